This design comes from an exercise in tuning for small area and a short achievable clock period on the open sky130 flow, not from production work. At most, simulation tests tie the RTL to the original design; equivalence was not proved. Order is by start time. A run may have started before the one above it ended, and the first run may already hold edits. Not every run is shown, and edits may drop behaviour that the tests do not exercise. Only the layout flow was run in runs 2 to 12, 18 to 21, 30 to 34 and 36; the RTL was not checked for function there. No activity file was given, so power comes from the tool's default toggle rates.

==> design/flow/design.v <==
module DCIM (
    input clk,
    input rst_n,
    input in_valid,
    input [127:0] in_data1,
    input [127:0] in_data2,
    input [127:0] in_data3,
    input [127:0] in_data4, 
    output reg out_valid,
    output reg [12:0] O1,
    output reg [12:0] O2,
    output reg [12:0] O3,
    output reg [12:0] O4
);
reg [127:0] in_data1_dff, in_data2_dff, in_data3_dff, in_data4_dff;
always @(posedge clk) begin
    in_data1_dff <= in_data1;
    in_data2_dff <= in_data2;
    in_data3_dff <= in_data3;
    in_data4_dff <= in_data4;
end
reg in_valid_dff, in_valid_d2, in_valid_d3, in_valid_d4, in_valid_d5, in_valid_d6, in_valid_d7, in_valid_d8;
reg [1:0] cnt;
always @(posedge clk or negedge rst_n) begin
    if (!rst_n) begin
        in_valid_dff <= 1'b0;
        in_valid_d2 <= 1'b0;
        in_valid_d3 <= 1'b0;
        in_valid_d4 <= 1'b0;
        in_valid_d5 <= 1'b0;
        in_valid_d6 <= 1'b0;
        in_valid_d7 <= 1'b0;
        in_valid_d8 <= 1'b0;
    end
    else begin
        in_valid_dff <= in_valid;
        in_valid_d2 <= in_valid_dff;
        in_valid_d3 <= in_valid_d2;
        in_valid_d4 <= in_valid_d3;
        in_valid_d5 <= in_valid_d4;
        in_valid_d6 <= in_valid_d5;
        in_valid_d7 <= in_valid_d6;
        in_valid_d8 <= in_valid_d7;
    end
end
reg [4:0] sum1_1 [0:15], sum2_1 [0:15], sum3_1 [0:15], sum4_1 [0:15];
reg [5:0] sum1_2 [0:7], sum2_2 [0:7], sum3_2 [0:7], sum4_2 [0:7];
reg [6:0] sum1_3 [0:3], sum2_3 [0:3], sum3_3 [0:3], sum4_3 [0:3];
reg [7:0] sum1_4 [0:1], sum2_4 [0:1], sum3_4 [0:1], sum4_4 [0:1];
reg [8:0] sum1_5, sum2_5, sum3_5, sum4_5;
generate
    genvar i_1;
    for (i_1 = 0; i_1 < 16; i_1 = i_1 + 1) begin
        always @(posedge clk) begin
            sum1_1[i_1] <= in_data1_dff[127-i_1*8:124-i_1*8] + in_data1_dff[123-i_1*8:120-i_1*8];
            sum2_1[i_1] <= in_data2_dff[127-i_1*8:124-i_1*8] + in_data2_dff[123-i_1*8:120-i_1*8];
            sum3_1[i_1] <= in_data3_dff[127-i_1*8:124-i_1*8] + in_data3_dff[123-i_1*8:120-i_1*8];
            sum4_1[i_1] <= in_data4_dff[127-i_1*8:124-i_1*8] + in_data4_dff[123-i_1*8:120-i_1*8];
        end
    end
endgenerate
generate
    genvar i_2;
    for (i_2 = 0; i_2 < 8; i_2 = i_2 + 1) begin
        always @(posedge clk) begin
            sum1_2[i_2] <= sum1_1[i_2*2] + sum1_1[i_2*2+1];
            sum2_2[i_2] <= sum2_1[i_2*2] + sum2_1[i_2*2+1];
            sum3_2[i_2] <= sum3_1[i_2*2] + sum3_1[i_2*2+1];
            sum4_2[i_2] <= sum4_1[i_2*2] + sum4_1[i_2*2+1];
        end
    end
endgenerate
generate
    genvar i_3;
    for (i_3 = 0; i_3 < 4; i_3 = i_3 + 1) begin
        always @(posedge clk) begin
            sum1_3[i_3] <= sum1_2[i_3*2] + sum1_2[i_3*2+1];
            sum2_3[i_3] <= sum2_2[i_3*2] + sum2_2[i_3*2+1];
            sum3_3[i_3] <= sum3_2[i_3*2] + sum3_2[i_3*2+1];
            sum4_3[i_3] <= sum4_2[i_3*2] + sum4_2[i_3*2+1];
        end
    end
endgenerate
generate
    genvar i_4;
    for (i_4 = 0; i_4 < 2; i_4 = i_4 + 1) begin
        always @(posedge clk) begin
            sum1_4[i_4] <= sum1_3[i_4*2] + sum1_3[i_4*2+1];
            sum2_4[i_4] <= sum2_3[i_4*2] + sum2_3[i_4*2+1];
            sum3_4[i_4] <= sum3_3[i_4*2] + sum3_3[i_4*2+1];
            sum4_4[i_4] <= sum4_3[i_4*2] + sum4_3[i_4*2+1];
        end
    end
endgenerate
always @(posedge clk) begin
    sum1_5 <= sum1_4[0] + sum1_4[1];
    sum2_5 <= sum2_4[0] + sum2_4[1];
    sum3_5 <= sum3_4[0] + sum3_4[1];
    sum4_5 <= sum4_4[0] + sum4_4[1];
end
always @(posedge clk or negedge rst_n) begin
    if (!rst_n) begin
        cnt <= 2'd0;
    end
    else begin
        if (in_valid_d6) begin
            cnt <= cnt + 1;
        end
    end
end
reg [12:0] sum1, sum2, sum3, sum4;
always @(posedge clk or negedge rst_n) begin
    if (!rst_n) begin
        sum1 <= 13'b0;
        sum2 <= 13'b0;
        sum3 <= 13'b0;
        sum4 <= 13'b0;
    end
    else begin
        if (in_valid_d6) begin
            if (~|cnt) begin
                sum1 <= sum1_5;
                sum2 <= sum2_5;
                sum3 <= sum3_5;
                sum4 <= sum4_5;
            end else begin
                sum1 <= {sum1[11:0], 1'b0} + sum1_5;
                sum2 <= {sum2[11:0], 1'b0} + sum2_5;
                sum3 <= {sum3[11:0], 1'b0} + sum3_5;
                sum4 <= {sum4[11:0], 1'b0} + sum4_5;
            end
        end
    end
end
always @(posedge clk or negedge rst_n) begin
    if (!rst_n) begin
        O1 <= 13'b0;
        O2 <= 13'b0;
        O3 <= 13'b0;
        O4 <= 13'b0;
    end
    else begin
        if (in_valid_d7 & ~|cnt) begin
            O1 <= sum1;
            O2 <= sum2;
            O3 <= sum3;
            O4 <= sum4;
        end 
        else begin
            O1 <= 13'b0;
            O2 <= 13'b0;
            O3 <= 13'b0;
            O4 <= 13'b0;
        end
    end
end
always @(posedge clk or negedge rst_n) begin
    if (!rst_n) begin
        out_valid <= 1'b0;
    end
    else begin
        if (in_valid_d7 & ~|cnt) begin
            out_valid <= 1'b1;
        end
        else begin
            out_valid <= 1'b0;
        end
    end
end
endmodule
==> design/flow/run.sh <==
#!/bin/bash
# synth_recipe.tcl (not shown) runs the flow's synth.tcl, then flattens the netlist and writes it again
# the make line also repeats each setting of config.mk as NAME=value (left out here)
make -C /OpenROAD-flow-scripts/flow DESIGN_CONFIG=/design/flow/config.mk WORK_HOME=/design/flow/orfs CLKGATE_MAP_FILE= SYNTH_SCRIPT=/design/flow/synth_recipe.tcl finish
==> design/flow/config.mk <==
export PLATFORM = sky130hd
export DESIGN_NAME = DCIM
export DESIGN_NICKNAME = DCIM
export VERILOG_FILES = /design/flow/design.v
export SDC_FILE = /design/flow/constraint.sdc
export NUM_CORES = 4
export LEC_CHECK = 0
export CAP_MARGIN = 20
export CORE_MARGIN = 2
export CORE_UTILIZATION = 40
export SLEW_MARGIN = 20
==> design/flow/constraint.sdc <==
create_clock -name core_clock -period 2.4 [get_ports {clk}]
set_input_delay 0.4800 -clock core_clock [delete_from_list [all_inputs] [get_ports {clk}]]
set_output_delay 0.4800 -clock core_clock [all_outputs]
set_load 0.01 [all_outputs]
==> results of run 1 <==
## power groups by stage
stage / clock, mW / combinational [mW] / sequential, mW
final: 23.0 / 25.6 / 30.8
after CTS: 23.8 / 26.3 / 30.9
after detailed placement: 0 / 26.1 / 31.4
after global placement: 0 / 25.8 / 31.3
after floorplan: 0 / 19.0 / 30.2
after global routing: 24.7 / 29.4 / 31.3
## timing repair
item | 4_1_cts | 5_1_grt
endpoints found under the hold margin | 28 | 0
hold buffers | 1 | 0
gates resized for setup | 0 | 0
## cells in the mapped netlist, types with 14 or more instances
cell type  instances
a21o_1           191
a21oi_1          250
and3_1            60
clkbuf_1          23
dfrtp_1          114
dfxtp_1         1236
fa_1             128
ha_1             633
inv_1            398
nand2_1           52
nand2b_1         115
nand3_1           17
nor2_1            53
nor2b_1          122
nor3_1            22
nor4_1            14
o21ai_0          142
o21ai_1           19
o21bai_1          24
xnor2_1          311
xor2_1            56
## per-layer routing
metal,vias up,wire length [um],global-route usage
li1,15237,-,-
met1,13484,43300,0.189
met2,546,49100,0.276
met3,203,4890,0.0377
met4,22,2680,0.0542
met5,-,147,0
## cells by family (layout without fill, tap and decap cells)
family | after synthesis | after routing
DFF | 1350 | 1350
adders and majority gates | 761 | 761
AOI/OAI and AO/OA | 717 | 717
and+or+nand+nor | 485 | 485
buffers and inverters | 427 | 1247
xor gates and xnor gates | 367 | 367
muxes | 13 | 13
other | 0 | 3
## flip-flops by register name, summed over array words and instances (netlist names), 48 cells and up
signal / flops
sum4_2: 48
sum4_1: 80
in_data1_dff: 128
in_data4_dff: 128
sum2_2: 48
sum2_1: 80
in_data3_dff: 128
sum3_2: 48
sum1_2: 48
sum1_1: 80
in_data2_dff: 128
sum3_1: 80
## worst paths after layout
check	from	to	depth (start not counted)
min reg2reg	in_valid_d2$_DFF_PN0_	in_valid_d3$_DFF_PN0_	0
min in group asynchronous	rst_n	sum2[4]$_DFFE_PN0P_	2
max in group asynchronous	rst_n	sum4[12]$_DFFE_PN0P_	3
max	sum1[0]$_DFFE_PN0P_	sum1[7]$_DFFE_PN0P_	8
max reg2reg	sum1[0]$_DFFE_PN0P_	sum1[7]$_DFFE_PN0P_	8
min	in_data1[113]	in_data1_dff[113]$_DFF_P_	1
## layout make-up
cell class | instances | share of cell area
Tap cell | 1650 | 0.0327
Sequential cell | 1350 | 0.437
Inverter | 398 | 0.0237
Antenna cell | 3 | 0.000119
Clock buffer | 210 | 0.0686
Timing Repair Buffer | 582 | 0.0925
Multi-Input combinational cell | 2343 | 0.334
Clock inverter | 57 | 0.0115
## critical path: stages, from the launching register on
cell and delay (ns):
dfrtp_1 0.36, ha_1 0.23, inv_1 0.08, fa_1 0.39, nor2b_1 0.21, o31a_1 0.21, o22ai_1 0.15, and4b_1 0.21
or3_1 0.33
## stage by stage
step                cell area (um^2)  instances  worst slack, ns  hold slack (ns)
finish                         63100       6593            0.136            0.169
global route                   63100       6591           0.0313            0.103
CTS                            63100       6590           0.0563           0.0854
detailed placement             58000       6322            0.136            0.335
global placement               58000       6322            0.203            0.332
floorplan                      50300       4120            0.348            0.184
==> impl_results.html, run 1 <==
<table>
<tr><th>Metric</th><th>Value</th></tr>
<tr><th colspan="2">Status</th></tr>
<tr><td>Run status</td><td>complete, no violations</td></tr>
<tr><th colspan="2">STA</th></tr>
<tr><td>Maximum achievable frequency</td><td>0.442 GHz</td></tr>
<tr><td>Final-report max-slew violation count</td><td>0</td></tr>
<tr><td>Final Hold Vio Count</td><td>0</td></tr>
<tr><td>Setup-failing EPs final</td><td>0</td></tr>
<tr><td>Relative slew slack</td><td>0.526</td></tr>
<tr><td>Unrepaired setup endpoints after global routing</td><td>no</td></tr>
<tr><td>Final worst path period share</td><td>0.943</td></tr>
<tr><td>Worst clock skew</td><td>0.0206 ns</td></tr>
<tr><td>Tightest Pin Transition</td><td>0.705 ns</td></tr>
<tr><td>Period minus WS final</td><td>2.26 ns</td></tr>
<tr><td>Total negative setup slack</td><td>0 ns</td></tr>
<tr><th colspan="2">Yosys</th></tr>
<tr><td>Number of synthesized register bits</td><td>1350</td></tr>
<tr><td>Mapped Nets</td><td>5396</td></tr>
<tr><td>Area fraction of the dominant cell type after synthesis</td><td>0.492</td></tr>
<tr><td>Netlist area before placement</td><td>50300 um^2</td></tr>
<tr><td>Gate Count Post-Synth</td><td>4120</td></tr>
<tr><td>Dominant cell type by area after synthesis</td><td>dfxtp_1</td></tr>
<tr><td>Area share of fa/ha/maj cells after synthesis</td><td>0.209</td></tr>
<tr><td>Netlist cell types</td><td>51</td></tr>
<tr><td>Most instantiated flip-flop cell in the synthesis netlist</td><td>dfxtp_1</td></tr>
<tr><td>Parity-gate share of the synthesized area counting xor and xnor cells</td><td>0.0640</td></tr>
<tr><td>Synth Area per Inst</td><td>12.2 um^2</td></tr>
<tr><td>YS warnings</td><td>17</td></tr>
<tr><td>Number of enable-type register cells in the synthesized netlist</td><td>0</td></tr>
<tr><td>Mux contribution to synthesized area</td><td>0.00279</td></tr>
<tr><td>Seq/Total Area, Yosys</td><td>0.549</td></tr>
<tr><td>Combinational family with the most area after synthesis</td><td>adder cells</td></tr>
<tr><td>Share of flip-flops with an asynchronous set or reset</td><td>0.0844</td></tr>
<tr><td>Post-synthesis compound-gate area fraction</td><td>0.0891</td></tr>
<tr><td>Simple-Gate Fraction of Synth Area</td><td>0.0545</td></tr>
<tr><td>Synth area leaders</td><td>dfxtp_1, ha_1, dfrtp_1</td></tr>
<tr><th colspan="2">Floorplan</th></tr>
<tr><td>Die Y</td><td>358 um</td></tr>
<tr><td>Top-level I/O count</td><td>568</td></tr>
<tr><td>DIE WIDTH</td><td>358 um</td></tr>
<tr><td>Std-Cell Core Area</td><td>125000 um^2</td></tr>
<tr><td>Area enclosed by the die boundary</td><td>128000 um^2</td></tr>
<tr><td>Row count</td><td>130</td></tr>
<tr><td>Starting utilization of the core area</td><td>0.402</td></tr>
<tr><th colspan="2">Worst setup path</th></tr>
<tr><td>Worst path arrival time</td><td>2.88 ns</td></tr>
<tr><td>Critical path startpoint category</td><td>flip-flop</td></tr>
<tr><td>Required time of the critical path</td><td>3.02 ns</td></tr>
<tr><td>Crit Path Category</td><td>flip-flop to flip-flop</td></tr>
<tr><td>Critical-path maximum fanout</td><td>4</td></tr>
<tr><td>Capturing element type of the critical path</td><td>flip-flop</td></tr>
<tr><td>Reg2Reg Setup Slack</td><td>0.14 ns</td></tr>
<tr><th colspan="2">Power and ir drop</th></tr>
<tr><td>Switching power share of the total</td><td>0.313</td></tr>
<tr><td>Maximum vdd drop</td><td>0.696 mV</td></tr>
<tr><td>Internal power</td><td>54.5 mW</td></tr>
<tr><td>Pwr/cell area</td><td>1260 nW/um^2</td></tr>
<tr><td>Clock Power Share</td><td>0.290</td></tr>
<tr><td>Gate power share</td><td>0.323</td></tr>
<tr><td>P_leak</td><td>29.2 nW</td></tr>
<tr><td>Switching pwr</td><td>24.8 mW</td></tr>
<tr><td>Final Total Pwr</td><td>79.4 mW</td></tr>
<tr><td>Sequential share of power</td><td>0.388</td></tr>
<tr><th colspan="2">Drt</th></tr>
<tr><td>Routed wire length</td><td>100000 um</td></tr>
<tr><td>Remaining DRCs</td><td>0</td></tr>
<tr><td>Length of the first detailed-routing pass in iterations</td><td>5</td></tr>
<tr><td>Number of vias in the routed layout</td><td>29.5k</td></tr>
<tr><td>DRT antenna net count</td><td>0</td></tr>
<tr><td>DR vias/cell</td><td>4.47</td></tr>
<tr><td>Iter 0 DRT Violations</td><td>1005</td></tr>
<tr><td>Post-detailed-route wirelength per cell</td><td>15.2 um</td></tr>
<tr><th colspan="2">Finish</th></tr>
<tr><td>Area delta synth-&gt;final</td><td>25.6%</td></tr>
<tr><td>Layout net count</td><td>6098</td></tr>
<tr><td>Footprint of the multi-input gates</td><td>21100 um^2</td></tr>
<tr><td>FF+latch area</td><td>27600 um^2</td></tr>
<tr><td>Utilization after layout</td><td>0.505</td></tr>
<tr><td>Fill cell instance count of the final layout</td><td>10.9k</td></tr>
<tr><td>Most frequent cells in the layout</td><td>dfxtp_1, ha_1, clkdlybuf4s50_1</td></tr>
<tr><td>Share of cells above drive strength 1</td><td>0.0581</td></tr>
<tr><td>Most common library cell in the layout ignoring fill and taps</td><td>dfxtp_1</td></tr>
<tr><th colspan="2">Clocking</th></tr>
<tr><td>Cell at the root of the clock tree</td><td>clkbuf_16</td></tr>
<tr><td>Number of buffers added by the clock tree synthesis step</td><td>147</td></tr>
<tr><td>Clock-pin transition on the worst setup and hold timing paths</td><td>0.06 ns</td></tr>
<tr><td>Worst-skew pair later-pin latency</td><td>0.75 ns</td></tr>
<tr><td>Buffer depth of the longest clock path</td><td>3</td></tr>
<tr><td>Post-CTS Setup Repair Bufs</td><td>0</td></tr>
<tr><td>Maximum level of the CTS H-tree</td><td>4</td></tr>
<tr><td>CTS tree</td><td>built</td></tr>
<tr><td>TritonCTS Sinks</td><td>1350</td></tr>
<tr><th colspan="2">Global route</th></tr>
<tr><td>First-pass GRT wire length</td><td>157000 um</td></tr>
<tr><td>Vias in the first global route</td><td>30.5k</td></tr>
<tr><td>Maximum number of pins on one net before global-route repair</td><td>62</td></tr>
<tr><td>Total congestion overflow after global routing</td><td>0</td></tr>
<tr><td>Gr usage total</td><td>0.158</td></tr>
<tr><td>Number of antenna violations at the first check in global routing</td><td>21</td></tr>
<tr><th colspan="2">Place</th></tr>
<tr><td>Final weighted congestion in routability-driven placement</td><td>0.808</td></tr>
<tr><td>Placed wire-length estimate after detailed placement</td><td>79900 um</td></tr>
<tr><td>Port Buffers</td><td>567</td></tr>
<tr><th colspan="2">Min path</th></tr>
<tr><td>Type of the tightest min-delay check</td><td>input port to flip-flop</td></tr>
<tr><th colspan="2">Flow run</th></tr>
<tr><td>Max cap viols</td><td>0</td></tr>
</table>
==> run 2: changes to the inputs <==
==> design/flow/design.v (replaced) <==
module DCIM (
    input clk,
    input rst_n,
    input in_valid,
    input [127:0] in_data1,
    input [127:0] in_data2,
    input [127:0] in_data3,
    input [127:0] in_data4,
    output reg out_valid,
    output reg [12:0] O1,
    output reg [12:0] O2,
    output reg [12:0] O3,
    output reg [12:0] O4
);
reg [12:0] acc1;
reg [12:0] acc2;
reg [12:0] acc3;
reg [12:0] acc4;
reg [6:1] v;
reg [1:0] cnt;
reg lst;
always @(posedge clk or negedge rst_n) begin
    if (!rst_n) begin
        v <= 6'd0; cnt <= 2'd0; lst <= 1'b0;
        out_valid <= 1'b0; O1 <= 13'd0; O2 <= 13'd0; O3 <= 13'd0; O4 <= 13'd0;
    end else begin
        v <= {v[5:1], in_valid};
        if (v[6]) cnt <= cnt + 2'd1;
        lst <= v[6] & (&cnt);
        out_valid <= lst;
        O1 <= lst ? acc1 : 13'd0;
        O2 <= lst ? acc2 : 13'd0;
        O3 <= lst ? acc3 : 13'd0;
        O4 <= lst ? acc4 : 13'd0;
    end
end
wire c1s1 = in_data1[0] ^ in_data1[4] ^ in_data1[8];
wire c1c2 = (in_data1[0] & in_data1[4]) | (in_data1[8] & (in_data1[0] ^ in_data1[4]));
wire c1s3 = in_data1[12] ^ in_data1[16] ^ in_data1[20];
wire c1c4 = (in_data1[12] & in_data1[16]) | (in_data1[20] & (in_data1[12] ^ in_data1[16]));
wire c1s5 = in_data1[24] ^ in_data1[28] ^ in_data1[32];
wire c1c6 = (in_data1[24] & in_data1[28]) | (in_data1[32] & (in_data1[24] ^ in_data1[28]));
wire c1s7 = in_data1[36] ^ in_data1[40] ^ in_data1[44];
wire c1c8 = (in_data1[36] & in_data1[40]) | (in_data1[44] & (in_data1[36] ^ in_data1[40]));
wire c1s9 = in_data1[48] ^ in_data1[52] ^ in_data1[56];
wire c1c10 = (in_data1[48] & in_data1[52]) | (in_data1[56] & (in_data1[48] ^ in_data1[52]));
wire c1s11 = in_data1[60] ^ in_data1[64] ^ in_data1[68];
wire c1c12 = (in_data1[60] & in_data1[64]) | (in_data1[68] & (in_data1[60] ^ in_data1[64]));
wire c1s13 = in_data1[72] ^ in_data1[76] ^ in_data1[80];
wire c1c14 = (in_data1[72] & in_data1[76]) | (in_data1[80] & (in_data1[72] ^ in_data1[76]));
wire c1s15 = in_data1[84] ^ in_data1[88] ^ in_data1[92];
wire c1c16 = (in_data1[84] & in_data1[88]) | (in_data1[92] & (in_data1[84] ^ in_data1[88]));
wire c1s17 = in_data1[96] ^ in_data1[100] ^ in_data1[104];
wire c1c18 = (in_data1[96] & in_data1[100]) | (in_data1[104] & (in_data1[96] ^ in_data1[100]));
wire c1s19 = in_data1[108] ^ in_data1[112] ^ in_data1[116];
wire c1c20 = (in_data1[108] & in_data1[112]) | (in_data1[116] & (in_data1[108] ^ in_data1[112]));
wire c1s21 = in_data1[120] ^ in_data1[124] ^ c1s1;
wire c1c22 = (in_data1[120] & in_data1[124]) | (c1s1 & (in_data1[120] ^ in_data1[124]));
wire c1s23 = c1s3 ^ c1s5 ^ c1s7;
wire c1c24 = (c1s3 & c1s5) | (c1s7 & (c1s3 ^ c1s5));
wire c1s25 = c1s9 ^ c1s11 ^ c1s13;
wire c1c26 = (c1s9 & c1s11) | (c1s13 & (c1s9 ^ c1s11));
wire c1s27 = c1s15 ^ c1s17 ^ c1s19;
wire c1c28 = (c1s15 & c1s17) | (c1s19 & (c1s15 ^ c1s17));
wire c1s29 = c1s21 ^ c1s23 ^ c1s25;
wire c1c30 = (c1s21 & c1s23) | (c1s25 & (c1s21 ^ c1s23));
wire c1s31 = in_data1[1] ^ in_data1[5] ^ in_data1[9];
wire c1c32 = (in_data1[1] & in_data1[5]) | (in_data1[9] & (in_data1[1] ^ in_data1[5]));
wire c1s33 = in_data1[13] ^ in_data1[17] ^ in_data1[21];
wire c1c34 = (in_data1[13] & in_data1[17]) | (in_data1[21] & (in_data1[13] ^ in_data1[17]));
wire c1s35 = in_data1[25] ^ in_data1[29] ^ in_data1[33];
wire c1c36 = (in_data1[25] & in_data1[29]) | (in_data1[33] & (in_data1[25] ^ in_data1[29]));
wire c1s37 = in_data1[37] ^ in_data1[41] ^ in_data1[45];
wire c1c38 = (in_data1[37] & in_data1[41]) | (in_data1[45] & (in_data1[37] ^ in_data1[41]));
wire c1s39 = in_data1[49] ^ in_data1[53] ^ in_data1[57];
wire c1c40 = (in_data1[49] & in_data1[53]) | (in_data1[57] & (in_data1[49] ^ in_data1[53]));
wire c1s41 = in_data1[61] ^ in_data1[65] ^ in_data1[69];
wire c1c42 = (in_data1[61] & in_data1[65]) | (in_data1[69] & (in_data1[61] ^ in_data1[65]));
wire c1s43 = in_data1[73] ^ in_data1[77] ^ in_data1[81];
wire c1c44 = (in_data1[73] & in_data1[77]) | (in_data1[81] & (in_data1[73] ^ in_data1[77]));
wire c1s45 = in_data1[85] ^ in_data1[89] ^ in_data1[93];
wire c1c46 = (in_data1[85] & in_data1[89]) | (in_data1[93] & (in_data1[85] ^ in_data1[89]));
wire c1s47 = in_data1[97] ^ in_data1[101] ^ in_data1[105];
wire c1c48 = (in_data1[97] & in_data1[101]) | (in_data1[105] & (in_data1[97] ^ in_data1[101]));
wire c1s49 = in_data1[109] ^ in_data1[113] ^ in_data1[117];
wire c1c50 = (in_data1[109] & in_data1[113]) | (in_data1[117] & (in_data1[109] ^ in_data1[113]));
wire c1s51 = in_data1[121] ^ in_data1[125] ^ c1c2;
wire c1c52 = (in_data1[121] & in_data1[125]) | (c1c2 & (in_data1[121] ^ in_data1[125]));
wire c1s53 = c1c4 ^ c1c6 ^ c1c8;
wire c1c54 = (c1c4 & c1c6) | (c1c8 & (c1c4 ^ c1c6));
wire c1s55 = c1c10 ^ c1c12 ^ c1c14;
wire c1c56 = (c1c10 & c1c12) | (c1c14 & (c1c10 ^ c1c12));
wire c1s57 = c1c16 ^ c1c18 ^ c1c20;
wire c1c58 = (c1c16 & c1c18) | (c1c20 & (c1c16 ^ c1c18));
wire c1s59 = c1s31 ^ c1s33 ^ c1s35;
wire c1c60 = (c1s31 & c1s33) | (c1s35 & (c1s31 ^ c1s33));
wire c1s61 = c1s37 ^ c1s39 ^ c1s41;
wire c1c62 = (c1s37 & c1s39) | (c1s41 & (c1s37 ^ c1s39));
wire c1s63 = c1s43 ^ c1s45 ^ c1s47;
wire c1c64 = (c1s43 & c1s45) | (c1s47 & (c1s43 ^ c1s45));
wire c1s65 = c1s49 ^ c1c22 ^ c1c24;
wire c1c66 = (c1s49 & c1c22) | (c1c24 & (c1s49 ^ c1c22));
wire c1s67 = c1c26 ^ c1c28 ^ c1s51;
wire c1c68 = (c1c26 & c1c28) | (c1s51 & (c1c26 ^ c1c28));
wire c1s69 = c1s53 ^ c1s55 ^ c1s57;
wire c1c70 = (c1s53 & c1s55) | (c1s57 & (c1s53 ^ c1s55));
wire c1s71 = c1s59 ^ c1s61 ^ c1s63;
wire c1c72 = (c1s59 & c1s61) | (c1s63 & (c1s59 ^ c1s61));
wire c1s73 = in_data1[2] ^ in_data1[6] ^ in_data1[10];
wire c1c74 = (in_data1[2] & in_data1[6]) | (in_data1[10] & (in_data1[2] ^ in_data1[6]));
wire c1s75 = in_data1[14] ^ in_data1[18] ^ in_data1[22];
wire c1c76 = (in_data1[14] & in_data1[18]) | (in_data1[22] & (in_data1[14] ^ in_data1[18]));
wire c1s77 = in_data1[26] ^ in_data1[30] ^ in_data1[34];
wire c1c78 = (in_data1[26] & in_data1[30]) | (in_data1[34] & (in_data1[26] ^ in_data1[30]));
wire c1s79 = in_data1[38] ^ in_data1[42] ^ in_data1[46];
wire c1c80 = (in_data1[38] & in_data1[42]) | (in_data1[46] & (in_data1[38] ^ in_data1[42]));
wire c1s81 = in_data1[50] ^ in_data1[54] ^ in_data1[58];
wire c1c82 = (in_data1[50] & in_data1[54]) | (in_data1[58] & (in_data1[50] ^ in_data1[54]));
wire c1s83 = in_data1[62] ^ in_data1[66] ^ in_data1[70];
wire c1c84 = (in_data1[62] & in_data1[66]) | (in_data1[70] & (in_data1[62] ^ in_data1[66]));
wire c1s85 = in_data1[74] ^ in_data1[78] ^ in_data1[82];
wire c1c86 = (in_data1[74] & in_data1[78]) | (in_data1[82] & (in_data1[74] ^ in_data1[78]));
wire c1s87 = in_data1[86] ^ in_data1[90] ^ in_data1[94];
wire c1c88 = (in_data1[86] & in_data1[90]) | (in_data1[94] & (in_data1[86] ^ in_data1[90]));
wire c1s89 = in_data1[98] ^ in_data1[102] ^ in_data1[106];
wire c1c90 = (in_data1[98] & in_data1[102]) | (in_data1[106] & (in_data1[98] ^ in_data1[102]));
wire c1s91 = in_data1[110] ^ in_data1[114] ^ in_data1[118];
wire c1c92 = (in_data1[110] & in_data1[114]) | (in_data1[118] & (in_data1[110] ^ in_data1[114]));
wire c1s93 = in_data1[122] ^ in_data1[126] ^ c1c32;
wire c1c94 = (in_data1[122] & in_data1[126]) | (c1c32 & (in_data1[122] ^ in_data1[126]));
wire c1s95 = c1c34 ^ c1c36 ^ c1c38;
wire c1c96 = (c1c34 & c1c36) | (c1c38 & (c1c34 ^ c1c36));
wire c1s97 = c1c40 ^ c1c42 ^ c1c44;
wire c1c98 = (c1c40 & c1c42) | (c1c44 & (c1c40 ^ c1c42));
wire c1s99 = c1c46 ^ c1c48 ^ c1c50;
wire c1c100 = (c1c46 & c1c48) | (c1c50 & (c1c46 ^ c1c48));
wire c1s101 = c1s73 ^ c1s75 ^ c1s77;
wire c1c102 = (c1s73 & c1s75) | (c1s77 & (c1s73 ^ c1s75));
wire c1s103 = c1s79 ^ c1s81 ^ c1s83;
wire c1c104 = (c1s79 & c1s81) | (c1s83 & (c1s79 ^ c1s81));
wire c1s105 = c1s85 ^ c1s87 ^ c1s89;
wire c1c106 = (c1s85 & c1s87) | (c1s89 & (c1s85 ^ c1s87));
wire c1s107 = c1s91 ^ c1c52 ^ c1c54;
wire c1c108 = (c1s91 & c1c52) | (c1c54 & (c1s91 ^ c1c52));
wire c1s109 = c1c56 ^ c1c58 ^ c1c60;
wire c1c110 = (c1c56 & c1c58) | (c1c60 & (c1c56 ^ c1c58));
wire c1s111 = c1c62 ^ c1c64 ^ c1s93;
wire c1c112 = (c1c62 & c1c64) | (c1s93 & (c1c62 ^ c1c64));
wire c1s113 = c1s95 ^ c1s97 ^ c1s99;
wire c1c114 = (c1s95 & c1s97) | (c1s99 & (c1s95 ^ c1s97));
wire c1s115 = c1s101 ^ c1s103 ^ c1s105;
wire c1c116 = (c1s101 & c1s103) | (c1s105 & (c1s101 ^ c1s103));
wire c1s117 = in_data1[3] ^ in_data1[7] ^ in_data1[11];
wire c1c118 = (in_data1[3] & in_data1[7]) | (in_data1[11] & (in_data1[3] ^ in_data1[7]));
wire c1s119 = in_data1[15] ^ in_data1[19] ^ in_data1[23];
wire c1c120 = (in_data1[15] & in_data1[19]) | (in_data1[23] & (in_data1[15] ^ in_data1[19]));
wire c1s121 = in_data1[27] ^ in_data1[31] ^ in_data1[35];
wire c1c122 = (in_data1[27] & in_data1[31]) | (in_data1[35] & (in_data1[27] ^ in_data1[31]));
wire c1s123 = in_data1[39] ^ in_data1[43] ^ in_data1[47];
wire c1c124 = (in_data1[39] & in_data1[43]) | (in_data1[47] & (in_data1[39] ^ in_data1[43]));
wire c1s125 = in_data1[51] ^ in_data1[55] ^ in_data1[59];
wire c1c126 = (in_data1[51] & in_data1[55]) | (in_data1[59] & (in_data1[51] ^ in_data1[55]));
wire c1s127 = in_data1[63] ^ in_data1[67] ^ in_data1[71];
wire c1c128 = (in_data1[63] & in_data1[67]) | (in_data1[71] & (in_data1[63] ^ in_data1[67]));
wire c1s129 = in_data1[75] ^ in_data1[79] ^ in_data1[83];
wire c1c130 = (in_data1[75] & in_data1[79]) | (in_data1[83] & (in_data1[75] ^ in_data1[79]));
wire c1s131 = in_data1[87] ^ in_data1[91] ^ in_data1[95];
wire c1c132 = (in_data1[87] & in_data1[91]) | (in_data1[95] & (in_data1[87] ^ in_data1[91]));
wire c1s133 = in_data1[99] ^ in_data1[103] ^ in_data1[107];
wire c1c134 = (in_data1[99] & in_data1[103]) | (in_data1[107] & (in_data1[99] ^ in_data1[103]));
wire c1s135 = in_data1[111] ^ in_data1[115] ^ in_data1[119];
wire c1c136 = (in_data1[111] & in_data1[115]) | (in_data1[119] & (in_data1[111] ^ in_data1[115]));
wire c1s137 = in_data1[123] ^ in_data1[127] ^ c1c74;
wire c1c138 = (in_data1[123] & in_data1[127]) | (c1c74 & (in_data1[123] ^ in_data1[127]));
wire c1s139 = c1c76 ^ c1c78 ^ c1c80;
wire c1c140 = (c1c76 & c1c78) | (c1c80 & (c1c76 ^ c1c78));
wire c1s141 = c1c82 ^ c1c84 ^ c1c86;
wire c1c142 = (c1c82 & c1c84) | (c1c86 & (c1c82 ^ c1c84));
wire c1s143 = c1c88 ^ c1c90 ^ c1c92;
wire c1c144 = (c1c88 & c1c90) | (c1c92 & (c1c88 ^ c1c90));
wire c1s145 = c1s117 ^ c1s119 ^ c1s121;
wire c1c146 = (c1s117 & c1s119) | (c1s121 & (c1s117 ^ c1s119));
wire c1s147 = c1s123 ^ c1s125 ^ c1s127;
wire c1c148 = (c1s123 & c1s125) | (c1s127 & (c1s123 ^ c1s125));
wire c1s149 = c1s129 ^ c1s131 ^ c1s133;
wire c1c150 = (c1s129 & c1s131) | (c1s133 & (c1s129 ^ c1s131));
wire c1s151 = c1s135 ^ c1c94 ^ c1c96;
wire c1c152 = (c1s135 & c1c94) | (c1c96 & (c1s135 ^ c1c94));
wire c1s153 = c1c98 ^ c1c100 ^ c1c102;
wire c1c154 = (c1c98 & c1c100) | (c1c102 & (c1c98 ^ c1c100));
wire c1s155 = c1c104 ^ c1c106 ^ c1s137;
wire c1c156 = (c1c104 & c1c106) | (c1s137 & (c1c104 ^ c1c106));
wire c1s157 = c1s139 ^ c1s141 ^ c1s143;
wire c1c158 = (c1s139 & c1s141) | (c1s143 & (c1s139 ^ c1s141));
wire c1s159 = c1s145 ^ c1s147 ^ c1s149;
wire c1c160 = (c1s145 & c1s147) | (c1s149 & (c1s145 ^ c1s147));
wire c1s161 = c1c118 ^ c1c120 ^ c1c122;
wire c1c162 = (c1c118 & c1c120) | (c1c122 & (c1c118 ^ c1c120));
wire c1s163 = c1c124 ^ c1c126 ^ c1c128;
wire c1c164 = (c1c124 & c1c126) | (c1c128 & (c1c124 ^ c1c126));
wire c1s165 = c1c130 ^ c1c132 ^ c1c134;
wire c1c166 = (c1c130 & c1c132) | (c1c134 & (c1c130 ^ c1c132));
wire c1s167 = c1c136 ^ c1c138 ^ c1c140;
wire c1c168 = (c1c136 & c1c138) | (c1c140 & (c1c136 ^ c1c138));
wire c1s169 = c1c142 ^ c1c144 ^ c1c146;
wire c1c170 = (c1c142 & c1c144) | (c1c146 & (c1c142 ^ c1c144));
wire c1s171 = c1c148 ^ c1c150 ^ c1s161;
wire c1c172 = (c1c148 & c1c150) | (c1s161 & (c1c148 ^ c1c150));
wire c1s173 = c1c162 ^ c1c164 ^ c1c166;
wire c1c174 = (c1c162 & c1c164) | (c1c166 & (c1c162 ^ c1c164));
reg [40:0] p1_r0;
always @(posedge clk) p1_r0 <= {c1c174, c1s173, c1c172, c1c170, c1c168, c1s171, c1s169, c1s167, c1c160, c1c158, c1c156, c1c154, c1c152, c1s165, c1s163, c1s159, c1s157, c1s155, c1s153, c1s151, c1c116, c1c114, c1c112, c1c110, c1c108, c1s115, c1s113, c1s111, c1s109, c1s107, c1c72, c1c70, c1c68, c1c66, c1s71, c1s69, c1s67, c1s65, c1c30, c1s29, c1s27};
wire c1s175 = p1_r0[2] ^ p1_r0[3] ^ p1_r0[4];
wire c1c176 = (p1_r0[2] & p1_r0[3]) | (p1_r0[4] & (p1_r0[2] ^ p1_r0[3]));
wire c1s177 = p1_r0[5] ^ p1_r0[6] ^ c1s175;
wire c1c178 = (p1_r0[5] & p1_r0[6]) | (c1s175 & (p1_r0[5] ^ p1_r0[6]));
wire c1s179 = p1_r0[7] ^ p1_r0[8] ^ p1_r0[9];
wire c1c180 = (p1_r0[7] & p1_r0[8]) | (p1_r0[9] & (p1_r0[7] ^ p1_r0[8]));
wire c1s181 = p1_r0[10] ^ p1_r0[11] ^ p1_r0[12];
wire c1c182 = (p1_r0[10] & p1_r0[11]) | (p1_r0[12] & (p1_r0[10] ^ p1_r0[11]));
wire c1s183 = p1_r0[13] ^ p1_r0[14] ^ p1_r0[15];
wire c1c184 = (p1_r0[13] & p1_r0[14]) | (p1_r0[15] & (p1_r0[13] ^ p1_r0[14]));
wire c1s185 = c1c176 ^ c1s179 ^ c1s181;
wire c1c186 = (c1c176 & c1s179) | (c1s181 & (c1c176 ^ c1s179));
wire c1s187 = c1s183 ^ c1c178 ^ c1s185;
wire c1c188 = (c1s183 & c1c178) | (c1s185 & (c1s183 ^ c1c178));
wire c1s189 = p1_r0[16] ^ p1_r0[17] ^ p1_r0[18];
wire c1c190 = (p1_r0[16] & p1_r0[17]) | (p1_r0[18] & (p1_r0[16] ^ p1_r0[17]));
wire c1s191 = p1_r0[19] ^ p1_r0[20] ^ p1_r0[21];
wire c1c192 = (p1_r0[19] & p1_r0[20]) | (p1_r0[21] & (p1_r0[19] ^ p1_r0[20]));
wire c1s193 = p1_r0[22] ^ p1_r0[23] ^ p1_r0[24];
wire c1c194 = (p1_r0[22] & p1_r0[23]) | (p1_r0[24] & (p1_r0[22] ^ p1_r0[23]));
wire c1s195 = p1_r0[25] ^ c1c180 ^ c1c182;
wire c1c196 = (p1_r0[25] & c1c180) | (c1c182 & (p1_r0[25] ^ c1c180));
wire c1s197 = c1c184 ^ c1s189 ^ c1s191;
wire c1c198 = (c1c184 & c1s189) | (c1s191 & (c1c184 ^ c1s189));
wire c1s199 = c1s193 ^ c1c186 ^ c1s195;
wire c1c200 = (c1s193 & c1c186) | (c1s195 & (c1s193 ^ c1c186));
wire c1s201 = p1_r0[26] ^ p1_r0[27] ^ p1_r0[28];
wire c1c202 = (p1_r0[26] & p1_r0[27]) | (p1_r0[28] & (p1_r0[26] ^ p1_r0[27]));
wire c1s203 = p1_r0[29] ^ p1_r0[30] ^ p1_r0[31];
wire c1c204 = (p1_r0[29] & p1_r0[30]) | (p1_r0[31] & (p1_r0[29] ^ p1_r0[30]));
wire c1s205 = p1_r0[32] ^ p1_r0[33] ^ p1_r0[34];
wire c1c206 = (p1_r0[32] & p1_r0[33]) | (p1_r0[34] & (p1_r0[32] ^ p1_r0[33]));
wire c1s207 = p1_r0[35] ^ c1c190 ^ c1c192;
wire c1c208 = (p1_r0[35] & c1c190) | (c1c192 & (p1_r0[35] ^ c1c190));
wire c1s209 = c1c194 ^ c1s201 ^ c1s203;
wire c1c210 = (c1c194 & c1s201) | (c1s203 & (c1c194 ^ c1s201));
wire c1s211 = c1s205 ^ c1c196 ^ c1c198;
wire c1c212 = (c1s205 & c1c196) | (c1c198 & (c1s205 ^ c1c196));
wire c1s213 = p1_r0[36] ^ p1_r0[37] ^ p1_r0[38];
wire c1c214 = (p1_r0[36] & p1_r0[37]) | (p1_r0[38] & (p1_r0[36] ^ p1_r0[37]));
wire c1s215 = p1_r0[39] ^ c1c202 ^ c1c204;
wire c1c216 = (p1_r0[39] & c1c202) | (c1c204 & (p1_r0[39] ^ c1c202));
wire c1s217 = c1c206 ^ c1s213 ^ c1c208;
wire c1c218 = (c1c206 & c1s213) | (c1c208 & (c1c206 ^ c1s213));
wire c1s219 = p1_r0[40] ^ c1c214 ^ c1c216;
wire c1c220 = (p1_r0[40] & c1c214) | (c1c216 & (p1_r0[40] ^ c1c214));
reg [17:0] p1_r1;
always @(posedge clk) p1_r1 <= {c1c220, c1s219, c1c218, c1s217, c1c212, c1s215, c1c210, c1s211, c1c200, c1s209, c1s207, c1s199, c1c188, c1s197, c1s187, c1s177, p1_r0[1], p1_r0[0]};
wire c1s221 = p1_r1[4] ^ p1_r1[5] ^ p1_r1[6];
wire c1c222 = (p1_r1[4] & p1_r1[5]) | (p1_r1[6] & (p1_r1[4] ^ p1_r1[5]));
wire c1s223 = p1_r1[7] ^ p1_r1[8] ^ p1_r1[9];
wire c1c224 = (p1_r1[7] & p1_r1[8]) | (p1_r1[9] & (p1_r1[7] ^ p1_r1[8]));
wire c1s225 = p1_r1[10] ^ c1c222 ^ c1s223;
wire c1c226 = (p1_r1[10] & c1c222) | (c1s223 & (p1_r1[10] ^ c1c222));
wire c1s227 = p1_r1[11] ^ p1_r1[12] ^ p1_r1[13];
wire c1c228 = (p1_r1[11] & p1_r1[12]) | (p1_r1[13] & (p1_r1[11] ^ p1_r1[12]));
wire c1s229 = p1_r1[14] ^ c1c224 ^ c1s227;
wire c1c230 = (p1_r1[14] & c1c224) | (c1s227 & (p1_r1[14] ^ c1c224));
wire c1s231 = p1_r1[15] ^ p1_r1[16] ^ c1c228;
wire c1c232 = (p1_r1[15] & p1_r1[16]) | (c1c228 & (p1_r1[15] ^ p1_r1[16]));
wire [8:0] S1_w = {p1_r1[17], c1c230, c1c226, c1s225, c1s221, p1_r1[3], p1_r1[2], p1_r1[0]} + {c1c232, c1s231, c1s229, 1'b0, 1'b0, 1'b0, 1'b0, p1_r1[1]};
reg [8:0] S1_r2;
always @(posedge clk) S1_r2 <= S1_w;
reg [8:0] S1_r3;
always @(posedge clk) S1_r3 <= S1_r2;
reg [8:0] S1_r4;
always @(posedge clk) S1_r4 <= S1_r3;
reg [8:0] S1_r5;
always @(posedge clk) S1_r5 <= S1_r4;
always @(posedge clk) if (v[6]) acc1 <= ((|cnt) ? {acc1[11:0], 1'b0} : 13'd0) + {4'd0, S1_r5};
wire c2s1 = in_data2[0] ^ in_data2[4] ^ in_data2[8];
wire c2c2 = (in_data2[0] & in_data2[4]) | (in_data2[8] & (in_data2[0] ^ in_data2[4]));
wire c2s3 = in_data2[12] ^ in_data2[16] ^ in_data2[20];
wire c2c4 = (in_data2[12] & in_data2[16]) | (in_data2[20] & (in_data2[12] ^ in_data2[16]));
wire c2s5 = in_data2[24] ^ in_data2[28] ^ in_data2[32];
wire c2c6 = (in_data2[24] & in_data2[28]) | (in_data2[32] & (in_data2[24] ^ in_data2[28]));
wire c2s7 = in_data2[36] ^ in_data2[40] ^ in_data2[44];
wire c2c8 = (in_data2[36] & in_data2[40]) | (in_data2[44] & (in_data2[36] ^ in_data2[40]));
wire c2s9 = in_data2[48] ^ in_data2[52] ^ in_data2[56];
wire c2c10 = (in_data2[48] & in_data2[52]) | (in_data2[56] & (in_data2[48] ^ in_data2[52]));
wire c2s11 = in_data2[60] ^ in_data2[64] ^ in_data2[68];
wire c2c12 = (in_data2[60] & in_data2[64]) | (in_data2[68] & (in_data2[60] ^ in_data2[64]));
wire c2s13 = in_data2[72] ^ in_data2[76] ^ in_data2[80];
wire c2c14 = (in_data2[72] & in_data2[76]) | (in_data2[80] & (in_data2[72] ^ in_data2[76]));
wire c2s15 = in_data2[84] ^ in_data2[88] ^ in_data2[92];
wire c2c16 = (in_data2[84] & in_data2[88]) | (in_data2[92] & (in_data2[84] ^ in_data2[88]));
wire c2s17 = in_data2[96] ^ in_data2[100] ^ in_data2[104];
wire c2c18 = (in_data2[96] & in_data2[100]) | (in_data2[104] & (in_data2[96] ^ in_data2[100]));
wire c2s19 = in_data2[108] ^ in_data2[112] ^ in_data2[116];
wire c2c20 = (in_data2[108] & in_data2[112]) | (in_data2[116] & (in_data2[108] ^ in_data2[112]));
wire c2s21 = in_data2[120] ^ in_data2[124] ^ c2s1;
wire c2c22 = (in_data2[120] & in_data2[124]) | (c2s1 & (in_data2[120] ^ in_data2[124]));
wire c2s23 = c2s3 ^ c2s5 ^ c2s7;
wire c2c24 = (c2s3 & c2s5) | (c2s7 & (c2s3 ^ c2s5));
wire c2s25 = c2s9 ^ c2s11 ^ c2s13;
wire c2c26 = (c2s9 & c2s11) | (c2s13 & (c2s9 ^ c2s11));
wire c2s27 = c2s15 ^ c2s17 ^ c2s19;
wire c2c28 = (c2s15 & c2s17) | (c2s19 & (c2s15 ^ c2s17));
wire c2s29 = c2s21 ^ c2s23 ^ c2s25;
wire c2c30 = (c2s21 & c2s23) | (c2s25 & (c2s21 ^ c2s23));
wire c2s31 = in_data2[1] ^ in_data2[5] ^ in_data2[9];
wire c2c32 = (in_data2[1] & in_data2[5]) | (in_data2[9] & (in_data2[1] ^ in_data2[5]));
wire c2s33 = in_data2[13] ^ in_data2[17] ^ in_data2[21];
wire c2c34 = (in_data2[13] & in_data2[17]) | (in_data2[21] & (in_data2[13] ^ in_data2[17]));
wire c2s35 = in_data2[25] ^ in_data2[29] ^ in_data2[33];
wire c2c36 = (in_data2[25] & in_data2[29]) | (in_data2[33] & (in_data2[25] ^ in_data2[29]));
wire c2s37 = in_data2[37] ^ in_data2[41] ^ in_data2[45];
wire c2c38 = (in_data2[37] & in_data2[41]) | (in_data2[45] & (in_data2[37] ^ in_data2[41]));
wire c2s39 = in_data2[49] ^ in_data2[53] ^ in_data2[57];
wire c2c40 = (in_data2[49] & in_data2[53]) | (in_data2[57] & (in_data2[49] ^ in_data2[53]));
wire c2s41 = in_data2[61] ^ in_data2[65] ^ in_data2[69];
wire c2c42 = (in_data2[61] & in_data2[65]) | (in_data2[69] & (in_data2[61] ^ in_data2[65]));
wire c2s43 = in_data2[73] ^ in_data2[77] ^ in_data2[81];
wire c2c44 = (in_data2[73] & in_data2[77]) | (in_data2[81] & (in_data2[73] ^ in_data2[77]));
wire c2s45 = in_data2[85] ^ in_data2[89] ^ in_data2[93];
wire c2c46 = (in_data2[85] & in_data2[89]) | (in_data2[93] & (in_data2[85] ^ in_data2[89]));
wire c2s47 = in_data2[97] ^ in_data2[101] ^ in_data2[105];
wire c2c48 = (in_data2[97] & in_data2[101]) | (in_data2[105] & (in_data2[97] ^ in_data2[101]));
wire c2s49 = in_data2[109] ^ in_data2[113] ^ in_data2[117];
wire c2c50 = (in_data2[109] & in_data2[113]) | (in_data2[117] & (in_data2[109] ^ in_data2[113]));
wire c2s51 = in_data2[121] ^ in_data2[125] ^ c2c2;
wire c2c52 = (in_data2[121] & in_data2[125]) | (c2c2 & (in_data2[121] ^ in_data2[125]));
wire c2s53 = c2c4 ^ c2c6 ^ c2c8;
wire c2c54 = (c2c4 & c2c6) | (c2c8 & (c2c4 ^ c2c6));
wire c2s55 = c2c10 ^ c2c12 ^ c2c14;
wire c2c56 = (c2c10 & c2c12) | (c2c14 & (c2c10 ^ c2c12));
wire c2s57 = c2c16 ^ c2c18 ^ c2c20;
wire c2c58 = (c2c16 & c2c18) | (c2c20 & (c2c16 ^ c2c18));
wire c2s59 = c2s31 ^ c2s33 ^ c2s35;
wire c2c60 = (c2s31 & c2s33) | (c2s35 & (c2s31 ^ c2s33));
wire c2s61 = c2s37 ^ c2s39 ^ c2s41;
wire c2c62 = (c2s37 & c2s39) | (c2s41 & (c2s37 ^ c2s39));
wire c2s63 = c2s43 ^ c2s45 ^ c2s47;
wire c2c64 = (c2s43 & c2s45) | (c2s47 & (c2s43 ^ c2s45));
wire c2s65 = c2s49 ^ c2c22 ^ c2c24;
wire c2c66 = (c2s49 & c2c22) | (c2c24 & (c2s49 ^ c2c22));
wire c2s67 = c2c26 ^ c2c28 ^ c2s51;
wire c2c68 = (c2c26 & c2c28) | (c2s51 & (c2c26 ^ c2c28));
wire c2s69 = c2s53 ^ c2s55 ^ c2s57;
wire c2c70 = (c2s53 & c2s55) | (c2s57 & (c2s53 ^ c2s55));
wire c2s71 = c2s59 ^ c2s61 ^ c2s63;
wire c2c72 = (c2s59 & c2s61) | (c2s63 & (c2s59 ^ c2s61));
wire c2s73 = in_data2[2] ^ in_data2[6] ^ in_data2[10];
wire c2c74 = (in_data2[2] & in_data2[6]) | (in_data2[10] & (in_data2[2] ^ in_data2[6]));
wire c2s75 = in_data2[14] ^ in_data2[18] ^ in_data2[22];
wire c2c76 = (in_data2[14] & in_data2[18]) | (in_data2[22] & (in_data2[14] ^ in_data2[18]));
wire c2s77 = in_data2[26] ^ in_data2[30] ^ in_data2[34];
wire c2c78 = (in_data2[26] & in_data2[30]) | (in_data2[34] & (in_data2[26] ^ in_data2[30]));
wire c2s79 = in_data2[38] ^ in_data2[42] ^ in_data2[46];
wire c2c80 = (in_data2[38] & in_data2[42]) | (in_data2[46] & (in_data2[38] ^ in_data2[42]));
wire c2s81 = in_data2[50] ^ in_data2[54] ^ in_data2[58];
wire c2c82 = (in_data2[50] & in_data2[54]) | (in_data2[58] & (in_data2[50] ^ in_data2[54]));
wire c2s83 = in_data2[62] ^ in_data2[66] ^ in_data2[70];
wire c2c84 = (in_data2[62] & in_data2[66]) | (in_data2[70] & (in_data2[62] ^ in_data2[66]));
wire c2s85 = in_data2[74] ^ in_data2[78] ^ in_data2[82];
wire c2c86 = (in_data2[74] & in_data2[78]) | (in_data2[82] & (in_data2[74] ^ in_data2[78]));
wire c2s87 = in_data2[86] ^ in_data2[90] ^ in_data2[94];
wire c2c88 = (in_data2[86] & in_data2[90]) | (in_data2[94] & (in_data2[86] ^ in_data2[90]));
wire c2s89 = in_data2[98] ^ in_data2[102] ^ in_data2[106];
wire c2c90 = (in_data2[98] & in_data2[102]) | (in_data2[106] & (in_data2[98] ^ in_data2[102]));
wire c2s91 = in_data2[110] ^ in_data2[114] ^ in_data2[118];
wire c2c92 = (in_data2[110] & in_data2[114]) | (in_data2[118] & (in_data2[110] ^ in_data2[114]));
wire c2s93 = in_data2[122] ^ in_data2[126] ^ c2c32;
wire c2c94 = (in_data2[122] & in_data2[126]) | (c2c32 & (in_data2[122] ^ in_data2[126]));
wire c2s95 = c2c34 ^ c2c36 ^ c2c38;
wire c2c96 = (c2c34 & c2c36) | (c2c38 & (c2c34 ^ c2c36));
wire c2s97 = c2c40 ^ c2c42 ^ c2c44;
wire c2c98 = (c2c40 & c2c42) | (c2c44 & (c2c40 ^ c2c42));
wire c2s99 = c2c46 ^ c2c48 ^ c2c50;
wire c2c100 = (c2c46 & c2c48) | (c2c50 & (c2c46 ^ c2c48));
wire c2s101 = c2s73 ^ c2s75 ^ c2s77;
wire c2c102 = (c2s73 & c2s75) | (c2s77 & (c2s73 ^ c2s75));
wire c2s103 = c2s79 ^ c2s81 ^ c2s83;
wire c2c104 = (c2s79 & c2s81) | (c2s83 & (c2s79 ^ c2s81));
wire c2s105 = c2s85 ^ c2s87 ^ c2s89;
wire c2c106 = (c2s85 & c2s87) | (c2s89 & (c2s85 ^ c2s87));
wire c2s107 = c2s91 ^ c2c52 ^ c2c54;
wire c2c108 = (c2s91 & c2c52) | (c2c54 & (c2s91 ^ c2c52));
wire c2s109 = c2c56 ^ c2c58 ^ c2c60;
wire c2c110 = (c2c56 & c2c58) | (c2c60 & (c2c56 ^ c2c58));
wire c2s111 = c2c62 ^ c2c64 ^ c2s93;
wire c2c112 = (c2c62 & c2c64) | (c2s93 & (c2c62 ^ c2c64));
wire c2s113 = c2s95 ^ c2s97 ^ c2s99;
wire c2c114 = (c2s95 & c2s97) | (c2s99 & (c2s95 ^ c2s97));
wire c2s115 = c2s101 ^ c2s103 ^ c2s105;
wire c2c116 = (c2s101 & c2s103) | (c2s105 & (c2s101 ^ c2s103));
wire c2s117 = in_data2[3] ^ in_data2[7] ^ in_data2[11];
wire c2c118 = (in_data2[3] & in_data2[7]) | (in_data2[11] & (in_data2[3] ^ in_data2[7]));
wire c2s119 = in_data2[15] ^ in_data2[19] ^ in_data2[23];
wire c2c120 = (in_data2[15] & in_data2[19]) | (in_data2[23] & (in_data2[15] ^ in_data2[19]));
wire c2s121 = in_data2[27] ^ in_data2[31] ^ in_data2[35];
wire c2c122 = (in_data2[27] & in_data2[31]) | (in_data2[35] & (in_data2[27] ^ in_data2[31]));
wire c2s123 = in_data2[39] ^ in_data2[43] ^ in_data2[47];
wire c2c124 = (in_data2[39] & in_data2[43]) | (in_data2[47] & (in_data2[39] ^ in_data2[43]));
wire c2s125 = in_data2[51] ^ in_data2[55] ^ in_data2[59];
wire c2c126 = (in_data2[51] & in_data2[55]) | (in_data2[59] & (in_data2[51] ^ in_data2[55]));
wire c2s127 = in_data2[63] ^ in_data2[67] ^ in_data2[71];
wire c2c128 = (in_data2[63] & in_data2[67]) | (in_data2[71] & (in_data2[63] ^ in_data2[67]));
wire c2s129 = in_data2[75] ^ in_data2[79] ^ in_data2[83];
wire c2c130 = (in_data2[75] & in_data2[79]) | (in_data2[83] & (in_data2[75] ^ in_data2[79]));
wire c2s131 = in_data2[87] ^ in_data2[91] ^ in_data2[95];
wire c2c132 = (in_data2[87] & in_data2[91]) | (in_data2[95] & (in_data2[87] ^ in_data2[91]));
wire c2s133 = in_data2[99] ^ in_data2[103] ^ in_data2[107];
wire c2c134 = (in_data2[99] & in_data2[103]) | (in_data2[107] & (in_data2[99] ^ in_data2[103]));
wire c2s135 = in_data2[111] ^ in_data2[115] ^ in_data2[119];
wire c2c136 = (in_data2[111] & in_data2[115]) | (in_data2[119] & (in_data2[111] ^ in_data2[115]));
wire c2s137 = in_data2[123] ^ in_data2[127] ^ c2c74;
wire c2c138 = (in_data2[123] & in_data2[127]) | (c2c74 & (in_data2[123] ^ in_data2[127]));
wire c2s139 = c2c76 ^ c2c78 ^ c2c80;
wire c2c140 = (c2c76 & c2c78) | (c2c80 & (c2c76 ^ c2c78));
wire c2s141 = c2c82 ^ c2c84 ^ c2c86;
wire c2c142 = (c2c82 & c2c84) | (c2c86 & (c2c82 ^ c2c84));
wire c2s143 = c2c88 ^ c2c90 ^ c2c92;
wire c2c144 = (c2c88 & c2c90) | (c2c92 & (c2c88 ^ c2c90));
wire c2s145 = c2s117 ^ c2s119 ^ c2s121;
wire c2c146 = (c2s117 & c2s119) | (c2s121 & (c2s117 ^ c2s119));
wire c2s147 = c2s123 ^ c2s125 ^ c2s127;
wire c2c148 = (c2s123 & c2s125) | (c2s127 & (c2s123 ^ c2s125));
wire c2s149 = c2s129 ^ c2s131 ^ c2s133;
wire c2c150 = (c2s129 & c2s131) | (c2s133 & (c2s129 ^ c2s131));
wire c2s151 = c2s135 ^ c2c94 ^ c2c96;
wire c2c152 = (c2s135 & c2c94) | (c2c96 & (c2s135 ^ c2c94));
wire c2s153 = c2c98 ^ c2c100 ^ c2c102;
wire c2c154 = (c2c98 & c2c100) | (c2c102 & (c2c98 ^ c2c100));
wire c2s155 = c2c104 ^ c2c106 ^ c2s137;
wire c2c156 = (c2c104 & c2c106) | (c2s137 & (c2c104 ^ c2c106));
wire c2s157 = c2s139 ^ c2s141 ^ c2s143;
wire c2c158 = (c2s139 & c2s141) | (c2s143 & (c2s139 ^ c2s141));
wire c2s159 = c2s145 ^ c2s147 ^ c2s149;
wire c2c160 = (c2s145 & c2s147) | (c2s149 & (c2s145 ^ c2s147));
wire c2s161 = c2c118 ^ c2c120 ^ c2c122;
wire c2c162 = (c2c118 & c2c120) | (c2c122 & (c2c118 ^ c2c120));
wire c2s163 = c2c124 ^ c2c126 ^ c2c128;
wire c2c164 = (c2c124 & c2c126) | (c2c128 & (c2c124 ^ c2c126));
wire c2s165 = c2c130 ^ c2c132 ^ c2c134;
wire c2c166 = (c2c130 & c2c132) | (c2c134 & (c2c130 ^ c2c132));
wire c2s167 = c2c136 ^ c2c138 ^ c2c140;
wire c2c168 = (c2c136 & c2c138) | (c2c140 & (c2c136 ^ c2c138));
wire c2s169 = c2c142 ^ c2c144 ^ c2c146;
wire c2c170 = (c2c142 & c2c144) | (c2c146 & (c2c142 ^ c2c144));
wire c2s171 = c2c148 ^ c2c150 ^ c2s161;
wire c2c172 = (c2c148 & c2c150) | (c2s161 & (c2c148 ^ c2c150));
wire c2s173 = c2c162 ^ c2c164 ^ c2c166;
wire c2c174 = (c2c162 & c2c164) | (c2c166 & (c2c162 ^ c2c164));
reg [40:0] p2_r0;
always @(posedge clk) p2_r0 <= {c2c174, c2s173, c2c172, c2c170, c2c168, c2s171, c2s169, c2s167, c2c160, c2c158, c2c156, c2c154, c2c152, c2s165, c2s163, c2s159, c2s157, c2s155, c2s153, c2s151, c2c116, c2c114, c2c112, c2c110, c2c108, c2s115, c2s113, c2s111, c2s109, c2s107, c2c72, c2c70, c2c68, c2c66, c2s71, c2s69, c2s67, c2s65, c2c30, c2s29, c2s27};
wire c2s175 = p2_r0[2] ^ p2_r0[3] ^ p2_r0[4];
wire c2c176 = (p2_r0[2] & p2_r0[3]) | (p2_r0[4] & (p2_r0[2] ^ p2_r0[3]));
wire c2s177 = p2_r0[5] ^ p2_r0[6] ^ c2s175;
wire c2c178 = (p2_r0[5] & p2_r0[6]) | (c2s175 & (p2_r0[5] ^ p2_r0[6]));
wire c2s179 = p2_r0[7] ^ p2_r0[8] ^ p2_r0[9];
wire c2c180 = (p2_r0[7] & p2_r0[8]) | (p2_r0[9] & (p2_r0[7] ^ p2_r0[8]));
wire c2s181 = p2_r0[10] ^ p2_r0[11] ^ p2_r0[12];
wire c2c182 = (p2_r0[10] & p2_r0[11]) | (p2_r0[12] & (p2_r0[10] ^ p2_r0[11]));
wire c2s183 = p2_r0[13] ^ p2_r0[14] ^ p2_r0[15];
wire c2c184 = (p2_r0[13] & p2_r0[14]) | (p2_r0[15] & (p2_r0[13] ^ p2_r0[14]));
wire c2s185 = c2c176 ^ c2s179 ^ c2s181;
wire c2c186 = (c2c176 & c2s179) | (c2s181 & (c2c176 ^ c2s179));
wire c2s187 = c2s183 ^ c2c178 ^ c2s185;
wire c2c188 = (c2s183 & c2c178) | (c2s185 & (c2s183 ^ c2c178));
wire c2s189 = p2_r0[16] ^ p2_r0[17] ^ p2_r0[18];
wire c2c190 = (p2_r0[16] & p2_r0[17]) | (p2_r0[18] & (p2_r0[16] ^ p2_r0[17]));
wire c2s191 = p2_r0[19] ^ p2_r0[20] ^ p2_r0[21];
wire c2c192 = (p2_r0[19] & p2_r0[20]) | (p2_r0[21] & (p2_r0[19] ^ p2_r0[20]));
wire c2s193 = p2_r0[22] ^ p2_r0[23] ^ p2_r0[24];
wire c2c194 = (p2_r0[22] & p2_r0[23]) | (p2_r0[24] & (p2_r0[22] ^ p2_r0[23]));
wire c2s195 = p2_r0[25] ^ c2c180 ^ c2c182;
wire c2c196 = (p2_r0[25] & c2c180) | (c2c182 & (p2_r0[25] ^ c2c180));
wire c2s197 = c2c184 ^ c2s189 ^ c2s191;
wire c2c198 = (c2c184 & c2s189) | (c2s191 & (c2c184 ^ c2s189));
wire c2s199 = c2s193 ^ c2c186 ^ c2s195;
wire c2c200 = (c2s193 & c2c186) | (c2s195 & (c2s193 ^ c2c186));
wire c2s201 = p2_r0[26] ^ p2_r0[27] ^ p2_r0[28];
wire c2c202 = (p2_r0[26] & p2_r0[27]) | (p2_r0[28] & (p2_r0[26] ^ p2_r0[27]));
wire c2s203 = p2_r0[29] ^ p2_r0[30] ^ p2_r0[31];
wire c2c204 = (p2_r0[29] & p2_r0[30]) | (p2_r0[31] & (p2_r0[29] ^ p2_r0[30]));
wire c2s205 = p2_r0[32] ^ p2_r0[33] ^ p2_r0[34];
wire c2c206 = (p2_r0[32] & p2_r0[33]) | (p2_r0[34] & (p2_r0[32] ^ p2_r0[33]));
wire c2s207 = p2_r0[35] ^ c2c190 ^ c2c192;
wire c2c208 = (p2_r0[35] & c2c190) | (c2c192 & (p2_r0[35] ^ c2c190));
wire c2s209 = c2c194 ^ c2s201 ^ c2s203;
wire c2c210 = (c2c194 & c2s201) | (c2s203 & (c2c194 ^ c2s201));
wire c2s211 = c2s205 ^ c2c196 ^ c2c198;
wire c2c212 = (c2s205 & c2c196) | (c2c198 & (c2s205 ^ c2c196));
wire c2s213 = p2_r0[36] ^ p2_r0[37] ^ p2_r0[38];
wire c2c214 = (p2_r0[36] & p2_r0[37]) | (p2_r0[38] & (p2_r0[36] ^ p2_r0[37]));
wire c2s215 = p2_r0[39] ^ c2c202 ^ c2c204;
wire c2c216 = (p2_r0[39] & c2c202) | (c2c204 & (p2_r0[39] ^ c2c202));
wire c2s217 = c2c206 ^ c2s213 ^ c2c208;
wire c2c218 = (c2c206 & c2s213) | (c2c208 & (c2c206 ^ c2s213));
wire c2s219 = p2_r0[40] ^ c2c214 ^ c2c216;
wire c2c220 = (p2_r0[40] & c2c214) | (c2c216 & (p2_r0[40] ^ c2c214));
reg [17:0] p2_r1;
always @(posedge clk) p2_r1 <= {c2c220, c2s219, c2c218, c2s217, c2c212, c2s215, c2c210, c2s211, c2c200, c2s209, c2s207, c2s199, c2c188, c2s197, c2s187, c2s177, p2_r0[1], p2_r0[0]};
wire c2s221 = p2_r1[4] ^ p2_r1[5] ^ p2_r1[6];
wire c2c222 = (p2_r1[4] & p2_r1[5]) | (p2_r1[6] & (p2_r1[4] ^ p2_r1[5]));
wire c2s223 = p2_r1[7] ^ p2_r1[8] ^ p2_r1[9];
wire c2c224 = (p2_r1[7] & p2_r1[8]) | (p2_r1[9] & (p2_r1[7] ^ p2_r1[8]));
wire c2s225 = p2_r1[10] ^ c2c222 ^ c2s223;
wire c2c226 = (p2_r1[10] & c2c222) | (c2s223 & (p2_r1[10] ^ c2c222));
wire c2s227 = p2_r1[11] ^ p2_r1[12] ^ p2_r1[13];
wire c2c228 = (p2_r1[11] & p2_r1[12]) | (p2_r1[13] & (p2_r1[11] ^ p2_r1[12]));
wire c2s229 = p2_r1[14] ^ c2c224 ^ c2s227;
wire c2c230 = (p2_r1[14] & c2c224) | (c2s227 & (p2_r1[14] ^ c2c224));
wire c2s231 = p2_r1[15] ^ p2_r1[16] ^ c2c228;
wire c2c232 = (p2_r1[15] & p2_r1[16]) | (c2c228 & (p2_r1[15] ^ p2_r1[16]));
wire [8:0] S2_w = {p2_r1[17], c2c230, c2c226, c2s225, c2s221, p2_r1[3], p2_r1[2], p2_r1[0]} + {c2c232, c2s231, c2s229, 1'b0, 1'b0, 1'b0, 1'b0, p2_r1[1]};
reg [8:0] S2_r2;
always @(posedge clk) S2_r2 <= S2_w;
reg [8:0] S2_r3;
always @(posedge clk) S2_r3 <= S2_r2;
reg [8:0] S2_r4;
always @(posedge clk) S2_r4 <= S2_r3;
reg [8:0] S2_r5;
always @(posedge clk) S2_r5 <= S2_r4;
always @(posedge clk) if (v[6]) acc2 <= ((|cnt) ? {acc2[11:0], 1'b0} : 13'd0) + {4'd0, S2_r5};
wire c3s1 = in_data3[0] ^ in_data3[4] ^ in_data3[8];
wire c3c2 = (in_data3[0] & in_data3[4]) | (in_data3[8] & (in_data3[0] ^ in_data3[4]));
wire c3s3 = in_data3[12] ^ in_data3[16] ^ in_data3[20];
wire c3c4 = (in_data3[12] & in_data3[16]) | (in_data3[20] & (in_data3[12] ^ in_data3[16]));
wire c3s5 = in_data3[24] ^ in_data3[28] ^ in_data3[32];
wire c3c6 = (in_data3[24] & in_data3[28]) | (in_data3[32] & (in_data3[24] ^ in_data3[28]));
wire c3s7 = in_data3[36] ^ in_data3[40] ^ in_data3[44];
wire c3c8 = (in_data3[36] & in_data3[40]) | (in_data3[44] & (in_data3[36] ^ in_data3[40]));
wire c3s9 = in_data3[48] ^ in_data3[52] ^ in_data3[56];
wire c3c10 = (in_data3[48] & in_data3[52]) | (in_data3[56] & (in_data3[48] ^ in_data3[52]));
wire c3s11 = in_data3[60] ^ in_data3[64] ^ in_data3[68];
wire c3c12 = (in_data3[60] & in_data3[64]) | (in_data3[68] & (in_data3[60] ^ in_data3[64]));
wire c3s13 = in_data3[72] ^ in_data3[76] ^ in_data3[80];
wire c3c14 = (in_data3[72] & in_data3[76]) | (in_data3[80] & (in_data3[72] ^ in_data3[76]));
wire c3s15 = in_data3[84] ^ in_data3[88] ^ in_data3[92];
wire c3c16 = (in_data3[84] & in_data3[88]) | (in_data3[92] & (in_data3[84] ^ in_data3[88]));
wire c3s17 = in_data3[96] ^ in_data3[100] ^ in_data3[104];
wire c3c18 = (in_data3[96] & in_data3[100]) | (in_data3[104] & (in_data3[96] ^ in_data3[100]));
wire c3s19 = in_data3[108] ^ in_data3[112] ^ in_data3[116];
wire c3c20 = (in_data3[108] & in_data3[112]) | (in_data3[116] & (in_data3[108] ^ in_data3[112]));
wire c3s21 = in_data3[120] ^ in_data3[124] ^ c3s1;
wire c3c22 = (in_data3[120] & in_data3[124]) | (c3s1 & (in_data3[120] ^ in_data3[124]));
wire c3s23 = c3s3 ^ c3s5 ^ c3s7;
wire c3c24 = (c3s3 & c3s5) | (c3s7 & (c3s3 ^ c3s5));
wire c3s25 = c3s9 ^ c3s11 ^ c3s13;
wire c3c26 = (c3s9 & c3s11) | (c3s13 & (c3s9 ^ c3s11));
wire c3s27 = c3s15 ^ c3s17 ^ c3s19;
wire c3c28 = (c3s15 & c3s17) | (c3s19 & (c3s15 ^ c3s17));
wire c3s29 = c3s21 ^ c3s23 ^ c3s25;
wire c3c30 = (c3s21 & c3s23) | (c3s25 & (c3s21 ^ c3s23));
wire c3s31 = in_data3[1] ^ in_data3[5] ^ in_data3[9];
wire c3c32 = (in_data3[1] & in_data3[5]) | (in_data3[9] & (in_data3[1] ^ in_data3[5]));
wire c3s33 = in_data3[13] ^ in_data3[17] ^ in_data3[21];
wire c3c34 = (in_data3[13] & in_data3[17]) | (in_data3[21] & (in_data3[13] ^ in_data3[17]));
wire c3s35 = in_data3[25] ^ in_data3[29] ^ in_data3[33];
wire c3c36 = (in_data3[25] & in_data3[29]) | (in_data3[33] & (in_data3[25] ^ in_data3[29]));
wire c3s37 = in_data3[37] ^ in_data3[41] ^ in_data3[45];
wire c3c38 = (in_data3[37] & in_data3[41]) | (in_data3[45] & (in_data3[37] ^ in_data3[41]));
wire c3s39 = in_data3[49] ^ in_data3[53] ^ in_data3[57];
wire c3c40 = (in_data3[49] & in_data3[53]) | (in_data3[57] & (in_data3[49] ^ in_data3[53]));
wire c3s41 = in_data3[61] ^ in_data3[65] ^ in_data3[69];
wire c3c42 = (in_data3[61] & in_data3[65]) | (in_data3[69] & (in_data3[61] ^ in_data3[65]));
wire c3s43 = in_data3[73] ^ in_data3[77] ^ in_data3[81];
wire c3c44 = (in_data3[73] & in_data3[77]) | (in_data3[81] & (in_data3[73] ^ in_data3[77]));
wire c3s45 = in_data3[85] ^ in_data3[89] ^ in_data3[93];
wire c3c46 = (in_data3[85] & in_data3[89]) | (in_data3[93] & (in_data3[85] ^ in_data3[89]));
wire c3s47 = in_data3[97] ^ in_data3[101] ^ in_data3[105];
wire c3c48 = (in_data3[97] & in_data3[101]) | (in_data3[105] & (in_data3[97] ^ in_data3[101]));
wire c3s49 = in_data3[109] ^ in_data3[113] ^ in_data3[117];
wire c3c50 = (in_data3[109] & in_data3[113]) | (in_data3[117] & (in_data3[109] ^ in_data3[113]));
wire c3s51 = in_data3[121] ^ in_data3[125] ^ c3c2;
wire c3c52 = (in_data3[121] & in_data3[125]) | (c3c2 & (in_data3[121] ^ in_data3[125]));
wire c3s53 = c3c4 ^ c3c6 ^ c3c8;
wire c3c54 = (c3c4 & c3c6) | (c3c8 & (c3c4 ^ c3c6));
wire c3s55 = c3c10 ^ c3c12 ^ c3c14;
wire c3c56 = (c3c10 & c3c12) | (c3c14 & (c3c10 ^ c3c12));
wire c3s57 = c3c16 ^ c3c18 ^ c3c20;
wire c3c58 = (c3c16 & c3c18) | (c3c20 & (c3c16 ^ c3c18));
wire c3s59 = c3s31 ^ c3s33 ^ c3s35;
wire c3c60 = (c3s31 & c3s33) | (c3s35 & (c3s31 ^ c3s33));
wire c3s61 = c3s37 ^ c3s39 ^ c3s41;
wire c3c62 = (c3s37 & c3s39) | (c3s41 & (c3s37 ^ c3s39));
wire c3s63 = c3s43 ^ c3s45 ^ c3s47;
wire c3c64 = (c3s43 & c3s45) | (c3s47 & (c3s43 ^ c3s45));
wire c3s65 = c3s49 ^ c3c22 ^ c3c24;
wire c3c66 = (c3s49 & c3c22) | (c3c24 & (c3s49 ^ c3c22));
wire c3s67 = c3c26 ^ c3c28 ^ c3s51;
wire c3c68 = (c3c26 & c3c28) | (c3s51 & (c3c26 ^ c3c28));
wire c3s69 = c3s53 ^ c3s55 ^ c3s57;
wire c3c70 = (c3s53 & c3s55) | (c3s57 & (c3s53 ^ c3s55));
wire c3s71 = c3s59 ^ c3s61 ^ c3s63;
wire c3c72 = (c3s59 & c3s61) | (c3s63 & (c3s59 ^ c3s61));
wire c3s73 = in_data3[2] ^ in_data3[6] ^ in_data3[10];
wire c3c74 = (in_data3[2] & in_data3[6]) | (in_data3[10] & (in_data3[2] ^ in_data3[6]));
wire c3s75 = in_data3[14] ^ in_data3[18] ^ in_data3[22];
wire c3c76 = (in_data3[14] & in_data3[18]) | (in_data3[22] & (in_data3[14] ^ in_data3[18]));
wire c3s77 = in_data3[26] ^ in_data3[30] ^ in_data3[34];
wire c3c78 = (in_data3[26] & in_data3[30]) | (in_data3[34] & (in_data3[26] ^ in_data3[30]));
wire c3s79 = in_data3[38] ^ in_data3[42] ^ in_data3[46];
wire c3c80 = (in_data3[38] & in_data3[42]) | (in_data3[46] & (in_data3[38] ^ in_data3[42]));
wire c3s81 = in_data3[50] ^ in_data3[54] ^ in_data3[58];
wire c3c82 = (in_data3[50] & in_data3[54]) | (in_data3[58] & (in_data3[50] ^ in_data3[54]));
wire c3s83 = in_data3[62] ^ in_data3[66] ^ in_data3[70];
wire c3c84 = (in_data3[62] & in_data3[66]) | (in_data3[70] & (in_data3[62] ^ in_data3[66]));
wire c3s85 = in_data3[74] ^ in_data3[78] ^ in_data3[82];
wire c3c86 = (in_data3[74] & in_data3[78]) | (in_data3[82] & (in_data3[74] ^ in_data3[78]));
wire c3s87 = in_data3[86] ^ in_data3[90] ^ in_data3[94];
wire c3c88 = (in_data3[86] & in_data3[90]) | (in_data3[94] & (in_data3[86] ^ in_data3[90]));
wire c3s89 = in_data3[98] ^ in_data3[102] ^ in_data3[106];
wire c3c90 = (in_data3[98] & in_data3[102]) | (in_data3[106] & (in_data3[98] ^ in_data3[102]));
wire c3s91 = in_data3[110] ^ in_data3[114] ^ in_data3[118];
wire c3c92 = (in_data3[110] & in_data3[114]) | (in_data3[118] & (in_data3[110] ^ in_data3[114]));
wire c3s93 = in_data3[122] ^ in_data3[126] ^ c3c32;
wire c3c94 = (in_data3[122] & in_data3[126]) | (c3c32 & (in_data3[122] ^ in_data3[126]));
wire c3s95 = c3c34 ^ c3c36 ^ c3c38;
wire c3c96 = (c3c34 & c3c36) | (c3c38 & (c3c34 ^ c3c36));
wire c3s97 = c3c40 ^ c3c42 ^ c3c44;
wire c3c98 = (c3c40 & c3c42) | (c3c44 & (c3c40 ^ c3c42));
wire c3s99 = c3c46 ^ c3c48 ^ c3c50;
wire c3c100 = (c3c46 & c3c48) | (c3c50 & (c3c46 ^ c3c48));
wire c3s101 = c3s73 ^ c3s75 ^ c3s77;
wire c3c102 = (c3s73 & c3s75) | (c3s77 & (c3s73 ^ c3s75));
wire c3s103 = c3s79 ^ c3s81 ^ c3s83;
wire c3c104 = (c3s79 & c3s81) | (c3s83 & (c3s79 ^ c3s81));
wire c3s105 = c3s85 ^ c3s87 ^ c3s89;
wire c3c106 = (c3s85 & c3s87) | (c3s89 & (c3s85 ^ c3s87));
wire c3s107 = c3s91 ^ c3c52 ^ c3c54;
wire c3c108 = (c3s91 & c3c52) | (c3c54 & (c3s91 ^ c3c52));
wire c3s109 = c3c56 ^ c3c58 ^ c3c60;
wire c3c110 = (c3c56 & c3c58) | (c3c60 & (c3c56 ^ c3c58));
wire c3s111 = c3c62 ^ c3c64 ^ c3s93;
wire c3c112 = (c3c62 & c3c64) | (c3s93 & (c3c62 ^ c3c64));
wire c3s113 = c3s95 ^ c3s97 ^ c3s99;
wire c3c114 = (c3s95 & c3s97) | (c3s99 & (c3s95 ^ c3s97));
wire c3s115 = c3s101 ^ c3s103 ^ c3s105;
wire c3c116 = (c3s101 & c3s103) | (c3s105 & (c3s101 ^ c3s103));
wire c3s117 = in_data3[3] ^ in_data3[7] ^ in_data3[11];
wire c3c118 = (in_data3[3] & in_data3[7]) | (in_data3[11] & (in_data3[3] ^ in_data3[7]));
wire c3s119 = in_data3[15] ^ in_data3[19] ^ in_data3[23];
wire c3c120 = (in_data3[15] & in_data3[19]) | (in_data3[23] & (in_data3[15] ^ in_data3[19]));
wire c3s121 = in_data3[27] ^ in_data3[31] ^ in_data3[35];
wire c3c122 = (in_data3[27] & in_data3[31]) | (in_data3[35] & (in_data3[27] ^ in_data3[31]));
wire c3s123 = in_data3[39] ^ in_data3[43] ^ in_data3[47];
wire c3c124 = (in_data3[39] & in_data3[43]) | (in_data3[47] & (in_data3[39] ^ in_data3[43]));
wire c3s125 = in_data3[51] ^ in_data3[55] ^ in_data3[59];
wire c3c126 = (in_data3[51] & in_data3[55]) | (in_data3[59] & (in_data3[51] ^ in_data3[55]));
wire c3s127 = in_data3[63] ^ in_data3[67] ^ in_data3[71];
wire c3c128 = (in_data3[63] & in_data3[67]) | (in_data3[71] & (in_data3[63] ^ in_data3[67]));
wire c3s129 = in_data3[75] ^ in_data3[79] ^ in_data3[83];
wire c3c130 = (in_data3[75] & in_data3[79]) | (in_data3[83] & (in_data3[75] ^ in_data3[79]));
wire c3s131 = in_data3[87] ^ in_data3[91] ^ in_data3[95];
wire c3c132 = (in_data3[87] & in_data3[91]) | (in_data3[95] & (in_data3[87] ^ in_data3[91]));
wire c3s133 = in_data3[99] ^ in_data3[103] ^ in_data3[107];
wire c3c134 = (in_data3[99] & in_data3[103]) | (in_data3[107] & (in_data3[99] ^ in_data3[103]));
wire c3s135 = in_data3[111] ^ in_data3[115] ^ in_data3[119];
wire c3c136 = (in_data3[111] & in_data3[115]) | (in_data3[119] & (in_data3[111] ^ in_data3[115]));
wire c3s137 = in_data3[123] ^ in_data3[127] ^ c3c74;
wire c3c138 = (in_data3[123] & in_data3[127]) | (c3c74 & (in_data3[123] ^ in_data3[127]));
wire c3s139 = c3c76 ^ c3c78 ^ c3c80;
wire c3c140 = (c3c76 & c3c78) | (c3c80 & (c3c76 ^ c3c78));
wire c3s141 = c3c82 ^ c3c84 ^ c3c86;
wire c3c142 = (c3c82 & c3c84) | (c3c86 & (c3c82 ^ c3c84));
wire c3s143 = c3c88 ^ c3c90 ^ c3c92;
wire c3c144 = (c3c88 & c3c90) | (c3c92 & (c3c88 ^ c3c90));
wire c3s145 = c3s117 ^ c3s119 ^ c3s121;
wire c3c146 = (c3s117 & c3s119) | (c3s121 & (c3s117 ^ c3s119));
wire c3s147 = c3s123 ^ c3s125 ^ c3s127;
wire c3c148 = (c3s123 & c3s125) | (c3s127 & (c3s123 ^ c3s125));
wire c3s149 = c3s129 ^ c3s131 ^ c3s133;
wire c3c150 = (c3s129 & c3s131) | (c3s133 & (c3s129 ^ c3s131));
wire c3s151 = c3s135 ^ c3c94 ^ c3c96;
wire c3c152 = (c3s135 & c3c94) | (c3c96 & (c3s135 ^ c3c94));
wire c3s153 = c3c98 ^ c3c100 ^ c3c102;
wire c3c154 = (c3c98 & c3c100) | (c3c102 & (c3c98 ^ c3c100));
wire c3s155 = c3c104 ^ c3c106 ^ c3s137;
wire c3c156 = (c3c104 & c3c106) | (c3s137 & (c3c104 ^ c3c106));
wire c3s157 = c3s139 ^ c3s141 ^ c3s143;
wire c3c158 = (c3s139 & c3s141) | (c3s143 & (c3s139 ^ c3s141));
wire c3s159 = c3s145 ^ c3s147 ^ c3s149;
wire c3c160 = (c3s145 & c3s147) | (c3s149 & (c3s145 ^ c3s147));
wire c3s161 = c3c118 ^ c3c120 ^ c3c122;
wire c3c162 = (c3c118 & c3c120) | (c3c122 & (c3c118 ^ c3c120));
wire c3s163 = c3c124 ^ c3c126 ^ c3c128;
wire c3c164 = (c3c124 & c3c126) | (c3c128 & (c3c124 ^ c3c126));
wire c3s165 = c3c130 ^ c3c132 ^ c3c134;
wire c3c166 = (c3c130 & c3c132) | (c3c134 & (c3c130 ^ c3c132));
wire c3s167 = c3c136 ^ c3c138 ^ c3c140;
wire c3c168 = (c3c136 & c3c138) | (c3c140 & (c3c136 ^ c3c138));
wire c3s169 = c3c142 ^ c3c144 ^ c3c146;
wire c3c170 = (c3c142 & c3c144) | (c3c146 & (c3c142 ^ c3c144));
wire c3s171 = c3c148 ^ c3c150 ^ c3s161;
wire c3c172 = (c3c148 & c3c150) | (c3s161 & (c3c148 ^ c3c150));
wire c3s173 = c3c162 ^ c3c164 ^ c3c166;
wire c3c174 = (c3c162 & c3c164) | (c3c166 & (c3c162 ^ c3c164));
reg [40:0] p3_r0;
always @(posedge clk) p3_r0 <= {c3c174, c3s173, c3c172, c3c170, c3c168, c3s171, c3s169, c3s167, c3c160, c3c158, c3c156, c3c154, c3c152, c3s165, c3s163, c3s159, c3s157, c3s155, c3s153, c3s151, c3c116, c3c114, c3c112, c3c110, c3c108, c3s115, c3s113, c3s111, c3s109, c3s107, c3c72, c3c70, c3c68, c3c66, c3s71, c3s69, c3s67, c3s65, c3c30, c3s29, c3s27};
wire c3s175 = p3_r0[2] ^ p3_r0[3] ^ p3_r0[4];
wire c3c176 = (p3_r0[2] & p3_r0[3]) | (p3_r0[4] & (p3_r0[2] ^ p3_r0[3]));
wire c3s177 = p3_r0[5] ^ p3_r0[6] ^ c3s175;
wire c3c178 = (p3_r0[5] & p3_r0[6]) | (c3s175 & (p3_r0[5] ^ p3_r0[6]));
wire c3s179 = p3_r0[7] ^ p3_r0[8] ^ p3_r0[9];
wire c3c180 = (p3_r0[7] & p3_r0[8]) | (p3_r0[9] & (p3_r0[7] ^ p3_r0[8]));
wire c3s181 = p3_r0[10] ^ p3_r0[11] ^ p3_r0[12];
wire c3c182 = (p3_r0[10] & p3_r0[11]) | (p3_r0[12] & (p3_r0[10] ^ p3_r0[11]));
wire c3s183 = p3_r0[13] ^ p3_r0[14] ^ p3_r0[15];
wire c3c184 = (p3_r0[13] & p3_r0[14]) | (p3_r0[15] & (p3_r0[13] ^ p3_r0[14]));
wire c3s185 = c3c176 ^ c3s179 ^ c3s181;
wire c3c186 = (c3c176 & c3s179) | (c3s181 & (c3c176 ^ c3s179));
wire c3s187 = c3s183 ^ c3c178 ^ c3s185;
wire c3c188 = (c3s183 & c3c178) | (c3s185 & (c3s183 ^ c3c178));
wire c3s189 = p3_r0[16] ^ p3_r0[17] ^ p3_r0[18];
wire c3c190 = (p3_r0[16] & p3_r0[17]) | (p3_r0[18] & (p3_r0[16] ^ p3_r0[17]));
wire c3s191 = p3_r0[19] ^ p3_r0[20] ^ p3_r0[21];
wire c3c192 = (p3_r0[19] & p3_r0[20]) | (p3_r0[21] & (p3_r0[19] ^ p3_r0[20]));
wire c3s193 = p3_r0[22] ^ p3_r0[23] ^ p3_r0[24];
wire c3c194 = (p3_r0[22] & p3_r0[23]) | (p3_r0[24] & (p3_r0[22] ^ p3_r0[23]));
wire c3s195 = p3_r0[25] ^ c3c180 ^ c3c182;
wire c3c196 = (p3_r0[25] & c3c180) | (c3c182 & (p3_r0[25] ^ c3c180));
wire c3s197 = c3c184 ^ c3s189 ^ c3s191;
wire c3c198 = (c3c184 & c3s189) | (c3s191 & (c3c184 ^ c3s189));
wire c3s199 = c3s193 ^ c3c186 ^ c3s195;
wire c3c200 = (c3s193 & c3c186) | (c3s195 & (c3s193 ^ c3c186));
wire c3s201 = p3_r0[26] ^ p3_r0[27] ^ p3_r0[28];
wire c3c202 = (p3_r0[26] & p3_r0[27]) | (p3_r0[28] & (p3_r0[26] ^ p3_r0[27]));
wire c3s203 = p3_r0[29] ^ p3_r0[30] ^ p3_r0[31];
wire c3c204 = (p3_r0[29] & p3_r0[30]) | (p3_r0[31] & (p3_r0[29] ^ p3_r0[30]));
wire c3s205 = p3_r0[32] ^ p3_r0[33] ^ p3_r0[34];
wire c3c206 = (p3_r0[32] & p3_r0[33]) | (p3_r0[34] & (p3_r0[32] ^ p3_r0[33]));
wire c3s207 = p3_r0[35] ^ c3c190 ^ c3c192;
wire c3c208 = (p3_r0[35] & c3c190) | (c3c192 & (p3_r0[35] ^ c3c190));
wire c3s209 = c3c194 ^ c3s201 ^ c3s203;
wire c3c210 = (c3c194 & c3s201) | (c3s203 & (c3c194 ^ c3s201));
wire c3s211 = c3s205 ^ c3c196 ^ c3c198;
wire c3c212 = (c3s205 & c3c196) | (c3c198 & (c3s205 ^ c3c196));
wire c3s213 = p3_r0[36] ^ p3_r0[37] ^ p3_r0[38];
wire c3c214 = (p3_r0[36] & p3_r0[37]) | (p3_r0[38] & (p3_r0[36] ^ p3_r0[37]));
wire c3s215 = p3_r0[39] ^ c3c202 ^ c3c204;
wire c3c216 = (p3_r0[39] & c3c202) | (c3c204 & (p3_r0[39] ^ c3c202));
wire c3s217 = c3c206 ^ c3s213 ^ c3c208;
wire c3c218 = (c3c206 & c3s213) | (c3c208 & (c3c206 ^ c3s213));
wire c3s219 = p3_r0[40] ^ c3c214 ^ c3c216;
wire c3c220 = (p3_r0[40] & c3c214) | (c3c216 & (p3_r0[40] ^ c3c214));
reg [17:0] p3_r1;
always @(posedge clk) p3_r1 <= {c3c220, c3s219, c3c218, c3s217, c3c212, c3s215, c3c210, c3s211, c3c200, c3s209, c3s207, c3s199, c3c188, c3s197, c3s187, c3s177, p3_r0[1], p3_r0[0]};
wire c3s221 = p3_r1[4] ^ p3_r1[5] ^ p3_r1[6];
wire c3c222 = (p3_r1[4] & p3_r1[5]) | (p3_r1[6] & (p3_r1[4] ^ p3_r1[5]));
wire c3s223 = p3_r1[7] ^ p3_r1[8] ^ p3_r1[9];
wire c3c224 = (p3_r1[7] & p3_r1[8]) | (p3_r1[9] & (p3_r1[7] ^ p3_r1[8]));
wire c3s225 = p3_r1[10] ^ c3c222 ^ c3s223;
wire c3c226 = (p3_r1[10] & c3c222) | (c3s223 & (p3_r1[10] ^ c3c222));
wire c3s227 = p3_r1[11] ^ p3_r1[12] ^ p3_r1[13];
wire c3c228 = (p3_r1[11] & p3_r1[12]) | (p3_r1[13] & (p3_r1[11] ^ p3_r1[12]));
wire c3s229 = p3_r1[14] ^ c3c224 ^ c3s227;
wire c3c230 = (p3_r1[14] & c3c224) | (c3s227 & (p3_r1[14] ^ c3c224));
wire c3s231 = p3_r1[15] ^ p3_r1[16] ^ c3c228;
wire c3c232 = (p3_r1[15] & p3_r1[16]) | (c3c228 & (p3_r1[15] ^ p3_r1[16]));
wire [8:0] S3_w = {p3_r1[17], c3c230, c3c226, c3s225, c3s221, p3_r1[3], p3_r1[2], p3_r1[0]} + {c3c232, c3s231, c3s229, 1'b0, 1'b0, 1'b0, 1'b0, p3_r1[1]};
reg [8:0] S3_r2;
always @(posedge clk) S3_r2 <= S3_w;
reg [8:0] S3_r3;
always @(posedge clk) S3_r3 <= S3_r2;
reg [8:0] S3_r4;
always @(posedge clk) S3_r4 <= S3_r3;
reg [8:0] S3_r5;
always @(posedge clk) S3_r5 <= S3_r4;
always @(posedge clk) if (v[6]) acc3 <= ((|cnt) ? {acc3[11:0], 1'b0} : 13'd0) + {4'd0, S3_r5};
wire c4s1 = in_data4[0] ^ in_data4[4] ^ in_data4[8];
wire c4c2 = (in_data4[0] & in_data4[4]) | (in_data4[8] & (in_data4[0] ^ in_data4[4]));
wire c4s3 = in_data4[12] ^ in_data4[16] ^ in_data4[20];
wire c4c4 = (in_data4[12] & in_data4[16]) | (in_data4[20] & (in_data4[12] ^ in_data4[16]));
wire c4s5 = in_data4[24] ^ in_data4[28] ^ in_data4[32];
wire c4c6 = (in_data4[24] & in_data4[28]) | (in_data4[32] & (in_data4[24] ^ in_data4[28]));
wire c4s7 = in_data4[36] ^ in_data4[40] ^ in_data4[44];
wire c4c8 = (in_data4[36] & in_data4[40]) | (in_data4[44] & (in_data4[36] ^ in_data4[40]));
wire c4s9 = in_data4[48] ^ in_data4[52] ^ in_data4[56];
wire c4c10 = (in_data4[48] & in_data4[52]) | (in_data4[56] & (in_data4[48] ^ in_data4[52]));
wire c4s11 = in_data4[60] ^ in_data4[64] ^ in_data4[68];
wire c4c12 = (in_data4[60] & in_data4[64]) | (in_data4[68] & (in_data4[60] ^ in_data4[64]));
wire c4s13 = in_data4[72] ^ in_data4[76] ^ in_data4[80];
wire c4c14 = (in_data4[72] & in_data4[76]) | (in_data4[80] & (in_data4[72] ^ in_data4[76]));
wire c4s15 = in_data4[84] ^ in_data4[88] ^ in_data4[92];
wire c4c16 = (in_data4[84] & in_data4[88]) | (in_data4[92] & (in_data4[84] ^ in_data4[88]));
wire c4s17 = in_data4[96] ^ in_data4[100] ^ in_data4[104];
wire c4c18 = (in_data4[96] & in_data4[100]) | (in_data4[104] & (in_data4[96] ^ in_data4[100]));
wire c4s19 = in_data4[108] ^ in_data4[112] ^ in_data4[116];
wire c4c20 = (in_data4[108] & in_data4[112]) | (in_data4[116] & (in_data4[108] ^ in_data4[112]));
wire c4s21 = in_data4[120] ^ in_data4[124] ^ c4s1;
wire c4c22 = (in_data4[120] & in_data4[124]) | (c4s1 & (in_data4[120] ^ in_data4[124]));
wire c4s23 = c4s3 ^ c4s5 ^ c4s7;
wire c4c24 = (c4s3 & c4s5) | (c4s7 & (c4s3 ^ c4s5));
wire c4s25 = c4s9 ^ c4s11 ^ c4s13;
wire c4c26 = (c4s9 & c4s11) | (c4s13 & (c4s9 ^ c4s11));
wire c4s27 = c4s15 ^ c4s17 ^ c4s19;
wire c4c28 = (c4s15 & c4s17) | (c4s19 & (c4s15 ^ c4s17));
wire c4s29 = c4s21 ^ c4s23 ^ c4s25;
wire c4c30 = (c4s21 & c4s23) | (c4s25 & (c4s21 ^ c4s23));
wire c4s31 = in_data4[1] ^ in_data4[5] ^ in_data4[9];
wire c4c32 = (in_data4[1] & in_data4[5]) | (in_data4[9] & (in_data4[1] ^ in_data4[5]));
wire c4s33 = in_data4[13] ^ in_data4[17] ^ in_data4[21];
wire c4c34 = (in_data4[13] & in_data4[17]) | (in_data4[21] & (in_data4[13] ^ in_data4[17]));
wire c4s35 = in_data4[25] ^ in_data4[29] ^ in_data4[33];
wire c4c36 = (in_data4[25] & in_data4[29]) | (in_data4[33] & (in_data4[25] ^ in_data4[29]));
wire c4s37 = in_data4[37] ^ in_data4[41] ^ in_data4[45];
wire c4c38 = (in_data4[37] & in_data4[41]) | (in_data4[45] & (in_data4[37] ^ in_data4[41]));
wire c4s39 = in_data4[49] ^ in_data4[53] ^ in_data4[57];
wire c4c40 = (in_data4[49] & in_data4[53]) | (in_data4[57] & (in_data4[49] ^ in_data4[53]));
wire c4s41 = in_data4[61] ^ in_data4[65] ^ in_data4[69];
wire c4c42 = (in_data4[61] & in_data4[65]) | (in_data4[69] & (in_data4[61] ^ in_data4[65]));
wire c4s43 = in_data4[73] ^ in_data4[77] ^ in_data4[81];
wire c4c44 = (in_data4[73] & in_data4[77]) | (in_data4[81] & (in_data4[73] ^ in_data4[77]));
wire c4s45 = in_data4[85] ^ in_data4[89] ^ in_data4[93];
wire c4c46 = (in_data4[85] & in_data4[89]) | (in_data4[93] & (in_data4[85] ^ in_data4[89]));
wire c4s47 = in_data4[97] ^ in_data4[101] ^ in_data4[105];
wire c4c48 = (in_data4[97] & in_data4[101]) | (in_data4[105] & (in_data4[97] ^ in_data4[101]));
wire c4s49 = in_data4[109] ^ in_data4[113] ^ in_data4[117];
wire c4c50 = (in_data4[109] & in_data4[113]) | (in_data4[117] & (in_data4[109] ^ in_data4[113]));
wire c4s51 = in_data4[121] ^ in_data4[125] ^ c4c2;
wire c4c52 = (in_data4[121] & in_data4[125]) | (c4c2 & (in_data4[121] ^ in_data4[125]));
wire c4s53 = c4c4 ^ c4c6 ^ c4c8;
wire c4c54 = (c4c4 & c4c6) | (c4c8 & (c4c4 ^ c4c6));
wire c4s55 = c4c10 ^ c4c12 ^ c4c14;
wire c4c56 = (c4c10 & c4c12) | (c4c14 & (c4c10 ^ c4c12));
wire c4s57 = c4c16 ^ c4c18 ^ c4c20;
wire c4c58 = (c4c16 & c4c18) | (c4c20 & (c4c16 ^ c4c18));
wire c4s59 = c4s31 ^ c4s33 ^ c4s35;
wire c4c60 = (c4s31 & c4s33) | (c4s35 & (c4s31 ^ c4s33));
wire c4s61 = c4s37 ^ c4s39 ^ c4s41;
wire c4c62 = (c4s37 & c4s39) | (c4s41 & (c4s37 ^ c4s39));
wire c4s63 = c4s43 ^ c4s45 ^ c4s47;
wire c4c64 = (c4s43 & c4s45) | (c4s47 & (c4s43 ^ c4s45));
wire c4s65 = c4s49 ^ c4c22 ^ c4c24;
wire c4c66 = (c4s49 & c4c22) | (c4c24 & (c4s49 ^ c4c22));
wire c4s67 = c4c26 ^ c4c28 ^ c4s51;
wire c4c68 = (c4c26 & c4c28) | (c4s51 & (c4c26 ^ c4c28));
wire c4s69 = c4s53 ^ c4s55 ^ c4s57;
wire c4c70 = (c4s53 & c4s55) | (c4s57 & (c4s53 ^ c4s55));
wire c4s71 = c4s59 ^ c4s61 ^ c4s63;
wire c4c72 = (c4s59 & c4s61) | (c4s63 & (c4s59 ^ c4s61));
wire c4s73 = in_data4[2] ^ in_data4[6] ^ in_data4[10];
wire c4c74 = (in_data4[2] & in_data4[6]) | (in_data4[10] & (in_data4[2] ^ in_data4[6]));
wire c4s75 = in_data4[14] ^ in_data4[18] ^ in_data4[22];
wire c4c76 = (in_data4[14] & in_data4[18]) | (in_data4[22] & (in_data4[14] ^ in_data4[18]));
wire c4s77 = in_data4[26] ^ in_data4[30] ^ in_data4[34];
wire c4c78 = (in_data4[26] & in_data4[30]) | (in_data4[34] & (in_data4[26] ^ in_data4[30]));
wire c4s79 = in_data4[38] ^ in_data4[42] ^ in_data4[46];
wire c4c80 = (in_data4[38] & in_data4[42]) | (in_data4[46] & (in_data4[38] ^ in_data4[42]));
wire c4s81 = in_data4[50] ^ in_data4[54] ^ in_data4[58];
wire c4c82 = (in_data4[50] & in_data4[54]) | (in_data4[58] & (in_data4[50] ^ in_data4[54]));
wire c4s83 = in_data4[62] ^ in_data4[66] ^ in_data4[70];
wire c4c84 = (in_data4[62] & in_data4[66]) | (in_data4[70] & (in_data4[62] ^ in_data4[66]));
wire c4s85 = in_data4[74] ^ in_data4[78] ^ in_data4[82];
wire c4c86 = (in_data4[74] & in_data4[78]) | (in_data4[82] & (in_data4[74] ^ in_data4[78]));
wire c4s87 = in_data4[86] ^ in_data4[90] ^ in_data4[94];
wire c4c88 = (in_data4[86] & in_data4[90]) | (in_data4[94] & (in_data4[86] ^ in_data4[90]));
wire c4s89 = in_data4[98] ^ in_data4[102] ^ in_data4[106];
wire c4c90 = (in_data4[98] & in_data4[102]) | (in_data4[106] & (in_data4[98] ^ in_data4[102]));
wire c4s91 = in_data4[110] ^ in_data4[114] ^ in_data4[118];
wire c4c92 = (in_data4[110] & in_data4[114]) | (in_data4[118] & (in_data4[110] ^ in_data4[114]));
wire c4s93 = in_data4[122] ^ in_data4[126] ^ c4c32;
wire c4c94 = (in_data4[122] & in_data4[126]) | (c4c32 & (in_data4[122] ^ in_data4[126]));
wire c4s95 = c4c34 ^ c4c36 ^ c4c38;
wire c4c96 = (c4c34 & c4c36) | (c4c38 & (c4c34 ^ c4c36));
wire c4s97 = c4c40 ^ c4c42 ^ c4c44;
wire c4c98 = (c4c40 & c4c42) | (c4c44 & (c4c40 ^ c4c42));
wire c4s99 = c4c46 ^ c4c48 ^ c4c50;
wire c4c100 = (c4c46 & c4c48) | (c4c50 & (c4c46 ^ c4c48));
wire c4s101 = c4s73 ^ c4s75 ^ c4s77;
wire c4c102 = (c4s73 & c4s75) | (c4s77 & (c4s73 ^ c4s75));
wire c4s103 = c4s79 ^ c4s81 ^ c4s83;
wire c4c104 = (c4s79 & c4s81) | (c4s83 & (c4s79 ^ c4s81));
wire c4s105 = c4s85 ^ c4s87 ^ c4s89;
wire c4c106 = (c4s85 & c4s87) | (c4s89 & (c4s85 ^ c4s87));
wire c4s107 = c4s91 ^ c4c52 ^ c4c54;
wire c4c108 = (c4s91 & c4c52) | (c4c54 & (c4s91 ^ c4c52));
wire c4s109 = c4c56 ^ c4c58 ^ c4c60;
wire c4c110 = (c4c56 & c4c58) | (c4c60 & (c4c56 ^ c4c58));
wire c4s111 = c4c62 ^ c4c64 ^ c4s93;
wire c4c112 = (c4c62 & c4c64) | (c4s93 & (c4c62 ^ c4c64));
wire c4s113 = c4s95 ^ c4s97 ^ c4s99;
wire c4c114 = (c4s95 & c4s97) | (c4s99 & (c4s95 ^ c4s97));
wire c4s115 = c4s101 ^ c4s103 ^ c4s105;
wire c4c116 = (c4s101 & c4s103) | (c4s105 & (c4s101 ^ c4s103));
wire c4s117 = in_data4[3] ^ in_data4[7] ^ in_data4[11];
wire c4c118 = (in_data4[3] & in_data4[7]) | (in_data4[11] & (in_data4[3] ^ in_data4[7]));
wire c4s119 = in_data4[15] ^ in_data4[19] ^ in_data4[23];
wire c4c120 = (in_data4[15] & in_data4[19]) | (in_data4[23] & (in_data4[15] ^ in_data4[19]));
wire c4s121 = in_data4[27] ^ in_data4[31] ^ in_data4[35];
wire c4c122 = (in_data4[27] & in_data4[31]) | (in_data4[35] & (in_data4[27] ^ in_data4[31]));
wire c4s123 = in_data4[39] ^ in_data4[43] ^ in_data4[47];
wire c4c124 = (in_data4[39] & in_data4[43]) | (in_data4[47] & (in_data4[39] ^ in_data4[43]));
wire c4s125 = in_data4[51] ^ in_data4[55] ^ in_data4[59];
wire c4c126 = (in_data4[51] & in_data4[55]) | (in_data4[59] & (in_data4[51] ^ in_data4[55]));
wire c4s127 = in_data4[63] ^ in_data4[67] ^ in_data4[71];
wire c4c128 = (in_data4[63] & in_data4[67]) | (in_data4[71] & (in_data4[63] ^ in_data4[67]));
wire c4s129 = in_data4[75] ^ in_data4[79] ^ in_data4[83];
wire c4c130 = (in_data4[75] & in_data4[79]) | (in_data4[83] & (in_data4[75] ^ in_data4[79]));
wire c4s131 = in_data4[87] ^ in_data4[91] ^ in_data4[95];
wire c4c132 = (in_data4[87] & in_data4[91]) | (in_data4[95] & (in_data4[87] ^ in_data4[91]));
wire c4s133 = in_data4[99] ^ in_data4[103] ^ in_data4[107];
wire c4c134 = (in_data4[99] & in_data4[103]) | (in_data4[107] & (in_data4[99] ^ in_data4[103]));
wire c4s135 = in_data4[111] ^ in_data4[115] ^ in_data4[119];
wire c4c136 = (in_data4[111] & in_data4[115]) | (in_data4[119] & (in_data4[111] ^ in_data4[115]));
wire c4s137 = in_data4[123] ^ in_data4[127] ^ c4c74;
wire c4c138 = (in_data4[123] & in_data4[127]) | (c4c74 & (in_data4[123] ^ in_data4[127]));
wire c4s139 = c4c76 ^ c4c78 ^ c4c80;
wire c4c140 = (c4c76 & c4c78) | (c4c80 & (c4c76 ^ c4c78));
wire c4s141 = c4c82 ^ c4c84 ^ c4c86;
wire c4c142 = (c4c82 & c4c84) | (c4c86 & (c4c82 ^ c4c84));
wire c4s143 = c4c88 ^ c4c90 ^ c4c92;
wire c4c144 = (c4c88 & c4c90) | (c4c92 & (c4c88 ^ c4c90));
wire c4s145 = c4s117 ^ c4s119 ^ c4s121;
wire c4c146 = (c4s117 & c4s119) | (c4s121 & (c4s117 ^ c4s119));
wire c4s147 = c4s123 ^ c4s125 ^ c4s127;
wire c4c148 = (c4s123 & c4s125) | (c4s127 & (c4s123 ^ c4s125));
wire c4s149 = c4s129 ^ c4s131 ^ c4s133;
wire c4c150 = (c4s129 & c4s131) | (c4s133 & (c4s129 ^ c4s131));
wire c4s151 = c4s135 ^ c4c94 ^ c4c96;
wire c4c152 = (c4s135 & c4c94) | (c4c96 & (c4s135 ^ c4c94));
wire c4s153 = c4c98 ^ c4c100 ^ c4c102;
wire c4c154 = (c4c98 & c4c100) | (c4c102 & (c4c98 ^ c4c100));
wire c4s155 = c4c104 ^ c4c106 ^ c4s137;
wire c4c156 = (c4c104 & c4c106) | (c4s137 & (c4c104 ^ c4c106));
wire c4s157 = c4s139 ^ c4s141 ^ c4s143;
wire c4c158 = (c4s139 & c4s141) | (c4s143 & (c4s139 ^ c4s141));
wire c4s159 = c4s145 ^ c4s147 ^ c4s149;
wire c4c160 = (c4s145 & c4s147) | (c4s149 & (c4s145 ^ c4s147));
wire c4s161 = c4c118 ^ c4c120 ^ c4c122;
wire c4c162 = (c4c118 & c4c120) | (c4c122 & (c4c118 ^ c4c120));
wire c4s163 = c4c124 ^ c4c126 ^ c4c128;
wire c4c164 = (c4c124 & c4c126) | (c4c128 & (c4c124 ^ c4c126));
wire c4s165 = c4c130 ^ c4c132 ^ c4c134;
wire c4c166 = (c4c130 & c4c132) | (c4c134 & (c4c130 ^ c4c132));
wire c4s167 = c4c136 ^ c4c138 ^ c4c140;
wire c4c168 = (c4c136 & c4c138) | (c4c140 & (c4c136 ^ c4c138));
wire c4s169 = c4c142 ^ c4c144 ^ c4c146;
wire c4c170 = (c4c142 & c4c144) | (c4c146 & (c4c142 ^ c4c144));
wire c4s171 = c4c148 ^ c4c150 ^ c4s161;
wire c4c172 = (c4c148 & c4c150) | (c4s161 & (c4c148 ^ c4c150));
wire c4s173 = c4c162 ^ c4c164 ^ c4c166;
wire c4c174 = (c4c162 & c4c164) | (c4c166 & (c4c162 ^ c4c164));
reg [40:0] p4_r0;
always @(posedge clk) p4_r0 <= {c4c174, c4s173, c4c172, c4c170, c4c168, c4s171, c4s169, c4s167, c4c160, c4c158, c4c156, c4c154, c4c152, c4s165, c4s163, c4s159, c4s157, c4s155, c4s153, c4s151, c4c116, c4c114, c4c112, c4c110, c4c108, c4s115, c4s113, c4s111, c4s109, c4s107, c4c72, c4c70, c4c68, c4c66, c4s71, c4s69, c4s67, c4s65, c4c30, c4s29, c4s27};
wire c4s175 = p4_r0[2] ^ p4_r0[3] ^ p4_r0[4];
wire c4c176 = (p4_r0[2] & p4_r0[3]) | (p4_r0[4] & (p4_r0[2] ^ p4_r0[3]));
wire c4s177 = p4_r0[5] ^ p4_r0[6] ^ c4s175;
wire c4c178 = (p4_r0[5] & p4_r0[6]) | (c4s175 & (p4_r0[5] ^ p4_r0[6]));
wire c4s179 = p4_r0[7] ^ p4_r0[8] ^ p4_r0[9];
wire c4c180 = (p4_r0[7] & p4_r0[8]) | (p4_r0[9] & (p4_r0[7] ^ p4_r0[8]));
wire c4s181 = p4_r0[10] ^ p4_r0[11] ^ p4_r0[12];
wire c4c182 = (p4_r0[10] & p4_r0[11]) | (p4_r0[12] & (p4_r0[10] ^ p4_r0[11]));
wire c4s183 = p4_r0[13] ^ p4_r0[14] ^ p4_r0[15];
wire c4c184 = (p4_r0[13] & p4_r0[14]) | (p4_r0[15] & (p4_r0[13] ^ p4_r0[14]));
wire c4s185 = c4c176 ^ c4s179 ^ c4s181;
wire c4c186 = (c4c176 & c4s179) | (c4s181 & (c4c176 ^ c4s179));
wire c4s187 = c4s183 ^ c4c178 ^ c4s185;
wire c4c188 = (c4s183 & c4c178) | (c4s185 & (c4s183 ^ c4c178));
wire c4s189 = p4_r0[16] ^ p4_r0[17] ^ p4_r0[18];
wire c4c190 = (p4_r0[16] & p4_r0[17]) | (p4_r0[18] & (p4_r0[16] ^ p4_r0[17]));
wire c4s191 = p4_r0[19] ^ p4_r0[20] ^ p4_r0[21];
wire c4c192 = (p4_r0[19] & p4_r0[20]) | (p4_r0[21] & (p4_r0[19] ^ p4_r0[20]));
wire c4s193 = p4_r0[22] ^ p4_r0[23] ^ p4_r0[24];
wire c4c194 = (p4_r0[22] & p4_r0[23]) | (p4_r0[24] & (p4_r0[22] ^ p4_r0[23]));
wire c4s195 = p4_r0[25] ^ c4c180 ^ c4c182;
wire c4c196 = (p4_r0[25] & c4c180) | (c4c182 & (p4_r0[25] ^ c4c180));
wire c4s197 = c4c184 ^ c4s189 ^ c4s191;
wire c4c198 = (c4c184 & c4s189) | (c4s191 & (c4c184 ^ c4s189));
wire c4s199 = c4s193 ^ c4c186 ^ c4s195;
wire c4c200 = (c4s193 & c4c186) | (c4s195 & (c4s193 ^ c4c186));
wire c4s201 = p4_r0[26] ^ p4_r0[27] ^ p4_r0[28];
wire c4c202 = (p4_r0[26] & p4_r0[27]) | (p4_r0[28] & (p4_r0[26] ^ p4_r0[27]));
wire c4s203 = p4_r0[29] ^ p4_r0[30] ^ p4_r0[31];
wire c4c204 = (p4_r0[29] & p4_r0[30]) | (p4_r0[31] & (p4_r0[29] ^ p4_r0[30]));
wire c4s205 = p4_r0[32] ^ p4_r0[33] ^ p4_r0[34];
wire c4c206 = (p4_r0[32] & p4_r0[33]) | (p4_r0[34] & (p4_r0[32] ^ p4_r0[33]));
wire c4s207 = p4_r0[35] ^ c4c190 ^ c4c192;
wire c4c208 = (p4_r0[35] & c4c190) | (c4c192 & (p4_r0[35] ^ c4c190));
wire c4s209 = c4c194 ^ c4s201 ^ c4s203;
wire c4c210 = (c4c194 & c4s201) | (c4s203 & (c4c194 ^ c4s201));
wire c4s211 = c4s205 ^ c4c196 ^ c4c198;
wire c4c212 = (c4s205 & c4c196) | (c4c198 & (c4s205 ^ c4c196));
wire c4s213 = p4_r0[36] ^ p4_r0[37] ^ p4_r0[38];
wire c4c214 = (p4_r0[36] & p4_r0[37]) | (p4_r0[38] & (p4_r0[36] ^ p4_r0[37]));
wire c4s215 = p4_r0[39] ^ c4c202 ^ c4c204;
wire c4c216 = (p4_r0[39] & c4c202) | (c4c204 & (p4_r0[39] ^ c4c202));
wire c4s217 = c4c206 ^ c4s213 ^ c4c208;
wire c4c218 = (c4c206 & c4s213) | (c4c208 & (c4c206 ^ c4s213));
wire c4s219 = p4_r0[40] ^ c4c214 ^ c4c216;
wire c4c220 = (p4_r0[40] & c4c214) | (c4c216 & (p4_r0[40] ^ c4c214));
reg [17:0] p4_r1;
always @(posedge clk) p4_r1 <= {c4c220, c4s219, c4c218, c4s217, c4c212, c4s215, c4c210, c4s211, c4c200, c4s209, c4s207, c4s199, c4c188, c4s197, c4s187, c4s177, p4_r0[1], p4_r0[0]};
wire c4s221 = p4_r1[4] ^ p4_r1[5] ^ p4_r1[6];
wire c4c222 = (p4_r1[4] & p4_r1[5]) | (p4_r1[6] & (p4_r1[4] ^ p4_r1[5]));
wire c4s223 = p4_r1[7] ^ p4_r1[8] ^ p4_r1[9];
wire c4c224 = (p4_r1[7] & p4_r1[8]) | (p4_r1[9] & (p4_r1[7] ^ p4_r1[8]));
wire c4s225 = p4_r1[10] ^ c4c222 ^ c4s223;
wire c4c226 = (p4_r1[10] & c4c222) | (c4s223 & (p4_r1[10] ^ c4c222));
wire c4s227 = p4_r1[11] ^ p4_r1[12] ^ p4_r1[13];
wire c4c228 = (p4_r1[11] & p4_r1[12]) | (p4_r1[13] & (p4_r1[11] ^ p4_r1[12]));
wire c4s229 = p4_r1[14] ^ c4c224 ^ c4s227;
wire c4c230 = (p4_r1[14] & c4c224) | (c4s227 & (p4_r1[14] ^ c4c224));
wire c4s231 = p4_r1[15] ^ p4_r1[16] ^ c4c228;
wire c4c232 = (p4_r1[15] & p4_r1[16]) | (c4c228 & (p4_r1[15] ^ p4_r1[16]));
wire [8:0] S4_w = {p4_r1[17], c4c230, c4c226, c4s225, c4s221, p4_r1[3], p4_r1[2], p4_r1[0]} + {c4c232, c4s231, c4s229, 1'b0, 1'b0, 1'b0, 1'b0, p4_r1[1]};
reg [8:0] S4_r2;
always @(posedge clk) S4_r2 <= S4_w;
reg [8:0] S4_r3;
always @(posedge clk) S4_r3 <= S4_r2;
reg [8:0] S4_r4;
always @(posedge clk) S4_r4 <= S4_r3;
reg [8:0] S4_r5;
always @(posedge clk) S4_r5 <= S4_r4;
always @(posedge clk) if (v[6]) acc4 <= ((|cnt) ? {acc4[11:0], 1'b0} : 13'd0) + {4'd0, S4_r5};
endmodule
==> run 2 against run 1 <==
Hold slack gained 0.15 ns; routed wire length is 49% lower; design area down 45%; worst setup slack got worse by 0.23 ns; total power fell by 45%; now fails the layout checks on setup timing; non-clock buffer count grew 53; sequential share of layout area fell by 13 points; clock skew is 0.0052 ns higher; largest power group is now combinational logic; first-iteration DRC count decreased by 65%; largest cell class is now multi-input gates; critical path type unchanged; fmax fell by 9.1%.
==> impl_results.html, run 2 <==
<table>
<tr><th>Metric</th><th>Value</th></tr>
<tr><th colspan="2">Floorplan</th></tr>
<tr><td>Row count</td><td>92</td></tr>
<tr><td>Die Y</td><td>256 um</td></tr>
<tr><td>DIE WIDTH</td><td>256 um</td></tr>
<tr><td>Starting utilization of the core area</td><td>0.404</td></tr>
<tr><td>Area enclosed by the die boundary</td><td>65700 um^2</td></tr>
<tr><td>Top-level I/O count</td><td>568</td></tr>
<tr><td>Std-Cell Core Area</td><td>63000 um^2</td></tr>
<tr><th colspan="2">Worst setup path</th></tr>
<tr><td>Worst flop-to-flop path startpoint</td><td>cnt[0]$_DFFE_PN0P_</td></tr>
<tr><td>Number of cell instances on the worst register-to-register path</td><td>9</td></tr>
<tr><td>Cell family with the largest share of critical-path delay</td><td>simple AND/OR/NAND/NOR gates</td></tr>
<tr><td>Critical-path maximum fanout</td><td>9</td></tr>
<tr><td>Cells along the critical path</td><td>inv_2, ha_4, buf_6, nor2b_1, ha_1, a211oi_4, or4_4, o21a_1, o32a_1</td></tr>
<tr><td>Capturing element type of the critical path</td><td>flip-flop</td></tr>
<tr><td>Max stage delay on crit path</td><td>0.55 ns</td></tr>
<tr><td>Reg2Reg Setup Slack</td><td>-0.09 ns</td></tr>
<tr><td>Critical path startpoint category</td><td>flip-flop</td></tr>
<tr><td>Worst Path Buf+Inv</td><td>2</td></tr>
<tr><td>Required time of the critical path</td><td>2.74 ns</td></tr>
<tr><td>Crit Path Category</td><td>flip-flop to flip-flop</td></tr>
<tr><td>Capturing point of the worst reg2reg path</td><td>acc2[12]$_DFFE_PP_</td></tr>
<tr><td>Worst path arrival time</td><td>2.83 ns</td></tr>
<tr><td>Worst path slowest cell</td><td>or4_4</td></tr>
<tr><th colspan="2">Yosys</th></tr>
<tr><td>YS warnings</td><td>1</td></tr>
<tr><td>Mapped Nets</td><td>3053</td></tr>
<tr><td>Seq/Total Area, Yosys</td><td>0.421</td></tr>
<tr><td>Share of flip-flops with an asynchronous set or reset</td><td>0.126</td></tr>
<tr><td>Dominant cell type by area after synthesis</td><td>fa_1</td></tr>
<tr><td>Number of enable-type register cells in the synthesized netlist</td><td>52</td></tr>
<tr><td>Synth area leaders</td><td>fa_1, dfxtp_1, inv_1</td></tr>
<tr><td>Netlist cell types</td><td>39</td></tr>
<tr><td>Most frequent cells after synthesis</td><td>inv_1, fa_1, dfxtp_1</td></tr>
<tr><td>Most instantiated flip-flop cell in the synthesis netlist</td><td>dfxtp_1</td></tr>
<tr><td>Most used standard cell by instance count after synthesis</td><td>inv_1</td></tr>
<tr><td>Synth Area per Inst</td><td>12.6 um^2</td></tr>
<tr><td>Number of synthesized register bits</td><td>494</td></tr>
<tr><td>Gate Count Post-Synth</td><td>2016</td></tr>
<tr><td>Area fraction of the dominant cell type after synthesis</td><td>0.368</td></tr>
<tr><td>Netlist area before placement</td><td>25400 um^2</td></tr>
<tr><th colspan="2">Finish</th></tr>
<tr><td>Area delta synth-&gt;final</td><td>37.1%</td></tr>
<tr><td>Finished layout cell area</td><td>34900 um^2</td></tr>
<tr><td>Share of cells above drive strength 1</td><td>0.0877</td></tr>
<tr><td>Most frequent cells in the layout</td><td>inv_1, clkdlybuf4s50_1, fa_1</td></tr>
<tr><td>Finished Layout Cells</td><td>3584</td></tr>
<tr><td>Layout net count</td><td>3731</td></tr>
<tr><td>Number of diodes</td><td>0</td></tr>
<tr><td>Most common library cell in the layout ignoring fill and taps</td><td>inv_1</td></tr>
<tr><td>Fill cell instance count of the final layout</td><td>5375</td></tr>
<tr><th colspan="2">Place</th></tr>
<tr><td>Placed wire-length estimate after detailed placement</td><td>44000 um</td></tr>
<tr><td>Post-DP Area</td><td>32600 um^2</td></tr>
<tr><td>Number of instances in the placed design</td><td>3468</td></tr>
<tr><td>Final weighted congestion in routability-driven placement</td><td>0.897</td></tr>
<tr><td>Port Buffers</td><td>567</td></tr>
<tr><th colspan="2">STA</th></tr>
<tr><td>Unrepaired setup endpoints after global routing</td><td>yes</td></tr>
<tr><td>Final-report max-slew violation count</td><td>0</td></tr>
<tr><td>Final worst path period share</td><td>1.04</td></tr>
<tr><td>Maximum achievable frequency</td><td>0.401 GHz</td></tr>
<tr><td>Tightest Pin Transition</td><td>0.753 ns</td></tr>
<tr><td>Setup-failing EPs final</td><td>6</td></tr>
<tr><td>Final Hold Vio Count</td><td>0</td></tr>
<tr><td>Relative slew slack</td><td>0.498</td></tr>
<tr><td>Period minus WS final</td><td>2.49 ns</td></tr>
<tr><td>Worst slack on hold paths</td><td>0.320 ns</td></tr>
<tr><td>Least setup slack across all paths after layout</td><td>-0.0913 ns</td></tr>
<tr><td>Worst clock skew</td><td>0.0258 ns</td></tr>
<tr><th colspan="2">Clocking</th></tr>
<tr><td>Cell at the root of the clock tree</td><td>clkbuf_16</td></tr>
<tr><td>TritonCTS Sinks</td><td>494</td></tr>
<tr><td>Clock-pin transition on the worst setup and hold timing paths</td><td>0.06 ns</td></tr>
<tr><td>CTS tree</td><td>built</td></tr>
<tr><td>Maximum level of the CTS H-tree</td><td>2</td></tr>
<tr><td>Worst-skew pair later-pin latency</td><td>0.59 ns</td></tr>
<tr><td>Number of buffers added by the clock tree synthesis step</td><td>52</td></tr>
<tr><td>Buffer depth of the longest clock path</td><td>3</td></tr>
<tr><th colspan="2">Drt</th></tr>
<tr><td>Routed wire length</td><td>51500 um</td></tr>
<tr><td>Remaining DRCs</td><td>0</td></tr>
<tr><td>Number of vias in the routed layout</td><td>14.9k</td></tr>
<tr><td>DR vias/cell</td><td>4.15</td></tr>
<tr><td>DRT antenna net count</td><td>0</td></tr>
<tr><td>Length of the first detailed-routing pass in iterations</td><td>4</td></tr>
<tr><td>Post-detailed-route wirelength per cell</td><td>14.4 um</td></tr>
<tr><td>Iter 0 DRT Violations</td><td>356</td></tr>
<tr><th colspan="2">Global route</th></tr>
<tr><td>Gr usage total</td><td>0.163</td></tr>
<tr><td>Maximum number of pins on one net before global-route repair</td><td>40</td></tr>
<tr><td>Vias in the first global route</td><td>17.3k</td></tr>
<tr><td>Number of antenna violations at the first check in global routing</td><td>1</td></tr>
<tr><td>Total congestion overflow after global routing</td><td>0</td></tr>
<tr><td>First-pass GRT wire length</td><td>85000 um</td></tr>
<tr><th colspan="2">Status</th></tr>
<tr><td>Violated Checks</td><td>setup timing</td></tr>
<tr><td>Run status</td><td>finished with violations</td></tr>
<tr><th colspan="2">Power and ir drop</th></tr>
<tr><td>Maximum vdd drop</td><td>0.794 mV</td></tr>
<tr><td>P_leak</td><td>16.1 nW</td></tr>
<tr><td>Pwr/cell area</td><td>1240 nW/um^2</td></tr>
<tr><th colspan="2">Flow run</th></tr>
<tr><td>Max cap viols</td><td>0</td></tr>
<tr><th colspan="2">Min path</th></tr>
<tr><td>Worst hold endpoint</td><td>S4_r3[7]$_DFF_P_</td></tr>
<tr><td>Type of the tightest min-delay check</td><td>flip-flop to flip-flop</td></tr>
<tr><td>Startpoint of the worst hold path</td><td>S4_r2[7]$_DFF_P_</td></tr>
<tr><td>Number of cells on the worst hold path</td><td>0</td></tr>
</table>
## run 2: logic make-up after synthesis
family                   share of synthesized area
buffers and inverters                       0.0956
AND/OR/NAND/NOR                             0.0413
multiplexers                              0.000885
AO/OA/AOI/OAI                               0.0270
adder cells (fa/ha/maj)                      0.395
flip-flops                                   0.421
XOR/XNOR                                    0.0193
## run 2: stage by stage
| step | setup WS (ns) | utilization | power, mW | TNS (ns) |
|---|---|---|---|---|
| after global routing | -0.210 | 0.554 | 47.9 | -1.96 |
| after detailed placement | -0.331 | 0.517 | 33.8 | -26.59 |
| after CTS | -0.0886 | 0.549 | 42.6 | -0.323 |
| after floorplan | -0.0948 | - | 27.3 | -0.260 |
| final | -0.0913 | 0.554 | 43.4 | -0.300 |
| after global placement | -0.317 | 0.517 | 33.4 | -24.95 |
## run 2: worst max-delay path by stage
stage	from	to	slack (ns)	depth (start not counted)
2_1_floorplan	cnt[0]$_DFFE_PN0P_	acc3[12]$_DFFE_PP_	-0.09	10
3_3_place_gp	in_data2[67]	p2_r0[25]$_DFF_P_	-0.32	6
3_5_place_dp	in_data1[72]	p1_r0[1]$_DFF_P_	-0.33	6
4_1_cts	cnt[1]$_DFFE_PN0P_	acc2[12]$_DFFE_PP_	-0.09	9
5_1_grt	cnt[1]$_DFFE_PN0P_	acc4[11]$_DFFE_PP_	-0.21	12
6_report	cnt[0]$_DFFE_PN0P_	acc2[12]$_DFFE_PP_	-0.09	9
## run 2: power by group
group          internal, mW  switching, mW  leakage [nW]
sequential             12.9           1.71          4.56
combinational          10.7           10.2          10.7
clock                  4.69           3.21         0.849
## run 2: area by class of cell
class | instances | area (um^2) | share of cell area
Sequential cell | 494 | 10700 | 0.307
Inverter | 635 | 2380 | 0.0683
Timing Repair Buffer | 635 | 6260 | 0.180
Clock buffer | 81 | 1590 | 0.0457
Multi-Input combinational cell | 876 | 12700 | 0.365
Clock inverter | 17 | 135 | 0.00387
Tap cell | 846 | 1060 | 0.0303
## run 2: repair_timing
action,in CTS,in global routing
setup endpoints to repair,26,33
buffers inserted,8,8
endpoints found under the hold margin,27,0
gates resized for setup,38,56
pin swaps,17,31
hold buffers,1,0
cloned,1,0
## run 2: routing by layer
| layer | vias up | part of all wire | track usage |
|---|---|---|---|
| met3 | 81 | 0.036 | 0.0241 |
| met5 | - | 0 | 0 |
| met2 | 304 | 0.53 | 0.293 |
| met1 | 7373 | 0.41 | 0.202 |
| li1 | 7129 | - | - |
| met4 | 0 | 0.026 | 0.0492 |
## Run 3: large edit since run 2, in outline
design/flow/design.v: 1021 -> 1021 lines; modules unchanged: 0
  DCIM: edited, 1021 -> 1021 lines, shown in part
==> module DCIM as of run 3, first 37 of 1021 lines <==
module DCIM (
    input clk,
    input rst_n,
    input in_valid,
    input [127:0] in_data1,
    input [127:0] in_data2,
    input [127:0] in_data3,
    input [127:0] in_data4,
    output reg out_valid,
    output reg [12:0] O1,
    output reg [12:0] O2,
    output reg [12:0] O3,
    output reg [12:0] O4
);
reg [12:0] acc1;
reg [12:0] acc2;
reg [12:0] acc3;
reg [12:0] acc4;
reg [6:1] v;
reg [1:0] cnt;
reg lst;
always @(posedge clk or negedge rst_n) begin
    if (!rst_n) begin
        v <= 6'd0; cnt <= 2'd0; lst <= 1'b0;
        out_valid <= 1'b0; O1 <= 13'd0; O2 <= 13'd0; O3 <= 13'd0; O4 <= 13'd0;
    end else begin
        v <= {v[5:1], in_valid};
        if (v[6]) cnt <= cnt + 2'd1;
        lst <= v[6] & (&cnt);
        out_valid <= lst;
        O1 <= lst ? acc1 : 13'd0;
        O2 <= lst ? acc2 : 13'd0;
        O3 <= lst ? acc3 : 13'd0;
        O4 <= lst ? acc4 : 13'd0;
    end
end
wire c1s1 = in_data1[0] ^ in_data1[4] ^ in_data1[8];
==> run 3 against run 2 <==
Still fails the layout checks on setup timing; non-clock buffer count increased by 48; sequential share of layout area fell by 3.9 points; synthesized cell count is 6.3% lower; sequential cell count fell by 80; design area fell by 2.7%; fmax shrank 14%; critical path depth increased by 1; count of clock-buffer cells in the layout decreased by 25; global-route usage up 0.082 points; highest routed layer unchanged.
==> impl_results.html, run 3 <==
<table>
<tr><th>Metric</th><th>Value</th></tr>
<tr><th colspan="2">STA</th></tr>
<tr><td>Worst clock skew</td><td>0.0254 ns</td></tr>
<tr><td>Tightest Pin Transition</td><td>0.784 ns</td></tr>
<tr><td>Final worst path period share</td><td>1.21</td></tr>
<tr><td>Setup-failing EPs final</td><td>44</td></tr>
<tr><td>Final-report max-slew violation count</td><td>0</td></tr>
<tr><td>Final Hold Vio Count</td><td>0</td></tr>
<tr><td>Worst slack on hold paths</td><td>0.314 ns</td></tr>
<tr><td>Period minus WS final</td><td>2.89 ns</td></tr>
<tr><td>Maximum achievable frequency</td><td>0.346 GHz</td></tr>
<tr><td>Least setup slack across all paths after layout</td><td>-0.493 ns</td></tr>
<tr><td>Unrepaired setup endpoints after global routing</td><td>yes</td></tr>
<tr><td>Relative slew slack</td><td>0.477</td></tr>
<tr><th colspan="2">Floorplan</th></tr>
<tr><td>Starting utilization of the core area</td><td>0.403</td></tr>
<tr><td>Row count</td><td>89</td></tr>
<tr><td>Top-level I/O count</td><td>568</td></tr>
<tr><td>Std-Cell Core Area</td><td>58700 um^2</td></tr>
<tr><td>Area enclosed by the die boundary</td><td>61100 um^2</td></tr>
<tr><td>DIE WIDTH</td><td>247 um</td></tr>
<tr><td>Die Y</td><td>247 um</td></tr>
<tr><th colspan="2">Yosys</th></tr>
<tr><td>Most frequent cells after synthesis</td><td>inv_1, fa_1, dfxtp_1</td></tr>
<tr><td>Gate Count Post-Synth</td><td>1889</td></tr>
<tr><td>Netlist cell types</td><td>49</td></tr>
<tr><td>Synth Area per Inst</td><td>12.5 um^2</td></tr>
<tr><td>Seq/Total Area, Yosys</td><td>0.386</td></tr>
<tr><td>Post-synthesis compound-gate area fraction</td><td>0.0296</td></tr>
<tr><td>Area share of fa/ha/maj cells after synthesis</td><td>0.425</td></tr>
<tr><td>Number of enable-type register cells in the synthesized netlist</td><td>52</td></tr>
<tr><td>Netlist area before placement</td><td>23600 um^2</td></tr>
<tr><td>Number of synthesized register bits</td><td>414</td></tr>
<tr><td>Share of flip-flops with an asynchronous set or reset</td><td>0.150</td></tr>
<tr><td>Most instantiated flip-flop cell in the synthesis netlist</td><td>dfxtp_1</td></tr>
<tr><td>Synth area leaders</td><td>fa_1, dfxtp_1, inv_1</td></tr>
<tr><td>Mux contribution to synthesized area</td><td>0.000423</td></tr>
<tr><td>Simple-Gate Fraction of Synth Area</td><td>0.0434</td></tr>
<tr><td>Area fraction of the dominant cell type after synthesis</td><td>0.396</td></tr>
<tr><td>Parity-gate share of the synthesized area counting xor and xnor cells</td><td>0.0189</td></tr>
<tr><td>Most used standard cell by instance count after synthesis</td><td>inv_1</td></tr>
<tr><td>Mapped Nets</td><td>2926</td></tr>
<tr><td>Dominant cell type by area after synthesis</td><td>fa_1</td></tr>
<tr><td>YS warnings</td><td>1</td></tr>
<tr><td>Combinational family with the most area after synthesis</td><td>adder cells</td></tr>
<tr><th colspan="2">Status</th></tr>
<tr><td>Run status</td><td>finished with violations</td></tr>
<tr><td>Violated Checks</td><td>setup timing</td></tr>
<tr><th colspan="2">Worst setup path</th></tr>
<tr><td>Cells along the critical path</td><td>inv_2, fa_1, fa_2, fa_2, fa_2, inv_2, ha_4, a21o_1, a21oi_2, xnor2_1</td></tr>
<tr><td>Worst flop-to-flop path startpoint</td><td>p1_r0[9]$_DFF_P_</td></tr>
<tr><td>Worst Path Buf+Inv</td><td>2</td></tr>
<tr><td>Critical-path maximum fanout</td><td>3</td></tr>
<tr><td>Cell repeated most along the worst path</td><td>fa_2</td></tr>
<tr><td>Capturing element type of the critical path</td><td>flip-flop</td></tr>
<tr><td>Cell family with the largest share of critical-path delay</td><td>adder cells</td></tr>
<tr><td>Required time of the critical path</td><td>2.90 ns</td></tr>
<tr><td>Crit Path Category</td><td>flip-flop to flip-flop</td></tr>
<tr><td>Critical path startpoint category</td><td>flip-flop</td></tr>
<tr><td>Worst path arrival time</td><td>3.39 ns</td></tr>
<tr><td>Worst path slowest cell</td><td>fa_1</td></tr>
<tr><td>Max stage delay on crit path</td><td>0.55 ns</td></tr>
<tr><td>Number of cell instances on the worst register-to-register path</td><td>10</td></tr>
<tr><td>Capturing point of the worst reg2reg path</td><td>S1_r1[7]$_DFF_P_</td></tr>
<tr><td>Reg2Reg Setup Slack</td><td>-0.49 ns</td></tr>
<tr><th colspan="2">Place</th></tr>
<tr><td>Number of instances in the placed design</td><td>3289</td></tr>
<tr><td>Post-DP Area</td><td>31300 um^2</td></tr>
<tr><td>Placed wire-length estimate after detailed placement</td><td>41400 um</td></tr>
<tr><td>Port Buffers</td><td>567</td></tr>
<tr><td>Final weighted congestion in routability-driven placement</td><td>0.863</td></tr>
<tr><th colspan="2">Finish</th></tr>
<tr><td>Fill cell instance count of the final layout</td><td>4853</td></tr>
<tr><td>Area delta synth-&gt;final</td><td>43.6%</td></tr>
<tr><td>Finished layout cell area</td><td>34000 um^2</td></tr>
<tr><td>Most frequent cells in the layout</td><td>inv_1, fa_1, dfxtp_1</td></tr>
<tr><td>Share of cells above drive strength 1</td><td>0.227</td></tr>
<tr><td>Footprint of the multi-input gates</td><td>13500 um^2</td></tr>
<tr><td>Number of diodes</td><td>0</td></tr>
<tr><td>Most common library cell in the layout ignoring fill and taps</td><td>inv_1</td></tr>
<tr><td>Finished Layout Cells</td><td>3412</td></tr>
<tr><td>Utilization after layout</td><td>0.579</td></tr>
<tr><td>Layout net count</td><td>3642</td></tr>
<tr><td>FF+latch area</td><td>9130 um^2</td></tr>
<tr><th colspan="2">Global route</th></tr>
<tr><td>Maximum number of pins on one net before global-route repair</td><td>63</td></tr>
<tr><td>First-pass GRT wire length</td><td>79200 um</td></tr>
<tr><td>Number of antenna violations at the first check in global routing</td><td>0</td></tr>
<tr><td>Vias in the first global route</td><td>16.6k</td></tr>
<tr><td>Total congestion overflow after global routing</td><td>0</td></tr>
<tr><td>Gr usage total</td><td>0.164</td></tr>
<tr><th colspan="2">Min path</th></tr>
<tr><td>Type of the tightest min-delay check</td><td>flip-flop to flip-flop</td></tr>
<tr><td>Worst hold endpoint</td><td>S4_r5[6]$_DFF_P_</td></tr>
<tr><td>Number of cells on the worst hold path</td><td>0</td></tr>
<tr><td>Startpoint of the worst hold path</td><td>S4_r4[6]$_DFF_P_</td></tr>
<tr><th colspan="2">Clocking</th></tr>
<tr><td>Number of buffers added by the clock tree synthesis step</td><td>42</td></tr>
<tr><td>Buffer depth of the longest clock path</td><td>3</td></tr>
<tr><td>Clock-pin transition on the worst setup and hold timing paths</td><td>0.06 ns</td></tr>
<tr><td>Cell at the root of the clock tree</td><td>clkbuf_16</td></tr>
<tr><td>CTS tree</td><td>built</td></tr>
<tr><td>Worst-skew pair later-pin latency</td><td>0.57 ns</td></tr>
<tr><td>TritonCTS Sinks</td><td>414</td></tr>
<tr><td>Maximum level of the CTS H-tree</td><td>2</td></tr>
<tr><th colspan="2">Drt</th></tr>
<tr><td>Number of vias in the routed layout</td><td>14.5k</td></tr>
<tr><td>Iter 0 DRT Violations</td><td>311</td></tr>
<tr><td>DR vias/cell</td><td>4.25</td></tr>
<tr><td>Length of the first detailed-routing pass in iterations</td><td>4</td></tr>
<tr><td>Remaining DRCs</td><td>0</td></tr>
<tr><td>Routed wire length</td><td>48900 um</td></tr>
<tr><td>Post-detailed-route wirelength per cell</td><td>14.3 um</td></tr>
<tr><td>DRT antenna net count</td><td>0</td></tr>
<tr><th colspan="2">Flow run</th></tr>
<tr><td>Max cap viols</td><td>0</td></tr>
<tr><th colspan="2">Power and ir drop</th></tr>
<tr><td>Pwr/cell area</td><td>1690 nW/um^2</td></tr>
<tr><td>Maximum vdd drop</td><td>1.96 mV</td></tr>
<tr><td>P_leak</td><td>16.4 nW</td></tr>
</table>
-- run 3: repair_timing --
item                                    4_1_cts  5_1_grt
pin swaps                                   185      207
gates cloned                                  0        0
hold endpoints to repair                     62        0
hold buffers                                  1        0
gates resized for setup                     432      309
endpoints found under the setup margin       77       74
buffers inserted                             30       29
-- run 3: power by group --
part           switching, mW  internal, mW
registers               1.24          11.3
clock network           2.77          3.96
logic                   17.1          20.9
-- run 3: worst register-to-register path, delay by kind of cell, from the launching register on --
kind                       cells  cell delay (ns)
AOI/OAI and AO/OA              2             0.35
DFF                            1             0.35
xor gates and xnor gates       1             0.12
adders and majority gates      5             1.91
buffers and inverters          2             0.12
-- run 3: cells by family after synthesis --
family / after synthesis
AOI/OAI and AO/OA: 106
xor gates and xnor gates: 51
adders and majority gates: 522
buffers and inverters: 611
DFF: 414
muxes: 1
and+or+nand+nor: 184
-- run 3: per-layer routing --
metal,track usage,up-vias,wire length [um]
li1,-,6861,-
met5,0,-,0
met1,0.197,7281,19200
met3,0.0238,77,1800
met4,0.0452,0,1050
met2,0.303,288,26900
-- run 3: worst max path at each step --
stage / end / slack [ns] / cells past startpoint / start
floorplan: S1_r1[7]$_DFF_P_ / -0.39 / 11 / p1_r0[9]$_DFF_P_
global placement: p2_r0[8]$_DFF_P_ / -0.88 / 7 / in_data2[2]
detailed placement: p1_r0[8]$_DFF_P_ / -0.89 / 7 / in_data1[14]
CTS: S1_r1[7]$_DFF_P_ / -0.51 / 10 / p1_r0[9]$_DFF_P_
global route: S1_r1[8]$_DFF_P_ / -0.58 / 11 / p1_r0[9]$_DFF_P_
finish: S1_r1[7]$_DFF_P_ / -0.49 / 10 / p1_r0[9]$_DFF_P_
-- run 3: final cells by class --
| cell class | count | share of cell area |
|---|---|---|
| clock buffers | 56 | 0.0369 |
| clock inverters | 22 | 0.00663 |
| inverters | 600 | 0.0666 |
| multi-input cells | 864 | 0.396 |
| flip-flops and latches | 414 | 0.269 |
| well taps | 773 | 0.0285 |
| repair buffers | 683 | 0.196 |
-- run 3: through the flow --
step	power, mW	setup slack [ns]	TNS (ns)
floorplan	35.5	-0.388	-10.35
global placement	45.8	-0.883	-63.33
detailed placement	46.4	-0.890	-65.93
CTS	55.5	-0.510	-10.71
global route	63.1	-0.578	-15.82
finish	57.2	-0.493	-11.01
==> run 4: changes to the inputs <==
==> design/flow/design.v: back to that of run 2 <==
==> design/flow/flow/run.sh (new file) <==
#!/bin/bash
# Standard ORFS layout with two changes:
#  - SYNTH_ARGS=-noabc: skip the abc -fast inside Yosys's generic synth, so the
#    full adders written in the RTL reach extract_fa in their plain polarity
#    (no inverters around every full adder); the final liberty abc still runs.
#  - port buffers use buf_1.
set -euo pipefail
bash standard.sh SYNTH_ARGS=-noabc "BUFFER_PORTS_ARGS=-buffer_cell sky130_fd_sc_hd__buf_1" finish > flow_make.log 2>&1
==> design/flow/standard.sh (new file) <==
#!/bin/bash
# synth_recipe.tcl (not shown) runs the flow's synth.tcl, then flattens the netlist and writes it again
# the make line also repeats each setting of config.mk as NAME=value (left out here)
make -C /OpenROAD-flow-scripts/flow DESIGN_CONFIG=/design/flow/config.mk WORK_HOME=/design/flow/orfs CLKGATE_MAP_FILE= SYNTH_SCRIPT=/design/flow/synth_recipe.tcl "${@:-finish}"
removed: design/flow/run.sh
==> run 4 against run 3 <==
The layout still fails its checks (setup timing); critical path depth is 2 higher; hold slack worse by 0.0075 ns; cell count is 16% lower; highest routed layer unchanged.
==> impl_results.html, run 4 <==
<table>
<tr><th>Metric</th><th>Value</th></tr>
<tr><th colspan="2">Status</th></tr>
<tr><td>Run status</td><td>finished with violations</td></tr>
<tr><td>Violated Checks</td><td>setup timing</td></tr>
<tr><th colspan="2">Power and ir drop</th></tr>
<tr><td>Pwr/cell area</td><td>1440 nW/um^2</td></tr>
<tr><td>Gate power share</td><td>0.455</td></tr>
<tr><td>P_leak</td><td>11.3 nW</td></tr>
<tr><td>Switching pwr</td><td>14.2 mW</td></tr>
<tr><td>Clock Power Share</td><td>0.191</td></tr>
<tr><td>Switching power share of the total</td><td>0.340</td></tr>
<tr><td>Internal power</td><td>27.6 mW</td></tr>
<tr><td>Maximum vdd drop</td><td>0.874 mV</td></tr>
<tr><td>Sequential share of power</td><td>0.353</td></tr>
<tr><th colspan="2">STA</th></tr>
<tr><td>Worst clock skew</td><td>0.0252 ns</td></tr>
<tr><td>Least setup slack across all paths after layout</td><td>-0.133 ns</td></tr>
<tr><td>Setup-failing EPs final</td><td>15</td></tr>
<tr><td>Total negative setup slack</td><td>-0.877 ns</td></tr>
<tr><td>Final Hold Vio Count</td><td>0</td></tr>
<tr><td>Maximum achievable frequency</td><td>0.395 GHz</td></tr>
<tr><td>Final worst path period share</td><td>1.06</td></tr>
<tr><td>Period minus WS final</td><td>2.53 ns</td></tr>
<tr><td>Tightest Pin Transition</td><td>0.864 ns</td></tr>
<tr><td>Unrepaired setup endpoints after global routing</td><td>yes</td></tr>
<tr><td>Final-report max-slew violation count</td><td>0</td></tr>
<tr><td>Relative slew slack</td><td>0.424</td></tr>
<tr><th colspan="2">Floorplan</th></tr>
<tr><td>DIE WIDTH</td><td>244 um</td></tr>
<tr><td>Top-level I/O count</td><td>568</td></tr>
<tr><td>Row count</td><td>88</td></tr>
<tr><td>Area enclosed by the die boundary</td><td>59600 um^2</td></tr>
<tr><td>Starting utilization of the core area</td><td>0.402</td></tr>
<tr><td>Die Y</td><td>244 um</td></tr>
<tr><td>Std-Cell Core Area</td><td>57400 um^2</td></tr>
<tr><th colspan="2">Finish</th></tr>
<tr><td>Utilization after layout</td><td>0.505</td></tr>
<tr><td>Fill cell instance count of the final layout</td><td>4887</td></tr>
<tr><td>Most common library cell in the layout ignoring fill and taps</td><td>buf_1</td></tr>
<tr><td>Layout net count</td><td>3107</td></tr>
<tr><td>Most frequent cells in the layout</td><td>buf_1, fa_1, dfxtp_1</td></tr>
<tr><td>Number of diodes</td><td>0</td></tr>
<tr><td>FF+latch area</td><td>10700 um^2</td></tr>
<tr><td>Area delta synth-&gt;final</td><td>25.6%</td></tr>
<tr><td>Share of cells above drive strength 1</td><td>0.119</td></tr>
<tr><td>Footprint of the multi-input gates</td><td>12700 um^2</td></tr>
<tr><td>Finished Layout Cells</td><td>2876</td></tr>
<tr><td>Finished layout cell area</td><td>29000 um^2</td></tr>
<tr><th colspan="2">Worst setup path</th></tr>
<tr><td>Worst Path Buf+Inv</td><td>3</td></tr>
<tr><td>Total stage count of the critical path</td><td>12</td></tr>
<tr><td>Cells along the critical path</td><td>inv_2, ha_4, buf_6, buf_12, nor2b_4, ha_2, fa_2, a211oi_4, nor2_4, o2111ai_2, xor2_1, nor2_1</td></tr>
<tr><td>Worst flop-to-flop path startpoint</td><td>cnt[1]$_DFFE_PN0P_</td></tr>
<tr><td>Capturing element type of the critical path</td><td>flip-flop</td></tr>
<tr><td>Reg2Reg Setup Slack</td><td>-0.13 ns</td></tr>
<tr><td>Required time of the critical path</td><td>2.74 ns</td></tr>
<tr><td>Critical path startpoint category</td><td>flip-flop</td></tr>
<tr><td>Capturing point of the worst reg2reg path</td><td>acc3[11]$_DFFE_PP_</td></tr>
<tr><td>Crit Path Category</td><td>flip-flop to flip-flop</td></tr>
<tr><td>Max stage delay on crit path</td><td>0.39 ns</td></tr>
<tr><td>Number of cell instances on the worst register-to-register path</td><td>12</td></tr>
<tr><td>Critical-path maximum fanout</td><td>8</td></tr>
<tr><td>Cell family with the largest share of critical-path delay</td><td>adder cells</td></tr>
<tr><td>Worst path arrival time</td><td>2.88 ns</td></tr>
<tr><td>Worst path slowest cell</td><td>dfrtp_1</td></tr>
<tr><th colspan="2">Min path</th></tr>
<tr><td>Number of cells on the worst hold path</td><td>0</td></tr>
<tr><td>Worst hold endpoint</td><td>S4_r5[8]$_DFF_P_</td></tr>
<tr><td>Startpoint of the worst hold path</td><td>S4_r4[8]$_DFF_P_</td></tr>
<tr><td>Type of the tightest min-delay check</td><td>flip-flop to flip-flop</td></tr>
<tr><th colspan="2">Yosys</th></tr>
<tr><td>Mapped Nets</td><td>2418</td></tr>
<tr><td>Share of flip-flops with an asynchronous set or reset</td><td>0.126</td></tr>
<tr><td>Area fraction of the dominant cell type after synthesis</td><td>0.406</td></tr>
<tr><td>Most frequent cells after synthesis</td><td>fa_1, dfxtp_1, dfrtp_1</td></tr>
<tr><td>YS warnings</td><td>1</td></tr>
<tr><td>Number of synthesized register bits</td><td>494</td></tr>
<tr><td>Most instantiated flip-flop cell in the synthesis netlist</td><td>dfxtp_1</td></tr>
<tr><td>Dominant cell type by area after synthesis</td><td>fa_1</td></tr>
<tr><td>Gate Count Post-Synth</td><td>1381</td></tr>
<tr><td>Synth area leaders</td><td>fa_1, dfxtp_1, edfxtp_1</td></tr>
<tr><td>Seq/Total Area, Yosys</td><td>0.464</td></tr>
<tr><td>Number of enable-type register cells in the synthesized netlist</td><td>52</td></tr>
<tr><td>Netlist area before placement</td><td>23100 um^2</td></tr>
<tr><td>Most used standard cell by instance count after synthesis</td><td>fa_1</td></tr>
<tr><td>Synth Area per Inst</td><td>16.7 um^2</td></tr>
<tr><td>Netlist cell types</td><td>47</td></tr>
<tr><th colspan="2">Drt</th></tr>
<tr><td>Iter 0 DRT Violations</td><td>449</td></tr>
<tr><td>Length of the first detailed-routing pass in iterations</td><td>4</td></tr>
<tr><td>Remaining DRCs</td><td>0</td></tr>
<tr><td>Routed wire length</td><td>43600 um</td></tr>
<tr><td>Number of vias in the routed layout</td><td>12.8k</td></tr>
<tr><td>Post-detailed-route wirelength per cell</td><td>15.2 um</td></tr>
<tr><td>DRT antenna net count</td><td>0</td></tr>
<tr><td>DR vias/cell</td><td>4.45</td></tr>
<tr><th colspan="2">Clocking</th></tr>
<tr><td>Buffer depth of the longest clock path</td><td>3</td></tr>
<tr><td>CTS tree</td><td>built</td></tr>
<tr><td>Number of buffers added by the clock tree synthesis step</td><td>50</td></tr>
<tr><td>TritonCTS Sinks</td><td>494</td></tr>
<tr><td>Cell at the root of the clock tree</td><td>clkbuf_16</td></tr>
<tr><td>Worst-skew pair later-pin latency</td><td>0.59 ns</td></tr>
<tr><td>Clock-pin transition on the worst setup and hold timing paths</td><td>0.07 ns</td></tr>
<tr><td>Maximum level of the CTS H-tree</td><td>2</td></tr>
<tr><th colspan="2">Place</th></tr>
<tr><td>Number of instances in the placed design</td><td>2741</td></tr>
<tr><td>Final weighted congestion in routability-driven placement</td><td>0.863</td></tr>
<tr><td>Placed wire-length estimate after detailed placement</td><td>36100 um</td></tr>
<tr><td>Post-DP Area</td><td>26500 um^2</td></tr>
<tr><td>Placement-stage worst setup slack</td><td>-0.147 ns</td></tr>
<tr><td>Port Buffers</td><td>567</td></tr>
<tr><th colspan="2">Global route</th></tr>
<tr><td>Number of antenna violations at the first check in global routing</td><td>0</td></tr>
<tr><td>Maximum number of pins on one net before global-route repair</td><td>29</td></tr>
<tr><td>First-pass GRT wire length</td><td>71000 um</td></tr>
<tr><td>Gr usage total</td><td>0.149</td></tr>
<tr><td>Vias in the first global route</td><td>14.4k</td></tr>
<tr><td>Total congestion overflow after global routing</td><td>0</td></tr>
<tr><th colspan="2">Flow run</th></tr>
<tr><td>Max cap viols</td><td>0</td></tr>
</table>
run 4: changes by cell type after synthesis, sizes merged, moves of 8 or more:
cell | before | now
dfxtp | 300 | 380
inv | 600 | 9
nand2 | 25 | 15
nand3 | 10 | 18
xnor2 | 38 | 30
run 4: layout make-up:
type | count | area share
flip-flops and latches | 494 | 0.370
multi-input cells | 866 | 0.439
clock inverters | 24 | 0.00975
well taps | 765 | 0.0330
clock buffers | 69 | 0.0502
inverters | 9 | 0.00116
repair buffers | 649 | 0.0974
run 4: worst max path at each step:
| stage | from | to |
|---|---|---|
| after floorplan | cnt[0]$_DFFE_PN0P_ | acc4[12]$_DFFE_PP_ |
| after global placement | cnt[1]$_DFFE_PN0P_ | acc2[12]$_DFFE_PP_ |
| after detailed placement | cnt[1]$_DFFE_PN0P_ | acc2[12]$_DFFE_PP_ |
| after CTS | cnt[0]$_DFFE_PN0P_ | acc3[10]$_DFFE_PP_ |
| after global routing | cnt[1]$_DFFE_PN0P_ | acc3[11]$_DFFE_PP_ |
| final | cnt[1]$_DFFE_PN0P_ | acc3[11]$_DFFE_PP_ |
run 4: cells by family after synthesis:
| family | count (synthesis) | synth area share |
|---|---|---|
| xor+xnor | 49 | 0.0186 |
| simple gates | 187 | 0.0460 |
| buf+inv | 21 | 0.00417 |
| fa+ha+maj | 522 | 0.435 |
| compound gates | 106 | 0.0306 |
| mux | 2 | 0.000976 |
| flops | 494 | 0.464 |
run 4: routing by layer:
| layer | global-route usage | share of wire | up-vias | wire length [um] |
|---|---|---|---|---|
| met5 | 0 | 0 | - | 0 |
| met4 | 0.0450 | 0.021 | 0 | 903 |
| met3 | 0.0226 | 0.041 | 70 | 1780 |
| met2 | 0.252 | 0.51 | 294 | 22300 |
| met1 | 0.201 | 0.43 | 6561 | 18700 |
| li1 | - | - | 5879 | - |
run 4: timing repair:
item,4_1_cts,5_1_grt
endpoints found under the hold margin,20,0
endpoints found under the setup margin,17,27
cloned,1,0
hold buffers,2,0
pin swaps,30,56
setup buffers,15,26
resized for setup,21,63
run 4: stage by stage:
stage	power (mW)	hold WS (ns)
floorplan	26.6	0.184
global placement	31.8	0.311
detailed placement	32.2	0.312
CTS	41.0	0.307
global route	45.8	0.326
finish	41.7	0.306
run 4: power groups by stage:
stage               logic [mW]  registers, mW  clock network [mW]
finish                    19.0           14.7                7.98
global route              22.0           15.2                8.58
CTS                       17.9           14.8                8.26
detailed placement        17.2           14.9                   0
global placement          16.8           14.9                   0
floorplan                 12.2           14.4                   0
==> run 5: too many edits to list; what changed since run 4 <==
design/flow/design.v: 1021 -> 1147 lines; modules unchanged: 0
  DCIM: edited, 1021 -> 1147 lines, not shown
==> run 5 against run 4 <==
Now clean on timing, DRC and antenna; clock skew is 0.0093 ns lower; combinational power is 16% lower; utilization is 1.3 points lower; cell count is 3.5% lower; synthesized cell count is 1.5% lower; count of clock-buffer cells in the layout is 2 higher; first-iteration DRC count is 34% lower; via count is 2.2% lower; critical endpoint is now slot1[12]$_DFFE_PP_.
==> impl_results.html, run 5 <==
<table>
<tr><th>Metric</th><th>Value</th></tr>
<tr><th colspan="2">Floorplan</th></tr>
<tr><td>Top-level I/O count</td><td>568</td></tr>
<tr><td>Row count</td><td>88</td></tr>
<tr><td>Std-Cell Core Area</td><td>57900 um^2</td></tr>
<tr><td>Area enclosed by the die boundary</td><td>60800 um^2</td></tr>
<tr><td>DIE WIDTH</td><td>247 um</td></tr>
<tr><td>Die Y</td><td>247 um</td></tr>
<tr><td>Starting utilization of the core area</td><td>0.407</td></tr>
<tr><th colspan="2">Finish</th></tr>
<tr><td>Share of cells above drive strength 1</td><td>0.0901</td></tr>
<tr><td>Finished layout cell area</td><td>28500 um^2</td></tr>
<tr><td>Layout net count</td><td>3066</td></tr>
<tr><td>Most frequent cells in the layout</td><td>buf_1, fa_1, dfxtp_1</td></tr>
<tr><td>Area delta synth-&gt;final</td><td>21.0%</td></tr>
<tr><td>Most common library cell in the layout ignoring fill and taps</td><td>buf_1</td></tr>
<tr><th colspan="2">STA</th></tr>
<tr><td>Worst clock skew</td><td>0.0159 ns</td></tr>
<tr><td>Final-report max-slew violation count</td><td>0</td></tr>
<tr><td>Final worst path period share</td><td>0.933</td></tr>
<tr><td>Maximum achievable frequency</td><td>0.446 GHz</td></tr>
<tr><td>Relative slew slack</td><td>0.443</td></tr>
<tr><td>Least setup slack across all paths after layout</td><td>0.160 ns</td></tr>
<tr><td>Tightest Pin Transition</td><td>0.835 ns</td></tr>
<tr><td>Unrepaired setup endpoints after global routing</td><td>no</td></tr>
<tr><td>Final Hold Vio Count</td><td>0</td></tr>
<tr><td>Period minus WS final</td><td>2.24 ns</td></tr>
<tr><td>Total negative setup slack</td><td>0 ns</td></tr>
<tr><td>Setup-failing EPs final</td><td>0</td></tr>
<tr><th colspan="2">Drt</th></tr>
<tr><td>Routed metal-1 wirelength</td><td>18400 um</td></tr>
<tr><td>Wire length on met2</td><td>22700 um</td></tr>
<tr><td>DR vias/cell</td><td>4.51</td></tr>
<tr><td>Highest metal layer with signal wires</td><td>met4</td></tr>
<tr><td>Post-detailed-route wirelength per cell</td><td>15.9 um</td></tr>
<tr><td>DRT antenna net count</td><td>0</td></tr>
<tr><td>Length of the first detailed-routing pass in iterations</td><td>4</td></tr>
<tr><td>Met3 routed wirelength</td><td>1920 um</td></tr>
<tr><td>Remaining DRCs</td><td>0</td></tr>
<tr><td>Iter 0 DRT Violations</td><td>297</td></tr>
<tr><td>Routed wire length</td><td>44100 um</td></tr>
<tr><td>Number of vias in the routed layout</td><td>12.5k</td></tr>
<tr><th colspan="2">Global route</th></tr>
<tr><td>Maximum number of pins on one net before global-route repair</td><td>64</td></tr>
<tr><td>Number of antenna violations at the first check in global routing</td><td>1</td></tr>
<tr><td>Vias in the first global route</td><td>14.5k</td></tr>
<tr><td>Gr usage total</td><td>0.151</td></tr>
<tr><td>Total congestion overflow after global routing</td><td>0</td></tr>
<tr><td>First-pass GRT wire length</td><td>71700 um</td></tr>
<tr><th colspan="2">Worst setup path</th></tr>
<tr><td>Required time of the critical path</td><td>2.72 ns</td></tr>
<tr><td>Worst path slowest cell</td><td>edfxtp_1</td></tr>
<tr><td>Cell repeated most along the worst path</td><td>a21o_1</td></tr>
<tr><td>Cells along the critical path</td><td>ha_1, fa_1, a21o_1, a2bb2oi_2, a31oi_1, a21o_1, a21oi_2, xnor2_1</td></tr>
<tr><td>Critical path startpoint category</td><td>flip-flop</td></tr>
<tr><td>Worst Path Buf+Inv</td><td>0</td></tr>
<tr><td>Critical-path maximum fanout</td><td>2</td></tr>
<tr><td>Total stage count of the critical path</td><td>8</td></tr>
<tr><td>Capturing element type of the critical path</td><td>flip-flop</td></tr>
<tr><td>Number of cell instances on the worst register-to-register path</td><td>8</td></tr>
<tr><td>Cell family with the largest share of critical-path delay</td><td>compound AO/OA/AOI/OAI gates</td></tr>
<tr><td>Worst path arrival time</td><td>2.56 ns</td></tr>
<tr><td>Max stage delay on crit path</td><td>0.40 ns</td></tr>
<tr><td>Crit Path Category</td><td>flip-flop to flip-flop</td></tr>
<tr><th colspan="2">Power and ir drop</th></tr>
<tr><td>Pwr/cell area</td><td>1280 nW/um^2</td></tr>
<tr><td>Gate power share</td><td>0.436</td></tr>
<tr><td>Maximum vdd drop</td><td>0.599 mV</td></tr>
<tr><td>Switching power share of the total</td><td>0.340</td></tr>
<tr><td>Clock Power Share</td><td>0.193</td></tr>
<tr><td>Internal power</td><td>24.0 mW</td></tr>
<tr><td>Switching pwr</td><td>12.4 mW</td></tr>
<tr><td>P_leak</td><td>10.8 nW</td></tr>
<tr><td>Sequential share of power</td><td>0.371</td></tr>
<tr><td>Final Total Pwr</td><td>36.4 mW</td></tr>
<tr><th colspan="2">Yosys</th></tr>
<tr><td>Area fraction of the dominant cell type after synthesis</td><td>0.428</td></tr>
<tr><td>Most instantiated flip-flop cell in the synthesis netlist</td><td>dfxtp_1</td></tr>
<tr><td>Netlist area before placement</td><td>23600 um^2</td></tr>
<tr><td>Most frequent cells after synthesis</td><td>fa_1, dfxtp_1, edfxtp_1</td></tr>
<tr><td>Seq/Total Area, Yosys</td><td>0.432</td></tr>
<tr><td>Dominant cell type by area after synthesis</td><td>fa_1</td></tr>
<tr><td>Share of flip-flops with an asynchronous set or reset</td><td>0.152</td></tr>
<tr><td>Number of synthesized register bits</td><td>415</td></tr>
<tr><td>Synth Area per Inst</td><td>17.3 um^2</td></tr>
<tr><td>Synth area leaders</td><td>fa_1, edfxtp_1, dfxtp_1</td></tr>
<tr><td>YS warnings</td><td>1</td></tr>
<tr><td>Most used standard cell by instance count after synthesis</td><td>fa_1</td></tr>
<tr><td>Gate Count Post-Synth</td><td>1360</td></tr>
<tr><td>Mapped Nets</td><td>2456</td></tr>
<tr><td>Number of enable-type register cells in the synthesized netlist</td><td>156</td></tr>
<tr><td>Netlist cell types</td><td>46</td></tr>
<tr><th colspan="2">Place</th></tr>
<tr><td>Final weighted congestion in routability-driven placement</td><td>0.868</td></tr>
<tr><td>Placement-stage worst setup slack</td><td>-0.218 ns</td></tr>
<tr><td>Post-DP Area</td><td>26900 um^2</td></tr>
<tr><td>Port Buffers</td><td>567</td></tr>
<tr><td>Placed wire-length estimate after detailed placement</td><td>38200 um</td></tr>
<tr><th colspan="2">Clocking</th></tr>
<tr><td>Maximum level of the CTS H-tree</td><td>2</td></tr>
<tr><td>Cell at the root of the clock tree</td><td>clkbuf_16</td></tr>
<tr><td>Number of buffers added by the clock tree synthesis step</td><td>46</td></tr>
<tr><td>TritonCTS Sinks</td><td>415</td></tr>
<tr><td>CTS tree</td><td>built</td></tr>
<tr><td>Post-CTS Setup Repair Bufs</td><td>0</td></tr>
<tr><td>Worst-skew pair later-pin latency</td><td>0.56 ns</td></tr>
<tr><td>Clock-pin transition on the worst setup and hold timing paths</td><td>0.06 ns</td></tr>
<tr><td>Buffer depth of the longest clock path</td><td>3</td></tr>
<tr><th colspan="2">Status</th></tr>
<tr><td>Run status</td><td>complete, no violations</td></tr>
<tr><th colspan="2">Min path</th></tr>
<tr><td>Type of the tightest min-delay check</td><td>input port to async pin</td></tr>
<tr><th colspan="2">Flow run</th></tr>
<tr><td>Max cap viols</td><td>0</td></tr>
</table>
-- run 5: cell count changes after synthesis, moves of 6 or more --
| cell | previous run | this run |
|---|---|---|
| a21o_1 | 8 | 15 |
| a211oi_1 | 8 | 2 |
| nor2_1 | 28 | 14 |
| dfxtp_1 | 380 | 196 |
| nand2b_1 | 9 | 3 |
| edfxtp_1 | 52 | 156 |
| ha_1 | 54 | 77 |
| fa_1 | 468 | 504 |
| nand3_1 | 18 | 4 |
| and2_1 | 54 | 146 |
| nor2b_1 | 40 | 3 |
-- run 5: layout make-up --
| cell class | instances | area, um^2 |
|---|---|---|
| Clock inverter | 15 | 133 |
| Tap cell | 765 | 957 |
| Sequential cell | 415 | 10200 |
| Antenna cell | 1 | 2.50 |
| Fill cell | 5023 | 29400 |
| Clock buffer | 71 | 1420 |
| Multi-Input combinational cell | 918 | 13500 |
| Inverter | 12 | 45.0 |
| Timing Repair Buffer | 577 | 2260 |
-- run 5: cell families after synthesis --
family / after synthesis / synth area share
fa+ha+maj: 581 / 0.469
buf+inv: 27 / 0.00430
mux: 1 / 0.000478
simple gates: 189 / 0.0477
flops: 415 / 0.432
xor+xnor: 52 / 0.0193
compound gates: 95 / 0.0264
-- run 5: path summary, 6_finish.rpt --
path / start / to / slack (ns)
max in group asynchronous: rst_n / v[2]$_DFF_PN0_ / 1.73
worst max register to register: as1[0]$_DFFE_PP_ / slot1[12]$_DFFE_PP_ / 0.16
worst max-delay path: as1[0]$_DFFE_PP_ / slot1[12]$_DFFE_PP_ / 0.16
min in group core_clock: p2_r0[0]$_DFF_P_ / p2_r1[0]$_DFF_P_ / 0.32
worst min register to register: p2_r0[0]$_DFF_P_ / p2_r1[0]$_DFF_P_ / 0.32
worst min-delay path: rst_n / O4[4]$_DFF_PN0_ / 0.03
-- run 5: timing repair --
item	in CTS	in global routing
gates resized for setup	0	6
setup endpoints to repair	0	4
endpoints found under the hold margin	1	0
hold buffers	1	0
-- run 5: metrics by stage --
step | instances | hold slack (ns) | util
floorplan | 1360 | 0.184 | -
global placement | 2686 | 0.313 | 0.465
detailed placement | 2686 | 0.315 | 0.465
CTS | 2773 | 0.0390 | 0.492
global route | 2773 | 0.0920 | 0.492
finish | 2774 | 0.0304 | 0.492
-- run 5: power by group through the flow --
stage	Combinational [mW]	Sequential, mW	Clock [mW]
after floorplan	11.5	13.4	0
after global placement	15.9	13.6	0
after detailed placement	16.3	13.7	0
after CTS	16.4	13.6	7.31
after global routing	19.0	13.9	7.62
final	15.9	13.5	7.04
-- run 5: layer usage --
metal,vias up,track usage
met5,-,0
met3,77,0.0233
met1,6413,0.199
met2,309,0.256
met4,0,0.0500
li1,5725,-
==> run 6: too many edits to list; what changed since run 5 <==
design/flow/design.v: 1147 -> 1147 lines; modules unchanged: 0
  DCIM: edited, 1147 -> 1147 lines, not shown
==> run 6 against run 5 <==
Fmax rose by 2.0%; total power rose by 7.6%; utilization decreased by 0.99 points; register-to-register slack improved by 0.04 ns; area after synthesis up 10%; sequential share of layout area rose by 3.6 points; sequential power increased by 19%; critical path type unchanged.
==> impl_results.html, run 6 <==
<table>
<tr><th>Metric</th><th>Value</th></tr>
<tr><th colspan="2">Finish</th></tr>
<tr><td>Number of diodes</td><td>0</td></tr>
<tr><td>Share of cells above drive strength 1</td><td>0.0522</td></tr>
<tr><td>Most frequent cells in the layout</td><td>buf_1, fa_1, dfxtp_1</td></tr>
<tr><td>Layout net count</td><td>3233</td></tr>
<tr><td>Fill cell instance count of the final layout</td><td>5588</td></tr>
<tr><td>Finished Layout Cells</td><td>3040</td></tr>
<tr><td>Most common library cell in the layout ignoring fill and taps</td><td>buf_1</td></tr>
<tr><td>Finished layout cell area</td><td>31000 um^2</td></tr>
<tr><td>Area delta synth-&gt;final</td><td>19.6%</td></tr>
<tr><th colspan="2">Place</th></tr>
<tr><td>Final weighted congestion in routability-driven placement</td><td>0.902</td></tr>
<tr><td>Number of instances in the placed design</td><td>2939</td></tr>
<tr><td>Port Buffers</td><td>567</td></tr>
<tr><td>Post-DP Area</td><td>29200 um^2</td></tr>
<tr><td>Placed wire-length estimate after detailed placement</td><td>39200 um</td></tr>
<tr><th colspan="2">Clocking</th></tr>
<tr><td>Worst-skew pair later-pin latency</td><td>0.60 ns</td></tr>
<tr><td>Number of buffers added by the clock tree synthesis step</td><td>53</td></tr>
<tr><td>TritonCTS Sinks</td><td>515</td></tr>
<tr><td>Cell at the root of the clock tree</td><td>clkbuf_16</td></tr>
<tr><td>Clock-pin transition on the worst setup and hold timing paths</td><td>0.06 ns</td></tr>
<tr><td>Post-CTS Setup Repair Bufs</td><td>0</td></tr>
<tr><td>Buffer depth of the longest clock path</td><td>3</td></tr>
<tr><td>Maximum level of the CTS H-tree</td><td>2</td></tr>
<tr><td>CTS tree</td><td>built</td></tr>
<tr><th colspan="2">Floorplan</th></tr>
<tr><td>DIE WIDTH</td><td>258 um</td></tr>
<tr><td>Std-Cell Core Area</td><td>64200 um^2</td></tr>
<tr><td>Top-level I/O count</td><td>568</td></tr>
<tr><td>Area enclosed by the die boundary</td><td>66800 um^2</td></tr>
<tr><td>Starting utilization of the core area</td><td>0.403</td></tr>
<tr><td>Row count</td><td>93</td></tr>
<tr><td>Die Y</td><td>258 um</td></tr>
<tr><th colspan="2">Global route</th></tr>
<tr><td>Total congestion overflow after global routing</td><td>0</td></tr>
<tr><td>Vias in the first global route</td><td>15.8k</td></tr>
<tr><td>Number of antenna violations at the first check in global routing</td><td>1</td></tr>
<tr><td>First-pass GRT wire length</td><td>76900 um</td></tr>
<tr><td>Gr usage total</td><td>0.144</td></tr>
<tr><td>Maximum number of pins on one net before global-route repair</td><td>48</td></tr>
<tr><th colspan="2">Yosys</th></tr>
<tr><td>Most frequent cells after synthesis</td><td>fa_1, dfxtp_1, edfxtp_1</td></tr>
<tr><td>Number of synthesized register bits</td><td>515</td></tr>
<tr><td>Seq/Total Area, Yosys</td><td>0.470</td></tr>
<tr><td>Most instantiated flip-flop cell in the synthesis netlist</td><td>dfxtp_1</td></tr>
<tr><td>Netlist area before placement</td><td>25900 um^2</td></tr>
<tr><td>Synth area leaders</td><td>fa_1, dfxtp_1, edfxtp_1</td></tr>
<tr><td>Area fraction of the dominant cell type after synthesis</td><td>0.390</td></tr>
<tr><td>Gate Count Post-Synth</td><td>1525</td></tr>
<tr><td>Netlist cell types</td><td>57</td></tr>
<tr><td>YS warnings</td><td>1</td></tr>
<tr><td>Synth Area per Inst</td><td>17.0 um^2</td></tr>
<tr><td>Share of flip-flops with an asynchronous set or reset</td><td>0.122</td></tr>
<tr><td>Mapped Nets</td><td>2617</td></tr>
<tr><td>Most used standard cell by instance count after synthesis</td><td>fa_1</td></tr>
<tr><td>Number of enable-type register cells in the synthesized netlist</td><td>156</td></tr>
<tr><td>Dominant cell type by area after synthesis</td><td>fa_1</td></tr>
<tr><th colspan="2">Drt</th></tr>
<tr><td>Length of the first detailed-routing pass in iterations</td><td>4</td></tr>
<tr><td>Number of vias in the routed layout</td><td>13.6k</td></tr>
<tr><td>DRT antenna net count</td><td>0</td></tr>
<tr><td>DR vias/cell</td><td>4.49</td></tr>
<tr><td>Post-detailed-route wirelength per cell</td><td>15.3 um</td></tr>
<tr><td>Remaining DRCs</td><td>0</td></tr>
<tr><td>Iter 0 DRT Violations</td><td>466</td></tr>
<tr><td>Routed wire length</td><td>46500 um</td></tr>
<tr><th colspan="2">Worst setup path</th></tr>
<tr><td>Capturing element type of the critical path</td><td>flip-flop</td></tr>
<tr><td>Launch point of the worst path</td><td>as2[0]$_DFFE_PP_</td></tr>
<tr><td>Required time of the critical path</td><td>2.73 ns</td></tr>
<tr><td>Worst path arrival time</td><td>2.53 ns</td></tr>
<tr><td>Crit Path Category</td><td>flip-flop to flip-flop</td></tr>
<tr><td>Critical-path maximum fanout</td><td>2</td></tr>
<tr><td>Critical path startpoint category</td><td>flip-flop</td></tr>
<tr><td>Worst flop-to-flop path startpoint</td><td>as2[0]$_DFFE_PP_</td></tr>
<tr><th colspan="2">STA</th></tr>
<tr><td>Final worst path period share</td><td>0.915</td></tr>
<tr><td>Unrepaired setup endpoints after global routing</td><td>no</td></tr>
<tr><td>Period minus WS final</td><td>2.20 ns</td></tr>
<tr><td>Setup-failing EPs final</td><td>0</td></tr>
<tr><td>Final-report max-slew violation count</td><td>0</td></tr>
<tr><td>Relative slew slack</td><td>0.561</td></tr>
<tr><td>Maximum achievable frequency</td><td>0.455 GHz</td></tr>
<tr><td>Final Hold Vio Count</td><td>0</td></tr>
<tr><td>Worst clock skew</td><td>0.0328 ns</td></tr>
<tr><td>Tightest Pin Transition</td><td>0.659 ns</td></tr>
<tr><td>Worst slack on hold paths</td><td>0.325 ns</td></tr>
<tr><th colspan="2">Power and ir drop</th></tr>
<tr><td>Gate power share</td><td>0.387</td></tr>
<tr><td>Final Total Pwr</td><td>39.2 mW</td></tr>
<tr><td>Maximum vdd drop</td><td>0.601 mV</td></tr>
<tr><td>P_leak</td><td>11.9 nW</td></tr>
<tr><td>Sequential share of power</td><td>0.408</td></tr>
<tr><td>Switching power share of the total</td><td>0.336</td></tr>
<tr><td>Switching pwr</td><td>13.2 mW</td></tr>
<tr><td>Pwr/cell area</td><td>1260 nW/um^2</td></tr>
<tr><td>Internal power</td><td>26.0 mW</td></tr>
<tr><td>Clock Power Share</td><td>0.205</td></tr>
<tr><th colspan="2">Status</th></tr>
<tr><td>Run status</td><td>complete, no violations</td></tr>
<tr><th colspan="2">Flow run</th></tr>
<tr><td>Max cap viols</td><td>0</td></tr>
<tr><th colspan="2">Min path</th></tr>
<tr><td>Type of the tightest min-delay check</td><td>flip-flop to flip-flop</td></tr>
<tr><td>Startpoint of the worst hold path</td><td>p3_r1[1]$_DFF_P_</td></tr>
</table>
## run 6: changes by cell type after synthesis, moves of 5 or more
| cell | delta |
|---|---|
| xnor2_1 | -12 |
| nand2_1 | +12 |
| nand3_1 | +5 |
| o21ai_0 | -7 |
| o21a_1 | +6 |
| o21ai_1 | +9 |
| nor2_1 | +6 |
| dfxtp_1 | +100 |
| mux2i_1 | +5 |
| nor3_1 | +12 |
## run 6: critical path, stage by stage (launching register included)
cell and delay, ns:
edfxtp_1 0.39, ha_1 0.24, fa_1 0.40, a211oi_1 0.27, o21bai_1 0.15, a211oi_1 0.25
a211oi_1 0.09, xor2_1 0.17
## run 6: power by group through the flow
stage | Combinational (mW) | Sequential [mW] | Clock (mW)
4_1_cts | 15.7 | 16.1 | 8.37
3_5_place_dp | 15.6 | 16.3 | 0
6_report | 15.2 | 16.0 | 8.05
5_1_grt | 18.0 | 16.5 | 8.70
2_1_floorplan | 10.8 | 15.8 | 0
3_3_place_gp | 15.0 | 16.2 | 0
## run 6: layer usage
layer / GRT usage / wire (um) / share of wire / up-vias
met3: 0.0246 / 2070 / 0.045 / 73
met1: 0.183 / 19100 / 0.41 / 6944
met2: 0.251 / 24200 / 0.52 / 313
met4: 0.0459 / 1060 / 0.023 / 0
met5: 0 / 0 / 0 / -
li1: - / - / - / 6319
## run 6: cells by family after synthesis
group           count (synthesis)  synth area share
flops                         515             0.470
fa+ha+maj                     577             0.425
simple gates                  244            0.0548
compound gates                113            0.0297
mux                             6           0.00237
buf+inv                        30           0.00435
xor+xnor                       40            0.0135
## run 6: area by class of cell
cell class / count / area [um^2] / share of cell area
multi-input cells: 980 / 13600 / 0.439
inverters: 11 / 41.3 / 0.00133
repair buffers: 580 / 2300 / 0.0742
clock buffers: 73 / 1580 / 0.0509
clock inverters: 26 / 189 / 0.00610
flip-flops and latches: 515 / 12200 / 0.394
well taps: 855 / 1070 / 0.0345
## run 6: what timing repair did
action / in CTS / in global routing
hold endpoints to repair: 42 / 0
gates resized for setup: 0 / 3
endpoints found under the setup margin: 0 / 4
hold buffers: 2 / 0
## run 6: through the flow
stage	setup slack (ns)	util	setup TNS [ns]
6_report	0.204	0.482	0
3_5_place_dp	-0.191	0.454	-1.05
2_1_floorplan	0.0215	-	0
3_3_place_gp	-0.138	0.454	-0.793
5_1_grt	0.00442	0.482	0
4_1_cts	0.146	0.482	0
## run 6: worst paths after layout
kind / to / slack (ns) / cells past startpoint
max in group asynchronous: O3[3]$_DFF_PN0_ / 1.32 / 3
worst min-delay path: p3_r2[1]$_DFF_P_ / 0.32 / 0
worst max register to register: slot2[10]$_DFFE_PP_ / 0.20 / 7
worst min register to register: p3_r2[1]$_DFF_P_ / 0.32 / 0
min in group asynchronous: O1[2]$_DFF_PN0_ / 0.46 / 2
worst max-delay path: slot2[10]$_DFFE_PP_ / 0.20 / 7
--- run 7: outline of the changes from run 6 ---
design/flow/design.v: 1147 -> 1633 lines; modules unchanged: 0
  DCIM: edited, 1147 -> 1633 lines, not shown
==> run 7 against run 6 <==
Register-to-register slack got worse by 0.08 ns; design area up 5.5%; count of clock-buffer cells in the layout up 18; die area is 4.5% higher; combinational power fell by 19%; non-clock buffer count decreased by 1; fmax shrank 3.6%; still clean on timing, DRC and antenna; cell count up 1.7%.
==> impl_results.html, run 7 <==
<table>
<tr><th>Metric</th><th>Value</th></tr>
<tr><th colspan="2">Flow run</th></tr>
<tr><td>Max cap viols</td><td>0</td></tr>
<tr><th colspan="2">Worst setup path</th></tr>
<tr><td>Critical path startpoint category</td><td>flip-flop</td></tr>
<tr><td>Capturing point of the worst reg2reg path</td><td>P3[9]$_DFF_P_</td></tr>
<tr><td>Critical-path maximum fanout</td><td>3</td></tr>
<tr><td>Required time of the critical path</td><td>2.85 ns</td></tr>
<tr><td>Crit Path Category</td><td>flip-flop to flip-flop</td></tr>
<tr><td>Critical Path Sink</td><td>P3[9]$_DFF_P_</td></tr>
<tr><td>Worst flop-to-flop path startpoint</td><td>as3[2]$_DFFE_PP_</td></tr>
<tr><td>Launch point of the worst path</td><td>as3[2]$_DFFE_PP_</td></tr>
<tr><td>Number of cell instances on the worst register-to-register path</td><td>7</td></tr>
<tr><td>Worst path arrival time</td><td>2.73 ns</td></tr>
<tr><td>Reg2Reg Setup Slack</td><td>0.12 ns</td></tr>
<tr><td>Capturing element type of the critical path</td><td>flip-flop</td></tr>
<tr><th colspan="2">Yosys</th></tr>
<tr><td>Number of enable-type register cells in the synthesized netlist</td><td>96</td></tr>
<tr><td>Gate Count Post-Synth</td><td>1537</td></tr>
<tr><td>Synth Area per Inst</td><td>17.6 um^2</td></tr>
<tr><td>Number of synthesized register bits</td><td>631</td></tr>
<tr><td>Dominant cell type by area after synthesis</td><td>fa_1</td></tr>
<tr><td>Most frequent cells after synthesis</td><td>fa_1, dfxtp_1, and2_1</td></tr>
<tr><td>Synth area leaders</td><td>fa_1, dfxtp_1, edfxtp_1</td></tr>
<tr><td>Mapped Nets</td><td>2637</td></tr>
<tr><td>Most used standard cell by instance count after synthesis</td><td>fa_1</td></tr>
<tr><td>Netlist area before placement</td><td>27100 um^2</td></tr>
<tr><td>YS warnings</td><td>1</td></tr>
<tr><td>Netlist cell types</td><td>31</td></tr>
<tr><td>Most instantiated flip-flop cell in the synthesis netlist</td><td>dfxtp_1</td></tr>
<tr><td>Seq/Total Area, Yosys</td><td>0.513</td></tr>
<tr><td>Area fraction of the dominant cell type after synthesis</td><td>0.370</td></tr>
<tr><td>Share of flip-flops with an asynchronous set or reset</td><td>0.0998</td></tr>
<tr><th colspan="2">Place</th></tr>
<tr><td>Final weighted congestion in routability-driven placement</td><td>0.882</td></tr>
<tr><td>Post-DP Area</td><td>30400 um^2</td></tr>
<tr><td>Number of instances in the placed design</td><td>2974</td></tr>
<tr><td>Placed wire-length estimate after detailed placement</td><td>38300 um</td></tr>
<tr><td>Placement-stage worst setup slack</td><td>-0.00781 ns</td></tr>
<tr><td>Port Buffers</td><td>567</td></tr>
<tr><th colspan="2">Drt</th></tr>
<tr><td>DRT antenna net count</td><td>0</td></tr>
<tr><td>Number of vias in the routed layout</td><td>13.6k</td></tr>
<tr><td>Remaining DRCs</td><td>0</td></tr>
<tr><td>Post-detailed-route wirelength per cell</td><td>14.9 um</td></tr>
<tr><td>Length of the first detailed-routing pass in iterations</td><td>4</td></tr>
<tr><td>Routed wire length</td><td>46000 um</td></tr>
<tr><td>Iter 0 DRT Violations</td><td>461</td></tr>
<tr><td>DR vias/cell</td><td>4.38</td></tr>
<tr><th colspan="2">Finish</th></tr>
<tr><td>Finished Layout Cells</td><td>3093</td></tr>
<tr><td>Number of diodes</td><td>0</td></tr>
<tr><td>Layout net count</td><td>3271</td></tr>
<tr><td>Share of cells above drive strength 1</td><td>0.0617</td></tr>
<tr><td>Most frequent cells in the layout</td><td>buf_1, fa_1, dfxtp_1</td></tr>
<tr><td>Utilization after layout</td><td>0.487</td></tr>
<tr><td>Most common library cell in the layout ignoring fill and taps</td><td>buf_1</td></tr>
<tr><td>Area delta synth-&gt;final</td><td>20.7%</td></tr>
<tr><td>Finished layout cell area</td><td>32700 um^2</td></tr>
<tr><th colspan="2">Floorplan</th></tr>
<tr><td>Top-level I/O count</td><td>568</td></tr>
<tr><td>Die Y</td><td>264 um</td></tr>
<tr><td>Area enclosed by the die boundary</td><td>69800 um^2</td></tr>
<tr><td>Std-Cell Core Area</td><td>67200 um^2</td></tr>
<tr><td>DIE WIDTH</td><td>264 um</td></tr>
<tr><td>Row count</td><td>95</td></tr>
<tr><td>Starting utilization of the core area</td><td>0.403</td></tr>
<tr><th colspan="2">Clocking</th></tr>
<tr><td>Cell at the root of the clock tree</td><td>clkbuf_16</td></tr>
<tr><td>Clock-pin transition on the worst setup and hold timing paths</td><td>0.06 ns</td></tr>
<tr><td>Post-CTS Setup Repair Bufs</td><td>0</td></tr>
<tr><td>Buffer depth of the longest clock path</td><td>3</td></tr>
<tr><td>Worst-skew pair later-pin latency</td><td>0.58 ns</td></tr>
<tr><td>Number of buffers added by the clock tree synthesis step</td><td>66</td></tr>
<tr><td>Maximum level of the CTS H-tree</td><td>3</td></tr>
<tr><td>TritonCTS Sinks</td><td>631</td></tr>
<tr><td>CTS tree</td><td>built</td></tr>
<tr><th colspan="2">Global route</th></tr>
<tr><td>Number of antenna violations at the first check in global routing</td><td>0</td></tr>
<tr><td>First-pass GRT wire length</td><td>77900 um</td></tr>
<tr><td>Vias in the first global route</td><td>16.1k</td></tr>
<tr><td>Total congestion overflow after global routing</td><td>0</td></tr>
<tr><td>Maximum number of pins on one net before global-route repair</td><td>82</td></tr>
<tr><td>Gr usage total</td><td>0.139</td></tr>
<tr><th colspan="2">STA</th></tr>
<tr><td>Final-report max-slew violation count</td><td>0</td></tr>
<tr><td>Period minus WS final</td><td>2.28 ns</td></tr>
<tr><td>Unrepaired setup endpoints after global routing</td><td>no</td></tr>
<tr><td>Worst clock skew</td><td>0.0304 ns</td></tr>
<tr><td>Relative slew slack</td><td>0.645</td></tr>
<tr><td>Worst slack on hold paths</td><td>0.210 ns</td></tr>
<tr><td>Maximum achievable frequency</td><td>0.439 GHz</td></tr>
<tr><td>Tightest Pin Transition</td><td>0.533 ns</td></tr>
<tr><td>Setup-failing EPs final</td><td>0</td></tr>
<tr><td>Final Hold Vio Count</td><td>0</td></tr>
<tr><td>Least setup slack across all paths after layout</td><td>0.121 ns</td></tr>
<tr><td>Final worst path period share</td><td>0.949</td></tr>
<tr><th colspan="2">Power and ir drop</th></tr>
<tr><td>Internal power</td><td>28.9 mW</td></tr>
<tr><td>Pwr/cell area</td><td>1260 nW/um^2</td></tr>
<tr><td>Gate power share</td><td>0.299</td></tr>
<tr><td>P_leak</td><td>13.0 nW</td></tr>
<tr><td>Maximum vdd drop</td><td>0.523 mV</td></tr>
<tr><td>Switching power share of the total</td><td>0.301</td></tr>
<tr><td>Sequential share of power</td><td>0.449</td></tr>
<tr><td>Switching pwr</td><td>12.4 mW</td></tr>
<tr><td>Clock Power Share</td><td>0.252</td></tr>
<tr><th colspan="2">Status</th></tr>
<tr><td>Run status</td><td>complete, no violations</td></tr>
<tr><th colspan="2">Min path</th></tr>
<tr><td>Type of the tightest min-delay check</td><td>input port to flip-flop</td></tr>
</table>
==> run 7: cell count changes after synthesis, moves of 5 or more <==
cell,delta
xor2_1,+8
nor2b_1,-7
nand2_1,-20
o21ai_1,-10
nand4_1,+5
clkbuf_1,-6
nor2_1,-13
and2_1,-7
dfxtp_1,+176
edfxtp_1,-60
a21oi_1,-18
a31o_2,+8
ha_1,+12
nand3_1,-8
==> run 7: per-layer routing <==
layer  up-vias  wire length (um)  track usage
met1      6911             18800        0.172
li1       6257                 -            -
met4         0              1210       0.0435
met3        94              1800       0.0293
met5         -                 0            0
met2       293             24200        0.245
==> run 7: cells by family (layout without fill, tap and decap cells) <==
| logic type | after synthesis | count (layout) | synth area share |
|---|---|---|---|
| compound gates | 68 | 68 | 0.0176 |
| fa+ha+maj | 585 | 585 | 0.409 |
| xor+xnor | 49 | 49 | 0.0158 |
| buf+inv | 21 | 704 | 0.00291 |
| mux | 2 | 2 | 0.000785 |
| flops | 631 | 631 | 0.513 |
| simple gates | 181 | 181 | 0.0406 |
==> run 7: worst min-delay path by stage <==
stage	start	to	slack, ns	cells past startpoint
floorplan	rst_n	O1[0]$_DFF_PN0_	0.18	0
global placement	p2_r2[0]$_DFF_P_	p2_r3[0]$_DFF_P_	0.31	0
detailed placement	p2_r2[4]$_DFF_P_	p2_r3[4]$_DFF_P_	0.31	0
CTS	in_data2[124]	p2_r0[0]$_DFF_P_	0.18	2
global route	in_data2[124]	p2_r0[0]$_DFF_P_	0.19	2
finish	in_data2[124]	p2_r0[0]$_DFF_P_	0.21	2
==> run 7: layout make-up <==
| cell class | count | area, um^2 |
|---|---|---|
| inverter | 8 | 30.0 |
| multi-input combinational | 885 | 13100 |
| clock buffer | 91 | 1970 |
| fill | 5747 | 34500 |
| tap | 873 | 1090 |
| timing repair buffer | 579 | 2250 |
| sequential | 631 | 13900 |
| clock inverter | 26 | 314 |
==> run 7: timing repair <==
item | 4_1_cts | 5_1_grt
endpoints found under the hold margin | 27 | 0
hold buffers | 2 | 0
gates resized for setup | 0 | 4
endpoints found under the setup margin | 0 | 5
==> run 7: per-stage QoR <==
step,TNS [ns],power (mW)
2_1_floorplan,0,26.9
3_3_place_gp,0,31.2
3_5_place_dp,-0.00781,31.7
4_1_cts,0,42.4
5_1_grt,0,45.3
6_report,0,41.3
==> run 7: power groups by stage <==
stage	logic, mW	clock network, mW	registers [mW]
2_1_floorplan	8.53	0	18.4
3_3_place_gp	12.4	0	18.8
3_5_place_dp	12.8	0	18.9
4_1_cts	12.9	10.8	18.7
5_1_grt	14.9	11.2	19.2
6_report	12.3	10.4	18.6
==> run 7: critical path, stage by stage (launching register included) <==
cell      delay (ns)
edfxtp_1        0.39
ha_1            0.23
fa_1            0.44
a211oi_2        0.22
o21bai_1        0.15
a21o_1          0.21
fa_1            0.37
xor2_1          0.15
## Run 8: large edit since run 7, in outline
design/flow/design.v: 1633 -> 1633 lines; modules unchanged: 0
  DCIM: edited, 1633 -> 1633 lines, shown in part
==> module DCIM as of run 8, first 36 of 1633 lines <==
module DCIM (
    input clk,
    input rst_n,
    input in_valid,
    input [127:0] in_data1,
    input [127:0] in_data2,
    input [127:0] in_data3,
    input [127:0] in_data4,
    output reg out_valid,
    output reg [12:0] O1,
    output reg [12:0] O2,
    output reg [12:0] O3,
    output reg [12:0] O4
);
reg [5:1] v;
reg [1:0] cnt;
reg l5, l6;
reg keep1;
reg keep2;
reg keep3;
reg keep4;
always @(posedge clk or negedge rst_n) begin
    if (!rst_n) begin
        v <= 5'd0; cnt <= 2'd0; l5 <= 1'b0; l6 <= 1'b0; out_valid <= 1'b0; O1 <= 13'd0; keep1 <= 1'b0; O2 <= 13'd0; keep2 <= 1'b0; O3 <= 13'd0; keep3 <= 1'b0; O4 <= 13'd0; keep4 <= 1'b0;
    end else begin
        v <= {v[4:1], in_valid};
        if (v[5]) cnt <= cnt + 2'd1;
        if (v[5]) keep1 <= ~(&cnt);
        if (v[5]) keep2 <= ~(&cnt);
        if (v[5]) keep3 <= ~(&cnt);
        if (v[5]) keep4 <= ~(&cnt);
        l5 <= v[5] & (&cnt);
        l6 <= l5;
        out_valid <= l6;
        O1 <= l6 ? P1 : 13'd0;
        O2 <= l6 ? P2 : 13'd0;
==> run 8 against run 7 <==
Sequential power fell by 5%; critical endpoint is now P4[9]$_DFF_P_; critical path depth unchanged; total power is 4.6% lower; clock skew up 0.0014 ns; largest power group unchanged; still clean on timing, DRC and antenna; worst setup slack lost 0.0021 ns; largest cell class is now multi-input gates; first-iteration DRC count decreased by 13%.
==> impl_results.html, run 8 <==
<table>
<tr><th>Metric</th><th>Value</th></tr>
<tr><th colspan="2">STA</th></tr>
<tr><td>Relative slew slack</td><td>0.495</td></tr>
<tr><td>Final worst path period share</td><td>0.950</td></tr>
<tr><td>Tightest Pin Transition</td><td>0.757 ns</td></tr>
<tr><td>Period minus WS final</td><td>2.28 ns</td></tr>
<tr><td>Maximum achievable frequency</td><td>0.438 GHz</td></tr>
<tr><td>Total negative setup slack</td><td>0 ns</td></tr>
<tr><td>Worst clock skew</td><td>0.0318 ns</td></tr>
<tr><td>Least setup slack across all paths after layout</td><td>0.119 ns</td></tr>
<tr><td>Final Hold Vio Count</td><td>0</td></tr>
<tr><td>Setup-failing EPs final</td><td>0</td></tr>
<tr><td>Unrepaired setup endpoints after global routing</td><td>yes</td></tr>
<tr><td>Final-report max-slew violation count</td><td>0</td></tr>
<tr><th colspan="2">Floorplan</th></tr>
<tr><td>Area enclosed by the die boundary</td><td>67800 um^2</td></tr>
<tr><td>Top-level I/O count</td><td>568</td></tr>
<tr><td>Std-Cell Core Area</td><td>64700 um^2</td></tr>
<tr><td>Starting utilization of the core area</td><td>0.406</td></tr>
<tr><td>Row count</td><td>93</td></tr>
<tr><td>DIE WIDTH</td><td>260 um</td></tr>
<tr><td>Die Y</td><td>260 um</td></tr>
<tr><th colspan="2">Worst setup path</th></tr>
<tr><td>Cells along the critical path</td><td>ha_1, fa_1, a211oi_2, o21bai_1, a21o_1, fa_1, xor2_1</td></tr>
<tr><td>Cell repeated most along the worst path</td><td>fa_1</td></tr>
<tr><td>Capturing element type of the critical path</td><td>flip-flop</td></tr>
<tr><td>Critical-path maximum fanout</td><td>3</td></tr>
<tr><td>Critical path startpoint category</td><td>flip-flop</td></tr>
<tr><td>Max stage delay on crit path</td><td>0.43 ns</td></tr>
<tr><td>Worst path slowest cell</td><td>fa_1</td></tr>
<tr><td>Crit Path Category</td><td>flip-flop to flip-flop</td></tr>
<tr><td>Worst path arrival time</td><td>2.75 ns</td></tr>
<tr><td>Required time of the critical path</td><td>2.87 ns</td></tr>
<tr><th colspan="2">Yosys</th></tr>
<tr><td>Synth Area per Inst</td><td>17.6 um^2</td></tr>
<tr><td>Number of enable-type register cells in the synthesized netlist</td><td>96</td></tr>
<tr><td>Synth area leaders</td><td>fa_1, dfxtp_1, edfxtp_1</td></tr>
<tr><td>Area share of fa/ha/maj cells after synthesis</td><td>0.421</td></tr>
<tr><td>Simple-Gate Fraction of Synth Area</td><td>0.0425</td></tr>
<tr><td>Netlist cell types</td><td>30</td></tr>
<tr><td>Gate Count Post-Synth</td><td>1497</td></tr>
<tr><td>Area fraction of the dominant cell type after synthesis</td><td>0.381</td></tr>
<tr><td>Parity-gate share of the synthesized area counting xor and xnor cells</td><td>0.0163</td></tr>
<tr><td>YS warnings</td><td>1</td></tr>
<tr><td>Share of flip-flops with an asynchronous set or reset</td><td>0.107</td></tr>
<tr><td>Number of synthesized register bits</td><td>591</td></tr>
<tr><td>Post-synthesis compound-gate area fraction</td><td>0.0180</td></tr>
<tr><td>Most used standard cell by instance count after synthesis</td><td>fa_1</td></tr>
<tr><td>Most instantiated flip-flop cell in the synthesis netlist</td><td>dfxtp_1</td></tr>
<tr><td>Most frequent cells after synthesis</td><td>fa_1, dfxtp_1, and2_1</td></tr>
<tr><td>Combinational family with the most area after synthesis</td><td>adder cells</td></tr>
<tr><td>Mux contribution to synthesized area</td><td>0.000428</td></tr>
<tr><td>Dominant cell type by area after synthesis</td><td>fa_1</td></tr>
<tr><td>Mapped Nets</td><td>2597</td></tr>
<tr><td>Seq/Total Area, Yosys</td><td>0.499</td></tr>
<tr><td>Netlist area before placement</td><td>26300 um^2</td></tr>
<tr><th colspan="2">Drt</th></tr>
<tr><td>DRT antenna net count</td><td>0</td></tr>
<tr><td>Post-detailed-route wirelength per cell</td><td>15.0 um</td></tr>
<tr><td>Routed wire length</td><td>45400 um</td></tr>
<tr><td>Length of the first detailed-routing pass in iterations</td><td>4</td></tr>
<tr><td>Iter 0 DRT Violations</td><td>403</td></tr>
<tr><td>Remaining DRCs</td><td>0</td></tr>
<tr><td>DR vias/cell</td><td>4.35</td></tr>
<tr><td>Number of vias in the routed layout</td><td>13.2k</td></tr>
<tr><th colspan="2">Finish</th></tr>
<tr><td>Most frequent cells in the layout</td><td>buf_1, fa_1, dfxtp_1</td></tr>
<tr><td>Most common library cell in the layout ignoring fill and taps</td><td>buf_1</td></tr>
<tr><td>Share of cells above drive strength 1</td><td>0.0593</td></tr>
<tr><td>Area delta synth-&gt;final</td><td>20.6%</td></tr>
<tr><td>Finished Layout Cells</td><td>3031</td></tr>
<tr><td>Number of diodes</td><td>0</td></tr>
<tr><td>Layout net count</td><td>3226</td></tr>
<tr><th colspan="2">Status</th></tr>
<tr><td>Run status</td><td>complete, no violations</td></tr>
<tr><th colspan="2">Global route</th></tr>
<tr><td>Vias in the first global route</td><td>15.4k</td></tr>
<tr><td>Total congestion overflow after global routing</td><td>0</td></tr>
<tr><td>Gr usage total</td><td>0.137</td></tr>
<tr><td>Maximum number of pins on one net before global-route repair</td><td>64</td></tr>
<tr><td>Number of antenna violations at the first check in global routing</td><td>0</td></tr>
<tr><td>First-pass GRT wire length</td><td>73900 um</td></tr>
<tr><th colspan="2">Clocking</th></tr>
<tr><td>Worst-skew pair later-pin latency</td><td>0.61 ns</td></tr>
<tr><td>CTS tree</td><td>built</td></tr>
<tr><td>Buffer depth of the longest clock path</td><td>3</td></tr>
<tr><td>Number of buffers added by the clock tree synthesis step</td><td>61</td></tr>
<tr><td>Maximum level of the CTS H-tree</td><td>2</td></tr>
<tr><td>TritonCTS Sinks</td><td>591</td></tr>
<tr><td>Clock-pin transition on the worst setup and hold timing paths</td><td>0.06 ns</td></tr>
<tr><td>Post-CTS Setup Repair Bufs</td><td>0</td></tr>
<tr><td>Cell at the root of the clock tree</td><td>clkbuf_16</td></tr>
<tr><th colspan="2">Power and ir drop</th></tr>
<tr><td>P_leak</td><td>12.5 nW</td></tr>
<tr><td>Pwr/cell area</td><td>1240 nW/um^2</td></tr>
<tr><td>Maximum vdd drop</td><td>0.596 mV</td></tr>
<tr><th colspan="2">Place</th></tr>
<tr><td>Placement-stage worst setup slack</td><td>-0.163 ns</td></tr>
<tr><td>Final weighted congestion in routability-driven placement</td><td>0.890</td></tr>
<tr><td>Number of instances in the placed design</td><td>2916</td></tr>
<tr><td>Port Buffers</td><td>567</td></tr>
<tr><td>Placed wire-length estimate after detailed placement</td><td>38000 um</td></tr>
<tr><th colspan="2">Flow run</th></tr>
<tr><td>Max cap viols</td><td>0</td></tr>
<tr><th colspan="2">Min path</th></tr>
<tr><td>Type of the tightest min-delay check</td><td>flip-flop to flip-flop</td></tr>
</table>
==> run 8: cell types whose count changed in the layout (fill, tap and decap cells not counted), moves of 5 or more <==
cell	before	now
dfxtp_1	472	432
clkbuf_1	9	15
xnor2_1	22	16
and2_1	138	143
xor2_1	27	33
==> run 8: final cells by class <==
type	instances	area [um^2]
Fill cell	5685	33000
Multi-Input combinational cell	886	13100
Sequential cell	591	13100
Timing Repair Buffer	580	2250
Clock buffer	97	1950
Tap cell	855	1070
Clock inverter	16	174
Inverter	6	22.5
==> run 8: worst max-delay path, delay by kind of cell, from the launching register on <==
kind | cells | cell delay, ns
AO/OA/AOI/OAI | 3 | 0.61
adder cells (fa/ha/maj) | 3 | 1.02
flip-flops | 1 | 0.38
XOR/XNOR | 1 | 0.15
==> run 8: per-stage QoR <==
stage | util | power, mW | hold WS (ns) | area [um^2]
6_report | 0.490 | 39.4 | 0.324 | 31700
5_1_grt | 0.490 | 43.2 | 0.328 | 31700
4_1_cts | 0.490 | 40.4 | 0.282 | 31700
3_5_place_dp | 0.457 | 30.6 | 0.312 | 29500
3_3_place_gp | 0.457 | 30.0 | 0.310 | 29500
2_1_floorplan | - | 26.0 | 0.184 | 26300
==> run 8: repair_timing <==
item / CTS / global route
setup endpoints to repair: 1 / 4
hold buffers: 2 / 0
pin swaps: 0 / 1
hold endpoints to repair: 36 / 0
resized for setup: 1 / 4
==> run 8: cells by family (layout without fill, tap and decap cells) <==
kind of cell,count (synthesis),after routing
xor gates and xnor gates,49,49
muxes,1,1
and+or+nand+nor,183,183
AOI/OAI and AO/OA,68,68
buffers and inverters,20,699
adders and majority gates,585,585
DFF,591,591
==> run 8: path summary, 6_finish.rpt <==
check                             startpoint               end  slack, ns  cells past startpoint
setup / recovery            as4[2]$_DFFE_PP_     P4[9]$_DFF_P_       0.12                      7
setup reg to reg            as4[2]$_DFFE_PP_     P4[9]$_DFF_P_       0.12                      7
min in group asynchronous              rst_n   O1[5]$_DFF_PN0_       0.42                      2
max in group asynchronous              rst_n   O4[1]$_DFF_PN0_       1.34                      3
hold / removal             p3_r2[10]$_DFF_P_  p3_r3[9]$_DFF_P_       0.32                      0
hold reg to reg            p3_r2[10]$_DFF_P_  p3_r3[9]$_DFF_P_       0.32                      0
==> run 8: metal layers <==
layer,vias to the layer above,wire length [um],GRT usage
met5,-,0,0
met4,0,1410,0.0525
met3,99,1790,0.0229
met2,299,24000,0.244
met1,6654,18200,0.166
li1,6125,-,-
==> run 8: power by group <==
group	switching, mW	leakage [nW]	internal, mW
Combinational	6.12	6.03	6.10
Clock	3.70	1.05	5.88
Sequential	2.13	5.45	15.5
==> run 9: too many edits to list; what changed since run 8 <==
design/flow/design.v: 1633 -> 1629 lines; modules unchanged: 0
  DCIM: edited, 1633 -> 1629 lines, not shown
==> run 9 against run 8 <==
Count of clock-buffer cells in the layout up 6; combinational power down 7%; global-route usage up 0.084 points; design area up 0.97%; critical path type unchanged; die area up 1.2%; via count down 1.3%; area after synthesis up 1.2%; still clean on timing, DRC and antenna; clock power up 2%; fmax up 13%.
==> impl_results.html, run 9 <==
<table>
<tr><th>Metric</th><th>Value</th></tr>
<tr><th colspan="2">Status</th></tr>
<tr><td>Run status</td><td>complete, no violations</td></tr>
<tr><th colspan="2">Global route</th></tr>
<tr><td>Total congestion overflow after global routing</td><td>0</td></tr>
<tr><td>Vias in the first global route</td><td>15.3k</td></tr>
<tr><td>First-pass GRT wire length</td><td>74200 um</td></tr>
<tr><td>Maximum number of pins on one net before global-route repair</td><td>64</td></tr>
<tr><td>Gr usage total</td><td>0.138</td></tr>
<tr><td>Number of antenna violations at the first check in global routing</td><td>2</td></tr>
<tr><th colspan="2">Floorplan</th></tr>
<tr><td>Die Y</td><td>262 um</td></tr>
<tr><td>Top-level I/O count</td><td>568</td></tr>
<tr><td>DIE WIDTH</td><td>262 um</td></tr>
<tr><td>Starting utilization of the core area</td><td>0.404</td></tr>
<tr><td>Std-Cell Core Area</td><td>65900 um^2</td></tr>
<tr><td>Row count</td><td>94</td></tr>
<tr><td>Area enclosed by the die boundary</td><td>68600 um^2</td></tr>
<tr><th colspan="2">STA</th></tr>
<tr><td>Final worst path period share</td><td>0.844</td></tr>
<tr><td>Tightest Pin Transition</td><td>0.652 ns</td></tr>
<tr><td>Setup-failing EPs final</td><td>0</td></tr>
<tr><td>Relative slew slack</td><td>0.565</td></tr>
<tr><td>Final-report max-slew violation count</td><td>0</td></tr>
<tr><td>Unrepaired setup endpoints after global routing</td><td>no</td></tr>
<tr><td>Worst clock skew</td><td>0.0193 ns</td></tr>
<tr><td>Period minus WS final</td><td>2.02 ns</td></tr>
<tr><td>Final Hold Vio Count</td><td>0</td></tr>
<tr><td>Worst slack on hold paths</td><td>0.320 ns</td></tr>
<tr><td>Maximum achievable frequency</td><td>0.494 GHz</td></tr>
<tr><td>Total negative setup slack</td><td>0 ns</td></tr>
<tr><th colspan="2">Worst setup path</th></tr>
<tr><td>Number of cell instances on the worst register-to-register path</td><td>3</td></tr>
<tr><td>Critical path startpoint category</td><td>flip-flop</td></tr>
<tr><td>Required time of the critical path</td><td>2.72 ns</td></tr>
<tr><td>Capturing point of the worst reg2reg path</td><td>as4[7]$_DFFE_PP_</td></tr>
<tr><td>Reg2Reg Setup Slack</td><td>0.38 ns</td></tr>
<tr><td>Critical-path maximum fanout</td><td>44</td></tr>
<tr><td>Worst flop-to-flop path startpoint</td><td>keep2$_DFFE_PN0P_</td></tr>
<tr><td>Worst path arrival time</td><td>2.34 ns</td></tr>
<tr><td>Critical Path Sink</td><td>as4[7]$_DFFE_PP_</td></tr>
<tr><td>Crit Path Category</td><td>flip-flop to flip-flop</td></tr>
<tr><td>Capturing element type of the critical path</td><td>flip-flop</td></tr>
<tr><td>Launch point of the worst path</td><td>keep2$_DFFE_PN0P_</td></tr>
<tr><th colspan="2">Yosys</th></tr>
<tr><td>Number of enable-type register cells in the synthesized netlist</td><td>96</td></tr>
<tr><td>Synth Area per Inst</td><td>18.1 um^2</td></tr>
<tr><td>Dominant cell type by area after synthesis</td><td>fa_1</td></tr>
<tr><td>Seq/Total Area, Yosys</td><td>0.514</td></tr>
<tr><td>Area fraction of the dominant cell type after synthesis</td><td>0.382</td></tr>
<tr><td>Most used standard cell by instance count after synthesis</td><td>fa_1</td></tr>
<tr><td>Mapped Nets</td><td>2571</td></tr>
<tr><td>Netlist cell types</td><td>25</td></tr>
<tr><td>Most frequent cells after synthesis</td><td>fa_1, dfxtp_1, and2_1</td></tr>
<tr><td>Synth area leaders</td><td>fa_1, dfxtp_1, edfxtp_1</td></tr>
<tr><td>Most instantiated flip-flop cell in the synthesis netlist</td><td>dfxtp_1</td></tr>
<tr><td>Number of synthesized register bits</td><td>619</td></tr>
<tr><td>Gate Count Post-Synth</td><td>1467</td></tr>
<tr><td>Netlist area before placement</td><td>26600 um^2</td></tr>
<tr><td>YS warnings</td><td>1</td></tr>
<tr><td>Share of flip-flops with an asynchronous set or reset</td><td>0.102</td></tr>
<tr><th colspan="2">Power and ir drop</th></tr>
<tr><td>Switching power share of the total</td><td>0.301</td></tr>
<tr><td>Sequential share of power</td><td>0.466</td></tr>
<tr><td>P_leak</td><td>12.7 nW</td></tr>
<tr><td>Maximum vdd drop</td><td>0.503 mV</td></tr>
<tr><td>Clock Power Share</td><td>0.247</td></tr>
<tr><td>Switching pwr</td><td>11.9 mW</td></tr>
<tr><td>Internal power</td><td>27.6 mW</td></tr>
<tr><td>Gate power share</td><td>0.287</td></tr>
<tr><td>Pwr/cell area</td><td>1240 nW/um^2</td></tr>
<tr><th colspan="2">Place</th></tr>
<tr><td>Port Buffers</td><td>567</td></tr>
<tr><td>Final weighted congestion in routability-driven placement</td><td>0.864</td></tr>
<tr><td>Placed wire-length estimate after detailed placement</td><td>38300 um</td></tr>
<tr><th colspan="2">Finish</th></tr>
<tr><td>Most common library cell in the layout ignoring fill and taps</td><td>buf_1</td></tr>
<tr><td>Utilization after layout</td><td>0.486</td></tr>
<tr><td>Layout net count</td><td>3200</td></tr>
<tr><td>Most frequent cells in the layout</td><td>buf_1, fa_1, dfxtp_1</td></tr>
<tr><td>Area delta synth-&gt;final</td><td>20.3%</td></tr>
<tr><td>Share of cells above drive strength 1</td><td>0.0563</td></tr>
<tr><th colspan="2">Drt</th></tr>
<tr><td>Routed metal-1 wirelength</td><td>18900 um</td></tr>
<tr><td>Met3 routed wirelength</td><td>2060 um</td></tr>
<tr><td>Highest metal layer with signal wires</td><td>met5</td></tr>
<tr><td>DR vias/cell</td><td>4.32</td></tr>
<tr><td>Post-detailed-route wirelength per cell</td><td>15.3 um</td></tr>
<tr><td>DRT antenna net count</td><td>0</td></tr>
<tr><td>Remaining DRCs</td><td>0</td></tr>
<tr><td>Wire length on met2</td><td>24000 um</td></tr>
<tr><td>Length of the first detailed-routing pass in iterations</td><td>4</td></tr>
<tr><td>Routed wire length</td><td>46000 um</td></tr>
<tr><td>Iter 0 DRT Violations</td><td>370</td></tr>
<tr><td>Number of vias in the routed layout</td><td>13.0k</td></tr>
<tr><th colspan="2">Min path</th></tr>
<tr><td>Startpoint of the worst hold path</td><td>p4_r1[1]$_DFF_P_</td></tr>
<tr><td>Type of the tightest min-delay check</td><td>flip-flop to flip-flop</td></tr>
<tr><th colspan="2">Clocking</th></tr>
<tr><td>Number of buffers added by the clock tree synthesis step</td><td>66</td></tr>
<tr><td>Buffer depth of the longest clock path</td><td>3</td></tr>
<tr><td>CTS tree</td><td>built</td></tr>
<tr><td>Clock-pin transition on the worst setup and hold timing paths</td><td>0.06 ns</td></tr>
<tr><td>Cell at the root of the clock tree</td><td>clkbuf_16</td></tr>
<tr><td>Number of resized instances in the post-cts repair step</td><td>0</td></tr>
<tr><td>TritonCTS Sinks</td><td>619</td></tr>
<tr><td>Worst-skew pair later-pin latency</td><td>0.60 ns</td></tr>
<tr><td>Maximum level of the CTS H-tree</td><td>3</td></tr>
<tr><th colspan="2">Flow run</th></tr>
<tr><td>Max cap viols</td><td>0</td></tr>
</table>
==> run 9: changes by cell type after synthesis, sizes merged, moves of 5 or more <==
| cell | previous run | this run |
|---|---|---|
| nand4 | 8 | 3 |
| a21oi | 16 | 11 |
| nor3 | 8 | 0 |
| a211oi | 8 | 0 |
| dfxtp | 432 | 460 |
| fa | 500 | 508 |
| o21ai | 6 | 0 |
| a21o | 14 | 19 |
| and2 | 143 | 134 |
| a31o | 8 | 0 |
==> run 9: cell families after synthesis <==
| family | share of synthesized area |
|---|---|
| xor gates and xnor gates | 0.0135 |
| DFF | 0.514 |
| muxes | 0.000423 |
| and+or+nand+nor | 0.0362 |
| buffers and inverters | 0.00329 |
| AOI/OAI and AO/OA | 0.0127 |
| adders and majority gates | 0.420 |
==> run 9: metal layers <==
layer	GRT usage	up-vias
li1	-	5972
met4	0.0419	2
met2	0.235	311
met5	0	-
met3	0.0304	91
met1	0.177	6632
==> run 9: repair_timing <==
action	CTS	global route
hold endpoints to repair	64	0
hold buffers	2	0
setup endpoints to repair	0	0
setup buffers	0	0
==> run 9: stage by stage <==
step           instance area, um^2  std cells  setup slack, ns  total power, mW
5_1_grt                      32000       3013            0.222             43.4
6_report                     32000       3013            0.375             39.5
3_5_place_dp                 29800       2890           -0.178             30.6
2_1_floorplan                26600       1467           0.0215             26.0
4_1_cts                      32000       3012            0.324             40.6
3_3_place_gp                 29800       2890           -0.119             30.1
==> run 9: worst min path at each step <==
stage | end | cells past startpoint
2_1_floorplan | O1[0]$_DFF_PN0_ | 0
3_3_place_gp | p2_r3[3]$_DFF_P_ | 0
3_5_place_dp | p1_r2[0]$_DFF_P_ | 0
4_1_cts | p2_r0[0]$_DFF_P_ | 3
5_1_grt | p2_r0[0]$_DFF_P_ | 3
6_report | p4_r2[1]$_DFF_P_ | 0
==> run 9: cell type report <==
cell class,count,area [um^2]
antenna,1,2.50
fill,5747,33900
inverter,8,30.0
clock inverter,17,141
sequential,619,13700
tap,864,1080
clock buffer,103,2010
timing repair buffer,575,2220
multi-input combinational,826,12900
==> run 9: worst max-delay path, cell delays in order, from the launching register on <==
cell and delay, ns:
dfrtp_2 0.79, buf_4 0.35, and2_1 0.19, fa_1 0.42
==> run 9: power by group through the flow <==
stage	Combinational (mW)	Clock (mW)	Sequential [mW]
floorplan	7.91	0	18.1
global placement	11.4	0	18.6
detailed placement	11.8	0	18.8
CTS	11.9	10.1	18.6
global route	13.8	10.5	19.0
finish	11.3	9.77	18.4
--- run 10: outline of the changes from run 9 ---
design/flow/design.v: 1629 -> 1629 lines; modules unchanged: 0
  DCIM: edited, 1629 -> 1629 lines, shown in part
==> module DCIM as of run 10, first 36 of 1629 lines <==
module DCIM (
    input clk,
    input rst_n,
    input in_valid,
    input [127:0] in_data1,
    input [127:0] in_data2,
    input [127:0] in_data3,
    input [127:0] in_data4,
    output reg out_valid,
    output reg [12:0] O1,
    output reg [12:0] O2,
    output reg [12:0] O3,
    output reg [12:0] O4
);
reg [5:1] v;
reg [1:0] cnt;
reg l5, l6;
reg keep1;
reg keep2;
reg keep3;
reg keep4;
always @(posedge clk or negedge rst_n) begin
    if (!rst_n) begin
        v <= 5'd0; cnt <= 2'd0; l5 <= 1'b0; l6 <= 1'b0; out_valid <= 1'b0; O1 <= 13'd0; keep1 <= 1'b0; O2 <= 13'd0; keep2 <= 1'b0; O3 <= 13'd0; keep3 <= 1'b0; O4 <= 13'd0; keep4 <= 1'b0;
    end else begin
        v <= {v[4:1], in_valid};
        if (v[5]) cnt <= cnt + 2'd1;
        if (v[5]) keep1 <= ~(&cnt);
        if (v[5]) keep2 <= ~(&cnt);
        if (v[5]) keep3 <= ~(&cnt);
        if (v[5]) keep4 <= ~(&cnt);
        l5 <= v[5] & (&cnt);
        l6 <= l5;
        out_valid <= l6;
        O1 <= l6 ? Q1 : 13'd0;
        O2 <= l6 ? Q2 : 13'd0;
==> run 10 against run 9 <==
Still clean on timing, DRC and antenna; clock power barely moved; sequential share of layout area increased by 1.3 points; first-iteration DRC count shrank 2.7%; die area is 2.9% higher; utilization grew 0.073 points; hold slack got worse by 0.13 ns; register-to-register slack better by 0.04 ns; highest routed layer is now met4.
==> impl_results.html, run 10 <==
<table>
<tr><th>Metric</th><th>Value</th></tr>
<tr><th colspan="2">STA</th></tr>
<tr><td>Final worst path period share</td><td>0.829</td></tr>
<tr><td>Maximum achievable frequency</td><td>0.503 GHz</td></tr>
<tr><td>Unrepaired setup endpoints after global routing</td><td>no</td></tr>
<tr><td>Total negative setup slack</td><td>0 ns</td></tr>
<tr><td>Setup-failing EPs final</td><td>0</td></tr>
<tr><td>Worst clock skew</td><td>0.0241 ns</td></tr>
<tr><td>Relative slew slack</td><td>0.476</td></tr>
<tr><td>Final Hold Vio Count</td><td>0</td></tr>
<tr><td>Final-report max-slew violation count</td><td>0</td></tr>
<tr><td>Tightest Pin Transition</td><td>0.785 ns</td></tr>
<tr><td>Period minus WS final</td><td>1.99 ns</td></tr>
<tr><th colspan="2">Min path</th></tr>
<tr><td>Type of the tightest min-delay check</td><td>input port to flip-flop</td></tr>
<tr><td>Startpoint of the worst hold path</td><td>in_data1[124]</td></tr>
<tr><th colspan="2">Worst setup path</th></tr>
<tr><td>Required time of the critical path</td><td>2.87 ns</td></tr>
<tr><td>Cells along the critical path</td><td>fa_1, a21o_1, a21o_1, fa_1, xor2_1, and2_1</td></tr>
<tr><td>Critical path startpoint category</td><td>flip-flop</td></tr>
<tr><td>Worst path slowest cell</td><td>fa_1</td></tr>
<tr><td>Max stage delay on crit path</td><td>0.48 ns</td></tr>
<tr><td>Critical-path maximum fanout</td><td>2</td></tr>
<tr><td>Capturing element type of the critical path</td><td>flip-flop</td></tr>
<tr><td>Launch point of the worst path</td><td>Ps2[0]$_DFF_P_</td></tr>
<tr><td>Crit Path Category</td><td>flip-flop to flip-flop</td></tr>
<tr><td>Worst flop-to-flop path startpoint</td><td>Ps2[0]$_DFF_P_</td></tr>
<tr><td>Reg2Reg Setup Slack</td><td>0.41 ns</td></tr>
<tr><td>Worst path arrival time</td><td>2.46 ns</td></tr>
<tr><th colspan="2">Floorplan</th></tr>
<tr><td>Area enclosed by the die boundary</td><td>70600 um^2</td></tr>
<tr><td>Top-level I/O count</td><td>568</td></tr>
<tr><td>Row count</td><td>95</td></tr>
<tr><td>Starting utilization of the core area</td><td>0.406</td></tr>
<tr><td>Die Y</td><td>266 um</td></tr>
<tr><td>DIE WIDTH</td><td>266 um</td></tr>
<tr><td>Std-Cell Core Area</td><td>67500 um^2</td></tr>
<tr><th colspan="2">Yosys</th></tr>
<tr><td>Number of enable-type register cells in the synthesized netlist</td><td>96</td></tr>
<tr><td>YS warnings</td><td>1</td></tr>
<tr><td>Number of synthesized register bits</td><td>659</td></tr>
<tr><td>Parity-gate share of the synthesized area counting xor and xnor cells</td><td>0.0131</td></tr>
<tr><td>Netlist area before placement</td><td>27400 um^2</td></tr>
<tr><td>Simple-Gate Fraction of Synth Area</td><td>0.0349</td></tr>
<tr><td>Area fraction of the dominant cell type after synthesis</td><td>0.371</td></tr>
<tr><td>Netlist cell types</td><td>25</td></tr>
<tr><td>Mapped Nets</td><td>2611</td></tr>
<tr><td>Synth Area per Inst</td><td>18.2 um^2</td></tr>
<tr><td>Share of flip-flops with an asynchronous set or reset</td><td>0.0956</td></tr>
<tr><td>Most frequent cells after synthesis</td><td>fa_1, dfxtp_1, and2_1</td></tr>
<tr><td>Mux contribution to synthesized area</td><td>0.000411</td></tr>
<tr><td>Area share of fa/ha/maj cells after synthesis</td><td>0.408</td></tr>
<tr><td>Most used standard cell by instance count after synthesis</td><td>fa_1</td></tr>
<tr><td>Dominant cell type by area after synthesis</td><td>fa_1</td></tr>
<tr><td>Synth area leaders</td><td>fa_1, dfxtp_1, edfxtp_1</td></tr>
<tr><td>Most instantiated flip-flop cell in the synthesis netlist</td><td>dfxtp_1</td></tr>
<tr><td>Post-synthesis compound-gate area fraction</td><td>0.0123</td></tr>
<tr><td>Combinational family with the most area after synthesis</td><td>adder cells</td></tr>
<tr><td>Gate Count Post-Synth</td><td>1507</td></tr>
<tr><td>Seq/Total Area, Yosys</td><td>0.528</td></tr>
<tr><th colspan="2">Place</th></tr>
<tr><td>Port Buffers</td><td>567</td></tr>
<tr><td>Placed wire-length estimate after detailed placement</td><td>39000 um</td></tr>
<tr><td>Post-DP Area</td><td>30700 um^2</td></tr>
<tr><td>Final weighted congestion in routability-driven placement</td><td>0.933</td></tr>
<tr><th colspan="2">Drt</th></tr>
<tr><td>Routed wire length</td><td>46800 um</td></tr>
<tr><td>Length of the first detailed-routing pass in iterations</td><td>4</td></tr>
<tr><td>DR vias/cell</td><td>4.29</td></tr>
<tr><td>Post-detailed-route wirelength per cell</td><td>15.3 um</td></tr>
<tr><td>Number of vias in the routed layout</td><td>13.1k</td></tr>
<tr><td>DRT antenna net count</td><td>0</td></tr>
<tr><td>Iter 0 DRT Violations</td><td>360</td></tr>
<tr><td>Remaining DRCs</td><td>0</td></tr>
<tr><th colspan="2">Finish</th></tr>
<tr><td>Share of cells above drive strength 1</td><td>0.0576</td></tr>
<tr><td>Number of diodes</td><td>0</td></tr>
<tr><td>Finished layout cell area</td><td>32900 um^2</td></tr>
<tr><td>Layout net count</td><td>3243</td></tr>
<tr><td>Area delta synth-&gt;final</td><td>19.9%</td></tr>
<tr><td>Most common library cell in the layout ignoring fill and taps</td><td>buf_1</td></tr>
<tr><td>Most frequent cells in the layout</td><td>buf_1, fa_1, dfxtp_1</td></tr>
<tr><th colspan="2">Global route</th></tr>
<tr><td>Gr usage total</td><td>0.140</td></tr>
<tr><td>Number of antenna violations at the first check in global routing</td><td>0</td></tr>
<tr><td>First-pass GRT wire length</td><td>77800 um</td></tr>
<tr><td>Total congestion overflow after global routing</td><td>0</td></tr>
<tr><td>Vias in the first global route</td><td>15.6k</td></tr>
<tr><td>Maximum number of pins on one net before global-route repair</td><td>54</td></tr>
<tr><th colspan="2">Power and ir drop</th></tr>
<tr><td>P_leak</td><td>13.1 nW</td></tr>
<tr><td>Maximum vdd drop</td><td>0.615 mV</td></tr>
<tr><td>Pwr/cell area</td><td>1250 nW/um^2</td></tr>
<tr><td>Final Total Pwr</td><td>41.0 mW</td></tr>
<tr><th colspan="2">Clocking</th></tr>
<tr><td>Clock-pin transition on the worst setup and hold timing paths</td><td>0.06 ns</td></tr>
<tr><td>Number of buffers added by the clock tree synthesis step</td><td>68</td></tr>
<tr><td>Maximum level of the CTS H-tree</td><td>3</td></tr>
<tr><td>TritonCTS Sinks</td><td>659</td></tr>
<tr><td>Number of resized instances in the post-cts repair step</td><td>0</td></tr>
<tr><td>Buffer depth of the longest clock path</td><td>3</td></tr>
<tr><td>Post-CTS Setup Repair Bufs</td><td>0</td></tr>
<tr><td>Hold buffer count at cts</td><td>2</td></tr>
<tr><td>Cell at the root of the clock tree</td><td>clkbuf_16</td></tr>
<tr><td>Worst-skew pair later-pin latency</td><td>0.60 ns</td></tr>
<tr><td>CTS tree</td><td>built</td></tr>
<tr><th colspan="2">Flow run</th></tr>
<tr><td>Max cap viols</td><td>0</td></tr>
<tr><th colspan="2">Status</th></tr>
<tr><td>Run status</td><td>complete, no violations</td></tr>
</table>
## run 10: report_power, final
group	internal [mW]	switching (mW)
combinational	5.71	5.65
clock	6.00	4.14
sequential	17.0	2.48
total	28.7	12.3
## run 10: metrics by stage
step,instances,hold WS (ns),utilization,setup WS [ns]
after global routing,3060,0.179,0.487,0.334
after floorplan,1507,0.184,-,0.382
after CTS,3060,0.153,0.487,0.398
final,3060,0.192,0.487,0.411
after global placement,2940,0.311,0.454,0.151
after detailed placement,2940,0.312,0.454,0.151
## run 10: worst max-delay path, delay by kind of cell, from the launching register on
kind,cells,cell delay (ns)
flip-flops,1,0.31
XOR/XNOR,1,0.15
adder cells (fa/ha/maj),2,0.85
AO/OA/AOI/OAI,2,0.41
AND/OR/NAND/NOR,1,0.15
## run 10: kinds of logic after synthesis
kind of cell             Yosys count
multiplexers                       1
adder cells (fa/ha/maj)          589
XOR/XNOR                          41
flip-flops                       659
AND/OR/NAND/NOR                  152
buffers and inverters             22
AO/OA/AOI/OAI                     43
## run 10: path summary, 6_finish.rpt
path | end | depth (start not counted)
max in group asynchronous | O2[2]$_DFF_PN0_ | 3
max reg2reg | O2[11]$_DFF_PN0_ | 6
min | p1_r0[0]$_DFF_P_ | 2
min in group asynchronous | O4[0]$_DFF_PN0_ | 2
min reg2reg | p1_r3[4]$_DFF_P_ | 0
max | O2[11]$_DFF_PN0_ | 6
## run 10: layout make-up
class,count,area [um^2]
clock buffers,94,1970
repair buffers,576,2230
fillers,5805,34700
inverters,8,30.0
multi-input cells,826,12800
well taps,873,1090
flip-flops and latches,659,14500
clock inverters,24,214
## run 10: layer usage
metal,routed length [um],part of all wire,global-route usage
met5,0,0,0
met4,1230,0.026,0.0442
met3,1860,0.040,0.0278
met2,24000,0.51,0.233
met1,19700,0.42,0.185
## Run 11: large edit since run 10, in outline
design/flow/design.v: 1629 -> 1797 lines; modules unchanged: 0
  DCIM: edited, 1629 -> 1797 lines, not shown
--- a/design/flow/config.mk
+++ b/design/flow/config.mk
@@ -8,4 +8,6 @@
 export CAP_MARGIN = 20
 export CORE_MARGIN = 2
 export CORE_UTILIZATION = 40
+export CTS_BUF_LIST = sky130_fd_sc_hd__clkbuf_8
+export CTS_CLUSTER_SIZE = 24
 export SLEW_MARGIN = 20
==> run 11 against run 10 <==
Cell count up 8.6%; non-clock buffer count up 1; first-iteration DRC count down 13%; global-route usage down 0.13 points; synthesized cell count up 8.4%; utilization down 0.40 points; critical endpoint is now Ph04[5]$_DFF_P_.
==> impl_results.html, run 11 <==
<table>
<tr><th>Metric</th><th>Value</th></tr>
<tr><th colspan="2">Status</th></tr>
<tr><td>Run status</td><td>complete, no violations</td></tr>
<tr><th colspan="2">Min path</th></tr>
<tr><td>Startpoint of the worst hold path</td><td>in_data4[124]</td></tr>
<tr><td>Number of cells on the worst hold path</td><td>2</td></tr>
<tr><td>Type of the tightest min-delay check</td><td>input port to flip-flop</td></tr>
<tr><td>Worst hold endpoint</td><td>p4_r0[0]$_DFF_P_</td></tr>
<tr><th colspan="2">Yosys</th></tr>
<tr><td>Number of synthesized register bits</td><td>663</td></tr>
<tr><td>Gate Count Post-Synth</td><td>1634</td></tr>
<tr><td>Simple-Gate Fraction of Synth Area</td><td>0.0379</td></tr>
<tr><td>YS warnings</td><td>1</td></tr>
<tr><td>Mapped Nets</td><td>2754</td></tr>
<tr><td>Most frequent cells after synthesis</td><td>fa_1, dfxtp_1, and2_1</td></tr>
<tr><td>Area share of fa/ha/maj cells after synthesis</td><td>0.402</td></tr>
<tr><td>Synth area leaders</td><td>fa_1, dfxtp_1, edfxtp_1</td></tr>
<tr><td>Number of enable-type register cells in the synthesized netlist</td><td>96</td></tr>
<tr><td>Most instantiated flip-flop cell in the synthesis netlist</td><td>dfxtp_1</td></tr>
<tr><td>Seq/Total Area, Yosys</td><td>0.511</td></tr>
<tr><td>Netlist area before placement</td><td>28500 um^2</td></tr>
<tr><td>Dominant cell type by area after synthesis</td><td>fa_1</td></tr>
<tr><td>Post-synthesis compound-gate area fraction</td><td>0.0162</td></tr>
<tr><td>Synth Area per Inst</td><td>17.4 um^2</td></tr>
<tr><td>Parity-gate share of the synthesized area counting xor and xnor cells</td><td>0.0166</td></tr>
<tr><td>Netlist cell types</td><td>43</td></tr>
<tr><td>Share of flip-flops with an asynchronous set or reset</td><td>0.0950</td></tr>
<tr><td>Area fraction of the dominant cell type after synthesis</td><td>0.363</td></tr>
<tr><td>Most used standard cell by instance count after synthesis</td><td>fa_1</td></tr>
<tr><td>Combinational family with the most area after synthesis</td><td>adder cells</td></tr>
<tr><td>Mux contribution to synthesized area</td><td>0.0109</td></tr>
<tr><th colspan="2">Power and ir drop</th></tr>
<tr><td>Pwr/cell area</td><td>1240 nW/um^2</td></tr>
<tr><td>P_leak</td><td>13.7 nW</td></tr>
<tr><td>Maximum vdd drop</td><td>0.498 mV</td></tr>
<tr><td>Final Total Pwr</td><td>42.2 mW</td></tr>
<tr><th colspan="2">Drt</th></tr>
<tr><td>Post-detailed-route wirelength per cell</td><td>14.6 um</td></tr>
<tr><td>Length of the first detailed-routing pass in iterations</td><td>7</td></tr>
<tr><td>Number of vias in the routed layout</td><td>14.2k</td></tr>
<tr><td>Remaining DRCs</td><td>0</td></tr>
<tr><td>Iter 0 DRT Violations</td><td>314</td></tr>
<tr><td>DRT antenna net count</td><td>0</td></tr>
<tr><td>DR vias/cell</td><td>4.28</td></tr>
<tr><td>Routed wire length</td><td>48700 um</td></tr>
<tr><th colspan="2">Clocking</th></tr>
<tr><td>Cell at the root of the clock tree</td><td>clkbuf_8</td></tr>
<tr><td>Maximum level of the CTS H-tree</td><td>3</td></tr>
<tr><td>Hold buffer count at cts</td><td>2</td></tr>
<tr><td>Worst-skew pair later-pin latency</td><td>0.68 ns</td></tr>
<tr><td>Clock-pin transition on the worst setup and hold timing paths</td><td>0.06 ns</td></tr>
<tr><td>Number of buffers added by the clock tree synthesis step</td><td>105</td></tr>
<tr><td>Number of resized instances in the post-cts repair step</td><td>0</td></tr>
<tr><td>TritonCTS Sinks</td><td>663</td></tr>
<tr><td>Post-CTS Setup Repair Bufs</td><td>0</td></tr>
<tr><td>Buffer depth of the longest clock path</td><td>3</td></tr>
<tr><td>CTS tree</td><td>built</td></tr>
<tr><th colspan="2">STA</th></tr>
<tr><td>Maximum achievable frequency</td><td>0.475 GHz</td></tr>
<tr><td>Total negative setup slack</td><td>0 ns</td></tr>
<tr><td>Tightest Pin Transition</td><td>0.789 ns</td></tr>
<tr><td>Unrepaired setup endpoints after global routing</td><td>no</td></tr>
<tr><td>Final-report max-slew violation count</td><td>0</td></tr>
<tr><td>Final worst path period share</td><td>0.876</td></tr>
<tr><td>Relative slew slack</td><td>0.474</td></tr>
<tr><td>Final Hold Vio Count</td><td>0</td></tr>
<tr><td>Period minus WS final</td><td>2.10 ns</td></tr>
<tr><td>Worst clock skew</td><td>0.0284 ns</td></tr>
<tr><td>Setup-failing EPs final</td><td>0</td></tr>
<tr><th colspan="2">Worst setup path</th></tr>
<tr><td>Required time of the critical path</td><td>2.95 ns</td></tr>
<tr><td>Critical path startpoint category</td><td>flip-flop</td></tr>
<tr><td>Crit Path Category</td><td>flip-flop to flip-flop</td></tr>
<tr><td>Capturing point of the worst reg2reg path</td><td>Ph04[5]$_DFF_P_</td></tr>
<tr><td>Worst flop-to-flop path startpoint</td><td>as4[6]$_DFFE_PP_</td></tr>
<tr><td>Capturing element type of the critical path</td><td>flip-flop</td></tr>
<tr><td>Critical-path maximum fanout</td><td>3</td></tr>
<tr><td>Reg2Reg Setup Slack</td><td>0.30 ns</td></tr>
<tr><td>Worst path arrival time</td><td>2.66 ns</td></tr>
<tr><td>Number of cell instances on the worst register-to-register path</td><td>7</td></tr>
<tr><th colspan="2">Floorplan</th></tr>
<tr><td>Std-Cell Core Area</td><td>70300 um^2</td></tr>
<tr><td>Starting utilization of the core area</td><td>0.405</td></tr>
<tr><td>Top-level I/O count</td><td>568</td></tr>
<tr><td>Row count</td><td>97</td></tr>
<tr><td>DIE WIDTH</td><td>271 um</td></tr>
<tr><td>Area enclosed by the die boundary</td><td>73400 um^2</td></tr>
<tr><td>Die Y</td><td>271 um</td></tr>
<tr><th colspan="2">Finish</th></tr>
<tr><td>Finished layout cell area</td><td>33900 um^2</td></tr>
<tr><td>Most common library cell in the layout ignoring fill and taps</td><td>buf_1</td></tr>
<tr><td>Area delta synth-&gt;final</td><td>19.1%</td></tr>
<tr><td>Most frequent cells in the layout</td><td>buf_1, fa_1, dfxtp_1</td></tr>
<tr><td>Share of cells above drive strength 1</td><td>0.0726</td></tr>
<tr><td>Fill cell instance count of the final layout</td><td>6107</td></tr>
<tr><td>Layout net count</td><td>3419</td></tr>
<tr><th colspan="2">Global route</th></tr>
<tr><td>Maximum number of pins on one net before global-route repair</td><td>64</td></tr>
<tr><td>Vias in the first global route</td><td>17.1k</td></tr>
<tr><td>Gr usage total</td><td>0.138</td></tr>
<tr><td>First-pass GRT wire length</td><td>81400 um</td></tr>
<tr><td>Number of antenna violations at the first check in global routing</td><td>1</td></tr>
<tr><td>Total congestion overflow after global routing</td><td>0</td></tr>
<tr><th colspan="2">Place</th></tr>
<tr><td>Port Buffers</td><td>567</td></tr>
<tr><td>Placed wire-length estimate after detailed placement</td><td>39700 um</td></tr>
<tr><td>Final weighted congestion in routability-driven placement</td><td>0.863</td></tr>
<tr><td>Post-DP Area</td><td>31800 um^2</td></tr>
<tr><th colspan="2">Flow run</th></tr>
<tr><td>Max cap viols</td><td>0</td></tr>
</table>
## run 11: changes by cell type after synthesis, sizes merged, moves of 5 or more
cell    delta
xor2      +14
and2      -23
a21oi      -6
mux2i     +30
nor2b     +31
nand2      +8
nand2b    +10
fa         +8
o21ai      +7
nor3       +5
ha         +8
clkbuf     +5
inv       +17
## run 11: logic make-up after synthesis
group	Yosys count
simple gates	177
compound gates	61
mux	31
flops	663
buf+inv	44
xor+xnor	53
fa+ha+maj	605
## run 11: power by group
part,total [mW],internal [mW],switching [mW]
combinational,13.1,6.56,6.55
sequential,19.9,17.3,2.65
clock,9.20,4.99,4.21
total,42.2,28.8,13.4
## run 11: metal layers
layer / part of all wire / global-route usage
met3: 0.040 / 0.0309
met1: 0.41 / 0.169
met5: 0 / 0
met4: 0.029 / 0.0542
met2: 0.53 / 0.239
## run 11: worst max-delay path, stage by stage, from the launching register on
cell and delay (ns):
edfxtp_1 0.40, ha_1 0.23, fa_1 0.42, a21o_1 0.20, nand2_1 0.10, nand2b_1 0.09, fa_1 0.41, xor2_1 0.16
## run 11: cell type report
cell class                      count  area [um^2]  share of cell area
Antenna cell                        1         2.50           0.0000738
Clock buffer                      123         1690              0.0499
Clock inverter                     68          387              0.0114
Inverter                           25         93.8             0.00277
Multi-Input combinational cell    927        13800               0.406
Sequential cell                   663        14600               0.429
Tap cell                          940         1180              0.0347
Timing Repair Buffer              577         2250              0.0663
## run 11: metrics by stage
stage	setup WS, ns	util	cells	hold slack, ns
5_1_grt	0.186	0.483	3324	0.0607
6_report	0.297	0.483	3324	0.112
4_1_cts	0.302	0.483	3323	0.0305
2_1_floorplan	0.382	-	1634	0.184
3_5_place_dp	0.198	0.453	3130	0.312
3_3_place_gp	0.226	0.453	3130	0.310
## run 11: worst max-delay path by stage
stage,from,end,slack (ns)
3_5_place_dp,in_data3[50],p3_r0[30]$_DFF_P_,0.20
6_report,as4[6]$_DFFE_PP_,Ph04[5]$_DFF_P_,0.30
4_1_cts,as1[6]$_DFFE_PP_,Ph01[5]$_DFF_P_,0.30
5_1_grt,as4[6]$_DFFE_PP_,Ph04[5]$_DFF_P_,0.19
3_3_place_gp,in_data3[86],p3_r0[30]$_DFF_P_,0.23
2_1_floorplan,in_data1[1],p1_r0[18]$_DFF_P_,0.38
==> run 12: changes to the inputs <==
--- a/design/flow/config.mk
+++ b/design/flow/config.mk
@@ -8,6 +8,4 @@
 export CAP_MARGIN = 20
 export CORE_MARGIN = 2
 export CORE_UTILIZATION = 40
-export CTS_BUF_LIST = sky130_fd_sc_hd__clkbuf_8
-export CTS_CLUSTER_SIZE = 24
 export SLEW_MARGIN = 20
==> run 12 against run 11 <==
Routed wire length is 0.13% lower; global-route usage hardly changed; via count is 1.4% lower; sequential cell count stayed put; sequential share of layout area is 0.39 points lower; design area is 0.92% higher.
==> impl_results.html, run 12 <==
<table>
<tr><th>Metric</th><th>Value</th></tr>
<tr><th colspan="2">Status</th></tr>
<tr><td>Run status</td><td>complete, no violations</td></tr>
<tr><th colspan="2">STA</th></tr>
<tr><td>Maximum achievable frequency</td><td>0.473 GHz</td></tr>
<tr><td>Final-report max-slew violation count</td><td>0</td></tr>
<tr><td>Tightest Pin Transition</td><td>0.787 ns</td></tr>
<tr><td>Final worst path period share</td><td>0.880</td></tr>
<tr><td>Total negative setup slack</td><td>0 ns</td></tr>
<tr><td>Final Hold Vio Count</td><td>0</td></tr>
<tr><td>Least setup slack across all paths after layout</td><td>0.288 ns</td></tr>
<tr><td>Period minus WS final</td><td>2.11 ns</td></tr>
<tr><td>Unrepaired setup endpoints after global routing</td><td>no</td></tr>
<tr><td>Relative slew slack</td><td>0.475</td></tr>
<tr><td>Setup-failing EPs final</td><td>0</td></tr>
<tr><td>Worst clock skew</td><td>0.0243 ns</td></tr>
<tr><th colspan="2">Place</th></tr>
<tr><td>Final weighted congestion in routability-driven placement</td><td>0.863</td></tr>
<tr><td>Placed wire-length estimate after detailed placement</td><td>39700 um</td></tr>
<tr><td>Post-DP Area</td><td>31800 um^2</td></tr>
<tr><td>Port Buffers</td><td>567</td></tr>
<tr><td>Placement-stage worst setup slack</td><td>0.198 ns</td></tr>
<tr><th colspan="2">Floorplan</th></tr>
<tr><td>Row count</td><td>97</td></tr>
<tr><td>Std-Cell Core Area</td><td>70300 um^2</td></tr>
<tr><td>Top-level I/O count</td><td>568</td></tr>
<tr><td>DIE WIDTH</td><td>271 um</td></tr>
<tr><td>Die Y</td><td>271 um</td></tr>
<tr><td>Starting utilization of the core area</td><td>0.405</td></tr>
<tr><td>Area enclosed by the die boundary</td><td>73400 um^2</td></tr>
<tr><th colspan="2">Worst setup path</th></tr>
<tr><td>Required time of the critical path</td><td>2.86 ns</td></tr>
<tr><td>Launch point of the worst path</td><td>as4[6]$_DFFE_PP_</td></tr>
<tr><td>Number of cell instances on the worst register-to-register path</td><td>7</td></tr>
<tr><td>Critical-path maximum fanout</td><td>3</td></tr>
<tr><td>Worst path arrival time</td><td>2.57 ns</td></tr>
<tr><td>Capturing point of the worst reg2reg path</td><td>Ph04[5]$_DFF_P_</td></tr>
<tr><td>Crit Path Category</td><td>flip-flop to flip-flop</td></tr>
<tr><td>Reg2Reg Setup Slack</td><td>0.29 ns</td></tr>
<tr><td>Worst flop-to-flop path startpoint</td><td>as4[6]$_DFFE_PP_</td></tr>
<tr><td>Critical path startpoint category</td><td>flip-flop</td></tr>
<tr><td>Critical Path Sink</td><td>Ph04[5]$_DFF_P_</td></tr>
<tr><td>Capturing element type of the critical path</td><td>flip-flop</td></tr>
<tr><th colspan="2">Yosys</th></tr>
<tr><td>Mapped Nets</td><td>2754</td></tr>
<tr><td>Number of synthesized register bits</td><td>663</td></tr>
<tr><td>Most instantiated flip-flop cell in the synthesis netlist</td><td>dfxtp_1</td></tr>
<tr><td>Synth Area per Inst</td><td>17.4 um^2</td></tr>
<tr><td>Synth area leaders</td><td>fa_1, dfxtp_1, edfxtp_1</td></tr>
<tr><td>Most frequent cells after synthesis</td><td>fa_1, dfxtp_1, and2_1</td></tr>
<tr><td>Number of enable-type register cells in the synthesized netlist</td><td>96</td></tr>
<tr><td>YS warnings</td><td>1</td></tr>
<tr><td>Netlist area before placement</td><td>28500 um^2</td></tr>
<tr><td>Share of flip-flops with an asynchronous set or reset</td><td>0.0950</td></tr>
<tr><td>Netlist cell types</td><td>43</td></tr>
<tr><td>Area fraction of the dominant cell type after synthesis</td><td>0.363</td></tr>
<tr><td>Seq/Total Area, Yosys</td><td>0.511</td></tr>
<tr><td>Most used standard cell by instance count after synthesis</td><td>fa_1</td></tr>
<tr><td>Dominant cell type by area after synthesis</td><td>fa_1</td></tr>
<tr><td>Gate Count Post-Synth</td><td>1634</td></tr>
<tr><th colspan="2">Drt</th></tr>
<tr><td>Post-detailed-route wirelength per cell</td><td>14.9 um</td></tr>
<tr><td>Length of the first detailed-routing pass in iterations</td><td>7</td></tr>
<tr><td>Routed wire length</td><td>48600 um</td></tr>
<tr><td>Number of vias in the routed layout</td><td>14.0k</td></tr>
<tr><td>Remaining DRCs</td><td>0</td></tr>
<tr><td>DR vias/cell</td><td>4.31</td></tr>
<tr><td>DRT antenna net count</td><td>0</td></tr>
<tr><td>Iter 0 DRT Violations</td><td>324</td></tr>
<tr><th colspan="2">Global route</th></tr>
<tr><td>Total congestion overflow after global routing</td><td>0</td></tr>
<tr><td>First-pass GRT wire length</td><td>81100 um</td></tr>
<tr><td>Gr usage total</td><td>0.138</td></tr>
<tr><td>Vias in the first global route</td><td>16.7k</td></tr>
<tr><td>Maximum number of pins on one net before global-route repair</td><td>64</td></tr>
<tr><td>Number of antenna violations at the first check in global routing</td><td>0</td></tr>
<tr><th colspan="2">Flow run</th></tr>
<tr><td>Max cap viols</td><td>0</td></tr>
<tr><th colspan="2">Finish</th></tr>
<tr><td>Most frequent cells in the layout</td><td>buf_1, fa_1, dfxtp_1</td></tr>
<tr><td>Area delta synth-&gt;final</td><td>20.2%</td></tr>
<tr><td>Fill cell instance count of the final layout</td><td>6025</td></tr>
<tr><td>Most common library cell in the layout ignoring fill and taps</td><td>buf_1</td></tr>
<tr><td>Utilization after layout</td><td>0.487</td></tr>
<tr><td>Layout net count</td><td>3385</td></tr>
<tr><td>Footprint of the multi-input gates</td><td>13800 um^2</td></tr>
<tr><td>Number of diodes</td><td>0</td></tr>
<tr><td>Share of cells above drive strength 1</td><td>0.0583</td></tr>
<tr><td>FF+latch area</td><td>14600 um^2</td></tr>
<tr><td>Finished layout cell area</td><td>34200 um^2</td></tr>
<tr><th colspan="2">Power and ir drop</th></tr>
<tr><td>Pwr/cell area</td><td>1280 nW/um^2</td></tr>
<tr><td>Sequential share of power</td><td>0.453</td></tr>
<tr><td>Switching power share of the total</td><td>0.306</td></tr>
<tr><td>P_leak</td><td>13.7 nW</td></tr>
<tr><td>Clock Power Share</td><td>0.247</td></tr>
<tr><td>Switching pwr</td><td>13.5 mW</td></tr>
<tr><td>Internal power</td><td>30.5 mW</td></tr>
<tr><td>Gate power share</td><td>0.300</td></tr>
<tr><td>Maximum vdd drop</td><td>0.525 mV</td></tr>
<tr><th colspan="2">Clocking</th></tr>
<tr><td>TritonCTS Sinks</td><td>663</td></tr>
<tr><td>Clock-pin transition on the worst setup and hold timing paths</td><td>0.06 ns</td></tr>
<tr><td>Cell at the root of the clock tree</td><td>clkbuf_16</td></tr>
<tr><td>Post-CTS Setup Repair Bufs</td><td>0</td></tr>
<tr><td>CTS tree</td><td>built</td></tr>
<tr><td>Hold buffer count at cts</td><td>2</td></tr>
<tr><td>Number of resized instances in the post-cts repair step</td><td>0</td></tr>
<tr><td>Buffer depth of the longest clock path</td><td>3</td></tr>
<tr><td>Maximum level of the CTS H-tree</td><td>3</td></tr>
<tr><td>Worst-skew pair later-pin latency</td><td>0.59 ns</td></tr>
<tr><td>Number of buffers added by the clock tree synthesis step</td><td>71</td></tr>
<tr><th colspan="2">Min path</th></tr>
<tr><td>Type of the tightest min-delay check</td><td>input port to flip-flop</td></tr>
</table>
run 12: cell counts after synthesis:
No cell type changed its count.
run 12: power by group through the flow:
stage | sequential [mW] | combinational, mW | clock (mW)
after floorplan | 19.5 | 9.29 | 0
after global placement | 20.2 | 13.1 | 0
after detailed placement | 20.3 | 13.6 | 0
after CTS | 20.1 | 13.8 | 11.3
after global routing | 20.6 | 15.9 | 11.7
final | 19.9 | 13.2 | 10.9
run 12: logic make-up after synthesis:
kind of cell / synth area share
xor+xnor: 0.0166
compound gates: 0.0162
flops: 0.511
fa+ha+maj: 0.402
simple gates: 0.0379
buf+inv: 0.00597
mux: 0.0109
run 12: worst max-delay path: stages (launching register included):
cell	delay, ns
edfxtp_1	0.40
ha_1	0.23
fa_1	0.42
a21o_1	0.20
nand2_1	0.09
nand2b_1	0.08
fa_1	0.41
xor2_1	0.16
run 12: metal layers:
metal,GRT usage,vias to the layer above,part of all wire
li1,-,6516,-
met1,0.169,7070,0.40
met2,0.240,325,0.53
met3,0.0299,112,0.043
met4,0.0496,0,0.031
met5,0,-,0
run 12: worst min-delay path by stage:
stage                     startpoint          endpoint  slack [ns]  cells after the start
floorplan                      rst_n   O1[0]$_DFF_PN0_        0.18                      0
global placement    p3_r2[0]$_DFF_P_  p3_r3[0]$_DFF_P_        0.31                      0
detailed placement  p3_r2[0]$_DFF_P_  p3_r3[0]$_DFF_P_        0.31                      0
CTS                    in_data4[124]  p4_r0[0]$_DFF_P_        0.16                      2
global route           in_data4[124]  p4_r0[0]$_DFF_P_        0.18                      2
finish                 in_data4[124]  p4_r0[0]$_DFF_P_        0.20                      2
run 12: cell type report:
cell class,instances,share of cell area
sequential,663,0.425
multi-input combinational,927,0.402
timing repair buffer,577,0.0657
clock buffer,104,0.0637
tap,940,0.0344
clock inverter,21,0.00625
inverter,25,0.00274
run 12: through the flow:
stage               hold WS, ns  instances  power, mW
floorplan                 0.184       1634       28.8
global placement          0.310       3130       33.2
detailed placement        0.312       3130       33.9
CTS                       0.155       3257       45.1
global route              0.177       3257       48.2
finish                    0.200       3257       44.0
--- run 13: outline of the changes from run 12 ---
design/flow/design.v: 1797 -> 1817 lines; modules unchanged: 0
  DCIM: edited, 1797 -> 1817 lines, not shown
==> run 13 against run 12 <==
Sequential power is 3% higher; utilization is 0.38 points lower; fmax is 16% higher; routed wire length is 3.5% higher; critical endpoint is now as2[3]$_DFFE_PP_; combinational power is 6% lower; hold slack worse by 0.0013 ns; count of clock-buffer cells in the layout is 3 higher; cell count is 0.52% lower; area after synthesis is 0.58% higher; clock skew is 0.0027 ns higher; critical path depth is 4 lower.
==> impl_results.html, run 13 <==
<table>
<tr><th>Metric</th><th>Value</th></tr>
<tr><th colspan="2">Status</th></tr>
<tr><td>Run status</td><td>complete, no violations</td></tr>
<tr><th colspan="2">Yosys</th></tr>
<tr><td>Number of enable-type register cells in the synthesized netlist</td><td>96</td></tr>
<tr><td>Netlist cell types</td><td>22</td></tr>
<tr><td>Post-synthesis compound-gate area fraction</td><td>0.0103</td></tr>
<tr><td>Most frequent cells after synthesis</td><td>fa_1, dfxtp_1, and2_1</td></tr>
<tr><td>Area share of fa/ha/maj cells after synthesis</td><td>0.405</td></tr>
<tr><td>YS warnings</td><td>1</td></tr>
<tr><td>Combinational family with the most area after synthesis</td><td>adder cells</td></tr>
<tr><td>Netlist area before placement</td><td>28700 um^2</td></tr>
<tr><td>Mux contribution to synthesized area</td><td>0.0147</td></tr>
<tr><td>Share of flip-flops with an asynchronous set or reset</td><td>0.0933</td></tr>
<tr><td>Most used standard cell by instance count after synthesis</td><td>fa_1</td></tr>
<tr><td>Synth Area per Inst</td><td>17.9 um^2</td></tr>
<tr><td>Seq/Total Area, Yosys</td><td>0.516</td></tr>
<tr><td>Area fraction of the dominant cell type after synthesis</td><td>0.366</td></tr>
<tr><td>Synth area leaders</td><td>fa_1, dfxtp_1, edfxtp_1</td></tr>
<tr><td>Number of synthesized register bits</td><td>675</td></tr>
<tr><td>Dominant cell type by area after synthesis</td><td>fa_1</td></tr>
<tr><td>Most instantiated flip-flop cell in the synthesis netlist</td><td>dfxtp_1</td></tr>
<tr><td>Parity-gate share of the synthesized area counting xor and xnor cells</td><td>0.0138</td></tr>
<tr><td>Mapped Nets</td><td>2731</td></tr>
<tr><td>Gate Count Post-Synth</td><td>1603</td></tr>
<tr><td>Simple-Gate Fraction of Synth Area</td><td>0.0317</td></tr>
<tr><th colspan="2">Floorplan</th></tr>
<tr><td>DIE WIDTH</td><td>272 um</td></tr>
<tr><td>Die Y</td><td>272 um</td></tr>
<tr><td>Top-level I/O count</td><td>568</td></tr>
<tr><td>Row count</td><td>98</td></tr>
<tr><td>Starting utilization of the core area</td><td>0.402</td></tr>
<tr><td>Std-Cell Core Area</td><td>71200 um^2</td></tr>
<tr><td>Area enclosed by the die boundary</td><td>73800 um^2</td></tr>
<tr><th colspan="2">Power and ir drop</th></tr>
<tr><td>Pwr/cell area</td><td>1280 nW/um^2</td></tr>
<tr><td>Clock Power Share</td><td>0.254</td></tr>
<tr><td>Maximum vdd drop</td><td>0.534 mV</td></tr>
<tr><td>Switching pwr</td><td>13.3 mW</td></tr>
<tr><td>P_leak</td><td>13.8 nW</td></tr>
<tr><td>Switching power share of the total</td><td>0.302</td></tr>
<tr><td>Gate power share</td><td>0.282</td></tr>
<tr><td>Internal power</td><td>30.7 mW</td></tr>
<tr><td>Sequential share of power</td><td>0.463</td></tr>
<tr><td>Final Total Pwr</td><td>44.0 mW</td></tr>
<tr><th colspan="2">Clocking</th></tr>
<tr><td>Number of buffers added by the clock tree synthesis step</td><td>71</td></tr>
<tr><td>Buffer depth of the longest clock path</td><td>3</td></tr>
<tr><td>Worst-skew pair later-pin latency</td><td>0.59 ns</td></tr>
<tr><td>Cell at the root of the clock tree</td><td>clkbuf_16</td></tr>
<tr><td>CTS tree</td><td>built</td></tr>
<tr><td>TritonCTS Sinks</td><td>675</td></tr>
<tr><td>Post-CTS Setup Repair Bufs</td><td>0</td></tr>
<tr><td>Clock-pin transition on the worst setup and hold timing paths</td><td>0.06 ns</td></tr>
<tr><td>Maximum level of the CTS H-tree</td><td>3</td></tr>
<tr><td>Hold buffer count at cts</td><td>2</td></tr>
<tr><td>Number of resized instances in the post-cts repair step</td><td>0</td></tr>
<tr><th colspan="2">Drt</th></tr>
<tr><td>Routed wire length</td><td>50300 um</td></tr>
<tr><td>DR vias/cell</td><td>4.28</td></tr>
<tr><td>Number of vias in the routed layout</td><td>13.9k</td></tr>
<tr><td>Remaining DRCs</td><td>0</td></tr>
<tr><td>Post-detailed-route wirelength per cell</td><td>15.5 um</td></tr>
<tr><td>DRT antenna net count</td><td>0</td></tr>
<tr><td>Length of the first detailed-routing pass in iterations</td><td>4</td></tr>
<tr><td>Iter 0 DRT Violations</td><td>436</td></tr>
<tr><th colspan="2">Finish</th></tr>
<tr><td>Area delta synth-&gt;final</td><td>20.2%</td></tr>
<tr><td>Share of cells above drive strength 1</td><td>0.0603</td></tr>
<tr><td>Most frequent cells in the layout</td><td>buf_1, fa_1, dfxtp_1</td></tr>
<tr><td>Most common library cell in the layout ignoring fill and taps</td><td>buf_1</td></tr>
<tr><td>Fill cell instance count of the final layout</td><td>6159</td></tr>
<tr><td>Layout net count</td><td>3362</td></tr>
<tr><th colspan="2">Flow run</th></tr>
<tr><td>Max cap viols</td><td>0</td></tr>
<tr><th colspan="2">STA</th></tr>
<tr><td>Tightest Pin Transition</td><td>0.509 ns</td></tr>
<tr><td>Worst clock skew</td><td>0.0270 ns</td></tr>
<tr><td>Setup-failing EPs final</td><td>0</td></tr>
<tr><td>Relative slew slack</td><td>0.661</td></tr>
<tr><td>Final Hold Vio Count</td><td>0</td></tr>
<tr><td>Final-report max-slew violation count</td><td>0</td></tr>
<tr><td>Period minus WS final</td><td>1.82 ns</td></tr>
<tr><td>Worst slack on hold paths</td><td>0.199 ns</td></tr>
<tr><td>Maximum achievable frequency</td><td>0.549 GHz</td></tr>
<tr><td>Total negative setup slack</td><td>0 ns</td></tr>
<tr><td>Final worst path period share</td><td>0.759</td></tr>
<tr><td>Unrepaired setup endpoints after global routing</td><td>no</td></tr>
<tr><th colspan="2">Worst setup path</th></tr>
<tr><td>Worst path slowest cell</td><td>dfrtp_2</td></tr>
<tr><td>Cells along the critical path</td><td>buf_12, and2_1, fa_1</td></tr>
<tr><td>Capturing element type of the critical path</td><td>flip-flop</td></tr>
<tr><td>Critical-path maximum fanout</td><td>43</td></tr>
<tr><td>Worst path arrival time</td><td>2.13 ns</td></tr>
<tr><td>Max stage delay on crit path</td><td>0.69 ns</td></tr>
<tr><td>Required time of the critical path</td><td>2.71 ns</td></tr>
<tr><td>Crit Path Category</td><td>flip-flop to flip-flop</td></tr>
<tr><td>Reg2Reg Setup Slack</td><td>0.58 ns</td></tr>
<tr><td>Critical path startpoint category</td><td>flip-flop</td></tr>
<tr><th colspan="2">Min path</th></tr>
<tr><td>Type of the tightest min-delay check</td><td>input port to flip-flop</td></tr>
<tr><th colspan="2">Place</th></tr>
<tr><td>Final weighted congestion in routability-driven placement</td><td>0.932</td></tr>
<tr><td>Placed wire-length estimate after detailed placement</td><td>41800 um</td></tr>
<tr><td>Port Buffers</td><td>567</td></tr>
<tr><th colspan="2">Global route</th></tr>
<tr><td>First-pass GRT wire length</td><td>81300 um</td></tr>
<tr><td>Number of antenna violations at the first check in global routing</td><td>2</td></tr>
<tr><td>Total congestion overflow after global routing</td><td>0</td></tr>
<tr><td>Gr usage total</td><td>0.141</td></tr>
<tr><td>Maximum number of pins on one net before global-route repair</td><td>49</td></tr>
<tr><td>Vias in the first global route</td><td>16.2k</td></tr>
</table>
-- run 13: cell count changes after synthesis, moves of 5 or more --
cell / delta
inv_1: +12
o21bai_1: -5
fa_1: +8
dfxtp_1: +12
nand2b_1: -10
o21ai_0: -6
nor3_1: -5
a31oi_1: -5
xor2_1: -10
clkbuf_1: -5
nand2_1: -8
-- run 13: area by class of cell --
class / instances / area (um^2) / area share
antenna: 1 / 2.50 / 0.0000727
sequential: 675 / 14800 / 0.430
clock buffer: 107 / 2200 / 0.0639
inverter: 36 / 135 / 0.00392
clock inverter: 21 / 250 / 0.00727
multi-input combinational: 874 / 13600 / 0.396
timing repair buffer: 576 / 2240 / 0.0651
tap: 950 / 1190 / 0.0345
-- run 13: logic make-up (layout without fill, tap and decap cells) --
kind of cell / after synthesis / in the layout
other cells: 0 / 1
simple gates: 143 / 143
flops: 675 / 675
xor+xnor: 45 / 45
mux: 37 / 37
compound gates: 36 / 36
fa+ha+maj: 613 / 613
buf+inv: 54 / 740
-- run 13: metrics by stage --
stage,utilization,instances,cell area (um^2),setup WS [ns]
after global placement,0.449,3109,32000,0.201
after detailed placement,0.449,3109,32000,0.179
after floorplan,-,1603,28700,0.382
after global routing,0.483,3239,34400,0.450
final,0.483,3240,34400,0.578
after CTS,0.483,3239,34400,0.549
-- run 13: metal layers --
layer | vias to the layer above | GRT usage | share of wire
met3 | 102 | 0.0333 | 0.048
met5 | - | 0 | 0
met2 | 336 | 0.236 | 0.51
met4 | 0 | 0.0458 | 0.027
met1 | 7060 | 0.181 | 0.41
li1 | 6355 | - | -
-- run 13: power groups by stage --
stage                     registers, mW  clock network, mW  logic (mW)
after floorplan                    19.9                  0        8.71
after global placement             20.7                  0        12.5
after detailed placement           20.8                  0        13.0
after CTS                          20.6               11.6        13.1
after global routing               21.1               12.0        15.1
final                              20.4               11.2        12.4
-- run 13: critical path: cells and delay by family (launching register included) --
family                   cells  cell delay (ns)
adder cells (fa/ha/maj)      1             0.42
flip-flops                   1             0.69
buffers and inverters        1             0.25
AND/OR/NAND/NOR              1             0.17
-- run 13: path summary, 6_finish.rpt --
check                                   start  depth (start not counted)               end
hold reg to reg              p2_r1[1]$_DFF_P_                          0  p2_r2[1]$_DFF_P_
min in group asynchronous               rst_n                          2   O1[1]$_DFF_PN0_
hold / removal                  in_data4[124]                          2  p4_r0[0]$_DFF_P_
setup / recovery           keepa2$_DFFE_PN0P_                          3  as2[3]$_DFFE_PP_
max in group asynchronous               rst_n                          3   O4[2]$_DFF_PN0_
setup reg to reg           keepa2$_DFFE_PN0P_                          3  as2[3]$_DFFE_PP_
==> run 14: changes to the inputs <==
--- a/design/flow/config.mk
+++ b/design/flow/config.mk
@@ -8,4 +8,5 @@
 export CAP_MARGIN = 20
 export CORE_MARGIN = 2
 export CORE_UTILIZATION = 40
+export SETUP_SLACK_MARGIN = 0.8
 export SLEW_MARGIN = 20
==> run 14 against run 13 <==
Die area is the same; clock power is 4% higher; routed wire length up 5.3%; hold slack improved by 0.011 ns; register-to-register slack better by 0.16 ns; sequential cell count unchanged; utilization grew 1.8 points; critical endpoint is now O2[5]; largest cell class unchanged.
==> impl_results.html, run 14 <==
<table>
<tr><th>Metric</th><th>Value</th></tr>
<tr><th colspan="2">STA</th></tr>
<tr><td>Unrepaired setup endpoints after global routing</td><td>yes</td></tr>
<tr><td>Tightest Pin Transition</td><td>0.717 ns</td></tr>
<tr><td>Final-report max-slew violation count</td><td>0</td></tr>
<tr><td>Relative slew slack</td><td>0.522</td></tr>
<tr><td>Worst clock skew</td><td>0.0282 ns</td></tr>
<tr><td>Maximum achievable frequency</td><td>0.602 GHz</td></tr>
<tr><td>Setup-failing EPs final</td><td>0</td></tr>
<tr><td>Period minus WS final</td><td>1.66 ns</td></tr>
<tr><td>Final worst path period share</td><td>0.692</td></tr>
<tr><td>Final Hold Vio Count</td><td>0</td></tr>
<tr><td>Worst slack on hold paths</td><td>0.209 ns</td></tr>
<tr><td>Total negative setup slack</td><td>0 ns</td></tr>
<tr><th colspan="2">Power and ir drop</th></tr>
<tr><td>Pwr/cell area</td><td>1280 nW/um^2</td></tr>
<tr><td>Final Total Pwr</td><td>45.7 mW</td></tr>
<tr><td>P_leak</td><td>14.1 nW</td></tr>
<tr><td>Maximum vdd drop</td><td>0.573 mV</td></tr>
<tr><th colspan="2">Finish</th></tr>
<tr><td>Most common library cell in the layout ignoring fill and taps</td><td>buf_1</td></tr>
<tr><td>Area delta synth-&gt;final</td><td>24.7%</td></tr>
<tr><td>Finished layout cell area</td><td>35700 um^2</td></tr>
<tr><td>Finished Layout Cells</td><td>3276</td></tr>
<tr><td>Share of cells above drive strength 1</td><td>0.208</td></tr>
<tr><td>Fill cell instance count of the final layout</td><td>6008</td></tr>
<tr><td>Layout net count</td><td>3400</td></tr>
<tr><td>Most frequent cells in the layout</td><td>buf_1, dfxtp_1, fa_1</td></tr>
<tr><th colspan="2">Global route</th></tr>
<tr><td>Number of antenna violations at the first check in global routing</td><td>0</td></tr>
<tr><td>Maximum number of pins on one net before global-route repair</td><td>49</td></tr>
<tr><td>Total congestion overflow after global routing</td><td>0</td></tr>
<tr><td>Vias in the first global route</td><td>16.5k</td></tr>
<tr><td>First-pass GRT wire length</td><td>84200 um</td></tr>
<tr><td>Gr usage total</td><td>0.146</td></tr>
<tr><th colspan="2">Yosys</th></tr>
<tr><td>Netlist cell types</td><td>22</td></tr>
<tr><td>Most used standard cell by instance count after synthesis</td><td>fa_1</td></tr>
<tr><td>Gate Count Post-Synth</td><td>1603</td></tr>
<tr><td>Synth Area per Inst</td><td>17.9 um^2</td></tr>
<tr><td>Netlist area before placement</td><td>28700 um^2</td></tr>
<tr><td>Area fraction of the dominant cell type after synthesis</td><td>0.366</td></tr>
<tr><td>Most instantiated flip-flop cell in the synthesis netlist</td><td>dfxtp_1</td></tr>
<tr><td>Mapped Nets</td><td>2731</td></tr>
<tr><td>Dominant cell type by area after synthesis</td><td>fa_1</td></tr>
<tr><td>YS warnings</td><td>1</td></tr>
<tr><td>Most frequent cells after synthesis</td><td>fa_1, dfxtp_1, and2_1</td></tr>
<tr><td>Synth area leaders</td><td>fa_1, dfxtp_1, edfxtp_1</td></tr>
<tr><td>Number of enable-type register cells in the synthesized netlist</td><td>96</td></tr>
<tr><td>Seq/Total Area, Yosys</td><td>0.516</td></tr>
<tr><td>Share of flip-flops with an asynchronous set or reset</td><td>0.0933</td></tr>
<tr><td>Number of synthesized register bits</td><td>675</td></tr>
<tr><th colspan="2">Clocking</th></tr>
<tr><td>CTS tree</td><td>built</td></tr>
<tr><td>Clock-pin transition on the worst setup and hold timing paths</td><td>0.06 ns</td></tr>
<tr><td>Number of buffers added by the clock tree synthesis step</td><td>73</td></tr>
<tr><td>Buffer depth of the longest clock path</td><td>3</td></tr>
<tr><td>Worst-skew pair later-pin latency</td><td>0.59 ns</td></tr>
<tr><td>TritonCTS Sinks</td><td>675</td></tr>
<tr><td>Cell at the root of the clock tree</td><td>clkbuf_16</td></tr>
<tr><td>Maximum level of the CTS H-tree</td><td>3</td></tr>
<tr><th colspan="2">Drt</th></tr>
<tr><td>Length of the first detailed-routing pass in iterations</td><td>5</td></tr>
<tr><td>DRT antenna net count</td><td>0</td></tr>
<tr><td>DR vias/cell</td><td>4.29</td></tr>
<tr><td>Iter 0 DRT Violations</td><td>405</td></tr>
<tr><td>Post-detailed-route wirelength per cell</td><td>16.2 um</td></tr>
<tr><td>Number of vias in the routed layout</td><td>14.1k</td></tr>
<tr><td>Remaining DRCs</td><td>0</td></tr>
<tr><td>Routed wire length</td><td>53000 um</td></tr>
<tr><th colspan="2">Floorplan</th></tr>
<tr><td>Std-Cell Core Area</td><td>71200 um^2</td></tr>
<tr><td>Die Y</td><td>272 um</td></tr>
<tr><td>Row count</td><td>98</td></tr>
<tr><td>Starting utilization of the core area</td><td>0.402</td></tr>
<tr><td>Area enclosed by the die boundary</td><td>73800 um^2</td></tr>
<tr><td>Top-level I/O count</td><td>568</td></tr>
<tr><td>DIE WIDTH</td><td>272 um</td></tr>
<tr><th colspan="2">Place</th></tr>
<tr><td>Port Buffers</td><td>567</td></tr>
<tr><td>Placed wire-length estimate after detailed placement</td><td>43000 um</td></tr>
<tr><td>Number of instances in the placed design</td><td>3110</td></tr>
<tr><td>Final weighted congestion in routability-driven placement</td><td>0.958</td></tr>
<tr><td>Post-DP Area</td><td>32500 um^2</td></tr>
<tr><th colspan="2">Worst setup path</th></tr>
<tr><td>Number of cell instances on the worst register-to-register path</td><td>4</td></tr>
<tr><td>Worst path slowest cell</td><td>dfrtp_1</td></tr>
<tr><td>Cell family with the largest share of critical-path delay</td><td>flip-flops</td></tr>
<tr><td>Worst path arrival time</td><td>1.18 ns</td></tr>
<tr><td>Launch point of the worst path</td><td>O2[5]$_DFF_PN0_</td></tr>
<tr><td>Capturing point of the worst reg2reg path</td><td>Pz3_0[3]$_DFF_P_</td></tr>
<tr><td>Critical path startpoint category</td><td>flip-flop</td></tr>
<tr><td>Reg2Reg Setup Slack</td><td>0.74 ns</td></tr>
<tr><td>Max stage delay on crit path</td><td>0.43 ns</td></tr>
<tr><td>Capturing element type of the critical path</td><td>output port</td></tr>
<tr><td>Cells along the critical path</td><td>buf_2</td></tr>
<tr><td>Total stage count of the critical path</td><td>1</td></tr>
<tr><td>Crit Path Category</td><td>flip-flop to output port</td></tr>
<tr><td>Critical-path maximum fanout</td><td>1</td></tr>
<tr><td>Critical Path Sink</td><td>O2[5]</td></tr>
<tr><td>Worst Path Buf+Inv</td><td>1</td></tr>
<tr><td>Required time of the critical path</td><td>1.92 ns</td></tr>
<tr><td>Worst flop-to-flop path startpoint</td><td>as3[6]$_DFFE_PP_</td></tr>
<tr><th colspan="2">Min path</th></tr>
<tr><td>Type of the tightest min-delay check</td><td>input port to flip-flop</td></tr>
<tr><th colspan="2">Flow run</th></tr>
<tr><td>Max cap viols</td><td>0</td></tr>
<tr><th colspan="2">Status</th></tr>
<tr><td>Run status</td><td>complete, no violations</td></tr>
</table>
-- run 14: cell counts after synthesis --
No cell type changed its count.
-- run 14: cells by family after synthesis --
| group | count (synthesis) | synth area share |
|---|---|---|
| adder cells (fa/ha/maj) | 613 | 0.405 |
| flip-flops | 675 | 0.516 |
| AND/OR/NAND/NOR | 143 | 0.0317 |
| AO/OA/AOI/OAI | 36 | 0.0103 |
| multiplexers | 37 | 0.0147 |
| buffers and inverters | 54 | 0.00830 |
| XOR/XNOR | 45 | 0.0138 |
-- run 14: metrics by stage --
stage | worst slack (ns) | util
final | 0.738 | 0.502
after global placement | 0.246 | 0.456
after floorplan | 0.444 | -
after detailed placement | 0.235 | 0.456
after CTS | 0.666 | 0.498
after global routing | 0.681 | 0.502
-- run 14: final cells by class --
cell class	instances	area (um^2)	share of cell area
Tap cell	950	1190	0.0333
Sequential cell	675	14800	0.414
Inverter	36	135	0.00378
Clock inverter	26	372	0.0104
Antenna cell	2	5.00	0.000140
Timing Repair Buffer	612	2770	0.0775
Clock buffer	101	2170	0.0607
Multi-Input combinational cell	874	14300	0.400
-- run 14: power breakdown --
| part | switching, mW | internal [mW] |
|---|---|---|
| combinational | 6.54 | 7.15 |
| clock | 4.37 | 7.20 |
| sequential | 2.82 | 17.6 |
| total | 13.7 | 31.9 |
-- run 14: worst min-delay path by stage --
stage / start / to / depth (start not counted)
5_1_grt: in_data2[124] / p2_r0[0]$_DFF_P_ / 2
6_report: in_data2[124] / p2_r0[0]$_DFF_P_ / 2
2_1_floorplan: rst_n / O1[0]$_DFF_PN0_ / 0
3_5_place_dp: p4_r2[0]$_DFF_P_ / p4_r3[0]$_DFF_P_ / 0
4_1_cts: in_data4[124] / p4_r0[0]$_DFF_P_ / 2
3_3_place_gp: p4_r1[0]$_DFF_P_ / p4_r2[0]$_DFF_P_ / 0
-- run 14: metal layers --
metal  GRT usage  part of all wire  up-vias
li1            -                 -     6431
met2       0.250              0.51      339
met4      0.0510             0.031        0
met5           0                 0        -
met1       0.183              0.41     7182
met3      0.0328             0.047      113
-- run 14: repair_timing --
item | CTS | global route
endpoints found under the hold margin | 46 | 0
setup buffers | 28 | 3
hold buffers | 2 | 0
gates resized for setup | 63 | 63
pin swaps | 4 | 10
cloned | 0 | 4
endpoints found under the setup margin | 86 | 89
==> run 15: changes to the inputs <==
--- a/design/flow/config.mk
+++ b/design/flow/config.mk
@@ -8,5 +8,5 @@
 export CAP_MARGIN = 20
 export CORE_MARGIN = 2
 export CORE_UTILIZATION = 40
-export SETUP_SLACK_MARGIN = 0.8
+export SETUP_SLACK_MARGIN = 1.0
 export SLEW_MARGIN = 20
==> run 15 against run 14 <==
Largest cell class is now multi-input gates; first-iteration DRC count is 42% lower; critical path type is now flip-flop to flip-flop; still clean on timing, DRC and antenna; routed wire length is 2.2% lower; clock skew is 0.0040 ns lower; global-route usage is 0.42 points lower; synthesized cell count stayed put; design area is 3.2% higher.
==> impl_results.html, run 15 <==
<table>
<tr><th>Metric</th><th>Value</th></tr>
<tr><th colspan="2">Worst setup path</th></tr>
<tr><td>Critical-path maximum fanout</td><td>16</td></tr>
<tr><td>Required time of the critical path</td><td>2.72 ns</td></tr>
<tr><td>Critical path startpoint category</td><td>flip-flop</td></tr>
<tr><td>Crit Path Category</td><td>flip-flop to flip-flop</td></tr>
<tr><td>Capturing point of the worst reg2reg path</td><td>as1[4]$_DFFE_PP_</td></tr>
<tr><td>Worst flop-to-flop path startpoint</td><td>keepa2$_DFFE_PN0P_</td></tr>
<tr><td>Reg2Reg Setup Slack</td><td>0.76 ns</td></tr>
<tr><td>Capturing element type of the critical path</td><td>flip-flop</td></tr>
<tr><td>Number of cell instances on the worst register-to-register path</td><td>3</td></tr>
<tr><td>Worst path arrival time</td><td>1.96 ns</td></tr>
<tr><th colspan="2">Yosys</th></tr>
<tr><td>Number of synthesized register bits</td><td>675</td></tr>
<tr><td>Netlist cell types</td><td>22</td></tr>
<tr><td>Area fraction of the dominant cell type after synthesis</td><td>0.366</td></tr>
<tr><td>Most frequent cells after synthesis</td><td>fa_1, dfxtp_1, and2_1</td></tr>
<tr><td>Number of enable-type register cells in the synthesized netlist</td><td>96</td></tr>
<tr><td>Gate Count Post-Synth</td><td>1603</td></tr>
<tr><td>Mapped Nets</td><td>2731</td></tr>
<tr><td>Synth Area per Inst</td><td>17.9 um^2</td></tr>
<tr><td>Share of flip-flops with an asynchronous set or reset</td><td>0.0933</td></tr>
<tr><td>Dominant cell type by area after synthesis</td><td>fa_1</td></tr>
<tr><td>Most used standard cell by instance count after synthesis</td><td>fa_1</td></tr>
<tr><td>Netlist area before placement</td><td>28700 um^2</td></tr>
<tr><td>Seq/Total Area, Yosys</td><td>0.516</td></tr>
<tr><td>YS warnings</td><td>1</td></tr>
<tr><td>Synth area leaders</td><td>fa_1, dfxtp_1, edfxtp_1</td></tr>
<tr><td>Most instantiated flip-flop cell in the synthesis netlist</td><td>dfxtp_1</td></tr>
<tr><th colspan="2">Global route</th></tr>
<tr><td>Total congestion overflow after global routing</td><td>0</td></tr>
<tr><td>Number of antenna violations at the first check in global routing</td><td>0</td></tr>
<tr><td>Maximum number of pins on one net before global-route repair</td><td>44</td></tr>
<tr><td>First-pass GRT wire length</td><td>83000 um</td></tr>
<tr><td>Gr usage total</td><td>0.142</td></tr>
<tr><td>Vias in the first global route</td><td>16.6k</td></tr>
<tr><th colspan="2">STA</th></tr>
<tr><td>Setup-failing EPs final</td><td>0</td></tr>
<tr><td>Worst slack on hold paths</td><td>0.262 ns</td></tr>
<tr><td>Tightest Pin Transition</td><td>0.421 ns</td></tr>
<tr><td>Final worst path period share</td><td>0.681</td></tr>
<tr><td>Relative slew slack</td><td>0.719</td></tr>
<tr><td>Total negative setup slack</td><td>0 ns</td></tr>
<tr><td>Final Hold Vio Count</td><td>0</td></tr>
<tr><td>Maximum achievable frequency</td><td>0.612 GHz</td></tr>
<tr><td>Worst clock skew</td><td>0.0242 ns</td></tr>
<tr><td>Final-report max-slew violation count</td><td>0</td></tr>
<tr><td>Period minus WS final</td><td>1.64 ns</td></tr>
<tr><td>Unrepaired setup endpoints after global routing</td><td>yes</td></tr>
<tr><th colspan="2">Min path</th></tr>
<tr><td>Worst hold endpoint</td><td>p3_r0[0]$_DFF_P_</td></tr>
<tr><td>Number of cells on the worst hold path</td><td>2</td></tr>
<tr><td>Type of the tightest min-delay check</td><td>input port to flip-flop</td></tr>
<tr><td>Startpoint of the worst hold path</td><td>in_data3[124]</td></tr>
<tr><th colspan="2">Clocking</th></tr>
<tr><td>CTS tree</td><td>built</td></tr>
<tr><td>Maximum level of the CTS H-tree</td><td>3</td></tr>
<tr><td>Buffer depth of the longest clock path</td><td>3</td></tr>
<tr><td>TritonCTS Sinks</td><td>675</td></tr>
<tr><td>Number of buffers added by the clock tree synthesis step</td><td>71</td></tr>
<tr><td>Worst-skew pair later-pin latency</td><td>0.59 ns</td></tr>
<tr><td>Clock-pin transition on the worst setup and hold timing paths</td><td>0.06 ns</td></tr>
<tr><td>Cell at the root of the clock tree</td><td>clkbuf_16</td></tr>
<tr><th colspan="2">Floorplan</th></tr>
<tr><td>Area enclosed by the die boundary</td><td>73800 um^2</td></tr>
<tr><td>Std-Cell Core Area</td><td>71200 um^2</td></tr>
<tr><td>DIE WIDTH</td><td>272 um</td></tr>
<tr><td>Top-level I/O count</td><td>568</td></tr>
<tr><td>Row count</td><td>98</td></tr>
<tr><td>Die Y</td><td>272 um</td></tr>
<tr><td>Starting utilization of the core area</td><td>0.402</td></tr>
<tr><th colspan="2">Finish</th></tr>
<tr><td>Share of cells above drive strength 1</td><td>0.353</td></tr>
<tr><td>Most frequent cells in the layout</td><td>dfxtp_1, buf_1, fa_2</td></tr>
<tr><td>Area delta synth-&gt;final</td><td>28.8%</td></tr>
<tr><td>Most common library cell in the layout ignoring fill and taps</td><td>dfxtp_1</td></tr>
<tr><td>Utilization after layout</td><td>0.518</td></tr>
<tr><td>Finished Layout Cells</td><td>3297</td></tr>
<tr><td>Layout net count</td><td>3418</td></tr>
<tr><th colspan="2">Power and ir drop</th></tr>
<tr><td>Pwr/cell area</td><td>1250 nW/um^2</td></tr>
<tr><td>Final Total Pwr</td><td>46.2 mW</td></tr>
<tr><td>P_leak</td><td>14.5 nW</td></tr>
<tr><td>Maximum vdd drop</td><td>0.530 mV</td></tr>
<tr><th colspan="2">Drt</th></tr>
<tr><td>DR vias/cell</td><td>4.25</td></tr>
<tr><td>Number of vias in the routed layout</td><td>14.0k</td></tr>
<tr><td>Length of the first detailed-routing pass in iterations</td><td>4</td></tr>
<tr><td>Iter 0 DRT Violations</td><td>235</td></tr>
<tr><td>Remaining DRCs</td><td>0</td></tr>
<tr><td>DRT antenna net count</td><td>0</td></tr>
<tr><td>Post-detailed-route wirelength per cell</td><td>15.7 um</td></tr>
<tr><td>Routed wire length</td><td>51800 um</td></tr>
<tr><th colspan="2">Place</th></tr>
<tr><td>Final weighted congestion in routability-driven placement</td><td>0.870</td></tr>
<tr><td>Placed wire-length estimate after detailed placement</td><td>41400 um</td></tr>
<tr><td>Port Buffers</td><td>567</td></tr>
<tr><td>Number of instances in the placed design</td><td>3110</td></tr>
<tr><th colspan="2">Flow run</th></tr>
<tr><td>Max cap viols</td><td>0</td></tr>
<tr><th colspan="2">Status</th></tr>
<tr><td>Run status</td><td>complete, no violations</td></tr>
</table>
run 15: cell counts after synthesis:
Identical to the previous run, type by type.
run 15: how the worst max path moves through the flow:
stage	end	startpoint	cells past startpoint	slack (ns)
floorplan	p1_r0[39]$_DFF_P_	in_data1[15]	3	0.44
global placement	p4_r0[39]$_DFF_P_	in_data4[3]	4	0.26
detailed placement	p3_r0[19]$_DFF_P_	in_data3[49]	4	0.25
CTS	O2[12]	O2[12]$_DFF_PN0_	1	0.77
global route	Po2_0[3]$_DFF_P_	ac2[6]$_DFFE_PP_	4	0.71
finish	as1[4]$_DFFE_PP_	keepa2$_DFFE_PN0P_	3	0.76
run 15: cell families after synthesis:
| kind of cell | Yosys count | synth area share |
|---|---|---|
| AO/OA/AOI/OAI | 36 | 0.0103 |
| XOR/XNOR | 45 | 0.0138 |
| adder cells (fa/ha/maj) | 613 | 0.405 |
| buffers and inverters | 54 | 0.00830 |
| flip-flops | 675 | 0.516 |
| multiplexers | 37 | 0.0147 |
| AND/OR/NAND/NOR | 143 | 0.0317 |
run 15: area by class of cell:
cell class	instances	area, um^2
fill	5880	34400
multi-input combinational	874	14900
sequential	675	14800
timing repair buffer	632	3480
clock buffer	110	2190
tap	950	1190
clock inverter	19	203
inverter	36	135
antenna	1	2.50
run 15: layer usage:
| layer | wire length (um) | global-route usage |
|---|---|---|
| met5 | 0 | 0 |
| met4 | 1310 | 0.0505 |
| met3 | 1860 | 0.0236 |
| met2 | 27500 | 0.250 |
| met1 | 21100 | 0.177 |
run 15: per-stage QoR:
step	instance area [um^2]	setup slack [ns]
after global placement	32700	0.260
after CTS	36100	0.768
after floorplan	29500	0.444
after detailed placement	32700	0.252
after global routing	36900	0.712
final	36900	0.765
run 15: what timing repair did:
item,CTS,global route
setup buffers,36,16
setup endpoints to repair,350,317
gates cloned,0,3
pin swaps,225,194
resized for setup,215,247
hold buffers,2,0
endpoints found under the hold margin,27,0
run 15: worst max-delay path, cell delays in order (launching register included):
cell,delay [ns]
dfrtp_4,0.57
buf_12,0.19
and2_1,0.15
fa_1,0.45
run 15: where the power goes:
| part | internal [mW] | switching [mW] | leakage (nW) |
|---|---|---|---|
| clock network | 6.63 | 4.26 | 1.18 |
| logic | 8.00 | 6.82 | 7.18 |
| registers | 17.6 | 2.87 | 6.15 |
==> run 16: changes to the inputs <==
--- a/design/flow/config.mk
+++ b/design/flow/config.mk
@@ -7,6 +7,6 @@
 export LEC_CHECK = 0
 export CAP_MARGIN = 20
 export CORE_MARGIN = 2
-export CORE_UTILIZATION = 40
-export SETUP_SLACK_MARGIN = 1.0
+export CORE_UTILIZATION = 60
+export SETUP_SLACK_MARGIN = 0.8
 export SLEW_MARGIN = 20
==> run 16 against run 15 <==
Still clean; fmax decreased by 0.12%; register-to-register slack about the same; area after synthesis unchanged; routed wire length decreased by 9.0%; first-iteration DRC count increased by 53%.
==> impl_results.html, run 16 <==
<table>
<tr><th>Metric</th><th>Value</th></tr>
<tr><th colspan="2">Yosys</th></tr>
<tr><td>Most used standard cell by instance count after synthesis</td><td>fa_1</td></tr>
<tr><td>Synth Area per Inst</td><td>17.9 um^2</td></tr>
<tr><td>Seq/Total Area, Yosys</td><td>0.516</td></tr>
<tr><td>Netlist area before placement</td><td>28700 um^2</td></tr>
<tr><td>Dominant cell type by area after synthesis</td><td>fa_1</td></tr>
<tr><td>YS warnings</td><td>1</td></tr>
<tr><td>Share of flip-flops with an asynchronous set or reset</td><td>0.0933</td></tr>
<tr><td>Synth area leaders</td><td>fa_1, dfxtp_1, edfxtp_1</td></tr>
<tr><td>Number of enable-type register cells in the synthesized netlist</td><td>96</td></tr>
<tr><td>Number of synthesized register bits</td><td>675</td></tr>
<tr><td>Mapped Nets</td><td>2731</td></tr>
<tr><td>Gate Count Post-Synth</td><td>1603</td></tr>
<tr><td>Most frequent cells after synthesis</td><td>fa_1, dfxtp_1, and2_1</td></tr>
<tr><td>Netlist cell types</td><td>22</td></tr>
<tr><td>Most instantiated flip-flop cell in the synthesis netlist</td><td>dfxtp_1</td></tr>
<tr><td>Area fraction of the dominant cell type after synthesis</td><td>0.366</td></tr>
<tr><th colspan="2">STA</th></tr>
<tr><td>Period minus WS final</td><td>1.64 ns</td></tr>
<tr><td>Unrepaired setup endpoints after global routing</td><td>yes</td></tr>
<tr><td>Final worst path period share</td><td>0.682</td></tr>
<tr><td>Least setup slack across all paths after layout</td><td>0.763 ns</td></tr>
<tr><td>Relative slew slack</td><td>0.631</td></tr>
<tr><td>Worst slack on hold paths</td><td>0.228 ns</td></tr>
<tr><td>Total negative setup slack</td><td>0 ns</td></tr>
<tr><td>Final Hold Vio Count</td><td>0</td></tr>
<tr><td>Setup-failing EPs final</td><td>0</td></tr>
<tr><td>Worst clock skew</td><td>0.0150 ns</td></tr>
<tr><td>Maximum achievable frequency</td><td>0.611 GHz</td></tr>
<tr><td>Final-report max-slew violation count</td><td>0</td></tr>
<tr><td>Tightest Pin Transition</td><td>0.553 ns</td></tr>
<tr><th colspan="2">Worst setup path</th></tr>
<tr><td>Crit Path Category</td><td>flip-flop to flip-flop</td></tr>
<tr><td>Worst path arrival time</td><td>2.08 ns</td></tr>
<tr><td>Critical path startpoint category</td><td>flip-flop</td></tr>
<tr><td>Required time of the critical path</td><td>2.84 ns</td></tr>
<tr><td>Critical-path maximum fanout</td><td>3</td></tr>
<tr><td>Capturing element type of the critical path</td><td>flip-flop</td></tr>
<tr><td>Number of cell instances on the worst register-to-register path</td><td>4</td></tr>
<tr><th colspan="2">Drt</th></tr>
<tr><td>Remaining DRCs</td><td>0</td></tr>
<tr><td>Length of the first detailed-routing pass in iterations</td><td>4</td></tr>
<tr><td>Post-detailed-route wirelength per cell</td><td>16.1 um</td></tr>
<tr><td>Iter 0 DRT Violations</td><td>360</td></tr>
<tr><td>Number of vias in the routed layout</td><td>13.8k</td></tr>
<tr><td>DR vias/cell</td><td>4.73</td></tr>
<tr><td>DRT antenna net count</td><td>0</td></tr>
<tr><td>Routed wire length</td><td>47100 um</td></tr>
<tr><th colspan="2">Global route</th></tr>
<tr><td>Total congestion overflow after global routing</td><td>0</td></tr>
<tr><td>First-pass GRT wire length</td><td>78800 um</td></tr>
<tr><td>Gr usage total</td><td>0.204</td></tr>
<tr><td>Maximum number of pins on one net before global-route repair</td><td>44</td></tr>
<tr><td>Vias in the first global route</td><td>16.4k</td></tr>
<tr><td>Number of antenna violations at the first check in global routing</td><td>0</td></tr>
<tr><th colspan="2">Floorplan</th></tr>
<tr><td>Die Y</td><td>223 um</td></tr>
<tr><td>Area enclosed by the die boundary</td><td>49500 um^2</td></tr>
<tr><td>Std-Cell Core Area</td><td>47400 um^2</td></tr>
<tr><td>Starting utilization of the core area</td><td>0.604</td></tr>
<tr><td>Row count</td><td>80</td></tr>
<tr><td>DIE WIDTH</td><td>223 um</td></tr>
<tr><td>Top-level I/O count</td><td>568</td></tr>
<tr><th colspan="2">Power and ir drop</th></tr>
<tr><td>Pwr/cell area</td><td>1270 nW/um^2</td></tr>
<tr><td>Maximum vdd drop</td><td>0.576 mV</td></tr>
<tr><td>P_leak</td><td>13.8 nW</td></tr>
<tr><th colspan="2">Clocking</th></tr>
<tr><td>Number of buffers added by the clock tree synthesis step</td><td>67</td></tr>
<tr><td>CTS tree</td><td>built</td></tr>
<tr><td>Cell at the root of the clock tree</td><td>clkbuf_16</td></tr>
<tr><td>Worst-skew pair later-pin latency</td><td>0.57 ns</td></tr>
<tr><td>TritonCTS Sinks</td><td>675</td></tr>
<tr><td>Buffer depth of the longest clock path</td><td>3</td></tr>
<tr><td>Clock-pin transition on the worst setup and hold timing paths</td><td>0.06 ns</td></tr>
<tr><td>Maximum level of the CTS H-tree</td><td>3</td></tr>
<tr><th colspan="2">Finish</th></tr>
<tr><td>Share of cells above drive strength 1</td><td>0.184</td></tr>
<tr><td>Layout net count</td><td>3385</td></tr>
<tr><td>Most frequent cells in the layout</td><td>buf_1, dfxtp_1, fa_1</td></tr>
<tr><td>Number of diodes</td><td>0</td></tr>
<tr><td>Finished Layout Cells</td><td>2925</td></tr>
<tr><td>Area delta synth-&gt;final</td><td>21.7%</td></tr>
<tr><td>Finished layout cell area</td><td>34900 um^2</td></tr>
<tr><td>Most common library cell in the layout ignoring fill and taps</td><td>buf_1</td></tr>
<tr><th colspan="2">Status</th></tr>
<tr><td>Run status</td><td>complete, no violations</td></tr>
<tr><th colspan="2">Place</th></tr>
<tr><td>Placement-stage worst setup slack</td><td>0.265 ns</td></tr>
<tr><td>Number of instances in the placed design</td><td>2774</td></tr>
<tr><td>Port Buffers</td><td>567</td></tr>
<tr><td>Post-DP Area</td><td>32100 um^2</td></tr>
<tr><td>Placed wire-length estimate after detailed placement</td><td>38400 um</td></tr>
<tr><td>Final weighted congestion in routability-driven placement</td><td>0.904</td></tr>
<tr><th colspan="2">Min path</th></tr>
<tr><td>Number of cells on the worst hold path</td><td>2</td></tr>
<tr><td>Type of the tightest min-delay check</td><td>input port to flip-flop</td></tr>
<tr><th colspan="2">Flow run</th></tr>
<tr><td>Max cap viols</td><td>0</td></tr>
</table>
[run 16: cell types whose count changed in the layout (fill, tap and decap cells not counted), sizes merged]
cell      delta
bufinv       +2
clkinv       -5
buf         +41
inv          +1
clkbuf      -76
clkinvlp     +1
diode        -1
[run 16: kinds of logic (layout without fill, tap and decap cells)]
group           after synthesis  after routing  synth area share
flops                       675            675             0.516
fa+ha+maj                   613            613             0.405
simple gates                143            143            0.0317
buf+inv                      54            761           0.00830
xor+xnor                     45             45            0.0138
mux                          37             37            0.0147
compound gates               36             36            0.0103
[run 16: metrics by stage]
| step | util | power (mW) |
|---|---|---|
| 2_1_floorplan | - | 28.8 |
| 5_1_grt | 0.735 | 48.3 |
| 3_3_place_gp | 0.676 | 32.9 |
| 4_1_cts | 0.731 | 44.9 |
| 6_report | 0.735 | 44.2 |
| 3_5_place_dp | 0.676 | 33.7 |
[run 16: worst max-delay path: stages, from the launching register on]
cell and delay, ns:
edfxtp_1 0.45, ha_1 0.31, a21o_1 0.15, a21o_1 0.16, fa_1 0.44
[run 16: area by class of cell]
| class | instances | area, um^2 |
|---|---|---|
| Sequential cell | 675 | 14800 |
| Multi-Input combinational cell | 874 | 14300 |
| Fill cell | 3029 | 12600 |
| Timing Repair Buffer | 603 | 2590 |
| Clock buffer | 104 | 2090 |
| Tap cell | 615 | 769 |
| Clock inverter | 18 | 225 |
| Inverter | 36 | 135 |
[run 16: metal layers]
metal  up-vias  global-route usage  routed length, um
met4         0              0.0756               1620
met5         -                   0                  0
li1       6409                   -                  -
met3       118              0.0395               2000
met1      6971               0.253              18600
met2       331               0.357              24900
[run 16: worst paths after layout]
check                            startpoint                to  slack, ns
setup / recovery           as1[6]$_DFFE_PP_  Po1_0[3]$_DFF_P_       0.76
hold / removal                in_data3[124]  p3_r0[0]$_DFF_P_       0.23
setup reg to reg           as1[6]$_DFFE_PP_  Po1_0[3]$_DFF_P_       0.76
hold reg to reg            p2_r2[1]$_DFF_P_  p2_r3[1]$_DFF_P_       0.32
max in group asynchronous             rst_n  O3[10]$_DFF_PN0_       1.32
min in group asynchronous             rst_n   O1[1]$_DFF_PN0_       0.44
[run 16: what timing repair did]
action | CTS | global route
pin swaps | 5 | 6
hold endpoints to repair | 33 | 0
hold buffers | 2 | 0
buffers inserted | 22 | 5
resized for setup | 52 | 39
endpoints found under the setup margin | 65 | 61
[run 16: where the power goes]
part | internal [mW] | leakage, nW | switching, mW
logic | 6.84 | 6.50 | 6.42
registers | 17.6 | 6.16 | 2.68
clock network | 6.56 | 1.14 | 4.11
total | 31.0 | 13.8 | 13.2
==> run 17: changes to the inputs <==
--- a/design/flow/config.mk
+++ b/design/flow/config.mk
@@ -7,6 +7,6 @@
 export LEC_CHECK = 0
 export CAP_MARGIN = 20
 export CORE_MARGIN = 2
-export CORE_UTILIZATION = 60
+export CORE_UTILIZATION = 75
 export SETUP_SLACK_MARGIN = 0.8
 export SLEW_MARGIN = 20
==> run 17 against run 16 <==
The flow now stops in global routing (5_1_grt); synthesized cell count unchanged; area after synthesis unchanged.
==> impl_results.html, run 17 <==
<table>
<tr><th>Metric</th><th>Value</th></tr>
<tr><th colspan="2">Status</th></tr>
<tr><td>Run status</td><td>aborted with a tool error</td></tr>
<tr><td>Failing step</td><td>global routing (5_1_grt)</td></tr>
<tr><td>First Error</td><td>[ERROR GRT-0232] Routing congestion too high. Check the congestion heatmap in the GUI.</td></tr>
<tr><th colspan="2">Clocking</th></tr>
<tr><td>Maximum level of the CTS H-tree</td><td>2</td></tr>
<tr><td>TritonCTS Sinks</td><td>675</td></tr>
<tr><td>Buffer depth of the longest clock path</td><td>3</td></tr>
<tr><td>Number of buffers added by the clock tree synthesis step</td><td>60</td></tr>
<tr><td>Cell at the root of the clock tree</td><td>clkbuf_16</td></tr>
<tr><th colspan="2">Yosys</th></tr>
<tr><td>Most used standard cell by instance count after synthesis</td><td>fa_1</td></tr>
<tr><td>Gate Count Post-Synth</td><td>1603</td></tr>
<tr><td>Dominant cell type by area after synthesis</td><td>fa_1</td></tr>
<tr><td>Netlist cell types</td><td>22</td></tr>
<tr><td>Most instantiated flip-flop cell in the synthesis netlist</td><td>dfxtp_1</td></tr>
<tr><td>Synth area leaders</td><td>fa_1, dfxtp_1, edfxtp_1</td></tr>
<tr><td>YS warnings</td><td>1</td></tr>
<tr><td>Synth Area per Inst</td><td>17.9 um^2</td></tr>
<tr><td>Netlist area before placement</td><td>28700 um^2</td></tr>
<tr><td>Mapped Nets</td><td>2731</td></tr>
<tr><td>Number of enable-type register cells in the synthesized netlist</td><td>96</td></tr>
<tr><td>Number of synthesized register bits</td><td>675</td></tr>
<tr><td>Share of flip-flops with an asynchronous set or reset</td><td>0.0933</td></tr>
<tr><td>Most frequent cells after synthesis</td><td>fa_1, dfxtp_1, and2_1</td></tr>
<tr><td>Seq/Total Area, Yosys</td><td>0.516</td></tr>
<tr><td>Area fraction of the dominant cell type after synthesis</td><td>0.366</td></tr>
<tr><th colspan="2">Floorplan</th></tr>
<tr><td>Row count</td><td>71</td></tr>
<tr><td>DIE WIDTH</td><td>199 um</td></tr>
<tr><td>Die Y</td><td>199 um</td></tr>
<tr><td>Starting utilization of the core area</td><td>0.761</td></tr>
<tr><td>Top-level I/O count</td><td>568</td></tr>
<tr><th colspan="2">STA</th></tr>
<tr><td>Worst Endpoint after GRT Repair</td><td>Po1_0[3]$_DFF_P_/D</td></tr>
<tr><td>Classification of the worst endpoint</td><td>register data pin</td></tr>
<tr><th colspan="2">Global route</th></tr>
<tr><td>Gr usage total</td><td>0.485</td></tr>
<tr><td>Maximum number of pins on one net before global-route repair</td><td>48</td></tr>
<tr><td>Total congestion overflow after global routing</td><td>7</td></tr>
<tr><th colspan="2">Place</th></tr>
<tr><td>Final weighted congestion in routability-driven placement</td><td>0.886</td></tr>
<tr><td>Number of instances in the placed design</td><td>2671</td></tr>
<tr><td>Placement-stage worst setup slack</td><td>0.172 ns</td></tr>
<tr><td>Post-DP Area</td><td>32000 um^2</td></tr>
<tr><td>Placed wire-length estimate after detailed placement</td><td>45300 um</td></tr>
<tr><td>Port Buffers</td><td>567</td></tr>
</table>
run 17: cell counts after synthesis:
Identical to the previous run, type by type.
run 17: worst max path at each step:
stage / start / endpoint / cells after the start
2_1_floorplan: in_data1[15] / p1_r0[39]$_DFF_P_ / 3
3_3_place_gp: in_data4[39] / p4_r0[39]$_DFF_P_ / 4
3_5_place_dp: in_data4[39] / p4_r0[39]$_DFF_P_ / 4
4_1_cts: O2[1]$_DFF_PN0_ / O2[1] / 1
run 17: metal layers:
| layer | overflow | GRT usage |
|---|---|---|
| met1 | 0 | 0.467 |
| met2 | 1 | 0.794 |
| met3 | 0 | 0.166 |
| met4 | 6 | 0.485 |
| met5 | 0 | 0.0192 |
run 17: what timing repair did:
item / 4_1_cts
buffers inserted: 29
hold endpoints to repair: 29
gates resized for setup: 78
pin swaps: 7
hold buffers: 2
setup endpoints to repair: 105
run 17: cells by family after synthesis:
group | after synthesis | synth area share
DFF | 675 | 0.516
adders and majority gates | 613 | 0.405
and+or+nand+nor | 143 | 0.0317
buffers and inverters | 54 | 0.00830
xor gates and xnor gates | 45 | 0.0138
muxes | 37 | 0.0147
AOI/OAI and AO/OA | 36 | 0.0103
run 17: power groups by stage:
stage | sequential (mW) | combinational, mW | clock (mW)
4_1_cts | 20.7 | 15.4 | 10.1
3_3_place_gp | 20.4 | 12.1 | 0
3_5_place_dp | 20.8 | 13.6 | 0
2_1_floorplan | 20.0 | 8.86 | 0
--- run 18: outline of the changes from run 17 ---
design/flow/design.v: 1817 -> 1897 lines; modules unchanged: 0
  DCIM: edited, 1817 -> 1897 lines, not shown
--- a/design/flow/config.mk
+++ b/design/flow/config.mk
@@ -7,6 +7,6 @@
 export LEC_CHECK = 0
 export CAP_MARGIN = 20
 export CORE_MARGIN = 2
-export CORE_UTILIZATION = 75
+export CORE_UTILIZATION = 60
 export SETUP_SLACK_MARGIN = 0.8
 export SLEW_MARGIN = 20
==> run 18 against run 17 <==
Now clean on timing, DRC and antenna; area after synthesis about the same; synthesized cell count up 7.9%.
==> impl_results.html, run 18 <==
<table>
<tr><th>Metric</th><th>Value</th></tr>
<tr><th colspan="2">Drt</th></tr>
<tr><td>Length of the first detailed-routing pass in iterations</td><td>5</td></tr>
<tr><td>Number of vias in the routed layout</td><td>15.1k</td></tr>
<tr><td>Post-detailed-route wirelength per cell</td><td>17.1 um</td></tr>
<tr><td>DRT antenna net count</td><td>0</td></tr>
<tr><td>DR vias/cell</td><td>4.95</td></tr>
<tr><td>Remaining DRCs</td><td>0</td></tr>
<tr><td>Iter 0 DRT Violations</td><td>576</td></tr>
<tr><td>Routed wire length</td><td>52100 um</td></tr>
<tr><th colspan="2">Min path</th></tr>
<tr><td>Type of the tightest min-delay check</td><td>input port to flip-flop</td></tr>
<tr><th colspan="2">Yosys</th></tr>
<tr><td>Most frequent cells after synthesis</td><td>dfxtp_1, fa_1, and2_1</td></tr>
<tr><td>YS warnings</td><td>1</td></tr>
<tr><td>Seq/Total Area, Yosys</td><td>0.505</td></tr>
<tr><td>Gate Count Post-Synth</td><td>1729</td></tr>
<tr><td>Most instantiated flip-flop cell in the synthesis netlist</td><td>dfxtp_1</td></tr>
<tr><td>Number of synthesized register bits</td><td>659</td></tr>
<tr><td>Area fraction of the dominant cell type after synthesis</td><td>0.349</td></tr>
<tr><td>Most used standard cell by instance count after synthesis</td><td>dfxtp_1</td></tr>
<tr><td>Netlist area before placement</td><td>28700 um^2</td></tr>
<tr><td>Share of flip-flops with an asynchronous set or reset</td><td>0.0956</td></tr>
<tr><td>Netlist cell types</td><td>48</td></tr>
<tr><td>Dominant cell type by area after synthesis</td><td>dfxtp_1</td></tr>
<tr><td>Number of enable-type register cells in the synthesized netlist</td><td>96</td></tr>
<tr><td>Synth area leaders</td><td>dfxtp_1, fa_1, edfxtp_1</td></tr>
<tr><td>Synth Area per Inst</td><td>16.6 um^2</td></tr>
<tr><td>Mapped Nets</td><td>2821</td></tr>
<tr><th colspan="2">Global route</th></tr>
<tr><td>Vias in the first global route</td><td>17.4k</td></tr>
<tr><td>Total congestion overflow after global routing</td><td>0</td></tr>
<tr><td>Maximum number of pins on one net before global-route repair</td><td>54</td></tr>
<tr><td>Gr usage total</td><td>0.217</td></tr>
<tr><td>Number of antenna violations at the first check in global routing</td><td>1</td></tr>
<tr><td>First-pass GRT wire length</td><td>84200 um</td></tr>
<tr><th colspan="2">STA</th></tr>
<tr><td>Worst clock skew</td><td>0.0132 ns</td></tr>
<tr><td>Final worst path period share</td><td>0.696</td></tr>
<tr><td>Total negative setup slack</td><td>0 ns</td></tr>
<tr><td>Worst slack on hold paths</td><td>0.192 ns</td></tr>
<tr><td>Maximum achievable frequency</td><td>0.599 GHz</td></tr>
<tr><td>Unrepaired setup endpoints after global routing</td><td>yes</td></tr>
<tr><td>Final-report max-slew violation count</td><td>0</td></tr>
<tr><td>Setup-failing EPs final</td><td>0</td></tr>
<tr><td>Final Hold Vio Count</td><td>0</td></tr>
<tr><td>Relative slew slack</td><td>0.445</td></tr>
<tr><td>Period minus WS final</td><td>1.67 ns</td></tr>
<tr><td>Tightest Pin Transition</td><td>0.833 ns</td></tr>
<tr><th colspan="2">Finish</th></tr>
<tr><td>Most common library cell in the layout ignoring fill and taps</td><td>buf_1</td></tr>
<tr><td>Finished Layout Cells</td><td>3046</td></tr>
<tr><td>Number of diodes</td><td>0</td></tr>
<tr><td>Share of cells above drive strength 1</td><td>0.195</td></tr>
<tr><td>Finished layout cell area</td><td>35100 um^2</td></tr>
<tr><td>Layout net count</td><td>3472</td></tr>
<tr><td>Area delta synth-&gt;final</td><td>22.4%</td></tr>
<tr><td>Most frequent cells in the layout</td><td>buf_1, dfxtp_1, fa_1</td></tr>
<tr><th colspan="2">Place</th></tr>
<tr><td>Number of instances in the placed design</td><td>2897</td></tr>
<tr><td>Port Buffers</td><td>567</td></tr>
<tr><td>Placed wire-length estimate after detailed placement</td><td>41600 um</td></tr>
<tr><td>Post-DP Area</td><td>32100 um^2</td></tr>
<tr><td>Final weighted congestion in routability-driven placement</td><td>0.898</td></tr>
<tr><th colspan="2">Worst setup path</th></tr>
<tr><td>Required time of the critical path</td><td>2.89 ns</td></tr>
<tr><td>Critical-path maximum fanout</td><td>4</td></tr>
<tr><td>Crit Path Category</td><td>flip-flop to flip-flop</td></tr>
<tr><td>Critical path startpoint category</td><td>flip-flop</td></tr>
<tr><td>Reg2Reg Setup Slack</td><td>0.73 ns</td></tr>
<tr><td>Worst path arrival time</td><td>2.15 ns</td></tr>
<tr><td>Capturing element type of the critical path</td><td>flip-flop</td></tr>
<tr><th colspan="2">Power and ir drop</th></tr>
<tr><td>Maximum vdd drop</td><td>0.693 mV</td></tr>
<tr><td>P_leak</td><td>13.6 nW</td></tr>
<tr><td>Pwr/cell area</td><td>1310 nW/um^2</td></tr>
<tr><th colspan="2">Floorplan</th></tr>
<tr><td>Die Y</td><td>223 um</td></tr>
<tr><td>DIE WIDTH</td><td>223 um</td></tr>
<tr><td>Starting utilization of the core area</td><td>0.604</td></tr>
<tr><td>Area enclosed by the die boundary</td><td>49600 um^2</td></tr>
<tr><td>Row count</td><td>80</td></tr>
<tr><td>Top-level I/O count</td><td>568</td></tr>
<tr><td>Std-Cell Core Area</td><td>47400 um^2</td></tr>
<tr><th colspan="2">Status</th></tr>
<tr><td>Run status</td><td>complete, no violations</td></tr>
<tr><th colspan="2">Clocking</th></tr>
<tr><td>Cell at the root of the clock tree</td><td>clkbuf_16</td></tr>
<tr><td>TritonCTS Sinks</td><td>659</td></tr>
<tr><td>Buffer depth of the longest clock path</td><td>3</td></tr>
<tr><td>Worst-skew pair later-pin latency</td><td>0.60 ns</td></tr>
<tr><td>Clock-pin transition on the worst setup and hold timing paths</td><td>0.06 ns</td></tr>
<tr><td>Number of buffers added by the clock tree synthesis step</td><td>60</td></tr>
<tr><td>Maximum level of the CTS H-tree</td><td>2</td></tr>
<tr><td>CTS tree</td><td>built</td></tr>
<tr><th colspan="2">Flow run</th></tr>
<tr><td>Max cap viols</td><td>0</td></tr>
</table>
run 18: changes by cell type after synthesis, sizes merged, moves of 10 or more:
cell | before | now
xor2 | 33 | 17
fa | 524 | 496
a2111oi | 0 | 12
dfxtp | 516 | 500
o21ai | 0 | 18
a211oi | 0 | 10
nand2 | 0 | 26
a21oi | 4 | 16
nand4 | 0 | 10
inv | 36 | 25
nor2 | 2 | 30
mux2i | 36 | 25
xnor2 | 12 | 50
run 18: repair_timing:
action	in CTS	in global routing
setup endpoints to repair	64	112
hold endpoints to repair	25	0
pin swaps	9	14
hold buffers	2	0
buffers inserted	17	17
resized for setup	70	77
run 18: worst paths after layout:
kind | startpoint | endpoint | cells after the start
max in group asynchronous | rst_n | l6$_DFF_PN0_ | 3
hold / removal | in_data1[124] | p1_r0[0]$_DFF_P_ | 2
hold reg to reg | p1_r2[4]$_DFF_P_ | p1_r3[4]$_DFF_P_ | 0
setup reg to reg | as1[8]$_DFFE_PP_ | Pz1_0[5]$_DFF_P_ | 4
min in group asynchronous | rst_n | O1[4]$_DFF_PN0_ | 2
setup / recovery | as1[8]$_DFFE_PP_ | Pz1_0[5]$_DFF_P_ | 4
run 18: power by group:
| group | switching, mW | total, mW | internal [mW] |
|---|---|---|---|
| logic | 7.84 | 16.1 | 8.23 |
| registers | 2.83 | 20.0 | 17.1 |
| clock network | 4.00 | 9.87 | 5.88 |
| total | 14.7 | 45.9 | 31.2 |
run 18: layout make-up:
class | instances | area [um^2]
clock buffer | 84 | 1760
clock inverter | 29 | 357
fill | 3047 | 12400
inverter | 25 | 97.6
multi-input combinational | 1023 | 14900
sequential | 659 | 14500
tap | 615 | 769
timing repair buffer | 611 | 2700
run 18: cell families (layout without fill, tap and decap cells):
family,after synthesis,in the layout,share of synthesized area
fa+ha+maj,577,577,0.382
mux,26,26,0.00912
simple gates,236,236,0.0466
compound gates,117,117,0.0300
buf+inv,47,749,0.00641
flops,659,659,0.505
xor+xnor,67,67,0.0215
run 18: layer usage:
layer  share of wire  GRT usage  up-vias  wire (um)
li1                -          -     6982          -
met1            0.40      0.269     7626      20900
met2            0.53      0.389      358      27600
met3           0.047     0.0430       97       2470
met4           0.022     0.0589        2       1170
met5         0.00025          0        -         13
run 18: worst max-delay path, cell delays in order (launching register included):
cell	delay, ns
edfxtp_1	0.48
ha_4	0.28
a211o_2	0.39
a2111oi_4	0.31
nor4b_1	0.09
run 18: metrics by stage:
| stage | util | power [mW] | worst slack (ns) |
|---|---|---|---|
| final | 0.740 | 45.9 | 0.731 |
| after global routing | 0.740 | 49.8 | 0.679 |
| after CTS | 0.730 | 45.7 | 0.710 |
| after detailed placement | 0.677 | 34.9 | 0.204 |
| after global placement | 0.677 | 34.1 | 0.238 |
| after floorplan | - | 29.8 | 0.444 |
## Run 19: large edit since run 18, in outline
design/flow/design.v: 1897 -> 1769 lines; modules unchanged: 0
  DCIM: edited, 1897 -> 1769 lines, not shown
==> run 19 against run 18 <==
Design area fell by 2.8%; global-route usage down 1.2 points; still clean on timing, DRC and antenna; critical path type unchanged; hold slack improved by 0.028 ns; total power down 3.8%; count of clock-buffer cells in the layout decreased by 1; cell count decreased by 5.1%; first-iteration DRC count decreased by 20%; non-clock buffer count is 1 higher; combinational power down 2%; sequential power decreased by 5%.
==> impl_results.html, run 19 <==
<table>
<tr><th>Metric</th><th>Value</th></tr>
<tr><th colspan="2">Floorplan</th></tr>
<tr><td>Std-Cell Core Area</td><td>45200 um^2</td></tr>
<tr><td>DIE WIDTH</td><td>218 um</td></tr>
<tr><td>Die Y</td><td>218 um</td></tr>
<tr><td>Area enclosed by the die boundary</td><td>47300 um^2</td></tr>
<tr><td>Row count</td><td>78</td></tr>
<tr><td>Starting utilization of the core area</td><td>0.605</td></tr>
<tr><td>Top-level I/O count</td><td>568</td></tr>
<tr><th colspan="2">Finish</th></tr>
<tr><td>Most common library cell in the layout ignoring fill and taps</td><td>buf_1</td></tr>
<tr><td>Fill cell instance count of the final layout</td><td>2792</td></tr>
<tr><td>Number of diodes</td><td>0</td></tr>
<tr><td>Layout net count</td><td>3326</td></tr>
<tr><td>Share of cells above drive strength 1</td><td>0.231</td></tr>
<tr><td>Footprint of the multi-input gates</td><td>14600 um^2</td></tr>
<tr><td>Most frequent cells in the layout</td><td>buf_1, dfxtp_1, fa_1</td></tr>
<tr><td>Finished layout cell area</td><td>34100 um^2</td></tr>
<tr><td>Area delta synth-&gt;final</td><td>24.7%</td></tr>
<tr><td>Utilization after layout</td><td>0.755</td></tr>
<tr><td>FF+latch area</td><td>13900 um^2</td></tr>
<tr><th colspan="2">Yosys</th></tr>
<tr><td>Gate Count Post-Synth</td><td>1583</td></tr>
<tr><td>Netlist area before placement</td><td>27400 um^2</td></tr>
<tr><td>Synth area leaders</td><td>fa_1, dfxtp_1, edfxtp_1</td></tr>
<tr><td>Share of flip-flops with an asynchronous set or reset</td><td>0.0998</td></tr>
<tr><td>Seq/Total Area, Yosys</td><td>0.508</td></tr>
<tr><td>Most used standard cell by instance count after synthesis</td><td>fa_1</td></tr>
<tr><td>Synth Area per Inst</td><td>17.3 um^2</td></tr>
<tr><td>Number of synthesized register bits</td><td>631</td></tr>
<tr><td>Most frequent cells after synthesis</td><td>fa_1, dfxtp_1, and2_1</td></tr>
<tr><td>YS warnings</td><td>1</td></tr>
<tr><td>Mapped Nets</td><td>2667</td></tr>
<tr><td>Netlist cell types</td><td>35</td></tr>
<tr><td>Number of enable-type register cells in the synthesized netlist</td><td>96</td></tr>
<tr><td>Area fraction of the dominant cell type after synthesis</td><td>0.360</td></tr>
<tr><td>Most instantiated flip-flop cell in the synthesis netlist</td><td>dfxtp_1</td></tr>
<tr><td>Dominant cell type by area after synthesis</td><td>fa_1</td></tr>
<tr><th colspan="2">Worst setup path</th></tr>
<tr><td>Worst flop-to-flop path startpoint</td><td>keepc1$_DFFE_PN0P_</td></tr>
<tr><td>Crit Path Category</td><td>flip-flop to flip-flop</td></tr>
<tr><td>Capturing element type of the critical path</td><td>flip-flop</td></tr>
<tr><td>Capturing point of the worst reg2reg path</td><td>as3[8]$_DFFE_PP_</td></tr>
<tr><td>Number of cell instances on the worst register-to-register path</td><td>4</td></tr>
<tr><td>Launch point of the worst path</td><td>keepc1$_DFFE_PN0P_</td></tr>
<tr><td>Worst path arrival time</td><td>2.01 ns</td></tr>
<tr><td>Reg2Reg Setup Slack</td><td>0.73 ns</td></tr>
<tr><td>Required time of the critical path</td><td>2.74 ns</td></tr>
<tr><td>Critical-path maximum fanout</td><td>6</td></tr>
<tr><td>Critical path startpoint category</td><td>flip-flop</td></tr>
<tr><td>Critical Path Sink</td><td>as3[8]$_DFFE_PP_</td></tr>
<tr><th colspan="2">Flow run</th></tr>
<tr><td>Max cap viols</td><td>0</td></tr>
<tr><th colspan="2">Global route</th></tr>
<tr><td>Gr usage total</td><td>0.205</td></tr>
<tr><td>Number of antenna violations at the first check in global routing</td><td>0</td></tr>
<tr><td>Met1 demand-to-capacity share in global routing</td><td>0.257</td></tr>
<tr><td>Met3 usage</td><td>0.0291</td></tr>
<tr><td>Vias in the first global route</td><td>16.0k</td></tr>
<tr><td>Met2 Use GR</td><td>0.366</td></tr>
<tr><td>First-pass GRT wire length</td><td>75700 um</td></tr>
<tr><td>Total congestion overflow after global routing</td><td>0</td></tr>
<tr><td>GRT Max-Usage Layer</td><td>met2</td></tr>
<tr><td>Maximum number of pins on one net before global-route repair</td><td>54</td></tr>
<tr><th colspan="2">Place</th></tr>
<tr><td>Placed wire-length estimate after detailed placement</td><td>36100 um</td></tr>
<tr><td>Post-DP Area</td><td>30800 um^2</td></tr>
<tr><td>Port Buffers</td><td>567</td></tr>
<tr><td>Final weighted congestion in routability-driven placement</td><td>0.804</td></tr>
<tr><th colspan="2">Drt</th></tr>
<tr><td>Length of the first detailed-routing pass in iterations</td><td>5</td></tr>
<tr><td>Iter 0 DRT Violations</td><td>461</td></tr>
<tr><td>DRT antenna net count</td><td>0</td></tr>
<tr><td>Remaining DRCs</td><td>0</td></tr>
<tr><td>Number of vias in the routed layout</td><td>14.0k</td></tr>
<tr><td>DR vias/cell</td><td>4.83</td></tr>
<tr><td>Routed wire length</td><td>47500 um</td></tr>
<tr><td>Post-detailed-route wirelength per cell</td><td>16.4 um</td></tr>
<tr><th colspan="2">Clocking</th></tr>
<tr><td>Clock-pin transition on the worst setup and hold timing paths</td><td>0.06 ns</td></tr>
<tr><td>TritonCTS Sinks</td><td>631</td></tr>
<tr><td>Cell at the root of the clock tree</td><td>clkbuf_16</td></tr>
<tr><td>Number of buffers added by the clock tree synthesis step</td><td>59</td></tr>
<tr><td>Maximum level of the CTS H-tree</td><td>2</td></tr>
<tr><td>Worst-skew pair later-pin latency</td><td>0.61 ns</td></tr>
<tr><td>CTS tree</td><td>built</td></tr>
<tr><td>Buffer depth of the longest clock path</td><td>3</td></tr>
<tr><th colspan="2">STA</th></tr>
<tr><td>Total negative setup slack</td><td>0 ns</td></tr>
<tr><td>Final worst path period share</td><td>0.698</td></tr>
<tr><td>Final-report max-slew violation count</td><td>0</td></tr>
<tr><td>Final Hold Vio Count</td><td>0</td></tr>
<tr><td>Setup-failing EPs final</td><td>0</td></tr>
<tr><td>Maximum achievable frequency</td><td>0.597 GHz</td></tr>
<tr><td>Worst clock skew</td><td>0.0167 ns</td></tr>
<tr><td>Unrepaired setup endpoints after global routing</td><td>yes</td></tr>
<tr><td>Worst slack on hold paths</td><td>0.220 ns</td></tr>
<tr><td>Relative slew slack</td><td>0.583</td></tr>
<tr><td>Tightest Pin Transition</td><td>0.625 ns</td></tr>
<tr><td>Period minus WS final</td><td>1.67 ns</td></tr>
<tr><th colspan="2">Power and ir drop</th></tr>
<tr><td>Gate power share</td><td>0.356</td></tr>
<tr><td>Sequential share of power</td><td>0.430</td></tr>
<tr><td>P_leak</td><td>13.1 nW</td></tr>
<tr><td>Maximum vdd drop</td><td>0.725 mV</td></tr>
<tr><td>Clock Power Share</td><td>0.214</td></tr>
<tr><td>Internal power</td><td>30.3 mW</td></tr>
<tr><td>Final Total Pwr</td><td>44.2 mW</td></tr>
<tr><td>Switching power share of the total</td><td>0.314</td></tr>
<tr><td>Switching pwr</td><td>13.9 mW</td></tr>
<tr><td>Pwr/cell area</td><td>1300 nW/um^2</td></tr>
<tr><th colspan="2">Status</th></tr>
<tr><td>Run status</td><td>complete, no violations</td></tr>
<tr><th colspan="2">Min path</th></tr>
<tr><td>Type of the tightest min-delay check</td><td>input port to flip-flop</td></tr>
</table>
run 19: worst min path at each step:
| stage | cells past startpoint | start | end | slack, ns |
|---|---|---|---|---|
| 6_report | 2 | in_data4[124] | p4_r0[0]$_DFF_P_ | 0.22 |
| 5_1_grt | 2 | in_data4[124] | p4_r0[0]$_DFF_P_ | 0.20 |
| 4_1_cts | 2 | in_data4[124] | p4_r0[0]$_DFF_P_ | 0.18 |
| 2_1_floorplan | 0 | rst_n | O1[0]$_DFF_PN0_ | 0.18 |
| 3_5_place_dp | 0 | p4_r2[3]$_DFF_P_ | p4_r3[3]$_DFF_P_ | 0.31 |
| 3_3_place_gp | 0 | p4_r2[3]$_DFF_P_ | p4_r3[3]$_DFF_P_ | 0.31 |
run 19: what timing repair did:
action	CTS	global route
pin swaps	13	26
gates cloned	3	3
hold endpoints to repair	11	0
gates resized for setup	96	111
hold buffers	2	0
buffers inserted	13	18
endpoints found under the setup margin	106	139
run 19: cell type report:
| type | count | area share |
|---|---|---|
| tap | 600 | 0.0220 |
| timing repair buffer | 612 | 0.0834 |
| clock buffer | 83 | 0.0499 |
| inverter | 10 | 0.00110 |
| sequential | 631 | 0.408 |
| multi-input combinational | 928 | 0.427 |
| clock inverter | 27 | 0.00895 |
run 19: layer usage:
layer	wire length (um)	up-vias	part of all wire
met4	1180	0	0.025
li1	-	6478	-
met3	1780	80	0.038
met1	18800	7088	0.40
met5	0	-	0
met2	25700	327	0.54
run 19: cell families (layout without fill, tap and decap cells):
group	Yosys count	count (layout)	synth area share
buf+inv	24	732	0.00329
flops	631	631	0.508
compound gates	86	86	0.0268
simple gates	203	203	0.0438
fa+ha+maj	569	569	0.395
xor+xnor	69	69	0.0221
mux	1	1	0.000412
run 19: critical path: stages (launching register included):
cell       delay [ns]
dfrtp_4          0.53
buf_8            0.16
clkbuf_16        0.16
and2_1           0.16
fa_2             0.40
run 19: power groups by stage:
stage / combinational, mW / sequential (mW) / clock [mW]
2_1_floorplan: 9.54 / 18.4 / 0
3_3_place_gp: 12.9 / 18.9 / 0
3_5_place_dp: 13.5 / 19.0 / 0
4_1_cts: 14.8 / 19.0 / 9.67
5_1_grt: 18.3 / 19.6 / 10.1
6_report: 15.7 / 19.0 / 9.43
run 19: stage by stage:
stage / setup slack (ns) / instances
after floorplan: 0.444 / 1583
after global placement: 0.303 / 2742
after detailed placement: 0.243 / 2742
final: 0.726 / 2891
after global routing: 0.632 / 2891
after CTS: 0.707 / 2870
==> run 20: changes to the inputs <==
--- a/design/flow/design.v
+++ b/design/flow/design.v
@@ -13,23 +13,25 @@
     output reg [12:0] O4
 );
 reg [5:1] v;
-reg [1:0] cnt;
+reg [1:0] cnt1;
+reg [1:0] cnt2;
+reg [1:0] cnt3;
+reg [1:0] cnt4;
 reg l5, l6;
-reg keepa1, keepc1;
-reg keepa2, keepc2;
-reg keepa3, keepc3;
-reg keepa4, keepc4;
+reg keep1;
+reg keep2;
+reg keep3;
+reg keep4;
 always @(posedge clk or negedge rst_n) begin
     if (!rst_n) begin
-        v <= 5'd0; cnt <= 2'd0; l5 <= 1'b0; l6 <= 1'b0; out_valid <= 1'b0; O1 <= 13'd0; keepa1 <= 1'b0; keepc1 <= 1'b0; O2 <= 13'd0; keepa2 <= 1'b0; keepc2 <= 1'b0; O3 <= 13'd0; keepa3 <= 1'b0; keepc3 <= 1'b0; O4 <= 13'd0; keepa4 <= 1'b0; keepc4 <= 1'b0;
+        v <= 5'd0; l5 <= 1'b0; l6 <= 1'b0; out_valid <= 1'b0; O1 <= 13'd0; cnt1 <= 2'd0; keep1 <= 1'b0; O2 <= 13'd0; cnt2 <= 2'd0; keep2 <= 1'b0; O3 <= 13'd0; cnt3 <= 2'd0; keep3 <= 1'b0; O4 <= 13'd0; cnt4 <= 2'd0; keep4 <= 1'b0;
     end else begin
         v <= {v[4:1], in_valid};
-        if (v[5]) cnt <= cnt + 2'd1;
-        if (v[5]) begin keepa1 <= ~(&cnt); keepc1 <= ~(&cnt); end
-        if (v[5]) begin keepa2 <= ~(&cnt); keepc2 <= ~(&cnt); end
-        if (v[5]) begin keepa3 <= ~(&cnt); keepc3 <= ~(&cnt); end
-        if (v[5]) begin keepa4 <= ~(&cnt); keepc4 <= ~(&cnt); end
-        l5 <= v[5] & (&cnt);
+        if (v[5]) begin cnt1 <= cnt1 + 2'd1; keep1 <= ~(&cnt1); end
+        if (v[5]) begin cnt2 <= cnt2 + 2'd1; keep2 <= ~(&cnt2); end
+        if (v[5]) begin cnt3 <= cnt3 + 2'd1; keep3 <= ~(&cnt3); end
+        if (v[5]) begin cnt4 <= cnt4 + 2'd1; keep4 <= ~(&cnt4); end
+        l5 <= v[5] & (&cnt1);
         l6 <= l5;
         out_valid <= l6;
         O1 <= l6 ? Q1 : 13'd0;
@@ -329,8 +331,8 @@
 reg [8:0] S1_r4;
 always @(posedge clk) S1_r4 <= S1_w;
 reg [12:0] as1, ac1;
-wire [12:0] ga1 = {as1[11:0], 1'b0} & {13{keepa1}};
-wire [12:0] gc1 = {ac1[11:0], 1'b0} & {13{keepc1}};
+wire [12:0] ga1 = {as1[11:0], 1'b0} & {13{keep1}};
+wire [12:0] gc1 = {ac1[11:0], 1'b0} & {13{keep1}};
 wire a1_s0 = S1_r4[0];
 wire a1_c0 = 1'b0;
 wire a1_s1 = S1_r4[1] ^ ga1[1] ^ gc1[1];
@@ -761,8 +763,8 @@
 reg [8:0] S2_r4;
 always @(posedge clk) S2_r4 <= S2_w;
 reg [12:0] as2, ac2;
-wire [12:0] ga2 = {as2[11:0], 1'b0} & {13{keepa2}};
-wire [12:0] gc2 = {ac2[11:0], 1'b0} & {13{keepc2}};
+wire [12:0] ga2 = {as2[11:0], 1'b0} & {13{keep2}};
+wire [12:0] gc2 = {ac2[11:0], 1'b0} & {13{keep2}};
 wire a2_s0 = S2_r4[0];
 wire a2_c0 = 1'b0;
 wire a2_s1 = S2_r4[1] ^ ga2[1] ^ gc2[1];
@@ -1193,8 +1195,8 @@
 reg [8:0] S3_r4;
 always @(posedge clk) S3_r4 <= S3_w;
 reg [12:0] as3, ac3;
-wire [12:0] ga3 = {as3[11:0], 1'b0} & {13{keepa3}};
-wire [12:0] gc3 = {ac3[11:0], 1'b0} & {13{keepc3}};
+wire [12:0] ga3 = {as3[11:0], 1'b0} & {13{keep3}};
+wire [12:0] gc3 = {ac3[11:0], 1'b0} & {13{keep3}};
 wire a3_s0 = S3_r4[0];
 wire a3_c0 = 1'b0;
 wire a3_s1 = S3_r4[1] ^ ga3[1] ^ gc3[1];
@@ -1625,8 +1627,8 @@
 reg [8:0] S4_r4;
 always @(posedge clk) S4_r4 <= S4_w;
 reg [12:0] as4, ac4;
-wire [12:0] ga4 = {as4[11:0], 1'b0} & {13{keepa4}};
-wire [12:0] gc4 = {ac4[11:0], 1'b0} & {13{keepc4}};
+wire [12:0] ga4 = {as4[11:0], 1'b0} & {13{keep4}};
+wire [12:0] gc4 = {ac4[11:0], 1'b0} & {13{keep4}};
 wire a4_s0 = S4_r4[0];
 wire a4_c0 = 1'b0;
 wire a4_s1 = S4_r4[1] ^ ga4[1] ^ gc4[1];
==> run 20 against run 19 <==
Critical path depth rose by 2; die area grew 1.3%; count of clock-buffer cells in the layout increased by 12; routed wire length is 5.9% higher; utilization decreased by 0.71 points; clock power increased by 2.2%; sequential cell count rose by 9; sequential power about the same; clock skew rose by 0.0090 ns; synthesized cell count rose by 1.3%; design area shrank 0.30%; critical path type unchanged; highest routed layer unchanged.
==> impl_results.html, run 20 <==
<table>
<tr><th>Metric</th><th>Value</th></tr>
<tr><th colspan="2">Status</th></tr>
<tr><td>Run status</td><td>complete, no violations</td></tr>
<tr><th colspan="2">STA</th></tr>
<tr><td>Period minus WS final</td><td>1.66 ns</td></tr>
<tr><td>Setup-failing EPs final</td><td>0</td></tr>
<tr><td>Tightest Pin Transition</td><td>0.490 ns</td></tr>
<tr><td>Total negative setup slack</td><td>0 ns</td></tr>
<tr><td>Final worst path period share</td><td>0.692</td></tr>
<tr><td>Unrepaired setup endpoints after global routing</td><td>yes</td></tr>
<tr><td>Final-report max-slew violation count</td><td>0</td></tr>
<tr><td>Least setup slack across all paths after layout</td><td>0.739 ns</td></tr>
<tr><td>Relative slew slack</td><td>0.669</td></tr>
<tr><td>Final Hold Vio Count</td><td>0</td></tr>
<tr><td>Worst clock skew</td><td>0.0257 ns</td></tr>
<tr><td>Maximum achievable frequency</td><td>0.602 GHz</td></tr>
<tr><td>Worst slack on hold paths</td><td>0.198 ns</td></tr>
<tr><th colspan="2">Yosys</th></tr>
<tr><td>YS warnings</td><td>1</td></tr>
<tr><td>Netlist area before placement</td><td>27700 um^2</td></tr>
<tr><td>Number of enable-type register cells in the synthesized netlist</td><td>96</td></tr>
<tr><td>Most frequent cells after synthesis</td><td>fa_1, dfxtp_1, and2_1</td></tr>
<tr><td>Synth Area per Inst</td><td>17.3 um^2</td></tr>
<tr><td>Most used standard cell by instance count after synthesis</td><td>fa_1</td></tr>
<tr><td>Most instantiated flip-flop cell in the synthesis netlist</td><td>dfxtp_1</td></tr>
<tr><td>Netlist cell types</td><td>35</td></tr>
<tr><td>Seq/Total Area, Yosys</td><td>0.510</td></tr>
<tr><td>Dominant cell type by area after synthesis</td><td>fa_1</td></tr>
<tr><td>Mapped Nets</td><td>2690</td></tr>
<tr><td>Share of flip-flops with an asynchronous set or reset</td><td>0.113</td></tr>
<tr><td>Number of synthesized register bits</td><td>640</td></tr>
<tr><td>Synth area leaders</td><td>fa_1, dfxtp_1, edfxtp_1</td></tr>
<tr><td>Area fraction of the dominant cell type after synthesis</td><td>0.355</td></tr>
<tr><td>Gate Count Post-Synth</td><td>1603</td></tr>
<tr><th colspan="2">Finish</th></tr>
<tr><td>Finished layout cell area</td><td>34000 um^2</td></tr>
<tr><td>Most frequent cells in the layout</td><td>buf_1, dfxtp_1, fa_1</td></tr>
<tr><td>Layout net count</td><td>3334</td></tr>
<tr><td>Fill cell instance count of the final layout</td><td>2913</td></tr>
<tr><td>Most common library cell in the layout ignoring fill and taps</td><td>buf_1</td></tr>
<tr><td>Area delta synth-&gt;final</td><td>22.6%</td></tr>
<tr><td>FF+latch area</td><td>14100 um^2</td></tr>
<tr><td>Footprint of the multi-input gates</td><td>14500 um^2</td></tr>
<tr><td>Share of cells above drive strength 1</td><td>0.213</td></tr>
<tr><th colspan="2">Global route</th></tr>
<tr><td>Gr usage total</td><td>0.219</td></tr>
<tr><td>Total congestion overflow after global routing</td><td>0</td></tr>
<tr><td>First-pass GRT wire length</td><td>80800 um</td></tr>
<tr><td>Vias in the first global route</td><td>16.5k</td></tr>
<tr><td>Maximum number of pins on one net before global-route repair</td><td>61</td></tr>
<tr><td>Number of antenna violations at the first check in global routing</td><td>1</td></tr>
<tr><th colspan="2">Power and ir drop</th></tr>
<tr><td>Sequential share of power</td><td>0.439</td></tr>
<tr><td>Switching power share of the total</td><td>0.312</td></tr>
<tr><td>Internal power</td><td>30.2 mW</td></tr>
<tr><td>Pwr/cell area</td><td>1290 nW/um^2</td></tr>
<tr><td>P_leak</td><td>13.1 nW</td></tr>
<tr><td>Switching pwr</td><td>13.7 mW</td></tr>
<tr><td>Clock Power Share</td><td>0.220</td></tr>
<tr><td>Final Total Pwr</td><td>43.9 mW</td></tr>
<tr><td>Gate power share</td><td>0.341</td></tr>
<tr><td>Maximum vdd drop</td><td>0.770 mV</td></tr>
<tr><th colspan="2">Floorplan</th></tr>
<tr><td>Top-level I/O count</td><td>568</td></tr>
<tr><td>Std-Cell Core Area</td><td>45500 um^2</td></tr>
<tr><td>Die Y</td><td>219 um</td></tr>
<tr><td>Row count</td><td>78</td></tr>
<tr><td>Starting utilization of the core area</td><td>0.610</td></tr>
<tr><td>Area enclosed by the die boundary</td><td>47900 um^2</td></tr>
<tr><td>DIE WIDTH</td><td>219 um</td></tr>
<tr><th colspan="2">Place</th></tr>
<tr><td>Port Buffers</td><td>567</td></tr>
<tr><td>Final weighted congestion in routability-driven placement</td><td>0.898</td></tr>
<tr><td>Placed wire-length estimate after detailed placement</td><td>40700 um</td></tr>
<tr><td>Post-DP Area</td><td>31200 um^2</td></tr>
<tr><td>Placement-stage worst setup slack</td><td>0.149 ns</td></tr>
<tr><th colspan="2">Drt</th></tr>
<tr><td>DR vias/cell</td><td>4.87</td></tr>
<tr><td>Number of vias in the routed layout</td><td>14.1k</td></tr>
<tr><td>Remaining DRCs</td><td>0</td></tr>
<tr><td>Routed wire length</td><td>50300 um</td></tr>
<tr><td>Post-detailed-route wirelength per cell</td><td>17.4 um</td></tr>
<tr><td>Length of the first detailed-routing pass in iterations</td><td>6</td></tr>
<tr><td>Iter 0 DRT Violations</td><td>431</td></tr>
<tr><td>DRT antenna net count</td><td>0</td></tr>
<tr><th colspan="2">Flow run</th></tr>
<tr><td>Max cap viols</td><td>0</td></tr>
<tr><th colspan="2">Clocking</th></tr>
<tr><td>Cell at the root of the clock tree</td><td>clkbuf_16</td></tr>
<tr><td>Worst-skew pair later-pin latency</td><td>0.60 ns</td></tr>
<tr><td>Buffer depth of the longest clock path</td><td>3</td></tr>
<tr><td>CTS tree</td><td>built</td></tr>
<tr><td>Number of buffers added by the clock tree synthesis step</td><td>60</td></tr>
<tr><td>Maximum level of the CTS H-tree</td><td>2</td></tr>
<tr><td>Clock-pin transition on the worst setup and hold timing paths</td><td>0.06 ns</td></tr>
<tr><td>TritonCTS Sinks</td><td>640</td></tr>
<tr><th colspan="2">Worst setup path</th></tr>
<tr><td>Critical-path maximum fanout</td><td>2</td></tr>
<tr><td>Capturing element type of the critical path</td><td>flip-flop</td></tr>
<tr><td>Required time of the critical path</td><td>2.93 ns</td></tr>
<tr><td>Crit Path Category</td><td>flip-flop to flip-flop</td></tr>
<tr><td>Critical path startpoint category</td><td>flip-flop</td></tr>
<tr><td>Worst path arrival time</td><td>2.19 ns</td></tr>
<tr><th colspan="2">Min path</th></tr>
<tr><td>Type of the tightest min-delay check</td><td>input port to flip-flop</td></tr>
</table>
## run 20: changes by cell type in the layout (fill, tap and decap cells not counted), sizes merged, moves of 3 or more
| cell | delta |
|---|---|
| ha | +3 |
| clkinv | -4 |
| dfrtp | +9 |
| clkinvlp | -3 |
| mux2 | +3 |
| clkbuf | +27 |
| buf | -30 |
## run 20: path summary, 6_finish.rpt
| path | startpoint | slack [ns] | cells after the start | to |
|---|---|---|---|---|
| setup reg to reg | ac4[3]$_DFFE_PP_ | 0.74 | 6 | P4[12]$_DFF_P_ |
| hold / removal | in_data4[124] | 0.20 | 2 | p4_r0[0]$_DFF_P_ |
| hold reg to reg | p4_r0[44]$_DFF_P_ | 0.32 | 0 | p4_r1[21]$_DFF_P_ |
| setup / recovery | ac4[3]$_DFFE_PP_ | 0.74 | 6 | P4[12]$_DFF_P_ |
| max in group asynchronous | rst_n | 1.44 | 3 | keep1$_DFFE_PN0P_ |
| min in group asynchronous | rst_n | 0.36 | 2 | O4[1]$_DFF_PN0_ |
## run 20: kinds of logic after synthesis
kind of cell | share of synthesized area
adders and majority gates | 0.391
AOI/OAI and AO/OA | 0.0277
muxes | 0.00162
buffers and inverters | 0.00370
DFF | 0.510
and+or+nand+nor | 0.0432
xor gates and xnor gates | 0.0227
## run 20: stage by stage
stage | cells | utilization
6_report | 2898 | 0.748
4_1_cts | 2887 | 0.739
3_5_place_dp | 2762 | 0.685
2_1_floorplan | 1603 | -
5_1_grt | 2898 | 0.748
3_3_place_gp | 2762 | 0.685
## run 20: power groups by stage
stage               clock (mW)  combinational, mW  sequential, mW
floorplan                    0               9.66            18.7
global placement             0               13.4            19.2
detailed placement           0               14.0            19.4
CTS                       9.89               14.7            19.3
global route              10.3               17.5            19.9
finish                    9.64               15.0            19.3
## run 20: per-layer routing
metal  track usage  vias to the layer above  share of wire
met1         0.272                     7174           0.40
li1              -                     6504              -
met3        0.0384                       83          0.041
met5             0                        -              0
met4        0.0610                        0          0.024
met2         0.397                      359           0.54
## run 20: what timing repair did
| item | 4_1_cts | 5_1_grt |
|---|---|---|
| buffers inserted | 11 | 10 |
| pin swaps | 14 | 29 |
| hold endpoints to repair | 29 | 0 |
| endpoints found under the setup margin | 92 | 86 |
| resized for setup | 53 | 87 |
| hold buffers | 2 | 0 |
## run 20: cell type report
type	count	share of cell area
Tap cell	600	0.0221
Antenna cell	1	0.0000736
Timing Repair Buffer	597	0.0733
Clock buffer	95	0.0546
Clock inverter	17	0.00655
Inverter	12	0.00132
Multi-Input combinational cell	936	0.426
Sequential cell	640	0.416
## run 20: worst max-delay path: stages, from the launching register on
cell	delay [ns]
edfxtp_1	0.45
ha_4	0.28
a211oi_4	0.28
buf_4	0.16
nor3_2	0.04
o2111a_1	0.24
a211oi_2	0.13
==> run 21: changes to the inputs <==
--- a/design/flow/config.mk
+++ b/design/flow/config.mk
@@ -8,5 +8,7 @@
 export CAP_MARGIN = 20
 export CORE_MARGIN = 2
 export CORE_UTILIZATION = 60
+export CTS_CLUSTER_DIAMETER = 80
+export CTS_CLUSTER_SIZE = 30
 export SETUP_SLACK_MARGIN = 0.8
 export SLEW_MARGIN = 20
==> run 21 against run 20 <==
Global-route usage is 0.72 points lower; critical endpoint unchanged; sequential share of layout area is 1.3 points higher; area after synthesis stayed put; critical path depth stayed put; die area stayed put; largest power group unchanged; routed wire length is 2.2% lower; via count is 2.1% lower; clock skew is 0.012 ns lower; count of clock-buffer cells in the layout is 58 lower.
==> impl_results.html, run 21 <==
<table>
<tr><th>Metric</th><th>Value</th></tr>
<tr><th colspan="2">Floorplan</th></tr>
<tr><td>Die Y</td><td>219 um</td></tr>
<tr><td>Area enclosed by the die boundary</td><td>47900 um^2</td></tr>
<tr><td>DIE WIDTH</td><td>219 um</td></tr>
<tr><td>Row count</td><td>78</td></tr>
<tr><td>Starting utilization of the core area</td><td>0.610</td></tr>
<tr><td>Top-level I/O count</td><td>568</td></tr>
<tr><td>Std-Cell Core Area</td><td>45500 um^2</td></tr>
<tr><th colspan="2">Drt</th></tr>
<tr><td>DRT antenna net count</td><td>0</td></tr>
<tr><td>Iter 0 DRT Violations</td><td>502</td></tr>
<tr><td>Routed wire length</td><td>49200 um</td></tr>
<tr><td>Number of vias in the routed layout</td><td>13.8k</td></tr>
<tr><td>Remaining DRCs</td><td>0</td></tr>
<tr><td>Post-detailed-route wirelength per cell</td><td>17.3 um</td></tr>
<tr><td>DR vias/cell</td><td>4.87</td></tr>
<tr><td>Length of the first detailed-routing pass in iterations</td><td>4</td></tr>
<tr><th colspan="2">STA</th></tr>
<tr><td>Period minus WS final</td><td>1.71 ns</td></tr>
<tr><td>Final worst path period share</td><td>0.712</td></tr>
<tr><td>Setup-failing EPs final</td><td>0</td></tr>
<tr><td>Worst clock skew</td><td>0.0141 ns</td></tr>
<tr><td>Total negative setup slack</td><td>0 ns</td></tr>
<tr><td>Least setup slack across all paths after layout</td><td>0.691 ns</td></tr>
<tr><td>Final Hold Vio Count</td><td>0</td></tr>
<tr><td>Unrepaired setup endpoints after global routing</td><td>yes</td></tr>
<tr><td>Worst slack on hold paths</td><td>0.223 ns</td></tr>
<tr><td>Relative slew slack</td><td>0.688</td></tr>
<tr><td>Maximum achievable frequency</td><td>0.585 GHz</td></tr>
<tr><td>Tightest Pin Transition</td><td>0.462 ns</td></tr>
<tr><td>Final-report max-slew violation count</td><td>0</td></tr>
<tr><th colspan="2">Clocking</th></tr>
<tr><td>Buffer depth of the longest clock path</td><td>3</td></tr>
<tr><td>Worst-skew pair later-pin latency</td><td>0.59 ns</td></tr>
<tr><td>Cell at the root of the clock tree</td><td>clkbuf_16</td></tr>
<tr><td>Maximum level of the CTS H-tree</td><td>1</td></tr>
<tr><td>Number of buffers added by the clock tree synthesis step</td><td>28</td></tr>
<tr><td>CTS tree</td><td>built</td></tr>
<tr><td>TritonCTS Sinks</td><td>640</td></tr>
<tr><td>Clock-pin transition on the worst setup and hold timing paths</td><td>0.11 ns</td></tr>
<tr><th colspan="2">Global route</th></tr>
<tr><td>Maximum number of pins on one net before global-route repair</td><td>61</td></tr>
<tr><td>First-pass GRT wire length</td><td>78600 um</td></tr>
<tr><td>Number of antenna violations at the first check in global routing</td><td>4</td></tr>
<tr><td>Gr usage total</td><td>0.212</td></tr>
<tr><td>Vias in the first global route</td><td>16.1k</td></tr>
<tr><td>Total congestion overflow after global routing</td><td>0</td></tr>
<tr><th colspan="2">Yosys</th></tr>
<tr><td>Most frequent cells after synthesis</td><td>fa_1, dfxtp_1, and2_1</td></tr>
<tr><td>Gate Count Post-Synth</td><td>1603</td></tr>
<tr><td>Netlist area before placement</td><td>27700 um^2</td></tr>
<tr><td>Synth area leaders</td><td>fa_1, dfxtp_1, edfxtp_1</td></tr>
<tr><td>YS warnings</td><td>1</td></tr>
<tr><td>Area fraction of the dominant cell type after synthesis</td><td>0.355</td></tr>
<tr><td>Most used standard cell by instance count after synthesis</td><td>fa_1</td></tr>
<tr><td>Number of enable-type register cells in the synthesized netlist</td><td>96</td></tr>
<tr><td>Mapped Nets</td><td>2690</td></tr>
<tr><td>Synth Area per Inst</td><td>17.3 um^2</td></tr>
<tr><td>Dominant cell type by area after synthesis</td><td>fa_1</td></tr>
<tr><td>Most instantiated flip-flop cell in the synthesis netlist</td><td>dfxtp_1</td></tr>
<tr><td>Seq/Total Area, Yosys</td><td>0.510</td></tr>
<tr><td>Share of flip-flops with an asynchronous set or reset</td><td>0.113</td></tr>
<tr><td>Number of synthesized register bits</td><td>640</td></tr>
<tr><td>Netlist cell types</td><td>35</td></tr>
<tr><th colspan="2">Power and ir drop</th></tr>
<tr><td>Pwr/cell area</td><td>1220 nW/um^2</td></tr>
<tr><td>Final Total Pwr</td><td>40.3 mW</td></tr>
<tr><td>P_leak</td><td>12.6 nW</td></tr>
<tr><td>Maximum vdd drop</td><td>0.761 mV</td></tr>
<tr><th colspan="2">Worst setup path</th></tr>
<tr><td>Reg2Reg Setup Slack</td><td>0.69 ns</td></tr>
<tr><td>Number of cell instances on the worst register-to-register path</td><td>6</td></tr>
<tr><td>Required time of the critical path</td><td>2.91 ns</td></tr>
<tr><td>Worst path slowest cell</td><td>edfxtp_1</td></tr>
<tr><td>Capturing element type of the critical path</td><td>flip-flop</td></tr>
<tr><td>Max stage delay on crit path</td><td>0.45 ns</td></tr>
<tr><td>Worst path arrival time</td><td>2.22 ns</td></tr>
<tr><td>Critical-path maximum fanout</td><td>2</td></tr>
<tr><td>Crit Path Category</td><td>flip-flop to flip-flop</td></tr>
<tr><td>Critical Path Sink</td><td>P4[12]$_DFF_P_</td></tr>
<tr><td>Critical path startpoint category</td><td>flip-flop</td></tr>
<tr><td>Cells along the critical path</td><td>ha_4, a211oi_4, buf_4, nor3_2, o2111a_1, a211oi_2</td></tr>
<tr><td>Capturing point of the worst reg2reg path</td><td>P4[12]$_DFF_P_</td></tr>
<tr><td>Worst flop-to-flop path startpoint</td><td>ac4[3]$_DFFE_PP_</td></tr>
<tr><td>Launch point of the worst path</td><td>ac4[3]$_DFFE_PP_</td></tr>
<tr><th colspan="2">Finish</th></tr>
<tr><td>Area delta synth-&gt;final</td><td>19.0%</td></tr>
<tr><td>Finished Layout Cells</td><td>2838</td></tr>
<tr><td>Most frequent cells in the layout</td><td>buf_1, dfxtp_1, fa_1</td></tr>
<tr><td>Fill cell instance count of the final layout</td><td>3047</td></tr>
<tr><td>Finished layout cell area</td><td>33000 um^2</td></tr>
<tr><td>Most common library cell in the layout ignoring fill and taps</td><td>buf_1</td></tr>
<tr><td>Layout net count</td><td>3303</td></tr>
<tr><td>Utilization after layout</td><td>0.726</td></tr>
<tr><td>Share of cells above drive strength 1</td><td>0.199</td></tr>
<tr><th colspan="2">Place</th></tr>
<tr><td>Number of instances in the placed design</td><td>2762</td></tr>
<tr><td>Port Buffers</td><td>567</td></tr>
<tr><td>Placed wire-length estimate after detailed placement</td><td>40700 um</td></tr>
<tr><td>Final weighted congestion in routability-driven placement</td><td>0.898</td></tr>
<tr><td>Placement-stage worst setup slack</td><td>0.149 ns</td></tr>
<tr><td>Post-DP Area</td><td>31200 um^2</td></tr>
<tr><th colspan="2">Flow run</th></tr>
<tr><td>Max cap viols</td><td>0</td></tr>
<tr><th colspan="2">Min path</th></tr>
<tr><td>Type of the tightest min-delay check</td><td>input port to flip-flop</td></tr>
<tr><td>Startpoint of the worst hold path</td><td>in_data1[124]</td></tr>
<tr><th colspan="2">Status</th></tr>
<tr><td>Run status</td><td>complete, no violations</td></tr>
</table>
run 21: changes by cell type in the layout (fill, tap and decap cells not counted), moves of 7 or more:
cell       before  now
ha_4           24   32
clkbuf_16      63   29
clkbuf_1       16    7
clkinv_2       10    0
ha_1           53   46
clkbuf_8       16    1
run 21: cell families after synthesis:
group           count (synthesis)  share of synthesized area
mux                             4                    0.00162
simple gates                  201                     0.0432
fa+ha+maj                     572                      0.391
flops                         640                      0.510
buf+inv                        27                    0.00370
compound gates                 87                     0.0277
xor+xnor                       72                     0.0227
run 21: how the worst min path moves through the flow:
stage	to	slack (ns)	cells past startpoint
global placement	p3_r2[2]$_DFF_P_	0.31	0
detailed placement	p3_r3[0]$_DFF_P_	0.31	0
finish	p1_r0[0]$_DFF_P_	0.22	2
CTS	p1_r0[0]$_DFF_P_	0.20	2
floorplan	O1[0]$_DFF_PN0_	0.18	0
global route	p1_r0[0]$_DFF_P_	0.21	2
run 21: layer usage:
metal | part of all wire | up-vias | global-route usage
met3 | 0.037 | 90 | 0.0251
met1 | 0.40 | 6987 | 0.266
met5 | 0 | - | 0
met4 | 0.035 | 0 | 0.0732
met2 | 0.53 | 331 | 0.382
li1 | - | 6415 | -
run 21: layout make-up:
type,count,area [um^2],area share
multi-input cells,936,14700,0.444
flip-flops and latches,640,14100,0.429
repair buffers,598,2500,0.0757
clock buffers,37,766,0.0232
well taps,600,751,0.0227
clock inverters,11,139,0.00421
inverters,12,45.0,0.00136
diodes,4,10.0,0.000303
run 21: power by group:
part           switching (mW)  internal, mW
clock network            3.29          2.37
registers                2.70          16.6
logic                    7.34          7.96
total                    13.3          26.9
run 21: critical path, delay by kind of cell (launching register included):
kind,cells,cell delay [ns]
adder cells (fa/ha/maj),1,0.28
buffers and inverters,1,0.16
flip-flops,1,0.45
AND/OR/NAND/NOR,1,0.04
AO/OA/AOI/OAI,3,0.70
run 21: repair_timing:
| item | CTS | global route |
|---|---|---|
| resized for setup | 51 | 107 |
| hold endpoints to repair | 29 | 0 |
| endpoints found under the setup margin | 73 | 84 |
| pin swaps | 16 | 37 |
| hold buffers | 2 | 0 |
| buffers inserted | 9 | 13 |
## Run 22: large edit since run 21, in outline
design/flow/design.v: 1771 -> 1847 lines; modules unchanged: 0
  DCIM: edited, 1771 -> 1847 lines, not shown
--- a/design/flow/config.mk
+++ b/design/flow/config.mk
@@ -8,7 +8,5 @@
 export CAP_MARGIN = 20
 export CORE_MARGIN = 2
 export CORE_UTILIZATION = 60
-export CTS_CLUSTER_DIAMETER = 80
-export CTS_CLUSTER_SIZE = 30
 export SETUP_SLACK_MARGIN = 0.8
 export SLEW_MARGIN = 20
==> run 22 against run 21 <==
Still clean on timing, DRC and antenna; sequential share of layout area is 0.24 points lower; critical path depth fell by 5; via count up 6.0%; largest cell class is now sequential cells.
==> impl_results.html, run 22 <==
<table>
<tr><th>Metric</th><th>Value</th></tr>
<tr><th colspan="2">Status</th></tr>
<tr><td>Run status</td><td>complete, no violations</td></tr>
<tr><th colspan="2">Yosys</th></tr>
<tr><td>Gate Count Post-Synth</td><td>1642</td></tr>
<tr><td>Dominant cell type by area after synthesis</td><td>fa_1</td></tr>
<tr><td>Synth area leaders</td><td>fa_1, dfxtp_1, edfxtp_1</td></tr>
<tr><td>Mapped Nets</td><td>2737</td></tr>
<tr><td>Synth Area per Inst</td><td>17.2 um^2</td></tr>
<tr><td>Netlist area before placement</td><td>28200 um^2</td></tr>
<tr><td>YS warnings</td><td>1</td></tr>
<tr><td>Most instantiated flip-flop cell in the synthesis netlist</td><td>dfxtp_1</td></tr>
<tr><td>Most frequent cells after synthesis</td><td>fa_1, dfxtp_1, and2_1</td></tr>
<tr><td>Seq/Total Area, Yosys</td><td>0.516</td></tr>
<tr><td>Number of synthesized register bits</td><td>660</td></tr>
<tr><td>Netlist cell types</td><td>31</td></tr>
<tr><td>Area fraction of the dominant cell type after synthesis</td><td>0.352</td></tr>
<tr><td>Most used standard cell by instance count after synthesis</td><td>fa_1</td></tr>
<tr><td>Number of enable-type register cells in the synthesized netlist</td><td>96</td></tr>
<tr><td>Share of flip-flops with an asynchronous set or reset</td><td>0.109</td></tr>
<tr><th colspan="2">Power and ir drop</th></tr>
<tr><td>Gate power share</td><td>0.325</td></tr>
<tr><td>Switching power share of the total</td><td>0.317</td></tr>
<tr><td>P_leak</td><td>13.4 nW</td></tr>
<tr><td>Clock Power Share</td><td>0.227</td></tr>
<tr><td>Pwr/cell area</td><td>1310 nW/um^2</td></tr>
<tr><td>Internal power</td><td>30.6 mW</td></tr>
<tr><td>Sequential share of power</td><td>0.449</td></tr>
<tr><td>Switching pwr</td><td>14.2 mW</td></tr>
<tr><td>Final Total Pwr</td><td>44.8 mW</td></tr>
<tr><td>Maximum vdd drop</td><td>1.11 mV</td></tr>
<tr><th colspan="2">Global route</th></tr>
<tr><td>First-pass GRT wire length</td><td>94800 um</td></tr>
<tr><td>Total congestion overflow after global routing</td><td>0</td></tr>
<tr><td>Maximum number of pins on one net before global-route repair</td><td>64</td></tr>
<tr><td>Gr usage total</td><td>0.268</td></tr>
<tr><td>Vias in the first global route</td><td>17.2k</td></tr>
<tr><td>Number of antenna violations at the first check in global routing</td><td>8</td></tr>
<tr><th colspan="2">Place</th></tr>
<tr><td>Final weighted congestion in routability-driven placement</td><td>0.973</td></tr>
<tr><td>Placed wire-length estimate after detailed placement</td><td>49300 um</td></tr>
<tr><td>Placement-stage worst setup slack</td><td>0.109 ns</td></tr>
<tr><td>Port Buffers</td><td>567</td></tr>
<tr><th colspan="2">Finish</th></tr>
<tr><td>Area delta synth-&gt;final</td><td>21.1%</td></tr>
<tr><td>Share of cells above drive strength 1</td><td>0.183</td></tr>
<tr><td>Fill cell instance count of the final layout</td><td>2882</td></tr>
<tr><td>Layout net count</td><td>3364</td></tr>
<tr><td>Most common library cell in the layout ignoring fill and taps</td><td>buf_1</td></tr>
<tr><td>Most frequent cells in the layout</td><td>buf_1, dfxtp_1, fa_1</td></tr>
<tr><th colspan="2">Drt</th></tr>
<tr><td>Routed wire length</td><td>62600 um</td></tr>
<tr><td>Post-detailed-route wirelength per cell</td><td>21.3 um</td></tr>
<tr><td>DRT antenna net count</td><td>0</td></tr>
<tr><td>DR vias/cell</td><td>4.99</td></tr>
<tr><td>Iter 0 DRT Violations</td><td>662</td></tr>
<tr><td>Length of the first detailed-routing pass in iterations</td><td>4</td></tr>
<tr><td>Number of vias in the routed layout</td><td>14.7k</td></tr>
<tr><td>Remaining DRCs</td><td>0</td></tr>
<tr><th colspan="2">Clocking</th></tr>
<tr><td>Number of buffers added by the clock tree synthesis step</td><td>61</td></tr>
<tr><td>TritonCTS Sinks</td><td>660</td></tr>
<tr><td>Clock-pin transition on the worst setup and hold timing paths</td><td>0.07 ns</td></tr>
<tr><td>CTS tree</td><td>built</td></tr>
<tr><td>Worst-skew pair later-pin latency</td><td>0.61 ns</td></tr>
<tr><td>Cell at the root of the clock tree</td><td>clkbuf_16</td></tr>
<tr><td>Buffer depth of the longest clock path</td><td>3</td></tr>
<tr><td>Maximum level of the CTS H-tree</td><td>2</td></tr>
<tr><th colspan="2">Min path</th></tr>
<tr><td>Type of the tightest min-delay check</td><td>input port to async pin</td></tr>
<tr><th colspan="2">STA</th></tr>
<tr><td>Relative slew slack</td><td>0.398</td></tr>
<tr><td>Period minus WS final</td><td>1.67 ns</td></tr>
<tr><td>Worst clock skew</td><td>0.0148 ns</td></tr>
<tr><td>Final-report max-slew violation count</td><td>0</td></tr>
<tr><td>Final worst path period share</td><td>0.696</td></tr>
<tr><td>Total negative setup slack</td><td>0 ns</td></tr>
<tr><td>Final Hold Vio Count</td><td>0</td></tr>
<tr><td>Tightest Pin Transition</td><td>0.904 ns</td></tr>
<tr><td>Setup-failing EPs final</td><td>0</td></tr>
<tr><td>Worst slack on hold paths</td><td>0.0213 ns</td></tr>
<tr><td>Unrepaired setup endpoints after global routing</td><td>yes</td></tr>
<tr><td>Maximum achievable frequency</td><td>0.599 GHz</td></tr>
<tr><td>Least setup slack across all paths after layout</td><td>0.730 ns</td></tr>
<tr><th colspan="2">Flow run</th></tr>
<tr><td>Max cap viols</td><td>0</td></tr>
<tr><th colspan="2">Floorplan</th></tr>
<tr><td>DIE WIDTH</td><td>221 um</td></tr>
<tr><td>Starting utilization of the core area</td><td>0.606</td></tr>
<tr><td>Std-Cell Core Area</td><td>46500 um^2</td></tr>
<tr><td>Row count</td><td>79</td></tr>
<tr><td>Top-level I/O count</td><td>568</td></tr>
<tr><td>Die Y</td><td>221 um</td></tr>
<tr><td>Area enclosed by the die boundary</td><td>48700 um^2</td></tr>
<tr><th colspan="2">Worst setup path</th></tr>
<tr><td>Worst path slowest cell</td><td>dfrtp_1</td></tr>
<tr><td>Cells along the critical path</td><td>clkbuf_2</td></tr>
<tr><td>Cell family with the largest share of critical-path delay</td><td>flip-flops</td></tr>
<tr><td>Required time of the critical path</td><td>1.92 ns</td></tr>
<tr><td>Crit Path Category</td><td>flip-flop to output port</td></tr>
<tr><td>Max stage delay on crit path</td><td>0.42 ns</td></tr>
<tr><td>Worst path arrival time</td><td>1.19 ns</td></tr>
<tr><td>Worst Path Buf+Inv</td><td>1</td></tr>
<tr><td>Critical path startpoint category</td><td>flip-flop</td></tr>
<tr><td>Capturing element type of the critical path</td><td>output port</td></tr>
<tr><td>Critical-path maximum fanout</td><td>1</td></tr>
</table>
## run 22: cell count changes in the layout (fill, tap and decap cells not counted), sizes merged, moves of 12 or more
cell | before | now
nor2b | 0 | 17
and2 | 145 | 124
clkbuf | 82 | 129
mux2i | 0 | 16
a21oi | 23 | 35
dfxtp | 472 | 492
## run 22: path summary, 6_finish.rpt
path	start	to	slack, ns	depth (start not counted)
min in group core_clock	in_data1[124]	p1_r0[0]$_DFF_P_	0.17	2
max in group asynchronous	rst_n	keep4$_DFFE_PN0P_	1.66	2
min	rst_n	O3[3]$_DFF_PN0_	0.02	1
max reg2reg	as3[3]$_DFFE_PP_	P3[8]$_DFF_P_	0.81	5
max	O1[11]$_DFF_PN0_	O1[11]	0.73	1
min reg2reg	p2_r0[3]$_DFF_P_	p2_r1[0]$_DFF_P_	0.33	0
## run 22: kinds of logic (layout without fill, tap and decap cells)
family / count (synthesis) / count (layout) / synth area share
flip-flops: 660 / 660 / 0.516
adder cells (fa/ha/maj): 580 / 580 / 0.390
AND/OR/NAND/NOR: 189 / 189 / 0.0402
AO/OA/AOI/OAI: 79 / 79 / 0.0175
XOR/XNOR: 79 / 79 / 0.0246
buffers and inverters: 35 / 713 / 0.00471
multiplexers: 20 / 20 / 0.00728
other: 0 / 9 / 0
## run 22: power by group through the flow
| stage | combinational [mW] | sequential, mW | clock [mW] |
|---|---|---|---|
| floorplan | 9.35 | 19.4 | 0 |
| global placement | 13.1 | 20.0 | 0 |
| detailed placement | 13.9 | 20.3 | 0 |
| CTS | 14.8 | 20.2 | 10.3 |
| global route | 16.8 | 20.7 | 10.7 |
| finish | 14.5 | 20.1 | 10.1 |
## run 22: metrics by stage
step,utilization,instances,area [um^2]
2_1_floorplan,-,1642,28700
3_3_place_gp,0.680,2803,31600
3_5_place_dp,0.680,2803,31600
4_1_cts,0.730,2926,33900
5_1_grt,0.735,2935,34100
6_report,0.735,2936,34100
## run 22: final cells by class
type	count	area [um^2]	area share
Sequential cell	660	14500	0.426
Multi-Input combinational cell	947	14100	0.414
Timing Repair Buffer	583	2430	0.0714
Clock buffer	92	1890	0.0553
Tap cell	607	759	0.0223
Clock inverter	22	283	0.00829
Inverter	16	60.1	0.00176
Antenna cell	9	22.5	0.000660
## run 22: routing by layer
layer / vias to the layer above / track usage / routed length, um
met5: - / 0 / 0
met4: 0 / 0.0849 / 1720
met3: 113 / 0.0612 / 3360
met2: 469 / 0.499 / 34900
met1: 7506 / 0.304 / 22600
li1: 6565 / - / -
## run 22: what timing repair did
item                       CTS  global route
pin swaps                    2             2
hold buffers                 1             0
setup buffers                8             1
setup endpoints to repair   79            72
hold endpoints to repair     1             0
gates resized for setup     38            71
==> run 23: changes to the inputs <==
--- a/design/flow/config.mk
+++ b/design/flow/config.mk
@@ -8,5 +8,7 @@
 export CAP_MARGIN = 20
 export CORE_MARGIN = 2
 export CORE_UTILIZATION = 60
+export CTS_CLUSTER_DIAMETER = 80
+export CTS_CLUSTER_SIZE = 30
 export SETUP_SLACK_MARGIN = 0.8
 export SLEW_MARGIN = 20
==> run 23 against run 22 <==
Still clean on timing, DRC and antenna; non-clock buffer count up 2; sequential share of layout area up 1.7 points; synthesized cell count unchanged; register-to-register slack about the same; combinational power down 3%; global-route usage down 1.9 points; routed wire length down 6.6%; count of clock-buffer cells in the layout down 59; largest cell class unchanged; highest routed layer unchanged.
==> impl_results.html, run 23 <==
<table>
<tr><th>Metric</th><th>Value</th></tr>
<tr><th colspan="2">Yosys</th></tr>
<tr><td>Mapped Nets</td><td>2737</td></tr>
<tr><td>Synth Area per Inst</td><td>17.2 um^2</td></tr>
<tr><td>Number of synthesized register bits</td><td>660</td></tr>
<tr><td>Netlist cell types</td><td>31</td></tr>
<tr><td>YS warnings</td><td>1</td></tr>
<tr><td>Number of enable-type register cells in the synthesized netlist</td><td>96</td></tr>
<tr><td>Most used standard cell by instance count after synthesis</td><td>fa_1</td></tr>
<tr><td>Dominant cell type by area after synthesis</td><td>fa_1</td></tr>
<tr><td>Gate Count Post-Synth</td><td>1642</td></tr>
<tr><td>Most instantiated flip-flop cell in the synthesis netlist</td><td>dfxtp_1</td></tr>
<tr><td>Netlist area before placement</td><td>28200 um^2</td></tr>
<tr><td>Synth area leaders</td><td>fa_1, dfxtp_1, edfxtp_1</td></tr>
<tr><td>Share of flip-flops with an asynchronous set or reset</td><td>0.109</td></tr>
<tr><td>Seq/Total Area, Yosys</td><td>0.516</td></tr>
<tr><td>Most frequent cells after synthesis</td><td>fa_1, dfxtp_1, and2_1</td></tr>
<tr><td>Area fraction of the dominant cell type after synthesis</td><td>0.352</td></tr>
<tr><th colspan="2">Worst setup path</th></tr>
<tr><td>Worst path arrival time</td><td>1.16 ns</td></tr>
<tr><td>Worst Path Buf+Inv</td><td>1</td></tr>
<tr><td>Cell family with the largest share of critical-path delay</td><td>flip-flops</td></tr>
<tr><td>Cells along the critical path</td><td>buf_6</td></tr>
<tr><td>Required time of the critical path</td><td>1.92 ns</td></tr>
<tr><td>Capturing element type of the critical path</td><td>output port</td></tr>
<tr><td>Max stage delay on crit path</td><td>0.44 ns</td></tr>
<tr><td>Critical-path maximum fanout</td><td>1</td></tr>
<tr><td>Critical path startpoint category</td><td>flip-flop</td></tr>
<tr><td>Worst path slowest cell</td><td>dfrtp_1</td></tr>
<tr><td>Crit Path Category</td><td>flip-flop to output port</td></tr>
<tr><th colspan="2">Power and ir drop</th></tr>
<tr><td>P_leak</td><td>12.8 nW</td></tr>
<tr><td>Clock Power Share</td><td>0.143</td></tr>
<tr><td>Final Total Pwr</td><td>39.8 mW</td></tr>
<tr><td>Switching pwr</td><td>13.1 mW</td></tr>
<tr><td>Pwr/cell area</td><td>1210 nW/um^2</td></tr>
<tr><td>Maximum vdd drop</td><td>0.823 mV</td></tr>
<tr><td>Switching power share of the total</td><td>0.329</td></tr>
<tr><td>Sequential share of power</td><td>0.502</td></tr>
<tr><td>Gate power share</td><td>0.355</td></tr>
<tr><td>Internal power</td><td>26.7 mW</td></tr>
<tr><th colspan="2">Floorplan</th></tr>
<tr><td>Top-level I/O count</td><td>568</td></tr>
<tr><td>Std-Cell Core Area</td><td>46500 um^2</td></tr>
<tr><td>Area enclosed by the die boundary</td><td>48700 um^2</td></tr>
<tr><td>Die Y</td><td>221 um</td></tr>
<tr><td>Row count</td><td>79</td></tr>
<tr><td>Starting utilization of the core area</td><td>0.606</td></tr>
<tr><td>DIE WIDTH</td><td>221 um</td></tr>
<tr><th colspan="2">Finish</th></tr>
<tr><td>Utilization after layout</td><td>0.707</td></tr>
<tr><td>Share of cells above drive strength 1</td><td>0.162</td></tr>
<tr><td>Most frequent cells in the layout</td><td>buf_1, dfxtp_1, fa_1</td></tr>
<tr><td>Fill cell instance count of the final layout</td><td>3063</td></tr>
<tr><td>Finished layout cell area</td><td>32800 um^2</td></tr>
<tr><td>Area delta synth-&gt;final</td><td>16.5%</td></tr>
<tr><td>Footprint of the multi-input gates</td><td>14100 um^2</td></tr>
<tr><td>Layout net count</td><td>3333</td></tr>
<tr><td>Most common library cell in the layout ignoring fill and taps</td><td>buf_1</td></tr>
<tr><td>FF+latch area</td><td>14500 um^2</td></tr>
<tr><td>Finished Layout Cells</td><td>2865</td></tr>
<tr><th colspan="2">Place</th></tr>
<tr><td>Number of instances in the placed design</td><td>2803</td></tr>
<tr><td>Final weighted congestion in routability-driven placement</td><td>0.973</td></tr>
<tr><td>Port Buffers</td><td>567</td></tr>
<tr><td>Post-DP Area</td><td>31600 um^2</td></tr>
<tr><td>Placed wire-length estimate after detailed placement</td><td>49300 um</td></tr>
<tr><th colspan="2">STA</th></tr>
<tr><td>Final-report max-slew violation count</td><td>0</td></tr>
<tr><td>Setup-failing EPs final</td><td>0</td></tr>
<tr><td>Tightest Pin Transition</td><td>0.906 ns</td></tr>
<tr><td>Worst clock skew</td><td>0.0216 ns</td></tr>
<tr><td>Final worst path period share</td><td>0.685</td></tr>
<tr><td>Final Hold Vio Count</td><td>0</td></tr>
<tr><td>Maximum achievable frequency</td><td>0.608 GHz</td></tr>
<tr><td>Relative slew slack</td><td>0.396</td></tr>
<tr><td>Unrepaired setup endpoints after global routing</td><td>yes</td></tr>
<tr><td>Total negative setup slack</td><td>0 ns</td></tr>
<tr><td>Period minus WS final</td><td>1.64 ns</td></tr>
<tr><th colspan="2">Global route</th></tr>
<tr><td>Gr usage total</td><td>0.248</td></tr>
<tr><td>Number of antenna violations at the first check in global routing</td><td>2</td></tr>
<tr><td>Maximum number of pins on one net before global-route repair</td><td>64</td></tr>
<tr><td>Vias in the first global route</td><td>16.4k</td></tr>
<tr><td>First-pass GRT wire length</td><td>89600 um</td></tr>
<tr><td>Total congestion overflow after global routing</td><td>0</td></tr>
<tr><th colspan="2">Status</th></tr>
<tr><td>Run status</td><td>complete, no violations</td></tr>
<tr><th colspan="2">Drt</th></tr>
<tr><td>Post-detailed-route wirelength per cell</td><td>20.4 um</td></tr>
<tr><td>Length of the first detailed-routing pass in iterations</td><td>4</td></tr>
<tr><td>Remaining DRCs</td><td>0</td></tr>
<tr><td>Routed wire length</td><td>58500 um</td></tr>
<tr><td>DRT antenna net count</td><td>0</td></tr>
<tr><td>Number of vias in the routed layout</td><td>14.2k</td></tr>
<tr><td>DR vias/cell</td><td>4.94</td></tr>
<tr><td>Iter 0 DRT Violations</td><td>635</td></tr>
<tr><th colspan="2">Clocking</th></tr>
<tr><td>Worst-skew pair later-pin latency</td><td>0.61 ns</td></tr>
<tr><td>CTS tree</td><td>built</td></tr>
<tr><td>Number of buffers added by the clock tree synthesis step</td><td>28</td></tr>
<tr><td>Cell at the root of the clock tree</td><td>clkbuf_16</td></tr>
<tr><td>Maximum level of the CTS H-tree</td><td>1</td></tr>
<tr><td>Buffer depth of the longest clock path</td><td>3</td></tr>
<tr><td>Clock-pin transition on the worst setup and hold timing paths</td><td>0.11 ns</td></tr>
<tr><td>TritonCTS Sinks</td><td>660</td></tr>
<tr><th colspan="2">Flow run</th></tr>
<tr><td>Max cap viols</td><td>0</td></tr>
<tr><th colspan="2">Min path</th></tr>
<tr><td>Type of the tightest min-delay check</td><td>input port to async pin</td></tr>
</table>
==> run 23: logic make-up after synthesis <==
kind of cell               share of synthesized area
buffers and inverters                        0.00471
muxes                                        0.00728
and+or+nand+nor                               0.0402
DFF                                            0.516
AOI/OAI and AO/OA                             0.0175
xor gates and xnor gates                      0.0246
adders and majority gates                      0.390
==> run 23: stage by stage <==
| step | hold slack [ns] | setup WS [ns] |
|---|---|---|
| 2_1_floorplan | 0.184 | 0.444 |
| 3_3_place_gp | 0.311 | 0.138 |
| 3_5_place_dp | 0.312 | 0.109 |
| 4_1_cts | 0.0166 | 0.721 |
| 5_1_grt | 0.0602 | 0.723 |
| 6_report | 0.0126 | 0.755 |
==> run 23: final timing paths <==
path	startpoint	end	slack, ns	cells after the start
hold reg to reg	p4_r0[44]$_DFF_P_	p4_r1[21]$_DFF_P_	0.33	0
setup reg to reg	as3[3]$_DFFE_PP_	P3[6]$_DFF_P_	0.80	5
max in group asynchronous	rst_n	keep4$_DFFE_PN0P_	1.66	2
setup / recovery	O4[3]$_DFF_PN0_	O4[3]	0.76	1
min in group core_clock	in_data1[124]	p1_r0[0]$_DFF_P_	0.20	2
hold / removal	rst_n	O3[8]$_DFF_PN0_	0.01	1
==> run 23: timing repair <==
action	CTS	global route
resized for setup	42	67
endpoints found under the hold margin	1	0
endpoints found under the setup margin	77	65
hold buffers	1	0
buffers inserted	6	5
pin swaps	0	7
==> run 23: power by group through the flow <==
| stage | sequential (mW) | clock, mW | combinational [mW] |
|---|---|---|---|
| finish | 20.0 | 5.68 | 14.1 |
| global route | 20.6 | 6.22 | 16.5 |
| CTS | 20.0 | 5.81 | 14.4 |
| detailed placement | 20.3 | 0 | 13.9 |
| global placement | 20.0 | 0 | 13.1 |
| floorplan | 19.4 | 0 | 9.35 |
==> run 23: layout make-up <==
class	count	area share
flip-flops and latches	660	0.443
inverters	16	0.00183
repair buffers	585	0.0747
multi-input cells	947	0.431
well taps	607	0.0231
diodes	3	0.000229
clock inverters	14	0.00423
clock buffers	33	0.0222
==> run 23: per-layer routing <==
metal	global-route usage	up-vias	wire length (um)
met3	0.0375	62	2610
met1	0.303	7270	22400
met2	0.468	357	32500
li1	-	6465	-
met4	0.0516	0	1020
met5	0	-	0
==> run 24: changes to the inputs <==
--- a/design/flow/config.mk
+++ b/design/flow/config.mk
@@ -10,5 +10,5 @@
 export CORE_UTILIZATION = 60
 export CTS_CLUSTER_DIAMETER = 80
 export CTS_CLUSTER_SIZE = 30
-export SETUP_SLACK_MARGIN = 0.8
+export SETUP_SLACK_MARGIN = 0.76
 export SLEW_MARGIN = 20
==> run 24 against run 23 <==
Still clean on timing, DRC and antenna; sequential power about the same; die area unchanged; critical path depth up 4; register-to-register slack got worse by 0.06 ns; count of clock-buffer cells in the layout did not move; worst setup slack worse by 0.013 ns; cell count down 0.14%; via count barely moved; first-iteration DRC count grew 5.5%; sequential cell count is the same; clock power is essentially flat; synthesized cell count unchanged; largest power group unchanged.
==> impl_results.html, run 24 <==
<table>
<tr><th>Metric</th><th>Value</th></tr>
<tr><th colspan="2">STA</th></tr>
<tr><td>Unrepaired setup endpoints after global routing</td><td>yes</td></tr>
<tr><td>Period minus WS final</td><td>1.66 ns</td></tr>
<tr><td>Setup-failing EPs final</td><td>0</td></tr>
<tr><td>Final Hold Vio Count</td><td>0</td></tr>
<tr><td>Relative slew slack</td><td>0.396</td></tr>
<tr><td>Total negative setup slack</td><td>0 ns</td></tr>
<tr><td>Final worst path period share</td><td>0.691</td></tr>
<tr><td>Final-report max-slew violation count</td><td>0</td></tr>
<tr><td>Maximum achievable frequency</td><td>0.603 GHz</td></tr>
<tr><td>Tightest Pin Transition</td><td>0.906 ns</td></tr>
<tr><td>Worst clock skew</td><td>0.0221 ns</td></tr>
<tr><th colspan="2">Finish</th></tr>
<tr><td>Share of cells above drive strength 1</td><td>0.148</td></tr>
<tr><td>Layout net count</td><td>3329</td></tr>
<tr><td>Footprint of the multi-input gates</td><td>14100 um^2</td></tr>
<tr><td>Fill cell instance count of the final layout</td><td>3084</td></tr>
<tr><td>Finished layout cell area</td><td>32700 um^2</td></tr>
<tr><td>Area delta synth-&gt;final</td><td>16.1%</td></tr>
<tr><td>Most common library cell in the layout ignoring fill and taps</td><td>buf_1</td></tr>
<tr><td>Most frequent cells in the layout</td><td>buf_1, dfxtp_1, fa_1</td></tr>
<tr><td>FF+latch area</td><td>14500 um^2</td></tr>
<tr><th colspan="2">Global route</th></tr>
<tr><td>Total congestion overflow after global routing</td><td>0</td></tr>
<tr><td>Number of antenna violations at the first check in global routing</td><td>2</td></tr>
<tr><td>Vias in the first global route</td><td>16.4k</td></tr>
<tr><td>First-pass GRT wire length</td><td>89400 um</td></tr>
<tr><td>Maximum number of pins on one net before global-route repair</td><td>64</td></tr>
<tr><td>Gr usage total</td><td>0.248</td></tr>
<tr><th colspan="2">Clocking</th></tr>
<tr><td>Clock-pin transition on the worst setup and hold timing paths</td><td>0.11 ns</td></tr>
<tr><td>Number of buffers added by the clock tree synthesis step</td><td>28</td></tr>
<tr><td>Maximum level of the CTS H-tree</td><td>1</td></tr>
<tr><td>Worst-skew pair later-pin latency</td><td>0.61 ns</td></tr>
<tr><td>Cell at the root of the clock tree</td><td>clkbuf_16</td></tr>
<tr><td>Buffer depth of the longest clock path</td><td>3</td></tr>
<tr><td>TritonCTS Sinks</td><td>660</td></tr>
<tr><td>CTS tree</td><td>built</td></tr>
<tr><th colspan="2">Power and ir drop</th></tr>
<tr><td>Sequential share of power</td><td>0.503</td></tr>
<tr><td>Pwr/cell area</td><td>1210 nW/um^2</td></tr>
<tr><td>P_leak</td><td>12.7 nW</td></tr>
<tr><td>Maximum vdd drop</td><td>1.05 mV</td></tr>
<tr><td>Switching pwr</td><td>13.0 mW</td></tr>
<tr><td>Clock Power Share</td><td>0.143</td></tr>
<tr><td>Switching power share of the total</td><td>0.329</td></tr>
<tr><td>Internal power</td><td>26.6 mW</td></tr>
<tr><td>Gate power share</td><td>0.353</td></tr>
<tr><th colspan="2">Yosys</th></tr>
<tr><td>Area fraction of the dominant cell type after synthesis</td><td>0.352</td></tr>
<tr><td>YS warnings</td><td>1</td></tr>
<tr><td>Mapped Nets</td><td>2737</td></tr>
<tr><td>Most used standard cell by instance count after synthesis</td><td>fa_1</td></tr>
<tr><td>Share of flip-flops with an asynchronous set or reset</td><td>0.109</td></tr>
<tr><td>Seq/Total Area, Yosys</td><td>0.516</td></tr>
<tr><td>Gate Count Post-Synth</td><td>1642</td></tr>
<tr><td>Number of synthesized register bits</td><td>660</td></tr>
<tr><td>Number of enable-type register cells in the synthesized netlist</td><td>96</td></tr>
<tr><td>Dominant cell type by area after synthesis</td><td>fa_1</td></tr>
<tr><td>Most frequent cells after synthesis</td><td>fa_1, dfxtp_1, and2_1</td></tr>
<tr><td>Netlist area before placement</td><td>28200 um^2</td></tr>
<tr><td>Netlist cell types</td><td>31</td></tr>
<tr><td>Synth area leaders</td><td>fa_1, dfxtp_1, edfxtp_1</td></tr>
<tr><td>Synth Area per Inst</td><td>17.2 um^2</td></tr>
<tr><td>Most instantiated flip-flop cell in the synthesis netlist</td><td>dfxtp_1</td></tr>
<tr><th colspan="2">Floorplan</th></tr>
<tr><td>Starting utilization of the core area</td><td>0.606</td></tr>
<tr><td>Area enclosed by the die boundary</td><td>48700 um^2</td></tr>
<tr><td>Die Y</td><td>221 um</td></tr>
<tr><td>Top-level I/O count</td><td>568</td></tr>
<tr><td>Row count</td><td>79</td></tr>
<tr><td>Std-Cell Core Area</td><td>46500 um^2</td></tr>
<tr><td>DIE WIDTH</td><td>221 um</td></tr>
<tr><th colspan="2">Flow run</th></tr>
<tr><td>Max cap viols</td><td>0</td></tr>
<tr><th colspan="2">Worst setup path</th></tr>
<tr><td>Number of cell instances on the worst register-to-register path</td><td>5</td></tr>
<tr><td>Capturing point of the worst reg2reg path</td><td>P1[6]$_DFF_P_</td></tr>
<tr><td>Worst path arrival time</td><td>2.20 ns</td></tr>
<tr><td>Critical-path maximum fanout</td><td>3</td></tr>
<tr><td>Critical path startpoint category</td><td>flip-flop</td></tr>
<tr><td>Required time of the critical path</td><td>2.94 ns</td></tr>
<tr><td>Crit Path Category</td><td>flip-flop to flip-flop</td></tr>
<tr><td>Reg2Reg Setup Slack</td><td>0.74 ns</td></tr>
<tr><td>Capturing element type of the critical path</td><td>flip-flop</td></tr>
<tr><td>Worst flop-to-flop path startpoint</td><td>as1[2]$_DFFE_PP_</td></tr>
<tr><th colspan="2">Drt</th></tr>
<tr><td>Length of the first detailed-routing pass in iterations</td><td>4</td></tr>
<tr><td>Remaining DRCs</td><td>0</td></tr>
<tr><td>Routed wire length</td><td>58200 um</td></tr>
<tr><td>Post-detailed-route wirelength per cell</td><td>20.4 um</td></tr>
<tr><td>DRT antenna net count</td><td>0</td></tr>
<tr><td>DR vias/cell</td><td>4.95</td></tr>
<tr><td>Number of vias in the routed layout</td><td>14.1k</td></tr>
<tr><td>Iter 0 DRT Violations</td><td>670</td></tr>
<tr><th colspan="2">Place</th></tr>
<tr><td>Port Buffers</td><td>567</td></tr>
<tr><td>Final weighted congestion in routability-driven placement</td><td>0.973</td></tr>
<tr><td>Placed wire-length estimate after detailed placement</td><td>49300 um</td></tr>
<tr><td>Post-DP Area</td><td>31600 um^2</td></tr>
<tr><th colspan="2">Status</th></tr>
<tr><td>Run status</td><td>complete, no violations</td></tr>
<tr><th colspan="2">Min path</th></tr>
<tr><td>Type of the tightest min-delay check</td><td>input port to async pin</td></tr>
</table>
run 24: cell counts after synthesis:
Identical to the previous run, type by type.
run 24: logic make-up (layout without fill, tap and decap cells):
kind of cell | Yosys count | count (layout) | synth area share
flip-flops | 660 | 660 | 0.516
AO/OA/AOI/OAI | 79 | 79 | 0.0175
buffers and inverters | 35 | 644 | 0.00471
other | 0 | 3 | 0
XOR/XNOR | 79 | 79 | 0.0246
AND/OR/NAND/NOR | 189 | 189 | 0.0402
multiplexers | 20 | 20 | 0.00728
adder cells (fa/ha/maj) | 580 | 580 | 0.390
run 24: layout make-up:
class,instances,area share
timing repair buffer,581,0.0725
sequential,660,0.445
antenna,3,0.000230
tap,607,0.0232
multi-input combinational,947,0.431
clock buffer,33,0.0223
clock inverter,14,0.00425
inverter,16,0.00184
run 24: through the flow:
stage / hold slack [ns] / std cells / worst slack (ns) / utilization / power, mW
2_1_floorplan: 0.184 / 1642 / 0.444 / - / 28.7
3_3_place_gp: 0.311 / 2803 / 0.138 / 0.680 / 33.1
3_5_place_dp: 0.312 / 2803 / 0.109 / 0.680 / 34.2
4_1_cts: 0.0166 / 2854 / 0.721 / 0.700 / 40.1
5_1_grt: 0.0622 / 2860 / 0.671 / 0.704 / 43.2
6_report: 0.0118 / 2861 / 0.742 / 0.704 / 39.6
run 24: worst max path at each step:
stage,start,endpoint
floorplan,in_data1[15],p1_r0[39]$_DFF_P_
global placement,in_data4[75],p4_r0[39]$_DFF_P_
detailed placement,in_data4[79],p4_r0[39]$_DFF_P_
CTS,O4[0]$_DFF_PN0_,O4[0]
global route,as1[2]$_DFFE_PP_,P1[6]$_DFF_P_
finish,as1[2]$_DFFE_PP_,P1[6]$_DFF_P_
run 24: what timing repair did:
action / 4_1_cts / 5_1_grt
buffers inserted: 3 / 4
pin swaps: 0 / 1
hold buffers: 1 / 0
endpoints found under the setup margin: 27 / 53
resized for setup: 19 / 59
endpoints found under the hold margin: 1 / 0
run 24: power by group through the flow:
| stage | sequential (mW) | clock (mW) | combinational [mW] |
|---|---|---|---|
| floorplan | 19.4 | 0 | 9.35 |
| global placement | 20.0 | 0 | 13.1 |
| detailed placement | 20.3 | 0 | 13.9 |
| CTS | 20.0 | 5.81 | 14.3 |
| global route | 20.5 | 6.22 | 16.4 |
| finish | 19.9 | 5.68 | 14.0 |
run 24: routing by layer:
layer	GRT usage	wire length, um	share of wire	up-vias
met2	0.467	32500	0.56	360
met3	0.0375	2670	0.046	57
met5	0	0	0	-
met1	0.302	22100	0.38	7270
met4	0.0500	959	0.016	0
li1	-	-	-	6461
run 24: critical path, stage by stage, from the launching register on:
cell and delay [ns]:
edfxtp_1 0.41, ha_1 0.26, fa_1 0.42, a21o_1 0.23, a21oi_2 0.16, xnor2_1 0.12
==> run 25: changes to the inputs <==
--- a/design/flow/config.mk
+++ b/design/flow/config.mk
@@ -7,8 +7,8 @@
 export LEC_CHECK = 0
 export CAP_MARGIN = 20
 export CORE_MARGIN = 2
-export CORE_UTILIZATION = 60
+export CORE_UTILIZATION = 66
 export CTS_CLUSTER_DIAMETER = 80
 export CTS_CLUSTER_SIZE = 30
-export SETUP_SLACK_MARGIN = 0.76
+export SETUP_SLACK_MARGIN = 0.8
 export SLEW_MARGIN = 20
==> run 25 against run 24 <==
Design area rose by 0.15%; worst setup slack got worse by 0.012 ns; clock power fell by 3%; area after synthesis did not move; sequential power barely moved; via count rose by 4.7%; non-clock buffer count rose by 5; critical endpoint is now O3[10]; largest power group unchanged.
==> impl_results.html, run 25 <==
<table>
<tr><th>Metric</th><th>Value</th></tr>
<tr><th colspan="2">Global route</th></tr>
<tr><td>Total congestion overflow after global routing</td><td>0</td></tr>
<tr><td>Vias in the first global route</td><td>17.6k</td></tr>
<tr><td>Met3 usage</td><td>0.0301</td></tr>
<tr><td>GRT Max-Usage Layer</td><td>met2</td></tr>
<tr><td>Maximum number of pins on one net before global-route repair</td><td>46</td></tr>
<tr><td>Number of antenna violations at the first check in global routing</td><td>6</td></tr>
<tr><td>Met2 Use GR</td><td>0.568</td></tr>
<tr><td>Met1 demand-to-capacity share in global routing</td><td>0.377</td></tr>
<tr><td>Gr usage total</td><td>0.301</td></tr>
<tr><td>First-pass GRT wire length</td><td>98100 um</td></tr>
<tr><th colspan="2">Clocking</th></tr>
<tr><td>Cell at the root of the clock tree</td><td>clkbuf_16</td></tr>
<tr><td>Clock-pin transition on the worst setup and hold timing paths</td><td>0.11 ns</td></tr>
<tr><td>CTS tree</td><td>built</td></tr>
<tr><td>Buffer depth of the longest clock path</td><td>3</td></tr>
<tr><td>Number of buffers added by the clock tree synthesis step</td><td>27</td></tr>
<tr><td>Maximum level of the CTS H-tree</td><td>1</td></tr>
<tr><td>TritonCTS Sinks</td><td>660</td></tr>
<tr><td>Worst-skew pair later-pin latency</td><td>0.59 ns</td></tr>
<tr><th colspan="2">Place</th></tr>
<tr><td>Number of instances in the placed design</td><td>2735</td></tr>
<tr><td>Post-DP Area</td><td>31500 um^2</td></tr>
<tr><td>Port Buffers</td><td>567</td></tr>
<tr><td>Final weighted congestion in routability-driven placement</td><td>0.972</td></tr>
<tr><td>Placement-stage worst setup slack</td><td>-0.0249 ns</td></tr>
<tr><td>Placed wire-length estimate after detailed placement</td><td>53800 um</td></tr>
<tr><th colspan="2">Yosys</th></tr>
<tr><td>Netlist area before placement</td><td>28200 um^2</td></tr>
<tr><td>Most frequent cells after synthesis</td><td>fa_1, dfxtp_1, and2_1</td></tr>
<tr><td>Seq/Total Area, Yosys</td><td>0.516</td></tr>
<tr><td>Synth Area per Inst</td><td>17.2 um^2</td></tr>
<tr><td>Mapped Nets</td><td>2737</td></tr>
<tr><td>Number of synthesized register bits</td><td>660</td></tr>
<tr><td>Dominant cell type by area after synthesis</td><td>fa_1</td></tr>
<tr><td>Netlist cell types</td><td>31</td></tr>
<tr><td>Most instantiated flip-flop cell in the synthesis netlist</td><td>dfxtp_1</td></tr>
<tr><td>Most used standard cell by instance count after synthesis</td><td>fa_1</td></tr>
<tr><td>Gate Count Post-Synth</td><td>1642</td></tr>
<tr><td>Share of flip-flops with an asynchronous set or reset</td><td>0.109</td></tr>
<tr><td>Synth area leaders</td><td>fa_1, dfxtp_1, edfxtp_1</td></tr>
<tr><td>Area fraction of the dominant cell type after synthesis</td><td>0.352</td></tr>
<tr><td>Number of enable-type register cells in the synthesized netlist</td><td>96</td></tr>
<tr><td>YS warnings</td><td>1</td></tr>
<tr><th colspan="2">Worst setup path</th></tr>
<tr><td>Worst path slowest cell</td><td>dfrtp_1</td></tr>
<tr><td>Cells along the critical path</td><td>buf_6</td></tr>
<tr><td>Capturing element type of the critical path</td><td>output port</td></tr>
<tr><td>Worst flop-to-flop path startpoint</td><td>as3[3]$_DFFE_PP_</td></tr>
<tr><td>Worst Path Buf+Inv</td><td>1</td></tr>
<tr><td>Critical-path maximum fanout</td><td>1</td></tr>
<tr><td>Worst path arrival time</td><td>1.19 ns</td></tr>
<tr><td>Launch point of the worst path</td><td>O3[10]$_DFF_PN0_</td></tr>
<tr><td>Critical path startpoint category</td><td>flip-flop</td></tr>
<tr><td>Cell family with the largest share of critical-path delay</td><td>flip-flops</td></tr>
<tr><td>Max stage delay on crit path</td><td>0.45 ns</td></tr>
<tr><td>Crit Path Category</td><td>flip-flop to output port</td></tr>
<tr><td>Required time of the critical path</td><td>1.92 ns</td></tr>
<tr><th colspan="2">Floorplan</th></tr>
<tr><td>DIE WIDTH</td><td>211 um</td></tr>
<tr><td>Die Y</td><td>211 um</td></tr>
<tr><td>Area enclosed by the die boundary</td><td>44400 um^2</td></tr>
<tr><td>Top-level I/O count</td><td>568</td></tr>
<tr><td>Std-Cell Core Area</td><td>42000 um^2</td></tr>
<tr><td>Row count</td><td>75</td></tr>
<tr><td>Starting utilization of the core area</td><td>0.670</td></tr>
<tr><th colspan="2">STA</th></tr>
<tr><td>Worst slack on hold paths</td><td>0.230 ns</td></tr>
<tr><td>Final-report max-slew violation count</td><td>0</td></tr>
<tr><td>Period minus WS final</td><td>1.67 ns</td></tr>
<tr><td>Maximum achievable frequency</td><td>0.599 GHz</td></tr>
<tr><td>Final Hold Vio Count</td><td>0</td></tr>
<tr><td>Tightest Pin Transition</td><td>0.489 ns</td></tr>
<tr><td>Final worst path period share</td><td>0.696</td></tr>
<tr><td>Relative slew slack</td><td>0.674</td></tr>
<tr><td>Worst clock skew</td><td>0.0140 ns</td></tr>
<tr><td>Unrepaired setup endpoints after global routing</td><td>yes</td></tr>
<tr><td>Setup-failing EPs final</td><td>0</td></tr>
<tr><td>Total negative setup slack</td><td>0 ns</td></tr>
<tr><td>Least setup slack across all paths after layout</td><td>0.730 ns</td></tr>
<tr><th colspan="2">Min path</th></tr>
<tr><td>Type of the tightest min-delay check</td><td>input port to flip-flop</td></tr>
<tr><td>Startpoint of the worst hold path</td><td>in_data1[124]</td></tr>
<tr><th colspan="2">Power and ir drop</th></tr>
<tr><td>Pwr/cell area</td><td>1250 nW/um^2</td></tr>
<tr><td>P_leak</td><td>12.7 nW</td></tr>
<tr><td>Maximum vdd drop</td><td>0.686 mV</td></tr>
<tr><td>Final Total Pwr</td><td>40.9 mW</td></tr>
<tr><th colspan="2">Status</th></tr>
<tr><td>Run status</td><td>complete, no violations</td></tr>
<tr><th colspan="2">Drt</th></tr>
<tr><td>DR vias/cell</td><td>5.30</td></tr>
<tr><td>DRT antenna net count</td><td>0</td></tr>
<tr><td>Routed wire length</td><td>65900 um</td></tr>
<tr><td>Iter 0 DRT Violations</td><td>867</td></tr>
<tr><td>Length of the first detailed-routing pass in iterations</td><td>6</td></tr>
<tr><td>Number of vias in the routed layout</td><td>14.8k</td></tr>
<tr><td>Post-detailed-route wirelength per cell</td><td>23.6 um</td></tr>
<tr><td>Remaining DRCs</td><td>0</td></tr>
<tr><th colspan="2">Finish</th></tr>
<tr><td>Most common library cell in the layout ignoring fill and taps</td><td>buf_1</td></tr>
<tr><td>Finished Layout Cells</td><td>2797</td></tr>
<tr><td>Finished layout cell area</td><td>32800 um^2</td></tr>
<tr><td>Layout net count</td><td>3333</td></tr>
<tr><td>Share of cells above drive strength 1</td><td>0.162</td></tr>
<tr><td>Fill cell instance count of the final layout</td><td>2254</td></tr>
<tr><td>Area delta synth-&gt;final</td><td>16.3%</td></tr>
<tr><td>Utilization after layout</td><td>0.779</td></tr>
<tr><td>Most frequent cells in the layout</td><td>buf_1, dfxtp_1, fa_1</td></tr>
<tr><th colspan="2">Flow run</th></tr>
<tr><td>Max cap viols</td><td>0</td></tr>
</table>
run 25: cell counts after synthesis:
No cell type changed its count.
run 25: routing by layer:
metal / routed length [um] / part of all wire
met5: 0 / 0
met4: 1600 / 0.024
met3: 2660 / 0.040
met2: 36900 / 0.56
met1: 24800 / 0.38
run 25: cell families after synthesis:
logic type | after synthesis | share of synthesized area
adder cells (fa/ha/maj) | 580 | 0.390
multiplexers | 20 | 0.00728
XOR/XNOR | 79 | 0.0246
buffers and inverters | 35 | 0.00471
flip-flops | 660 | 0.516
AND/OR/NAND/NOR | 189 | 0.0402
AO/OA/AOI/OAI | 79 | 0.0175
run 25: worst paths after layout:
kind | to | slack [ns] | cells after the start
min in group asynchronous | O3[2]$_DFF_PN0_ | 0.41 | 2
worst max register to register | P3[6]$_DFF_P_ | 0.78 | 5
worst min register to register | p2_r2[0]$_DFF_P_ | 0.33 | 0
max in group asynchronous | keep4$_DFFE_PN0P_ | 1.38 | 3
worst min-delay path | p1_r0[0]$_DFF_P_ | 0.23 | 2
worst max-delay path | O3[10] | 0.73 | 1
run 25: area by class of cell:
| type | count | area [um^2] | area share |
|---|---|---|---|
| Sequential cell | 660 | 14500 | 0.444 |
| Timing Repair Buffer | 586 | 2460 | 0.0750 |
| Tap cell | 539 | 674 | 0.0206 |
| Multi-Input combinational cell | 947 | 14200 | 0.434 |
| Clock buffer | 37 | 723 | 0.0221 |
| Antenna cell | 4 | 10.0 | 0.000306 |
| Clock inverter | 8 | 83.8 | 0.00256 |
| Inverter | 16 | 60.1 | 0.00183 |
run 25: what timing repair did:
| item | in CTS | in global routing |
|---|---|---|
| gates resized for setup | 55 | 56 |
| hold buffers | 2 | 0 |
| hold endpoints to repair | 31 | 0 |
| pin swaps | 4 | 11 |
| setup endpoints to repair | 70 | 57 |
| setup buffers | 6 | 5 |
run 25: report_power, final:
part	switching, mW	internal, mW	total [mW]
clock network	3.30	2.20	5.50
logic	7.62	7.51	15.1
registers	3.11	17.1	20.2
==> run 26: changes to the inputs <==
--- a/design/flow/config.mk
+++ b/design/flow/config.mk
@@ -7,8 +7,9 @@
 export LEC_CHECK = 0
 export CAP_MARGIN = 20
 export CORE_MARGIN = 2
-export CORE_UTILIZATION = 66
+export CORE_UTILIZATION = 60
 export CTS_CLUSTER_DIAMETER = 80
 export CTS_CLUSTER_SIZE = 30
 export SETUP_SLACK_MARGIN = 0.8
 export SLEW_MARGIN = 20
+export TNS_END_PERCENT = 10
==> run 26 against run 25 <==
Still clean; clock skew down 0.0010 ns; register-to-register slack worse by 0.07 ns; worst setup slack got worse by 0.022 ns; area after synthesis unchanged; die area is 9.8% higher; via count decreased by 4.8%.
==> impl_results.html, run 26 <==
<table>
<tr><th>Metric</th><th>Value</th></tr>
<tr><th colspan="2">Status</th></tr>
<tr><td>Run status</td><td>complete, no violations</td></tr>
<tr><th colspan="2">Finish</th></tr>
<tr><td>Most common library cell in the layout ignoring fill and taps</td><td>buf_1</td></tr>
<tr><td>Utilization after layout</td><td>0.695</td></tr>
<tr><td>Most frequent cells in the layout</td><td>buf_1, dfxtp_1, fa_1</td></tr>
<tr><td>Layout net count</td><td>3328</td></tr>
<tr><td>Share of cells above drive strength 1</td><td>0.0720</td></tr>
<tr><td>Area delta synth-&gt;final</td><td>14.7%</td></tr>
<tr><th colspan="2">Drt</th></tr>
<tr><td>Met3 routed wirelength</td><td>2800 um</td></tr>
<tr><td>Wire length on met2</td><td>31200 um</td></tr>
<tr><td>Routed wire length</td><td>58200 um</td></tr>
<tr><td>DRT antenna net count</td><td>0</td></tr>
<tr><td>Remaining DRCs</td><td>0</td></tr>
<tr><td>Highest metal layer with signal wires</td><td>met4</td></tr>
<tr><td>DR vias/cell</td><td>4.92</td></tr>
<tr><td>Length of the first detailed-routing pass in iterations</td><td>4</td></tr>
<tr><td>Routed metal-1 wirelength</td><td>22300 um</td></tr>
<tr><td>Number of vias in the routed layout</td><td>14.1k</td></tr>
<tr><td>Post-detailed-route wirelength per cell</td><td>20.3 um</td></tr>
<tr><td>Iter 0 DRT Violations</td><td>638</td></tr>
<tr><th colspan="2">Clocking</th></tr>
<tr><td>Maximum level of the CTS H-tree</td><td>1</td></tr>
<tr><td>TritonCTS Sinks</td><td>660</td></tr>
<tr><td>Buffer depth of the longest clock path</td><td>3</td></tr>
<tr><td>Clock-pin transition on the worst setup and hold timing paths</td><td>0.11 ns</td></tr>
<tr><td>Cell at the root of the clock tree</td><td>clkbuf_16</td></tr>
<tr><td>Worst-skew pair later-pin latency</td><td>0.58 ns</td></tr>
<tr><td>Number of buffers added by the clock tree synthesis step</td><td>27</td></tr>
<tr><td>CTS tree</td><td>built</td></tr>
<tr><th colspan="2">Power and ir drop</th></tr>
<tr><td>Final Total Pwr</td><td>39.1 mW</td></tr>
<tr><td>P_leak</td><td>12.6 nW</td></tr>
<tr><td>Maximum vdd drop</td><td>1.26 mV</td></tr>
<tr><td>Pwr/cell area</td><td>1210 nW/um^2</td></tr>
<tr><th colspan="2">Floorplan</th></tr>
<tr><td>Die Y</td><td>221 um</td></tr>
<tr><td>Row count</td><td>79</td></tr>
<tr><td>Area enclosed by the die boundary</td><td>48700 um^2</td></tr>
<tr><td>Starting utilization of the core area</td><td>0.606</td></tr>
<tr><td>DIE WIDTH</td><td>221 um</td></tr>
<tr><td>Std-Cell Core Area</td><td>46500 um^2</td></tr>
<tr><td>Top-level I/O count</td><td>568</td></tr>
<tr><th colspan="2">Yosys</th></tr>
<tr><td>Dominant cell type by area after synthesis</td><td>fa_1</td></tr>
<tr><td>Mapped Nets</td><td>2737</td></tr>
<tr><td>Seq/Total Area, Yosys</td><td>0.516</td></tr>
<tr><td>Netlist area before placement</td><td>28200 um^2</td></tr>
<tr><td>Number of enable-type register cells in the synthesized netlist</td><td>96</td></tr>
<tr><td>Netlist cell types</td><td>31</td></tr>
<tr><td>Most instantiated flip-flop cell in the synthesis netlist</td><td>dfxtp_1</td></tr>
<tr><td>Most frequent cells after synthesis</td><td>fa_1, dfxtp_1, and2_1</td></tr>
<tr><td>Share of flip-flops with an asynchronous set or reset</td><td>0.109</td></tr>
<tr><td>Area fraction of the dominant cell type after synthesis</td><td>0.352</td></tr>
<tr><td>Most used standard cell by instance count after synthesis</td><td>fa_1</td></tr>
<tr><td>Synth Area per Inst</td><td>17.2 um^2</td></tr>
<tr><td>YS warnings</td><td>1</td></tr>
<tr><td>Synth area leaders</td><td>fa_1, dfxtp_1, edfxtp_1</td></tr>
<tr><td>Gate Count Post-Synth</td><td>1642</td></tr>
<tr><td>Number of synthesized register bits</td><td>660</td></tr>
<tr><th colspan="2">Global route</th></tr>
<tr><td>Number of antenna violations at the first check in global routing</td><td>8</td></tr>
<tr><td>Total congestion overflow after global routing</td><td>0</td></tr>
<tr><td>First-pass GRT wire length</td><td>89100 um</td></tr>
<tr><td>Vias in the first global route</td><td>16.2k</td></tr>
<tr><td>Gr usage total</td><td>0.249</td></tr>
<tr><td>Maximum number of pins on one net before global-route repair</td><td>41</td></tr>
<tr><th colspan="2">STA</th></tr>
<tr><td>Relative slew slack</td><td>0.631</td></tr>
<tr><td>Tightest Pin Transition</td><td>0.554 ns</td></tr>
<tr><td>Maximum achievable frequency</td><td>0.591 GHz</td></tr>
<tr><td>Period minus WS final</td><td>1.69 ns</td></tr>
<tr><td>Unrepaired setup endpoints after global routing</td><td>yes</td></tr>
<tr><td>Final worst path period share</td><td>0.705</td></tr>
<tr><td>Final Hold Vio Count</td><td>0</td></tr>
<tr><td>Worst clock skew</td><td>0.0130 ns</td></tr>
<tr><td>Setup-failing EPs final</td><td>0</td></tr>
<tr><td>Total negative setup slack</td><td>0 ns</td></tr>
<tr><td>Final-report max-slew violation count</td><td>0</td></tr>
<tr><th colspan="2">Flow run</th></tr>
<tr><td>Max cap viols</td><td>0</td></tr>
<tr><th colspan="2">Worst setup path</th></tr>
<tr><td>Required time of the critical path</td><td>2.91 ns</td></tr>
<tr><td>Worst path arrival time</td><td>2.21 ns</td></tr>
<tr><td>Critical-path maximum fanout</td><td>3</td></tr>
<tr><td>Critical path startpoint category</td><td>flip-flop</td></tr>
<tr><td>Capturing element type of the critical path</td><td>flip-flop</td></tr>
<tr><td>Crit Path Category</td><td>flip-flop to flip-flop</td></tr>
<tr><th colspan="2">Place</th></tr>
<tr><td>Port Buffers</td><td>567</td></tr>
<tr><td>Placed wire-length estimate after detailed placement</td><td>50300 um</td></tr>
<tr><td>Final weighted congestion in routability-driven placement</td><td>1.01</td></tr>
<tr><th colspan="2">Min path</th></tr>
<tr><td>Type of the tightest min-delay check</td><td>input port to flip-flop</td></tr>
</table>
[run 26: cell counts after synthesis]
No cell type changed its count.
[run 26: report_power, final]
group	internal (mW)	total [mW]	switching [mW]
sequential	17.1	19.9	2.84
clock	2.30	5.54	3.24
combinational	6.87	13.6	6.72
[run 26: layout make-up]
| cell class | count | area [um^2] |
|---|---|---|
| multi-input cells | 947 | 13800 |
| flip-flops and latches | 660 | 14500 |
| well taps | 607 | 759 |
| fillers | 3122 | 14200 |
| clock buffers | 39 | 731 |
| diodes | 9 | 22.5 |
| clock inverters | 6 | 90.1 |
| repair buffers | 581 | 2290 |
| inverters | 16 | 60.1 |
[run 26: kinds of logic (layout without fill, tap and decap cells)]
| family | after synthesis | in the layout | share of synthesized area |
|---|---|---|---|
| AOI/OAI and AO/OA | 79 | 79 | 0.0175 |
| xor gates and xnor gates | 79 | 79 | 0.0246 |
| adders and majority gates | 580 | 580 | 0.390 |
| buffers and inverters | 35 | 642 | 0.00471 |
| DFF | 660 | 660 | 0.516 |
| muxes | 20 | 20 | 0.00728 |
| other | 0 | 9 | 0 |
| and+or+nand+nor | 189 | 189 | 0.0402 |
[run 26: critical path, cell delays in order, from the launching register on]
cell and delay [ns]:
edfxtp_1 0.42, ha_1 0.26, fa_1 0.42, a21o_1 0.17, a21oi_1 0.20, xnor2_1 0.15
[run 26: metal layers]
metal | global-route usage | vias to the layer above
met1 | 0.305 | 7179
met4 | 0.0816 | 0
met2 | 0.449 | 370
li1 | - | 6460
met3 | 0.0438 | 89
met5 | 0 | -
[run 26: worst paths after layout]
path / startpoint / end / slack (ns) / depth (start not counted)
setup / recovery: as4[2]$_DFFE_PP_ / P4[6]$_DFF_P_ / 0.71 / 5
setup reg to reg: as4[2]$_DFFE_PP_ / P4[6]$_DFF_P_ / 0.71 / 5
hold / removal: in_data1[124] / p1_r0[0]$_DFF_P_ / 0.22 / 2
min in group asynchronous: rst_n / O3[10]$_DFF_PN0_ / 0.44 / 2
max in group asynchronous: rst_n / keep1$_DFFE_PN0P_ / 1.35 / 3
hold reg to reg: p2_r2[4]$_DFF_P_ / p2_r3[4]$_DFF_P_ / 0.33 / 0
[run 26: through the flow]
stage	cell area [um^2]	setup WS [ns]	instances	hold slack, ns
5_1_grt	32300	0.653	2864	0.213
6_report	32300	0.708	2865	0.218
2_1_floorplan	28400	0.430	1642	0.184
4_1_cts	32200	0.716	2854	0.202
3_5_place_dp	31300	0.00270	2805	0.312
3_3_place_gp	31300	0.0455	2805	0.311
[run 26: repair_timing]
action,4_1_cts,5_1_grt
setup endpoints to repair,62,103
hold buffers,2,0
setup buffers,2,2
pin swaps,0,2
gates resized for setup,7,12
endpoints found under the hold margin,37,0
==> run 27: changes to the inputs <==
--- a/design/flow/config.mk
+++ b/design/flow/config.mk
@@ -7,9 +7,8 @@
 export LEC_CHECK = 0
 export CAP_MARGIN = 20
 export CORE_MARGIN = 2
-export CORE_UTILIZATION = 60
+export CORE_UTILIZATION = 55
 export CTS_CLUSTER_DIAMETER = 80
 export CTS_CLUSTER_SIZE = 30
 export SETUP_SLACK_MARGIN = 0.8
 export SLEW_MARGIN = 20
-export TNS_END_PERCENT = 10
==> run 27 against run 26 <==
Critical path type is now flip-flop to output port; register-to-register slack better by 0.10 ns; cell count rose by 2.5%; hold slack got worse by 0.022 ns; clock skew grew 0.019 ns; largest power group unchanged; area after synthesis is the same; total power increased by 1.1%; sequential power about the same; die area is 8.9% higher; still clean.
==> impl_results.html, run 27 <==
<table>
<tr><th>Metric</th><th>Value</th></tr>
<tr><th colspan="2">Status</th></tr>
<tr><td>Run status</td><td>complete, no violations</td></tr>
<tr><th colspan="2">Yosys</th></tr>
<tr><td>YS warnings</td><td>1</td></tr>
<tr><td>Mux contribution to synthesized area</td><td>0.00728</td></tr>
<tr><td>Synth area leaders</td><td>fa_1, dfxtp_1, edfxtp_1</td></tr>
<tr><td>Post-synthesis compound-gate area fraction</td><td>0.0175</td></tr>
<tr><td>Area fraction of the dominant cell type after synthesis</td><td>0.352</td></tr>
<tr><td>Seq/Total Area, Yosys</td><td>0.516</td></tr>
<tr><td>Netlist cell types</td><td>31</td></tr>
<tr><td>Share of flip-flops with an asynchronous set or reset</td><td>0.109</td></tr>
<tr><td>Parity-gate share of the synthesized area counting xor and xnor cells</td><td>0.0246</td></tr>
<tr><td>Most frequent cells after synthesis</td><td>fa_1, dfxtp_1, and2_1</td></tr>
<tr><td>Dominant cell type by area after synthesis</td><td>fa_1</td></tr>
<tr><td>Area share of fa/ha/maj cells after synthesis</td><td>0.390</td></tr>
<tr><td>Mapped Nets</td><td>2737</td></tr>
<tr><td>Combinational family with the most area after synthesis</td><td>adder cells</td></tr>
<tr><td>Synth Area per Inst</td><td>17.2 um^2</td></tr>
<tr><td>Number of synthesized register bits</td><td>660</td></tr>
<tr><td>Simple-Gate Fraction of Synth Area</td><td>0.0402</td></tr>
<tr><td>Netlist area before placement</td><td>28200 um^2</td></tr>
<tr><td>Number of enable-type register cells in the synthesized netlist</td><td>96</td></tr>
<tr><td>Gate Count Post-Synth</td><td>1642</td></tr>
<tr><td>Most used standard cell by instance count after synthesis</td><td>fa_1</td></tr>
<tr><td>Most instantiated flip-flop cell in the synthesis netlist</td><td>dfxtp_1</td></tr>
<tr><th colspan="2">Global route</th></tr>
<tr><td>Met1 demand-to-capacity share in global routing</td><td>0.231</td></tr>
<tr><td>Total congestion overflow after global routing</td><td>0</td></tr>
<tr><td>Maximum number of pins on one net before global-route repair</td><td>57</td></tr>
<tr><td>Met2 Use GR</td><td>0.328</td></tr>
<tr><td>Number of antenna violations at the first check in global routing</td><td>0</td></tr>
<tr><td>GRT Max-Usage Layer</td><td>met2</td></tr>
<tr><td>Met3 usage</td><td>0.0206</td></tr>
<tr><td>Vias in the first global route</td><td>15.7k</td></tr>
<tr><td>Gr usage total</td><td>0.180</td></tr>
<tr><td>First-pass GRT wire length</td><td>76100 um</td></tr>
<tr><th colspan="2">STA</th></tr>
<tr><td>Tightest Pin Transition</td><td>0.625 ns</td></tr>
<tr><td>Least setup slack across all paths after layout</td><td>0.746 ns</td></tr>
<tr><td>Final worst path period share</td><td>0.689</td></tr>
<tr><td>Unrepaired setup endpoints after global routing</td><td>yes</td></tr>
<tr><td>Worst clock skew</td><td>0.0325 ns</td></tr>
<tr><td>Period minus WS final</td><td>1.65 ns</td></tr>
<tr><td>Final Hold Vio Count</td><td>0</td></tr>
<tr><td>Relative slew slack</td><td>0.583</td></tr>
<tr><td>Total negative setup slack</td><td>0 ns</td></tr>
<tr><td>Maximum achievable frequency</td><td>0.605 GHz</td></tr>
<tr><td>Setup-failing EPs final</td><td>0</td></tr>
<tr><td>Final-report max-slew violation count</td><td>0</td></tr>
<tr><th colspan="2">Place</th></tr>
<tr><td>Number of instances in the placed design</td><td>2867</td></tr>
<tr><td>Final weighted congestion in routability-driven placement</td><td>0.863</td></tr>
<tr><td>Port Buffers</td><td>567</td></tr>
<tr><td>Placement-stage worst setup slack</td><td>0.261 ns</td></tr>
<tr><td>Placed wire-length estimate after detailed placement</td><td>39100 um</td></tr>
<tr><th colspan="2">Worst setup path</th></tr>
<tr><td>Required time of the critical path</td><td>1.92 ns</td></tr>
<tr><td>Capturing point of the worst reg2reg path</td><td>as1[4]$_DFFE_PP_</td></tr>
<tr><td>Number of cell instances on the worst register-to-register path</td><td>4</td></tr>
<tr><td>Crit Path Category</td><td>flip-flop to output port</td></tr>
<tr><td>Worst path slowest cell</td><td>dfrtp_1</td></tr>
<tr><td>Capturing element type of the critical path</td><td>output port</td></tr>
<tr><td>Critical-path maximum fanout</td><td>1</td></tr>
<tr><td>Worst flop-to-flop path startpoint</td><td>ac1[3]$_DFFE_PP_</td></tr>
<tr><td>Worst path arrival time</td><td>1.17 ns</td></tr>
<tr><td>Critical path startpoint category</td><td>flip-flop</td></tr>
<tr><td>Cell family with the largest share of critical-path delay</td><td>flip-flops</td></tr>
<tr><td>Reg2Reg Setup Slack</td><td>0.81 ns</td></tr>
<tr><td>Cells along the critical path</td><td>buf_6</td></tr>
<tr><td>Max stage delay on crit path</td><td>0.43 ns</td></tr>
<tr><td>Worst Path Buf+Inv</td><td>1</td></tr>
<tr><th colspan="2">Finish</th></tr>
<tr><td>Most frequent cells in the layout</td><td>buf_1, dfxtp_1, fa_1</td></tr>
<tr><td>Share of cells above drive strength 1</td><td>0.162</td></tr>
<tr><td>Number of diodes</td><td>0</td></tr>
<tr><td>FF+latch area</td><td>14500 um^2</td></tr>
<tr><td>Fill cell instance count of the final layout</td><td>3682</td></tr>
<tr><td>Layout net count</td><td>3338</td></tr>
<tr><td>Finished Layout Cells</td><td>2937</td></tr>
<tr><td>Most common library cell in the layout ignoring fill and taps</td><td>buf_1</td></tr>
<tr><td>Area delta synth-&gt;final</td><td>17.6%</td></tr>
<tr><td>Footprint of the multi-input gates</td><td>14200 um^2</td></tr>
<tr><th colspan="2">Clocking</th></tr>
<tr><td>Buffer depth of the longest clock path</td><td>3</td></tr>
<tr><td>TritonCTS Sinks</td><td>660</td></tr>
<tr><td>Cell at the root of the clock tree</td><td>clkbuf_16</td></tr>
<tr><td>Number of buffers added by the clock tree synthesis step</td><td>30</td></tr>
<tr><td>CTS tree</td><td>built</td></tr>
<tr><td>Worst-skew pair later-pin latency</td><td>0.61 ns</td></tr>
<tr><td>Clock-pin transition on the worst setup and hold timing paths</td><td>0.10 ns</td></tr>
<tr><td>Maximum level of the CTS H-tree</td><td>1</td></tr>
<tr><th colspan="2">Drt</th></tr>
<tr><td>Length of the first detailed-routing pass in iterations</td><td>6</td></tr>
<tr><td>DRT antenna net count</td><td>0</td></tr>
<tr><td>Remaining DRCs</td><td>0</td></tr>
<tr><td>Routed wire length</td><td>46500 um</td></tr>
<tr><td>Iter 0 DRT Violations</td><td>509</td></tr>
<tr><td>Post-detailed-route wirelength per cell</td><td>15.8 um</td></tr>
<tr><td>Number of vias in the routed layout</td><td>13.7k</td></tr>
<tr><td>DR vias/cell</td><td>4.68</td></tr>
<tr><th colspan="2">Flow run</th></tr>
<tr><td>Max cap viols</td><td>0</td></tr>
<tr><th colspan="2">Power and ir drop</th></tr>
<tr><td>Internal power</td><td>26.8 mW</td></tr>
<tr><td>Switching power share of the total</td><td>0.321</td></tr>
<tr><td>Clock Power Share</td><td>0.159</td></tr>
<tr><td>Maximum vdd drop</td><td>0.617 mV</td></tr>
<tr><td>Gate power share</td><td>0.340</td></tr>
<tr><td>P_leak</td><td>12.8 nW</td></tr>
<tr><td>Final Total Pwr</td><td>39.5 mW</td></tr>
<tr><td>Sequential share of power</td><td>0.501</td></tr>
<tr><td>Switching pwr</td><td>12.7 mW</td></tr>
<tr><td>Pwr/cell area</td><td>1190 nW/um^2</td></tr>
<tr><th colspan="2">Min path</th></tr>
<tr><td>Worst hold endpoint</td><td>p3_r0[0]$_DFF_P_</td></tr>
<tr><td>Type of the tightest min-delay check</td><td>input port to flip-flop</td></tr>
<tr><td>Number of cells on the worst hold path</td><td>2</td></tr>
<tr><td>Startpoint of the worst hold path</td><td>in_data3[124]</td></tr>
<tr><th colspan="2">Floorplan</th></tr>
<tr><td>Area enclosed by the die boundary</td><td>53000 um^2</td></tr>
<tr><td>Die Y</td><td>230 um</td></tr>
<tr><td>Std-Cell Core Area</td><td>50400 um^2</td></tr>
<tr><td>Row count</td><td>82</td></tr>
<tr><td>Top-level I/O count</td><td>568</td></tr>
<tr><td>DIE WIDTH</td><td>230 um</td></tr>
<tr><td>Starting utilization of the core area</td><td>0.559</td></tr>
</table>
==> run 27: final cells by class <==
class,count,share of cell area
Multi-Input combinational cell,947,0.428
Sequential cell,660,0.439
Clock buffer,38,0.0255
Timing Repair Buffer,588,0.0747
Tap cell,672,0.0254
Inverter,16,0.00181
Clock inverter,16,0.00619
==> run 27: power by group through the flow <==
stage,registers (mW),logic [mW],clock network [mW]
floorplan,19.4,9.35,0
global placement,20.0,13.0,0
detailed placement,20.2,13.4,0
CTS,19.9,13.7,6.49
global route,20.4,16.0,6.87
finish,19.8,13.4,6.27
==> run 27: worst max path at each step <==
stage	slack (ns)	cells after the start	to	start
after floorplan	0.44	3	p1_r0[39]$_DFF_P_	in_data1[15]
final	0.75	1	O1[4]	O1[4]$_DFF_PN0_
after CTS	0.72	1	O4[10]	O4[10]$_DFF_PN0_
after global routing	0.71	1	O4[6]	O4[6]$_DFF_PN0_
after global placement	0.28	4	p1_r0[30]$_DFF_P_	in_data1[98]
after detailed placement	0.26	4	p3_r0[9]$_DFF_P_	in_data3[84]
==> run 27: timing repair <==
item | 4_1_cts | 5_1_grt
cloned | 0 | 0
buffers inserted | 7 | 7
hold buffers | 2 | 0
pin swaps | 2 | 9
gates resized for setup | 61 | 50
setup endpoints to repair | 68 | 60
hold endpoints to repair | 41 | 0
==> run 27: routing by layer <==
layer	vias up	routed length (um)
met5	-	0
met4	0	1160
met3	74	1370
met2	259	24900
met1	6935	19000
li1	6470	-
==> run 27: through the flow <==
step	util	instance area (um^2)	hold WS, ns
after CTS	0.654	32900	0.160
after detailed placement	0.629	31700	0.312
final	0.658	33100	0.197
after global routing	0.658	33100	0.189
after global placement	0.629	31700	0.310
after floorplan	-	28700	0.184
==> run 27: kinds of logic after synthesis <==
group	Yosys count
DFF	660
and+or+nand+nor	189
xor gates and xnor gates	79
muxes	20
adders and majority gates	580
AOI/OAI and AO/OA	79
buffers and inverters	35
==> run 28: changes to the inputs <==
--- a/design/flow/config.mk
+++ b/design/flow/config.mk
@@ -7,8 +7,8 @@
 export LEC_CHECK = 0
 export CAP_MARGIN = 20
 export CORE_MARGIN = 2
-export CORE_UTILIZATION = 55
+export CORE_UTILIZATION = 60
 export CTS_CLUSTER_DIAMETER = 80
 export CTS_CLUSTER_SIZE = 30
-export SETUP_SLACK_MARGIN = 0.8
+export SETUP_SLACK_MARGIN = 0.85
 export SLEW_MARGIN = 20
==> run 28 against run 27 <==
Count of clock-buffer cells in the layout is the same; total power is 1.9% higher; largest cell class unchanged; area after synthesis stayed put; critical endpoint is now O4[5]; largest power group unchanged; via count rose by 5.3%; non-clock buffer count is 11 higher; cell count fell by 1.5%; sequential power about the same; clock skew decreased by 0.018 ns; die area is 8.2% lower; worst setup slack gained 0.0082 ns.
==> impl_results.html, run 28 <==
<table>
<tr><th>Metric</th><th>Value</th></tr>
<tr><th colspan="2">Drt</th></tr>
<tr><td>Routed wire length</td><td>62100 um</td></tr>
<tr><td>Post-detailed-route wirelength per cell</td><td>21.5 um</td></tr>
<tr><td>DRT antenna net count</td><td>0</td></tr>
<tr><td>Number of vias in the routed layout</td><td>14.5k</td></tr>
<tr><td>DR vias/cell</td><td>5.00</td></tr>
<tr><td>Length of the first detailed-routing pass in iterations</td><td>4</td></tr>
<tr><td>Remaining DRCs</td><td>0</td></tr>
<tr><td>Iter 0 DRT Violations</td><td>670</td></tr>
<tr><th colspan="2">STA</th></tr>
<tr><td>Final-report max-slew violation count</td><td>0</td></tr>
<tr><td>Final Hold Vio Count</td><td>0</td></tr>
<tr><td>Least setup slack across all paths after layout</td><td>0.754 ns</td></tr>
<tr><td>Relative slew slack</td><td>0.716</td></tr>
<tr><td>Final worst path period share</td><td>0.686</td></tr>
<tr><td>Tightest Pin Transition</td><td>0.425 ns</td></tr>
<tr><td>Total negative setup slack</td><td>0 ns</td></tr>
<tr><td>Setup-failing EPs final</td><td>0</td></tr>
<tr><td>Period minus WS final</td><td>1.65 ns</td></tr>
<tr><td>Worst clock skew</td><td>0.0145 ns</td></tr>
<tr><td>Worst slack on hold paths</td><td>0.202 ns</td></tr>
<tr><td>Unrepaired setup endpoints after global routing</td><td>yes</td></tr>
<tr><td>Maximum achievable frequency</td><td>0.608 GHz</td></tr>
<tr><th colspan="2">Yosys</th></tr>
<tr><td>Mapped Nets</td><td>2737</td></tr>
<tr><td>YS warnings</td><td>1</td></tr>
<tr><td>Most used standard cell by instance count after synthesis</td><td>fa_1</td></tr>
<tr><td>Netlist cell types</td><td>31</td></tr>
<tr><td>Most frequent cells after synthesis</td><td>fa_1, dfxtp_1, and2_1</td></tr>
<tr><td>Mux contribution to synthesized area</td><td>0.00728</td></tr>
<tr><td>Most instantiated flip-flop cell in the synthesis netlist</td><td>dfxtp_1</td></tr>
<tr><td>Share of flip-flops with an asynchronous set or reset</td><td>0.109</td></tr>
<tr><td>Synth Area per Inst</td><td>17.2 um^2</td></tr>
<tr><td>Seq/Total Area, Yosys</td><td>0.516</td></tr>
<tr><td>Netlist area before placement</td><td>28200 um^2</td></tr>
<tr><td>Area fraction of the dominant cell type after synthesis</td><td>0.352</td></tr>
<tr><td>Gate Count Post-Synth</td><td>1642</td></tr>
<tr><td>Combinational family with the most area after synthesis</td><td>adder cells</td></tr>
<tr><td>Number of synthesized register bits</td><td>660</td></tr>
<tr><td>Synth area leaders</td><td>fa_1, dfxtp_1, edfxtp_1</td></tr>
<tr><td>Parity-gate share of the synthesized area counting xor and xnor cells</td><td>0.0246</td></tr>
<tr><td>Post-synthesis compound-gate area fraction</td><td>0.0175</td></tr>
<tr><td>Number of enable-type register cells in the synthesized netlist</td><td>96</td></tr>
<tr><td>Dominant cell type by area after synthesis</td><td>fa_1</td></tr>
<tr><td>Simple-Gate Fraction of Synth Area</td><td>0.0402</td></tr>
<tr><td>Area share of fa/ha/maj cells after synthesis</td><td>0.390</td></tr>
<tr><th colspan="2">Clocking</th></tr>
<tr><td>Buffer depth of the longest clock path</td><td>3</td></tr>
<tr><td>TritonCTS Sinks</td><td>660</td></tr>
<tr><td>Number of buffers added by the clock tree synthesis step</td><td>27</td></tr>
<tr><td>Cell at the root of the clock tree</td><td>clkbuf_16</td></tr>
<tr><td>Maximum level of the CTS H-tree</td><td>1</td></tr>
<tr><td>Worst-skew pair later-pin latency</td><td>0.59 ns</td></tr>
<tr><td>Clock-pin transition on the worst setup and hold timing paths</td><td>0.10 ns</td></tr>
<tr><td>CTS tree</td><td>built</td></tr>
<tr><th colspan="2">Finish</th></tr>
<tr><td>Layout net count</td><td>3346</td></tr>
<tr><td>Most frequent cells in the layout</td><td>buf_1, dfxtp_1, fa_1</td></tr>
<tr><td>Footprint of the multi-input gates</td><td>14300 um^2</td></tr>
<tr><td>Utilization after layout</td><td>0.713</td></tr>
<tr><td>Fill cell instance count of the final layout</td><td>3048</td></tr>
<tr><td>Most common library cell in the layout ignoring fill and taps</td><td>buf_1</td></tr>
<tr><td>Finished Layout Cells</td><td>2892</td></tr>
<tr><td>Area delta synth-&gt;final</td><td>17.5%</td></tr>
<tr><td>FF+latch area</td><td>14500 um^2</td></tr>
<tr><td>Finished layout cell area</td><td>33100 um^2</td></tr>
<tr><td>Share of cells above drive strength 1</td><td>0.178</td></tr>
<tr><th colspan="2">Place</th></tr>
<tr><td>Port Buffers</td><td>567</td></tr>
<tr><td>Post-DP Area</td><td>31600 um^2</td></tr>
<tr><td>Number of instances in the placed design</td><td>2808</td></tr>
<tr><td>Placed wire-length estimate after detailed placement</td><td>52400 um</td></tr>
<tr><td>Placement-stage worst setup slack</td><td>0.126 ns</td></tr>
<tr><td>Final weighted congestion in routability-driven placement</td><td>1.05</td></tr>
<tr><th colspan="2">Floorplan</th></tr>
<tr><td>Area enclosed by the die boundary</td><td>48700 um^2</td></tr>
<tr><td>Top-level I/O count</td><td>568</td></tr>
<tr><td>Starting utilization of the core area</td><td>0.606</td></tr>
<tr><td>DIE WIDTH</td><td>221 um</td></tr>
<tr><td>Std-Cell Core Area</td><td>46500 um^2</td></tr>
<tr><td>Die Y</td><td>221 um</td></tr>
<tr><td>Row count</td><td>79</td></tr>
<tr><th colspan="2">Min path</th></tr>
<tr><td>Startpoint of the worst hold path</td><td>in_data2[124]</td></tr>
<tr><td>Number of cells on the worst hold path</td><td>2</td></tr>
<tr><td>Type of the tightest min-delay check</td><td>input port to flip-flop</td></tr>
<tr><th colspan="2">Flow run</th></tr>
<tr><td>Max cap viols</td><td>0</td></tr>
<tr><th colspan="2">Worst setup path</th></tr>
<tr><td>Worst path slowest cell</td><td>dfrtp_1</td></tr>
<tr><td>Critical-path maximum fanout</td><td>1</td></tr>
<tr><td>Cells along the critical path</td><td>buf_6</td></tr>
<tr><td>Required time of the critical path</td><td>1.92 ns</td></tr>
<tr><td>Max stage delay on crit path</td><td>0.44 ns</td></tr>
<tr><td>Number of cell instances on the worst register-to-register path</td><td>5</td></tr>
<tr><td>Worst flop-to-flop path startpoint</td><td>ac2[3]$_DFFE_PP_</td></tr>
<tr><td>Critical path startpoint category</td><td>flip-flop</td></tr>
<tr><td>Capturing element type of the critical path</td><td>output port</td></tr>
<tr><td>Crit Path Category</td><td>flip-flop to output port</td></tr>
<tr><td>Worst Path Buf+Inv</td><td>1</td></tr>
<tr><td>Total stage count of the critical path</td><td>1</td></tr>
<tr><td>Worst path arrival time</td><td>1.17 ns</td></tr>
<tr><td>Launch point of the worst path</td><td>O4[5]$_DFF_PN0_</td></tr>
<tr><td>Cell family with the largest share of critical-path delay</td><td>flip-flops</td></tr>
<tr><th colspan="2">Power and ir drop</th></tr>
<tr><td>Switching pwr</td><td>13.4 mW</td></tr>
<tr><td>Internal power</td><td>26.9 mW</td></tr>
<tr><td>P_leak</td><td>12.8 nW</td></tr>
<tr><td>Sequential share of power</td><td>0.498</td></tr>
<tr><td>Final Total Pwr</td><td>40.2 mW</td></tr>
<tr><td>Maximum vdd drop</td><td>0.859 mV</td></tr>
<tr><td>Switching power share of the total</td><td>0.332</td></tr>
<tr><td>Pwr/cell area</td><td>1220 nW/um^2</td></tr>
<tr><td>Clock Power Share</td><td>0.138</td></tr>
<tr><td>Gate power share</td><td>0.364</td></tr>
<tr><th colspan="2">Global route</th></tr>
<tr><td>Number of antenna violations at the first check in global routing</td><td>19</td></tr>
<tr><td>Maximum number of pins on one net before global-route repair</td><td>73</td></tr>
<tr><td>Total congestion overflow after global routing</td><td>0</td></tr>
<tr><td>Gr usage total</td><td>0.262</td></tr>
<tr><td>Vias in the first global route</td><td>16.8k</td></tr>
<tr><td>First-pass GRT wire length</td><td>92500 um</td></tr>
<tr><th colspan="2">Status</th></tr>
<tr><td>Run status</td><td>complete, no violations</td></tr>
</table>
## run 28: cell counts after synthesis
Identical to the previous run, type by type.
## run 28: layout make-up
| class | instances | share of cell area |
|---|---|---|
| flip-flops and latches | 660 | 0.439 |
| well taps | 607 | 0.0229 |
| inverters | 16 | 0.00181 |
| multi-input cells | 947 | 0.431 |
| diodes | 18 | 0.00136 |
| repair buffers | 599 | 0.0787 |
| clock inverters | 7 | 0.00231 |
| clock buffers | 38 | 0.0223 |
## run 28: repair_timing
item                       4_1_cts  5_1_grt
buffers inserted                 9       10
hold endpoints to repair        73        0
setup endpoints to repair      126       73
hold buffers                     2        0
pin swaps                       12       28
gates resized for setup         57       90
## run 28: cell families after synthesis
logic type	Yosys count
AOI/OAI and AO/OA	79
xor gates and xnor gates	79
muxes	20
adders and majority gates	580
and+or+nand+nor	189
buffers and inverters	35
DFF	660
## run 28: power by group through the flow
stage	Clock (mW)	Combinational, mW	Sequential [mW]
after floorplan	0	9.35	19.4
after global placement	0	13.3	20.1
after detailed placement	0	14.2	20.3
after CTS	5.67	14.7	20.1
after global routing	6.06	17.0	20.6
final	5.54	14.7	20.0
## run 28: routing by layer
layer	vias up	part of all wire	GRT usage
met5	-	0.00055	0.0172
met4	2	0.033	0.0867
met3	89	0.050	0.0481
met2	423	0.54	0.476
met1	7442	0.38	0.316
li1	6515	-	-
## run 28: path summary, 6_finish.rpt
check	slack, ns	end
setup / recovery	0.75	O4[5]
hold / removal	0.20	p2_r0[0]$_DFF_P_
setup reg to reg	0.81	P2[6]$_DFF_P_
hold reg to reg	0.33	p2_r2[0]$_DFF_P_
max in group asynchronous	1.59	keep4$_DFFE_PN0P_
min in group asynchronous	0.44	O4[4]$_DFF_PN0_
==> run 29: changes to the inputs <==
--- a/design/flow/config.mk
+++ b/design/flow/config.mk
@@ -5,10 +5,11 @@
 export SDC_FILE = /design/flow/constraint.sdc
 export NUM_CORES = 4
 export LEC_CHECK = 0
+export ABC_AREA = 1
 export CAP_MARGIN = 20
 export CORE_MARGIN = 2
 export CORE_UTILIZATION = 60
 export CTS_CLUSTER_DIAMETER = 80
 export CTS_CLUSTER_SIZE = 30
-export SETUP_SLACK_MARGIN = 0.85
+export SETUP_SLACK_MARGIN = 0.8
 export SLEW_MARGIN = 20
==> run 29 against run 28 <==
Sequential power decreased by 3%; design area increased by 0.17%; via count increased by 1.7%; global-route usage decreased by 6.5 points; sequential share of layout area decreased by 0.076 points; hold slack got worse by 0.0047 ns; sequential cell count unchanged; synthesized cell count increased by 17%; utilization decreased by 0.33 points; cell count increased by 8.6%; worst setup slack got worse by 0.016 ns; die area increased by 1.4%; still clean; largest cell class unchanged.
==> impl_results.html, run 29 <==
<table>
<tr><th>Metric</th><th>Value</th></tr>
<tr><th colspan="2">Status</th></tr>
<tr><td>Run status</td><td>complete, no violations</td></tr>
<tr><th colspan="2">Global route</th></tr>
<tr><td>Number of antenna violations at the first check in global routing</td><td>0</td></tr>
<tr><td>Total congestion overflow after global routing</td><td>0</td></tr>
<tr><td>Met1 demand-to-capacity share in global routing</td><td>0.256</td></tr>
<tr><td>First-pass GRT wire length</td><td>78600 um</td></tr>
<tr><td>Met2 Use GR</td><td>0.353</td></tr>
<tr><td>Met3 usage</td><td>0.0262</td></tr>
<tr><td>Gr usage total</td><td>0.197</td></tr>
<tr><td>Vias in the first global route</td><td>16.9k</td></tr>
<tr><td>Maximum number of pins on one net before global-route repair</td><td>73</td></tr>
<tr><td>GRT Max-Usage Layer</td><td>met2</td></tr>
<tr><th colspan="2">Min path</th></tr>
<tr><td>Startpoint of the worst hold path</td><td>in_data1[124]</td></tr>
<tr><td>Worst hold endpoint</td><td>p1_r0[0]$_DFF_P_</td></tr>
<tr><td>Type of the tightest min-delay check</td><td>input port to flip-flop</td></tr>
<tr><td>Number of cells on the worst hold path</td><td>2</td></tr>
<tr><th colspan="2">Power and ir drop</th></tr>
<tr><td>Switching pwr</td><td>12.4 mW</td></tr>
<tr><td>Sequential share of power</td><td>0.516</td></tr>
<tr><td>Internal power</td><td>25.1 mW</td></tr>
<tr><td>Pwr/cell area</td><td>1130 nW/um^2</td></tr>
<tr><td>P_leak</td><td>14.0 nW</td></tr>
<tr><td>Maximum vdd drop</td><td>0.689 mV</td></tr>
<tr><td>Gate power share</td><td>0.326</td></tr>
<tr><td>Switching power share of the total</td><td>0.332</td></tr>
<tr><td>Clock Power Share</td><td>0.158</td></tr>
<tr><td>Final Total Pwr</td><td>37.5 mW</td></tr>
<tr><th colspan="2">Finish</th></tr>
<tr><td>Area delta synth-&gt;final</td><td>16.0%</td></tr>
<tr><td>Number of diodes</td><td>0</td></tr>
<tr><td>Most frequent cells in the layout</td><td>buf_1, dfxtp_1, fa_1</td></tr>
<tr><td>Share of cells above drive strength 1</td><td>0.130</td></tr>
<tr><td>Layout net count</td><td>3608</td></tr>
<tr><td>Most common library cell in the layout ignoring fill and taps</td><td>buf_1</td></tr>
<tr><th colspan="2">STA</th></tr>
<tr><td>Final Hold Vio Count</td><td>0</td></tr>
<tr><td>Worst slack on hold paths</td><td>0.197 ns</td></tr>
<tr><td>Period minus WS final</td><td>1.66 ns</td></tr>
<tr><td>Final worst path period share</td><td>0.692</td></tr>
<tr><td>Setup-failing EPs final</td><td>0</td></tr>
<tr><td>Final-report max-slew violation count</td><td>0</td></tr>
<tr><td>Worst clock skew</td><td>0.0177 ns</td></tr>
<tr><td>Total negative setup slack</td><td>0 ns</td></tr>
<tr><td>Unrepaired setup endpoints after global routing</td><td>yes</td></tr>
<tr><td>Relative slew slack</td><td>0.498</td></tr>
<tr><td>Tightest Pin Transition</td><td>0.754 ns</td></tr>
<tr><td>Maximum achievable frequency</td><td>0.602 GHz</td></tr>
<tr><th colspan="2">Floorplan</th></tr>
<tr><td>Std-Cell Core Area</td><td>46800 um^2</td></tr>
<tr><td>Starting utilization of the core area</td><td>0.611</td></tr>
<tr><td>Area enclosed by the die boundary</td><td>49400 um^2</td></tr>
<tr><td>Top-level I/O count</td><td>568</td></tr>
<tr><td>Die Y</td><td>222 um</td></tr>
<tr><td>Row count</td><td>79</td></tr>
<tr><td>DIE WIDTH</td><td>222 um</td></tr>
<tr><th colspan="2">Place</th></tr>
<tr><td>Final weighted congestion in routability-driven placement</td><td>0.880</td></tr>
<tr><td>Port Buffers</td><td>567</td></tr>
<tr><td>Placed wire-length estimate after detailed placement</td><td>38400 um</td></tr>
<tr><th colspan="2">Worst setup path</th></tr>
<tr><td>Max stage delay on crit path</td><td>0.43 ns</td></tr>
<tr><td>Critical path startpoint category</td><td>flip-flop</td></tr>
<tr><td>Worst path slowest cell</td><td>dfrtp_1</td></tr>
<tr><td>Worst Path Buf+Inv</td><td>1</td></tr>
<tr><td>Number of cell instances on the worst register-to-register path</td><td>3</td></tr>
<tr><td>Required time of the critical path</td><td>1.92 ns</td></tr>
<tr><td>Capturing element type of the critical path</td><td>output port</td></tr>
<tr><td>Crit Path Category</td><td>flip-flop to output port</td></tr>
<tr><td>Cells along the critical path</td><td>buf_2</td></tr>
<tr><td>Critical-path maximum fanout</td><td>1</td></tr>
<tr><td>Worst flop-to-flop path startpoint</td><td>keep3$_DFFE_PN0P_</td></tr>
<tr><td>Reg2Reg Setup Slack</td><td>0.88 ns</td></tr>
<tr><td>Capturing point of the worst reg2reg path</td><td>as3[6]$_DFFE_PP_</td></tr>
<tr><td>Worst path arrival time</td><td>1.18 ns</td></tr>
<tr><td>Cell family with the largest share of critical-path delay</td><td>flip-flops</td></tr>
<tr><th colspan="2">Yosys</th></tr>
<tr><td>Number of enable-type register cells in the synthesized netlist</td><td>96</td></tr>
<tr><td>Synth area leaders</td><td>fa_1, dfxtp_1, edfxtp_1</td></tr>
<tr><td>Gate Count Post-Synth</td><td>1917</td></tr>
<tr><td>Netlist cell types</td><td>22</td></tr>
<tr><td>YS warnings</td><td>1</td></tr>
<tr><td>Area fraction of the dominant cell type after synthesis</td><td>0.347</td></tr>
<tr><td>Mux contribution to synthesized area</td><td>0</td></tr>
<tr><td>Most used standard cell by instance count after synthesis</td><td>fa_1</td></tr>
<tr><td>Simple-Gate Fraction of Synth Area</td><td>0.0527</td></tr>
<tr><td>Number of synthesized register bits</td><td>660</td></tr>
<tr><td>Most instantiated flip-flop cell in the synthesis netlist</td><td>dfxtp_1</td></tr>
<tr><td>Seq/Total Area, Yosys</td><td>0.509</td></tr>
<tr><td>Share of flip-flops with an asynchronous set or reset</td><td>0.109</td></tr>
<tr><td>Area share of fa/ha/maj cells after synthesis</td><td>0.384</td></tr>
<tr><td>Combinational family with the most area after synthesis</td><td>adder cells</td></tr>
<tr><td>Synth Area per Inst</td><td>14.9 um^2</td></tr>
<tr><td>Mapped Nets</td><td>3012</td></tr>
<tr><td>Dominant cell type by area after synthesis</td><td>fa_1</td></tr>
<tr><td>Netlist area before placement</td><td>28600 um^2</td></tr>
<tr><td>Parity-gate share of the synthesized area counting xor and xnor cells</td><td>0.0184</td></tr>
<tr><td>Most frequent cells after synthesis</td><td>fa_1, dfxtp_1, nand2_1</td></tr>
<tr><td>Post-synthesis compound-gate area fraction</td><td>0.0106</td></tr>
<tr><th colspan="2">Drt</th></tr>
<tr><td>DR vias/cell</td><td>4.69</td></tr>
<tr><td>Iter 0 DRT Violations</td><td>569</td></tr>
<tr><td>Routed wire length</td><td>45700 um</td></tr>
<tr><td>Length of the first detailed-routing pass in iterations</td><td>7</td></tr>
<tr><td>DRT antenna net count</td><td>0</td></tr>
<tr><td>Number of vias in the routed layout</td><td>14.7k</td></tr>
<tr><td>Post-detailed-route wirelength per cell</td><td>14.6 um</td></tr>
<tr><td>Remaining DRCs</td><td>0</td></tr>
<tr><th colspan="2">Clocking</th></tr>
<tr><td>TritonCTS Sinks</td><td>660</td></tr>
<tr><td>Maximum level of the CTS H-tree</td><td>1</td></tr>
<tr><td>Clock-pin transition on the worst setup and hold timing paths</td><td>0.11 ns</td></tr>
<tr><td>Buffer depth of the longest clock path</td><td>3</td></tr>
<tr><td>Number of buffers added by the clock tree synthesis step</td><td>29</td></tr>
<tr><td>Cell at the root of the clock tree</td><td>clkbuf_16</td></tr>
<tr><td>CTS tree</td><td>built</td></tr>
<tr><td>Worst-skew pair later-pin latency</td><td>0.60 ns</td></tr>
<tr><th colspan="2">Flow run</th></tr>
<tr><td>Max cap viols</td><td>0</td></tr>
</table>
run 29: changes by cell type after synthesis, sizes merged, moves of 20 or more:
| cell | before | now |
|---|---|---|
| and2 | 124 | 0 |
| inv | 16 | 174 |
| nand2 | 10 | 249 |
| nand3 | 16 | 48 |
| nor2 | 8 | 63 |
| o21ai | 7 | 27 |
| xnor2 | 51 | 21 |
run 29: worst max path at each step:
stage | startpoint | to | slack (ns) | cells past startpoint
floorplan | in_data1[15] | p1_r0[39]$_DFF_P_ | 0.44 | 3
global placement | in_data3[43] | p3_r0[39]$_DFF_P_ | 0.29 | 4
detailed placement | in_data3[0] | p3_r0[7]$_DFF_P_ | 0.24 | 4
CTS | O1[7]$_DFF_PN0_ | O1[7] | 0.70 | 1
global route | O1[9]$_DFF_PN0_ | O1[9] | 0.68 | 1
finish | O1[7]$_DFF_PN0_ | O1[7] | 0.74 | 1
run 29: final cells by class:
class	count	area, um^2
sequential	660	14500
multi-input combinational	1067	13800
fill	3266	13600
timing repair buffer	580	2410
clock buffer	41	792
tap	607	759
inverter	175	658
clock inverter	11	151
run 29: layer usage:
| layer | vias to the layer above | wire length [um] |
|---|---|---|
| met1 | 7254 | 19000 |
| met2 | 281 | 23900 |
| li1 | 7102 | - |
| met4 | 0 | 1200 |
| met5 | - | 0 |
| met3 | 79 | 1680 |
run 29: power groups by stage:
stage	combinational (mW)	sequential (mW)	clock, mW
final	12.2	19.4	5.92
after global routing	14.9	20.0	6.52
after CTS	12.8	19.5	6.11
after detailed placement	12.6	19.7	0
after global placement	11.9	19.6	0
after floorplan	8.75	19.0	0
run 29: per-stage QoR:
stage	util	instances	setup slack, ns	instance area (um^2)
finish	0.709	3141	0.738	33200
global route	0.709	3141	0.678	33200
CTS	0.708	3141	0.699	33100
detailed placement	0.685	3086	0.244	32000
global placement	0.685	3086	0.292	32000
floorplan	-	1917	0.444	29100
run 29: logic make-up after synthesis:
| group | Yosys count |
|---|---|
| fa+ha+maj | 580 |
| compound gates | 60 |
| buf+inv | 190 |
| flops | 660 |
| simple gates | 367 |
| xor+xnor | 60 |
run 29: repair_timing:
item	4_1_cts	5_1_grt
gates resized for setup	41	37
setup buffers	1	0
hold buffers	2	0
setup endpoints to repair	67	63
endpoints found under the hold margin	73	0
==> run 30: changes to the inputs <==
--- a/design/flow/design.v
+++ b/design/flow/design.v
@@ -270,16 +270,16 @@
 wire c1_c112 = (p1_r1[19] & p1_r1[20]) | (c1_c109 & (p1_r1[19] ^ p1_r1[20]));
 wire c1_s113 = p1_r1[21] ^ p1_r1[22] ^ p1_r1[23];
 wire c1_c113 = (p1_r1[21] & p1_r1[22]) | (p1_r1[23] & (p1_r1[21] ^ p1_r1[22]));
-reg [14:0] p1_r2;
-always @(posedge clk) p1_r2 <= {c1_c113, c1_c112, c1_s113, c1_c111, c1_s112, c1_c110, c1_s111, c1_s110, c1_c108, c1_s109, c1_s108, c1_s105, p1_r1[2], p1_r1[1], p1_r1[0]};
-wire c1_s114 = p1_r2[5] ^ p1_r2[6] ^ p1_r2[7];
-wire c1_c114 = (p1_r2[5] & p1_r2[6]) | (p1_r2[7] & (p1_r2[5] ^ p1_r2[6]));
-wire c1_s115 = p1_r2[8] ^ p1_r2[9] ^ p1_r2[10];
-wire c1_c115 = (p1_r2[8] & p1_r2[9]) | (p1_r2[10] & (p1_r2[8] ^ p1_r2[9]));
-wire c1_s116 = p1_r2[11] ^ p1_r2[12] ^ p1_r2[13];
-wire c1_c116 = (p1_r2[11] & p1_r2[12]) | (p1_r2[13] & (p1_r2[11] ^ p1_r2[12]));
+wire c1_s114 = c1_c111 ^ c1_s113 ^ c1_c112;
+wire c1_c114 = (c1_c111 & c1_s113) | (c1_c112 & (c1_c111 ^ c1_s113));
+reg [13:0] p1_r2;
+always @(posedge clk) p1_r2 <= {c1_c114, c1_c113, c1_s114, c1_s112, c1_c110, c1_s111, c1_s110, c1_c108, c1_s109, c1_s108, c1_s105, p1_r1[2], p1_r1[1], p1_r1[0]};
+wire c1_s115 = p1_r2[5] ^ p1_r2[6] ^ p1_r2[7];
+wire c1_c115 = (p1_r2[5] & p1_r2[6]) | (p1_r2[7] & (p1_r2[5] ^ p1_r2[6]));
+wire c1_s116 = p1_r2[8] ^ p1_r2[9] ^ p1_r2[10];
+wire c1_c116 = (p1_r2[8] & p1_r2[9]) | (p1_r2[10] & (p1_r2[8] ^ p1_r2[9]));
 reg [11:0] p1_r3;
-always @(posedge clk) p1_r3 <= {c1_c116, p1_r2[14], c1_s116, c1_c115, c1_s115, c1_c114, c1_s114, p1_r2[4], p1_r2[3], p1_r2[2], p1_r2[1], p1_r2[0]};
+always @(posedge clk) p1_r3 <= {p1_r2[13], p1_r2[12], c1_c116, p1_r2[11], c1_s116, c1_c115, c1_s115, p1_r2[4], p1_r2[3], p1_r2[2], p1_r2[1], p1_r2[0]};
 wire S1_w_g0 = p1_r3[0] & p1_r3[1];
 wire S1_w_p0 = p1_r3[0] ^ p1_r3[1];
 wire S1_w_g5 = p1_r3[6] & p1_r3[7];
@@ -721,16 +721,16 @@
 wire c2_c112 = (p2_r1[19] & p2_r1[20]) | (c2_c109 & (p2_r1[19] ^ p2_r1[20]));
 wire c2_s113 = p2_r1[21] ^ p2_r1[22] ^ p2_r1[23];
 wire c2_c113 = (p2_r1[21] & p2_r1[22]) | (p2_r1[23] & (p2_r1[21] ^ p2_r1[22]));
-reg [14:0] p2_r2;
-always @(posedge clk) p2_r2 <= {c2_c113, c2_c112, c2_s113, c2_c111, c2_s112, c2_c110, c2_s111, c2_s110, c2_c108, c2_s109, c2_s108, c2_s105, p2_r1[2], p2_r1[1], p2_r1[0]};
-wire c2_s114 = p2_r2[5] ^ p2_r2[6] ^ p2_r2[7];
-wire c2_c114 = (p2_r2[5] & p2_r2[6]) | (p2_r2[7] & (p2_r2[5] ^ p2_r2[6]));
-wire c2_s115 = p2_r2[8] ^ p2_r2[9] ^ p2_r2[10];
-wire c2_c115 = (p2_r2[8] & p2_r2[9]) | (p2_r2[10] & (p2_r2[8] ^ p2_r2[9]));
-wire c2_s116 = p2_r2[11] ^ p2_r2[12] ^ p2_r2[13];
-wire c2_c116 = (p2_r2[11] & p2_r2[12]) | (p2_r2[13] & (p2_r2[11] ^ p2_r2[12]));
+wire c2_s114 = c2_c111 ^ c2_s113 ^ c2_c112;
+wire c2_c114 = (c2_c111 & c2_s113) | (c2_c112 & (c2_c111 ^ c2_s113));
+reg [13:0] p2_r2;
+always @(posedge clk) p2_r2 <= {c2_c114, c2_c113, c2_s114, c2_s112, c2_c110, c2_s111, c2_s110, c2_c108, c2_s109, c2_s108, c2_s105, p2_r1[2], p2_r1[1], p2_r1[0]};
+wire c2_s115 = p2_r2[5] ^ p2_r2[6] ^ p2_r2[7];
+wire c2_c115 = (p2_r2[5] & p2_r2[6]) | (p2_r2[7] & (p2_r2[5] ^ p2_r2[6]));
+wire c2_s116 = p2_r2[8] ^ p2_r2[9] ^ p2_r2[10];
+wire c2_c116 = (p2_r2[8] & p2_r2[9]) | (p2_r2[10] & (p2_r2[8] ^ p2_r2[9]));
 reg [11:0] p2_r3;
-always @(posedge clk) p2_r3 <= {c2_c116, p2_r2[14], c2_s116, c2_c115, c2_s115, c2_c114, c2_s114, p2_r2[4], p2_r2[3], p2_r2[2], p2_r2[1], p2_r2[0]};
+always @(posedge clk) p2_r3 <= {p2_r2[13], p2_r2[12], c2_c116, p2_r2[11], c2_s116, c2_c115, c2_s115, p2_r2[4], p2_r2[3], p2_r2[2], p2_r2[1], p2_r2[0]};
 wire S2_w_g0 = p2_r3[0] & p2_r3[1];
 wire S2_w_p0 = p2_r3[0] ^ p2_r3[1];
 wire S2_w_g5 = p2_r3[6] & p2_r3[7];
@@ -1172,16 +1172,16 @@
 wire c3_c112 = (p3_r1[19] & p3_r1[20]) | (c3_c109 & (p3_r1[19] ^ p3_r1[20]));
 wire c3_s113 = p3_r1[21] ^ p3_r1[22] ^ p3_r1[23];
 wire c3_c113 = (p3_r1[21] & p3_r1[22]) | (p3_r1[23] & (p3_r1[21] ^ p3_r1[22]));
-reg [14:0] p3_r2;
-always @(posedge clk) p3_r2 <= {c3_c113, c3_c112, c3_s113, c3_c111, c3_s112, c3_c110, c3_s111, c3_s110, c3_c108, c3_s109, c3_s108, c3_s105, p3_r1[2], p3_r1[1], p3_r1[0]};
-wire c3_s114 = p3_r2[5] ^ p3_r2[6] ^ p3_r2[7];
-wire c3_c114 = (p3_r2[5] & p3_r2[6]) | (p3_r2[7] & (p3_r2[5] ^ p3_r2[6]));
-wire c3_s115 = p3_r2[8] ^ p3_r2[9] ^ p3_r2[10];
-wire c3_c115 = (p3_r2[8] & p3_r2[9]) | (p3_r2[10] & (p3_r2[8] ^ p3_r2[9]));
-wire c3_s116 = p3_r2[11] ^ p3_r2[12] ^ p3_r2[13];
-wire c3_c116 = (p3_r2[11] & p3_r2[12]) | (p3_r2[13] & (p3_r2[11] ^ p3_r2[12]));
+wire c3_s114 = c3_c111 ^ c3_s113 ^ c3_c112;
+wire c3_c114 = (c3_c111 & c3_s113) | (c3_c112 & (c3_c111 ^ c3_s113));
+reg [13:0] p3_r2;
+always @(posedge clk) p3_r2 <= {c3_c114, c3_c113, c3_s114, c3_s112, c3_c110, c3_s111, c3_s110, c3_c108, c3_s109, c3_s108, c3_s105, p3_r1[2], p3_r1[1], p3_r1[0]};
+wire c3_s115 = p3_r2[5] ^ p3_r2[6] ^ p3_r2[7];
+wire c3_c115 = (p3_r2[5] & p3_r2[6]) | (p3_r2[7] & (p3_r2[5] ^ p3_r2[6]));
+wire c3_s116 = p3_r2[8] ^ p3_r2[9] ^ p3_r2[10];
+wire c3_c116 = (p3_r2[8] & p3_r2[9]) | (p3_r2[10] & (p3_r2[8] ^ p3_r2[9]));
 reg [11:0] p3_r3;
-always @(posedge clk) p3_r3 <= {c3_c116, p3_r2[14], c3_s116, c3_c115, c3_s115, c3_c114, c3_s114, p3_r2[4], p3_r2[3], p3_r2[2], p3_r2[1], p3_r2[0]};
+always @(posedge clk) p3_r3 <= {p3_r2[13], p3_r2[12], c3_c116, p3_r2[11], c3_s116, c3_c115, c3_s115, p3_r2[4], p3_r2[3], p3_r2[2], p3_r2[1], p3_r2[0]};
 wire S3_w_g0 = p3_r3[0] & p3_r3[1];
 wire S3_w_p0 = p3_r3[0] ^ p3_r3[1];
 wire S3_w_g5 = p3_r3[6] & p3_r3[7];
@@ -1623,16 +1623,16 @@
 wire c4_c112 = (p4_r1[19] & p4_r1[20]) | (c4_c109 & (p4_r1[19] ^ p4_r1[20]));
 wire c4_s113 = p4_r1[21] ^ p4_r1[22] ^ p4_r1[23];
 wire c4_c113 = (p4_r1[21] & p4_r1[22]) | (p4_r1[23] & (p4_r1[21] ^ p4_r1[22]));
-reg [14:0] p4_r2;
-always @(posedge clk) p4_r2 <= {c4_c113, c4_c112, c4_s113, c4_c111, c4_s112, c4_c110, c4_s111, c4_s110, c4_c108, c4_s109, c4_s108, c4_s105, p4_r1[2], p4_r1[1], p4_r1[0]};
-wire c4_s114 = p4_r2[5] ^ p4_r2[6] ^ p4_r2[7];
-wire c4_c114 = (p4_r2[5] & p4_r2[6]) | (p4_r2[7] & (p4_r2[5] ^ p4_r2[6]));
-wire c4_s115 = p4_r2[8] ^ p4_r2[9] ^ p4_r2[10];
-wire c4_c115 = (p4_r2[8] & p4_r2[9]) | (p4_r2[10] & (p4_r2[8] ^ p4_r2[9]));
-wire c4_s116 = p4_r2[11] ^ p4_r2[12] ^ p4_r2[13];
-wire c4_c116 = (p4_r2[11] & p4_r2[12]) | (p4_r2[13] & (p4_r2[11] ^ p4_r2[12]));
+wire c4_s114 = c4_c111 ^ c4_s113 ^ c4_c112;
+wire c4_c114 = (c4_c111 & c4_s113) | (c4_c112 & (c4_c111 ^ c4_s113));
+reg [13:0] p4_r2;
+always @(posedge clk) p4_r2 <= {c4_c114, c4_c113, c4_s114, c4_s112, c4_c110, c4_s111, c4_s110, c4_c108, c4_s109, c4_s108, c4_s105, p4_r1[2], p4_r1[1], p4_r1[0]};
+wire c4_s115 = p4_r2[5] ^ p4_r2[6] ^ p4_r2[7];
+wire c4_c115 = (p4_r2[5] & p4_r2[6]) | (p4_r2[7] & (p4_r2[5] ^ p4_r2[6]));
+wire c4_s116 = p4_r2[8] ^ p4_r2[9] ^ p4_r2[10];
+wire c4_c116 = (p4_r2[8] & p4_r2[9]) | (p4_r2[10] & (p4_r2[8] ^ p4_r2[9]));
 reg [11:0] p4_r3;
-always @(posedge clk) p4_r3 <= {c4_c116, p4_r2[14], c4_s116, c4_c115, c4_s115, c4_c114, c4_s114, p4_r2[4], p4_r2[3], p4_r2[2], p4_r2[1], p4_r2[0]};
+always @(posedge clk) p4_r3 <= {p4_r2[13], p4_r2[12], c4_c116, p4_r2[11], c4_s116, c4_c115, c4_s115, p4_r2[4], p4_r2[3], p4_r2[2], p4_r2[1], p4_r2[0]};
 wire S4_w_g0 = p4_r3[0] & p4_r3[1];
 wire S4_w_p0 = p4_r3[0] ^ p4_r3[1];
 wire S4_w_g5 = p4_r3[6] & p4_r3[7];
--- a/design/flow/config.mk
+++ b/design/flow/config.mk
@@ -5,11 +5,11 @@
 export SDC_FILE = /design/flow/constraint.sdc
 export NUM_CORES = 4
 export LEC_CHECK = 0
-export ABC_AREA = 1
 export CAP_MARGIN = 20
 export CORE_MARGIN = 2
 export CORE_UTILIZATION = 60
 export CTS_CLUSTER_DIAMETER = 80
 export CTS_CLUSTER_SIZE = 30
+export GPL_TIMING_DRIVEN = 0
 export SETUP_SLACK_MARGIN = 0.8
 export SLEW_MARGIN = 20
==> run 30 against run 29 <==
Hold slack better by 0.023 ns; routed wire length up 6.3%; synthesized cell count down 14%; clock skew down 0.00092 ns; clock power down 12%; sequential power about the same; highest routed layer unchanged; die area down 1.7%; combinational power up 15%; total power up 3.2%; fmax up 0.57%.
==> impl_results.html, run 30 <==
<table>
<tr><th>Metric</th><th>Value</th></tr>
<tr><th colspan="2">Floorplan</th></tr>
<tr><td>Row count</td><td>79</td></tr>
<tr><td>Die Y</td><td>220 um</td></tr>
<tr><td>Std-Cell Core Area</td><td>46400 um^2</td></tr>
<tr><td>DIE WIDTH</td><td>220 um</td></tr>
<tr><td>Area enclosed by the die boundary</td><td>48600 um^2</td></tr>
<tr><td>Starting utilization of the core area</td><td>0.606</td></tr>
<tr><td>Top-level I/O count</td><td>568</td></tr>
<tr><th colspan="2">STA</th></tr>
<tr><td>Worst clock skew</td><td>0.0168 ns</td></tr>
<tr><td>Worst slack on hold paths</td><td>0.220 ns</td></tr>
<tr><td>Final-report max-slew violation count</td><td>0</td></tr>
<tr><td>Period minus WS final</td><td>1.65 ns</td></tr>
<tr><td>Final Hold Vio Count</td><td>0</td></tr>
<tr><td>Final worst path period share</td><td>0.689</td></tr>
<tr><td>Tightest Pin Transition</td><td>0.481 ns</td></tr>
<tr><td>Setup-failing EPs final</td><td>0</td></tr>
<tr><td>Relative slew slack</td><td>0.680</td></tr>
<tr><td>Unrepaired setup endpoints after global routing</td><td>yes</td></tr>
<tr><td>Maximum achievable frequency</td><td>0.605 GHz</td></tr>
<tr><th colspan="2">Yosys</th></tr>
<tr><td>Synth Area per Inst</td><td>17.1 um^2</td></tr>
<tr><td>Most instantiated flip-flop cell in the synthesis netlist</td><td>dfxtp_1</td></tr>
<tr><td>Most used standard cell by instance count after synthesis</td><td>fa_1</td></tr>
<tr><td>Synth area leaders</td><td>fa_1, dfxtp_1, edfxtp_1</td></tr>
<tr><td>Seq/Total Area, Yosys</td><td>0.515</td></tr>
<tr><td>YS warnings</td><td>1</td></tr>
<tr><td>Dominant cell type by area after synthesis</td><td>fa_1</td></tr>
<tr><td>Mapped Nets</td><td>2737</td></tr>
<tr><td>Area fraction of the dominant cell type after synthesis</td><td>0.353</td></tr>
<tr><td>Netlist cell types</td><td>31</td></tr>
<tr><td>Netlist area before placement</td><td>28100 um^2</td></tr>
<tr><td>Most frequent cells after synthesis</td><td>fa_1, dfxtp_1, and2_1</td></tr>
<tr><td>Gate Count Post-Synth</td><td>1642</td></tr>
<tr><td>Number of enable-type register cells in the synthesized netlist</td><td>96</td></tr>
<tr><td>Share of flip-flops with an asynchronous set or reset</td><td>0.110</td></tr>
<tr><td>Number of synthesized register bits</td><td>656</td></tr>
<tr><th colspan="2">Worst setup path</th></tr>
<tr><td>Capturing element type of the critical path</td><td>flip-flop</td></tr>
<tr><td>Critical-path maximum fanout</td><td>1</td></tr>
<tr><td>Worst path arrival time</td><td>2.10 ns</td></tr>
<tr><td>Worst path slowest cell</td><td>fa_1</td></tr>
<tr><td>Critical path startpoint category</td><td>flip-flop</td></tr>
<tr><td>Crit Path Category</td><td>flip-flop to flip-flop</td></tr>
<tr><td>Cells along the critical path</td><td>fa_2, fa_2, fa_1</td></tr>
<tr><td>Max stage delay on crit path</td><td>0.47 ns</td></tr>
<tr><td>Required time of the critical path</td><td>2.85 ns</td></tr>
<tr><td>Worst Path Buf+Inv</td><td>0</td></tr>
<tr><td>Cell repeated most along the worst path</td><td>fa_2</td></tr>
<tr><td>Cell family with the largest share of critical-path delay</td><td>adder cells</td></tr>
<tr><th colspan="2">Power and ir drop</th></tr>
<tr><td>P_leak</td><td>12.7 nW</td></tr>
<tr><td>Final Total Pwr</td><td>38.7 mW</td></tr>
<tr><td>Maximum vdd drop</td><td>0.891 mV</td></tr>
<tr><td>Pwr/cell area</td><td>1180 nW/um^2</td></tr>
<tr><th colspan="2">Finish</th></tr>
<tr><td>Share of cells above drive strength 1</td><td>0.158</td></tr>
<tr><td>Utilization after layout</td><td>0.706</td></tr>
<tr><td>Finished layout cell area</td><td>32800 um^2</td></tr>
<tr><td>Fill cell instance count of the final layout</td><td>3160</td></tr>
<tr><td>Area delta synth-&gt;final</td><td>16.6%</td></tr>
<tr><td>Footprint of the multi-input gates</td><td>14100 um^2</td></tr>
<tr><td>Finished Layout Cells</td><td>2882</td></tr>
<tr><td>FF+latch area</td><td>14500 um^2</td></tr>
<tr><td>Most frequent cells in the layout</td><td>buf_1, dfxtp_1, fa_1</td></tr>
<tr><td>Most common library cell in the layout ignoring fill and taps</td><td>buf_1</td></tr>
<tr><td>Layout net count</td><td>3350</td></tr>
<tr><th colspan="2">Global route</th></tr>
<tr><td>Number of antenna violations at the first check in global routing</td><td>6</td></tr>
<tr><td>Maximum number of pins on one net before global-route repair</td><td>49</td></tr>
<tr><td>Total congestion overflow after global routing</td><td>0</td></tr>
<tr><td>Gr usage total</td><td>0.204</td></tr>
<tr><td>Vias in the first global route</td><td>15.5k</td></tr>
<tr><td>First-pass GRT wire length</td><td>75800 um</td></tr>
<tr><th colspan="2">Clocking</th></tr>
<tr><td>Clock-pin transition on the worst setup and hold timing paths</td><td>0.11 ns</td></tr>
<tr><td>TritonCTS Sinks</td><td>656</td></tr>
<tr><td>Worst-skew pair later-pin latency</td><td>0.59 ns</td></tr>
<tr><td>CTS tree</td><td>built</td></tr>
<tr><td>Cell at the root of the clock tree</td><td>clkbuf_16</td></tr>
<tr><td>Buffer depth of the longest clock path</td><td>3</td></tr>
<tr><td>Number of buffers added by the clock tree synthesis step</td><td>26</td></tr>
<tr><td>Maximum level of the CTS H-tree</td><td>1</td></tr>
<tr><th colspan="2">Place</th></tr>
<tr><td>Placed wire-length estimate after detailed placement</td><td>41600 um</td></tr>
<tr><td>Post-DP Area</td><td>31600 um^2</td></tr>
<tr><td>Port Buffers</td><td>567</td></tr>
<tr><td>Final weighted congestion in routability-driven placement</td><td>0.910</td></tr>
<tr><td>Number of instances in the placed design</td><td>2819</td></tr>
<tr><th colspan="2">Drt</th></tr>
<tr><td>Iter 0 DRT Violations</td><td>460</td></tr>
<tr><td>Number of vias in the routed layout</td><td>13.9k</td></tr>
<tr><td>Post-detailed-route wirelength per cell</td><td>16.9 um</td></tr>
<tr><td>DR vias/cell</td><td>4.81</td></tr>
<tr><td>Routed wire length</td><td>48600 um</td></tr>
<tr><td>DRT antenna net count</td><td>0</td></tr>
<tr><td>Remaining DRCs</td><td>0</td></tr>
<tr><td>Length of the first detailed-routing pass in iterations</td><td>4</td></tr>
<tr><th colspan="2">Status</th></tr>
<tr><td>Run status</td><td>complete, no violations</td></tr>
<tr><th colspan="2">Flow run</th></tr>
<tr><td>Max cap viols</td><td>0</td></tr>
<tr><th colspan="2">Min path</th></tr>
<tr><td>Type of the tightest min-delay check</td><td>input port to flip-flop</td></tr>
</table>
run 30: changes by cell type in the layout (fill, tap and decap cells not counted), moves of 11 or more:
cell     previous run  this run
and2_1              0       121
dfxtp_1           492       481
nor2b_1             0        16
inv_1             174        16
nand2_1           249        12
o21ai_0            23         4
xnor2_1            21        50
mux2i_1             0        16
fa_2              212       224
fa_1              284       272
a21o_1              0        18
nor2_1             59        11
nand3_1            44        16
run 30: layout make-up:
class / count / share of cell area
Timing Repair Buffer: 585 / 0.0752
Clock inverter: 6 / 0.00176
Tap cell: 607 / 0.0232
Sequential cell: 656 / 0.442
Antenna cell: 6 / 0.000458
Buffer: 19 / 0.00309
Clock buffer: 36 / 0.0210
Multi-Input combinational cell: 951 / 0.432
Inverter: 16 / 0.00183
run 30: kinds of logic after synthesis:
family,count (synthesis),synth area share
AOI/OAI and AO/OA,79,0.0173
and+or+nand+nor,192,0.0404
xor gates and xnor gates,80,0.0249
muxes,20,0.00730
DFF,656,0.515
buffers and inverters,35,0.00472
adders and majority gates,580,0.391
run 30: path summary, 6_finish.rpt:
check,startpoint,endpoint,slack (ns),cells after the start
hold reg to reg,p1_r1[2]$_DFF_P_,p1_r2[2]$_DFF_P_,0.33,0
min in group asynchronous,rst_n,O3[12]$_DFF_PN0_,0.38,2
setup reg to reg,p3_r1[14]$_DFF_P_,p3_r2[11]$_DFF_P_,0.75,3
max in group asynchronous,rst_n,v[5]$_DFF_PN0_,1.27,4
hold / removal,in_data2[124],p2_r0[0]$_DFF_P_,0.22,2
setup / recovery,p3_r1[14]$_DFF_P_,p3_r2[11]$_DFF_P_,0.75,3
run 30: where the power goes:
part / switching, mW / total (mW) / internal, mW
Sequential: 2.49 / 19.5 / 17.0
Clock: 3.15 / 5.22 / 2.07
Combinational: 6.86 / 14.0 / 7.12
run 30: what timing repair did:
action / 4_1_cts / 5_1_grt
resized for setup: 53 / 55
setup endpoints to repair: 71 / 62
hold endpoints to repair: 20 / 0
setup buffers: 9 / 4
pin swaps: 8 / 7
hold buffers: 2 / 0
run 30: layer usage:
layer | routed length, um | GRT usage | vias to the layer above | part of all wire
met5 | 0 | 0 | - | 0
met2 | 26500 | 0.366 | 296 | 0.54
li1 | - | - | 6496 | -
met4 | 964 | 0.0629 | 0 | 0.020
met3 | 1870 | 0.0256 | 48 | 0.038
met1 | 19300 | 0.260 | 7015 | 0.40
run 30: metrics by stage:
stage          worst slack [ns]  setup TNS (ns)
6_report                  0.748               0
5_1_grt                   0.728               0
4_1_cts                   0.722               0
3_5_place_dp             0.0881               0
3_3_place_gp              -2.38         -129.10
2_1_floorplan             0.444               0
run 30: worst reg2reg max path, stage by stage (launching register included):
cell	delay, ns
dfxtp_2	0.34
fa_2	0.38
fa_2	0.34
fa_1	0.47
==> run 31: changes to the inputs <==
--- a/design/flow/design.v
+++ b/design/flow/design.v
@@ -268,36 +268,34 @@
 wire c1_c111 = (p1_r1[16] & p1_r1[17]) | (p1_r1[18] & (p1_r1[16] ^ p1_r1[17]));
 wire c1_s112 = p1_r1[19] ^ p1_r1[20] ^ c1_c109;
 wire c1_c112 = (p1_r1[19] & p1_r1[20]) | (c1_c109 & (p1_r1[19] ^ p1_r1[20]));
-wire c1_s113 = p1_r1[21] ^ p1_r1[22] ^ p1_r1[23];
-wire c1_c113 = (p1_r1[21] & p1_r1[22]) | (p1_r1[23] & (p1_r1[21] ^ p1_r1[22]));
-wire c1_s114 = c1_c111 ^ c1_s113 ^ c1_c112;
-wire c1_c114 = (c1_c111 & c1_s113) | (c1_c112 & (c1_c111 ^ c1_s113));
-reg [13:0] p1_r2;
-always @(posedge clk) p1_r2 <= {c1_c114, c1_c113, c1_s114, c1_s112, c1_c110, c1_s111, c1_s110, c1_c108, c1_s109, c1_s108, c1_s105, p1_r1[2], p1_r1[1], p1_r1[0]};
-wire c1_s115 = p1_r2[5] ^ p1_r2[6] ^ p1_r2[7];
-wire c1_c115 = (p1_r2[5] & p1_r2[6]) | (p1_r2[7] & (p1_r2[5] ^ p1_r2[6]));
-wire c1_s116 = p1_r2[8] ^ p1_r2[9] ^ p1_r2[10];
-wire c1_c116 = (p1_r2[8] & p1_r2[9]) | (p1_r2[10] & (p1_r2[8] ^ p1_r2[9]));
-reg [11:0] p1_r3;
-always @(posedge clk) p1_r3 <= {p1_r2[13], p1_r2[12], c1_c116, p1_r2[11], c1_s116, c1_c115, c1_s115, p1_r2[4], p1_r2[3], p1_r2[2], p1_r2[1], p1_r2[0]};
-wire S1_w_g0 = p1_r3[0] & p1_r3[1];
-wire S1_w_p0 = p1_r3[0] ^ p1_r3[1];
-wire S1_w_g5 = p1_r3[6] & p1_r3[7];
-wire S1_w_p5 = p1_r3[6] ^ p1_r3[7];
-wire S1_w_g6 = p1_r3[8] & p1_r3[9];
-wire S1_w_p6 = p1_r3[8] ^ p1_r3[9];
-wire S1_w_g7 = p1_r3[10] & p1_r3[11];
-wire S1_w_p7 = p1_r3[10] ^ p1_r3[11];
-wire S1_w_n1 = p1_r3[2] & p1_r3[0] & p1_r3[1];
-wire S1_w_n2 = p1_r3[2] & S1_w_p0;
-wire S1_w_n3 = p1_r3[4] & p1_r3[3];
-wire S1_w_n4 = S1_w_p5 & p1_r3[5];
+wire c1_s113 = c1_s111 ^ c1_c110 ^ c1_s112;
+wire c1_c113 = (c1_s111 & c1_c110) | (c1_s112 & (c1_s111 ^ c1_c110));
+wire c1_s114 = p1_r1[21] ^ p1_r1[22] ^ p1_r1[23];
+wire c1_c114 = (p1_r1[21] & p1_r1[22]) | (p1_r1[23] & (p1_r1[21] ^ p1_r1[22]));
+wire c1_s115 = c1_c111 ^ c1_s114 ^ c1_c112;
+wire c1_c115 = (c1_c111 & c1_s114) | (c1_c112 & (c1_c111 ^ c1_s114));
+reg [12:0] p1_r2;
+always @(posedge clk) p1_r2 <= {c1_c115, c1_c114, c1_s115, c1_c113, c1_s113, c1_s110, c1_c108, c1_s109, c1_s108, c1_s105, p1_r1[2], p1_r1[1], p1_r1[0]};
+wire c1_s116 = p1_r2[5] ^ p1_r2[6] ^ p1_r2[7];
+wire c1_c116 = (p1_r2[5] & p1_r2[6]) | (p1_r2[7] & (p1_r2[5] ^ p1_r2[6]));
+wire S1_w_g0 = p1_r2[0] & p1_r2[1];
+wire S1_w_p0 = p1_r2[0] ^ p1_r2[1];
+wire S1_w_g5 = p1_r2[8] & c1_c116;
+wire S1_w_p5 = p1_r2[8] ^ c1_c116;
+wire S1_w_g6 = p1_r2[9] & p1_r2[10];
+wire S1_w_p6 = p1_r2[9] ^ p1_r2[10];
+wire S1_w_g7 = p1_r2[11] & p1_r2[12];
+wire S1_w_p7 = p1_r2[11] ^ p1_r2[12];
+wire S1_w_n1 = p1_r2[2] & p1_r2[0] & p1_r2[1];
+wire S1_w_n2 = p1_r2[2] & S1_w_p0;
+wire S1_w_n3 = p1_r2[4] & p1_r2[3];
+wire S1_w_n4 = S1_w_p5 & c1_s116;
 wire S1_w_n5 = S1_w_p7 & S1_w_g6;
 wire S1_w_n6 = S1_w_g7 | S1_w_n5;
 wire S1_w_n7 = S1_w_p7 & S1_w_p6;
-wire S1_w_n8 = p1_r3[3] & p1_r3[2];
+wire S1_w_n8 = p1_r2[3] & p1_r2[2];
 wire S1_w_n9 = S1_w_n8 & S1_w_g0;
-wire S1_w_n10 = p1_r3[3] & S1_w_n2;
+wire S1_w_n10 = p1_r2[3] & S1_w_n2;
 wire S1_w_n11 = S1_w_n3 & S1_w_n1;
 wire S1_w_n12 = S1_w_n3 & S1_w_n2;
 wire S1_w_n13 = S1_w_p6 & S1_w_g5;
@@ -306,9 +304,9 @@
 wire S1_w_n16 = S1_w_n7 & S1_w_g5;
 wire S1_w_n17 = S1_w_n6 | S1_w_n16;
 wire S1_w_n18 = S1_w_n7 & S1_w_n4;
-wire S1_w_n19 = p1_r3[5] & p1_r3[4];
+wire S1_w_n19 = c1_s116 & p1_r2[4];
 wire S1_w_n20 = S1_w_n19 & S1_w_n9;
-wire S1_w_n21 = p1_r3[5] & S1_w_n12;
+wire S1_w_n21 = c1_s116 & S1_w_n12;
 wire S1_w_n22 = S1_w_n4 & S1_w_n11;
 wire S1_w_n23 = S1_w_g5 | S1_w_n22;
 wire S1_w_n24 = S1_w_n4 & S1_w_n12;
@@ -320,16 +318,18 @@
 wire S1_w_n30 = S1_w_n18 & S1_w_n12;
 wire [8:0] S1_w;
 assign S1_w[0] = S1_w_p0;
-assign S1_w[1] = p1_r3[2] ^ S1_w_g0;
-assign S1_w[2] = p1_r3[3] ^ S1_w_n1;
-assign S1_w[3] = p1_r3[4] ^ S1_w_n9;
-assign S1_w[4] = p1_r3[5] ^ S1_w_n11;
+assign S1_w[1] = p1_r2[2] ^ S1_w_g0;
+assign S1_w[2] = p1_r2[3] ^ S1_w_n1;
+assign S1_w[3] = p1_r2[4] ^ S1_w_n9;
+assign S1_w[4] = c1_s116 ^ S1_w_n11;
 assign S1_w[5] = S1_w_p5 ^ S1_w_n20;
 assign S1_w[6] = S1_w_p6 ^ S1_w_n23;
 assign S1_w[7] = S1_w_p7 ^ S1_w_n26;
 assign S1_w[8] = S1_w_n29;
+reg [8:0] S1_r3;
+always @(posedge clk) S1_r3 <= S1_w;
 reg [8:0] S1_r4;
-always @(posedge clk) S1_r4 <= S1_w;
+always @(posedge clk) S1_r4 <= S1_r3;
 reg [12:0] as1, ac1;
 wire [12:0] ga1 = {as1[11:0], 1'b0} & {13{keep1}};
 wire [12:0] gc1 = {ac1[11:0], 1'b0} & {13{keep1}};
@@ -719,36 +719,34 @@
 wire c2_c111 = (p2_r1[16] & p2_r1[17]) | (p2_r1[18] & (p2_r1[16] ^ p2_r1[17]));
 wire c2_s112 = p2_r1[19] ^ p2_r1[20] ^ c2_c109;
 wire c2_c112 = (p2_r1[19] & p2_r1[20]) | (c2_c109 & (p2_r1[19] ^ p2_r1[20]));
-wire c2_s113 = p2_r1[21] ^ p2_r1[22] ^ p2_r1[23];
-wire c2_c113 = (p2_r1[21] & p2_r1[22]) | (p2_r1[23] & (p2_r1[21] ^ p2_r1[22]));
-wire c2_s114 = c2_c111 ^ c2_s113 ^ c2_c112;
-wire c2_c114 = (c2_c111 & c2_s113) | (c2_c112 & (c2_c111 ^ c2_s113));
-reg [13:0] p2_r2;
-always @(posedge clk) p2_r2 <= {c2_c114, c2_c113, c2_s114, c2_s112, c2_c110, c2_s111, c2_s110, c2_c108, c2_s109, c2_s108, c2_s105, p2_r1[2], p2_r1[1], p2_r1[0]};
-wire c2_s115 = p2_r2[5] ^ p2_r2[6] ^ p2_r2[7];
-wire c2_c115 = (p2_r2[5] & p2_r2[6]) | (p2_r2[7] & (p2_r2[5] ^ p2_r2[6]));
-wire c2_s116 = p2_r2[8] ^ p2_r2[9] ^ p2_r2[10];
-wire c2_c116 = (p2_r2[8] & p2_r2[9]) | (p2_r2[10] & (p2_r2[8] ^ p2_r2[9]));
-reg [11:0] p2_r3;
-always @(posedge clk) p2_r3 <= {p2_r2[13], p2_r2[12], c2_c116, p2_r2[11], c2_s116, c2_c115, c2_s115, p2_r2[4], p2_r2[3], p2_r2[2], p2_r2[1], p2_r2[0]};
-wire S2_w_g0 = p2_r3[0] & p2_r3[1];
-wire S2_w_p0 = p2_r3[0] ^ p2_r3[1];
-wire S2_w_g5 = p2_r3[6] & p2_r3[7];
-wire S2_w_p5 = p2_r3[6] ^ p2_r3[7];
-wire S2_w_g6 = p2_r3[8] & p2_r3[9];
-wire S2_w_p6 = p2_r3[8] ^ p2_r3[9];
-wire S2_w_g7 = p2_r3[10] & p2_r3[11];
-wire S2_w_p7 = p2_r3[10] ^ p2_r3[11];
-wire S2_w_n1 = p2_r3[2] & p2_r3[0] & p2_r3[1];
-wire S2_w_n2 = p2_r3[2] & S2_w_p0;
-wire S2_w_n3 = p2_r3[4] & p2_r3[3];
-wire S2_w_n4 = S2_w_p5 & p2_r3[5];
+wire c2_s113 = c2_s111 ^ c2_c110 ^ c2_s112;
+wire c2_c113 = (c2_s111 & c2_c110) | (c2_s112 & (c2_s111 ^ c2_c110));
+wire c2_s114 = p2_r1[21] ^ p2_r1[22] ^ p2_r1[23];
+wire c2_c114 = (p2_r1[21] & p2_r1[22]) | (p2_r1[23] & (p2_r1[21] ^ p2_r1[22]));
+wire c2_s115 = c2_c111 ^ c2_s114 ^ c2_c112;
+wire c2_c115 = (c2_c111 & c2_s114) | (c2_c112 & (c2_c111 ^ c2_s114));
+reg [12:0] p2_r2;
+always @(posedge clk) p2_r2 <= {c2_c115, c2_c114, c2_s115, c2_c113, c2_s113, c2_s110, c2_c108, c2_s109, c2_s108, c2_s105, p2_r1[2], p2_r1[1], p2_r1[0]};
+wire c2_s116 = p2_r2[5] ^ p2_r2[6] ^ p2_r2[7];
+wire c2_c116 = (p2_r2[5] & p2_r2[6]) | (p2_r2[7] & (p2_r2[5] ^ p2_r2[6]));
+wire S2_w_g0 = p2_r2[0] & p2_r2[1];
+wire S2_w_p0 = p2_r2[0] ^ p2_r2[1];
+wire S2_w_g5 = p2_r2[8] & c2_c116;
+wire S2_w_p5 = p2_r2[8] ^ c2_c116;
+wire S2_w_g6 = p2_r2[9] & p2_r2[10];
+wire S2_w_p6 = p2_r2[9] ^ p2_r2[10];
+wire S2_w_g7 = p2_r2[11] & p2_r2[12];
+wire S2_w_p7 = p2_r2[11] ^ p2_r2[12];
+wire S2_w_n1 = p2_r2[2] & p2_r2[0] & p2_r2[1];
+wire S2_w_n2 = p2_r2[2] & S2_w_p0;
+wire S2_w_n3 = p2_r2[4] & p2_r2[3];
+wire S2_w_n4 = S2_w_p5 & c2_s116;
 wire S2_w_n5 = S2_w_p7 & S2_w_g6;
 wire S2_w_n6 = S2_w_g7 | S2_w_n5;
 wire S2_w_n7 = S2_w_p7 & S2_w_p6;
-wire S2_w_n8 = p2_r3[3] & p2_r3[2];
+wire S2_w_n8 = p2_r2[3] & p2_r2[2];
 wire S2_w_n9 = S2_w_n8 & S2_w_g0;
-wire S2_w_n10 = p2_r3[3] & S2_w_n2;
+wire S2_w_n10 = p2_r2[3] & S2_w_n2;
 wire S2_w_n11 = S2_w_n3 & S2_w_n1;
 wire S2_w_n12 = S2_w_n3 & S2_w_n2;
 wire S2_w_n13 = S2_w_p6 & S2_w_g5;
@@ -757,9 +755,9 @@
 wire S2_w_n16 = S2_w_n7 & S2_w_g5;
 wire S2_w_n17 = S2_w_n6 | S2_w_n16;
 wire S2_w_n18 = S2_w_n7 & S2_w_n4;
-wire S2_w_n19 = p2_r3[5] & p2_r3[4];
+wire S2_w_n19 = c2_s116 & p2_r2[4];
 wire S2_w_n20 = S2_w_n19 & S2_w_n9;
-wire S2_w_n21 = p2_r3[5] & S2_w_n12;
+wire S2_w_n21 = c2_s116 & S2_w_n12;
 wire S2_w_n22 = S2_w_n4 & S2_w_n11;
 wire S2_w_n23 = S2_w_g5 | S2_w_n22;
 wire S2_w_n24 = S2_w_n4 & S2_w_n12;
@@ -771,16 +769,18 @@
 wire S2_w_n30 = S2_w_n18 & S2_w_n12;
 wire [8:0] S2_w;
 assign S2_w[0] = S2_w_p0;
-assign S2_w[1] = p2_r3[2] ^ S2_w_g0;
-assign S2_w[2] = p2_r3[3] ^ S2_w_n1;
-assign S2_w[3] = p2_r3[4] ^ S2_w_n9;
-assign S2_w[4] = p2_r3[5] ^ S2_w_n11;
+assign S2_w[1] = p2_r2[2] ^ S2_w_g0;
+assign S2_w[2] = p2_r2[3] ^ S2_w_n1;
+assign S2_w[3] = p2_r2[4] ^ S2_w_n9;
+assign S2_w[4] = c2_s116 ^ S2_w_n11;
 assign S2_w[5] = S2_w_p5 ^ S2_w_n20;
 assign S2_w[6] = S2_w_p6 ^ S2_w_n23;
 assign S2_w[7] = S2_w_p7 ^ S2_w_n26;
 assign S2_w[8] = S2_w_n29;
+reg [8:0] S2_r3;
+always @(posedge clk) S2_r3 <= S2_w;
 reg [8:0] S2_r4;
-always @(posedge clk) S2_r4 <= S2_w;
+always @(posedge clk) S2_r4 <= S2_r3;
 reg [12:0] as2, ac2;
 wire [12:0] ga2 = {as2[11:0], 1'b0} & {13{keep2}};
 wire [12:0] gc2 = {ac2[11:0], 1'b0} & {13{keep2}};
@@ -1170,36 +1170,34 @@
 wire c3_c111 = (p3_r1[16] & p3_r1[17]) | (p3_r1[18] & (p3_r1[16] ^ p3_r1[17]));
 wire c3_s112 = p3_r1[19] ^ p3_r1[20] ^ c3_c109;
 wire c3_c112 = (p3_r1[19] & p3_r1[20]) | (c3_c109 & (p3_r1[19] ^ p3_r1[20]));
-wire c3_s113 = p3_r1[21] ^ p3_r1[22] ^ p3_r1[23];
-wire c3_c113 = (p3_r1[21] & p3_r1[22]) | (p3_r1[23] & (p3_r1[21] ^ p3_r1[22]));
-wire c3_s114 = c3_c111 ^ c3_s113 ^ c3_c112;
-wire c3_c114 = (c3_c111 & c3_s113) | (c3_c112 & (c3_c111 ^ c3_s113));
-reg [13:0] p3_r2;
-always @(posedge clk) p3_r2 <= {c3_c114, c3_c113, c3_s114, c3_s112, c3_c110, c3_s111, c3_s110, c3_c108, c3_s109, c3_s108, c3_s105, p3_r1[2], p3_r1[1], p3_r1[0]};
-wire c3_s115 = p3_r2[5] ^ p3_r2[6] ^ p3_r2[7];
-wire c3_c115 = (p3_r2[5] & p3_r2[6]) | (p3_r2[7] & (p3_r2[5] ^ p3_r2[6]));
-wire c3_s116 = p3_r2[8] ^ p3_r2[9] ^ p3_r2[10];
-wire c3_c116 = (p3_r2[8] & p3_r2[9]) | (p3_r2[10] & (p3_r2[8] ^ p3_r2[9]));
-reg [11:0] p3_r3;
-always @(posedge clk) p3_r3 <= {p3_r2[13], p3_r2[12], c3_c116, p3_r2[11], c3_s116, c3_c115, c3_s115, p3_r2[4], p3_r2[3], p3_r2[2], p3_r2[1], p3_r2[0]};
-wire S3_w_g0 = p3_r3[0] & p3_r3[1];
-wire S3_w_p0 = p3_r3[0] ^ p3_r3[1];
-wire S3_w_g5 = p3_r3[6] & p3_r3[7];
-wire S3_w_p5 = p3_r3[6] ^ p3_r3[7];
-wire S3_w_g6 = p3_r3[8] & p3_r3[9];
-wire S3_w_p6 = p3_r3[8] ^ p3_r3[9];
-wire S3_w_g7 = p3_r3[10] & p3_r3[11];
-wire S3_w_p7 = p3_r3[10] ^ p3_r3[11];
-wire S3_w_n1 = p3_r3[2] & p3_r3[0] & p3_r3[1];
-wire S3_w_n2 = p3_r3[2] & S3_w_p0;
-wire S3_w_n3 = p3_r3[4] & p3_r3[3];
-wire S3_w_n4 = S3_w_p5 & p3_r3[5];
+wire c3_s113 = c3_s111 ^ c3_c110 ^ c3_s112;
+wire c3_c113 = (c3_s111 & c3_c110) | (c3_s112 & (c3_s111 ^ c3_c110));
+wire c3_s114 = p3_r1[21] ^ p3_r1[22] ^ p3_r1[23];
+wire c3_c114 = (p3_r1[21] & p3_r1[22]) | (p3_r1[23] & (p3_r1[21] ^ p3_r1[22]));
+wire c3_s115 = c3_c111 ^ c3_s114 ^ c3_c112;
+wire c3_c115 = (c3_c111 & c3_s114) | (c3_c112 & (c3_c111 ^ c3_s114));
+reg [12:0] p3_r2;
+always @(posedge clk) p3_r2 <= {c3_c115, c3_c114, c3_s115, c3_c113, c3_s113, c3_s110, c3_c108, c3_s109, c3_s108, c3_s105, p3_r1[2], p3_r1[1], p3_r1[0]};
+wire c3_s116 = p3_r2[5] ^ p3_r2[6] ^ p3_r2[7];
+wire c3_c116 = (p3_r2[5] & p3_r2[6]) | (p3_r2[7] & (p3_r2[5] ^ p3_r2[6]));
+wire S3_w_g0 = p3_r2[0] & p3_r2[1];
+wire S3_w_p0 = p3_r2[0] ^ p3_r2[1];
+wire S3_w_g5 = p3_r2[8] & c3_c116;
+wire S3_w_p5 = p3_r2[8] ^ c3_c116;
+wire S3_w_g6 = p3_r2[9] & p3_r2[10];
+wire S3_w_p6 = p3_r2[9] ^ p3_r2[10];
+wire S3_w_g7 = p3_r2[11] & p3_r2[12];
+wire S3_w_p7 = p3_r2[11] ^ p3_r2[12];
+wire S3_w_n1 = p3_r2[2] & p3_r2[0] & p3_r2[1];
+wire S3_w_n2 = p3_r2[2] & S3_w_p0;
+wire S3_w_n3 = p3_r2[4] & p3_r2[3];
+wire S3_w_n4 = S3_w_p5 & c3_s116;
 wire S3_w_n5 = S3_w_p7 & S3_w_g6;
 wire S3_w_n6 = S3_w_g7 | S3_w_n5;
 wire S3_w_n7 = S3_w_p7 & S3_w_p6;
-wire S3_w_n8 = p3_r3[3] & p3_r3[2];
+wire S3_w_n8 = p3_r2[3] & p3_r2[2];
 wire S3_w_n9 = S3_w_n8 & S3_w_g0;
-wire S3_w_n10 = p3_r3[3] & S3_w_n2;
+wire S3_w_n10 = p3_r2[3] & S3_w_n2;
 wire S3_w_n11 = S3_w_n3 & S3_w_n1;
 wire S3_w_n12 = S3_w_n3 & S3_w_n2;
 wire S3_w_n13 = S3_w_p6 & S3_w_g5;
@@ -1208,9 +1206,9 @@
 wire S3_w_n16 = S3_w_n7 & S3_w_g5;
 wire S3_w_n17 = S3_w_n6 | S3_w_n16;
 wire S3_w_n18 = S3_w_n7 & S3_w_n4;
-wire S3_w_n19 = p3_r3[5] & p3_r3[4];
+wire S3_w_n19 = c3_s116 & p3_r2[4];
 wire S3_w_n20 = S3_w_n19 & S3_w_n9;
-wire S3_w_n21 = p3_r3[5] & S3_w_n12;
+wire S3_w_n21 = c3_s116 & S3_w_n12;
 wire S3_w_n22 = S3_w_n4 & S3_w_n11;
 wire S3_w_n23 = S3_w_g5 | S3_w_n22;
 wire S3_w_n24 = S3_w_n4 & S3_w_n12;
@@ -1222,16 +1220,18 @@
 wire S3_w_n30 = S3_w_n18 & S3_w_n12;
 wire [8:0] S3_w;
 assign S3_w[0] = S3_w_p0;
-assign S3_w[1] = p3_r3[2] ^ S3_w_g0;
-assign S3_w[2] = p3_r3[3] ^ S3_w_n1;
-assign S3_w[3] = p3_r3[4] ^ S3_w_n9;
-assign S3_w[4] = p3_r3[5] ^ S3_w_n11;
+assign S3_w[1] = p3_r2[2] ^ S3_w_g0;
+assign S3_w[2] = p3_r2[3] ^ S3_w_n1;
+assign S3_w[3] = p3_r2[4] ^ S3_w_n9;
+assign S3_w[4] = c3_s116 ^ S3_w_n11;
 assign S3_w[5] = S3_w_p5 ^ S3_w_n20;
 assign S3_w[6] = S3_w_p6 ^ S3_w_n23;
 assign S3_w[7] = S3_w_p7 ^ S3_w_n26;
 assign S3_w[8] = S3_w_n29;
+reg [8:0] S3_r3;
+always @(posedge clk) S3_r3 <= S3_w;
 reg [8:0] S3_r4;
-always @(posedge clk) S3_r4 <= S3_w;
+always @(posedge clk) S3_r4 <= S3_r3;
 reg [12:0] as3, ac3;
 wire [12:0] ga3 = {as3[11:0], 1'b0} & {13{keep3}};
 wire [12:0] gc3 = {ac3[11:0], 1'b0} & {13{keep3}};
@@ -1621,36 +1621,34 @@
 wire c4_c111 = (p4_r1[16] & p4_r1[17]) | (p4_r1[18] & (p4_r1[16] ^ p4_r1[17]));
 wire c4_s112 = p4_r1[19] ^ p4_r1[20] ^ c4_c109;
 wire c4_c112 = (p4_r1[19] & p4_r1[20]) | (c4_c109 & (p4_r1[19] ^ p4_r1[20]));
-wire c4_s113 = p4_r1[21] ^ p4_r1[22] ^ p4_r1[23];
-wire c4_c113 = (p4_r1[21] & p4_r1[22]) | (p4_r1[23] & (p4_r1[21] ^ p4_r1[22]));
-wire c4_s114 = c4_c111 ^ c4_s113 ^ c4_c112;
-wire c4_c114 = (c4_c111 & c4_s113) | (c4_c112 & (c4_c111 ^ c4_s113));
-reg [13:0] p4_r2;
-always @(posedge clk) p4_r2 <= {c4_c114, c4_c113, c4_s114, c4_s112, c4_c110, c4_s111, c4_s110, c4_c108, c4_s109, c4_s108, c4_s105, p4_r1[2], p4_r1[1], p4_r1[0]};
-wire c4_s115 = p4_r2[5] ^ p4_r2[6] ^ p4_r2[7];
-wire c4_c115 = (p4_r2[5] & p4_r2[6]) | (p4_r2[7] & (p4_r2[5] ^ p4_r2[6]));
-wire c4_s116 = p4_r2[8] ^ p4_r2[9] ^ p4_r2[10];
-wire c4_c116 = (p4_r2[8] & p4_r2[9]) | (p4_r2[10] & (p4_r2[8] ^ p4_r2[9]));
-reg [11:0] p4_r3;
-always @(posedge clk) p4_r3 <= {p4_r2[13], p4_r2[12], c4_c116, p4_r2[11], c4_s116, c4_c115, c4_s115, p4_r2[4], p4_r2[3], p4_r2[2], p4_r2[1], p4_r2[0]};
-wire S4_w_g0 = p4_r3[0] & p4_r3[1];
-wire S4_w_p0 = p4_r3[0] ^ p4_r3[1];
-wire S4_w_g5 = p4_r3[6] & p4_r3[7];
-wire S4_w_p5 = p4_r3[6] ^ p4_r3[7];
-wire S4_w_g6 = p4_r3[8] & p4_r3[9];
-wire S4_w_p6 = p4_r3[8] ^ p4_r3[9];
-wire S4_w_g7 = p4_r3[10] & p4_r3[11];
-wire S4_w_p7 = p4_r3[10] ^ p4_r3[11];
-wire S4_w_n1 = p4_r3[2] & p4_r3[0] & p4_r3[1];
-wire S4_w_n2 = p4_r3[2] & S4_w_p0;
-wire S4_w_n3 = p4_r3[4] & p4_r3[3];
-wire S4_w_n4 = S4_w_p5 & p4_r3[5];
+wire c4_s113 = c4_s111 ^ c4_c110 ^ c4_s112;
+wire c4_c113 = (c4_s111 & c4_c110) | (c4_s112 & (c4_s111 ^ c4_c110));
+wire c4_s114 = p4_r1[21] ^ p4_r1[22] ^ p4_r1[23];
+wire c4_c114 = (p4_r1[21] & p4_r1[22]) | (p4_r1[23] & (p4_r1[21] ^ p4_r1[22]));
+wire c4_s115 = c4_c111 ^ c4_s114 ^ c4_c112;
+wire c4_c115 = (c4_c111 & c4_s114) | (c4_c112 & (c4_c111 ^ c4_s114));
+reg [12:0] p4_r2;
+always @(posedge clk) p4_r2 <= {c4_c115, c4_c114, c4_s115, c4_c113, c4_s113, c4_s110, c4_c108, c4_s109, c4_s108, c4_s105, p4_r1[2], p4_r1[1], p4_r1[0]};
+wire c4_s116 = p4_r2[5] ^ p4_r2[6] ^ p4_r2[7];
+wire c4_c116 = (p4_r2[5] & p4_r2[6]) | (p4_r2[7] & (p4_r2[5] ^ p4_r2[6]));
+wire S4_w_g0 = p4_r2[0] & p4_r2[1];
+wire S4_w_p0 = p4_r2[0] ^ p4_r2[1];
+wire S4_w_g5 = p4_r2[8] & c4_c116;
+wire S4_w_p5 = p4_r2[8] ^ c4_c116;
+wire S4_w_g6 = p4_r2[9] & p4_r2[10];
+wire S4_w_p6 = p4_r2[9] ^ p4_r2[10];
+wire S4_w_g7 = p4_r2[11] & p4_r2[12];
+wire S4_w_p7 = p4_r2[11] ^ p4_r2[12];
+wire S4_w_n1 = p4_r2[2] & p4_r2[0] & p4_r2[1];
+wire S4_w_n2 = p4_r2[2] & S4_w_p0;
+wire S4_w_n3 = p4_r2[4] & p4_r2[3];
+wire S4_w_n4 = S4_w_p5 & c4_s116;
 wire S4_w_n5 = S4_w_p7 & S4_w_g6;
 wire S4_w_n6 = S4_w_g7 | S4_w_n5;
 wire S4_w_n7 = S4_w_p7 & S4_w_p6;
-wire S4_w_n8 = p4_r3[3] & p4_r3[2];
+wire S4_w_n8 = p4_r2[3] & p4_r2[2];
 wire S4_w_n9 = S4_w_n8 & S4_w_g0;
-wire S4_w_n10 = p4_r3[3] & S4_w_n2;
+wire S4_w_n10 = p4_r2[3] & S4_w_n2;
 wire S4_w_n11 = S4_w_n3 & S4_w_n1;
 wire S4_w_n12 = S4_w_n3 & S4_w_n2;
 wire S4_w_n13 = S4_w_p6 & S4_w_g5;
@@ -1659,9 +1657,9 @@
 wire S4_w_n16 = S4_w_n7 & S4_w_g5;
 wire S4_w_n17 = S4_w_n6 | S4_w_n16;
 wire S4_w_n18 = S4_w_n7 & S4_w_n4;
-wire S4_w_n19 = p4_r3[5] & p4_r3[4];
+wire S4_w_n19 = c4_s116 & p4_r2[4];
 wire S4_w_n20 = S4_w_n19 & S4_w_n9;
-wire S4_w_n21 = p4_r3[5] & S4_w_n12;
+wire S4_w_n21 = c4_s116 & S4_w_n12;
 wire S4_w_n22 = S4_w_n4 & S4_w_n11;
 wire S4_w_n23 = S4_w_g5 | S4_w_n22;
 wire S4_w_n24 = S4_w_n4 & S4_w_n12;
@@ -1673,16 +1671,18 @@
 wire S4_w_n30 = S4_w_n18 & S4_w_n12;
 wire [8:0] S4_w;
 assign S4_w[0] = S4_w_p0;
-assign S4_w[1] = p4_r3[2] ^ S4_w_g0;
-assign S4_w[2] = p4_r3[3] ^ S4_w_n1;
-assign S4_w[3] = p4_r3[4] ^ S4_w_n9;
-assign S4_w[4] = p4_r3[5] ^ S4_w_n11;
+assign S4_w[1] = p4_r2[2] ^ S4_w_g0;
+assign S4_w[2] = p4_r2[3] ^ S4_w_n1;
+assign S4_w[3] = p4_r2[4] ^ S4_w_n9;
+assign S4_w[4] = c4_s116 ^ S4_w_n11;
 assign S4_w[5] = S4_w_p5 ^ S4_w_n20;
 assign S4_w[6] = S4_w_p6 ^ S4_w_n23;
 assign S4_w[7] = S4_w_p7 ^ S4_w_n26;
 assign S4_w[8] = S4_w_n29;
+reg [8:0] S4_r3;
+always @(posedge clk) S4_r3 <= S4_w;
 reg [8:0] S4_r4;
-always @(posedge clk) S4_r4 <= S4_w;
+always @(posedge clk) S4_r4 <= S4_r3;
 reg [12:0] as4, ac4;
 wire [12:0] ga4 = {as4[11:0], 1'b0} & {13{keep4}};
 wire [12:0] gc4 = {ac4[11:0], 1'b0} & {13{keep4}};
==> run 31 against run 30 <==
Still clean; via count is 1.0% lower; hold slack worse by 0.020 ns; sequential share of layout area is 0.97 points lower; first-iteration DRC count is 10% higher; count of clock-buffer cells in the layout is 4 higher; largest cell class is now multi-input gates; highest routed layer unchanged.
==> impl_results.html, run 31 <==
<table>
<tr><th>Metric</th><th>Value</th></tr>
<tr><th colspan="2">Status</th></tr>
<tr><td>Run status</td><td>complete, no violations</td></tr>
<tr><th colspan="2">Place</th></tr>
<tr><td>Placement-stage worst setup slack</td><td>0.168 ns</td></tr>
<tr><td>Port Buffers</td><td>567</td></tr>
<tr><td>Placed wire-length estimate after detailed placement</td><td>39000 um</td></tr>
<tr><td>Final weighted congestion in routability-driven placement</td><td>0.880</td></tr>
<tr><th colspan="2">Global route</th></tr>
<tr><td>Gr usage total</td><td>0.200</td></tr>
<tr><td>Vias in the first global route</td><td>15.8k</td></tr>
<tr><td>Maximum number of pins on one net before global-route repair</td><td>48</td></tr>
<tr><td>Total congestion overflow after global routing</td><td>0</td></tr>
<tr><td>First-pass GRT wire length</td><td>75000 um</td></tr>
<tr><td>Number of antenna violations at the first check in global routing</td><td>0</td></tr>
<tr><th colspan="2">Worst setup path</th></tr>
<tr><td>Total stage count of the critical path</td><td>3</td></tr>
<tr><td>Cell family with the largest share of critical-path delay</td><td>adder cells</td></tr>
<tr><td>Worst path slowest cell</td><td>fa_2</td></tr>
<tr><td>Crit Path Category</td><td>flip-flop to flip-flop</td></tr>
<tr><td>Critical-path maximum fanout</td><td>1</td></tr>
<tr><td>Worst path arrival time</td><td>2.26 ns</td></tr>
<tr><td>Cell repeated most along the worst path</td><td>fa_2</td></tr>
<tr><td>Critical path startpoint category</td><td>flip-flop</td></tr>
<tr><td>Number of cell instances on the worst register-to-register path</td><td>3</td></tr>
<tr><td>Worst Path Buf+Inv</td><td>0</td></tr>
<tr><td>Required time of the critical path</td><td>2.86 ns</td></tr>
<tr><td>Capturing element type of the critical path</td><td>flip-flop</td></tr>
<tr><td>Worst flop-to-flop path startpoint</td><td>p1_r1[14]$_DFF_P_</td></tr>
<tr><td>Max stage delay on crit path</td><td>0.55 ns</td></tr>
<tr><td>Cells along the critical path</td><td>fa_2, fa_2, fa_2</td></tr>
<tr><td>Capturing point of the worst reg2reg path</td><td>p1_r2[8]$_DFF_P_</td></tr>
<tr><td>Reg2Reg Setup Slack</td><td>0.60 ns</td></tr>
<tr><th colspan="2">Floorplan</th></tr>
<tr><td>Row count</td><td>78</td></tr>
<tr><td>Starting utilization of the core area</td><td>0.610</td></tr>
<tr><td>DIE WIDTH</td><td>219 um</td></tr>
<tr><td>Top-level I/O count</td><td>568</td></tr>
<tr><td>Die Y</td><td>219 um</td></tr>
<tr><td>Std-Cell Core Area</td><td>45500 um^2</td></tr>
<tr><td>Area enclosed by the die boundary</td><td>48000 um^2</td></tr>
<tr><th colspan="2">Clocking</th></tr>
<tr><td>Maximum level of the CTS H-tree</td><td>1</td></tr>
<tr><td>CTS tree</td><td>built</td></tr>
<tr><td>Worst-skew pair later-pin latency</td><td>0.59 ns</td></tr>
<tr><td>Clock-pin transition on the worst setup and hold timing paths</td><td>0.11 ns</td></tr>
<tr><td>Cell at the root of the clock tree</td><td>clkbuf_16</td></tr>
<tr><td>Buffer depth of the longest clock path</td><td>3</td></tr>
<tr><td>Number of buffers added by the clock tree synthesis step</td><td>26</td></tr>
<tr><td>TritonCTS Sinks</td><td>640</td></tr>
<tr><th colspan="2">Flow run</th></tr>
<tr><td>Max cap viols</td><td>0</td></tr>
<tr><th colspan="2">Drt</th></tr>
<tr><td>Remaining DRCs</td><td>0</td></tr>
<tr><td>DRT antenna net count</td><td>0</td></tr>
<tr><td>Routed wire length</td><td>46000 um</td></tr>
<tr><td>DR vias/cell</td><td>4.78</td></tr>
<tr><td>Post-detailed-route wirelength per cell</td><td>16.0 um</td></tr>
<tr><td>Number of vias in the routed layout</td><td>13.7k</td></tr>
<tr><td>Length of the first detailed-routing pass in iterations</td><td>4</td></tr>
<tr><td>Iter 0 DRT Violations</td><td>507</td></tr>
<tr><th colspan="2">Yosys</th></tr>
<tr><td>Area fraction of the dominant cell type after synthesis</td><td>0.358</td></tr>
<tr><td>Most frequent cells after synthesis</td><td>fa_1, dfxtp_1, and2_1</td></tr>
<tr><td>Mapped Nets</td><td>2721</td></tr>
<tr><td>Synth area leaders</td><td>fa_1, dfxtp_1, edfxtp_1</td></tr>
<tr><td>Share of flip-flops with an asynchronous set or reset</td><td>0.113</td></tr>
<tr><td>Gate Count Post-Synth</td><td>1626</td></tr>
<tr><td>Number of synthesized register bits</td><td>640</td></tr>
<tr><td>YS warnings</td><td>1</td></tr>
<tr><td>Synth Area per Inst</td><td>17.1 um^2</td></tr>
<tr><td>Dominant cell type by area after synthesis</td><td>fa_1</td></tr>
<tr><td>Seq/Total Area, Yosys</td><td>0.509</td></tr>
<tr><td>Most instantiated flip-flop cell in the synthesis netlist</td><td>dfxtp_1</td></tr>
<tr><td>Number of enable-type register cells in the synthesized netlist</td><td>96</td></tr>
<tr><td>Netlist cell types</td><td>33</td></tr>
<tr><td>Netlist area before placement</td><td>27800 um^2</td></tr>
<tr><td>Most used standard cell by instance count after synthesis</td><td>fa_1</td></tr>
<tr><th colspan="2">STA</th></tr>
<tr><td>Unrepaired setup endpoints after global routing</td><td>yes</td></tr>
<tr><td>Relative slew slack</td><td>0.660</td></tr>
<tr><td>Worst slack on hold paths</td><td>0.200 ns</td></tr>
<tr><td>Maximum achievable frequency</td><td>0.554 GHz</td></tr>
<tr><td>Worst clock skew</td><td>0.0292 ns</td></tr>
<tr><td>Total negative setup slack</td><td>0 ns</td></tr>
<tr><td>Period minus WS final</td><td>1.80 ns</td></tr>
<tr><td>Least setup slack across all paths after layout</td><td>0.595 ns</td></tr>
<tr><td>Setup-failing EPs final</td><td>0</td></tr>
<tr><td>Final worst path period share</td><td>0.752</td></tr>
<tr><td>Final-report max-slew violation count</td><td>0</td></tr>
<tr><td>Tightest Pin Transition</td><td>0.509 ns</td></tr>
<tr><td>Final Hold Vio Count</td><td>0</td></tr>
<tr><th colspan="2">Finish</th></tr>
<tr><td>Most frequent cells in the layout</td><td>buf_1, dfxtp_1, fa_1</td></tr>
<tr><td>Utilization after layout</td><td>0.721</td></tr>
<tr><td>Area delta synth-&gt;final</td><td>18.1%</td></tr>
<tr><td>Share of cells above drive strength 1</td><td>0.184</td></tr>
<tr><td>Layout net count</td><td>3347</td></tr>
<tr><td>Number of diodes</td><td>0</td></tr>
<tr><td>Fill cell instance count of the final layout</td><td>3002</td></tr>
<tr><td>Most common library cell in the layout ignoring fill and taps</td><td>buf_1</td></tr>
<tr><th colspan="2">Power and ir drop</th></tr>
<tr><td>Gate power share</td><td>0.381</td></tr>
<tr><td>Internal power</td><td>26.7 mW</td></tr>
<tr><td>Sequential share of power</td><td>0.482</td></tr>
<tr><td>Switching pwr</td><td>12.8 mW</td></tr>
<tr><td>P_leak</td><td>12.7 nW</td></tr>
<tr><td>Switching power share of the total</td><td>0.325</td></tr>
<tr><td>Maximum vdd drop</td><td>0.862 mV</td></tr>
<tr><td>Clock Power Share</td><td>0.137</td></tr>
<tr><td>Pwr/cell area</td><td>1200 nW/um^2</td></tr>
<tr><th colspan="2">Min path</th></tr>
<tr><td>Type of the tightest min-delay check</td><td>input port to flip-flop</td></tr>
<tr><td>Worst hold endpoint</td><td>p4_r0[0]$_DFF_P_</td></tr>
<tr><td>Startpoint of the worst hold path</td><td>in_data4[124]</td></tr>
<tr><td>Number of cells on the worst hold path</td><td>2</td></tr>
</table>
## run 31: cell count changes after synthesis, sizes merged, moves of 2 or more
cell,previous run,this run
a31oi,6,4
and3,2,4
a21oi,35,37
dfxtp,488,472
a21bo,0,2
nand4,4,2
nor3,0,2
## run 31: power groups by stage
| stage | registers, mW | clock network (mW) | logic (mW) |
|---|---|---|---|
| 2_1_floorplan | 18.8 | 0 | 10.2 |
| 5_1_grt | 19.6 | 5.97 | 17.7 |
| 6_report | 19.0 | 5.40 | 15.0 |
| 4_1_cts | 19.1 | 5.58 | 15.2 |
| 3_5_place_dp | 19.3 | 0 | 14.7 |
| 3_3_place_gp | 19.2 | 0 | 13.9 |
## run 31: repair_timing
action,in CTS,in global routing
hold endpoints to repair,29,0
hold buffers,2,0
setup buffers,14,11
resized for setup,80,61
setup endpoints to repair,95,83
pin swaps,23,16
## run 31: per-layer routing
layer	routed length [um]	GRT usage
met5	0	0
met4	1190	0.0525
met2	24800	0.366
met3	1540	0.0198
met1	18500	0.255
## run 31: cell families after synthesis
kind of cell	count (synthesis)	synth area share
muxes	20	0.00739
AOI/OAI and AO/OA	79	0.0175
buffers and inverters	35	0.00478
xor gates and xnor gates	79	0.0249
DFF	640	0.509
adders and majority gates	580	0.396
and+or+nand+nor	193	0.0407
## run 31: final cells by class
cell class                      instances  area (um^2)  area share
Timing Repair Buffer                  598         2600      0.0793
Clock buffer                           40          734      0.0224
Multi-Input combinational cell        951        14300       0.436
Buffer                                 19         98.8     0.00302
Clock inverter                          6         83.8     0.00256
Tap cell                              600          751      0.0229
Sequential cell                       640        14200       0.432
Inverter                               16         60.1     0.00183
## run 31: worst max-delay path by stage
stage | end | startpoint | slack [ns]
floorplan | p1_r0[39]$_DFF_P_ | in_data1[15] | 0.44
global placement | v[5]$_DFF_PN0_ | rst_n | -2.26
detailed placement | p1_r0[8]$_DFF_P_ | in_data1[76] | 0.17
CTS | p1_r2[8]$_DFF_P_ | p1_r1[14]$_DFF_P_ | 0.59
global route | p1_r2[8]$_DFF_P_ | p1_r1[14]$_DFF_P_ | 0.55
finish | p1_r2[8]$_DFF_P_ | p1_r1[14]$_DFF_P_ | 0.60
## run 31: metrics by stage
stage / cell area [um^2] / total power [mW] / instances
6_report: 32800 / 39.5 / 2870
5_1_grt: 32800 / 43.3 / 2870
4_1_cts: 32500 / 39.9 / 2859
3_5_place_dp: 31400 / 34.0 / 2797
3_3_place_gp: 31300 / 33.1 / 2793
2_1_floorplan: 28400 / 28.9 / 1626
--- run 32: outline of the changes from run 31 ---
design/flow/design.v: 1847 -> 1643 lines; modules unchanged: 0
  DCIM: edited, 1847 -> 1643 lines, not shown
==> run 32 against run 31 <==
Non-clock buffer count is 5 higher; critical path type unchanged; routed wire length fell by 5.2%; first-iteration DRC count shrank 8.5%; cell count shrank 5.0%; register-to-register slack got worse by 0.07 ns; design area down 5.4%; largest power group unchanged; via count down 3.3%.
==> impl_results.html, run 32 <==
<table>
<tr><th>Metric</th><th>Value</th></tr>
<tr><th colspan="2">Yosys</th></tr>
<tr><td>Most used standard cell by instance count after synthesis</td><td>dfxtp_1</td></tr>
<tr><td>Gate Count Post-Synth</td><td>1537</td></tr>
<tr><td>Netlist cell types</td><td>38</td></tr>
<tr><td>YS warnings</td><td>1</td></tr>
<tr><td>Synth area leaders</td><td>dfxtp_1, fa_1, dfrtp_1</td></tr>
<tr><td>Area fraction of the dominant cell type after synthesis</td><td>0.369</td></tr>
<tr><td>Share of flip-flops with an asynchronous set or reset</td><td>0.120</td></tr>
<tr><td>Most frequent cells after synthesis</td><td>dfxtp_1, fa_1, and2_1</td></tr>
<tr><td>Netlist area before placement</td><td>25600 um^2</td></tr>
<tr><td>Seq/Total Area, Yosys</td><td>0.506</td></tr>
<tr><td>Number of synthesized register bits</td><td>600</td></tr>
<tr><td>Dominant cell type by area after synthesis</td><td>dfxtp_1</td></tr>
<tr><td>Synth Area per Inst</td><td>16.6 um^2</td></tr>
<tr><td>Number of enable-type register cells in the synthesized netlist</td><td>56</td></tr>
<tr><td>Most instantiated flip-flop cell in the synthesis netlist</td><td>dfxtp_1</td></tr>
<tr><td>Mapped Nets</td><td>2576</td></tr>
<tr><th colspan="2">Drt</th></tr>
<tr><td>DRT antenna net count</td><td>0</td></tr>
<tr><td>Routed wire length</td><td>43600 um</td></tr>
<tr><td>Iter 0 DRT Violations</td><td>464</td></tr>
<tr><td>Length of the first detailed-routing pass in iterations</td><td>4</td></tr>
<tr><td>Remaining DRCs</td><td>0</td></tr>
<tr><td>DR vias/cell</td><td>4.86</td></tr>
<tr><td>Post-detailed-route wirelength per cell</td><td>16.0 um</td></tr>
<tr><td>Number of vias in the routed layout</td><td>13.3k</td></tr>
<tr><th colspan="2">Finish</th></tr>
<tr><td>Layout net count</td><td>3212</td></tr>
<tr><td>Most frequent cells in the layout</td><td>buf_1, dfxtp_1, fa_1</td></tr>
<tr><td>Share of cells above drive strength 1</td><td>0.204</td></tr>
<tr><td>Area delta synth-&gt;final</td><td>21.1%</td></tr>
<tr><td>Utilization after layout</td><td>0.737</td></tr>
<tr><td>Number of diodes</td><td>0</td></tr>
<tr><td>Most common library cell in the layout ignoring fill and taps</td><td>buf_1</td></tr>
<tr><td>Finished Layout Cells</td><td>2727</td></tr>
<tr><th colspan="2">STA</th></tr>
<tr><td>Relative slew slack</td><td>0.638</td></tr>
<tr><td>Setup-failing EPs final</td><td>0</td></tr>
<tr><td>Tightest Pin Transition</td><td>0.542 ns</td></tr>
<tr><td>Least setup slack across all paths after layout</td><td>0.526 ns</td></tr>
<tr><td>Final-report max-slew violation count</td><td>0</td></tr>
<tr><td>Unrepaired setup endpoints after global routing</td><td>yes</td></tr>
<tr><td>Final Hold Vio Count</td><td>0</td></tr>
<tr><td>Final worst path period share</td><td>0.781</td></tr>
<tr><td>Period minus WS final</td><td>1.87 ns</td></tr>
<tr><td>Total negative setup slack</td><td>0 ns</td></tr>
<tr><td>Worst clock skew</td><td>0.0301 ns</td></tr>
<tr><td>Maximum achievable frequency</td><td>0.534 GHz</td></tr>
<tr><td>Worst slack on hold paths</td><td>0.213 ns</td></tr>
<tr><th colspan="2">Place</th></tr>
<tr><td>Placement-stage worst setup slack</td><td>0.235 ns</td></tr>
<tr><td>Port Buffers</td><td>567</td></tr>
<tr><td>Final weighted congestion in routability-driven placement</td><td>0.834</td></tr>
<tr><td>Number of instances in the placed design</td><td>2645</td></tr>
<tr><td>Placed wire-length estimate after detailed placement</td><td>36000 um</td></tr>
<tr><th colspan="2">Min path</th></tr>
<tr><td>Type of the tightest min-delay check</td><td>input port to flip-flop</td></tr>
<tr><th colspan="2">Worst setup path</th></tr>
<tr><td>Required time of the critical path</td><td>2.71 ns</td></tr>
<tr><td>Cells along the critical path</td><td>buf_8, and2_4, ha_4, a21oi_4, o22ai_4, mux2i_1, a221oi_2</td></tr>
<tr><td>Critical path startpoint category</td><td>flip-flop</td></tr>
<tr><td>Worst Path Buf+Inv</td><td>1</td></tr>
<tr><td>Cell family with the largest share of critical-path delay</td><td>flip-flops</td></tr>
<tr><td>Worst path slowest cell</td><td>dfrtp_2</td></tr>
<tr><td>Max stage delay on crit path</td><td>0.45 ns</td></tr>
<tr><td>Critical-path maximum fanout</td><td>5</td></tr>
<tr><td>Capturing element type of the critical path</td><td>flip-flop</td></tr>
<tr><td>Worst path arrival time</td><td>2.19 ns</td></tr>
<tr><td>Crit Path Category</td><td>flip-flop to flip-flop</td></tr>
<tr><th colspan="2">Clocking</th></tr>
<tr><td>Clock-pin transition on the worst setup and hold timing paths</td><td>0.10 ns</td></tr>
<tr><td>Worst-skew pair later-pin latency</td><td>0.58 ns</td></tr>
<tr><td>Number of buffers added by the clock tree synthesis step</td><td>25</td></tr>
<tr><td>Buffer depth of the longest clock path</td><td>3</td></tr>
<tr><td>Cell at the root of the clock tree</td><td>clkbuf_16</td></tr>
<tr><td>CTS tree</td><td>built</td></tr>
<tr><td>TritonCTS Sinks</td><td>600</td></tr>
<tr><td>Maximum level of the CTS H-tree</td><td>1</td></tr>
<tr><th colspan="2">Floorplan</th></tr>
<tr><td>Std-Cell Core Area</td><td>42000 um^2</td></tr>
<tr><td>Top-level I/O count</td><td>568</td></tr>
<tr><td>DIE WIDTH</td><td>210 um</td></tr>
<tr><td>Starting utilization of the core area</td><td>0.609</td></tr>
<tr><td>Row count</td><td>75</td></tr>
<tr><td>Die Y</td><td>210 um</td></tr>
<tr><td>Area enclosed by the die boundary</td><td>44300 um^2</td></tr>
<tr><th colspan="2">Global route</th></tr>
<tr><td>Vias in the first global route</td><td>15.1k</td></tr>
<tr><td>First-pass GRT wire length</td><td>71200 um</td></tr>
<tr><td>Maximum number of pins on one net before global-route repair</td><td>35</td></tr>
<tr><td>Number of antenna violations at the first check in global routing</td><td>1</td></tr>
<tr><td>Gr usage total</td><td>0.204</td></tr>
<tr><td>Total congestion overflow after global routing</td><td>0</td></tr>
<tr><th colspan="2">Status</th></tr>
<tr><td>Run status</td><td>complete, no violations</td></tr>
<tr><th colspan="2">Power and ir drop</th></tr>
<tr><td>Maximum vdd drop</td><td>0.622 mV</td></tr>
<tr><td>Pwr/cell area</td><td>1250 nW/um^2</td></tr>
<tr><td>P_leak</td><td>11.8 nW</td></tr>
<tr><th colspan="2">Flow run</th></tr>
<tr><td>Max cap viols</td><td>0</td></tr>
</table>
==> run 32: cell types whose count changed in the layout (fill, tap and decap cells not counted), moves of 21 or more <==
cell,delta
a21oi_1,-22
fa_2,-32
and2_4,+21
ha_1,-47
and2_1,-51
edfxtp_1,-40
==> run 32: where the power goes <==
part / total [mW] / internal [mW] / switching, mW
sequential: 17.9 / 15.5 / 2.43
combinational: 15.7 / 8.37 / 7.37
clock: 5.18 / 2.24 / 2.94
total: 38.8 / 26.1 / 12.8
==> run 32: what timing repair did <==
item,in CTS,in global routing
resized for setup,94,60
endpoints found under the setup margin,58,78
hold endpoints to repair,41,0
setup buffers,33,3
gates cloned,2,0
hold buffers,2,0
pin swaps,45,38
==> run 32: cells by family (layout without fill, tap and decap cells) <==
| group | Yosys count | in the layout | share of synthesized area |
|---|---|---|---|
| xor+xnor | 80 | 80 | 0.0274 |
| simple gates | 216 | 216 | 0.0457 |
| mux | 10 | 10 | 0.00411 |
| flops | 600 | 600 | 0.506 |
| buf+inv | 24 | 675 | 0.00357 |
| fa+ha+maj | 524 | 524 | 0.392 |
| compound gates | 83 | 83 | 0.0213 |
==> run 32: cell type report <==
| type | count | area (um^2) |
|---|---|---|
| fillers | 2788 | 11100 |
| plain buffers | 13 | 96.3 |
| well taps | 539 | 674 |
| flip-flops and latches | 600 | 12900 |
| inverters | 11 | 41.3 |
| clock buffers | 35 | 706 |
| repair buffers | 609 | 2700 |
| clock inverters | 7 | 90.1 |
| multi-input cells | 913 | 13700 |
==> run 32: per-layer routing <==
metal  up-vias  global-route usage  part of all wire
met5         -                   0                 0
met4         0              0.0401             0.021
li1       6194                   -                 -
met3        65              0.0292             0.042
met1      6672               0.266              0.40
met2       331               0.369              0.53
==> run 32: path summary, 6_finish.rpt <==
check | from | to | slack (ns) | depth (start not counted)
max | keep1$_DFFE_PN0P_ | lo1[7]$_DFFE_PP_ | 0.53 | 7
min | in_data3[124] | p3_r0[0]$_DFF_P_ | 0.21 | 2
max reg2reg | keep1$_DFFE_PN0P_ | lo1[7]$_DFFE_PP_ | 0.53 | 7
min reg2reg | p4_r2[0]$_DFF_P_ | p4_r3[0]$_DFF_P_ | 0.33 | 0
max in group asynchronous | rst_n | cnt2[1]$_DFFE_PN0P_ | 1.43 | 4
min in group asynchronous | rst_n | O1[4]$_DFF_PN0_ | 0.29 | 2
==> run 32: through the flow <==
step | power [mW] | area, um^2
floorplan | 27.6 | 26500
global placement | 31.3 | 29300
detailed placement | 32.1 | 29300
CTS | 38.8 | 30800
global route | 42.4 | 31000
finish | 38.8 | 31000
==> run 33: too many edits to list; what changed since run 32 <==
design/flow/design.v: 1643 -> 1755 lines; modules unchanged: 0
  DCIM: edited, 1643 -> 1755 lines, not shown
==> run 33 against run 32 <==
Area after synthesis is essentially flat; largest power group unchanged; first-iteration DRC count grew 7.8%; fmax decreased by 6.8%; largest cell class unchanged; critical path depth grew 1; cell count decreased by 0.29%.
==> impl_results.html, run 33 <==
<table>
<tr><th>Metric</th><th>Value</th></tr>
<tr><th colspan="2">Drt</th></tr>
<tr><td>Wire length on met2</td><td>23100 um</td></tr>
<tr><td>Length of the first detailed-routing pass in iterations</td><td>5</td></tr>
<tr><td>Number of vias in the routed layout</td><td>13.1k</td></tr>
<tr><td>Iter 0 DRT Violations</td><td>500</td></tr>
<tr><td>DR vias/cell</td><td>4.82</td></tr>
<tr><td>DRT antenna net count</td><td>0</td></tr>
<tr><td>Post-detailed-route wirelength per cell</td><td>15.8 um</td></tr>
<tr><td>Routed metal-1 wirelength</td><td>17500 um</td></tr>
<tr><td>Remaining DRCs</td><td>0</td></tr>
<tr><td>Met3 routed wirelength</td><td>1530 um</td></tr>
<tr><td>Routed wire length</td><td>42800 um</td></tr>
<tr><td>Highest metal layer with signal wires</td><td>met4</td></tr>
<tr><th colspan="2">Finish</th></tr>
<tr><td>Finished Layout Cells</td><td>2719</td></tr>
<tr><td>Finished layout cell area</td><td>31000 um^2</td></tr>
<tr><td>Number of diodes</td><td>0</td></tr>
<tr><td>Most common library cell in the layout ignoring fill and taps</td><td>buf_1</td></tr>
<tr><td>Footprint of the multi-input gates</td><td>13700 um^2</td></tr>
<tr><td>Layout net count</td><td>3205</td></tr>
<tr><td>Share of cells above drive strength 1</td><td>0.202</td></tr>
<tr><td>Area delta synth-&gt;final</td><td>21.3%</td></tr>
<tr><td>Utilization after layout</td><td>0.738</td></tr>
<tr><td>Most frequent cells in the layout</td><td>buf_1, dfxtp_1, fa_1</td></tr>
<tr><td>FF+latch area</td><td>12900 um^2</td></tr>
<tr><td>Fill cell instance count of the final layout</td><td>2772</td></tr>
<tr><th colspan="2">Global route</th></tr>
<tr><td>Gr usage total</td><td>0.201</td></tr>
<tr><td>Maximum number of pins on one net before global-route repair</td><td>32</td></tr>
<tr><td>Vias in the first global route</td><td>14.9k</td></tr>
<tr><td>Number of antenna violations at the first check in global routing</td><td>0</td></tr>
<tr><td>Total congestion overflow after global routing</td><td>0</td></tr>
<tr><td>First-pass GRT wire length</td><td>70600 um</td></tr>
<tr><th colspan="2">Clocking</th></tr>
<tr><td>TritonCTS Sinks</td><td>600</td></tr>
<tr><td>Number of buffers added by the clock tree synthesis step</td><td>27</td></tr>
<tr><td>Maximum level of the CTS H-tree</td><td>1</td></tr>
<tr><td>Buffer depth of the longest clock path</td><td>3</td></tr>
<tr><td>CTS tree</td><td>built</td></tr>
<tr><td>Cell at the root of the clock tree</td><td>clkbuf_16</td></tr>
<tr><td>Worst-skew pair later-pin latency</td><td>0.58 ns</td></tr>
<tr><td>Clock-pin transition on the worst setup and hold timing paths</td><td>0.10 ns</td></tr>
<tr><th colspan="2">Power and ir drop</th></tr>
<tr><td>Maximum vdd drop</td><td>0.557 mV</td></tr>
<tr><td>P_leak</td><td>11.8 nW</td></tr>
<tr><td>Pwr/cell area</td><td>1250 nW/um^2</td></tr>
<tr><td>Final Total Pwr</td><td>38.6 mW</td></tr>
<tr><th colspan="2">Worst setup path</th></tr>
<tr><td>Capturing element type of the critical path</td><td>flip-flop</td></tr>
<tr><td>Required time of the critical path</td><td>2.84 ns</td></tr>
<tr><td>Critical path startpoint category</td><td>flip-flop</td></tr>
<tr><td>Worst path arrival time</td><td>2.45 ns</td></tr>
<tr><td>Critical-path maximum fanout</td><td>3</td></tr>
<tr><td>Crit Path Category</td><td>flip-flop to flip-flop</td></tr>
<tr><th colspan="2">STA</th></tr>
<tr><td>Tightest Pin Transition</td><td>0.635 ns</td></tr>
<tr><td>Period minus WS final</td><td>2.01 ns</td></tr>
<tr><td>Final-report max-slew violation count</td><td>0</td></tr>
<tr><td>Maximum achievable frequency</td><td>0.497 GHz</td></tr>
<tr><td>Unrepaired setup endpoints after global routing</td><td>yes</td></tr>
<tr><td>Final Hold Vio Count</td><td>0</td></tr>
<tr><td>Final worst path period share</td><td>0.838</td></tr>
<tr><td>Worst clock skew</td><td>0.0132 ns</td></tr>
<tr><td>Setup-failing EPs final</td><td>0</td></tr>
<tr><td>Total negative setup slack</td><td>0 ns</td></tr>
<tr><td>Relative slew slack</td><td>0.576</td></tr>
<tr><th colspan="2">Yosys</th></tr>
<tr><td>Share of flip-flops with an asynchronous set or reset</td><td>0.120</td></tr>
<tr><td>Number of enable-type register cells in the synthesized netlist</td><td>56</td></tr>
<tr><td>Most frequent cells after synthesis</td><td>dfxtp_1, fa_1, and2_1</td></tr>
<tr><td>Synth Area per Inst</td><td>16.8 um^2</td></tr>
<tr><td>Dominant cell type by area after synthesis</td><td>dfxtp_1</td></tr>
<tr><td>Seq/Total Area, Yosys</td><td>0.506</td></tr>
<tr><td>Netlist cell types</td><td>39</td></tr>
<tr><td>Most used standard cell by instance count after synthesis</td><td>dfxtp_1</td></tr>
<tr><td>Gate Count Post-Synth</td><td>1525</td></tr>
<tr><td>Mapped Nets</td><td>2568</td></tr>
<tr><td>Number of synthesized register bits</td><td>600</td></tr>
<tr><td>Area fraction of the dominant cell type after synthesis</td><td>0.370</td></tr>
<tr><td>YS warnings</td><td>1</td></tr>
<tr><td>Synth area leaders</td><td>dfxtp_1, fa_1, dfrtp_1</td></tr>
<tr><td>Most instantiated flip-flop cell in the synthesis netlist</td><td>dfxtp_1</td></tr>
<tr><td>Netlist area before placement</td><td>25600 um^2</td></tr>
<tr><th colspan="2">Place</th></tr>
<tr><td>Post-DP Area</td><td>29400 um^2</td></tr>
<tr><td>Port Buffers</td><td>567</td></tr>
<tr><td>Final weighted congestion in routability-driven placement</td><td>0.839</td></tr>
<tr><td>Placed wire-length estimate after detailed placement</td><td>35200 um</td></tr>
<tr><td>Number of instances in the placed design</td><td>2633</td></tr>
<tr><th colspan="2">Floorplan</th></tr>
<tr><td>DIE WIDTH</td><td>210 um</td></tr>
<tr><td>Row count</td><td>75</td></tr>
<tr><td>Starting utilization of the core area</td><td>0.608</td></tr>
<tr><td>Std-Cell Core Area</td><td>42000 um^2</td></tr>
<tr><td>Die Y</td><td>210 um</td></tr>
<tr><td>Area enclosed by the die boundary</td><td>44300 um^2</td></tr>
<tr><td>Top-level I/O count</td><td>568</td></tr>
<tr><th colspan="2">Status</th></tr>
<tr><td>Run status</td><td>complete, no violations</td></tr>
<tr><th colspan="2">Min path</th></tr>
<tr><td>Type of the tightest min-delay check</td><td>input port to flip-flop</td></tr>
<tr><th colspan="2">Flow run</th></tr>
<tr><td>Max cap viols</td><td>0</td></tr>
</table>
-- run 33: cell count changes in the layout (fill, tap and decap cells not counted), moves of 5 or more --
cell | before | now
fa_2 | 212 | 224
nand2_1 | 27 | 32
a21oi_2 | 8 | 13
fa_1 | 252 | 240
buf_1 | 526 | 532
a21oi_4 | 9 | 4
clkbuf_2 | 24 | 14
xnor2_1 | 42 | 49
and2_1 | 70 | 76
nand3_1 | 34 | 26
ha_1 | 29 | 36
-- run 33: cells by family (layout without fill, tap and decap cells) --
group | Yosys count | after routing | share of synthesized area
compound gates | 78 | 78 | 0.0203
xor+xnor | 88 | 88 | 0.0301
fa+ha+maj | 528 | 528 | 0.395
buf+inv | 19 | 674 | 0.00289
flops | 600 | 600 | 0.506
mux | 6 | 6 | 0.00254
simple gates | 206 | 206 | 0.0438
-- run 33: worst paths after layout --
path,startpoint,slack (ns),endpoint,cells past startpoint
max,keep2$_DFFE_PN0P_,0.39,hi2[5]$_DFFE_PP_,8
min,in_data3[124],0.21,p3_r0[0]$_DFF_P_,2
max reg2reg,keep2$_DFFE_PN0P_,0.39,hi2[5]$_DFFE_PP_,8
min reg2reg,p1_r2[4]$_DFF_P_,0.33,p1_r3[4]$_DFF_P_,0
max in group asynchronous,rst_n,1.19,v[5]$_DFF_PN0_,4
min in group asynchronous,rst_n,0.45,O1[0]$_DFF_PN0_,2
-- run 33: critical path, stage by stage, from the launching register on --
cell and delay (ns):
dfrtp_2 0.44, buf_8 0.12, and2_4 0.13, ha_4 0.22, ha_4 0.26, a21o_1 0.13, a21oi_2 0.08, or3_4 0.37
a21oi_2 0.13
-- run 33: through the flow --
step / hold slack [ns] / setup slack, ns
final: 0.206 / 0.389
after global routing: 0.218 / 0.351
after CTS: 0.188 / 0.392
after detailed placement: 0.312 / 0.195
after global placement: 0.312 / -2.30
after floorplan: 0.184 / 0.440
-- run 33: where the power goes --
group | total (mW) | internal, mW | leakage [nW] | switching (mW)
sequential | 17.9 | 15.5 | 5.48 | 2.44
clock | 5.47 | 2.35 | 0.424 | 3.12
combinational | 15.2 | 8.26 | 5.91 | 6.97
-- run 33: metal layers --
metal	vias up	global-route usage
met3	49	0.0198
li1	6169	-
met2	286	0.367
met4	0	0.0359
met1	6591	0.268
met5	-	0
-- run 33: what timing repair did --
item	CTS	global route
gates cloned	1	1
endpoints found under the setup margin	68	68
hold buffers	2	0
pin swaps	28	42
endpoints found under the hold margin	29	0
setup buffers	22	13
gates resized for setup	78	67
-- run 33: cell type report --
class,count,area share
well taps,539,0.0217
inverters,8,0.000968
flip-flops and latches,600,0.417
clock buffers,34,0.0230
clock inverters,13,0.00537
multi-input cells,906,0.441
repair buffers,608,0.0878
plain buffers,11,0.00286
==> run 34: too many edits to list; what changed since run 33 <==
design/flow/design.v: 1755 -> 1783 lines; modules unchanged: 0
  DCIM: edited, 1755 -> 1783 lines, not shown
==> run 34 against run 33 <==
Via count up 2.6%; sequential cell count unchanged; critical path depth unchanged; sequential share of layout area down 0.27 points; clock power down 9.3%; design area up 0.66%; synthesized cell count up 2.2%; hold slack better by 0.012 ns; non-clock buffer count up 1; total power up 0.88%; fmax down 6.2%; utilization up 0.32 points; critical path type unchanged; critical endpoint is now hi1[6]$_DFFE_PP_.
==> impl_results.html, run 34 <==
<table>
<tr><th>Metric</th><th>Value</th></tr>
<tr><th colspan="2">Clocking</th></tr>
<tr><td>Worst-skew pair later-pin latency</td><td>0.57 ns</td></tr>
<tr><td>Maximum level of the CTS H-tree</td><td>1</td></tr>
<tr><td>Clock-pin transition on the worst setup and hold timing paths</td><td>0.11 ns</td></tr>
<tr><td>Number of buffers added by the clock tree synthesis step</td><td>25</td></tr>
<tr><td>Cell at the root of the clock tree</td><td>clkbuf_16</td></tr>
<tr><td>Buffer depth of the longest clock path</td><td>3</td></tr>
<tr><td>TritonCTS Sinks</td><td>600</td></tr>
<tr><td>CTS tree</td><td>built</td></tr>
<tr><th colspan="2">STA</th></tr>
<tr><td>Final-report max-slew violation count</td><td>0</td></tr>
<tr><td>Maximum achievable frequency</td><td>0.466 GHz</td></tr>
<tr><td>Worst clock skew</td><td>0.0319 ns</td></tr>
<tr><td>Period minus WS final</td><td>2.14 ns</td></tr>
<tr><td>Setup-failing EPs final</td><td>0</td></tr>
<tr><td>Relative slew slack</td><td>0.665</td></tr>
<tr><td>Final Hold Vio Count</td><td>0</td></tr>
<tr><td>Final worst path period share</td><td>0.893</td></tr>
<tr><td>Tightest Pin Transition</td><td>0.503 ns</td></tr>
<tr><td>Worst slack on hold paths</td><td>0.218 ns</td></tr>
<tr><td>Unrepaired setup endpoints after global routing</td><td>yes</td></tr>
<tr><th colspan="2">Yosys</th></tr>
<tr><td>Share of flip-flops with an asynchronous set or reset</td><td>0.120</td></tr>
<tr><td>Number of synthesized register bits</td><td>600</td></tr>
<tr><td>Mapped Nets</td><td>2602</td></tr>
<tr><td>Gate Count Post-Synth</td><td>1559</td></tr>
<tr><td>Area fraction of the dominant cell type after synthesis</td><td>0.367</td></tr>
<tr><td>Netlist area before placement</td><td>25700 um^2</td></tr>
<tr><td>Most used standard cell by instance count after synthesis</td><td>dfxtp_1</td></tr>
<tr><td>Synth Area per Inst</td><td>16.5 um^2</td></tr>
<tr><td>Netlist cell types</td><td>42</td></tr>
<tr><td>Most instantiated flip-flop cell in the synthesis netlist</td><td>dfxtp_1</td></tr>
<tr><td>Synth area leaders</td><td>dfxtp_1, fa_1, dfrtp_1</td></tr>
<tr><td>YS warnings</td><td>1</td></tr>
<tr><td>Most frequent cells after synthesis</td><td>dfxtp_1, fa_1, and2_1</td></tr>
<tr><td>Dominant cell type by area after synthesis</td><td>dfxtp_1</td></tr>
<tr><td>Number of enable-type register cells in the synthesized netlist</td><td>56</td></tr>
<tr><td>Seq/Total Area, Yosys</td><td>0.503</td></tr>
<tr><th colspan="2">Finish</th></tr>
<tr><td>Finished layout cell area</td><td>31200 um^2</td></tr>
<tr><td>Layout net count</td><td>3238</td></tr>
<tr><td>Share of cells above drive strength 1</td><td>0.223</td></tr>
<tr><td>Most common library cell in the layout ignoring fill and taps</td><td>buf_1</td></tr>
<tr><td>Most frequent cells in the layout</td><td>buf_1, dfxtp_1, fa_2</td></tr>
<tr><td>Area delta synth-&gt;final</td><td>21.4%</td></tr>
<tr><td>Number of diodes</td><td>0</td></tr>
<tr><th colspan="2">Floorplan</th></tr>
<tr><td>Std-Cell Core Area</td><td>42100 um^2</td></tr>
<tr><td>Top-level I/O count</td><td>568</td></tr>
<tr><td>DIE WIDTH</td><td>211 um</td></tr>
<tr><td>Area enclosed by the die boundary</td><td>44500 um^2</td></tr>
<tr><td>Die Y</td><td>211 um</td></tr>
<tr><td>Starting utilization of the core area</td><td>0.610</td></tr>
<tr><td>Row count</td><td>75</td></tr>
<tr><th colspan="2">Worst setup path</th></tr>
<tr><td>Cell repeated most along the worst path</td><td>ha_4</td></tr>
<tr><td>Capturing element type of the critical path</td><td>flip-flop</td></tr>
<tr><td>Critical-path maximum fanout</td><td>4</td></tr>
<tr><td>Required time of the critical path</td><td>2.72 ns</td></tr>
<tr><td>Worst path arrival time</td><td>2.46 ns</td></tr>
<tr><td>Worst Path Buf+Inv</td><td>0</td></tr>
<tr><td>Crit Path Category</td><td>flip-flop to flip-flop</td></tr>
<tr><td>Max stage delay on crit path</td><td>0.46 ns</td></tr>
<tr><td>Launch point of the worst path</td><td>keep1$_DFFE_PN0P_</td></tr>
<tr><td>Cells along the critical path</td><td>and2_4, ha_4, xor2_2, ha_4, a21oi_2, o22ai_2, mux2i_1, nand3_1</td></tr>
<tr><td>Worst path slowest cell</td><td>dfrtp_2</td></tr>
<tr><td>Critical path startpoint category</td><td>flip-flop</td></tr>
<tr><td>Cell family with the largest share of critical-path delay</td><td>adder cells</td></tr>
<tr><td>Worst flop-to-flop path startpoint</td><td>keep1$_DFFE_PN0P_</td></tr>
<tr><th colspan="2">Power and ir drop</th></tr>
<tr><td>Final Total Pwr</td><td>39.0 mW</td></tr>
<tr><td>Sequential share of power</td><td>0.463</td></tr>
<tr><td>Internal power</td><td>26.0 mW</td></tr>
<tr><td>Gate power share</td><td>0.410</td></tr>
<tr><td>Switching power share of the total</td><td>0.332</td></tr>
<tr><td>Pwr/cell area</td><td>1250 nW/um^2</td></tr>
<tr><td>Maximum vdd drop</td><td>0.626 mV</td></tr>
<tr><td>Switching pwr</td><td>12.9 mW</td></tr>
<tr><td>Clock Power Share</td><td>0.127</td></tr>
<tr><td>P_leak</td><td>11.8 nW</td></tr>
<tr><th colspan="2">Global route</th></tr>
<tr><td>Gr usage total</td><td>0.204</td></tr>
<tr><td>Vias in the first global route</td><td>15.4k</td></tr>
<tr><td>Number of antenna violations at the first check in global routing</td><td>0</td></tr>
<tr><td>First-pass GRT wire length</td><td>72000 um</td></tr>
<tr><td>Maximum number of pins on one net before global-route repair</td><td>32</td></tr>
<tr><td>Total congestion overflow after global routing</td><td>0</td></tr>
<tr><th colspan="2">Status</th></tr>
<tr><td>Run status</td><td>complete, no violations</td></tr>
<tr><th colspan="2">Drt</th></tr>
<tr><td>Remaining DRCs</td><td>0</td></tr>
<tr><td>Post-detailed-route wirelength per cell</td><td>16.1 um</td></tr>
<tr><td>Iter 0 DRT Violations</td><td>474</td></tr>
<tr><td>Number of vias in the routed layout</td><td>13.4k</td></tr>
<tr><td>Routed wire length</td><td>44200 um</td></tr>
<tr><td>DR vias/cell</td><td>4.89</td></tr>
<tr><td>Length of the first detailed-routing pass in iterations</td><td>4</td></tr>
<tr><td>DRT antenna net count</td><td>0</td></tr>
<tr><th colspan="2">Place</th></tr>
<tr><td>Post-DP Area</td><td>29400 um^2</td></tr>
<tr><td>Placed wire-length estimate after detailed placement</td><td>36200 um</td></tr>
<tr><td>Final weighted congestion in routability-driven placement</td><td>0.885</td></tr>
<tr><td>Port Buffers</td><td>567</td></tr>
<tr><th colspan="2">Flow run</th></tr>
<tr><td>Max cap viols</td><td>0</td></tr>
<tr><th colspan="2">Min path</th></tr>
<tr><td>Type of the tightest min-delay check</td><td>input port to flip-flop</td></tr>
<tr><td>Startpoint of the worst hold path</td><td>in_data2[124]</td></tr>
</table>
[run 34: final timing paths]
path / cells past startpoint / slack [ns] / endpoint
min in group asynchronous: 2 / 0.36 / O4[0]$_DFF_PN0_
max in group asynchronous: 4 / 1.31 / keep3$_DFFE_PN0P_
max: 8 / 0.26 / hi1[6]$_DFFE_PP_
min: 2 / 0.22 / p2_r0[0]$_DFF_P_
min reg2reg: 0 / 0.33 / p4_r1[21]$_DFF_P_
max reg2reg: 8 / 0.26 / hi1[6]$_DFFE_PP_
[run 34: what timing repair did]
| item | in CTS | in global routing |
|---|---|---|
| hold endpoints to repair | 19 | 0 |
| buffers inserted | 31 | 7 |
| gates resized for setup | 110 | 55 |
| setup endpoints to repair | 72 | 51 |
| pin swaps | 38 | 32 |
| gates cloned | 0 | 0 |
| hold buffers | 2 | 0 |
[run 34: power by group through the flow]
stage               combinational (mW)  sequential [mW]  clock, mW
floorplan                         9.54             17.7          0
global placement                  12.9             18.1          0
detailed placement                13.5             18.3          0
CTS                               15.5             18.0       5.13
global route                      18.5             18.6       5.52
finish                            16.0             18.0       4.96
[run 34: metrics by stage]
step / TNS (ns) / setup slack (ns) / utilization / cells
2_1_floorplan: 0 / 0.318 / - / 1559
3_3_place_gp: -116.87 / -2.18 / 0.697 / 2665
3_5_place_dp: 0 / 0.0772 / 0.698 / 2667
4_1_cts: 0 / 0.212 / 0.734 / 2740
5_1_grt: 0 / 0.220 / 0.741 / 2747
6_report: 0 / 0.256 / 0.741 / 2747
[run 34: final cells by class]
class / count / area, um^2
multi-input cells: 940 / 14100
flip-flops and latches: 600 / 12900
fillers: 2735 / 10900
repair buffers: 609 / 2630
well taps: 539 / 674
clock buffers: 32 / 662
plain buffers: 11 / 98.8
clock inverters: 8 / 75.1
inverters: 8 / 30.0
[run 34: layer usage]
metal,vias up,global-route usage,wire [um]
met5,-,0,0
met1,6781,0.271,18000
met3,65,0.0226,1770
li1,6264,-,-
met2,331,0.364,23400
met4,0,0.0483,993
[run 34: cell families (layout without fill, tap and decap cells)]
group                      count (synthesis)  in the layout  synth area share
AOI/OAI and AO/OA                         79             79            0.0186
xor gates and xnor gates                  92             92            0.0313
adders and majority gates                528            528             0.392
buffers and inverters                     19            668           0.00282
DFF                                      600            600             0.503
muxes                                      7              7           0.00292
and+or+nand+nor                          234            234            0.0490
[run 34: worst register-to-register path, cell delays in order, from the launching register on]
cell	delay (ns)
dfrtp_2	0.46
and2_4	0.16
ha_4	0.16
xor2_2	0.15
ha_4	0.31
a21oi_2	0.07
o22ai_2	0.23
mux2i_1	0.26
nand3_1	0.10
==> run 35: changes to the inputs <==
==> design/flow/design.v: back to that of run 22 <==
==> run 35 against run 34 <==
Sequential power increased by about 10%; combinational power is about 10% lower; routed wire length rose by 31%; largest cell class is now sequential cells.
==> impl_results.html, run 35 <==
<table>
<tr><th>Metric</th><th>Value</th></tr>
<tr><th colspan="2">Yosys</th></tr>
<tr><td>Synth area leaders</td><td>fa_1, dfxtp_1, edfxtp_1</td></tr>
<tr><td>Gate Count Post-Synth</td><td>1642</td></tr>
<tr><td>Most frequent cells after synthesis</td><td>fa_1, dfxtp_1, and2_1</td></tr>
<tr><td>Netlist cell types</td><td>31</td></tr>
<tr><td>Number of enable-type register cells in the synthesized netlist</td><td>96</td></tr>
<tr><td>Seq/Total Area, Yosys</td><td>0.516</td></tr>
<tr><td>YS warnings</td><td>1</td></tr>
<tr><td>Dominant cell type by area after synthesis</td><td>fa_1</td></tr>
<tr><td>Most instantiated flip-flop cell in the synthesis netlist</td><td>dfxtp_1</td></tr>
<tr><td>Share of flip-flops with an asynchronous set or reset</td><td>0.109</td></tr>
<tr><td>Area fraction of the dominant cell type after synthesis</td><td>0.352</td></tr>
<tr><td>Netlist area before placement</td><td>28200 um^2</td></tr>
<tr><td>Most used standard cell by instance count after synthesis</td><td>fa_1</td></tr>
<tr><td>Mapped Nets</td><td>2737</td></tr>
<tr><td>Synth Area per Inst</td><td>17.2 um^2</td></tr>
<tr><td>Number of synthesized register bits</td><td>660</td></tr>
<tr><th colspan="2">Worst setup path</th></tr>
<tr><td>Crit Path Category</td><td>flip-flop to output port</td></tr>
<tr><td>Cell family with the largest share of critical-path delay</td><td>flip-flops</td></tr>
<tr><td>Reg2Reg Setup Slack</td><td>0.81 ns</td></tr>
<tr><td>Critical path startpoint category</td><td>flip-flop</td></tr>
<tr><td>Worst Path Buf+Inv</td><td>1</td></tr>
<tr><td>Capturing element type of the critical path</td><td>output port</td></tr>
<tr><td>Worst path arrival time</td><td>1.15 ns</td></tr>
<tr><td>Number of cell instances on the worst register-to-register path</td><td>5</td></tr>
<tr><td>Worst path slowest cell</td><td>dfrtp_1</td></tr>
<tr><td>Required time of the critical path</td><td>1.92 ns</td></tr>
<tr><td>Capturing point of the worst reg2reg path</td><td>P2[6]$_DFF_P_</td></tr>
<tr><td>Max stage delay on crit path</td><td>0.40 ns</td></tr>
<tr><td>Cells along the critical path</td><td>clkbuf_2</td></tr>
<tr><td>Critical-path maximum fanout</td><td>1</td></tr>
<tr><td>Worst flop-to-flop path startpoint</td><td>as2[2]$_DFFE_PP_</td></tr>
<tr><th colspan="2">Finish</th></tr>
<tr><td>Layout net count</td><td>3350</td></tr>
<tr><td>Fill cell instance count of the final layout</td><td>3030</td></tr>
<tr><td>Utilization after layout</td><td>0.709</td></tr>
<tr><td>Most common library cell in the layout ignoring fill and taps</td><td>buf_1</td></tr>
<tr><td>FF+latch area</td><td>14500 um^2</td></tr>
<tr><td>Share of cells above drive strength 1</td><td>0.162</td></tr>
<tr><td>Footprint of the multi-input gates</td><td>14100 um^2</td></tr>
<tr><td>Most frequent cells in the layout</td><td>buf_1, dfxtp_1, fa_1</td></tr>
<tr><td>Area delta synth-&gt;final</td><td>16.9%</td></tr>
<tr><th colspan="2">STA</th></tr>
<tr><td>Setup-failing EPs final</td><td>0</td></tr>
<tr><td>Least setup slack across all paths after layout</td><td>0.771 ns</td></tr>
<tr><td>Relative slew slack</td><td>0.561</td></tr>
<tr><td>Period minus WS final</td><td>1.63 ns</td></tr>
<tr><td>Total negative setup slack</td><td>0 ns</td></tr>
<tr><td>Maximum achievable frequency</td><td>0.614 GHz</td></tr>
<tr><td>Final Hold Vio Count</td><td>0</td></tr>
<tr><td>Unrepaired setup endpoints after global routing</td><td>yes</td></tr>
<tr><td>Final-report max-slew violation count</td><td>0</td></tr>
<tr><td>Tightest Pin Transition</td><td>0.658 ns</td></tr>
<tr><td>Final worst path period share</td><td>0.679</td></tr>
<tr><td>Worst clock skew</td><td>0.0239 ns</td></tr>
<tr><th colspan="2">Power and ir drop</th></tr>
<tr><td>Maximum vdd drop</td><td>0.926 mV</td></tr>
<tr><td>Pwr/cell area</td><td>1210 nW/um^2</td></tr>
<tr><td>P_leak</td><td>12.8 nW</td></tr>
<tr><th colspan="2">Clocking</th></tr>
<tr><td>Cell at the root of the clock tree</td><td>clkbuf_16</td></tr>
<tr><td>CTS tree</td><td>built</td></tr>
<tr><td>Worst-skew pair later-pin latency</td><td>0.61 ns</td></tr>
<tr><td>Number of buffers added by the clock tree synthesis step</td><td>29</td></tr>
<tr><td>Maximum level of the CTS H-tree</td><td>1</td></tr>
<tr><td>Clock-pin transition on the worst setup and hold timing paths</td><td>0.11 ns</td></tr>
<tr><td>Buffer depth of the longest clock path</td><td>3</td></tr>
<tr><td>TritonCTS Sinks</td><td>660</td></tr>
<tr><th colspan="2">Global route</th></tr>
<tr><td>Vias in the first global route</td><td>16.8k</td></tr>
<tr><td>Gr usage total</td><td>0.248</td></tr>
<tr><td>Met3 usage</td><td>0.0445</td></tr>
<tr><td>GRT Max-Usage Layer</td><td>met2</td></tr>
<tr><td>Total congestion overflow after global routing</td><td>0</td></tr>
<tr><td>Met2 Use GR</td><td>0.464</td></tr>
<tr><td>Maximum number of pins on one net before global-route repair</td><td>49</td></tr>
<tr><td>First-pass GRT wire length</td><td>89500 um</td></tr>
<tr><td>Met1 demand-to-capacity share in global routing</td><td>0.296</td></tr>
<tr><td>Number of antenna violations at the first check in global routing</td><td>1</td></tr>
<tr><th colspan="2">Min path</th></tr>
<tr><td>Startpoint of the worst hold path</td><td>in_data4[124]</td></tr>
<tr><td>Worst hold endpoint</td><td>p4_r0[0]$_DFF_P_</td></tr>
<tr><td>Type of the tightest min-delay check</td><td>input port to flip-flop</td></tr>
<tr><td>Number of cells on the worst hold path</td><td>2</td></tr>
<tr><th colspan="2">Drt</th></tr>
<tr><td>DRT antenna net count</td><td>0</td></tr>
<tr><td>Number of vias in the routed layout</td><td>14.3k</td></tr>
<tr><td>Iter 0 DRT Violations</td><td>516</td></tr>
<tr><td>DR vias/cell</td><td>4.95</td></tr>
<tr><td>Routed wire length</td><td>57900 um</td></tr>
<tr><td>Length of the first detailed-routing pass in iterations</td><td>4</td></tr>
<tr><td>Post-detailed-route wirelength per cell</td><td>20.1 um</td></tr>
<tr><td>Remaining DRCs</td><td>0</td></tr>
<tr><th colspan="2">Floorplan</th></tr>
<tr><td>Top-level I/O count</td><td>568</td></tr>
<tr><td>DIE WIDTH</td><td>221 um</td></tr>
<tr><td>Die Y</td><td>221 um</td></tr>
<tr><td>Starting utilization of the core area</td><td>0.606</td></tr>
<tr><td>Area enclosed by the die boundary</td><td>48700 um^2</td></tr>
<tr><td>Std-Cell Core Area</td><td>46500 um^2</td></tr>
<tr><td>Row count</td><td>79</td></tr>
<tr><th colspan="2">Status</th></tr>
<tr><td>Run status</td><td>complete, no violations</td></tr>
<tr><th colspan="2">Place</th></tr>
<tr><td>Placed wire-length estimate after detailed placement</td><td>49500 um</td></tr>
<tr><td>Final weighted congestion in routability-driven placement</td><td>0.954</td></tr>
<tr><td>Placement-stage worst setup slack</td><td>0.0792 ns</td></tr>
<tr><td>Port Buffers</td><td>567</td></tr>
<tr><th colspan="2">Flow run</th></tr>
<tr><td>Max cap viols</td><td>0</td></tr>
</table>
==> run 35: changes by cell type in the layout (fill, tap and decap cells not counted), sizes merged, moves of 13 or more <==
| cell | previous run | this run |
|---|---|---|
| nand3 | 35 | 16 |
| and2 | 94 | 124 |
| xor2 | 50 | 28 |
| nor2 | 33 | 8 |
| buf | 607 | 535 |
| clkbuf | 43 | 101 |
| mux2i | 3 | 16 |
| ha | 64 | 84 |
| nand2 | 37 | 10 |
| nor2b | 4 | 17 |
| dfxtp | 472 | 492 |
| edfxtp | 56 | 96 |
| a21o | 4 | 19 |
| fa | 464 | 496 |
==> run 35: worst max-delay path by stage <==
stage / slack [ns] / start / cells past startpoint / end
5_1_grt: 0.71 / ac4[3]$_DFFE_PP_ / 5 / P4[8]$_DFF_P_
6_report: 0.77 / O3[6]$_DFF_PN0_ / 1 / O3[6]
2_1_floorplan: 0.44 / in_data1[15] / 3 / p1_r0[39]$_DFF_P_
3_5_place_dp: 0.08 / in_data4[75] / 4 / p4_r0[39]$_DFF_P_
4_1_cts: 0.70 / ac4[3]$_DFFE_PP_ / 5 / P4[8]$_DFF_P_
3_3_place_gp: -2.12 / rst_n / 1 / v[5]$_DFF_PN0_
==> run 35: through the flow <==
step / instances / total power [mW] / hold slack [ns] / area, um^2
floorplan: 1642 / 28.7 / 0.184 / 28700
global route: 2880 / 43.6 / 0.165 / 32900
detailed placement: 2819 / 34.4 / 0.312 / 31700
CTS: 2875 / 40.5 / 0.166 / 32700
global placement: 2816 / 33.3 / 0.311 / 31600
finish: 2880 / 40.0 / 0.191 / 32900
==> run 35: per-layer routing <==
layer / vias up / part of all wire
li1: 6492 / -
met1: 7337 / 0.38
met2: 367 / 0.55
met3: 65 / 0.049
met4: 0 / 0.022
met5: - / 0
==> run 35: layout make-up <==
type | count | share of cell area
inverters | 16 | 0.00182
plain buffers | 19 | 0.00300
well taps | 607 | 0.0231
diodes | 1 | 0.0000760
clock buffers | 37 | 0.0229
clock inverters | 11 | 0.00475
multi-input cells | 947 | 0.429
flip-flops and latches | 660 | 0.441
repair buffers | 582 | 0.0735
==> run 35: power by group <==
group | switching (mW) | internal (mW)
sequential | 2.69 | 17.1
combinational | 7.15 | 7.22
clock | 3.44 | 2.38
total | 13.3 | 26.7
==> run 35: kinds of logic (layout without fill, tap and decap cells) <==
family	Yosys count	in the layout	share of synthesized area
DFF	660	660	0.516
adders and majority gates	580	580	0.390
and+or+nand+nor	189	189	0.0402
AOI/OAI and AO/OA	79	79	0.0175
xor gates and xnor gates	79	79	0.0246
buffers and inverters	35	665	0.00471
muxes	20	20	0.00728
other	0	1	0
==> run 35: what timing repair did <==
| item | CTS | global route |
|---|---|---|
| hold buffers | 2 | 0 |
| setup endpoints to repair | 94 | 71 |
| gates resized for setup | 31 | 73 |
| pin swaps | 2 | 3 |
| buffers inserted | 6 | 4 |
| gates cloned | 0 | 0 |
| endpoints found under the hold margin | 12 | 0 |
## Run 36: large edit since run 35, in outline
design/flow/design.v: 1847 -> 1815 lines; modules unchanged: 0
  DCIM: edited, 1847 -> 1815 lines, not shown
==> run 36 against run 35 <==
Still clean on timing, DRC and antenna; combinational power decreased by 3%; clock skew decreased by 0.0047 ns; design area increased by 0.47%; total power decreased by 2.3%; sequential cell count decreased by 8; critical path type is now flip-flop to flip-flop; largest power group unchanged; highest routed layer unchanged.
==> impl_results.html, run 36 <==
<table>
<tr><th>Metric</th><th>Value</th></tr>
<tr><th colspan="2">Yosys</th></tr>
<tr><td>Area share of fa/ha/maj cells after synthesis</td><td>0.392</td></tr>
<tr><td>Number of synthesized register bits</td><td>652</td></tr>
<tr><td>Most frequent cells after synthesis</td><td>fa_1, dfxtp_1, and2_1</td></tr>
<tr><td>Post-synthesis compound-gate area fraction</td><td>0.0205</td></tr>
<tr><td>Mapped Nets</td><td>2729</td></tr>
<tr><td>Synth area leaders</td><td>fa_1, dfxtp_1, edfxtp_1</td></tr>
<tr><td>Area fraction of the dominant cell type after synthesis</td><td>0.355</td></tr>
<tr><td>Share of flip-flops with an asynchronous set or reset</td><td>0.110</td></tr>
<tr><td>Parity-gate share of the synthesized area counting xor and xnor cells</td><td>0.0222</td></tr>
<tr><td>Gate Count Post-Synth</td><td>1634</td></tr>
<tr><td>Seq/Total Area, Yosys</td><td>0.513</td></tr>
<tr><td>Simple-Gate Fraction of Synth Area</td><td>0.0403</td></tr>
<tr><td>Netlist cell types</td><td>35</td></tr>
<tr><td>Mux contribution to synthesized area</td><td>0.00661</td></tr>
<tr><td>Combinational family with the most area after synthesis</td><td>adder cells</td></tr>
<tr><td>Dominant cell type by area after synthesis</td><td>fa_1</td></tr>
<tr><td>Most instantiated flip-flop cell in the synthesis netlist</td><td>dfxtp_1</td></tr>
<tr><td>Most used standard cell by instance count after synthesis</td><td>fa_1</td></tr>
<tr><td>YS warnings</td><td>1</td></tr>
<tr><td>Netlist area before placement</td><td>28000 um^2</td></tr>
<tr><td>Number of enable-type register cells in the synthesized netlist</td><td>96</td></tr>
<tr><td>Synth Area per Inst</td><td>17.1 um^2</td></tr>
<tr><th colspan="2">Status</th></tr>
<tr><td>Run status</td><td>complete, no violations</td></tr>
<tr><th colspan="2">Floorplan</th></tr>
<tr><td>Row count</td><td>79</td></tr>
<tr><td>Starting utilization of the core area</td><td>0.605</td></tr>
<tr><td>Std-Cell Core Area</td><td>46300 um^2</td></tr>
<tr><td>Area enclosed by the die boundary</td><td>48400 um^2</td></tr>
<tr><td>Top-level I/O count</td><td>568</td></tr>
<tr><td>Die Y</td><td>220 um</td></tr>
<tr><td>DIE WIDTH</td><td>220 um</td></tr>
<tr><th colspan="2">Clocking</th></tr>
<tr><td>CTS tree</td><td>built</td></tr>
<tr><td>Number of buffers added by the clock tree synthesis step</td><td>29</td></tr>
<tr><td>Clock-pin transition on the worst setup and hold timing paths</td><td>0.10 ns</td></tr>
<tr><td>Cell at the root of the clock tree</td><td>clkbuf_16</td></tr>
<tr><td>Buffer depth of the longest clock path</td><td>3</td></tr>
<tr><td>Worst-skew pair later-pin latency</td><td>0.60 ns</td></tr>
<tr><td>TritonCTS Sinks</td><td>652</td></tr>
<tr><td>Maximum level of the CTS H-tree</td><td>1</td></tr>
<tr><th colspan="2">Flow run</th></tr>
<tr><td>Max cap viols</td><td>0</td></tr>
<tr><th colspan="2">Worst setup path</th></tr>
<tr><td>Worst path arrival time</td><td>2.22 ns</td></tr>
<tr><td>Crit Path Category</td><td>flip-flop to flip-flop</td></tr>
<tr><td>Capturing element type of the critical path</td><td>flip-flop</td></tr>
<tr><td>Critical-path maximum fanout</td><td>3</td></tr>
<tr><td>Critical path startpoint category</td><td>flip-flop</td></tr>
<tr><td>Reg2Reg Setup Slack</td><td>0.67 ns</td></tr>
<tr><td>Required time of the critical path</td><td>2.88 ns</td></tr>
<tr><th colspan="2">Place</th></tr>
<tr><td>Placement-stage worst setup slack</td><td>0.250 ns</td></tr>
<tr><td>Post-DP Area</td><td>31600 um^2</td></tr>
<tr><td>Port Buffers</td><td>567</td></tr>
<tr><td>Final weighted congestion in routability-driven placement</td><td>0.825</td></tr>
<tr><td>Placed wire-length estimate after detailed placement</td><td>37700 um</td></tr>
<tr><th colspan="2">Drt</th></tr>
<tr><td>Remaining DRCs</td><td>0</td></tr>
<tr><td>Post-detailed-route wirelength per cell</td><td>15.6 um</td></tr>
<tr><td>Iter 0 DRT Violations</td><td>557</td></tr>
<tr><td>Length of the first detailed-routing pass in iterations</td><td>4</td></tr>
<tr><td>DR vias/cell</td><td>4.78</td></tr>
<tr><td>Routed wire length</td><td>45100 um</td></tr>
<tr><td>Number of vias in the routed layout</td><td>13.8k</td></tr>
<tr><td>DRT antenna net count</td><td>0</td></tr>
<tr><th colspan="2">STA</th></tr>
<tr><td>Worst slack on hold paths</td><td>0.220 ns</td></tr>
<tr><td>Setup-failing EPs final</td><td>0</td></tr>
<tr><td>Least setup slack across all paths after layout</td><td>0.668 ns</td></tr>
<tr><td>Final-report max-slew violation count</td><td>0</td></tr>
<tr><td>Final Hold Vio Count</td><td>0</td></tr>
<tr><td>Maximum achievable frequency</td><td>0.577 GHz</td></tr>
<tr><td>Relative slew slack</td><td>0.736</td></tr>
<tr><td>Period minus WS final</td><td>1.73 ns</td></tr>
<tr><td>Worst clock skew</td><td>0.0192 ns</td></tr>
<tr><td>Tightest Pin Transition</td><td>0.395 ns</td></tr>
<tr><td>Final worst path period share</td><td>0.722</td></tr>
<tr><td>Unrepaired setup endpoints after global routing</td><td>yes</td></tr>
<tr><th colspan="2">Finish</th></tr>
<tr><td>Area delta synth-&gt;final</td><td>18.2%</td></tr>
<tr><td>Finished layout cell area</td><td>33100 um^2</td></tr>
<tr><td>Most frequent cells in the layout</td><td>buf_1, dfxtp_1, fa_1</td></tr>
<tr><td>Layout net count</td><td>3354</td></tr>
<tr><td>Share of cells above drive strength 1</td><td>0.177</td></tr>
<tr><td>Number of diodes</td><td>0</td></tr>
<tr><td>Most common library cell in the layout ignoring fill and taps</td><td>buf_1</td></tr>
<tr><th colspan="2">Power and ir drop</th></tr>
<tr><td>Pwr/cell area</td><td>1180 nW/um^2</td></tr>
<tr><td>P_leak</td><td>12.8 nW</td></tr>
<tr><td>Maximum vdd drop</td><td>0.830 mV</td></tr>
<tr><th colspan="2">Global route</th></tr>
<tr><td>Maximum number of pins on one net before global-route repair</td><td>55</td></tr>
<tr><td>Number of antenna violations at the first check in global routing</td><td>0</td></tr>
<tr><td>Total congestion overflow after global routing</td><td>0</td></tr>
<tr><td>Vias in the first global route</td><td>15.6k</td></tr>
<tr><td>Gr usage total</td><td>0.194</td></tr>
<tr><td>First-pass GRT wire length</td><td>74000 um</td></tr>
<tr><th colspan="2">Min path</th></tr>
<tr><td>Type of the tightest min-delay check</td><td>input port to flip-flop</td></tr>
</table>
-- run 36: cell types whose count changed after synthesis, sizes merged, moves of 6 or more --
| cell | change |
|---|---|
| inv | +6 |
| nor3 | +6 |
| xor2 | +10 |
| a21o | -7 |
| dfxtp | -8 |
| xnor2 | -18 |
| o21a | +8 |
| clkbuf | -6 |
| a21oi | -17 |
| nor2 | +20 |
-- run 36: kinds of logic (layout without fill, tap and decap cells) --
kind of cell    Yosys count  after routing
mux                      18             18
flops                   652            652
fa+ha+maj               580            580
simple gates            200            200
compound gates           78             78
xor+xnor                 71             71
buf+inv                  35            681
-- run 36: routing by layer --
metal	vias up	GRT usage	part of all wire
met1	6975	0.259	0.42
li1	6498	-	-
met3	66	0.0264	0.034
met2	266	0.342	0.53
met5	-	0	0
met4	0	0.0405	0.020
-- run 36: cell type report --
type                       instances  area, um^2
tap                              607         759
clock inverter                    14         154
buffer                            13        73.8
timing repair buffer             594        2640
fill                            3142       13200
sequential                       652       14400
clock buffer                      38         779
inverter                          22        82.6
multi-input combinational        947       14200
-- run 36: critical path, cell delays in order, from the launching register on --
cell and delay, ns:
edfxtp_1 0.42, ha_1 0.33, a211o_1 0.33, a2111oi_4 0.31, nor2_1 0.08, xor2_1 0.14
-- run 36: stage by stage --
stage	setup TNS, ns	util	instances	total power [mW]
floorplan	0	-	1634	28.6
global placement	-123.65	0.681	2808	32.6
detailed placement	0	0.683	2812	33.4
CTS	0	0.710	2877	39.6
global route	0	0.715	2887	43.0
finish	0	0.715	2887	39.1
-- run 36: final timing paths --
| path | from | end | cells past startpoint |
|---|---|---|---|
| max in group asynchronous | rst_n | v[5]$_DFF_PN0_ | 4 |
| hold / removal | in_data2[124] | p2_r0[0]$_DFF_P_ | 2 |
| min in group asynchronous | rst_n | O3[0]$_DFF_PN0_ | 2 |
| setup / recovery | ac2[3]$_DFFE_PP_ | P2[8]$_DFF_P_ | 5 |
| setup reg to reg | ac2[3]$_DFFE_PP_ | P2[8]$_DFF_P_ | 5 |
| hold reg to reg | p4_r2[2]$_DFF_P_ | p4_r3[2]$_DFF_P_ | 0 |
-- run 36: what timing repair did --
item | 4_1_cts | 5_1_grt
cloned | 0 | 0
buffers inserted | 11 | 10
hold buffers | 2 | 0
pin swaps | 16 | 17
resized for setup | 74 | 58
setup endpoints to repair | 100 | 92
endpoints found under the hold margin | 32 | 0
-- run 36: report_power, final --
group	switching [mW]	leakage, nW	internal, mW
clock network	3.38	0.459	2.43
registers	2.47	5.99	16.9
logic	6.74	6.39	7.16
total	12.6	12.8	26.5
==> run 37: changes to the inputs <==
==> design/flow/design.v: back to that of run 22 <==
--- a/design/flow/config.mk
+++ b/design/flow/config.mk
@@ -11,5 +11,6 @@
 export CTS_CLUSTER_DIAMETER = 80
 export CTS_CLUSTER_SIZE = 30
 export GPL_TIMING_DRIVEN = 0
+export PLACE_DENSITY = 0.7
 export SETUP_SLACK_MARGIN = 0.8
 export SLEW_MARGIN = 20
==> run 37 against run 36 <==
Sequential power barely moved; worst setup slack improved by 0.063 ns; largest power group unchanged; global-route usage up 1.0 points; routed wire length rose by 7.7%; fmax increased by 3.8%; hold slack lost 0.0093 ns.
==> impl_results.html, run 37 <==
<table>
<tr><th>Metric</th><th>Value</th></tr>
<tr><th colspan="2">Floorplan</th></tr>
<tr><td>Row count</td><td>79</td></tr>
<tr><td>Top-level I/O count</td><td>568</td></tr>
<tr><td>DIE WIDTH</td><td>221 um</td></tr>
<tr><td>Starting utilization of the core area</td><td>0.606</td></tr>
<tr><th colspan="2">Power and ir drop</th></tr>
<tr><td>Sequential share of power</td><td>0.500</td></tr>
<tr><td>Pwr/cell area</td><td>1190 nW/um^2</td></tr>
<tr><th colspan="2">Finish</th></tr>
<tr><td>Fill cell instance count of the final layout</td><td>3179</td></tr>
<tr><td>Most common library cell in the layout ignoring fill and taps</td><td>buf_1</td></tr>
<tr><td>Layout net count</td><td>3354</td></tr>
<tr><th colspan="2">Place</th></tr>
<tr><td>Placed wire-length estimate after detailed placement</td><td>41100 um</td></tr>
<tr><td>Post-DP Area</td><td>31700 um^2</td></tr>
<tr><td>Placement-stage worst setup slack</td><td>0.210 ns</td></tr>
<tr><td>Port Buffers</td><td>567</td></tr>
<tr><th colspan="2">Worst setup path</th></tr>
<tr><td>Max stage delay on crit path</td><td>0.43 ns</td></tr>
<tr><td>Worst flop-to-flop path startpoint</td><td>as3[2]$_DFFE_PP_</td></tr>
<tr><td>Required time of the critical path</td><td>1.92 ns</td></tr>
<tr><td>Worst path arrival time</td><td>1.19 ns</td></tr>
<tr><td>Cell family with the largest share of critical-path delay</td><td>flip-flops</td></tr>
<tr><td>Capturing point of the worst reg2reg path</td><td>P3[6]$_DFF_P_</td></tr>
<tr><td>Worst path slowest cell</td><td>dfrtp_1</td></tr>
<tr><th colspan="2">Yosys</th></tr>
<tr><td>Seq/Total Area, Yosys</td><td>0.516</td></tr>
<tr><td>Area fraction of the dominant cell type after synthesis</td><td>0.352</td></tr>
<tr><td>Synth area leaders</td><td>fa_1, dfxtp_1, edfxtp_1</td></tr>
<tr><td>Most used standard cell by instance count after synthesis</td><td>fa_1</td></tr>
<tr><td>Most frequent cells after synthesis</td><td>fa_1, dfxtp_1, and2_1</td></tr>
<tr><td>Gate Count Post-Synth</td><td>1642</td></tr>
<tr><td>Number of enable-type register cells in the synthesized netlist</td><td>96</td></tr>
<tr><td>Dominant cell type by area after synthesis</td><td>fa_1</td></tr>
<tr><td>Netlist cell types</td><td>31</td></tr>
<tr><th colspan="2">STA</th></tr>
<tr><td>Period minus WS final</td><td>1.67 ns</td></tr>
<tr><td>Relative slew slack</td><td>0.575</td></tr>
<tr><td>Tightest Pin Transition</td><td>0.638 ns</td></tr>
<tr><td>Final Hold Vio Count</td><td>0</td></tr>
<tr><td>Worst clock skew</td><td>0.0204 ns</td></tr>
<tr><td>Setup-failing EPs final</td><td>0</td></tr>
<tr><td>Final-report max-slew violation count</td><td>0</td></tr>
<tr><th colspan="2">Global route</th></tr>
<tr><td>Gr usage total</td><td>0.204</td></tr>
<tr><th colspan="2">Min path</th></tr>
<tr><td>Startpoint of the worst hold path</td><td>in_data2[124]</td></tr>
<tr><td>Type of the tightest min-delay check</td><td>input port to flip-flop</td></tr>
<tr><td>Number of cells on the worst hold path</td><td>2</td></tr>
<tr><td>Worst hold endpoint</td><td>p2_r0[0]$_DFF_P_</td></tr>
<tr><th colspan="2">Drt</th></tr>
<tr><td>DR vias/cell</td><td>4.81</td></tr>
<tr><td>Length of the first detailed-routing pass in iterations</td><td>4</td></tr>
<tr><td>Routed wire length</td><td>48600 um</td></tr>
<tr><td>Post-detailed-route wirelength per cell</td><td>16.8 um</td></tr>
<tr><td>Number of vias in the routed layout</td><td>13.9k</td></tr>
<tr><th colspan="2">Clocking</th></tr>
<tr><td>CTS tree</td><td>built</td></tr>
<tr><td>Worst-skew pair later-pin latency</td><td>0.61 ns</td></tr>
<tr><th colspan="2">Status</th></tr>
<tr><td>Run status</td><td>complete, no violations</td></tr>
</table>
run 37: cell count changes in the layout (fill, tap and decap cells not counted), sizes merged, moves of 10 or more:
cell / before / now
nor2: 28 / 8
buf: 564 / 547
clkbuf: 79 / 94
xnor2: 33 / 51
xor2: 38 / 28
a21oi: 18 / 35
run 37: routing by layer:
layer	wire length, um	global-route usage
met1	19600	0.269
met2	26200	0.362
met3	1670	0.0254
met4	1070	0.0542
met5	0	0
run 37: cell families after synthesis:
group                      after synthesis  share of synthesized area
DFF                                    660                      0.516
adders and majority gates              580                      0.390
and+or+nand+nor                        189                     0.0402
AOI/OAI and AO/OA                       79                     0.0175
xor gates and xnor gates                79                     0.0246
buffers and inverters                   35                    0.00471
muxes                                   20                    0.00728
run 37: worst max-delay path by stage:
stage	start	endpoint	slack, ns	cells after the start
after floorplan	in_data1[15]	p1_r0[39]$_DFF_P_	0.44	3
after global placement	rst_n	v[5]$_DFF_PN0_	-2.39	1
after detailed placement	in_data4[98]	p4_r0[30]$_DFF_P_	0.21	4
after CTS	O2[4]$_DFF_PN0_	O2[4]	0.71	1
after global routing	O2[6]$_DFF_PN0_	O2[6]	0.70	1
final	O2[7]$_DFF_PN0_	O2[7]	0.73	1
run 37: cell type report:
class | count | area, um^2 | area share
sequential | 660 | 14500 | 0.440
inverter | 16 | 60.1 | 0.00182
clock inverter | 12 | 151 | 0.00458
buffer | 19 | 98.8 | 0.00299
clock buffer | 38 | 791 | 0.0239
antenna | 2 | 5.00 | 0.000151
tap | 607 | 759 | 0.0230
multi-input combinational | 947 | 14200 | 0.428
timing repair buffer | 586 | 2490 | 0.0753
run 37: worst reg2reg max path, stage by stage, from the launching register on:
cell	delay [ns]
edfxtp_1	0.43
ha_2	0.24
fa_2	0.36
a21o_1	0.17
a21oi_1	0.17
xnor2_1	0.13
run 37: timing repair:
action	CTS	global route
pin swaps	3	12
gates resized for setup	35	73
setup buffers	6	8
gates cloned	0	0
endpoints found under the hold margin	25	0
hold buffers	2	0
setup endpoints to repair	77	67
run 37: per-stage QoR:
step | setup TNS [ns] | total power [mW] | instances
floorplan | 0 | 28.7 | 1642
global placement | -130.77 | 33.0 | 2816
detailed placement | 0 | 33.7 | 2819
CTS | 0 | 39.7 | 2877
global route | 0 | 43.0 | 2887
finish | 0 | 39.3 | 2887
run 37: power by group through the flow:
stage          clock (mW)  sequential [mW]  combinational [mW]
2_1_floorplan           0             19.4                9.35
3_3_place_gp            0             19.9                13.1
3_5_place_dp            0             20.0                13.7
4_1_cts              6.07             19.7                14.0
5_1_grt              6.48             20.3                16.3
6_report             5.89             19.6                13.7

==> separate check: timing with driven ports <==
No port has a modelled driver above. Below, the same layouts with a new extraction and two added sets of constraints. Step 1, drivers: a clkbuf_16 drives clk and a buf_2 each remaining input, both assumed. Step 2 moves the port delays by t, midway between the first and last clock arrival at a register: inputs arrive t later, outputs are due t later. That takes back most of the time a late clock gives input paths. a / b / c = ideal ports / drivers / drivers and shift; a / b = the first two.
| run | t (ns) | setup WS [ns] | worst hold slack (ns) | clock arrival spread, ns |
|---|---|---|---|---|
| run 1 | 0.812 | 0.136 / 0.086 / 0.136 | 0.169 / 0.115 / 0.334 | 0.025 / 0.025 |
| run 2 | 0.636 | -0.091 / -0.091 / -0.347 | 0.320 / 0.299 / 0.320 | 0.033 / 0.032 |
| run 3 | 0.611 | -0.493 / -0.493 / -0.573 | 0.314 / 0.314 / 0.314 | 0.029 / 0.029 |
| run 4 | 0.631 | -0.133 / -0.133 / -0.133 | 0.306 / 0.306 / 0.306 | 0.029 / 0.029 |
| run 5 | 0.607 | 0.160 / 0.160 / -0.235 | 0.030 / 0.003 / 0.324 | 0.019 / 0.019 |
| run 6 | 0.639 | 0.204 / 0.204 / -0.177 | 0.325 / 0.322 / 0.325 | 0.033 / 0.033 |
| run 7 | 0.627 | 0.121 / 0.121 / 0.121 | 0.210 / 0.171 / 0.314 | 0.031 / 0.031 |
| run 8 | 0.653 | 0.119 / 0.119 / -0.169 | 0.324 / 0.306 / 0.324 | 0.035 / 0.035 |
| run 9 | 0.643 | 0.375 / 0.375 / -0.177 | 0.320 / 0.305 / 0.320 | 0.032 / 0.033 |
| run 10 | 0.647 | 0.411 / 0.411 / 0.130 | 0.192 / 0.159 / 0.314 | 0.024 / 0.025 |
| run 11 | 0.716 | 0.297 / 0.297 / 0.199 | 0.112 / 0.084 / 0.315 | 0.037 / 0.037 |
| run 12 | 0.637 | 0.288 / 0.288 / 0.202 | 0.200 / 0.166 / 0.315 | 0.026 / 0.025 |
| run 13 | 0.647 | 0.578 / 0.578 / 0.161 | 0.199 / 0.155 / 0.315 | 0.028 / 0.028 |
| run 14 | 0.641 | 0.738 / 0.676 / 0.228 | 0.209 / 0.178 / 0.323 | 0.030 / 0.029 |
| run 15 | 0.633 | 0.765 / 0.760 / 0.213 | 0.262 / 0.233 / 0.321 | 0.024 / 0.024 |
| run 16 | 0.624 | 0.763 / 0.731 / 0.263 | 0.228 / 0.207 / 0.318 | 0.016 / 0.016 |
| run 18 | 0.662 | 0.731 / 0.684 / 0.173 | 0.192 / 0.162 / 0.322 | 0.018 / 0.018 |
| run 19 | 0.649 | 0.726 / 0.700 / 0.246 | 0.220 / 0.191 / 0.317 | 0.021 / 0.021 |
| run 20 | 0.659 | 0.739 / 0.693 / 0.194 | 0.198 / 0.157 / 0.317 | 0.033 / 0.033 |
| run 21 | 0.643 | 0.691 / 0.691 / 0.212 | 0.223 / 0.188 / 0.329 | 0.018 / 0.018 |
| run 22 | 0.670 | 0.730 / 0.667 / 0.142 | 0.021 / -0.015 / 0.326 | 0.025 / 0.024 |
| run 23 | 0.661 | 0.755 / 0.690 / 0.178 | 0.013 / -0.026 / 0.331 | 0.025 / 0.025 |
| run 24 | 0.661 | 0.742 / 0.692 / 0.132 | 0.012 / -0.026 / 0.331 | 0.026 / 0.025 |
| run 25 | 0.640 | 0.730 / 0.664 / 0.107 | 0.230 / 0.192 / 0.333 | 0.024 / 0.024 |
| run 26 | 0.639 | 0.708 / 0.708 / 0.135 | 0.218 / 0.189 / 0.331 | 0.021 / 0.022 |
| run 27 | 0.655 | 0.746 / 0.685 / 0.265 | 0.197 / 0.166 / 0.323 | 0.033 / 0.033 |
| run 28 | 0.653 | 0.754 / 0.686 / 0.187 | 0.202 / 0.159 / 0.334 | 0.019 / 0.019 |
| run 29 | 0.649 | 0.738 / 0.680 / 0.246 | 0.197 / 0.189 / 0.322 | 0.021 / 0.021 |
| run 30 | 0.639 | 0.748 / 0.732 / 0.176 | 0.220 / 0.190 / 0.329 | 0.020 / 0.019 |
| run 31 | 0.631 | 0.595 / 0.595 / 0.199 | 0.200 / 0.166 / 0.329 | 0.032 / 0.033 |
| run 32 | 0.617 | 0.526 / 0.526 / 0.253 | 0.213 / 0.185 / 0.333 | 0.033 / 0.032 |
| run 33 | 0.625 | 0.389 / 0.389 / 0.260 | 0.206 / 0.176 / 0.329 | 0.016 / 0.015 |
| run 34 | 0.609 | 0.256 / 0.256 / 0.217 | 0.218 / 0.190 / 0.328 | 0.032 / 0.033 |
| run 35 | 0.663 | 0.771 / 0.706 / 0.157 | 0.191 / 0.173 / 0.328 | 0.041 / 0.041 |
| run 36 | 0.644 | 0.668 / 0.668 / 0.235 | 0.220 / 0.186 / 0.320 | 0.022 / 0.022 |
| run 37 | 0.653 | 0.731 / 0.672 / 0.167 | 0.211 / 0.181 / 0.332 | 0.025 / 0.025 |
With both steps, setup timing fails in run 5, run 6, run 8 and run 9, where it was met with ideal ports. The setup slack of run 25, which loses most, moves by -0.066 ns with the drivers and by -0.623 ns with both steps.
